From an optimization exercise on the open Yosys and OpenROAD flow, aimed at small area and a short achievable clock period; shortcuts taken in it are not production practice.
At most, simulation tests tie the RTL to the original design; equivalence was not proved.
The runs stand in the order in which they began. Some may have run side by side, so a run need not build on the results above it, and the first need not be the original design.
Some runs may be left out. An edit can pass the tests and still lose a function that they never use.
No functional check of the RTL was part of runs 7 to 9, 11 to 23, 27 to 29, 31, 32 and 34.
No driver is modelled on the clock port, so clocking that relies on it looks cheaper here than on a real chip.
Power is estimated from default activity; no workload was simulated.

## config.mk

```make
export PLATFORM = sky130hd
export DESIGN_NAME = axis_master
export DESIGN_NICKNAME = axis_master
export VERILOG_FILES = /design/flow/design.v
export SDC_FILE = /design/flow/constraint.sdc
export NUM_CORES = 4
export LEC_CHECK = 0
export CAP_MARGIN = 20
export CORE_MARGIN = 2
export CORE_UTILIZATION = 40
export SLEW_MARGIN = 20
```

## constraint.sdc

```tcl
create_clock -name core_clock -period 5.0 [get_ports {axi_aclk}]
set_input_delay 1.0000 -clock core_clock [delete_from_list [all_inputs] [get_ports {axi_aclk}]]
set_output_delay 1.0000 -clock core_clock [all_outputs]
set_load 0.01 [all_outputs]
```

## design.v

```verilog
module axis_fifo#(WIDTH=8, DEPTH=8)(
    input clk,
    input rst_n,
    input wr_vld,
    input rd_rdy,
    input clear,
    input [WIDTH - 1:0] data_in,
    output logic [WIDTH - 1:0] data_out,
    output logic wr_rdy,
    output logic rd_vld
);
    logic [WIDTH - 1:0] fifo [DEPTH - 1:0];
    logic [7:0] wr_pointer, rd_pointer;
    logic [7:0] wr_count, rd_count;
    logic empty, full, sync_rd_vld;
    always_ff@(posedge clk or negedge rst_n)begin
        if(~rst_n)begin
            wr_pointer <= 8'h0;
            rd_pointer <= 8'h0;
            wr_count <= 8'h0;
            rd_count <= 8'h0;
        end
        else begin
            if(clear)begin
                wr_pointer <= 8'h0;
                rd_pointer <= 8'h0;
                wr_count <= 8'h0;
                rd_count <= 8'h0;
            end
            if(rd_rdy && rd_vld && wr_rdy && wr_vld)begin  
                rd_pointer <= (rd_pointer == (DEPTH - 1)) ? 8'h0 : rd_pointer + 1;
                wr_pointer <= (wr_pointer == (DEPTH - 1)) ? 8'h0 : wr_pointer + 1;
                fifo[wr_pointer] <= data_in;
                wr_count <= wr_count + 1;
                rd_count <= rd_count + 1;
            end
            else if(rd_rdy && rd_vld)begin  
                rd_pointer <= (rd_pointer == (DEPTH - 1)) ? 8'h0 : rd_pointer + 1;
                rd_count <= rd_count + 1;
            end
            else if(wr_rdy && wr_vld)begin  
                wr_pointer <= (wr_pointer == (DEPTH - 1)) ? 8'h0 : wr_pointer + 1;
                wr_count <= wr_count + 1;
                fifo[wr_pointer] <= data_in;
            end
        end
    end
    always_comb begin  
        data_out = '0;  
        if(empty == 0)begin
            data_out = fifo[rd_pointer];
        end
    end
    always_ff@(posedge clk or negedge rst_n)
        if(~rst_n)  sync_rd_vld <= 1'b0;
        else        sync_rd_vld <= rd_vld;
    always_comb begin
        wr_rdy = 1'b0;
        rd_vld = 1'b0;
        if((wr_count - rd_count) > 8'h1)  
            rd_vld = 1'b1;
        else if(wr_count == 8'h1 && rd_count == 8'h0 && ~sync_rd_vld)  
            rd_vld = 1'b1;
        else
            rd_vld = 1'b0;
        if(full == 0)  
            wr_rdy = 1'b1;
        else
            wr_rdy = 1'b0;
    end
    always_comb begin
        empty = ((wr_count - rd_count) == 8'h0);
        full = ((wr_count - rd_count) == DEPTH);
    end
endmodule
module axis_master(
    input logic bk_start,
    input logic [31:0] bk_data,
    input logic [3:0] bk_tstrb,
    input logic [3:0] bk_tkeep,
    input logic [1:0] bk_tid,
    input logic [1:0] bk_user,
    output logic bk_nordy,
    output logic bk_done,
    input axi_aclk,
    input axi_aresetn,
    output logic axis_tvalid,
    output logic [31:0] axis_tdata,
    output logic [3:0] axis_tstrb,
    output logic [3:0] axis_tkeep,
    output logic axis_tlast,
    output logic [1:0] axis_tid,
    output logic [1:0] axis_tuser,
    input axis_tready
);
    logic enough_data, next_data;
    logic [7:0] no_rdy_count;
    logic [31:0] fifo_out_tdata;
    logic [3:0] fifo_out_tstrb, fifo_out_tkeep;
    logic [1:0] fifo_out_tid, fifo_out_user;
    parameter AXIS_FIFO_DEPTH = 8'd8, AXIS_FIFO_WIDTH = 8'd44, AXIS_RDY_TIMEOUT = 8'd5;
    logic fifo_wr_vld, fifo_wr_rdy, fifo_rd_vld, fifo_rd_rdy, fifo_clear;
    logic [43:0] fifo_data_in, fifo_data_out;
    enum logic [2:0] {AXIS_WAIT_DATA, AXIS_SEND_DATA} axis_state, axis_next_state;
    always_ff@(posedge axi_aclk or negedge axi_aresetn)begin
        if(~axi_aresetn)begin
            axis_state <= AXIS_WAIT_DATA;
        end
        else begin
            axis_state <= axis_next_state;
        end
    end
    assign enough_data = fifo_rd_vld;
    always_comb begin
        axis_next_state = axis_state;
        case(axis_state)
            AXIS_WAIT_DATA:
                if(enough_data)begin
                    axis_next_state = AXIS_SEND_DATA;
                end
            AXIS_SEND_DATA:
                if(enough_data)begin
                    axis_next_state = AXIS_SEND_DATA;
                end
                else begin
                    axis_next_state = AXIS_WAIT_DATA;
                end
            default:
                axis_next_state = AXIS_WAIT_DATA;
        endcase
    end
    always_comb begin
        axis_tvalid = 1'b0;
        axis_tdata = 32'h0;
        axis_tstrb = 4'h0;
        axis_tkeep = 4'h0;
        axis_tid = 2'h0;
        axis_tuser = 2'h0;
        next_data = 1'b0;
        case(axis_state)
            AXIS_SEND_DATA:begin
                axis_tvalid = 1'b1;
                axis_tdata = fifo_out_tdata;
                axis_tstrb = fifo_out_tstrb;
                axis_tkeep = fifo_out_tkeep;
                axis_tid = fifo_out_tid;
                axis_tuser = fifo_out_user;
                if(axis_tready)begin
                    next_data = 1'b1;
                end
                else begin
                    next_data = 1'b0;
                end
            end
        endcase
    end
    always_ff@(posedge axi_aclk or negedge axi_aresetn)begin
        if(~axi_aresetn)
            no_rdy_count <= 8'h0;
        else if(axis_state == AXIS_SEND_DATA)
            if(axis_tready)
                no_rdy_count <= 8'h0;
            else
                no_rdy_count <= no_rdy_count + 1'b1;
        else
            no_rdy_count <= 8'h0;
    end
    assign bk_nordy = (no_rdy_count >= AXIS_RDY_TIMEOUT) ? 1'b1 : 1'b0;
    axis_fifo #(.WIDTH(AXIS_FIFO_WIDTH), .DEPTH(AXIS_FIFO_DEPTH)) fifo(
        .clk(axi_aclk),
        .rst_n(axi_aresetn),
        .wr_vld(fifo_wr_vld),
        .rd_rdy(fifo_rd_rdy),
        .data_in(fifo_data_in),
        .data_out(fifo_data_out),
        .wr_rdy(fifo_wr_rdy),
        .rd_vld(fifo_rd_vld),
        .clear(fifo_clear));
    always_comb begin
        fifo_data_in = '0;
        fifo_wr_vld = 1'b0;
        if(bk_start)begin
            fifo_data_in = {bk_data, bk_tstrb, bk_tkeep, bk_tid, bk_user};
            fifo_wr_vld = 1'b1;
        end
    end
    always_comb begin
        {fifo_out_tdata, fifo_out_tstrb, fifo_out_tkeep, fifo_out_tid, fifo_out_user} = '0;
        fifo_rd_rdy = 1'b0;
        fifo_clear = 1'b0;
        if(axis_state == AXIS_SEND_DATA)begin
            {fifo_out_tdata, fifo_out_tstrb, fifo_out_tkeep, fifo_out_tid, fifo_out_user} = fifo_data_out;
        end
        if(next_data)begin  
            fifo_rd_rdy = 1'b1;
        end
        if(bk_done)begin  
            fifo_clear = 1'b1;
        end
    end
    assign bk_done = (axis_state == AXIS_SEND_DATA) & (axis_next_state == AXIS_WAIT_DATA);
    assign axis_tlast = bk_done;  
endmodule
```

## run.sh

```bash
#!/bin/bash
# synth_recipe.tcl (not shown) runs the flow's synth.tcl, then flattens the netlist and writes it again
# the make line also repeats each setting of config.mk as NAME=value (left out here)
make -C /OpenROAD-flow-scripts/flow DESIGN_CONFIG=/design/flow/config.mk WORK_HOME=/design/flow/orfs CLKGATE_MAP_FILE= SYNTH_SCRIPT=/design/flow/synth_recipe.tcl finish
```

==> reports/qor.csv, run 1 <==
metric,value,unit
Startpoint Class,register,
CP Data Arrival Time,3.71,ns
drt wl/cell,21.4,um
nets,1277,
cell mode on critical path,a211oi_1,
switching share of power,31.8,%
Die Width,206,um
PortBufs,95,
largest net degree at the start of global routing,68,
Yosys reg bits,396,
Seq pwr share,42.7,%
crit path time final,4.71,ns
Ys Warns,3,
WP data required,4.00,ns
core outline area,39900,um^2
GRT met2 Usage,29.5,%
Slew HR,32.0,%
I/O Pins,96,
final design utilization,48.1,%
DP Cell Count,1678,
Sink Count,396,
routability cong.,0.839,
register area share after synthesis,71.7,%
M3 GR Usage,2.66,%
hold wc startpoint,fifo.rd_count[1],
worst min-delay path category,register to register,
clock share of power,30.6,%
Max Fclk,212,MHz
"Slowest-stage cell, CP",clkdlybuf4s50_1,
DP HPWL,20.2,mm
CP max FO,21,
CP bufs+invs,3,
Gate power share,26.7,%
"slowest stage delay, CP",0.50,ns
Area Overhead vs Synth,17.9,%
Placement Rows,73,
drt via density,5.52,
Crit. Startpoint,fifo.wr_count[4],
Diodes inserted,0,
Mapped Area,16300,um^2
met1 Usage GRT,24.7,%
global-route wire length before repair,57.2,mm
DRC errors left,0,
reg2reg start,fifo.wr_count[4],
placed instance area,17900,um^2
RSZ-0062 raised after global routing,no,
hold path cells,1,
H-tree Lvls,2,
CTS tree,done,
grt total ovfl,0,
Synth async-reset ratio,11.1,%
Cell Pwr Density,491,nW/um^2
"Reg clk slew, reported paths",0.06,ns
Overall Global Routing Usage,17.9,%
clock latency (worst-skew pair),0.54,ns
Crit path max-delay family,compound AO/OA/AOI/OAI gates,
Root Buffer,clkbuf_16,
share of post-route cells with drive strength above 1,14.0,%
period utilisation layout,94.2,%
total power,9.42,mW
busiest grt layer,met2,
Leak,6.56,nW
post-route cell area,19200,um^2
Int Power,6.42,mW
critical path class,register to output pin,
WP depth,10,
CTS Buf Count,42,
Avg Synthesized Cell Area,14.9,um^2
die area,42300,um^2
TritonRoute pass-1 iters,6,
CP endpoint kind,output pin,
maxcap violations,0,
maximum root-to-sink buffer count,3,
Routed Antenna Nets,0,
"Top FF cell, synth",edfxtp_1,
Starting Density,40.8,%
number of global-route vias before repair,9698,
final wirelength,37.6,mm
via count,9718,
Fin. Hold Viols,0,
R2R depth,10,
Sw Pwr,2.99,mW
Worst-Margin Slew,1.01,ns
synthesized instance count,1095,
Post-synth EDFFs,352,
number of library cell types mapped by synthesis,54,
Die Ht,206,um
First DRT Iteration DRCs,785,
Worst VDD drop,0.334,mV
cell chain of the critical path,"ha_1, nand2_1, a211oi_1, o311ai_1, and2_4, o41ai_4, buf_4, buf_6, a211oi_1, clkdlybuf4s50_1",
status,timing/DRC/antenna clean,
skew final,0.0172,ns
worst hold slack,0.546,ns
initial antenna violation count,1,
final count of negative-setup-slack endpoints,0,
post-route non-filler standard cell count,1760,
Final Max Tran Viols,0,
-- sequential cells by signal, summed over array words and instances, names as in the netlist --
register,flops
fifo.rd_count,8
axis_state,3
fifo.wr_pointer,8
fifo.sync_rd_vld,1
fifo.wr_count,8
fifo.fifo,352
no_rdy_count,8
fifo.rd_pointer,8
-- power groups by stage --
stage | registers, mW | logic [mW] | clock network [mW]
final | 4.02 | 2.52 | 2.88
after global routing | 4.05 | 2.80 | 3.08
after CTS | 4.02 | 2.53 | 2.94
after detailed placement | 4.09 | 2.51 | 0
after global placement | 4.08 | 2.51 | 0
after floorplan | 4.06 | 1.64 | 0
-- path summary, 6_finish.rpt --
check	endpoint	slack [ns]
worst min-delay path	fifo.rd_count[1]	0.55
worst max register to register	fifo.fifo[1][23]	1.25
min in group asynchronous	fifo.wr_count[5]	0.63
worst max-delay path	axis_tdata[30]	0.29
worst min register to register	fifo.rd_count[1]	0.55
max in group asynchronous	fifo.rd_pointer[2]	3.95
-- worst register-to-register path, stage by stage, from the launching register on --
cell	delay [ns]
dfrtp_1	0.46
ha_1	0.39
nand2_1	0.09
a211oi_1	0.40
nor3_1	0.13
o211ai_1	0.34
buf_4	0.20
o31a_4	0.25
nand2_1	0.23
nor3_2	0.17
buf_4	0.68
-- metrics by stage --
| stage | setup TNS, ns | setup WS [ns] |
|---|---|---|
| after detailed placement | 0 | 0.630 |
| after CTS | 0 | 0.0449 |
| after global routing | 0 | 0.0227 |
| after floorplan | -192.35 | -0.729 |
| final | 0 | 0.288 |
| after global placement | 0 | 0.731 |
-- final cells by class --
class                      count  area [um^2]
clock buffer                  58         1110
clock inverter                19          158
fill                        3470        20700
inverter                      28          105
multi-input combinational    609         4270
sequential                   396        11700
tap                          525          657
timing repair buffer         125         1210
-- kinds of logic (layout without fill, tap and decap cells) --
family                     after synthesis  in the layout  synth area share, %
DFF                                    396            396                 71.7
and+or+nand+nor                        313            313                 9.63
AOI/OAI and AO/OA                      197            197                 9.47
buffers and inverters                   91            230                 2.34
muxes                                   59             59                 4.11
adders and majority gates               27             27                 2.12
xor gates and xnor gates                11             11                0.592
other                                    1              2               0.0230
-- Yosys cell counts (19+ instances only) --
master      n  area, um^2
edfxtp_1  352       10600
nand2_1    76         285
nor2_1     66         248
mux2_2     58         653
o21ai_0    57         285
clkbuf_1   51         191
and2_1     50         313
a222oi_1   44         440
dfrtp_1    44        1100
nand4_1    38         238
inv_1      28         105
ha_1       26         325
nor3_1     23         115
a221oi_1   22         193
and3_1     19         119
-- layout by cell type (no fill, tap or decap), types with 26 or more instances in the layout --
| cell | count |
|---|---|
| clkdlybuf4s50_1 | 93 |
| clkbuf_16 | 43 |
| nand2_1 | 76 |
| buf_4 | 26 |
| mux2_2 | 58 |
| nand4_1 | 38 |
| edfxtp_1 | 352 |
| and2_1 | 50 |
| nor2_1 | 66 |
| o21ai_0 | 57 |
| inv_1 | 28 |
| dfrtp_1 | 43 |
| a222oi_1 | 44 |
-- per-layer routing --
layer  vias to the layer above  part of all wire [%]
met2                       275                    48
met1                      4915                    45
met5                         -                     0
li1                       4470                     -
met4                         0                   1.9
met3                        58                   5.4
-- repair_timing --
action                                  4_1_cts  5_1_grt
buffers inserted                              0        4
hold buffers                                  0        0
endpoints found under the hold margin         0        0
endpoints found under the setup margin        0       42
resized for setup                             0        1
==> run 2, diff against run 1 <==
==> design.v (replaced) <==
module axis_master(
    input logic bk_start,
    input logic [31:0] bk_data,
    input logic [3:0] bk_tstrb,
    input logic [3:0] bk_tkeep,
    input logic [1:0] bk_tid,
    input logic [1:0] bk_user,
    output logic bk_nordy,
    output logic bk_done,
    input axi_aclk,
    input axi_aresetn,
    output logic axis_tvalid,
    output logic [31:0] axis_tdata,
    output logic [3:0] axis_tstrb,
    output logic [3:0] axis_tkeep,
    output logic axis_tlast,
    output logic [1:0] axis_tid,
    output logic [1:0] axis_tuser,
    input axis_tready
);
    localparam DEPTH = 8, WIDTH = 44;
    logic [WIDTH - 1:0] fifo [DEPTH - 1:0];
    logic [WIDTH - 1:0] din, head, o_q, o_n;
    logic [7:0] d_q, d_n, w_q, w_n, cnt_q, cnt_n, nx_q, nx_n;
    logic s_q, v_q, l_q, nordy_q, v_n;
    logic full, wr, rd, byp, hold, show;
    assign din = {bk_data, bk_tstrb, bk_tkeep, bk_tid, bk_user};
    assign full = (d_q == 8'd8);
    assign wr   = bk_start & ~full;
    assign rd   = s_q & v_q & axis_tready;
    always_comb begin
        if (l_q) begin
            w_n = wr ? w_q + 8'd1 : 8'd0;
            d_n = w_n;
        end
        else begin
            w_n = w_q + {7'd0, wr};
            case ({wr, rd})
                2'b10:   d_n = d_q + 8'd1;
                2'b01:   d_n = d_q - 8'd1;
                default: d_n = d_q;
            endcase
        end
    end
    assign v_n = (d_n > 8'd1) | ((d_n == 8'd1) & (w_n == 8'd1) & ~v_q);
    always_comb begin
        if (~v_q)      nx_n = 8'b0000_0001;
        else if (~s_q) nx_n = 8'b0000_0010;
        else if (rd)   nx_n = {nx_q[6:0], nx_q[7]};
        else           nx_n = nx_q;
    end
    assign cnt_n = (s_q & ~axis_tready) ? cnt_q + 8'd1 : 8'd0;
    always_comb begin
        head = '0;
        for (int i = 0; i < DEPTH; i++)
            head = head | (fifo[i] & {WIDTH{nx_q[i]}});
    end
    assign byp  = wr & (rd ? (d_q[2:0] == 3'd1) : (d_q[2:0] == 3'd0));
    assign hold = s_q & ~axis_tready;
    assign show = v_q & (d_n != 8'd0);
    assign o_n  = ~show ? '0 : byp ? din : hold ? o_q : head;
    always_ff @(posedge axi_aclk) begin
        if (wr) fifo[w_q[2:0]] <= din;
    end
    always_ff @(posedge axi_aclk or negedge axi_aresetn) begin
        if (~axi_aresetn) begin
            d_q     <= 8'd0;
            w_q     <= 8'd0;
            cnt_q   <= 8'd0;
            nx_q    <= 8'b0000_0001;
            s_q     <= 1'b0;
            v_q     <= 1'b0;
            l_q     <= 1'b0;
            nordy_q <= 1'b0;
            o_q     <= '0;
        end
        else begin
            d_q     <= d_n;
            w_q     <= w_n;
            cnt_q   <= cnt_n;
            nx_q    <= nx_n;
            s_q     <= v_q;
            v_q     <= v_n;
            l_q     <= v_q & ~v_n;
            nordy_q <= (cnt_n >= 8'd5);
            o_q     <= o_n;
        end
    end
    assign axis_tvalid = s_q;
    assign axis_tlast  = l_q;
    assign bk_done     = l_q;
    assign bk_nordy    = nordy_q;
    assign {axis_tdata, axis_tstrb, axis_tkeep, axis_tid, axis_tuser} = o_q;
endmodule
==> run 2 against run 1 <==
First-iteration DRC count rose by 7.6%. Critical endpoint is now o_q[26]. Non-clock buffer count rose by 2. Flip-flop and latch count rose by 36. Worst hold slack got worse by 0.029 ns. Sequential power rose by 32%. Fmax rose by 20%. Largest power group unchanged. Utilization fell by 0.74 points. Cell count rose by 7.6%. Worst setup slack improved by 0.80 ns.
==> reports/qor.csv, run 2 <==
metric,value,unit,change
status,timing/DRC/antenna clean,,
Int Power,7.85,mW,+22%
H-tree Lvls,2,,unchanged
largest net degree at the start of global routing,57,,-16%
Seq pwr share,44.6,%,+1.9 points
Placement Rows,76,,+4.1%
leading area contributor after synthesis,edfxtp_1,,
Slew HR,41.5,%,+9.5 points
synthesized instance count,1193,,+8.9%
CP Data Arrival Time,4.32,ns,+0.61 ns
final count of negative-setup-slack endpoints,0,,unchanged
Sw Pwr,4.08,mW,+36%
Routed Antenna Nets,0,,unchanged
"Reg clk slew, reported paths",0.06,ns,about the same
Die Ht,212,um,+3.0%
post-route non-filler standard cell count,1894,,+7.6%
hold wc startpoint,cnt_q[0],,
hold path cells,1,,unchanged
final wirelength,44.9,mm,+19%
CTS Buf Count,46,,+9.5%
PortBufs,95,,unchanged
CTS tree,done,,
Leak,6.81,nW,+3.8%
clock share of power,27.0,%,-3.6 points
nets,1327,,+3.9%
via count,10848,,+12%
R2R depth,12,,+2
Fin. Hold Viols,0,,unchanged
Yosys top cell area share,61.1,%,-3.8 points
critical path class,register to register,,
Cell Pwr Density,588,nW/um^2,+20%
drt via density,5.73,,+3.7%
Max Fclk,255,MHz,+20%
reg2reg start,d_q[0],,
number of library cell types mapped by synthesis,69,,+28%
Avg Synthesized Cell Area,14.5,um^2,-2.4%
Largest register FFs,352,,unchanged
Synth async-reset ratio,18.5,%,+7.4 points
period utilisation layout,78.3,%,-16 points
switching share of power,34.2,%,+2.4 points
CP max FO,46,,+120%
Overall Global Routing Usage,20.2,%,+2.3 points
met1 Usage GRT,28.3,%,+3.6 points
register area share after synthesis,72.7,%,+0.98 points
share of post-route cells with drive strength above 1,10.9,%,-3.2 points
maxcap violations,0,,unchanged
"Top FF cell, synth",edfxtp_1,,
Die Width,212,um,+3.0%
Area contributors post-synth,"edfxtp_1, dfrtp_1, a22oi_1, o21ai_0, nand2_1",,
busiest grt layer,met2,,
grt total ovfl,0,,unchanged
Yosys reg bits,432,,+9.1%
GRT met2 Usage,32.4,%,+2.8 points
initial antenna violation count,0,,-1
CP endpoint kind,register,,
TritonRoute pass-1 iters,5,,-1
Ys Warns,1,,-2
DP Cell Count,1808,,+7.7%
crit path time final,3.91,ns,-0.798 ns
"top cells by count, synth","edfxtp_1, nand2_1, o21ai_0, a22oi_1, dfrtp_1",,
WP data required,5.41,ns,+1.41 ns
post-CTS sizing,0,,unchanged
First DRT Iteration DRCs,845,,+7.6%
"commonest cells after routing, fill and taps aside","edfxtp_1, nand2_1, o21ai_0",,
DP HPWL,23.0,mm,+14%
setup ws final,1.09,ns,+0.798 ns
CTS Hold Bufs,0,,unchanged
RSZ-0062 raised after global routing,no,,
Root Buffer,clkbuf_16,,
number of global-route vias before repair,10742,,+11%
routability cong.,0.806,,-4.0%
maximum root-to-sink buffer count,3,,unchanged
pre-CTS setup slack,0.591,ns,-0.0388 ns
cell with the most instances after synthesis,edfxtp_1,,
Gate power share,28.5,%,+1.8 points
skew final,0.0155,ns,-0.00163 ns
"commonest non-fill, non-tap cell in the layout",edfxtp_1,,
M3 GR Usage,3.34,%,+0.68 points
Post-synth EDFFs,352,,unchanged
Startpoint Class,register,,
Final Max Tran Viols,0,,unchanged
global-route wire length before repair,67.6,mm,+18%
Starting Density,40.3,%,-0.44 points
worst hold slack,0.517,ns,-0.0294 ns
Sink Count,432,,+9.1%
final design utilization,47.3,%,-0.74 points
die area,44900,um^2,+6.2%
Worst-Margin Slew,0.878,ns,-0.135 ns
I/O Pins,96,,unchanged
worst min-delay path category,register to register,,
Area Overhead vs Synth,17.3,%,
clock latency (worst-skew pair),0.57,ns,+0.03 ns
drt wl/cell,23.7,um,+11%
Worst VDD drop,0.297,mV,-11%
Crit. Startpoint,d_q[0],,
postcts setup bufs,0,,unchanged
core outline area,42900,um^2,+7.4%
DRC errors left,0,,unchanged
Mapped Area,17300,um^2,+6.3%
==> run 2: changes by cell type after synthesis, moves of 19 or more <==
cell	delta
a21oi_1	+43
a221oi_1	+22
a222oi_1	-44
a22o_1	+35
a22oi_1	+82
and2_1	-50
dfrtp_1	+35
inv_1	-19
mux2_2	-57
nand2_1	+27
nor2_1	-36
nor3_1	-19
o21ai_0	+41
==> run 2: kinds of logic after synthesis <==
family,Yosys count,share of synthesized area (%)
AO/OA/AOI/OAI,374,15.0
XOR/XNOR,22,1.11
adder cells (fa/ha/maj),8,0.579
buffers and inverters,107,2.85
flip-flops,432,72.7
multiplexers,16,0.933
AND/OR/NAND/NOR,234,6.88
==> run 2: area by class of cell <==
cell class	instances	area, um^2
Timing Repair Buffer	127	1200
Clock inverter	24	191
Antenna cell	1	2.50
Multi-Input combinational cell	654	4320
Sequential cell	432	12600
Clock buffer	61	1220
Inverter	10	45.0
Fill cell	3735	22600
Tap cell	585	732
==> run 2: through the flow <==
step                      power (mW)  setup TNS, ns  instance area, um^2
final                           11.9              0                20300
after global routing            12.5              0                20300
after CTS                       12.0              0                20300
after detailed placement        8.79              0                18900
after global placement          8.74              0                18900
after floorplan                 7.31         -98.23                17300
==> run 2: path summary, 6_finish.rpt <==
check	endpoint	slack [ns]
setup / recovery	o_q[26]	1.09
setup reg to reg	o_q[26]	1.09
min in group asynchronous	w_q[5]	0.54
hold reg to reg	cnt_q[0]	0.52
hold / removal	cnt_q[0]	0.52
max in group asynchronous	nx_q[0]	3.48
==> run 2: metal layers <==
layer / part of all wire [%] / vias up
li1: - / 4880
met1: 44 / 5543
met2: 48 / 376
met3: 6.0 / 49
met4: 1.7 / 0
met5: 0 / -
==> run 2: power groups by stage <==
| stage | logic, mW | registers [mW] | clock network [mW] |
|---|---|---|---|
| after floorplan | 2.30 | 5.01 | 0 |
| after global placement | 3.37 | 5.37 | 0 |
| after detailed placement | 3.41 | 5.38 | 0 |
| after CTS | 3.42 | 5.32 | 3.27 |
| after global routing | 3.72 | 5.39 | 3.42 |
| final | 3.39 | 5.32 | 3.21 |
==> run 2: worst max-delay path: stages (launching register included) <==
cell	delay (ns)
dfrtp_1	0.54
nor3_4	0.30
a41o_1	0.23
buf_4	0.26
ha_1	0.47
nor2b_1	0.13
a31o_2	0.23
a22oi_1	0.20
a2111oi_0	0.16
or3b_4	0.44
nor4_4	0.34
buf_12	0.33
a21oi_1	0.13
==> run 3, diff against run 2 <==
--- a/design.v
+++ b/design.v
@@ -20,7 +20,7 @@
 );
     localparam DEPTH = 8, WIDTH = 44;
     logic [WIDTH - 1:0] fifo [DEPTH - 1:0];
-    logic [WIDTH - 1:0] din, head, o_q, o_n;
+    logic [WIDTH - 1:0] din, o_q, o_n;
     logic [7:0] d_q, d_n, w_q, w_n, cnt_q, cnt_n, nx_q, nx_n;
     logic s_q, v_q, l_q, nordy_q, v_n;
     logic full, wr, rd, byp, hold, show;
@@ -28,37 +28,68 @@
     assign full = (d_q == 8'd8);
     assign wr   = bk_start & ~full;
     assign rd   = s_q & v_q & axis_tready;
+    logic [7:0] d_inc, d_dec, w_inc;
+    logic d_is0, d_is1, d_is2, d_is255, w_is0, w_is1, w_is255;
+    logic gt1_inc, gt1_dec, gt1_same, v_inc, v_dec, v_same0, v_same1, v_clr;
+    logic [7:0] nx_rot;
+    logic [2:0] dl;
+    assign d_inc = d_q + 8'd1;
+    assign d_dec = d_q - 8'd1;
+    assign w_inc = w_q + 8'd1;
+    assign d_is0   = (d_q == 8'd0);
+    assign d_is1   = (d_q == 8'd1);
+    assign d_is2   = (d_q == 8'd2);
+    assign d_is255 = (d_q == 8'd255);
+    assign w_is0   = (w_q == 8'd0);
+    assign w_is1   = (w_q == 8'd1);
+    assign w_is255 = (w_q == 8'd255);
+    assign gt1_same = ~d_is0 & ~d_is1;
+    assign gt1_inc  = ~d_is0 & ~d_is255;
+    assign gt1_dec  = ~d_is1 & ~d_is2;
+    assign v_inc    = gt1_inc | (d_is0 & w_is0 & ~v_q);    
+    assign v_dec    = gt1_dec;                             
+    assign v_same0  = gt1_same | (d_is1 & w_is1 & ~v_q);   
+    assign v_same1  = gt1_same;                            
+    assign v_clr    = ~w_is255;                            
     always_comb begin
         if (l_q) begin
-            w_n = wr ? w_q + 8'd1 : 8'd0;
-            d_n = w_n;
+            w_n = wr ? w_inc : 8'd0;
+            d_n = wr ? w_inc : 8'd0;
+            v_n = wr & v_clr;
         end
         else begin
-            w_n = w_q + {7'd0, wr};
+            w_n = wr ? w_inc : w_q;
             case ({wr, rd})
-                2'b10:   d_n = d_q + 8'd1;
-                2'b01:   d_n = d_q - 8'd1;
-                default: d_n = d_q;
+                2'b10:   begin d_n = d_inc; v_n = v_inc;   end
+                2'b01:   begin d_n = d_dec; v_n = v_dec;   end
+                2'b11:   begin d_n = d_q;   v_n = v_same1; end
+                default: begin d_n = d_q;   v_n = v_same0; end
             endcase
         end
     end
-    assign v_n = (d_n > 8'd1) | ((d_n == 8'd1) & (w_n == 8'd1) & ~v_q);
+    assign nx_rot = {nx_q[6:0], nx_q[7]};
     always_comb begin
         if (~v_q)      nx_n = 8'b0000_0001;
         else if (~s_q) nx_n = 8'b0000_0010;
-        else if (rd)   nx_n = {nx_q[6:0], nx_q[7]};
+        else if (rd)   nx_n = nx_rot;
         else           nx_n = nx_q;
     end
     assign cnt_n = (s_q & ~axis_tready) ? cnt_q + 8'd1 : 8'd0;
+    logic en_b, en_h, en_m;
+    logic [DEPTH - 1:0] sel;
+    assign dl   = d_q[2:0];
+    assign byp  = wr & (rd ? (dl == 3'd1) : (dl == 3'd0));
+    assign hold = s_q & ~axis_tready;
+    assign show = v_q & ~(d_is255 & wr & ~rd);
+    assign en_b = show & byp;
+    assign en_h = show & ~byp & hold;
+    assign en_m = show & ~byp & ~hold;
+    assign sel  = nx_q & {DEPTH{en_m}};
     always_comb begin
-        head = '0;
+        o_n = (din & {WIDTH{en_b}}) | (o_q & {WIDTH{en_h}});
         for (int i = 0; i < DEPTH; i++)
-            head = head | (fifo[i] & {WIDTH{nx_q[i]}});
+            o_n = o_n | (fifo[i] & {WIDTH{sel[i]}});
     end
-    assign byp  = wr & (rd ? (d_q[2:0] == 3'd1) : (d_q[2:0] == 3'd0));
-    assign hold = s_q & ~axis_tready;
-    assign show = v_q & (d_n != 8'd0);
-    assign o_n  = ~show ? '0 : byp ? din : hold ? o_q : head;
     always_ff @(posedge axi_aclk) begin
         if (wr) fifo[w_q[2:0]] <= din;
     end
@@ -82,7 +113,7 @@
             s_q     <= v_q;
             v_q     <= v_n;
             l_q     <= v_q & ~v_n;
-            nordy_q <= (cnt_n >= 8'd5);
+            nordy_q <= s_q & ~axis_tready & (cnt_q >= 8'd4) & (cnt_q != 8'd255);
             o_q     <= o_n;
         end
     end
==> run 3 against run 2 <==
Die area shrank 4.5%. Power is 7.1% lower. Largest power group unchanged. Wire length fell by 5.6%. Fmax grew 27%. Combinational power shrank 19%. Design area down 3.7%. Utilization up 0.64 points. Cell count fell by 12%. Global-route usage fell by 0.80 points. Non-clock buffer count fell by 3.
==> reports/qor.csv, run 3 <==
metric,value,unit,change
status,timing/DRC/antenna clean,,
Routed Antenna Nets,0,,unchanged
total power,11.1,mW,-7.1%
Yosys top cell area share,64.1,%,+3.0 points
drt wl/cell,25.4,um,+7.3%
CP bufs+invs,2,,unchanged
"Reg clk slew, reported paths",0.06,ns,about the same
Post-synth EDFFs,352,,unchanged
Cell Pwr Density,567,nW/um^2,-3.5%
First DRT Iteration DRCs,956,,+13%
leading area contributor after synthesis,edfxtp_1,,
Die Width,207,um,-2.3%
Final Max Tran Viols,0,,unchanged
die area,42900,um^2,-4.5%
Placement Rows,74,,-2.6%
R2R depth,8,,-4
CP endpoint kind,register,,
CP Data Arrival Time,3.56,ns,-0.76 ns
final wirelength,42.4,mm,-5.6%
postcts setup bufs,0,,unchanged
Diodes inserted,0,,-1
Area contributors post-synth,"edfxtp_1, dfrtp_1, a22oi_1, a221o_1, a221oi_1",,
Seq pwr share,45.1,%,+0.5 points
Overall Global Routing Usage,19.4,%,-0.80 points
crit path time final,3.07,ns,-0.839 ns
PortBufs,95,,unchanged
Ys Warns,1,,unchanged
register area share after synthesis,76.2,%,+3.5 points
final count of negative-setup-slack endpoints,0,,unchanged
"commonest non-fill, non-tap cell in the layout",edfxtp_1,,
share of post-route cells with drive strength above 1,11.0,%,+0.16 points
nets,1155,,-13%
switching share of power,30.2,%,-4.0 points
maximum root-to-sink buffer count,3,,unchanged
initial antenna violation count,0,,unchanged
cell with the most instances after synthesis,edfxtp_1,,
Die Ht,207,um,-2.3%
WP data required,5.48,ns,+0.07 ns
Fillers,3463,,-7.3%
Fin. Hold Viols,0,,unchanged
Int Power,7.73,mW,-1.4%
number of library cell types mapped by synthesis,58,,-16%
Avg Synthesized Cell Area,16.4,um^2,+13%
clock share of power,30.1,%,+3.1 points
Starting Density,40.5,%,+0.17 points
total negative setup slack,0,ns,unchanged
Synth async-reset ratio,18.5,%,unchanged
Sink Count,432,,unchanged
Slew HR,41.4,%,-0.090 points
via count,9952,,-8.3%
Worst-Margin Slew,0.878,ns,-0.000506 ns
"Top FF cell, synth",edfxtp_1,,
"Slowest-stage cell, CP",and3_1,,
DP HPWL,21.7,mm,-5.6%
CTS Buf Count,46,,unchanged
critical path class,input pin to register,,
WP depth,6,,-6
Worst VDD drop,0.227,mV,-24%
core outline area,40700,um^2,-5.0%
CP max FO,54,,+17%
post-route cell area,19500,um^2,-3.7%
H-tree Lvls,2,,unchanged
grt total ovfl,0,,unchanged
"top cells by count, synth","edfxtp_1, a22oi_1, dfrtp_1, o21ai_0, clkbuf_1",,
register area,12600,um^2,about the same
Crit path max-delay family,buffers and inverters,,
"slowest stage delay, CP",0.72,ns,+0.18 ns
Gate power share,24.8,%,-3.7 points
CTS Hold Bufs,0,,unchanged
maxcap violations,0,,unchanged
Max Fclk,325,MHz,+27%
worst min-delay path category,register to register,,
Largest register FFs,352,,unchanged
worst hold slack,0.492,ns,-0.0244 ns
hold path cells,1,,unchanged
CTS tree,done,,
skew final,0.0273,ns,+0.0118 ns
cell chain of the critical path,"clkdlybuf4s50_1, nand2b_2, buf_4, and3_1, a221o_1, a22o_1",,
Root Buffer,clkbuf_16,,
RSZ-0062 raised after global routing,no,,
final design utilization,48.0,%,+0.64 points
"commonest cells after routing, fill and taps aside","edfxtp_1, clkdlybuf4s50_1, a22oi_1",,
clock latency (worst-skew pair),0.56,ns,about the same
period utilisation layout,61.5,%,-17 points
Area Overhead vs Synth,18.4,%,
drt via density,5.97,,+4.2%
placed instance area,18100,um^2,-4.4%
area of the multi-input gates,3610,um^2,-17%
number of global-route vias before repair,9900,,-7.8%
DRC errors left,0,,unchanged
synthesized instance count,1004,,-16%
routability cong.,0.772,,-4.2%
post-CTS sizing,0,,unchanged
Mapped Area,16500,um^2,-4.6%
Yosys reg bits,432,,unchanged
largest net degree at the start of global routing,55,,-3.5%
Sw Pwr,3.35,mW,-18%
global-route wire length before repair,63.6,mm,-5.9%
I/O Pins,96,,unchanged
Startpoint Class,input pin,,
TritonRoute pass-1 iters,5,,unchanged
Leak,6.54,nW,-4.0%
## run 3: path summary, 6_finish.rpt
path / to / slack (ns) / from
min in group asynchronous: d_q[6] / 0.54 / axi_aresetn
max in group asynchronous: nx_q[6] / 3.41 / axi_aresetn
hold reg to reg: cnt_q[0] / 0.49 / cnt_q[0]
setup / recovery: o_q[20] / 1.93 / axis_tready
setup reg to reg: fifo[6][39] / 2.18 / d_q[0]
hold / removal: cnt_q[0] / 0.49 / cnt_q[0]
## run 3: cell type report
cell class	instances	share of cell area (%)
sequential	432	64.4
clock buffer	61	6.38
inverter	9	0.173
multi-input combinational	484	18.5
tap	532	3.41
timing repair buffer	124	5.97
clock inverter	25	1.22
## run 3: metal layers
metal	vias to the layer above	share of wire, %	wire, um	GRT usage, %
li1	4342	-	-	-
met1	5166	44	18800	27.7
met2	393	48	20300	31.2
met3	51	6.2	2650	3.06
met4	0	1.6	682	4.56
met5	-	0	0	0
## run 3: through the flow
| stage | std cells | setup WS [ns] |
|---|---|---|
| floorplan | 1004 | -1.04 |
| CTS | 1667 | 1.93 |
| global route | 1667 | 1.82 |
| global placement | 1581 | 1.45 |
| finish | 1667 | 1.93 |
| detailed placement | 1581 | 1.38 |
## run 3: power groups by stage
| stage | Combinational (mW) | Clock, mW | Sequential [mW] |
|---|---|---|---|
| after floorplan | 1.69 | 0 | 4.97 |
| after global placement | 2.71 | 0 | 5.05 |
| after detailed placement | 2.76 | 0 | 5.06 |
| after CTS | 2.76 | 3.38 | 5.00 |
| after global routing | 2.98 | 3.52 | 5.06 |
| final | 2.75 | 3.33 | 4.99 |
## run 3: cells by family (layout without fill, tap and decap cells)
kind of cell | after synthesis | count (layout) | share of synthesized area (%)
flops | 432 | 432 | 76.2
compound gates | 356 | 356 | 16.3
simple gates | 91 | 91 | 2.89
buf+inv | 88 | 219 | 2.37
xor+xnor | 17 | 17 | 0.902
fa+ha+maj | 10 | 10 | 0.758
mux | 10 | 10 | 0.614
==> run 4, diff against run 3 <==
--- a/config.mk
+++ b/config.mk
@@ -8,4 +8,6 @@
 export CAP_MARGIN = 20
 export CORE_MARGIN = 2
 export CORE_UTILIZATION = 40
+export CTS_BUF_LIST = sky130_fd_sc_hd__clkbuf_8
+export SETUP_SLACK_MARGIN = 3.0
 export SLEW_MARGIN = 20
==> run 4 against run 3 <==
Clock skew is 0.0021 ns lower. Global-route usage is 1.8 points higher. Fmax is 39% higher. Via count is 5.7% higher. Sequential power hardly changed.
==> reports/qor.csv, run 4 <==
metric,value,unit,change
status,timing/DRC/antenna clean,,
Ys Warns,1,,unchanged
cell chain of the critical path,buf_6,,
cell with the most instances after synthesis,edfxtp_1,,
via count,10521,,+5.7%
leading area contributor after synthesis,edfxtp_1,,
Critical R2R Capture,o_q[42],,
Overall Global Routing Usage,21.1,%,+1.8 points
CTS Buf Count,72,,+57%
H-tree Lvls,3,,+1
"commonest cells after routing, fill and taps aside","edfxtp_1, clkbuf_8, a22oi_1",,
Die Width,207,um,unchanged
Cell Pwr Density,559,nW/um^2,-1.5%
die area,42900,um^2,unchanged
Placement Rows,74,,unchanged
WL met3,3.70,mm,+40%
I/O Pins,96,,unchanged
PortBufs,95,,unchanged
"Reg clk slew, reported paths",0.06,ns,about the same
CP Data Arrival Time,1.21,ns,-2.35 ns
"slowest stage delay, CP",0.45,ns,-0.27 ns
met2 wire length,21.7,mm,+6.9%
initial antenna violation count,1,,+1
Starting Density,40.5,%,unchanged
R2R depth,6,,-2
DP HPWL,21.7,mm,+0.12%
total negative setup slack,0,ns,unchanged
maxcap violations,0,,unchanged
Sink Count,432,,unchanged
Slew HR,47.3,%,+6.0 points
Avg Synthesized Cell Area,16.4,um^2,unchanged
reg2reg start,nx_q[7],,
"Top FF cell, synth",edfxtp_1,,
TritonRoute pass-1 iters,7,,+2
Die Ht,207,um,unchanged
CP bufs+invs,1,,-1
Final Max Tran Viols,0,,unchanged
CP endpoint kind,output pin,,
Area Overhead vs Synth,23.7,%,
share of post-route cells with drive strength above 1,24.2,%,+13 points
number of library cell types mapped by synthesis,58,,unchanged
Leak,7.13,nW,+9.1%
metal1 wirelength,20.3,mm,+8.2%
"Slowest-stage cell, CP",dfrtp_1,,
DRC errors left,0,,unchanged
total power,11.4,mW,+2.9%
skew final,0.0251,ns,-0.00215 ns
Fin. Hold Viols,0,,unchanged
final wirelength,46.6,mm,+9.9%
drt via density,5.97,,about the same
CTS tree,done,,
Post-synth EDFFs,352,,unchanged
Crit path max-delay family,flip-flops,,
Max Fclk,452,MHz,+39%
First DRT Iteration DRCs,1004,,+5.0%
routability cong.,0.802,,+3.8%
Worst-Margin Slew,0.790,ns,-0.0874 ns
flop-to-flop setup slack,2.90,ns,+0.72 ns
Mapped Area,16500,um^2,unchanged
core outline area,40700,um^2,unchanged
Startpoint Class,register,,
Yosys top cell area share,64.1,%,unchanged
"commonest non-fill, non-tap cell in the layout",edfxtp_1,,
drt wl/cell,26.4,um,+4.0%
critical path class,register to output pin,,
register area share after synthesis,76.2,%,unchanged
clock latency (worst-skew pair),0.61,ns,+0.05 ns
largest net degree at the start of global routing,57,,+3.6%
Root Buffer,clkbuf_8,,
crit path time final,2.21,ns,-0.864 ns
Largest register FFs,352,,unchanged
Synth async-reset ratio,18.5,%,unchanged
nets,1230,,+6.5%
"top cells by count, synth","edfxtp_1, a22oi_1, dfrtp_1, o21ai_0, clkbuf_1",,
WP data required,4.00,ns,-1.48 ns
RSZ-0062 raised after global routing,yes,,
worst min-delay path category,input pin to asynchronous set/reset pin,,
period utilisation layout,44.2,%,-17 points
Yosys reg bits,432,,unchanged
synthesized instance count,1004,,unchanged
Routed Antenna Nets,0,,unchanged
maximum root-to-sink buffer count,3,,unchanged
global-route wire length before repair,67.5,mm,+6.1%
top layer reached by signal wires,met4,,
final count of negative-setup-slack endpoints,0,,unchanged
CP max FO,2,,-96%
grt total ovfl,0,,unchanged
number of global-route vias before repair,10271,,+3.7%
CTS Hold Bufs,0,,unchanged
Worst VDD drop,0.267,mV,+17%
Area contributors post-synth,"edfxtp_1, dfrtp_1, a22oi_1, a221o_1, a221oi_1",,
[run 4: stage by stage]
step                setup WS (ns)  std cells  util [%]  cell area, um^2  hold WS (ns)
detailed placement           1.05       1576      44.5            18100         0.485
finish                       2.79       1763      50.1            20400         0.392
CTS                          2.76       1746      49.0            20000         0.375
global route                 2.76       1762      50.1            20400         0.409
global placement             1.11       1576      44.5            18100         0.479
floorplan                    1.82       1004         -            16800         0.349
[run 4: repair_timing]
| item | 4_1_cts | 5_1_grt |
|---|---|---|
| resized for setup | 268 | 50 |
| gates cloned | 10 | 4 |
| endpoints found under the setup margin | 471 | 255 |
| pin swaps | 9 | 8 |
| buffers inserted | 28 | 12 |
[run 4: final cells by class]
cell class	instances	area (um^2)
sequential	432	12600
tap	532	666
antenna	1	2.50
fill	3443	20300
timing repair buffer	165	1620
clock buffer	89	1220
inverter	9	38.8
clock inverter	43	230
multi-input combinational	492	4030
[run 4: kinds of logic after synthesis]
group	count (synthesis)	share of synthesized area, %
adders and majority gates	10	0.758
muxes	10	0.614
buffers and inverters	88	2.37
xor gates and xnor gates	17	0.902
DFF	432	76.2
and+or+nand+nor	91	2.89
AOI/OAI and AO/OA	356	16.3
[run 4: worst max path at each step]
stage / start / endpoint / slack (ns) / depth (start not counted)
2_1_floorplan: bk_start / fifo[0][0] / 1.82 / 3
3_3_place_gp: axis_tready / o_q[42] / 1.11 / 5
3_5_place_dp: axis_tready / o_q[42] / 1.05 / 7
4_1_cts: l_q / axis_tlast / 2.76 / 1
5_1_grt: l_q / axis_tlast / 2.76 / 1
6_report: o_q[42] / axis_tdata[30] / 2.79 / 1
[run 4: where the power goes]
group	internal, mW	switching [mW]
sequential	4.59	0.424
clock	1.71	1.38
combinational	1.41	1.88
[run 4: per-layer routing]
layer  vias to the layer above  track usage [%]
met5                         -                0
met4                         0             6.67
met3                        66             4.26
met2                       487             32.3
met1                      5440             30.4
li1                       4528                -
==> run 5, diff against run 4 <==
--- a/config.mk
+++ b/config.mk
@@ -8,6 +8,7 @@
 export CAP_MARGIN = 20
 export CORE_MARGIN = 2
 export CORE_UTILIZATION = 40
-export CTS_BUF_LIST = sky130_fd_sc_hd__clkbuf_8
+export CTS_CLUSTER_DIAMETER = 150
+export CTS_CLUSTER_SIZE = 30
 export SETUP_SLACK_MARGIN = 3.0
 export SLEW_MARGIN = 20
==> run 5 against run 4 <==
Non-clock buffer count up 4. Global-route usage shrank 0.57 points. Via count fell by 2.5%. Largest cell class unchanged. Largest power group unchanged. Highest routed layer unchanged.
==> reports/qor.csv, run 5 <==
metric,value,unit,change
Int Power,6.75,mW,-13%
leading area contributor after synthesis,edfxtp_1,,
Root Buffer,clkbuf_16,,
Largest register FFs,352,,unchanged
post-route cell area,19700,um^2,-3.6%
Startpoint Class,register,,
Worst VDD drop,0.282,mV,+5.8%
"slowest stage delay, CP",0.44,ns,about the same
initial antenna violation count,1,,unchanged
crit path time final,2.22,ns,+0.0139 ns
cell chain of the critical path,"buf_6, buf_6",,
Overall Global Routing Usage,20.5,%,-0.57 points
Ys Warns,1,,unchanged
pre-CTS setup slack,1.05,ns,unchanged
CP bufs+invs,2,,+1
reg2reg start,nx_q[7],,
"top cells by count, synth","edfxtp_1, a22oi_1, dfrtp_1, o21ai_0, clkbuf_1",,
Crit. Startpoint,l_q,,
skew final,0.0266,ns,+0.00149 ns
Crit path max-delay family,flip-flops,,
period utilisation layout,44.5,%,+0.28 points
total negative setup slack,0,ns,unchanged
CTS tree,done,,
DRC errors left,0,,unchanged
routability cong.,0.802,,unchanged
"Reg clk slew, reported paths",0.12,ns,+0.06 ns
final design utilization,48.3,%,-1.8 points
Area contributors post-synth,"edfxtp_1, dfrtp_1, a22oi_1, a221o_1, a221oi_1",,
Mapped Area,16500,um^2,unchanged
"commonest non-fill, non-tap cell in the layout",edfxtp_1,,
maxcap violations,0,,unchanged
Routed Antenna Nets,0,,unchanged
switching share of power,33.7,%,+1.3 points
number of library cell types mapped by synthesis,58,,unchanged
CP max FO,2,,unchanged
Yosys reg bits,432,,unchanged
post-route non-filler standard cell count,1670,,-5.3%
WP data required,4.00,ns,about the same
Synth async-reset ratio,18.5,%,unchanged
largest net degree at the start of global routing,57,,unchanged
worst min-delay path category,input pin to asynchronous set/reset pin,,
Cell Pwr Density,517,nW/um^2,-7.5%
share of post-route cells with drive strength above 1,20.7,%,-3.6 points
"Top FF cell, synth",edfxtp_1,,
RSZ-0062 raised after global routing,yes,,
global-route wire length before repair,66.3,mm,-1.7%
final count of negative-setup-slack endpoints,0,,unchanged
setup ws final,2.78,ns,-0.0139 ns
Placement Rows,74,,unchanged
clock latency (worst-skew pair),0.54,ns,-0.07 ns
clock share of power,17.8,%,-9.4 points
critical path class,register to output pin,,
via count,10258,,-2.5%
core outline area,40700,um^2,unchanged
CTS Hold Bufs,0,,unchanged
PortBufs,95,,unchanged
drt wl/cell,28.0,um,+5.8%
cell mode on critical path,buf_6,,
synthesized instance count,1004,,unchanged
WP depth,2,,+1
Sink Count,432,,unchanged
Fin. Hold Viols,0,,unchanged
H-tree Lvls,1,,-2
Final Max Tran Viols,0,,unchanged
Yosys top cell area share,64.1,%,unchanged
Area Overhead vs Synth,19.3,%,
Max Fclk,449,MHz,-0.62%
register area share after synthesis,76.2,%,unchanged
cell with the most instances after synthesis,edfxtp_1,,
placed instance area,18100,um^2,unchanged
nets,1183,,-3.8%
Fillers,3479,,+1.0%
TritonRoute pass-1 iters,5,,-2
final wirelength,46.7,mm,+0.20%
status,timing/DRC/antenna clean,,
CP endpoint,axis_tlast,,
I/O Pins,96,,unchanged
Slew HR,46.7,%,-0.65 points
DP Cell Count,1576,,unchanged
R2R depth,6,,unchanged
die area,42900,um^2,unchanged
Starting Density,40.5,%,unchanged
flop-to-flop setup slack,2.82,ns,-0.08 ns
Die Width,207,um,unchanged
drt via density,6.14,,+2.9%
number of global-route vias before repair,9739,,-5.2%
CTS Buf Count,18,,-75%
Avg Synthesized Cell Area,16.4,um^2,unchanged
First DRT Iteration DRCs,1234,,+23%
Post-synth EDFFs,352,,unchanged
"commonest cells after routing, fill and taps aside","edfxtp_1, a22oi_1, dfrtp_1",,
Critical R2R Capture,o_q[42],,
Leak,6.61,nW,-7.3%
Sw Pwr,3.42,mW,-7.2%
Gate power share,33.1,%,+4.2 points
Seq pwr share,49.2,%,+5.2 points
CP endpoint kind,output pin,,
CP Data Arrival Time,1.22,ns,about the same
"Slowest-stage cell, CP",dfrtp_2,,
maximum root-to-sink buffer count,3,,unchanged
DP HPWL,21.7,mm,unchanged
grt total ovfl,0,,unchanged
Worst-Margin Slew,0.800,ns,+0.00970 ns
Die Ht,207,um,unchanged
## run 5: cell types whose count changed in the layout (fill, tap and decap cells not counted), moves of 5 or more
cell	previous run	this run
inv_1	32	7
clkbuf_16	4	24
clkinv_2	5	0
clkinv_1	9	0
clkbuf_8	89	0
clkbuf_1	0	12
## run 5: logic make-up (layout without fill, tap and decap cells)
family,Yosys count,count (layout),share of synthesized area [%]
AND/OR/NAND/NOR,91,102,2.89
multiplexers,10,10,0.614
buffers and inverters,88,210,2.37
flip-flops,432,432,76.2
other,0,1,0
XOR/XNOR,17,17,0.902
AO/OA/AOI/OAI,356,356,16.3
adder cells (fa/ha/maj),10,10,0.758
## run 5: power by group through the flow
stage          combinational [mW]  clock (mW)  sequential (mW)
6_report                     3.36        1.81             5.00
5_1_grt                      3.59        1.94             5.05
4_1_cts                      3.13        1.84             4.98
3_5_place_dp                 2.79           0             5.08
3_3_place_gp                 2.73           0             5.08
2_1_floorplan                1.81           0             4.94
## run 5: worst min-delay path by stage
stage | to | slack (ns) | start | cells after the start
finish | d_q[5] | 0.43 | axi_aresetn | 1
global route | d_q[5] | 0.46 | axi_aresetn | 1
CTS | d_q[5] | 0.45 | axi_aresetn | 1
detailed placement | cnt_q[0] | 0.49 | cnt_q[0] | 1
global placement | cnt_q[0] | 0.48 | cnt_q[0] | 1
floorplan | s_q | 0.35 | v_q | 0
## run 5: repair_timing
action                                  4_1_cts  5_1_grt
gates resized for setup                     280       65
gates cloned                                 11        9
endpoints found under the setup margin      471      249
buffers inserted                             40        1
pin swaps                                    11       17
## run 5: area by class of cell
class / instances / area, um^2 / share of cell area, %
diodes: 1 / 2.50 / 0.0127
clock buffers: 31 / 520 / 2.65
clock inverters: 1 / 20.0 / 0.102
inverters: 9 / 38.8 / 0.197
multi-input cells: 495 / 4100 / 20.8
flip-flops and latches: 432 / 12600 / 64.1
well taps: 532 / 666 / 3.38
repair buffers: 169 / 1730 / 8.78
## run 5: per-layer routing
metal	share of wire (%)	track usage, %	wire (um)
met5	0	0	0
met4	1.7	4.19	816
met3	8.7	3.26	4040
met2	46	32.1	21500
met1	44	30.6	20300
## run 5: worst register-to-register path, cell delays in order, from the launching register on
cell,delay [ns]
dfrtp_4,0.65
buf_4,0.34
a22o_1,0.27
a221oi_1,0.23
a21oi_1,0.12
a221o_1,0.27
a22o_1,0.20
## run 5: stage by stage
step | hold WS, ns | total power [mW]
3_5_place_dp | 0.485 | 7.88
2_1_floorplan | 0.349 | 6.75
3_3_place_gp | 0.479 | 7.81
6_report | 0.433 | 10.2
5_1_grt | 0.461 | 10.6
4_1_cts | 0.449 | 9.95
==> run 6, diff against run 5 <==
--- a/config.mk
+++ b/config.mk
@@ -7,8 +7,6 @@
 export LEC_CHECK = 0
 export CAP_MARGIN = 20
 export CORE_MARGIN = 2
-export CORE_UTILIZATION = 40
-export CTS_CLUSTER_DIAMETER = 150
-export CTS_CLUSTER_SIZE = 30
+export CORE_UTILIZATION = 60
 export SETUP_SLACK_MARGIN = 3.0
 export SLEW_MARGIN = 20
==> run 6 against run 5 <==
Register-to-register slack better by 0.06 ns. Flip-flop and latch count unchanged. Critical endpoint is now axis_tdata[13]. Sequential power grew 0.8%. Clock power grew about 70%. Critical path type unchanged. Highest routed layer unchanged. Die area fell by 33%. Area after synthesis unchanged. Fmax grew 3.0%.
==> reports/qor.csv, run 6 <==
metric,value,unit,change
clock share of power,25.3,%,+7.5 points
Mapped Area,16500,um^2,unchanged
number of library cell types mapped by synthesis,58,,unchanged
CP Data Arrival Time,1.16,ns,-0.06 ns
Startpoint Class,register,,
final wirelength,50.0,mm,+7.1%
"Top FF cell, synth",edfxtp_1,,
"slowest stage delay, CP",0.44,ns,about the same
Sw Pwr,3.96,mW,+16%
Die Width,170,um,-18%
initial antenna violation count,0,,-1
routability cong.,0.796,,-0.74%
die area,28800,um^2,-33%
maxcap violations,0,,unchanged
register area share after synthesis,76.2,%,unchanged
cell with the most instances after synthesis,edfxtp_1,,
Diodes inserted,0,,-1
Root Buffer,clkbuf_16,,
CTS Buf Count,42,,+24
Die Ht,170,um,-18%
Area Overhead vs Synth,28.1,%,
skew final,0.0192,ns,-0.00738 ns
CP bufs+invs,1,,-1
"Slowest-stage cell, CP",dfrtp_1,,
Worst VDD drop,0.338,mV,+20%
WP depth,1,,-1
Post-synth EDFFs,352,,unchanged
TritonRoute pass-1 iters,7,,+2
nets,1240,,+4.8%
core outline area,27000,um^2,-34%
"commonest cells after routing, fill and taps aside","edfxtp_1, a22oi_1, dfrtp_1",,
CP max FO,2,,unchanged
drt via density,7.17,,+17%
CTS tree,done,,
switching share of power,32.7,%,-0.96 points
pre-CTS setup slack,1.58,ns,+0.523 ns
clock latency (worst-skew pair),0.54,ns,about the same
worst min-delay path category,register to register,,
compound-gate portion of the synthesized area,16.3,%,unchanged
"commonest non-fill, non-tap cell in the layout",edfxtp_1,,
Routed Antenna Nets,0,,unchanged
Worst-Margin Slew,1.18,ns,+0.378 ns
met2 wire length,23.1,mm,+7.2%
setup ws final,2.84,ns,+0.0647 ns
"top cells by count, synth","edfxtp_1, a22oi_1, dfrtp_1, o21ai_0, clkbuf_1",,
number of global-route vias before repair,10767,,+11%
largest family of logic cells by synthesized area,compound AO/OA/AOI/OAI gates,,
critical path class,register to output pin,,
WL met3,5.81,mm,+44%
Fin. Hold Viols,0,,unchanged
PortBufs,95,,unchanged
grt total ovfl,0,,unchanged
Yosys top cell area share,64.1,%,unchanged
Crit path max-delay family,flip-flops,,
largest net degree at the start of global routing,61,,+7.0%
Largest register FFs,352,,unchanged
Gate power share,33.0,%,about the same
final design utilization,78.4,%,+30 points
Int Power,8.15,mW,+21%
"Reg clk slew, reported paths",0.07,ns,-0.05 ns
Max Fclk,463,MHz,+3.0%
maximum root-to-sink buffer count,3,,unchanged
Leak,7.38,nW,+12%
total power,12.1,mW,+19%
hold path cells,1,,
Seq pwr share,41.6,%,-7.6 points
metal1 wirelength,19.2,mm,-5.7%
share of post-route cells with drive strength above 1,27.2,%,+6.6 points
Avg Synthesized Cell Area,16.4,um^2,unchanged
crit path time final,2.16,ns,-0.0647 ns
leading area contributor after synthesis,edfxtp_1,,
RSZ-0062 raised after global routing,yes,,
Yosys reg bits,432,,unchanged
Slew HR,21.5,%,-25 points
drt wl/cell,32.2,um,+15%
via count,11155,,+8.7%
top layer reached by signal wires,met4,,
Fillers,1468,,-58%
global-route wire length before repair,70.3,mm,+6.0%
status,timing/DRC/antenna clean,,
Post-Synth Simple-Gate Area,2.89,%,unchanged
I/O Pins,96,,unchanged
cell chain of the critical path,buf_2,,
H-tree Lvls,2,,+1
Starting Density,61.2,%,+21 points
period utilisation layout,43.2,%,-1.3 points
Final Max Tran Viols,0,,unchanged
DP HPWL,20.3,mm,-6.6%
Post-Synth XOR/XNOR Area,0.902,%,unchanged
total negative setup slack,0,ns,unchanged
adder-cell share of the synthesized area,0.758,%,unchanged
Ys Warns,1,,unchanged
R2R depth,9,,+3
Sink Count,432,,unchanged
final count of negative-setup-slack endpoints,0,,unchanged
WP data required,4.00,ns,about the same
Cell Pwr Density,573,nW/um^2,+11%
CP endpoint kind,output pin,,
First DRT Iteration DRCs,1720,,+39%
Area contributors post-synth,"edfxtp_1, dfrtp_1, a22oi_1, a221o_1, a221oi_1",,
post-synthesis mux area share,0.614,%,unchanged
Overall Global Routing Usage,33.8,%,+13 points
Placement Rows,60,,-19%
DRC errors left,0,,unchanged
synthesized instance count,1004,,unchanged
Synth async-reset ratio,18.5,%,unchanged
run 6: cell counts after synthesis:
No cell type changed its count.
run 6: stage by stage:
stage                     hold slack (ns)  cells  area (um^2)
after detailed placement            0.482   1386        17900
final                               0.480   1556        21100
after global routing                0.511   1556        21100
after floorplan                     0.349   1004        16800
after CTS                           0.486   1528        20500
after global placement              0.474   1386        17900
run 6: what timing repair did:
| action | in CTS | in global routing |
|---|---|---|
| hold buffers | 0 | 0 |
| pin swaps | 32 | 29 |
| resized for setup | 348 | 68 |
| endpoints found under the setup margin | 470 | 205 |
| cloned | 30 | 6 |
| buffers inserted | 35 | 22 |
run 6: final timing paths:
kind | startpoint | endpoint | slack [ns]
max | o_q[25] | axis_tdata[13] | 2.84
max in group asynchronous | axi_aresetn | o_q[7] | 3.52
min in group asynchronous | axi_aresetn | d_q[5] | 0.59
max reg2reg | s_q | o_q[17] | 2.88
min | cnt_q[0] | cnt_q[0] | 0.48
min reg2reg | cnt_q[0] | cnt_q[0] | 0.48
run 6: area by class of cell:
cell class	count	area (um^2)	area share (%)
Clock buffer	69	1220	5.79
Timing Repair Buffer	198	2250	10.7
Tap cell	341	427	2.02
Inverter	9	36.3	0.172
Sequential cell	432	12600	59.6
Clock inverter	8	103	0.486
Multi-Input combinational cell	499	4490	21.3
run 6: power by group through the flow:
stage	combinational, mW	sequential (mW)	clock, mW
final	4.00	5.04	3.07
after global routing	4.16	5.08	3.24
after CTS	3.51	5.00	3.08
after detailed placement	2.78	5.05	0
after global placement	2.73	5.04	0
after floorplan	1.81	4.94	0
run 6: kinds of logic after synthesis:
family,count (synthesis)
AOI/OAI and AO/OA,356
xor gates and xnor gates,17
adders and majority gates,10
buffers and inverters,88
DFF,432
muxes,10
and+or+nand+nor,91
run 6: layer usage:
layer	vias up	track usage (%)
li1	4548	-
met1	5633	48.1
met2	820	52.4
met3	154	7.23
met4	0	12.5
met5	-	0
==> run 7, diff against run 6 <==
--- a/design.v
+++ b/design.v
@@ -84,9 +84,9 @@
     assign en_b = show & byp;
     assign en_h = show & ~byp & hold;
     assign en_m = show & ~byp & ~hold;
-    assign sel  = nx_q & {DEPTH{en_m}};
+    assign sel  = (nx_q & {DEPTH{en_m}}) | ({nx_q[0], nx_q[7:1]} & {DEPTH{en_h}});
     always_comb begin
-        o_n = (din & {WIDTH{en_b}}) | (o_q & {WIDTH{en_h}});
+        o_n = din & {WIDTH{en_b}};
         for (int i = 0; i < DEPTH; i++)
             o_n = o_n | (fifo[i] & {WIDTH{sel[i]}});
     end
==> flow/run.sh (new file) <==
#!/bin/bash
# Standard ORFS layout, except that the port buffers inserted before global
# placement are the small sky130_fd_sc_hd__buf_1 instead of the default pick;
# timing repair still resizes them where needed.
set -euo pipefail
bash standard.sh "BUFFER_PORTS_ARGS=-buffer_cell sky130_fd_sc_hd__buf_1" finish > make_finish.log 2>&1
==> standard.sh (new file) <==
#!/bin/bash
# synth_recipe.tcl (not shown) runs the flow's synth.tcl, then flattens the netlist and writes it again
# the make line also repeats each setting of config.mk as NAME=value (left out here)
make -C /OpenROAD-flow-scripts/flow DESIGN_CONFIG=/design/flow/config.mk WORK_HOME=/design/flow/orfs CLKGATE_MAP_FILE= SYNTH_SCRIPT=/design/flow/synth_recipe.tcl "${@:-finish}"
--- a/config.mk
+++ b/config.mk
@@ -7,6 +7,8 @@
 export LEC_CHECK = 0
 export CAP_MARGIN = 20
 export CORE_MARGIN = 2
-export CORE_UTILIZATION = 60
+export CORE_UTILIZATION = 40
+export CTS_CLUSTER_DIAMETER = 150
+export CTS_CLUSTER_SIZE = 30
 export SETUP_SLACK_MARGIN = 3.0
 export SLEW_MARGIN = 20
removed: run.sh
==> run 7 against run 6 <==
Critical path depth increased by 7. Sequential share of layout area about the same. Sequential power decreased by 3%. Count of clock-buffer cells in the layout decreased by 38. Clock skew increased by 0.022 ns. First-iteration DRC count decreased by 23%. Still clean on timing, DRC and antenna. Via count decreased by 5.6%. Worst setup slack got worse by 0.23 ns. Cell count increased by 14%. Global-route usage decreased by 13 points. Design area about the same.
==> reports/qor.csv, run 7 <==
metric,value,unit,change
Placement Rows,73,,+22%
"commonest cells after routing, fill and taps aside","edfxtp_1, a22oi_1, nand2_1",,
"commonest non-fill, non-tap cell in the layout",edfxtp_1,,
CTS Hold Bufs,0,,unchanged
Ys Warns,1,,unchanged
Final Max Tran Viols,0,,unchanged
CP Data Arrival Time,2.70,ns,+1.54 ns
Avg Synthesized Cell Area,16.2,um^2,-1.6%
drt via density,5.92,,-17%
status,timing/DRC/antenna clean,,
global-route wire length before repair,63.9,mm,-9.1%
Fin. Hold Viols,0,,unchanged
metal1 wirelength,20.1,mm,+4.6%
setup ws final,2.61,ns,-0.233 ns
top layer reached by signal wires,met5,,
First DRT Iteration DRCs,1328,,-23%
total negative setup slack,0,ns,unchanged
register area share after synthesis,77.4,%,+1.2 points
WL met3,4.13,mm,-29%
number of library cell types mapped by synthesis,50,,-14%
period utilisation layout,47.9,%,+4.7 points
die area,42200,um^2,+46%
I/O Pins,96,,unchanged
Largest register FFs,352,,unchanged
Starting Density,40.7,%,-21 points
Max Fclk,418,MHz,-9.7%
met2 wire length,23.0,mm,-0.26%
via count,10527,,-5.6%
cell with the most instances after synthesis,edfxtp_1,,
nets,1299,,+4.8%
CTS Buf Count,18,,-57%
post-route non-filler standard cell count,1779,,+14%
Leak,7.38,nW,about the same
Cell Pwr Density,493,nW/um^2,-14%
worst min-delay path category,register to register,,
Worst VDD drop,0.246,mV,-27%
"Reg clk slew, reported paths",0.12,ns,+0.05 ns
pre-CTS setup slack,0.995,ns,-0.580 ns
Mapped Area,16200,um^2,-1.6%
Post-Synth XOR/XNOR Area,0.971,%,+0.068 points
"top cells by count, synth","edfxtp_1, a22oi_1, nand2_1, dfrtp_1, a31oi_1",,
Die Ht,206,um,+21%
Routed Antenna Nets,0,,unchanged
number of global-route vias before repair,9803,,-9.0%
DRC errors left,0,,unchanged
drt wl/cell,27.2,um,-15%
total power,10.4,mW,-14%
largest family of logic cells by synthesized area,compound AO/OA/AOI/OAI gates,,
CP endpoint kind,register,,
Yosys reg bits,432,,unchanged
Yosys top cell area share,65.1,%,+1.0 points
H-tree Lvls,1,,-1
compound-gate portion of the synthesized area,12.7,%,-3.6 points
Post-synth EDFFs,352,,unchanged
Slew HR,35.6,%,+14 points
DP Cell Count,1598,,+15%
adder-cell share of the synthesized area,0.770,%,+0.012 points
skew final,0.0416,ns,+0.0224 ns
post-synthesis mux area share,0.986,%,+0.37 points
WP data required,5.31,ns,+1.31 ns
Die Width,206,um,+21%
largest net degree at the start of global routing,58,,-4.9%
Area Overhead vs Synth,30.1,%,
Post-Synth Simple-Gate Area,5.43,%,+2.5 points
synthesized instance count,1004,,unchanged
CP max FO,7,,+5
DP HPWL,21.2,mm,+4.5%
Sink Count,432,,unchanged
Overall Global Routing Usage,20.4,%,-13 points
TritonRoute pass-1 iters,5,,-2
initial antenna violation count,2,,+2
RSZ-0062 raised after global routing,yes,,
core outline area,39900,um^2,+48%
routability cong.,0.846,,+6.3%
"Top FF cell, synth",edfxtp_1,,
maximum root-to-sink buffer count,3,,unchanged
Worst-Margin Slew,0.966,ns,-0.212 ns
CTS tree,done,,
PortBufs,95,,unchanged
Startpoint Class,register,,
final wirelength,48.4,mm,-3.2%
share of post-route cells with drive strength above 1,32.5,%,+5.2 points
grt total ovfl,0,,unchanged
final count of negative-setup-slack endpoints,0,,unchanged
leading area contributor after synthesis,edfxtp_1,,
Area contributors post-synth,"edfxtp_1, dfrtp_1, a22oi_1, nand2_1, a221oi_1",,
crit path time final,2.39,ns,+0.233 ns
Synth async-reset ratio,18.5,%,unchanged
critical path class,register to register,,
clock latency (worst-skew pair),0.54,ns,about the same
Root Buffer,clkbuf_16,,
maxcap violations,0,,unchanged
run 7: worst max-delay path, stage by stage, from the launching register on:
cell	delay, ns
dfrtp_2	0.45
or4_4	0.57
o31ai_4	0.34
buf_12	0.19
buf_12	0.12
nor2_4	0.04
buf_12	0.15
buf_6	0.14
buf_16	0.15
run 7: worst paths after layout:
kind / from / end / slack (ns) / cells past startpoint
hold / removal: fifo[5][37] / o_q[37] / 0.45 / 2
min in group asynchronous: axi_aresetn / w_q[7] / 0.63 / 1
hold reg to reg: fifo[5][37] / o_q[37] / 0.45 / 2
max in group asynchronous: axi_aresetn / s_q / 3.43 / 2
setup / recovery: d_q[5] / fifo[7][30] / 2.61 / 8
setup reg to reg: d_q[5] / fifo[7][30] / 2.61 / 8
run 7: kinds of logic after synthesis:
| family | Yosys count |
|---|---|
| adders and majority gates | 10 |
| DFF | 432 |
| buffers and inverters | 63 |
| xor gates and xnor gates | 18 |
| AOI/OAI and AO/OA | 270 |
| and+or+nand+nor | 195 |
| muxes | 16 |
run 7: stage by stage:
step	area (um^2)	hold slack [ns]	util [%]
floorplan	16700	0.415	-
global placement	17600	0.422	44.2
detailed placement	17600	0.429	44.2
CTS	19600	0.448	49.2
global route	21100	0.463	53.0
finish	21100	0.448	53.0
run 7: power breakdown:
group	internal [mW]	switching [mW]	leakage, nW
clock network	0.735	1.07	0.258
registers	4.53	0.360	4.22
logic	1.67	2.06	2.90
run 7: layout make-up:
class                   instances  area [um^2]
well taps                     525          657
repair buffers                256         2880
clock buffers                  31          520
clock inverters                 1         20.0
multi-input cells             525         4430
inverters                       8         33.8
diodes                          1         2.50
fillers                      3130        18800
flip-flops and latches        432        12600
run 7: repair_timing:
item	CTS	global route
endpoints found under the setup margin	462	462
setup buffers	57	35
cloned	24	32
resized for setup	147	193
pin swaps	21	54
run 7: layer usage:
metal	global-route usage [%]	vias up
met1	29.6	5431
met4	5.11	2
met3	2.80	76
li1	-	4509
met2	32.7	509
met5	0	-
==> run 8, diff against run 7 <==
--- a/design.v
+++ b/design.v
@@ -23,19 +23,32 @@
     logic [WIDTH - 1:0] din, o_q, o_n;
     logic [7:0] d_q, d_n, w_q, w_n, cnt_q, cnt_n, nx_q, nx_n;
     logic s_q, v_q, l_q, nordy_q, v_n;
-    logic full, wr, rd, byp, hold, show;
+    logic full_q, full_n, wr, rd, byp, hold, show;
+    logic [DEPTH - 1:0] ws_q, ws_n;    
     assign din = {bk_data, bk_tstrb, bk_tkeep, bk_tid, bk_user};
-    assign full = (d_q == 8'd8);
-    assign wr   = bk_start & ~full;
+    assign wr   = bk_start & ~full_q;
     assign rd   = s_q & v_q & axis_tready;
-    logic [7:0] d_inc, d_dec, w_inc;
+    logic [7:0] w_inc;
     logic d_is0, d_is1, d_is2, d_is255, w_is0, w_is1, w_is255;
     logic gt1_inc, gt1_dec, gt1_same, v_inc, v_dec, v_same0, v_same1, v_clr;
     logic [7:0] nx_rot;
     logic [2:0] dl;
-    assign d_inc = d_q + 8'd1;
-    assign d_dec = d_q - 8'd1;
-    assign w_inc = w_q + 8'd1;
+    logic [7:0] d_all1, d_all0, w_all1, d_tgl;
+    logic up, dn;
+    always_comb begin
+        d_all1[0] = 1'b1;
+        d_all0[0] = 1'b1;
+        w_all1[0] = 1'b1;
+        for (int i = 1; i < 8; i++) begin
+            d_all1[i] = d_all1[i - 1] & d_q[i - 1];
+            d_all0[i] = d_all0[i - 1] & ~d_q[i - 1];
+            w_all1[i] = w_all1[i - 1] & w_q[i - 1];
+        end
+    end
+    assign w_inc = w_q ^ w_all1;
+    assign up    = wr & ~rd;
+    assign dn    = rd & ~wr;
+    assign d_tgl = ({8{up}} & d_all1) | ({8{dn}} & d_all0);
     assign d_is0   = (d_q == 8'd0);
     assign d_is1   = (d_q == 8'd1);
     assign d_is2   = (d_q == 8'd2);
@@ -59,13 +72,29 @@
         end
         else begin
             w_n = wr ? w_inc : w_q;
+            d_n = d_q ^ d_tgl;
             case ({wr, rd})
-                2'b10:   begin d_n = d_inc; v_n = v_inc;   end
-                2'b01:   begin d_n = d_dec; v_n = v_dec;   end
-                2'b11:   begin d_n = d_q;   v_n = v_same1; end
-                default: begin d_n = d_q;   v_n = v_same0; end
+                2'b10:   v_n = v_inc;
+                2'b01:   v_n = v_dec;
+                2'b11:   v_n = v_same1;
+                default: v_n = v_same0;
             endcase
         end
+    end
+    always_comb begin
+        if (l_q)
+            full_n = wr & (w_q == 8'd7);
+        else if (up)
+            full_n = (d_q == 8'd7);
+        else if (dn)
+            full_n = (d_q == 8'd9);
+        else
+            full_n = full_q;
+    end
+    always_comb begin
+        if (l_q & ~wr) ws_n = 8'b0000_0001;
+        else if (wr)   ws_n = {ws_q[6:0], ws_q[7]};
+        else           ws_n = ws_q;
     end
     assign nx_rot = {nx_q[6:0], nx_q[7]};
     always_comb begin
@@ -74,7 +103,13 @@
         else if (rd)   nx_n = nx_rot;
         else           nx_n = nx_q;
     end
-    assign cnt_n = (s_q & ~axis_tready) ? cnt_q + 8'd1 : 8'd0;
+    logic [7:0] c_all1;
+    always_comb begin
+        c_all1[0] = 1'b1;
+        for (int i = 1; i < 8; i++)
+            c_all1[i] = c_all1[i - 1] & cnt_q[i - 1];
+    end
+    assign cnt_n = (s_q & ~axis_tready) ? cnt_q ^ c_all1 : 8'd0;
     logic en_b, en_h, en_m;
     logic [DEPTH - 1:0] sel;
     assign dl   = d_q[2:0];
@@ -91,7 +126,8 @@
             o_n = o_n | (fifo[i] & {WIDTH{sel[i]}});
     end
     always_ff @(posedge axi_aclk) begin
-        if (wr) fifo[w_q[2:0]] <= din;
+        for (int i = 0; i < DEPTH; i++)
+            if (bk_start & ~full_q & ws_q[i]) fifo[i] <= din;
     end
     always_ff @(posedge axi_aclk or negedge axi_aresetn) begin
         if (~axi_aresetn) begin
@@ -99,6 +135,8 @@
             w_q     <= 8'd0;
             cnt_q   <= 8'd0;
             nx_q    <= 8'b0000_0001;
+            ws_q    <= 8'b0000_0001;
+            full_q  <= 1'b0;
             s_q     <= 1'b0;
             v_q     <= 1'b0;
             l_q     <= 1'b0;
@@ -110,6 +148,8 @@
             w_q     <= w_n;
             cnt_q   <= cnt_n;
             nx_q    <= nx_n;
+            ws_q    <= ws_n;
+            full_q  <= full_n;
             s_q     <= v_q;
             v_q     <= v_n;
             l_q     <= v_q & ~v_n;
==> run.sh (new file) <==
#!/bin/bash
# synth_recipe.tcl (not shown) runs the flow's synth.tcl, then flattens the netlist and writes it again
# the make line also repeats each setting of config.mk as NAME=value (left out here)
make -C /OpenROAD-flow-scripts/flow DESIGN_CONFIG=/design/flow/config.mk WORK_HOME=/design/flow/orfs CLKGATE_MAP_FILE= SYNTH_SCRIPT=/design/flow/synth_recipe.tcl finish
removed: flow/run.sh
removed: standard.sh
==> run 8 against run 7 <==
Still clean on timing, DRC and antenna. Worst setup slack better by 0.16 ns. Critical path depth grew 3. Power shrank 1.4%. Cell count fell by 4.4%. Area after synthesis up 3.0%. Non-clock buffer count shrank 102. Flip-flop and latch count increased by 9. Clock skew shrank 0.024 ns. Via count decreased by 0.51%. Design area shrank 2.8%. Combinational power shrank 7.5%. Largest cell class unchanged.
==> reports/qor.csv, run 8 <==
metric,value,unit,change
nets,1221,,-6.0%
reg2reg start,s_q,,
CTS tree,done,,
Area Overhead vs Synth,22.8,%,
number of global-route vias before repair,10252,,+4.6%
final design utilization,50.1,%,-2.9 points
post-route non-filler standard cell count,1701,,-4.4%
core outline area,41000,um^2,+2.8%
largest net degree at the start of global routing,57,,-1.7%
Die Width,208,um,+1.4%
number of library cell types mapped by synthesis,51,,+2.0%
Root Buffer,clkbuf_16,,
DP HPWL,18.9,mm,-11%
I/O Pins,96,,unchanged
period utilisation layout,44.6,%,-3.3 points
Routed Antenna Nets,0,,unchanged
"Reg clk slew, reported paths",0.12,ns,about the same
hold wc startpoint,cnt_q[0],,
Area contributors post-synth,"edfxtp_1, dfrtp_1, a22oi_1, a22o_1, a221oi_2",,
CTS Hold Bufs,0,,unchanged
share of post-route cells with drive strength above 1,29.8,%,-2.7 points
cell with the most instances after synthesis,edfxtp_1,,
final wirelength,51.3,mm,+5.8%
CTS Buf Count,18,,unchanged
grt total ovfl,0,,unchanged
drt via density,6.16,,+4.0%
clock share of power,17.7,%,+0.4 points
Gate power share,33.6,%,-2.2 points
global-route wire length before repair,74.0,mm,+16%
Yosys top cell area share,63.2,%,-1.9 points
total negative setup slack,0,ns,unchanged
Largest register FFs,352,,unchanged
Ys Warns,2,,+1
Int Power,6.76,mW,-2.6%
"commonest non-fill, non-tap cell in the layout",edfxtp_1,,
Final Max Tran Viols,0,,unchanged
Avg Synthesized Cell Area,16.9,um^2,+4.4%
clock latency (worst-skew pair),0.54,ns,about the same
"Top FF cell, synth",edfxtp_1,,
die area,43500,um^2,+2.9%
drt wl/cell,30.1,um,+11%
worst hold slack,0.468,ns,+0.0205 ns
WHS Endpoint,cnt_q[0],,
Worst-Margin Slew,0.906,ns,-0.0593 ns
DRC errors left,0,,unchanged
routability cong.,0.757,,-11%
Seq pwr share,48.7,%,+1.8 points
Synth async-reset ratio,20.2,%,+1.7 points
"top cells by count, synth","edfxtp_1, a22oi_1, dfrtp_1, a22o_1, a21oi_1",,
leading area contributor after synthesis,edfxtp_1,,
Critical R2R Capture,full_q,,
"commonest cells after routing, fill and taps aside","edfxtp_1, dfrtp_1, a22oi_1",,
initial antenna violation count,4,,+2
Cell Pwr Density,500,nW/um^2,+1.4%
Post-synth EDFFs,352,,unchanged
CP Data Arrival Time,2.71,ns,about the same
total power,10.3,mW,-1.4%
crit path time final,2.23,ns,-0.165 ns
R2R depth,10,,+2
Overall Global Routing Usage,23.4,%,+3.0 points
Fin. Hold Viols,0,,unchanged
TritonRoute pass-1 iters,5,,unchanged
Starting Density,40.8,%,+0.078 points
synthesized instance count,990,,-1.4%
critical path class,input pin to register,,
CP max FO,7,,unchanged
switching share of power,34.2,%,+0.76 points
Mapped Area,16700,um^2,+3.0%
maximum root-to-sink buffer count,3,,unchanged
register area share after synthesis,76.5,%,-0.87 points
Max Fclk,449,MHz,+7.4%
RSZ-0062 raised after global routing,yes,,
worst min-delay path category,register to register,,
H-tree Lvls,1,,unchanged
Startpoint Class,input pin,,
final count of negative-setup-slack endpoints,0,,unchanged
Worst VDD drop,0.254,mV,+2.9%
PortBufs,95,,unchanged
hold path cells,1,,-1
skew final,0.0176,ns,-0.0240 ns
WP data required,5.48,ns,+0.17 ns
CP endpoint kind,register,,
via count,10473,,-0.51%
Yosys reg bits,441,,+2.1%
Sw Pwr,3.52,mW,+0.79%
Placement Rows,74,,+1.4%
DP Cell Count,1563,,-2.2%
Slew HR,39.6,%,+4.0 points
Sink Count,441,,+2.1%
Leak,7.15,nW,-3.1%
status,timing/DRC/antenna clean,,
First DRT Iteration DRCs,1297,,-2.3%
maxcap violations,0,,unchanged
Die Ht,208,um,+1.4%
flop-to-flop setup slack,2.83,ns,+0.22 ns
run 8: cell count changes in the layout (fill, tap and decap cells not counted), sizes merged, moves of 42 or more:
cell / before / now
clkdlybuf4s50: 0 / 44
o21ai: 19 / 61
a22o: 0 / 50
buf: 204 / 108
clkbuf: 83 / 33
nand2: 114 / 9
a22oi: 132 / 87
run 8: worst max-delay path by stage:
stage,start,depth (start not counted),slack (ns),to
6_report,axis_tready,11,2.77,full_q
5_1_grt,l_q,1,2.75,bk_done
4_1_cts,l_q,1,2.77,axis_tlast
3_5_place_dp,axis_tready,8,1.0,o_q[24]
3_3_place_gp,axis_tready,8,1.02,o_q[24]
2_1_floorplan,axis_tready,8,2.57,d_q[6]
run 8: critical path, stage by stage:
cell     delay [ns]
buf_6          0.07
buf_8          0.12
nand3_4        0.12
buf_6          0.14
buf_6          0.11
ha_4           0.15
or4b_4         0.47
o21ai_1        0.10
and4b_1        0.24
a31oi_2        0.05
o21ai_1        0.14
run 8: final cells by class:
cell class | count | area [um^2]
Multi-Input combinational cell | 530 | 5030
Inverter | 8 | 53.8
Timing Repair Buffer | 154 | 1420
Timing Repair inverter | 1 | 8.76
Fill cell | 3370 | 20500
Clock buffer | 31 | 520
Clock inverter | 1 | 11.3
Antenna cell | 3 | 7.51
Tap cell | 532 | 666
Sequential cell | 441 | 12800
run 8: what timing repair did:
action                                  in CTS  in global routing
endpoints found under the setup margin     469                115
pin swaps                                   59                 35
setup buffers                               45                  5
gates resized for setup                    344                 65
gates cloned                                51                  2
run 8: logic make-up (layout without fill, tap and decap cells):
group           after synthesis  count (layout)  share of synthesized area [%]
compound gates              306             306                           13.6
other cells                   0               3                              0
buf+inv                      68             195                           2.12
simple gates                124             150                           4.36
mux                          21              43                           1.38
fa+ha+maj                    19              19                           1.42
xor+xnor                     11              12                          0.576
flops                       441             441                           76.5
run 8: stage by stage:
stage | setup WS, ns | cell area, um^2
6_report | 2.77 | 20500
5_1_grt | 2.75 | 20500
3_3_place_gp | 1.02 | 18300
2_1_floorplan | 2.57 | 17000
4_1_cts | 2.77 | 20100
3_5_place_dp | 0.996 | 18300
run 8: power by group through the flow:
stage               Sequential [mW]  Clock [mW]  Combinational [mW]
floorplan                      4.89           0                1.56
global placement               4.96           0                2.32
detailed placement             4.97           0                2.35
CTS                            4.98        1.84                3.25
global route                   5.06        1.98                3.64
finish                         5.00        1.82                3.45
run 8: layer usage:
metal	GRT usage [%]	share of wire (%)
met5	0	0.055
met4	7.57	3.4
met3	4.02	8.8
met2	37.8	48
met1	32.5	40
==> run 9, diff against run 8 <==
==> flow/run.sh (new file) <==
#!/bin/bash
# Standard ORFS layout, except that the port buffers inserted before global
# placement are the small sky130_fd_sc_hd__buf_1 instead of the default pick;
# timing repair still resizes them where needed.
set -euo pipefail
bash standard.sh "BUFFER_PORTS_ARGS=-buffer_cell sky130_fd_sc_hd__buf_1" finish > make_finish.log 2>&1
==> standard.sh (new file) <==
#!/bin/bash
# synth_recipe.tcl (not shown) runs the flow's synth.tcl, then flattens the netlist and writes it again
# the make line also repeats each setting of config.mk as NAME=value (left out here)
make -C /OpenROAD-flow-scripts/flow DESIGN_CONFIG=/design/flow/config.mk WORK_HOME=/design/flow/orfs CLKGATE_MAP_FILE= SYNTH_SCRIPT=/design/flow/synth_recipe.tcl "${@:-finish}"
removed: run.sh
==> run 9 against run 8 <==
Flip-flop and latch count is the same. Design area is 1.0% lower. Combinational power about the same. Count of clock-buffer cells in the layout unchanged. Sequential power about the same. Critical path type unchanged. Largest power group unchanged.
==> reports/qor.csv, run 9 <==
metric,value,unit,change
"commonest cells after routing, fill and taps aside","edfxtp_1, dfrtp_1, a22oi_1",,
CP max FO,7,,unchanged
share of post-route cells with drive strength above 1,28.4,%,-1.3 points
Crit path max-delay family,compound AO/OA/AOI/OAI gates,,
drt wl/cell,29.2,um,-3.2%
Starting Density,40.8,%,unchanged
synthesized instance count,990,,unchanged
cell mode on critical path,buf_6,,
"top cells by count, synth","edfxtp_1, a22oi_1, dfrtp_1, a22o_1, a21oi_1",,
Slew HR,37.1,%,-2.5 points
global-route wire length before repair,70.3,mm,-5.1%
PortBufs,95,,unchanged
routability cong.,0.747,,-1.4%
Avg Synthesized Cell Area,16.9,um^2,unchanged
RSZ-0062 raised after global routing,yes,,
crit path time final,2.26,ns,+0.0275 ns
Sink Count,441,,unchanged
Largest register FFs,352,,unchanged
Synth async-reset ratio,20.2,%,unchanged
area of the multi-input gates,4860,um^2,-3.4%
Yosys reg bits,441,,unchanged
skew final,0.0126,ns,-0.00502 ns
First DRT Iteration DRCs,1029,,-21%
initial antenna violation count,5,,+1
Placement Rows,74,,unchanged
Die Width,208,um,unchanged
placed instance area,17700,um^2,-3.1%
CTS Buf Count,18,,unchanged
Final Max Tran Viols,0,,unchanged
met1 Usage GRT,29.8,%,-2.7 points
Ys Warns,2,,unchanged
maximum root-to-sink buffer count,3,,unchanged
worst min-delay path category,input pin to asynchronous set/reset pin,,
TritonRoute pass-1 iters,5,,unchanged
cell with the most instances after synthesis,edfxtp_1,,
Startpoint Class,input pin,,
nets,1220,,-0.082%
final wirelength,49.6,mm,-3.3%
drt via density,6.02,,-2.2%
total negative setup slack,0,ns,unchanged
Root Buffer,clkbuf_16,,
via count,10230,,-2.3%
total power,10.3,mW,about the same
"slowest stage delay, CP",0.41,ns,-0.06 ns
post-route cell area,20300,um^2,-1.0%
"commonest non-fill, non-tap cell in the layout",edfxtp_1,,
core outline area,41000,um^2,unchanged
Yosys top cell area share,63.2,%,unchanged
Area contributors post-synth,"edfxtp_1, dfrtp_1, a22oi_1, a22o_1, a221oi_2",,
Mapped Area,16700,um^2,unchanged
H-tree Lvls,1,,unchanged
register area share after synthesis,76.5,%,unchanged
cell chain of the critical path,"buf_6, buf_6, nand2b_4, buf_12, buf_16, mux2_4, a22o_1, a221oi_2, a21oi_2",,
final count of negative-setup-slack endpoints,0,,unchanged
Post-synth EDFFs,352,,unchanged
"Slowest-stage cell, CP",mux2_4,,
register area,12800,um^2,about the same
number of library cell types mapped by synthesis,51,,unchanged
leading area contributor after synthesis,edfxtp_1,,
Worst VDD drop,0.251,mV,-0.84%
number of global-route vias before repair,10181,,-0.69%
M3 GR Usage,3.77,%,-0.24 points
clock latency (worst-skew pair),0.55,ns,about the same
I/O Pins,96,,unchanged
status,timing/DRC/antenna clean,,
Cell Pwr Density,505,nW/um^2,+0.99%
Fillers,3371,,+0.030%
DP HPWL,19.6,mm,+4.0%
Fin. Hold Viols,0,,unchanged
critical path class,input pin to register,,
die area,43500,um^2,unchanged
CP bufs+invs,4,,unchanged
grt total ovfl,0,,unchanged
DRC errors left,0,,unchanged
CP endpoint kind,register,,
"Reg clk slew, reported paths",0.11,ns,about the same
period utilisation layout,45.1,%,+0.55 points
largest net degree at the start of global routing,46,,-19%
GRT met2 Usage,36.3,%,-1.5 points
Area Overhead vs Synth,21.6,%,
CTS tree,done,,
WP data required,5.43,ns,-0.05 ns
Routed Antenna Nets,0,,unchanged
CP Data Arrival Time,2.68,ns,-0.03 ns
busiest grt layer,met2,,
Worst-Margin Slew,0.940,ns,+0.0337 ns
"Top FF cell, synth",edfxtp_1,,
Overall Global Routing Usage,22.2,%,-1.3 points
maxcap violations,0,,unchanged
Max Fclk,443,MHz,-1.2%
Die Ht,208,um,unchanged
Leak,7.15,nW,about the same
[run 9: cell counts after synthesis]
Identical to the previous run, type by type.
[run 9: power breakdown]
part | switching (mW) | internal, mW
logic | 1.98 | 1.50
registers | 0.393 | 4.58
clock network | 1.09 | 0.731
total | 3.46 | 6.81
[run 9: worst paths after layout]
kind	endpoint	slack, ns	startpoint	cells past startpoint
worst max-delay path	o_q[8]	2.74	axis_tready	9
worst min-delay path	w_q[5]	0.37	axi_aresetn	1
worst max register to register	o_q[12]	2.86	s_q	9
worst min register to register	cnt_q[0]	0.48	cnt_q[0]	1
max in group asynchronous	s_q	3.70	axi_aresetn	2
min in group core_clock	cnt_q[0]	0.48	cnt_q[0]	1
[run 9: logic make-up (layout without fill, tap and decap cells)]
kind of cell / count (synthesis) / count (layout) / synth area share (%)
flops: 441 / 441 / 76.5
compound gates: 306 / 306 / 13.6
simple gates: 124 / 134 / 4.36
buf+inv: 68 / 202 / 2.12
mux: 21 / 52 / 1.38
fa+ha+maj: 19 / 19 / 1.42
xor+xnor: 11 / 11 / 0.576
other cells: 0 / 2 / 0
[run 9: metrics by stage]
stage	instances	setup slack [ns]	hold WS [ns]	util [%]
6_report	1699	2.74	0.369	49.6
5_1_grt	1697	2.72	0.378	49.6
3_5_place_dp	1567	1.38	0.466	43.2
4_1_cts	1684	2.77	0.377	48.5
2_1_floorplan	990	2.57	0.428	-
3_3_place_gp	1567	1.43	0.459	43.2
[run 9: worst reg2reg max path, stage by stage, from the launching register on]
cell and delay (ns):
dfrtp_2 0.45, buf_4 0.15, nand3_4 0.10, inv_6 0.06
xnor2_4 0.14, or4_4 0.50, buf_12 0.21, buf_8 0.15
and3_1 0.20, a21oi_2 0.13
[run 9: area by class of cell]
class	instances	share of cell area [%]
tap	532	3.27
antenna	2	0.0246
inverter	8	0.197
clock inverter	1	0.0554
clock buffer	31	2.56
sequential	441	63.0
timing repair buffer	162	6.95
multi-input combinational	522	23.9
[run 9: routing by layer]
layer  wire, um  part of all wire (%)  up-vias
met5         26                 0.052        -
met4       2110                   4.2        4
met3       4020                   8.1      126
met2      23400                    47      478
met1      20000                    40     5246
li1           -                     -     4376
[run 9: repair_timing]
item                       CTS  global route
pin swaps                   47            51
setup endpoints to repair  455           233
setup buffers               39             5
hold buffers                 0             0
gates resized for setup    136            87
cloned                      46             8
==> run 10, diff against run 9 <==
==> design.v: back to that of run 3 <==
==> run.sh (new file) <==
#!/bin/bash
# synth_recipe.tcl (not shown) runs the flow's synth.tcl, then flattens the netlist and writes it again
# the make line also repeats each setting of config.mk as NAME=value (left out here)
make -C /OpenROAD-flow-scripts/flow DESIGN_CONFIG=/design/flow/config.mk WORK_HOME=/design/flow/orfs CLKGATE_MAP_FILE= SYNTH_SCRIPT=/design/flow/synth_recipe.tcl finish
--- a/config.mk
+++ b/config.mk
@@ -8,7 +8,5 @@
 export CAP_MARGIN = 20
 export CORE_MARGIN = 2
 export CORE_UTILIZATION = 40
-export CTS_CLUSTER_DIAMETER = 150
-export CTS_CLUSTER_SIZE = 30
 export SETUP_SLACK_MARGIN = 3.0
 export SLEW_MARGIN = 20
removed: flow/run.sh
removed: standard.sh
==> run 10 against run 9 <==
Still clean on timing, DRC and antenna. Cell count increased by 1.6%. Worst hold slack improved by 0.068 ns. Clock power increased by 73%. Sequential power increased by 0.8%. Count of clock-buffer cells in the layout increased by 31. Fmax increased by 5.3%. Largest cell class unchanged. Highest routed layer is now met4.
==> reports/qor.csv, run 10 <==
metric,value,unit,change
Largest register FFs,352,,unchanged
Cell Pwr Density,562,nW/um^2,+11%
grt total ovfl,0,,unchanged
Placement Rows,74,,unchanged
"Reg clk slew, reported paths",0.06,ns,-0.05 ns
CP Data Arrival Time,1.14,ns,-1.54 ns
global-route wire length before repair,66.1,mm,-5.9%
Leak,7.08,nW,-0.95%
maximum root-to-sink buffer count,3,,unchanged
Worst VDD drop,0.257,mV,+2.3%
Die Ht,207,um,-0.66%
CTS Hold Bufs,0,,unchanged
"top cells by count, synth","edfxtp_1, a22oi_1, dfrtp_1, o21ai_0, clkbuf_1",,
DRC errors left,0,,unchanged
CTS Buf Count,44,,+26
die area,42900,um^2,-1.3%
maxcap violations,0,,unchanged
nets,1216,,-0.33%
"commonest non-fill, non-tap cell in the layout",edfxtp_1,,
Yosys top cell area share,64.1,%,+0.86 points
Yosys reg bits,432,,-2.0%
"Slowest-stage cell, CP",dfrtp_2,,
"Top FF cell, synth",edfxtp_1,,
Routed Antenna Nets,0,,unchanged
largest net degree at the start of global routing,57,,+24%
drt wl/cell,27.6,um,-5.3%
cell chain of the critical path,buf_6,,
WP data required,4.00,ns,-1.43 ns
Startpoint Class,register,,
Avg Synthesized Cell Area,16.4,um^2,-2.7%
TritonRoute pass-1 iters,5,,unchanged
setup ws final,2.86,ns,+0.113 ns
DP HPWL,21.7,mm,+11%
Root Buffer,clkbuf_16,,
status,timing/DRC/antenna clean,,
total power,11.6,mW,+13%
Worst-Margin Slew,0.806,ns,-0.134 ns
skew final,0.0211,ns,+0.00855 ns
Max Fclk,467,MHz,+5.3%
crit path time final,2.14,ns,-0.113 ns
Die Width,207,um,-0.66%
Mapped Area,16500,um^2,-1.3%
WP depth,1,,-8
Area contributors post-synth,"edfxtp_1, dfrtp_1, a22oi_1, a221o_1, a221oi_1",,
synthesized instance count,1004,,+1.4%
Starting Density,40.5,%,-0.27 points
CP endpoint kind,output pin,,
drt via density,6.14,,+1.9%
CP max FO,3,,-4
number of library cell types mapped by synthesis,58,,+14%
critical path class,register to output pin,,
cell with the most instances after synthesis,edfxtp_1,,
worst min-delay path category,input pin to asynchronous set/reset pin,,
number of global-route vias before repair,10052,,-1.3%
First DRT Iteration DRCs,1234,,+20%
PortBufs,95,,unchanged
"commonest cells after routing, fill and taps aside","edfxtp_1, a22oi_1, dfrtp_1",,
R2R depth,6,,-3
pre-CTS setup slack,1.05,ns,-0.325 ns
Ys Warns,1,,-1
Synth async-reset ratio,18.5,%,-1.7 points
Post-synth EDFFs,352,,unchanged
DP Cell Count,1576,,+0.57%
post-route non-filler standard cell count,1726,,+1.6%
Crit path max-delay family,flip-flops,,
H-tree Lvls,2,,+1
Final Max Tran Viols,0,,unchanged
I/O Pins,96,,unchanged
RSZ-0062 raised after global routing,yes,,
share of post-route cells with drive strength above 1,23.6,%,-4.9 points
area of the multi-input gates,4150,um^2,-15%
flop-to-flop setup slack,2.90,ns,+0.04 ns
register area,12600,um^2,-1.6%
initial antenna violation count,1,,-4
leading area contributor after synthesis,edfxtp_1,,
Fin. Hold Viols,0,,unchanged
register area share after synthesis,76.2,%,-0.33 points
clock latency (worst-skew pair),0.55,ns,about the same
routability cong.,0.802,,+7.4%
final design utilization,50.6,%,+1.0 points
via count,10594,,+3.6%
core outline area,40700,um^2,-0.68%
Area Overhead vs Synth,24.9,%,
Slew HR,46.3,%,+9.2 points
CTS tree,done,,
total negative setup slack,0,ns,unchanged
CP bufs+invs,1,,-3
Sink Count,432,,-2.0%
"slowest stage delay, CP",0.45,ns,+0.04 ns
Fillers,3392,,+0.62%
final count of negative-setup-slack endpoints,0,,unchanged
final wirelength,47.7,mm,-3.7%
Overall Global Routing Usage,20.5,%,-1.6 points
period utilisation layout,42.9,%,-2.3 points
run 10: cell types whose count changed after synthesis, moves of 9 or more:
cell      change
a221o_1      +44
a21oi_1      -40
a31oi_1      +40
and3_1       -38
clkbuf_1     +27
a221oi_1     +22
o21ai_1      -22
a221oi_2     -21
o21ai_0      +21
and2_1       -14
ha_1          -9
o22ai_1       +9
run 10: path summary, 6_finish.rpt:
check	from	end
setup / recovery	l_q	axis_tlast
hold / removal	axi_aresetn	d_q[4]
setup reg to reg	nx_q[7]	o_q[42]
hold reg to reg	cnt_q[0]	cnt_q[0]
max in group asynchronous	axi_aresetn	nx_q[4]
min in group core_clock	cnt_q[0]	cnt_q[0]
run 10: logic make-up after synthesis:
family	count (synthesis)	share of synthesized area, %
DFF	432	76.2
xor gates and xnor gates	17	0.902
adders and majority gates	10	0.758
muxes	10	0.614
and+or+nand+nor	91	2.89
buffers and inverters	88	2.37
AOI/OAI and AO/OA	356	16.3
run 10: cell type report:
cell class | count | share of cell area, %
repair buffers | 173 | 8.65
diodes | 1 | 0.0121
flip-flops and latches | 432 | 61.1
clock inverters | 19 | 0.826
clock buffers | 62 | 5.82
well taps | 532 | 3.23
multi-input cells | 498 | 20.1
inverters | 9 | 0.188
run 10: repair_timing:
action / CTS / global route
resized for setup: 271 / 80
buffers inserted: 30 / 12
pin swaps: 10 / 37
setup endpoints to repair: 471 / 271
cloned: 9 / 17
run 10: metrics by stage:
step	instance area (um^2)	hold WS, ns
after global routing	20600	0.467
after floorplan	16800	0.349
after detailed placement	18100	0.485
after CTS	19900	0.440
after global placement	18100	0.479
final	20600	0.437
run 10: per-layer routing:
layer | vias to the layer above | GRT usage, % | part of all wire (%)
met5 | - | 0 | 0
li1 | 4504 | - | -
met4 | 0 | 5.69 | 2.2
met2 | 557 | 31.9 | 47
met1 | 5466 | 30.1 | 43
met3 | 67 | 3.38 | 8.2
run 10: power breakdown:
part           internal (mW)  switching (mW)  total, mW
Sequential              4.59           0.432       5.02
Combinational           1.47            1.93       3.40
Clock                   1.83            1.32       3.15
==> run 11, diff against run 10 <==
--- a/design.v
+++ b/design.v
@@ -1,3 +1,15 @@
+module axis_aoi222 #(parameter WIDTH = 44)(
+    input logic [WIDTH - 1:0] a1, a2, b1, b2, c1, c2,
+    output logic [WIDTH - 1:0] y
+);
+    assign y = ~((a1 & a2) | (b1 & b2) | (c1 & c2));
+endmodule
+module axis_nand3 #(parameter WIDTH = 44)(
+    input logic [WIDTH - 1:0] a, b, c,
+    output logic [WIDTH - 1:0] y
+);
+    assign y = ~(a & b & c);
+endmodule
 module axis_master(
     input logic bk_start,
     input logic [31:0] bk_data,
@@ -23,19 +35,32 @@
     logic [WIDTH - 1:0] din, o_q, o_n;
     logic [7:0] d_q, d_n, w_q, w_n, cnt_q, cnt_n, nx_q, nx_n;
     logic s_q, v_q, l_q, nordy_q, v_n;
-    logic full, wr, rd, byp, hold, show;
+    logic full_q, full_n, wr, rd, byp, hold, show;
+    logic [DEPTH - 1:0] ws_q, ws_n;    
     assign din = {bk_data, bk_tstrb, bk_tkeep, bk_tid, bk_user};
-    assign full = (d_q == 8'd8);
-    assign wr   = bk_start & ~full;
+    assign wr   = bk_start & ~full_q;
     assign rd   = s_q & v_q & axis_tready;
-    logic [7:0] d_inc, d_dec, w_inc;
+    logic [7:0] w_inc;
     logic d_is0, d_is1, d_is2, d_is255, w_is0, w_is1, w_is255;
     logic gt1_inc, gt1_dec, gt1_same, v_inc, v_dec, v_same0, v_same1, v_clr;
     logic [7:0] nx_rot;
     logic [2:0] dl;
-    assign d_inc = d_q + 8'd1;
-    assign d_dec = d_q - 8'd1;
-    assign w_inc = w_q + 8'd1;
+    logic [7:0] d_all1, d_all0, w_all1, d_tgl;
+    logic up, dn;
+    always_comb begin
+        d_all1[0] = 1'b1;
+        d_all0[0] = 1'b1;
+        w_all1[0] = 1'b1;
+        for (int i = 1; i < 8; i++) begin
+            d_all1[i] = d_all1[i - 1] & d_q[i - 1];
+            d_all0[i] = d_all0[i - 1] & ~d_q[i - 1];
+            w_all1[i] = w_all1[i - 1] & w_q[i - 1];
+        end
+    end
+    assign w_inc = w_q ^ w_all1;
+    assign up    = wr & ~rd;
+    assign dn    = rd & ~wr;
+    assign d_tgl = ({8{up}} & d_all1) | ({8{dn}} & d_all0);
     assign d_is0   = (d_q == 8'd0);
     assign d_is1   = (d_q == 8'd1);
     assign d_is2   = (d_q == 8'd2);
@@ -59,13 +84,29 @@
         end
         else begin
             w_n = wr ? w_inc : w_q;
+            d_n = d_q ^ d_tgl;
             case ({wr, rd})
-                2'b10:   begin d_n = d_inc; v_n = v_inc;   end
-                2'b01:   begin d_n = d_dec; v_n = v_dec;   end
-                2'b11:   begin d_n = d_q;   v_n = v_same1; end
-                default: begin d_n = d_q;   v_n = v_same0; end
+                2'b10:   v_n = v_inc;
+                2'b01:   v_n = v_dec;
+                2'b11:   v_n = v_same1;
+                default: v_n = v_same0;
             endcase
         end
+    end
+    always_comb begin
+        if (l_q)
+            full_n = wr & (w_q == 8'd7);
+        else if (up)
+            full_n = (d_q == 8'd7);
+        else if (dn)
+            full_n = (d_q == 8'd9);
+        else
+            full_n = full_q;
+    end
+    always_comb begin
+        if (l_q & ~wr) ws_n = 8'b0000_0001;
+        else if (wr)   ws_n = {ws_q[6:0], ws_q[7]};
+        else           ws_n = ws_q;
     end
     assign nx_rot = {nx_q[6:0], nx_q[7]};
     always_comb begin
@@ -74,7 +115,13 @@
         else if (rd)   nx_n = nx_rot;
         else           nx_n = nx_q;
     end
-    assign cnt_n = (s_q & ~axis_tready) ? cnt_q + 8'd1 : 8'd0;
+    logic [7:0] c_all1;
+    always_comb begin
+        c_all1[0] = 1'b1;
+        for (int i = 1; i < 8; i++)
+            c_all1[i] = c_all1[i - 1] & cnt_q[i - 1];
+    end
+    assign cnt_n = (s_q & ~axis_tready) ? cnt_q ^ c_all1 : 8'd0;
     logic en_b, en_h, en_m;
     logic [DEPTH - 1:0] sel;
     assign dl   = d_q[2:0];
@@ -84,14 +131,29 @@
     assign en_b = show & byp;
     assign en_h = show & ~byp & hold;
     assign en_m = show & ~byp & ~hold;
-    assign sel  = nx_q & {DEPTH{en_m}};
-    always_comb begin
-        o_n = (din & {WIDTH{en_b}}) | (o_q & {WIDTH{en_h}});
+    assign sel  = (nx_q & {DEPTH{en_m}}) | ({nx_q[0], nx_q[7:1]} & {DEPTH{en_h}});
+    logic [WIDTH - 1:0] grp0, grp1, grp2;
+    axis_aoi222 #(.WIDTH(WIDTH)) payload_g0(
+        .a1({WIDTH{sel[0]}}), .a2(fifo[0]),
+        .b1({WIDTH{sel[1]}}), .b2(fifo[1]),
+        .c1({WIDTH{sel[2]}}), .c2(fifo[2]),
+        .y(grp0));
+    axis_aoi222 #(.WIDTH(WIDTH)) payload_g1(
+        .a1({WIDTH{sel[3]}}), .a2(fifo[3]),
+        .b1({WIDTH{sel[4]}}), .b2(fifo[4]),
+        .c1({WIDTH{sel[5]}}), .c2(fifo[5]),
+        .y(grp1));
+    axis_aoi222 #(.WIDTH(WIDTH)) payload_g2(
+        .a1({WIDTH{sel[6]}}), .a2(fifo[6]),
+        .b1({WIDTH{sel[7]}}), .b2(fifo[7]),
+        .c1({WIDTH{en_b}}),   .c2(din),
+        .y(grp2));
+    axis_nand3 #(.WIDTH(WIDTH)) payload_or(
+        .a(grp0), .b(grp1), .c(grp2),
+        .y(o_n));
+    always_ff @(posedge axi_aclk) begin
         for (int i = 0; i < DEPTH; i++)
-            o_n = o_n | (fifo[i] & {WIDTH{sel[i]}});
-    end
-    always_ff @(posedge axi_aclk) begin
-        if (wr) fifo[w_q[2:0]] <= din;
+            if (bk_start & ~full_q & ws_q[i]) fifo[i] <= din;
     end
     always_ff @(posedge axi_aclk or negedge axi_aresetn) begin
         if (~axi_aresetn) begin
@@ -99,6 +161,8 @@
             w_q     <= 8'd0;
             cnt_q   <= 8'd0;
             nx_q    <= 8'b0000_0001;
+            ws_q    <= 8'b0000_0001;
+            full_q  <= 1'b0;
             s_q     <= 1'b0;
             v_q     <= 1'b0;
             l_q     <= 1'b0;
@@ -110,6 +174,8 @@
             w_q     <= w_n;
             cnt_q   <= cnt_n;
             nx_q    <= nx_n;
+            ws_q    <= ws_n;
+            full_q  <= full_n;
             s_q     <= v_q;
             v_q     <= v_n;
             l_q     <= v_q & ~v_n;
--- a/config.mk
+++ b/config.mk
@@ -8,5 +8,8 @@
 export CAP_MARGIN = 20
 export CORE_MARGIN = 2
 export CORE_UTILIZATION = 40
+export CTS_CLUSTER_DIAMETER = 100
+export CTS_CLUSTER_SIZE = 20
 export SETUP_SLACK_MARGIN = 3.0
 export SLEW_MARGIN = 20
+export SYNTH_HIERARCHICAL = 1
==> run 11 against run 10 <==
Via count shrank 12%. Sequential share of layout area up 4.9 points. Count of clock-buffer cells in the layout decreased by 17. Worst hold slack improved by 0.033 ns. Synthesized cell count is 17% lower. Wire length decreased by 14%. First-iteration DRC count is 14% higher. Register-to-register slack worse by 0.13 ns. Critical path depth grew 10. Critical path type is now register to register. Largest cell class unchanged.
==> reports/qor.csv, run 11 <==
metric,value,unit,change
status,timing/DRC/antenna clean,,
RSZ-0062 raised after global routing,yes,,
Ys Warns,9,,+8
Sw Pwr,2.74,mW,-26%
Synth async-reset ratio,20.2,%,+1.7 points
Cell Pwr Density,478,nW/um^2,-15%
Mapped Area,15700,um^2,-4.6%
"top cells by count, synth","edfxtp_1, a222oi_1, dfrtp_1, nand3_1, nand2_1",,
clock latency (worst-skew pair),0.57,ns,+0.02 ns
Largest register FFs,352,,unchanged
routability cong.,0.768,,-4.2%
Post-synth EDFFs,352,,unchanged
grt total ovfl,0,,unchanged
Leak,6.86,nW,-3.1%
Yosys reg bits,441,,+2.1%
final wirelength,41.0,mm,-14%
TritonRoute pass-1 iters,6,,+1
DRC errors left,0,,unchanged
critical path class,register to register,,
switching share of power,29.5,%,-2.4 points
core outline area,38700,um^2,-4.9%
CTS Buf Count,26,,-41%
Fin. Hold Viols,0,,unchanged
leading area contributor after synthesis,edfxtp_1,,
worst min-delay path category,input pin to asynchronous set/reset pin,,
Final Max Tran Viols,0,,unchanged
Die Width,202,um,-2.3%
register area share after synthesis,81.3,%,+5.1 points
Sink Count,441,,+2.1%
"commonest non-fill, non-tap cell in the layout",edfxtp_1,,
share of post-route cells with drive strength above 1,23.0,%,-0.54 points
Yosys top cell area share,67.2,%,+3.1 points
Slew HR,51.8,%,+5.5 points
CP endpoint kind,register,,
I/O Pins,96,,unchanged
CP Data Arrival Time,2.66,ns,+1.52 ns
initial antenna violation count,2,,+1
Max Fclk,448,MHz,-4.1%
Worst-Margin Slew,0.724,ns,-0.0821 ns
WP data required,5.43,ns,+1.43 ns
cell with the most instances after synthesis,edfxtp_1,,
total negative setup slack,0,ns,unchanged
maxcap violations,0,,unchanged
PortBufs,95,,unchanged
CP max FO,6,,+3
maximum root-to-sink buffer count,3,,unchanged
H-tree Lvls,1,,-1
Root Buffer,clkbuf_16,,
final count of negative-setup-slack endpoints,0,,unchanged
clock share of power,23.5,%,-3.7 points
"Top FF cell, synth",edfxtp_1,,
nets,1107,,-9.0%
Starting Density,40.6,%,+0.13 points
Overall Global Routing Usage,19.0,%,-1.5 points
Area contributors post-synth,"edfxtp_1, dfrtp_1, a222oi_1, nand3_1, ha_1",,
period utilisation layout,44.7,%,+1.8 points
First DRT Iteration DRCs,1401,,+14%
global-route wire length before repair,58.2,mm,-12%
worst hold slack,0.469,ns,+0.0326 ns
Int Power,6.54,mW,-17%
DP HPWL,19.2,mm,-12%
die area,41000,um^2,-4.5%
CTS tree,done,,
Gate power share,24.3,%,-5.1 points
Seq pwr share,52.3,%,+8.9 points
synthesized instance count,835,,-17%
drt via density,5.87,,-4.3%
Die Ht,202,um,-2.3%
largest net degree at the start of global routing,46,,-19%
drt wl/cell,25.9,um,-6.2%
CTS Hold Bufs,0,,unchanged
Routed Antenna Nets,0,,unchanged
Placement Rows,72,,-2.7%
via count,9272,,-12%
Worst VDD drop,0.338,mV,+32%
number of library cell types mapped by synthesis,44,,-24%
number of global-route vias before repair,8999,,-10%
Startpoint Class,register,,
skew final,0.0271,ns,+0.00604 ns
"commonest cells after routing, fill and taps aside","edfxtp_1, a222oi_1, dfrtp_1",,
Avg Synthesized Cell Area,18.9,um^2,+15%
crit path time final,2.23,ns,+0.0906 ns
"Reg clk slew, reported paths",0.09,ns,+0.03 ns
Area Overhead vs Synth,23.3,%,
==> run 11: cell types whose count changed in the layout (fill, tap and decap cells not counted), sizes merged, moves of 20 or more <==
cell / previous run / this run
a222oi: 0 / 132
a22oi: 86 / 0
nand3: 12 / 62
a221oi: 45 / 0
a221o: 44 / 0
a31oi: 45 / 1
o21ai: 60 / 19
a22o: 45 / 6
and2: 2 / 22
==> run 11: worst paths after layout <==
check,startpoint,to,slack [ns],cells after the start
setup / recovery,s_q,o_q[34],2.77,11
hold / removal,axi_aresetn,d_q[6],0.47,1
setup reg to reg,s_q,o_q[34],2.77,11
hold reg to reg,cnt_q[0],cnt_q[0],0.47,1
max in group asynchronous,axi_aresetn,d_q[0],3.32,2
min in group core_clock,cnt_q[0],cnt_q[0],0.47,1
==> run 11: layout make-up <==
type / count / area [um^2]
clock buffers: 45 / 722
repair buffers: 184 / 1930
clock inverters: 3 / 51.3
multi-input cells: 378 / 3190
flip-flops and latches: 441 / 12800
fillers: 3211 / 19300
well taps: 518 / 648
inverters: 9 / 40.0
diodes: 1 / 2.50
==> run 11: through the flow <==
| stage | worst slack [ns] | utilization [%] | total power [mW] | cells | area, um^2 |
|---|---|---|---|---|---|
| CTS | 2.77 | 49.1 | 9.20 | 1552 | 19000 |
| global placement | 1.06 | 45.3 | 6.71 | 1450 | 17600 |
| finish | 2.77 | 50.1 | 9.27 | 1579 | 19400 |
| global route | 2.66 | 50.1 | 9.66 | 1578 | 19400 |
| detailed placement | 1.04 | 45.3 | 6.74 | 1450 | 17600 |
| floorplan | 2.42 | - | 5.88 | 835 | 16000 |
==> run 11: layer usage <==
layer,routed length (um),GRT usage (%)
met1,17700,27.7
met2,19100,30.3
met3,3360,3.32
met4,750,3.68
met5,13,0
==> run 11: kinds of logic (layout without fill, tap and decap cells) <==
group | Yosys count | in the layout | synth area share (%)
compound gates | 184 | 185 | 10.5
xor+xnor | 10 | 10 | 0.556
fa+ha+maj | 19 | 19 | 1.51
buf+inv | 25 | 241 | 0.755
flops | 441 | 441 | 81.3
mux | 9 | 9 | 0.572
other cells | 0 | 1 | 0
simple gates | 147 | 155 | 4.82
==> run 11: worst max-delay path, stage by stage, from the launching register on <==
cell and delay (ns):
dfrtp_2 0.41, buf_6 0.13, a31o_4 0.24, a21oi_4 0.13, o21ai_2 0.09, nand2_4 0.12, buf_12 0.14, a21oi_4 0.04
buf_12 0.15, buf_12 0.14, a222oi_1 0.34, nand3_1 0.15
==> run 11: repair_timing <==
action                                  in CTS  in global routing
pin swaps                                   84                 44
endpoints found under the setup margin     471                105
hold endpoints to repair                     0                  0
setup buffers                               38                 18
cloned                                      16                  8
resized for setup                          286                 38
==> run 11: power groups by stage <==
stage | clock [mW] | sequential [mW] | combinational [mW]
floorplan | 0 | 4.86 | 1.02
global placement | 0 | 4.94 | 1.77
detailed placement | 0 | 4.94 | 1.79
CTS | 2.21 | 4.84 | 2.15
global route | 2.34 | 4.89 | 2.42
finish | 2.18 | 4.85 | 2.25
==> run 12, diff against run 11 <==
==> flow/run.sh (new file) <==
#!/bin/bash
# Standard ORFS layout, except that the port buffers inserted before global
# placement are the small sky130_fd_sc_hd__buf_1 instead of the default pick;
# timing repair still resizes them where needed.
set -euo pipefail
bash standard.sh "BUFFER_PORTS_ARGS=-buffer_cell sky130_fd_sc_hd__buf_1" finish > make_finish.log 2>&1
==> standard.sh (new file) <==
#!/bin/bash
# synth_recipe.tcl (not shown) runs the flow's synth.tcl, then flattens the netlist and writes it again
# the make line also repeats each setting of config.mk as NAME=value (left out here)
make -C /OpenROAD-flow-scripts/flow DESIGN_CONFIG=/design/flow/config.mk WORK_HOME=/design/flow/orfs CLKGATE_MAP_FILE= SYNTH_SCRIPT=/design/flow/synth_recipe.tcl "${@:-finish}"
removed: run.sh
==> run 12 against run 11 <==
Still clean on timing, DRC and antenna. Worst setup slack got worse by 0.12 ns. Design area decreased by 2.0%. Sequential share of layout area increased by 1.4 points. Critical path type is now input pin to register. Highest routed layer unchanged.
==> reports/qor.csv, run 12 <==
metric,value,unit,change
cell chain of the critical path,"buf_12, nand3_4, inv_4, nor4_4, o21ai_4, nand2_8, buf_12, a21oi_4, buf_12, buf_8, a222oi_1, nand3_1",,
Placement Rows,72,,unchanged
DRC errors left,0,,unchanged
H-tree Lvls,1,,unchanged
critical path class,input pin to register,,
Max Fclk,424,MHz,-5.2%
Routed Antenna Nets,0,,unchanged
leading area contributor after synthesis,edfxtp_1,,
nets,1107,,unchanged
final count of negative-setup-slack endpoints,0,,unchanged
Final Max Tran Viols,0,,unchanged
area of the multi-input gates,3270,um^2,+2.5%
via count,9361,,+0.96%
TritonRoute pass-1 iters,6,,unchanged
final wirelength,41.5,mm,+1.4%
CP bufs+invs,5,,+1
"Slowest-stage cell, CP",a222oi_1,,
"top cells by count, synth","edfxtp_1, a222oi_1, dfrtp_1, nand3_1, nand2_1",,
"commonest non-fill, non-tap cell in the layout",edfxtp_1,,
CP endpoint kind,register,,
setup ws final,2.64,ns,-0.122 ns
share of post-route cells with drive strength above 1,22.2,%,-0.85 points
largest net degree at the start of global routing,55,,+20%
pre-CTS setup slack,1.21,ns,+0.167 ns
crit path time final,2.36,ns,+0.122 ns
Post-synth EDFFs,352,,unchanged
Starting Density,40.6,%,unchanged
Sink Count,441,,unchanged
CP max FO,8,,+2
Yosys reg bits,441,,unchanged
CTS Hold Bufs,0,,unchanged
Leak,6.65,nW,-3.1%
DP HPWL,19.2,mm,+0.24%
Avg Synthesized Cell Area,18.9,um^2,unchanged
worst min-delay path category,register to register,,
skew final,0.0222,ns,-0.00497 ns
Die Width,202,um,unchanged
Overall Global Routing Usage,19.9,%,+0.84 points
CTS tree,done,,
register area share after synthesis,81.3,%,unchanged
CTS Buf Count,26,,unchanged
Fillers,3256,,+1.4%
Largest register FFs,352,,unchanged
Crit path max-delay family,simple AND/OR/NAND/NOR gates,,
Cell Pwr Density,493,nW/um^2,+3.3%
Yosys top cell area share,67.2,%,unchanged
maximum root-to-sink buffer count,3,,unchanged
total negative setup slack,0,ns,unchanged
Worst VDD drop,0.380,mV,+12%
core outline area,38700,um^2,unchanged
"Reg clk slew, reported paths",0.09,ns,about the same
grt total ovfl,0,,unchanged
number of library cell types mapped by synthesis,44,,unchanged
drt via density,5.93,,+0.96%
cell mode on critical path,buf_12,,
clock latency (worst-skew pair),0.57,ns,about the same
RSZ-0062 raised after global routing,yes,,
Root Buffer,clkbuf_16,,
Area contributors post-synth,"edfxtp_1, dfrtp_1, a222oi_1, nand3_1, ha_1",,
Ys Warns,9,,unchanged
Area Overhead vs Synth,20.8,%,
register area,12800,um^2,unchanged
PortBufs,95,,unchanged
"commonest cells after routing, fill and taps aside","edfxtp_1, a222oi_1, dfrtp_1",,
Mapped Area,15700,um^2,unchanged
maxcap violations,0,,unchanged
WP data required,5.41,ns,-0.02 ns
drt wl/cell,26.3,um,+1.4%
"slowest stage delay, CP",0.32,ns,-0.09 ns
Synth async-reset ratio,20.2,%,unchanged
First DRT Iteration DRCs,1486,,+6.1%
Fin. Hold Viols,0,,unchanged
routability cong.,0.789,,+2.7%
period utilisation layout,47.1,%,+2.4 points
status,timing/DRC/antenna clean,,
Worst-Margin Slew,0.890,ns,+0.166 ns
number of global-route vias before repair,9071,,+0.80%
Slew HR,40.7,%,-11 points
"Top FF cell, synth",edfxtp_1,,
synthesized instance count,835,,unchanged
initial antenna violation count,3,,+1
I/O Pins,96,,unchanged
Die Ht,202,um,unchanged
Startpoint Class,input pin,,
die area,41000,um^2,unchanged
CP Data Arrival Time,2.77,ns,+0.11 ns
cell with the most instances after synthesis,edfxtp_1,,
global-route wire length before repair,60.1,mm,+3.1%
==> run 12: changes by cell type in the layout (fill, tap and decap cells not counted), sizes merged <==
cell / previous run / this run
clkdlybuf4s50: 44 / 0
clkinvlp: 1 / 0
bufinv: 0 / 1
bufbuf: 1 / 0
clkbuf: 52 / 78
nand2: 29 / 30
buf: 132 / 146
a21oi: 12 / 16
==> run 12: path summary, 6_finish.rpt <==
| path | startpoint | endpoint | depth (start not counted) | slack (ns) |
|---|---|---|---|---|
| min in group asynchronous | axi_aresetn | d_q[6] | 1 | 0.57 |
| min reg2reg | cnt_q[0] | cnt_q[0] | 1 | 0.47 |
| min | cnt_q[0] | cnt_q[0] | 1 | 0.47 |
| max reg2reg | v_q | o_q[26] | 11 | 2.65 |
| max | axis_tready | o_q[26] | 12 | 2.64 |
| max in group asynchronous | axi_aresetn | s_q | 2 | 3.29 |
==> run 12: repair_timing <==
action	in CTS	in global routing
endpoints found under the setup margin	455	98
pin swaps	61	48
resized for setup	104	54
cloned	14	4
setup buffers	55	6
==> run 12: cell type report <==
type | count | area share (%)
Antenna cell | 1 | 0.0132
Tap cell | 518 | 3.41
Sequential cell | 441 | 67.4
Timing Repair Buffer | 179 | 7.58
Clock buffer | 45 | 3.85
Inverter | 9 | 0.191
Clock inverter | 3 | 0.329
Multi-Input combinational cell | 383 | 17.2
==> run 12: cells by family (layout without fill, tap and decap cells) <==
kind of cell,count (synthesis),in the layout,share of synthesized area [%]
buffers and inverters,25,236,0.755
DFF,441,441,81.3
AOI/OAI and AO/OA,184,189,10.5
other,0,1,0
xor gates and xnor gates,10,10,0.556
adders and majority gates,19,19,1.51
and+or+nand+nor,147,156,4.82
muxes,9,9,0.572
==> run 12: layer usage <==
layer	global-route usage, %	vias up	part of all wire [%]
li1	-	4028	-
met1	29.4	4824	42
met2	30.8	451	47
met3	3.79	54	8.9
met4	4.01	4	1.9
met5	0	-	0.065
==> run 12: power by group <==
group | internal, mW | switching [mW] | total [mW]
Sequential | 4.58 | 0.274 | 4.86
Clock | 1.06 | 1.16 | 2.22
Combinational | 0.929 | 1.38 | 2.31
Total | 6.57 | 2.81 | 9.38
==> run 12: metrics by stage <==
| step | util [%] | area [um^2] | total power [mW] | instances | hold slack (ns) |
|---|---|---|---|---|---|
| finish | 49.1 | 19000 | 9.38 | 1579 | 0.470 |
| global route | 49.1 | 19000 | 9.76 | 1578 | 0.491 |
| CTS | 48.4 | 18700 | 9.22 | 1568 | 0.469 |
| detailed placement | 43.8 | 17000 | 6.54 | 1451 | 0.457 |
| global placement | 43.8 | 17000 | 6.51 | 1451 | 0.448 |
| floorplan | - | 16000 | 5.88 | 835 | 0.349 |
==> run 13, diff against run 12 <==
--- a/design.v
+++ b/design.v
@@ -35,7 +35,7 @@
     logic [WIDTH - 1:0] din, o_q, o_n;
     logic [7:0] d_q, d_n, w_q, w_n, cnt_q, cnt_n, nx_q, nx_n;
     logic s_q, v_q, l_q, nordy_q, v_n;
-    logic full_q, full_n, wr, rd, byp, hold, show;
+    logic full_q, full_n, wr, rd;
     logic [DEPTH - 1:0] ws_q, ws_n;    
     assign din = {bk_data, bk_tstrb, bk_tkeep, bk_tid, bk_user};
     assign wr   = bk_start & ~full_q;
@@ -122,16 +122,21 @@
             c_all1[i] = c_all1[i - 1] & cnt_q[i - 1];
     end
     assign cnt_n = (s_q & ~axis_tready) ? cnt_q ^ c_all1 : 8'd0;
-    logic en_b, en_h, en_m;
-    logic [DEPTH - 1:0] sel;
-    assign dl   = d_q[2:0];
-    assign byp  = wr & (rd ? (dl == 3'd1) : (dl == 3'd0));
-    assign hold = s_q & ~axis_tready;
-    assign show = v_q & ~(d_is255 & wr & ~rd);
-    assign en_b = show & byp;
-    assign en_h = show & ~byp & hold;
-    assign en_m = show & ~byp & ~hold;
-    assign sel  = (nx_q & {DEPTH{en_m}}) | ({nx_q[0], nx_q[7:1]} & {DEPTH{en_h}});
+    logic en_b, g, dl0, dl1, sv;
+    logic x0, x1, y0, y1;
+    logic [DEPTH - 1:0] sel, nx_hold;
+    assign dl  = d_q[2:0];
+    assign dl0 = (dl == 3'd0);
+    assign dl1 = (dl == 3'd1);
+    assign sv  = s_q & v_q;
+    assign x0  = ~full_q & (d_is255 | dl0);
+    assign x1  = ~full_q & (sv ? dl1 : (d_is255 | dl0));
+    assign y0  = ~full_q & dl0 & ~d_is255;
+    assign y1  = ~full_q & (sv ? dl1 : (dl0 & ~d_is255));
+    assign g    = v_q & ~(bk_start & (axis_tready ? x1 : x0));
+    assign en_b = v_q & bk_start & (axis_tready ? y1 : y0);
+    assign nx_hold = s_q ? {nx_q[0], nx_q[7:1]} : nx_q;
+    assign sel     = {DEPTH{g}} & (axis_tready ? nx_q : nx_hold);
     logic [WIDTH - 1:0] grp0, grp1, grp2;
     axis_aoi222 #(.WIDTH(WIDTH)) payload_g0(
         .a1({WIDTH{sel[0]}}), .a2(fifo[0]),
==> run.sh (new file) <==
#!/bin/bash
# synth_recipe.tcl (not shown) runs the flow's synth.tcl, then flattens the netlist and writes it again
# the make line also repeats each setting of config.mk as NAME=value (left out here)
make -C /OpenROAD-flow-scripts/flow DESIGN_CONFIG=/design/flow/config.mk WORK_HOME=/design/flow/orfs CLKGATE_MAP_FILE= SYNTH_SCRIPT=/design/flow/synth_recipe.tcl finish
removed: flow/run.sh
removed: standard.sh
==> run 13 against run 12 <==
Highest routed layer unchanged. Critical path type is now register to register. Utilization increased by 0.98 points. First-iteration DRC count increased by 8.2%. Area after synthesis up 0.37%. Combinational power increased by 21%. Flip-flop and latch count unchanged. Via count up 2.2%. Critical path depth shrank 3. Non-clock buffer count is 6 lower. Design area grew 2.2%. Synthesized cell count down 0.36%. Power up 4.3%. Global-route usage rose by 1.2 points.
==> reports/qor.csv, run 13 <==
metric,value,unit,change
status,timing/DRC/antenna clean,,
final wirelength,46.5,mm,+12%
global-route wire length before repair,63.5,mm,+5.8%
Startpoint Class,register,,
register area share after synthesis,81.0,%,-0.30 points
Largest register FFs,352,,unchanged
Yosys top cell area share,66.9,%,-0.25 points
leading area contributor after synthesis,edfxtp_1,,
CTS Buf Count,26,,unchanged
CP Data Arrival Time,2.86,ns,+0.09 ns
Area Overhead vs Synth,23.0,%,
R2R depth,9,,-2
I/O Pins,96,,unchanged
Slew HR,31.8,%,-8.8 points
routability cong.,0.764,,-3.1%
crit path time final,2.36,ns,+0.00804 ns
Avg Synthesized Cell Area,19.0,um^2,+0.74%
via count,9570,,+2.2%
drt wl/cell,29.7,um,+13%
reg2reg start,d_q[0],,
Cell Pwr Density,503,nW/um^2,+2.0%
PortBufs,95,,unchanged
core outline area,38800,um^2,+0.23%
die area,41100,um^2,+0.37%
"slowest stage delay, CP",0.46,ns,+0.14 ns
CTS Hold Bufs,0,,unchanged
Area contributors post-synth,"edfxtp_1, dfrtp_1, a222oi_1, nand3_1, ha_1",,
initial antenna violation count,2,,-1
DP HPWL,19.0,mm,-1.1%
Worst-Margin Slew,1.02,ns,+0.133 ns
Final Max Tran Viols,0,,unchanged
WP depth,9,,-3
Synth async-reset ratio,20.2,%,unchanged
Die Width,203,um,+0.18%
grt total ovfl,0,,unchanged
maximum root-to-sink buffer count,3,,unchanged
Die Ht,203,um,+0.18%
drt via density,6.11,,+3.0%
DRC errors left,0,,unchanged
RSZ-0062 raised after global routing,yes,,
maxcap violations,0,,unchanged
cell with the most instances after synthesis,edfxtp_1,,
H-tree Lvls,1,,unchanged
Placement Rows,72,,unchanged
First DRT Iteration DRCs,1608,,+8.2%
CP max FO,6,,-2
"Slowest-stage cell, CP",dfrtp_2,,
clock latency (worst-skew pair),0.58,ns,about the same
Root Buffer,clkbuf_16,,
share of post-route cells with drive strength above 1,22.0,%,-0.15 points
"commonest cells after routing, fill and taps aside","edfxtp_1, a222oi_1, dfrtp_1",,
skew final,0.0158,ns,-0.00633 ns
period utilisation layout,47.3,%,+0.16 points
nets,1096,,-0.99%
"commonest non-fill, non-tap cell in the layout",edfxtp_1,,
Crit path max-delay family,compound AO/OA/AOI/OAI gates,,
total power,9.78,mW,+4.3%
Fin. Hold Viols,0,,unchanged
Mapped Area,15800,um^2,+0.37%
number of global-route vias before repair,9353,,+3.1%
total negative setup slack,0,ns,unchanged
hold wc startpoint,cnt_q[0],,
TritonRoute pass-1 iters,6,,unchanged
Crit. Startpoint,d_q[0],,
Max Fclk,423,MHz,-0.34%
worst min-delay path category,register to register,,
Sink Count,441,,unchanged
"Top FF cell, synth",edfxtp_1,,
final count of negative-setup-slack endpoints,0,,unchanged
hold path cells,1,,unchanged
cell chain of the critical path,"and4_4, a311oi_4, o31ai_4, buf_6, buf_4, a21oi_4, clkbuf_16, a222oi_1, nand3_1",,
Yosys reg bits,441,,unchanged
Worst VDD drop,0.359,mV,-5.5%
Routed Antenna Nets,0,,unchanged
"top cells by count, synth","edfxtp_1, a222oi_1, dfrtp_1, nand3_1, nand2_1",,
Diodes inserted,0,,-1
largest net degree at the start of global routing,64,,+16%
Leak,6.87,nW,+3.3%
Post-synth EDFFs,352,,unchanged
"Reg clk slew, reported paths",0.08,ns,about the same
critical path class,register to register,,
Ys Warns,9,,unchanged
CTS tree,done,,
number of library cell types mapped by synthesis,52,,+18%
WP data required,5.49,ns,+0.08 ns
CP endpoint kind,register,,
Starting Density,40.7,%,+0.057 points
Overall Global Routing Usage,21.1,%,+1.2 points
CP bufs+invs,3,,-2
synthesized instance count,832,,-0.36%
## run 13: changes by cell type in the layout (fill, tap and decap cells not counted), sizes merged, moves of 8 or more
cell           previous run  this run
clkdlybuf4s50             0        44
clkbuf                   78        53
o21ai                    19         9
nand3                    62        54
nand2                    30        21
buf                     146       121
## run 13: cell families after synthesis
group | share of synthesized area (%)
adders and majority gates | 1.50
AOI/OAI and AO/OA | 11.0
buffers and inverters | 0.744
and+or+nand+nor | 4.67
DFF | 81.0
muxes | 0.570
xor gates and xnor gates | 0.499
## run 13: path summary, 6_finish.rpt
check	end	slack [ns]
min in group asynchronous	w_q[5]	0.58
hold / removal	cnt_q[0]	0.47
max in group asynchronous	ws_q[0]	3.33
hold reg to reg	cnt_q[0]	0.47
setup / recovery	o_q[6]	2.64
setup reg to reg	o_q[6]	2.64
## run 13: report_power, final
part           internal (mW)  leakage [nW]  switching, mW
Clock                  0.997         0.361           1.18
Combinational           1.18          2.16           1.60
Sequential              4.56          4.35          0.267
## run 13: final cells by class
class	count	area, um^2
fill	3147	19400
sequential	441	12800
multi-input combinational	378	3320
timing repair buffer	173	1860
clock buffer	45	722
tap	518	648
clock inverter	3	41.3
inverter	9	41.3
## run 13: per-stage QoR
| step | setup WS (ns) | hold slack (ns) | cell area [um^2] | util [%] | std cells |
|---|---|---|---|---|---|
| 3_3_place_gp | 0.896 | 0.454 | 17600 | 45.4 | 1444 |
| 2_1_floorplan | 2.10 | 0.349 | 16100 | - | 832 |
| 6_report | 2.64 | 0.471 | 19400 | 50.1 | 1567 |
| 5_1_grt | 2.56 | 0.493 | 19400 | 50.1 | 1567 |
| 3_5_place_dp | 0.858 | 0.454 | 17600 | 45.4 | 1444 |
| 4_1_cts | 2.64 | 0.479 | 19100 | 49.1 | 1552 |
## run 13: what timing repair did
action	4_1_cts	5_1_grt
cloned	18	12
buffers inserted	42	3
endpoints found under the setup margin	471	104
hold endpoints to repair	0	0
pin swaps	56	74
resized for setup	284	25
## run 13: metal layers
metal | part of all wire, % | vias up | GRT usage [%]
li1 | - | 4027 | -
met1 | 38 | 4930 | 29.2
met2 | 47 | 533 | 34.2
met3 | 12 | 74 | 4.90
met4 | 2.6 | 6 | 4.85
met5 | 0.11 | - | 0
==> run 14, diff against run 13 <==
--- a/design.v
+++ b/design.v
@@ -36,7 +36,6 @@
     logic [7:0] d_q, d_n, w_q, w_n, cnt_q, cnt_n, nx_q, nx_n;
     logic s_q, v_q, l_q, nordy_q, v_n;
     logic full_q, full_n, wr, rd;
-    logic [DEPTH - 1:0] ws_q, ws_n;    
     assign din = {bk_data, bk_tstrb, bk_tkeep, bk_tid, bk_user};
     assign wr   = bk_start & ~full_q;
     assign rd   = s_q & v_q & axis_tready;
@@ -103,11 +102,6 @@
         else
             full_n = full_q;
     end
-    always_comb begin
-        if (l_q & ~wr) ws_n = 8'b0000_0001;
-        else if (wr)   ws_n = {ws_q[6:0], ws_q[7]};
-        else           ws_n = ws_q;
-    end
     assign nx_rot = {nx_q[6:0], nx_q[7]};
     always_comb begin
         if (~v_q)      nx_n = 8'b0000_0001;
@@ -158,7 +152,7 @@
         .y(o_n));
     always_ff @(posedge axi_aclk) begin
         for (int i = 0; i < DEPTH; i++)
-            if (bk_start & ~full_q & ws_q[i]) fifo[i] <= din;
+            if (bk_start & ~full_q & (w_q[2:0] == i)) fifo[i] <= din;
     end
     always_ff @(posedge axi_aclk or negedge axi_aresetn) begin
         if (~axi_aresetn) begin
@@ -166,7 +160,6 @@
             w_q     <= 8'd0;
             cnt_q   <= 8'd0;
             nx_q    <= 8'b0000_0001;
-            ws_q    <= 8'b0000_0001;
             full_q  <= 1'b0;
             s_q     <= 1'b0;
             v_q     <= 1'b0;
@@ -179,7 +172,6 @@
             w_q     <= w_n;
             cnt_q   <= cnt_n;
             nx_q    <= nx_n;
-            ws_q    <= ws_n;
             full_q  <= full_n;
             s_q     <= v_q;
             v_q     <= v_n;
==> run 14 against run 13 <==
Fmax decreased by 0.85%. Synthesized cell count decreased by 2.2%. Clock power decreased by 3%. Still clean. First-iteration DRC count increased by 5.5%. Clock skew increased by 0.0014 ns. Flip-flop and latch count decreased by 8. Sequential share of layout area decreased by 0.12 points. Largest power group unchanged.
==> reports/qor.csv, run 14 <==
metric,value,unit,change
Crit. Startpoint,d_q[2],,
Overall Global Routing Usage,20.2,%,-0.88 points
nets,1098,,+0.18%
cell chain of the critical path,"or2_4, nor3_4, a21oi_2, o21ai_4, buf_12, buf_16, buf_12, a21oi_4, a222oi_1, nand3_1",,
die area,40300,um^2,-2.1%
Fin. Hold Viols,0,,unchanged
largest net degree at the start of global routing,60,,-6.3%
crit path time final,2.38,ns,+0.0203 ns
reg2reg start,d_q[2],,
Final Max Tran Viols,0,,unchanged
"slowest stage delay, CP",0.44,ns,-0.02 ns
Yosys top cell area share,68.3,%,+1.4 points
clock share of power,22.5,%,+0.3 points
post-route non-filler standard cell count,1568,,+0.064%
Sw Pwr,2.81,mW,-7.6%
Die Ht,201,um,-1.0%
Synth async-reset ratio,18.7,%,-1.5 points
Post-synth EDFFs,352,,unchanged
Gate power share,26.8,%,-1.7 points
CP Data Arrival Time,2.80,ns,-0.06 ns
CP max FO,7,,+1
skew final,0.0173,ns,+0.00144 ns
"Top FF cell, synth",edfxtp_1,,
Max Fclk,419,MHz,-0.85%
RSZ-0062 raised after global routing,yes,,
worst min-delay path category,register to register,,
CTS Buf Count,25,,-3.8%
total negative setup slack,0,ns,unchanged
"top cells by count, synth","edfxtp_1, a222oi_1, dfrtp_1, nand3_1, nand2_1",,
WP data required,5.41,ns,-0.08 ns
switching share of power,30.0,%,-1.2 points
First DRT Iteration DRCs,1697,,+5.5%
synthesized instance count,814,,-2.2%
Ys Warns,9,,unchanged
Starting Density,40.3,%,-0.39 points
number of global-route vias before repair,9182,,-1.8%
Crit path max-delay family,compound AO/OA/AOI/OAI gates,,
Yosys reg bits,433,,-1.8%
critical path class,register to register,,
global-route wire length before repair,60.8,mm,-4.4%
Sink Count,433,,-1.8%
"commonest cells after routing, fill and taps aside","edfxtp_1, a222oi_1, dfrtp_1",,
leading area contributor after synthesis,edfxtp_1,,
maximum root-to-sink buffer count,3,,unchanged
post-route cell area,19200,um^2,-1.4%
drt via density,5.95,,-2.6%
Cell Pwr Density,490,nW/um^2,-2.7%
register area,12600,um^2,-1.5%
maxcap violations,0,,unchanged
total power,9.39,mW,-4.0%
CP endpoint kind,register,,
final count of negative-setup-slack endpoints,0,,unchanged
Slew HR,44.5,%,+13 points
Area contributors post-synth,"edfxtp_1, dfrtp_1, a222oi_1, nand3_1, ha_1",,
Leak,6.63,nW,-3.4%
CP bufs+invs,3,,unchanged
"Reg clk slew, reported paths",0.09,ns,about the same
initial antenna violation count,5,,+3
Startpoint Class,register,,
cell mode on critical path,buf_12,,
DRC errors left,0,,unchanged
placed instance area,17300,um^2,-1.6%
DP HPWL,19.2,mm,+1.3%
via count,9327,,-2.5%
"Slowest-stage cell, CP",dfrtp_2,,
hold wc startpoint,cnt_q[0],,
cell with the most instances after synthesis,edfxtp_1,,
PortBufs,95,,unchanged
Int Power,6.58,mW,-2.3%
Worst-Margin Slew,0.833,ns,-0.190 ns
Die Width,201,um,-1.0%
register area share after synthesis,81.5,%,+0.45 points
Placement Rows,72,,unchanged
Largest register FFs,352,,unchanged
Root Buffer,clkbuf_16,,
number of library cell types mapped by synthesis,41,,-21%
Worst VDD drop,0.275,mV,-23%
Area Overhead vs Synth,24.0,%,
"commonest non-fill, non-tap cell in the layout",edfxtp_1,,
grt total ovfl,0,,unchanged
Fillers,3228,,+2.6%
I/O Pins,96,,unchanged
Mapped Area,15500,um^2,-2.1%
routability cong.,0.783,,+2.5%
clock latency (worst-skew pair),0.56,ns,-0.02 ns
period utilisation layout,47.7,%,+0.41 points
core outline area,38400,um^2,-1.2%
area of the multi-input gates,3360,um^2,+1.2%
DP Cell Count,1432,,-0.83%
CTS tree,done,,
H-tree Lvls,1,,unchanged
Routed Antenna Nets,0,,unchanged
status,timing/DRC/antenna clean,,
share of post-route cells with drive strength above 1,23.0,%,+0.98 points
drt wl/cell,26.7,um,-10%
TritonRoute pass-1 iters,9,,+3
final wirelength,41.8,mm,-10%
Seq pwr share,50.8,%,+1.5 points
Avg Synthesized Cell Area,19.0,um^2,about the same
run 14: power by group through the flow:
stage          clock network, mW  registers, mW  logic [mW]
2_1_floorplan                  0           4.81        1.03
3_3_place_gp                   0           4.88        1.82
3_5_place_dp                   0           4.88        1.84
4_1_cts                     2.15           4.76        2.39
5_1_grt                     2.28           4.82        2.68
6_report                    2.11           4.77        2.52
run 14: cell type report:
class                      count  area share (%)
sequential                   433            65.8
multi-input combinational    379            17.5
timing repair buffer         179            9.11
clock buffer                  43            3.62
tap                          518            3.38
inverter                      10           0.294
clock inverter                 3           0.228
timing repair inverter         1          0.0457
antenna                        2          0.0261
run 14: repair_timing:
| item | 4_1_cts | 5_1_grt |
|---|---|---|
| setup endpoints to repair | 456 | 210 |
| resized for setup | 277 | 26 |
| cloned | 23 | 5 |
| pin swaps | 100 | 41 |
| hold buffers | 0 | 0 |
| setup buffers | 49 | 11 |
run 14: worst paths after layout:
path | to | slack (ns) | depth (start not counted)
setup / recovery | o_q[15] | 2.62 | 10
hold / removal | cnt_q[0] | 0.47 | 1
setup reg to reg | o_q[15] | 2.62 | 10
hold reg to reg | cnt_q[0] | 0.47 | 1
max in group asynchronous | w_q[2] | 3.53 | 2
min in group asynchronous | o_q[30] | 0.54 | 1
run 14: cells by family (layout without fill, tap and decap cells):
group                      count (synthesis)  after routing  share of synthesized area, %
muxes                                      9              9                         0.583
AOI/OAI and AO/OA                        176            187                          10.3
and+or+nand+nor                          139            149                          4.54
xor gates and xnor gates                  13             13                         0.736
adders and majority gates                 21             21                          1.70
DFF                                      433            433                          81.5
other                                      0              2                             0
buffers and inverters                     23            236                         0.639
run 14: metrics by stage:
stage / worst slack (ns) / hold WS [ns] / util [%]
floorplan: 2.07 / 0.430 / -
detailed placement: 0.897 / 0.458 / 45.2
finish: 2.62 / 0.469 / 50.0
CTS: 2.64 / 0.470 / 49.2
global placement: 0.905 / 0.451 / 45.2
global route: 2.48 / 0.485 / 50.0
run 14: layer usage:
metal | up-vias | GRT usage (%) | share of wire [%]
met5 | - | 0 | 0.098
met4 | 6 | 4.79 | 2.1
met3 | 59 | 3.90 | 9.7
met2 | 475 | 32.3 | 47
met1 | 4787 | 28.9 | 42
li1 | 4000 | - | -
==> run 15, diff against run 14 <==
--- a/design.v
+++ b/design.v
@@ -3,6 +3,17 @@
     output logic [WIDTH - 1:0] y
 );
     assign y = ~((a1 & a2) | (b1 & b2) | (c1 & c2));
+endmodule
+module axis_payload_sel #(parameter DEPTH = 8)(
+    input logic start, ready, v, x0, x1, y0, y1,
+    input logic [DEPTH - 1:0] nx, nx_hold,
+    output logic en_b,
+    output logic [DEPTH - 1:0] sel
+);
+    logic g;
+    assign g    = v & ~(start & (ready ? x1 : x0));
+    assign en_b = v & start & (ready ? y1 : y0);
+    assign sel  = {DEPTH{g}} & (ready ? nx : nx_hold);
 endmodule
 module axis_nand3 #(parameter WIDTH = 44)(
     input logic [WIDTH - 1:0] a, b, c,
@@ -116,7 +127,7 @@
             c_all1[i] = c_all1[i - 1] & cnt_q[i - 1];
     end
     assign cnt_n = (s_q & ~axis_tready) ? cnt_q ^ c_all1 : 8'd0;
-    logic en_b, g, dl0, dl1, sv;
+    logic en_b, dl0, dl1, sv;
     logic x0, x1, y0, y1;
     logic [DEPTH - 1:0] sel, nx_hold;
     assign dl  = d_q[2:0];
@@ -127,10 +138,12 @@
     assign x1  = ~full_q & (sv ? dl1 : (d_is255 | dl0));
     assign y0  = ~full_q & dl0 & ~d_is255;
     assign y1  = ~full_q & (sv ? dl1 : (dl0 & ~d_is255));
-    assign g    = v_q & ~(bk_start & (axis_tready ? x1 : x0));
-    assign en_b = v_q & bk_start & (axis_tready ? y1 : y0);
     assign nx_hold = s_q ? {nx_q[0], nx_q[7:1]} : nx_q;
-    assign sel     = {DEPTH{g}} & (axis_tready ? nx_q : nx_hold);
+    axis_payload_sel #(.DEPTH(DEPTH)) payload_sel(
+        .start(bk_start), .ready(axis_tready), .v(v_q),
+        .x0(x0), .x1(x1), .y0(y0), .y1(y1),
+        .nx(nx_q), .nx_hold(nx_hold),
+        .en_b(en_b), .sel(sel));
     logic [WIDTH - 1:0] grp0, grp1, grp2;
     axis_aoi222 #(.WIDTH(WIDTH)) payload_g0(
         .a1({WIDTH{sel[0]}}), .a2(fifo[0]),
==> run 15 against run 14 <==
Flip-flop and latch count stayed put. Critical path type unchanged. Cell count is 0.64% lower. Highest routed layer unchanged. Via count is 0.62% lower. Clock power hardly changed. Power is 3.8% lower. Worst hold slack worse by 0.011 ns. Clock skew is 0.0086 ns higher. Area after synthesis is 1.5% higher. Count of clock-buffer cells in the layout is 1 higher.
==> reports/qor.csv, run 15 <==
metric,value,unit,change
cell mode on critical path,buf_6,,
drt wl/cell,26.7,um,+0.26%
reg2reg start,d_q[1],,
Crit path max-delay family,buffers and inverters,,
Area contributors post-synth,"edfxtp_1, dfrtp_1, a222oi_1, nand3_1, ha_1",,
hold wc startpoint,cnt_q[0],,
Worst-Margin Slew,0.936,ns,+0.103 ns
"Top FF cell, synth",edfxtp_1,,
Crit. Startpoint,d_q[1],,
WP depth,13,,+3
global-route wire length before repair,59.4,mm,-2.3%
DRC errors left,0,,unchanged
Worst VDD drop,0.338,mV,+23%
CTS Buf Count,25,,unchanged
PortBufs,95,,unchanged
"commonest cells after routing, fill and taps aside","edfxtp_1, a222oi_1, dfrtp_1",,
maximum root-to-sink buffer count,3,,unchanged
met1 Usage GRT,27.4,%,-1.5 points
Placement Rows,72,,unchanged
core outline area,38600,um^2,+0.70%
cell chain of the critical path,"nand3_4, nor3_4, buf_4, nor2_2, nor2_1, mux2_4, buf_6, buf_12, a211oi_4, buf_6, buf_16, a222oi_1, nand3_1",,
Post-synth EDFFs,352,,unchanged
busiest grt layer,met2,,
critical path class,register to register,,
maxcap violations,0,,unchanged
Fillers,3155,,-2.3%
status,timing/DRC/antenna clean,,
leading area contributor after synthesis,edfxtp_1,,
routability cong.,0.773,,-1.4%
register area share after synthesis,80.3,%,-1.2 points
nets,1088,,-0.91%
initial antenna violation count,2,,-3
H-tree Lvls,1,,unchanged
I/O Pins,96,,unchanged
final count of negative-setup-slack endpoints,0,,unchanged
Area Overhead vs Synth,22.4,%,
DP HPWL,17.8,mm,-7.4%
hold path cells,1,,unchanged
Overall Global Routing Usage,19.6,%,-0.57 points
RSZ-0062 raised after global routing,yes,,
Fin. Hold Viols,0,,unchanged
die area,40800,um^2,+1.5%
cell with the most instances after synthesis,edfxtp_1,,
R2R depth,13,,+3
CTS tree,done,,
number of global-route vias before repair,9006,,-1.9%
number of library cell types mapped by synthesis,41,,unchanged
CP bufs+invs,5,,+2
skew final,0.0259,ns,+0.00861 ns
Avg Synthesized Cell Area,19.1,um^2,+0.39%
TritonRoute pass-1 iters,8,,-1
WP data required,5.50,ns,+0.09 ns
Final Max Tran Viols,0,,unchanged
First DRT Iteration DRCs,1331,,-22%
CP endpoint kind,register,,
"commonest non-fill, non-tap cell in the layout",edfxtp_1,,
"slowest stage delay, CP",0.49,ns,+0.05 ns
Slew HR,37.6,%,-6.9 points
Die Ht,202,um,+0.73%
Critical R2R Capture,o_q[35],,
largest net degree at the start of global routing,61,,+1.7%
final wirelength,41.7,mm,-0.38%
total negative setup slack,0,ns,unchanged
Synth async-reset ratio,18.7,%,unchanged
flop-to-flop setup slack,2.45,ns,-0.17 ns
clock latency (worst-skew pair),0.58,ns,+0.02 ns
synthesized instance count,823,,+1.1%
Max Fclk,392,MHz,-6.5%
share of post-route cells with drive strength above 1,22.5,%,-0.45 points
GRT met2 Usage,31.5,%,-0.80 points
M3 GR Usage,4.16,%,+0.26 points
Startpoint Class,register,,
CP endpoint,o_q[35],,
CP max FO,7,,unchanged
CTS Hold Bufs,0,,unchanged
Routed Antenna Nets,0,,unchanged
"Slowest-stage cell, CP",dfrtp_2,,
drt via density,5.95,,about the same
Starting Density,40.6,%,+0.32 points
Yosys reg bits,433,,unchanged
Root Buffer,clkbuf_16,,
period utilisation layout,51.0,%,+3.3 points
"Reg clk slew, reported paths",0.09,ns,about the same
worst hold slack,0.458,ns,-0.0112 ns
Sink Count,433,,unchanged
Leak,6.69,nW,+0.98%
Die Width,202,um,+0.73%
grt total ovfl,0,,unchanged
Ys Warns,9,,unchanged
via count,9269,,-0.62%
CP Data Arrival Time,3.05,ns,+0.25 ns
Largest register FFs,352,,unchanged
crit path time final,2.55,ns,+0.165 ns
worst min-delay path category,register to register,,
Mapped Area,15700,um^2,+1.5%
"top cells by count, synth","edfxtp_1, a222oi_1, dfrtp_1, nand3_1, ha_1",,
Yosys top cell area share,67.3,%,-1.0 points
Cell Pwr Density,471,nW/um^2,-3.9%
## run 15: cell count changes in the layout (fill, tap and decap cells not counted), sizes merged, moves of 3 or more
cell | previous run | this run
and3 | 13 | 20
mux2i | 9 | 18
mux2 | 0 | 9
a21oi | 23 | 5
a211oi | 0 | 8
nor2 | 15 | 20
nand2 | 27 | 12
buf | 132 | 122
xnor2 | 8 | 5
## run 15: per-layer routing
layer	vias to the layer above	part of all wire (%)
met1	4765	41
met4	2	2.4
met3	54	9.4
li1	4002	-
met2	446	47
met5	-	0.077
## run 15: timing repair
action | CTS | global route
gates cloned | 19 | 6
pin swaps | 35 | 41
endpoints found under the setup margin | 470 | 265
resized for setup | 288 | 25
buffers inserted | 34 | 18
## run 15: worst register-to-register path, stage by stage, from the launching register on
cell and delay, ns:
dfrtp_2 0.49, nand3_4 0.13, nor3_4 0.05, buf_4 0.13
nor2_2 0.08, nor2_1 0.05, mux2_4 0.29, buf_6 0.13
buf_12 0.13, a211oi_4 0.47, buf_6 0.21, buf_16 0.14
a222oi_1 0.10, nand3_1 0.10
## run 15: layout make-up
type	count	area (um^2)	share of cell area, %
flip-flops and latches	433	12600	65.7
multi-input cells	379	3420	17.8
repair buffers	169	1720	8.94
clock buffers	44	718	3.74
well taps	518	648	3.37
inverters	11	63.8	0.332
clock inverters	2	25.0	0.130
diodes	2	5.00	0.0261
## run 15: cells by family (layout without fill, tap and decap cells)
| family | Yosys count | count (layout) | synth area share [%] |
|---|---|---|---|
| flops | 433 | 433 | 80.3 |
| compound gates | 174 | 174 | 10.5 |
| simple gates | 131 | 145 | 4.30 |
| mux | 27 | 27 | 1.82 |
| buf+inv | 25 | 226 | 0.797 |
| fa+ha+maj | 21 | 21 | 1.67 |
| xor+xnor | 12 | 12 | 0.670 |
| other cells | 0 | 2 | 0 |
## run 15: metrics by stage
step / area [um^2] / total power, mW / cells / utilization, % / setup slack [ns]
finish: 19200 / 9.04 / 1558 / 49.7 / 2.45
global route: 19200 / 9.43 / 1557 / 49.7 / 2.34
CTS: 18800 / 8.94 / 1532 / 48.8 / 2.46
detailed placement: 17500 / 6.54 / 1433 / 45.2 / 1.22
global placement: 17500 / 6.52 / 1433 / 45.2 / 1.24
floorplan: 15900 / 5.74 / 823 / - / 2.07
## run 15: how the worst min path moves through the flow
stage / to / slack (ns)
floorplan: cnt_q[0] / 0.43
global placement: cnt_q[0] / 0.45
detailed placement: cnt_q[0] / 0.45
CTS: cnt_q[0] / 0.47
global route: cnt_q[0] / 0.49
finish: cnt_q[0] / 0.46
## run 15: report_power, final
part | internal (mW) | switching (mW)
combinational | 0.965 | 1.32
clock | 0.987 | 1.14
sequential | 4.40 | 0.228
total | 6.36 | 2.68
==> run 16, diff against run 15 <==
--- a/design.v
+++ b/design.v
@@ -54,7 +54,6 @@
     logic d_is0, d_is1, d_is2, d_is255, w_is0, w_is1, w_is255;
     logic gt1_inc, gt1_dec, gt1_same, v_inc, v_dec, v_same0, v_same1, v_clr;
     logic [7:0] nx_rot;
-    logic [2:0] dl;
     logic [7:0] d_all1, d_all0, w_all1, d_tgl;
     logic up, dn;
     always_comb begin
@@ -130,14 +129,14 @@
     logic en_b, dl0, dl1, sv;
     logic x0, x1, y0, y1;
     logic [DEPTH - 1:0] sel, nx_hold;
-    assign dl  = d_q[2:0];
-    assign dl0 = (dl == 3'd0);
-    assign dl1 = (dl == 3'd1);
+    logic dl0_q, dl1_q, d255_q;
+    assign dl0 = dl0_q;
+    assign dl1 = dl1_q;
     assign sv  = s_q & v_q;
-    assign x0  = ~full_q & (d_is255 | dl0);
-    assign x1  = ~full_q & (sv ? dl1 : (d_is255 | dl0));
-    assign y0  = ~full_q & dl0 & ~d_is255;
-    assign y1  = ~full_q & (sv ? dl1 : (dl0 & ~d_is255));
+    assign x0  = ~full_q & (d255_q | dl0);
+    assign x1  = ~full_q & (sv ? dl1 : (d255_q | dl0));
+    assign y0  = ~full_q & dl0 & ~d255_q;
+    assign y1  = ~full_q & (sv ? dl1 : (dl0 & ~d255_q));
     assign nx_hold = s_q ? {nx_q[0], nx_q[7:1]} : nx_q;
     axis_payload_sel #(.DEPTH(DEPTH)) payload_sel(
         .start(bk_start), .ready(axis_tready), .v(v_q),
@@ -174,6 +173,9 @@
             cnt_q   <= 8'd0;
             nx_q    <= 8'b0000_0001;
             full_q  <= 1'b0;
+            dl0_q   <= 1'b1;
+            dl1_q   <= 1'b0;
+            d255_q  <= 1'b0;
             s_q     <= 1'b0;
             v_q     <= 1'b0;
             l_q     <= 1'b0;
@@ -186,6 +188,9 @@
             cnt_q   <= cnt_n;
             nx_q    <= nx_n;
             full_q  <= full_n;
+            dl0_q   <= (d_n[2:0] == 3'd0);
+            dl1_q   <= (d_n[2:0] == 3'd1);
+            d255_q  <= (d_n == 8'd255);
             s_q     <= v_q;
             v_q     <= v_n;
             l_q     <= v_q & ~v_n;
==> run 16 against run 15 <==
Still clean. Flip-flop and latch count up 3. Design area up 4.5%. Worst setup slack worse by 0.13 ns. Sequential share of layout area down 2.5 points. Sequential power up 4.3%. Worst hold slack better by 0.018 ns. Die area up 0.78%. Clock skew down 0.0097 ns. Critical endpoint is now d255_q. Largest cell class unchanged.
==> reports/qor.csv, run 16 <==
metric,value,unit,change
core outline area,38800,um^2,+0.47%
status,timing/DRC/antenna clean,,
Overall Global Routing Usage,20.9,%,+1.3 points
Fin. Hold Viols,0,,unchanged
final count of negative-setup-slack endpoints,0,,unchanged
Yosys top cell area share,66.8,%,-0.53 points
drt via density,6.02,,+1.2%
worst min-delay path category,register to register,,
WP data required,5.50,ns,about the same
number of library cell types mapped by synthesis,47,,+15%
Placement Rows,72,,unchanged
CTS tree,done,,
Synth async-reset ratio,19.3,%,+0.56 points
Die Ht,203,um,+0.39%
routability cong.,0.729,,-5.7%
"commonest cells after routing, fill and taps aside","edfxtp_1, a222oi_1, dfrtp_1",,
CP endpoint kind,register,,
"commonest non-fill, non-tap cell in the layout",edfxtp_1,,
maxcap violations,0,,unchanged
Leak,7.15,nW,+6.8%
Fillers,3085,,-2.2%
crit path time final,2.68,ns,+0.129 ns
Area Overhead vs Synth,26.8,%,
Largest register FFs,352,,unchanged
leading area contributor after synthesis,edfxtp_1,,
die area,41200,um^2,+0.78%
area of the multi-input gates,3380,um^2,-1.2%
Area contributors post-synth,"edfxtp_1, dfrtp_1, a222oi_1, nand3_1, ha_1",,
"top cells by count, synth","edfxtp_1, a222oi_1, dfrtp_1, nand3_1, nor2_1",,
Worst VDD drop,0.304,mV,-10%
synthesized instance count,835,,+1.5%
post-route non-filler standard cell count,1599,,+2.6%
PortBufs,95,,unchanged
DRC errors left,0,,unchanged
TritonRoute pass-1 iters,6,,-2
Cell Pwr Density,482,nW/um^2,+2.4%
nets,1130,,+3.9%
"Slowest-stage cell, CP",or4b_4,,
Startpoint Class,input pin,,
DP HPWL,19.5,mm,+9.5%
Mapped Area,15800,um^2,+0.80%
cell mode on critical path,buf_12,,
Die Width,203,um,+0.39%
"slowest stage delay, CP",0.48,ns,about the same
Post-synth EDFFs,352,,unchanged
Slew HR,38.4,%,+0.79 points
share of post-route cells with drive strength above 1,24.2,%,+1.6 points
period utilisation layout,53.6,%,+2.6 points
via count,9628,,+3.9%
register area share after synthesis,80.1,%,-0.15 points
drt wl/cell,28.3,um,+5.9%
critical path class,input pin to register,,
Worst-Margin Slew,0.924,ns,-0.0118 ns
initial antenna violation count,4,,+2
Ys Warns,9,,unchanged
Sink Count,436,,+0.69%
worst hold slack,0.476,ns,+0.0184 ns
"Reg clk slew, reported paths",0.08,ns,about the same
maximum root-to-sink buffer count,3,,unchanged
total negative setup slack,0,ns,unchanged
CTS Hold Bufs,0,,unchanged
Routed Antenna Nets,0,,unchanged
CTS Buf Count,26,,+4.0%
DP Cell Count,1460,,+1.9%
Root Buffer,clkbuf_16,,
H-tree Lvls,1,,unchanged
Max Fclk,373,MHz,-4.8%
CP max FO,3,,-4
grt total ovfl,0,,unchanged
Starting Density,40.7,%,+0.13 points
cell with the most instances after synthesis,edfxtp_1,,
Final Max Tran Viols,0,,unchanged
CP Data Arrival Time,3.18,ns,+0.13 ns
clock latency (worst-skew pair),0.57,ns,about the same
Yosys reg bits,436,,+0.69%
Avg Synthesized Cell Area,18.9,um^2,-0.65%
final wirelength,45.3,mm,+8.7%
number of global-route vias before repair,9299,,+3.3%
largest net degree at the start of global routing,58,,-4.9%
register area,12700,um^2,+0.55%
RSZ-0062 raised after global routing,yes,,
"Top FF cell, synth",edfxtp_1,,
global-route wire length before repair,62.8,mm,+5.8%
skew final,0.0162,ns,-0.00966 ns
cell chain of the critical path,"buf_6, buf_12, nor2b_4, buf_12, clkinv_8, ha_4, or4b_4, o22ai_2, xnor2_1, o21ai_2, or4b_1, and4b_1",,
I/O Pins,96,,unchanged
First DRT Iteration DRCs,1531,,+15%
## run 16: path summary, 6_finish.rpt
path                            cells past startpoint        start  slack [ns]  endpoint
worst max-delay path                               12     bk_start        2.32    d255_q
worst min-delay path                                2  fifo[5][29]        0.48   o_q[29]
worst max register to register                     13          v_q        2.43   o_q[12]
worst min register to register                      2  fifo[5][29]        0.48   o_q[29]
max in group asynchronous                           2  axi_aresetn        3.45  cnt_q[5]
min in group asynchronous                           1  axi_aresetn        0.56    d_q[2]
## run 16: layer usage
| layer | up-vias | track usage, % | share of wire (%) |
|---|---|---|---|
| met1 | 4959 | 28.4 | 40 |
| met5 | - | 0 | 0.082 |
| li1 | 4094 | - | - |
| met4 | 6 | 7.33 | 3.4 |
| met3 | 93 | 4.01 | 8.3 |
| met2 | 476 | 33.9 | 48 |
## run 16: kinds of logic (layout without fill, tap and decap cells)
group | count (synthesis) | after routing | share of synthesized area [%]
flops | 436 | 436 | 80.1
mux | 29 | 29 | 1.93
other cells | 0 | 1 | 0
buf+inv | 26 | 264 | 0.712
xor+xnor | 10 | 10 | 0.554
fa+ha+maj | 21 | 21 | 1.66
compound gates | 175 | 175 | 10.4
simple gates | 138 | 145 | 4.63
## run 16: what timing repair did
item,CTS,global route
gates resized for setup,303,53
setup buffers,46,13
endpoints found under the setup margin,466,218
gates cloned,23,9
hold endpoints to repair,0,0
pin swaps,91,74
## run 16: layout make-up
cell class	instances	share of cell area (%)
timing repair buffer	204	12.6
antenna	1	0.0125
sequential	436	63.2
multi-input combinational	380	16.8
clock buffer	43	3.56
inverter	13	0.306
tap	518	3.23
clock inverter	4	0.293
## run 16: worst max-delay path: cells and delay by family
kind | cells | cell delay [ns]
xor+xnor | 1 | 0.11
compound gates | 2 | 0.31
buf+inv | 4 | 0.39
fa+ha+maj | 1 | 0.11
simple gates | 4 | 1.28
## run 16: where the power goes
part,internal (mW),total (mW),switching (mW)
Clock,0.999,2.16,1.16
Sequential,4.55,4.83,0.282
Combinational,1.18,2.68,1.49
## run 16: metrics by stage
step / power (mW) / setup slack (ns) / util, % / instance area (um^2)
2_1_floorplan: 5.93 / 1.97 / - / 16000
3_3_place_gp: 6.86 / 1.08 / 45.6 / 17700
3_5_place_dp: 6.88 / 1.03 / 45.6 / 17700
4_1_cts: 9.47 / 2.32 / 50.4 / 19600
5_1_grt: 10.1 / 2.26 / 51.7 / 20100
6_report: 9.67 / 2.32 / 51.7 / 20100
==> run 17, diff against run 16 <==
--- a/design.v
+++ b/design.v
@@ -111,6 +111,29 @@
             full_n = (d_q == 8'd9);
         else
             full_n = full_q;
+    end
+    logic dl0_n, dl1_n, d255_n;
+    always_comb begin
+        if (l_q) begin
+            dl0_n  = ~wr | (w_q[2:0] == 3'd7);
+            dl1_n  = wr & (w_q[2:0] == 3'd0);
+            d255_n = wr & (w_q == 8'd254);
+        end
+        else if (up) begin
+            dl0_n  = (d_q[2:0] == 3'd7);
+            dl1_n  = dl0_q;
+            d255_n = (d_q == 8'd254);
+        end
+        else if (dn) begin
+            dl0_n  = dl1_q;
+            dl1_n  = (d_q[2:0] == 3'd2);
+            d255_n = d_is0;
+        end
+        else begin
+            dl0_n  = dl0_q;
+            dl1_n  = dl1_q;
+            d255_n = d255_q;
+        end
     end
     assign nx_rot = {nx_q[6:0], nx_q[7]};
     always_comb begin
@@ -188,9 +211,9 @@
             cnt_q   <= cnt_n;
             nx_q    <= nx_n;
             full_q  <= full_n;
-            dl0_q   <= (d_n[2:0] == 3'd0);
-            dl1_q   <= (d_n[2:0] == 3'd1);
-            d255_q  <= (d_n == 8'd255);
+            dl0_q   <= dl0_n;
+            dl1_q   <= dl1_n;
+            d255_q  <= d255_n;
             s_q     <= v_q;
             v_q     <= v_n;
             l_q     <= v_q & ~v_n;
==> run 17 against run 16 <==
Still clean on timing, DRC and antenna. Register-to-register slack improved by 0.29 ns. Power increased by 1.6%. Synthesized cell count up 2.0%. Flip-flop and latch count stayed put. Design area decreased by 0.44%. Critical endpoint is now o_q[25]. Largest cell class unchanged.
==> reports/qor.csv, run 17 <==
metric,value,unit,change
Fin. Hold Viols,0,,unchanged
CTS Hold Bufs,0,,unchanged
Yosys top cell area share,66.5,%,-0.29 points
Die Width,203,um,+0.22%
drt wl/cell,27.4,um,-3.3%
Mapped Area,15900,um^2,+0.44%
DP HPWL,19.0,mm,-2.6%
Area Overhead vs Synth,25.7,%,
grt total ovfl,0,,unchanged
Yosys reg bits,436,,unchanged
Placement Rows,73,,+1.4%
CP endpoint kind,register,,
core outline area,39500,um^2,+1.6%
hold path cells,1,,-1
Root Buffer,clkbuf_16,,
"Top FF cell, synth",edfxtp_1,,
synthesized instance count,852,,+2.0%
"commonest non-fill, non-tap cell in the layout",edfxtp_1,,
drt via density,6.05,,+0.56%
PortBufs,95,,unchanged
total negative setup slack,0,ns,unchanged
Routed Antenna Nets,0,,unchanged
CTS Buf Count,26,,unchanged
final count of negative-setup-slack endpoints,0,,unchanged
clock latency (worst-skew pair),0.58,ns,about the same
cell mode on critical path,buf_6,,
Sink Count,436,,unchanged
R2R depth,12,,-1
Cell Pwr Density,492,nW/um^2,+2.0%
Synth async-reset ratio,19.3,%,unchanged
CP max FO,6,,+3
Area contributors post-synth,"edfxtp_1, dfrtp_1, a222oi_1, nand3_1, ha_1",,
Overall Global Routing Usage,20.4,%,-0.54 points
CP Data Arrival Time,2.78,ns,-0.40 ns
share of post-route cells with drive strength above 1,24.3,%,+0.16 points
crit path time final,2.28,ns,-0.400 ns
Starting Density,40.3,%,-0.47 points
Leak,6.98,nW,-2.4%
DRC errors left,0,,unchanged
placed instance area,17700,um^2,about the same
Critical R2R Capture,o_q[25],,
Post-synth EDFFs,352,,unchanged
Ys Warns,9,,unchanged
nets,1126,,-0.35%
WHS Endpoint,cnt_q[0],,
maximum root-to-sink buffer count,3,,unchanged
"top cells by count, synth","edfxtp_1, a222oi_1, dfrtp_1, nand3_1, nor2_1",,
cell chain of the critical path,"buf_6, buf_6, nand3_4, a21oi_2, mux2_4, buf_6, a211oi_4, buf_6, buf_12, buf_16, a222oi_1, nand3_1",,
Largest register FFs,352,,unchanged
"commonest cells after routing, fill and taps aside","edfxtp_1, a222oi_1, dfrtp_1",,
Die Ht,203,um,+0.22%
Fillers,3255,,+5.5%
via count,9700,,+0.75%
Worst VDD drop,0.296,mV,-2.5%
largest net degree at the start of global routing,61,,+5.2%
number of global-route vias before repair,9510,,+2.3%
RSZ-0062 raised after global routing,yes,,
CTS tree,done,,
register area share after synthesis,79.8,%,-0.35 points
final design utilization,50.6,%,-1.1 points
global-route wire length before repair,62.6,mm,-0.38%
worst min-delay path category,register to register,,
number of library cell types mapped by synthesis,48,,+2.1%
DP Cell Count,1469,,+0.62%
register area,12700,um^2,about the same
"Reg clk slew, reported paths",0.09,ns,about the same
area of the multi-input gates,3630,um^2,+7.5%
H-tree Lvls,1,,unchanged
die area,41300,um^2,+0.43%
Diodes inserted,0,,-1
period utilisation layout,45.6,%,-8.0 points
hold wc startpoint,cnt_q[0],,
maxcap violations,0,,unchanged
Crit path max-delay family,buffers and inverters,,
WP data required,5.50,ns,about the same
First DRT Iteration DRCs,1606,,+4.9%
I/O Pins,96,,unchanged
leading area contributor after synthesis,edfxtp_1,,
status,timing/DRC/antenna clean,,
initial antenna violation count,0,,-4
Startpoint Class,register,,
reg2reg start,s_q,,
CP bufs+invs,6,,+2
final wirelength,43.9,mm,-3.2%
post-route non-filler standard cell count,1602,,+0.19%
post-route cell area,20000,um^2,-0.44%
Worst-Margin Slew,0.919,ns,-0.00521 ns
"Slowest-stage cell, CP",dfrtp_2,,
critical path class,register to register,,
routability cong.,0.815,,+12%
Slew HR,38.7,%,+0.35 points
Avg Synthesized Cell Area,18.7,um^2,-1.6%
flop-to-flop setup slack,2.72,ns,+0.29 ns
Max Fclk,439,MHz,+18%
skew final,0.0209,ns,+0.00465 ns
"slowest stage delay, CP",0.42,ns,-0.06 ns
cell with the most instances after synthesis,edfxtp_1,,
Final Max Tran Viols,0,,unchanged
TritonRoute pass-1 iters,9,,+3
[run 17: cells by family after synthesis]
logic type                 after synthesis  synth area share (%)
adders and majority gates               21                  1.65
xor gates and xnor gates                10                 0.551
DFF                                    436                  79.8
muxes                                   28                  1.87
AOI/OAI and AO/OA                      186                  10.8
and+or+nand+nor                        141                  4.50
buffers and inverters                   30                 0.874
[run 17: how the worst max path moves through the flow]
stage           startpoint          end  slack (ns)  cells after the start
6_report               s_q      o_q[25]        2.72                     12
5_1_grt                s_q      o_q[30]        2.65                     11
4_1_cts                s_q      o_q[38]        2.72                     11
3_5_place_dp      bk_start   fifo[6][9]        1.33                      4
3_3_place_gp      bk_start  fifo[0][43]        1.38                      4
2_1_floorplan  axis_tready      o_q[42]        2.07                      5
[run 17: power by group]
| part | internal [mW] | switching [mW] | leakage [nW] | total, mW |
|---|---|---|---|---|
| logic | 1.16 | 1.53 | 2.30 | 2.68 |
| clock network | 1.10 | 1.20 | 0.389 | 2.30 |
| registers | 4.56 | 0.291 | 4.29 | 4.85 |
[run 17: routing by layer]
metal	share of wire, %	track usage (%)	up-vias
li1	-	-	4123
met1	41	29.4	5015
met2	48	33.3	505
met3	9.2	2.43	57
met4	2.1	4.82	0
met5	0	0	-
[run 17: what timing repair did]
item | in CTS | in global routing
gates cloned | 27 | 8
pin swaps | 62 | 74
endpoints found under the setup margin | 466 | 231
gates resized for setup | 304 | 47
buffers inserted | 35 | 15
[run 17: final cells by class]
| class | count | area share [%] |
|---|---|---|
| sequential | 436 | 63.5 |
| multi-input combinational | 398 | 18.2 |
| timing repair buffer | 181 | 10.5 |
| clock buffer | 43 | 3.58 |
| tap | 525 | 3.29 |
| clock inverter | 5 | 0.551 |
| inverter | 14 | 0.426 |
[run 17: stage by stage]
step	hold WS, ns	power (mW)	worst slack, ns
global placement	0.447	6.92	1.38
floorplan	0.427	6.05	2.07
finish	0.470	9.83	2.72
detailed placement	0.462	6.95	1.33
global route	0.510	10.2	2.65
CTS	0.474	9.67	2.72
==> run 18, diff against run 17 <==
--- a/design.v
+++ b/design.v
@@ -149,9 +149,9 @@
             c_all1[i] = c_all1[i - 1] & cnt_q[i - 1];
     end
     assign cnt_n = (s_q & ~axis_tready) ? cnt_q ^ c_all1 : 8'd0;
-    logic en_b, dl0, dl1, sv;
+    logic dl0, dl1, sv;
     logic x0, x1, y0, y1;
-    logic [DEPTH - 1:0] sel, nx_hold;
+    logic [DEPTH - 1:0] nx_hold;
     logic dl0_q, dl1_q, d255_q;
     assign dl0 = dl0_q;
     assign dl1 = dl1_q;
@@ -161,26 +161,40 @@
     assign y0  = ~full_q & dl0 & ~d255_q;
     assign y1  = ~full_q & (sv ? dl1 : (dl0 & ~d255_q));
     assign nx_hold = s_q ? {nx_q[0], nx_q[7:1]} : nx_q;
-    axis_payload_sel #(.DEPTH(DEPTH)) payload_sel(
-        .start(bk_start), .ready(axis_tready), .v(v_q),
-        .x0(x0), .x1(x1), .y0(y0), .y1(y1),
-        .nx(nx_q), .nx_hold(nx_hold),
-        .en_b(en_b), .sel(sel));
+    localparam GROUPS = 2, GW = WIDTH / GROUPS;
+    logic [GROUPS - 1:0] en_b_g;
+    logic [DEPTH - 1:0] sel_g [GROUPS];
+    logic [WIDTH - 1:0] sel_w [DEPTH];
+    logic [WIDTH - 1:0] en_b_w;
+    for (genvar k = 0; k < GROUPS; k++) begin : sel_copy
+        axis_payload_sel #(.DEPTH(DEPTH)) payload_sel(
+            .start(bk_start), .ready(axis_tready), .v(v_q),
+            .x0(x0), .x1(x1), .y0(y0), .y1(y1),
+            .nx(nx_q), .nx_hold(nx_hold),
+            .en_b(en_b_g[k]), .sel(sel_g[k]));
+    end
+    always_comb begin
+        for (int j = 0; j < WIDTH; j++) begin
+            en_b_w[j] = en_b_g[j / GW];
+            for (int i = 0; i < DEPTH; i++)
+                sel_w[i][j] = sel_g[j / GW][i];
+        end
+    end
     logic [WIDTH - 1:0] grp0, grp1, grp2;
     axis_aoi222 #(.WIDTH(WIDTH)) payload_g0(
-        .a1({WIDTH{sel[0]}}), .a2(fifo[0]),
-        .b1({WIDTH{sel[1]}}), .b2(fifo[1]),
-        .c1({WIDTH{sel[2]}}), .c2(fifo[2]),
+        .a1(sel_w[0]), .a2(fifo[0]),
+        .b1(sel_w[1]), .b2(fifo[1]),
+        .c1(sel_w[2]), .c2(fifo[2]),
         .y(grp0));
     axis_aoi222 #(.WIDTH(WIDTH)) payload_g1(
-        .a1({WIDTH{sel[3]}}), .a2(fifo[3]),
-        .b1({WIDTH{sel[4]}}), .b2(fifo[4]),
-        .c1({WIDTH{sel[5]}}), .c2(fifo[5]),
+        .a1(sel_w[3]), .a2(fifo[3]),
+        .b1(sel_w[4]), .b2(fifo[4]),
+        .c1(sel_w[5]), .c2(fifo[5]),
         .y(grp1));
     axis_aoi222 #(.WIDTH(WIDTH)) payload_g2(
-        .a1({WIDTH{sel[6]}}), .a2(fifo[6]),
-        .b1({WIDTH{sel[7]}}), .b2(fifo[7]),
-        .c1({WIDTH{en_b}}),   .c2(din),
+        .a1(sel_w[6]), .a2(fifo[6]),
+        .b1(sel_w[7]), .b2(fifo[7]),
+        .c1(en_b_w),   .c2(din),
         .y(grp2));
     axis_nand3 #(.WIDTH(WIDTH)) payload_or(
         .a(grp0), .b(grp1), .c(grp2),
==> run 18 against run 17 <==
Still clean. Global-route usage decreased by 1.1 points. Non-clock buffer count decreased by 14. Critical endpoint is now axis_tvalid. Count of clock-buffer cells in the layout decreased by 1. Largest cell class unchanged. Wire length decreased by 2.4%. Utilization decreased by 0.62 points. Design area decreased by 0.54%. Sequential power about the same. Area after synthesis increased by 1.5%. Cell count increased by 0.75%. Clock skew increased by 0.0037 ns. First-iteration DRC count decreased by 18%. Register-to-register slack improved by 0.02 ns.
==> reports/qor.csv, run 18 <==
metric,value,unit,change
Yosys top cell area share,65.6,%,-0.96 points
nets,1141,,+1.3%
Synth async-reset ratio,19.3,%,unchanged
critical path class,register to output pin,,
total negative setup slack,0,ns,unchanged
Crit path max-delay family,flip-flops,,
Worst-Margin Slew,0.857,ns,-0.0617 ns
"Reg clk slew, reported paths",0.10,ns,about the same
Startpoint Class,register,,
global-route wire length before repair,59.8,mm,-4.4%
largest net degree at the start of global routing,49,,-20%
Mapped Area,16100,um^2,+1.5%
CTS Buf Count,26,,unchanged
Worst VDD drop,0.313,mV,+5.6%
Cell Pwr Density,491,nW/um^2,-0.22%
grt total ovfl,0,,unchanged
Max Fclk,438,MHz,-0.15%
WP data required,4.00,ns,-1.50 ns
Starting Density,40.6,%,+0.31 points
cell chain of the critical path,"buf_6, buf_6",,
Avg Synthesized Cell Area,18.4,um^2,-1.2%
Sink Count,436,,unchanged
First DRT Iteration DRCs,1313,,-18%
maxcap violations,0,,unchanged
"commonest cells after routing, fill and taps aside","edfxtp_1, a222oi_1, dfrtp_1",,
number of library cell types mapped by synthesis,48,,unchanged
"slowest stage delay, CP",0.48,ns,+0.06 ns
pre-CTS setup slack,1.61,ns,+0.274 ns
Yosys reg bits,436,,unchanged
CP bufs+invs,2,,-4
final wirelength,42.8,mm,-2.4%
RSZ-0062 raised after global routing,yes,,
Routed Antenna Nets,0,,unchanged
"Top FF cell, synth",edfxtp_1,,
period utilisation layout,45.6,%,+0.070 points
routability cong.,0.770,,-5.5%
Fin. Hold Viols,0,,unchanged
CTS Hold Bufs,0,,unchanged
H-tree Lvls,1,,unchanged
Ys Warns,12,,+3
"commonest non-fill, non-tap cell in the layout",edfxtp_1,,
Die Width,205,um,+0.72%
final count of negative-setup-slack endpoints,0,,unchanged
"top cells by count, synth","edfxtp_1, a222oi_1, dfrtp_1, nand3_1, nor2_1",,
I/O Pins,96,,unchanged
maximum root-to-sink buffer count,3,,unchanged
Leak,6.88,nW,-1.5%
setup ws final,2.72,ns,-0.00351 ns
Diodes inserted,0,,unchanged
WP depth,2,,-10
CP Data Arrival Time,1.28,ns,-1.50 ns
synthesized instance count,875,,+2.7%
drt wl/cell,26.5,um,-3.1%
CP max FO,4,,-2
CTS tree,done,,
initial antenna violation count,1,,+1
number of global-route vias before repair,9299,,-2.2%
cell mode on critical path,buf_6,,
Area contributors post-synth,"edfxtp_1, dfrtp_1, a222oi_1, nand3_1, ha_1",,
TritonRoute pass-1 iters,6,,-3
status,timing/DRC/antenna clean,,
clock latency (worst-skew pair),0.57,ns,about the same
hold path cells,1,,unchanged
total power,9.75,mW,-0.76%
R2R depth,9,,-3
register area share after synthesis,78.6,%,-1.2 points
Area Overhead vs Synth,23.2,%,
Slew HR,42.8,%,+4.1 points
cell with the most instances after synthesis,edfxtp_1,,
Final Max Tran Viols,0,,unchanged
drt via density,6.08,,+0.42%
skew final,0.0246,ns,+0.00372 ns
Largest register FFs,352,,unchanged
core outline area,39700,um^2,+0.69%
Die Ht,205,um,+0.72%
DP HPWL,20.4,mm,+7.4%
Overall Global Routing Usage,19.2,%,-1.1 points
PortBufs,95,,unchanged
die area,41900,um^2,+1.4%
DRC errors left,0,,unchanged
Post-synth EDFFs,352,,unchanged
Placement Rows,73,,unchanged
crit path time final,2.28,ns,+0.00351 ns
via count,9814,,+1.2%
CP endpoint kind,output pin,,
leading area contributor after synthesis,edfxtp_1,,
Fillers,3240,,-0.46%
"Slowest-stage cell, CP",dfrtp_2,,
worst min-delay path category,register to register,,
Root Buffer,clkbuf_16,,
share of post-route cells with drive strength above 1,24.3,%,about the same
run 18: cell count changes in the layout (fill, tap and decap cells not counted), sizes merged, moves of 2 or more:
cell    previous run  this run
bufinv             2         0
and2              11        13
a211oi             8        16
buf              129       116
inv               13        16
and3              19        24
mux2i             17        26
clkinv             2         0
run 18: logic make-up (layout without fill, tap and decap cells):
kind of cell | Yosys count | after routing | synth area share [%]
xor+xnor | 10 | 10 | 0.543
simple gates | 143 | 162 | 4.49
buf+inv | 33 | 228 | 0.985
fa+ha+maj | 21 | 21 | 1.63
compound gates | 194 | 194 | 11.3
flops | 436 | 436 | 78.6
mux | 38 | 38 | 2.50
run 18: final timing paths:
kind,startpoint,to,slack (ns)
max reg2reg,v_q,o_q[33],2.74
min,cnt_q[0],cnt_q[0],0.46
max in group asynchronous,axi_aresetn,s_q,3.40
max,s_q,axis_tvalid,2.72
min reg2reg,cnt_q[0],cnt_q[0],0.46
min in group asynchronous,axi_aresetn,o_q[22],0.54
run 18: cell type report:
type	count	area (um^2)	share of cell area, %
flip-flops and latches	436	12700	63.8
multi-input cells	425	3990	20.1
repair buffers	167	1680	8.46
clock buffers	42	732	3.68
well taps	525	657	3.31
inverters	15	83.8	0.422
clock inverters	3	30.0	0.151
repair inverters	1	8.76	0.0441
run 18: metal layers:
layer	up-vias	GRT usage, %	routed length [um]
met5	-	0	11
met4	2	4.84	863
met3	56	2.75	3800
met2	476	30.4	20200
met1	5084	28.1	17900
li1	4196	-	-
run 18: power by group:
group | switching [mW] | internal, mW | leakage (nW) | total (mW)
Clock | 1.14 | 1.01 | 0.363 | 2.15
Sequential | 0.299 | 4.55 | 4.30 | 4.85
Combinational | 1.62 | 1.13 | 2.22 | 2.75
Total | 3.06 | 6.70 | 6.88 | 9.75
run 18: timing repair:
| item | 4_1_cts | 5_1_grt |
|---|---|---|
| cloned | 17 | 11 |
| setup endpoints to repair | 466 | 241 |
| setup buffers | 26 | 17 |
| pin swaps | 26 | 37 |
| gates resized for setup | 265 | 60 |
run 18: per-stage QoR:
step / hold slack (ns) / cells / cell area [um^2] / utilization, %
3_3_place_gp: 0.443 / 1496 / 18000 / 45.3
6_report: 0.455 / 1614 / 19900 / 50.0
2_1_floorplan: 0.427 / 875 / 16400 / -
4_1_cts: 0.461 / 1586 / 19200 / 48.3
3_5_place_dp: 0.448 / 1498 / 18000 / 45.4
5_1_grt: 0.481 / 1614 / 19900 / 50.0
==> run 19, diff against run 18 <==
--- a/design.v
+++ b/design.v
@@ -14,6 +14,17 @@
     assign g    = v & ~(start & (ready ? x1 : x0));
     assign en_b = v & start & (ready ? y1 : y0);
     assign sel  = {DEPTH{g}} & (ready ? nx : nx_hold);
+endmodule
+module axis_out_flag(
+    input logic clk,
+    input logic rst_n,
+    input logic d,
+    output logic q
+);
+    always_ff @(posedge clk or negedge rst_n) begin
+        if (~rst_n) q <= 1'b0;
+        else        q <= d;
+    end
 endmodule
 module axis_nand3 #(parameter WIDTH = 44)(
     input logic [WIDTH - 1:0] a, b, c,
@@ -235,9 +246,9 @@
             o_q     <= o_n;
         end
     end
-    assign axis_tvalid = s_q;
-    assign axis_tlast  = l_q;
-    assign bk_done     = l_q;
+    axis_out_flag tvalid_flag(.clk(axi_aclk), .rst_n(axi_aresetn), .d(v_q), .q(axis_tvalid));
+    axis_out_flag tlast_flag(.clk(axi_aclk), .rst_n(axi_aresetn), .d(v_q & ~v_n), .q(axis_tlast));
+    axis_out_flag done_flag(.clk(axi_aclk), .rst_n(axi_aresetn), .d(v_q & ~v_n), .q(bk_done));
     assign bk_nordy    = nordy_q;
     assign {axis_tdata, axis_tstrb, axis_tkeep, axis_tid, axis_tuser} = o_q;
 endmodule
==> run 19 against run 18 <==
Worst setup slack better by 0.074 ns. First-iteration DRC count down 2.5%. Fmax up 3.4%. Area after synthesis up 0.42%. Clock skew is 0.0066 ns lower. Count of clock-buffer cells in the layout increased by 3. Global-route usage fell by 0.19 points. Flip-flop and latch count up 3. Power grew 0.34%. Critical path type is now register to register. Largest power group unchanged.
==> reports/qor.csv, run 19 <==
metric,value,unit,change
status,timing/DRC/antenna clean,,
Area Overhead vs Synth,23.7,%,
core outline area,39800,um^2,+0.23%
final count of negative-setup-slack endpoints,0,,unchanged
Gate power share,27.4,%,-0.8 points
Sink Count,439,,+0.69%
Cell Pwr Density,489,nW/um^2,-0.47%
Yosys reg bits,439,,+0.69%
number of global-route vias before repair,9466,,+1.8%
Worst VDD drop,0.260,mV,-17%
share of post-route cells with drive strength above 1,25.3,%,+0.92 points
"commonest cells after routing, fill and taps aside","edfxtp_1, a222oi_1, dfrtp_1",,
worst hold slack,0.483,ns,+0.0282 ns
drt via density,5.96,,-1.9%
Seq pwr share,50.4,%,+0.6 points
WL met3,3.20,mm,-16%
maxcap violations,0,,unchanged
DP HPWL,20.1,mm,-1.4%
CP bufs+invs,1,,-1
Avg Synthesized Cell Area,18.5,um^2,+0.19%
Fillers,3335,,+2.9%
Crit. Startpoint,dl0_q,,
Fin. Hold Viols,0,,unchanged
Placement Rows,73,,unchanged
cell chain of the critical path,"o21ai_2, a21oi_2, mux2_4, a211oi_4, buf_6, a222oi_1, nand3_1",,
"Slowest-stage cell, CP",dfstp_2,,
"slowest stage delay, CP",0.57,ns,+0.09 ns
nets,1146,,+0.44%
Startpoint Class,register,,
clock latency (worst-skew pair),0.56,ns,about the same
Sw Pwr,3.06,mW,about the same
PortBufs,95,,unchanged
pre-CTS setup slack,1.58,ns,-0.0299 ns
"Top FF cell, synth",edfxtp_1,,
"top cells by count, synth","edfxtp_1, a222oi_1, dfrtp_1, nand3_1, nor2_1",,
Worst-Margin Slew,0.991,ns,+0.134 ns
clock share of power,22.3,%,+0.3 points
register area share after synthesis,78.7,%,+0.14 points
via count,9671,,-1.5%
Mapped Area,16200,um^2,+0.42%
Leak,6.95,nW,+0.98%
Starting Density,40.7,%,+0.077 points
total negative setup slack,0,ns,unchanged
I/O Pins,96,,unchanged
Crit path max-delay family,compound AO/OA/AOI/OAI gates,,
worst min-delay path category,register to register,,
Synth async-reset ratio,19.8,%,+0.55 points
First DRT Iteration DRCs,1280,,-2.5%
hold wc startpoint,fifo[5][5],,
synthesized instance count,877,,+0.23%
Max Fclk,453,MHz,+3.4%
"commonest non-fill, non-tap cell in the layout",edfxtp_1,,
crit path time final,2.21,ns,-0.0744 ns
setup ws final,2.79,ns,+0.0744 ns
Post-synth EDFFs,352,,unchanged
Int Power,6.73,mW,+0.50%
drt wl/cell,26.2,um,-1.1%
cell with the most instances after synthesis,edfxtp_1,,
global-route wire length before repair,60.3,mm,+0.70%
WP data required,5.41,ns,+1.41 ns
Ys Warns,13,,+1
critical path class,register to register,,
Final Max Tran Viols,0,,unchanged
grt total ovfl,0,,unchanged
top layer reached by signal wires,met5,,
die area,42100,um^2,+0.41%
Root Buffer,clkbuf_16,,
met2 wire length,20.4,mm,+0.92%
Slew HR,33.9,%,-8.9 points
Die Width,205,um,+0.21%
metal1 wirelength,18.2,mm,+1.5%
H-tree Lvls,1,,unchanged
period utilisation layout,44.1,%,-1.5 points
Largest register FFs,352,,unchanged
final wirelength,42.5,mm,-0.63%
CTS Hold Bufs,0,,unchanged
leading area contributor after synthesis,edfxtp_1,,
Overall Global Routing Usage,19.1,%,-0.19 points
initial antenna violation count,2,,+1
RSZ-0062 raised after global routing,yes,,
maximum root-to-sink buffer count,3,,unchanged
routability cong.,0.775,,+0.69%
TritonRoute pass-1 iters,7,,+1
largest net degree at the start of global routing,59,,+20%
CP endpoint kind,register,,
switching share of power,31.2,%,-0.11 points
Die Ht,205,um,+0.21%
Yosys top cell area share,65.3,%,-0.27 points
CP max FO,8,,+4
CP Data Arrival Time,2.61,ns,+1.33 ns
register area,12800,um^2,+0.57%
area of the multi-input gates,3960,um^2,-0.88%
CTS Buf Count,26,,unchanged
skew final,0.0180,ns,-0.00663 ns
Diodes inserted,0,,unchanged
DRC errors left,0,,unchanged
"Reg clk slew, reported paths",0.09,ns,about the same
Area contributors post-synth,"edfxtp_1, dfrtp_1, a222oi_1, nand3_1, ha_1",,
Routed Antenna Nets,0,,unchanged
number of library cell types mapped by synthesis,47,,-2.1%
CTS tree,done,,
reg2reg start,dl0_q,,
## run 19: cell types whose count changed after synthesis
cell,before,now
dfrtp_1,82,85
buf_4,1,0
## run 19: power by group through the flow
stage                     clock [mW]  combinational, mW  sequential, mW
after floorplan                    0               1.30            4.89
after global placement             0               2.11            5.00
after detailed placement           0               2.13            5.01
after CTS                       2.22               2.48            4.92
after global routing            2.34               2.85            4.99
final                           2.18               2.68            4.93
## run 19: final cells by class
cell class,count,share of cell area [%]
clock buffers,45,3.71
clock inverters,3,0.131
inverters,15,0.437
multi-input cells,421,19.8
flip-flops and latches,439,63.7
well taps,525,3.28
repair buffers,173,8.96
repair inverters,1,0.0437
## run 19: worst paths after layout
check | end | slack (ns) | cells past startpoint
setup / recovery | o_q[42] | 2.79 | 7
hold / removal | o_q[5] | 0.48 | 2
setup reg to reg | o_q[42] | 2.79 | 7
hold reg to reg | o_q[5] | 0.48 | 2
max in group asynchronous | nx_q[0] | 3.35 | 2
min in group asynchronous | o_q[22] | 0.55 | 1
## run 19: layer usage
metal,track usage (%),vias up
met5,0,-
met4,3.85,4
met3,2.98,51
met2,30.8,420
met1,27.5,4998
li1,-,4198
## run 19: cell families (layout without fill, tap and decap cells)
kind of cell,Yosys count,after routing,synth area share [%]
compound gates,194,194,11.2
xor+xnor,10,10,0.541
fa+ha+maj,21,21,1.62
buf+inv,32,237,0.935
flops,439,439,78.7
mux,38,38,2.49
simple gates,143,158,4.47
## run 19: per-stage QoR
stage	instances	util [%]	instance area [um^2]	power, mW
after floorplan	877	-	16500	6.19
after global placement	1500	45.4	18100	7.10
after detailed placement	1500	45.4	18100	7.14
after CTS	1594	49.2	19600	9.61
after global routing	1622	50.3	20000	10.2
final	1622	50.3	20000	9.79
## run 19: worst register-to-register path, cell delays in order (launching register included)
cell and delay [ns]:
dfstp_2 0.57, o21ai_2 0.06, a21oi_2 0.19, mux2_4 0.34, a211oi_4 0.15, buf_6 0.17, a222oi_1 0.40, nand3_1 0.17
## run 19: per-module statistics from Yosys (local to each module, per instance), excerpt
| module | times used | flip-flops and latches |
|---|---|---|
| axis_out_flag | 3 | 1 |
| axis_master | 1 | 436 |
## run 19: timing repair
action	CTS	global route
gates resized for setup	301	39
endpoints found under the setup margin	468	221
gates cloned	17	10
pin swaps	78	62
buffers inserted	29	18
==> run 20, diff against run 19 <==
--- a/config.mk
+++ b/config.mk
@@ -8,8 +8,8 @@
 export CAP_MARGIN = 20
 export CORE_MARGIN = 2
 export CORE_UTILIZATION = 40
-export CTS_CLUSTER_DIAMETER = 100
-export CTS_CLUSTER_SIZE = 20
+export CTS_CLUSTER_DIAMETER = 120
+export CTS_CLUSTER_SIZE = 25
 export SETUP_SLACK_MARGIN = 3.0
 export SLEW_MARGIN = 20
 export SYNTH_HIERARCHICAL = 1
==> run 20 against run 19 <==
Register-to-register slack got worse by 0.03 ns. Area after synthesis unchanged. Via count decreased by 0.88%. Non-clock buffer count increased by 6. Still clean on timing, DRC and antenna. Critical path type unchanged. Utilization decreased by 0.37 points. Sequential share of layout area increased by 0.48 points. Fmax decreased by 1.3%. Largest power group unchanged. Power decreased by 4.2%. Design area decreased by 0.74%.
==> reports/qor.csv, run 20 <==
metric,value,unit,change
flop-to-flop setup slack,2.76,ns,-0.03 ns
Fin. Hold Viols,0,,unchanged
Starting Density,40.7,%,unchanged
"top cells by count, synth","edfxtp_1, a222oi_1, dfrtp_1, nand3_1, nor2_1",,
die area,42100,um^2,unchanged
CTS Hold Bufs,0,,unchanged
Ys Warns,13,,unchanged
Routed Antenna Nets,0,,unchanged
Avg Synthesized Cell Area,18.5,um^2,unchanged
PortBufs,95,,unchanged
Largest register FFs,352,,unchanged
grt total ovfl,0,,unchanged
Mapped Area,16200,um^2,unchanged
H-tree Lvls,1,,unchanged
First DRT Iteration DRCs,1333,,+4.1%
Overall Global Routing Usage,19.5,%,+0.48 points
final wirelength,42.0,mm,-1.2%
Startpoint Class,register,,
setup ws final,2.76,ns,-0.0291 ns
critical path class,register to register,,
Yosys reg bits,439,,unchanged
Sink Count,439,,unchanged
"Reg clk slew, reported paths",0.11,ns,+0.02 ns
Worst-Margin Slew,1.02,ns,+0.0256 ns
maximum root-to-sink buffer count,3,,unchanged
Max Fclk,447,MHz,-1.3%
Final Max Tran Viols,0,,unchanged
DP HPWL,20.1,mm,unchanged
"commonest cells after routing, fill and taps aside","edfxtp_1, a222oi_1, dfrtp_1",,
Post-synth EDFFs,352,,unchanged
Die Ht,205,um,unchanged
total negative setup slack,0,ns,unchanged
Slew HR,32.2,%,-1.7 points
Root Buffer,clkbuf_16,,
final count of negative-setup-slack endpoints,0,,unchanged
number of library cell types mapped by synthesis,47,,unchanged
core outline area,39800,um^2,unchanged
Placement Rows,73,,unchanged
Yosys top cell area share,65.3,%,unchanged
initial antenna violation count,3,,+1
Area Overhead vs Synth,22.8,%,
R2R depth,9,,+2
clock latency (worst-skew pair),0.54,ns,-0.02 ns
cell with the most instances after synthesis,edfxtp_1,,
largest net degree at the start of global routing,59,,unchanged
skew final,0.0144,ns,-0.00354 ns
RSZ-0062 raised after global routing,yes,,
crit path time final,2.24,ns,+0.0291 ns
TritonRoute pass-1 iters,9,,+2
share of post-route cells with drive strength above 1,24.8,%,-0.48 points
DRC errors left,0,,unchanged
CTS tree,done,,
leading area contributor after synthesis,edfxtp_1,,
"Top FF cell, synth",edfxtp_1,,
CP max FO,6,,-2
via count,9586,,-0.88%
nets,1145,,-0.087%
routability cong.,0.775,,unchanged
Synth async-reset ratio,19.8,%,unchanged
drt via density,5.93,,-0.51%
drt wl/cell,26.0,um,-0.80%
CP endpoint kind,register,,
I/O Pins,96,,unchanged
Area contributors post-synth,"edfxtp_1, dfrtp_1, a222oi_1, nand3_1, ha_1",,
number of global-route vias before repair,9391,,-0.79%
total power,9.38,mW,-4.2%
final design utilization,49.9,%,-0.37 points
CTS Buf Count,21,,-19%
Worst VDD drop,0.214,mV,-18%
register area share after synthesis,78.7,%,unchanged
period utilisation layout,44.7,%,+0.58 points
CP Data Arrival Time,2.64,ns,+0.03 ns
maxcap violations,0,,unchanged
Leak,6.88,nW,-0.94%
"commonest non-fill, non-tap cell in the layout",edfxtp_1,,
global-route wire length before repair,61.2,mm,+1.6%
status,timing/DRC/antenna clean,,
Cell Pwr Density,472,nW/um^2,-3.5%
hold path cells,1,,-1
synthesized instance count,877,,unchanged
Die Width,205,um,unchanged
WP data required,5.40,ns,about the same
pre-CTS setup slack,1.58,ns,unchanged
worst min-delay path category,register to register,,
## run 20: repair_timing
| item | CTS | global route |
|---|---|---|
| pin swaps | 50 | 50 |
| setup endpoints to repair | 468 | 182 |
| gates resized for setup | 292 | 38 |
| cloned | 18 | 5 |
| buffers inserted | 27 | 28 |
## run 20: Yosys stat by module, one instance, submodules excluded, a selection
module         times used  flip-flops and latches  cells  cell area [um^2]
axis_master             1                     436    652             14100
axis_out_flag           3                       1      1              25.0
## run 20: cell type report
cell class / instances / area [um^2]
Fill cell: 3347 / 19900
Sequential cell: 439 / 12800
Multi-Input combinational cell: 419 / 3950
Timing Repair Buffer: 179 / 1830
Tap cell: 525 / 657
Clock buffer: 35 / 578
Inverter: 15 / 87.6
Clock inverter: 2 / 13.8
Timing Repair inverter: 1 / 8.76
Antenna cell: 1 / 2.50
## run 20: worst max-delay path: stages, from the launching register on
cell and delay (ns):
dfstp_2 0.59, o21ai_4 0.07, a21oi_4 0.17, mux2_4 0.24
buf_6 0.12, a211oi_4 0.09, buf_4 0.16, buf_12 0.13
a222oi_1 0.40, nand3_1 0.12
## run 20: report_power, final
group          total [mW]  switching, mW  internal (mW)  leakage (nW)
combinational        2.55           1.51           1.04          2.26
clock                1.89           1.09          0.805         0.284
sequential           4.93          0.345           4.59          4.33
total                9.38           2.94           6.44          6.88
## run 20: path summary, 6_finish.rpt
path                                   from        to
worst max-delay path                  dl0_q   o_q[27]
min in group asynchronous       axi_aresetn   o_q[22]
worst min register to register     cnt_q[0]  cnt_q[0]
worst min-delay path               cnt_q[0]  cnt_q[0]
max in group asynchronous       axi_aresetn   nx_q[0]
worst max register to register        dl0_q   o_q[27]
## run 20: routing by layer
layer / share of wire, % / GRT usage, % / vias up
li1: - / - / 4184
met1: 44 / 29.2 / 4964
met2: 47 / 31.0 / 386
met3: 7.2 / 2.25 / 48
met4: 1.8 / 4.21 / 4
met5: 0.055 / 0 / -
## run 20: metrics by stage
stage               hold slack [ns]  cell area, um^2  std cells
floorplan                     0.427            16500        877
global placement              0.446            18100       1500
detailed placement            0.473            18100       1500
CTS                           0.487            19400       1582
global route                  0.511            19900       1616
finish                        0.480            19900       1616
## run 20: cell families (layout without fill, tap and decap cells)
logic type	Yosys count	after routing	synth area share, %
flops	439	439	78.7
compound gates	194	194	11.2
simple gates	143	156	4.47
mux	38	38	2.49
buf+inv	32	232	0.935
fa+ha+maj	21	21	1.62
xor+xnor	10	10	0.541
other cells	0	1	0
==> run 21, diff against run 20 <==
--- a/design.v
+++ b/design.v
@@ -132,7 +132,7 @@
         end
         else if (up) begin
             dl0_n  = (d_q[2:0] == 3'd7);
-            dl1_n  = dl0_q;
+            dl1_n  = ~dl0n_q;
             d255_n = (d_q == 8'd254);
         end
         else if (dn) begin
@@ -141,7 +141,7 @@
             d255_n = d_is0;
         end
         else begin
-            dl0_n  = dl0_q;
+            dl0_n  = ~dl0n_q;
             dl1_n  = dl1_q;
             d255_n = d255_q;
         end
@@ -163,8 +163,8 @@
     logic dl0, dl1, sv;
     logic x0, x1, y0, y1;
     logic [DEPTH - 1:0] nx_hold;
-    logic dl0_q, dl1_q, d255_q;
-    assign dl0 = dl0_q;
+    logic dl0n_q, dl1_q, d255_q;    
+    assign dl0 = ~dl0n_q;
     assign dl1 = dl1_q;
     assign sv  = s_q & v_q;
     assign x0  = ~full_q & (d255_q | dl0);
@@ -221,7 +221,7 @@
             cnt_q   <= 8'd0;
             nx_q    <= 8'b0000_0001;
             full_q  <= 1'b0;
-            dl0_q   <= 1'b1;
+            dl0n_q  <= 1'b0;
             dl1_q   <= 1'b0;
             d255_q  <= 1'b0;
             s_q     <= 1'b0;
@@ -236,7 +236,7 @@
             cnt_q   <= cnt_n;
             nx_q    <= nx_n;
             full_q  <= full_n;
-            dl0_q   <= dl0_n;
+            dl0n_q  <= ~dl0_n;
             dl1_q   <= dl1_n;
             d255_q  <= d255_n;
             s_q     <= v_q;
--- a/config.mk
+++ b/config.mk
@@ -8,8 +8,8 @@
 export CAP_MARGIN = 20
 export CORE_MARGIN = 2
 export CORE_UTILIZATION = 40
-export CTS_CLUSTER_DIAMETER = 120
-export CTS_CLUSTER_SIZE = 25
+export CTS_CLUSTER_DIAMETER = 100
+export CTS_CLUSTER_SIZE = 20
 export SETUP_SLACK_MARGIN = 3.0
 export SLEW_MARGIN = 20
 export SYNTH_HIERARCHICAL = 1
==> run 21 against run 20 <==
Sequential share of layout area decreased by 0.86 points. Worst hold slack got worse by 0.15 ns. Via count increased by 3.2%. Clock skew increased by 0.010 ns. Combinational power increased by 5%. Fmax increased by 1.9%. Clock power increased by 15%. Count of clock-buffer cells in the layout increased by 10. Synthesized cell count increased by 1.5%. Critical path type unchanged. Critical endpoint is now o_q[1].
==> reports/qor.csv, run 21 <==
metric,value,unit,change
global-route wire length before repair,61.9,mm,+1.1%
drt wl/cell,27.1,um,+4.2%
skew final,0.0248,ns,+0.0104 ns
Fin. Hold Viols,0,,unchanged
Avg Synthesized Cell Area,18.4,um^2,-0.36%
switching share of power,31.1,%,-0.28 points
final count of negative-setup-slack endpoints,0,,unchanged
Yosys reg bits,439,,unchanged
"top cells by count, synth","edfxtp_1, a222oi_1, dfrtp_1, nand3_1, nor2_1",,
Yosys top cell area share,64.6,%,-0.72 points
drt via density,6.06,,+2.1%
largest net degree at the start of global routing,66,,+12%
synthesized instance count,890,,+1.5%
CP Data Arrival Time,2.60,ns,-0.04 ns
final wirelength,44.3,mm,+5.3%
Slew HR,32.5,%,+0.25 points
Routed Antenna Nets,0,,unchanged
grt total ovfl,0,,unchanged
DRC errors left,0,,unchanged
busiest grt layer,met2,,
die area,42600,um^2,+1.1%
Critical R2R Capture,o_q[1],,
H-tree Lvls,1,,unchanged
crit path time final,2.19,ns,-0.0425 ns
Root Buffer,clkbuf_16,,
register area share after synthesis,77.9,%,-0.88 points
maxcap violations,0,,unchanged
number of global-route vias before repair,9467,,+0.81%
Die Ht,206,um,+0.55%
Final Max Tran Viols,0,,unchanged
clock latency (worst-skew pair),0.57,ns,+0.03 ns
Worst VDD drop,0.289,mV,+35%
Fillers,3296,,-1.5%
CTS tree,done,,
reg2reg start,s_q,,
Cell Pwr Density,482,nW/um^2,+2.3%
area of the multi-input gates,4140,um^2,+4.7%
leading area contributor after synthesis,edfxtp_1,,
Sink Count,439,,unchanged
R2R depth,9,,unchanged
initial antenna violation count,3,,unchanged
Synth async-reset ratio,19.8,%,unchanged
RSZ-0062 raised after global routing,yes,,
routability cong.,0.785,,+1.2%
DP HPWL,19.6,mm,-2.3%
via count,9893,,+3.2%
"commonest non-fill, non-tap cell in the layout",edfxtp_1,,
First DRT Iteration DRCs,1423,,+6.8%
Overall Global Routing Usage,19.8,%,+0.23 points
status,timing/DRC/antenna clean,,
M3 GR Usage,2.95,%,+0.70 points
share of post-route cells with drive strength above 1,24.1,%,-0.66 points
cell with the most instances after synthesis,edfxtp_1,,
CTS Buf Count,26,,+24%
CP endpoint kind,register,,
Int Power,6.70,mW,+4.1%
"Top FF cell, synth",edfxtp_1,,
Startpoint Class,register,,
Area contributors post-synth,"edfxtp_1, dfrtp_1, a222oi_1, nand3_1, mux2i_1",,
CP max FO,22,,+16
Largest register FFs,352,,unchanged
Placement Rows,74,,+1.4%
number of library cell types mapped by synthesis,58,,+23%
flop-to-flop setup slack,2.81,ns,+0.04 ns
Mapped Area,16400,um^2,+1.1%
Area Overhead vs Synth,23.0,%,
Starting Density,40.3,%,-0.38 points
"commonest cells after routing, fill and taps aside","edfxtp_1, a222oi_1, dfrtp_1",,
final design utilization,49.6,%,-0.36 points
Gate power share,27.5,%,+0.3 points
Ys Warns,13,,unchanged
period utilisation layout,43.9,%,-0.85 points
Max Fclk,456,MHz,+1.9%
register area,12800,um^2,about the same
maximum root-to-sink buffer count,3,,unchanged
TritonRoute pass-1 iters,6,,-3
met1 Usage GRT,28.0,%,-1.2 points
core outline area,40600,um^2,+2.1%
clock share of power,22.3,%,+2.1 points
CTS Hold Bufs,0,,unchanged
GRT met2 Usage,32.3,%,+1.3 points
worst min-delay path category,input pin to asynchronous set/reset pin,,
WP data required,5.41,ns,about the same
PortBufs,95,,unchanged
"Reg clk slew, reported paths",0.09,ns,-0.02 ns
nets,1148,,+0.26%
Post-synth EDFFs,352,,unchanged
Sw Pwr,3.02,mW,+2.7%
Die Width,206,um,+0.55%
I/O Pins,96,,unchanged
total negative setup slack,0,ns,unchanged
Leak,6.95,nW,+1.1%
Seq pwr share,50.2,%,-2.4 points
critical path class,register to register,,
Worst-Margin Slew,1.01,ns,-0.00368 ns
[run 21: per-stage QoR]
step                      hold WS [ns]  cell area (um^2)  total power, mW  setup WS [ns]  std cells
after floorplan                  0.427             16700             6.10           2.43        890
after global placement           0.447             18200             6.90           1.74       1517
after detailed placement         0.463             18200             6.93           1.70       1517
after CTS                        0.474             19700             9.56           2.81       1613
after global routing             0.346             20100             10.1           2.72       1632
final                            0.332             20100             9.72           2.81       1633
[run 21: area by class of cell]
cell class,instances,share of cell area [%]
clock inverters,3,0.124
multi-input cells,436,20.6
diodes,2,0.0248
inverters,15,0.391
repair buffers,160,8.57
clock buffers,45,3.69
repair inverters,1,0.0435
flip-flops and latches,439,63.3
well taps,532,3.30
[run 21: kinds of logic after synthesis]
family | after synthesis | synth area share [%]
DFF | 439 | 77.9
AOI/OAI and AO/OA | 197 | 11.5
and+or+nand+nor | 152 | 4.85
muxes | 37 | 2.38
buffers and inverters | 35 | 1.36
adders and majority gates | 21 | 1.60
xor gates and xnor gates | 9 | 0.481
[run 21: worst max-delay path by stage]
stage	startpoint	endpoint	slack (ns)
after global placement	bk_start	d_q[5]	1.74
after floorplan	axis_tready	d_q[6]	2.43
after detailed placement	bk_start	d_q[5]	1.70
final	s_q	o_q[1]	2.81
after CTS	o_q[12]	axis_tdata[0]	2.81
after global routing	s_q	o_q[18]	2.72
[run 21: timing repair]
item                       in CTS  in global routing
pin swaps                      65                 30
setup endpoints to repair     462                266
resized for setup             313                 38
setup buffers                  28                  8
gates cloned                   20                  9
[run 21: Yosys stat by module (local to each module, per instance), excerpt]
module / copies in the design / area [um^2] / cells inside
axis_out_flag: 3 / 25.0 / 1
axis_master: 1 / 14300 / 665
[run 21: power groups by stage]
stage | registers [mW] | clock network, mW | logic, mW
floorplan | 4.84 | 0 | 1.26
global placement | 4.96 | 0 | 1.93
detailed placement | 4.97 | 0 | 1.95
CTS | 4.87 | 2.21 | 2.49
global route | 4.94 | 2.34 | 2.83
finish | 4.88 | 2.17 | 2.67
[run 21: critical path, cell delays in order, from the launching register on]
cell      delay, ns
dfrtp_2        0.43
buf_6          0.13
nand3_4        0.08
a21oi_4        0.20
mux2_4         0.26
buf_12         0.14
a211oi_4       0.06
buf_12         0.18
a222oi_1       0.39
nand3_1        0.13
[run 21: per-layer routing]
layer | routed length (um) | share of wire (%)
met5 | 11 | 0.025
met4 | 850 | 1.9
met3 | 4190 | 9.5
met2 | 21300 | 48
met1 | 17900 | 40
==> run 22, diff against run 21 <==
--- a/design.v
+++ b/design.v
@@ -132,7 +132,7 @@
         end
         else if (up) begin
             dl0_n  = (d_q[2:0] == 3'd7);
-            dl1_n  = ~dl0n_q;
+            dl1_n  = dl0_q;
             d255_n = (d_q == 8'd254);
         end
         else if (dn) begin
@@ -141,7 +141,7 @@
             d255_n = d_is0;
         end
         else begin
-            dl0_n  = ~dl0n_q;
+            dl0_n  = dl0_q;
             dl1_n  = dl1_q;
             d255_n = d255_q;
         end
@@ -163,8 +163,8 @@
     logic dl0, dl1, sv;
     logic x0, x1, y0, y1;
     logic [DEPTH - 1:0] nx_hold;
-    logic dl0n_q, dl1_q, d255_q;    
-    assign dl0 = ~dl0n_q;
+    logic dl0_q, dl1_q, d255_q;
+    assign dl0 = dl0_q;
     assign dl1 = dl1_q;
     assign sv  = s_q & v_q;
     assign x0  = ~full_q & (d255_q | dl0);
@@ -221,7 +221,7 @@
             cnt_q   <= 8'd0;
             nx_q    <= 8'b0000_0001;
             full_q  <= 1'b0;
-            dl0n_q  <= 1'b0;
+            dl0_q   <= 1'b1;
             dl1_q   <= 1'b0;
             d255_q  <= 1'b0;
             s_q     <= 1'b0;
@@ -236,7 +236,7 @@
             cnt_q   <= cnt_n;
             nx_q    <= nx_n;
             full_q  <= full_n;
-            dl0n_q  <= ~dl0_n;
+            dl0_q   <= dl0_n;
             dl1_q   <= dl1_n;
             d255_q  <= d255_n;
             s_q     <= v_q;
--- a/config.mk
+++ b/config.mk
@@ -10,6 +10,6 @@
 export CORE_UTILIZATION = 40
 export CTS_CLUSTER_DIAMETER = 100
 export CTS_CLUSTER_SIZE = 20
-export SETUP_SLACK_MARGIN = 3.0
+export SETUP_SLACK_MARGIN = 2.8
 export SLEW_MARGIN = 20
 export SYNTH_HIERARCHICAL = 1
==> run 22 against run 21 <==
Worst hold slack improved by 0.14 ns. Largest power group unchanged. Register-to-register slack lost 0.02 ns. Die area fell by 1.1%. Sequential share of layout area increased by 0.97 points. Global-route usage down 0.51 points.
==> reports/qor.csv, run 22 <==
metric,value,unit,change
status,timing/DRC/antenna clean,,
nets,1138,,-0.87%
CP endpoint kind,register,,
Ys Warns,13,,unchanged
Placement Rows,73,,-1.4%
crit path time final,2.22,ns,+0.0241 ns
WP data required,5.43,ns,+0.02 ns
Root Buffer,clkbuf_16,,
routability cong.,0.762,,-2.9%
"Top FF cell, synth",edfxtp_1,,
met1 Usage GRT,28.5,%,+0.44 points
maximum root-to-sink buffer count,3,,unchanged
DP HPWL,19.8,mm,+0.68%
Leak,6.89,nW,-0.89%
post-route cell area,19800,um^2,-1.5%
Final Max Tran Viols,0,,unchanged
"commonest non-fill, non-tap cell in the layout",edfxtp_1,,
placed instance area,18100,um^2,-0.56%
share of post-route cells with drive strength above 1,21.1,%,-3.0 points
clock latency (worst-skew pair),0.57,ns,about the same
Mapped Area,16200,um^2,-1.1%
setup ws final,2.78,ns,-0.0241 ns
leading area contributor after synthesis,edfxtp_1,,
total negative setup slack,0,ns,unchanged
via count,9622,,-2.7%
Starting Density,40.7,%,+0.38 points
largest net degree at the start of global routing,49,,-26%
cell with the most instances after synthesis,edfxtp_1,,
PortBufs,95,,unchanged
Largest register FFs,352,,unchanged
Startpoint Class,register,,
number of library cell types mapped by synthesis,47,,-19%
DP Cell Count,1498,,-1.3%
Avg Synthesized Cell Area,18.5,um^2,+0.36%
post-route non-filler standard cell count,1614,,-1.2%
RSZ-0062 raised after global routing,yes,,
CTS Buf Count,26,,unchanged
Diodes inserted,0,,-2
total power,9.85,mW,+1.3%
CTS Hold Bufs,0,,unchanged
Post-synth EDFFs,352,,unchanged
Fin. Hold Viols,0,,unchanged
"commonest cells after routing, fill and taps aside","edfxtp_1, a222oi_1, dfrtp_1",,
GRT met2 Usage,30.2,%,-2.1 points
skew final,0.0216,ns,-0.00316 ns
Yosys reg bits,439,,unchanged
M3 GR Usage,2.49,%,-0.46 points
synthesized instance count,877,,-1.5%
Area contributors post-synth,"edfxtp_1, dfrtp_1, a222oi_1, nand3_1, ha_1",,
Max Fclk,451,MHz,-1.1%
final wirelength,41.1,mm,-7.0%
Die Width,205,um,-0.55%
I/O Pins,96,,unchanged
CP max FO,6,,-73%
pre-CTS setup slack,1.58,ns,-0.118 ns
grt total ovfl,0,,unchanged
Fillers,3317,,+0.64%
"slowest stage delay, CP",0.40,ns,-0.03 ns
Slew HR,41.4,%,+8.9 points
"Slowest-stage cell, CP",dfrtp_1,,
Worst-Margin Slew,0.880,ns,-0.134 ns
die area,42100,um^2,-1.1%
"top cells by count, synth","edfxtp_1, a222oi_1, dfrtp_1, nand3_1, nor2_1",,
Sink Count,439,,unchanged
H-tree Lvls,1,,unchanged
CP Data Arrival Time,2.65,ns,+0.05 ns
drt via density,5.96,,-1.6%
final design utilization,49.8,%,+0.25 points
drt wl/cell,25.5,um,-5.9%
cell mode on critical path,buf_12,,
CTS tree,done,,
worst min-delay path category,register to register,,
maxcap violations,0,,unchanged
initial antenna violation count,1,,-2
busiest grt layer,met2,,
global-route wire length before repair,60.4,mm,-2.5%
"Reg clk slew, reported paths",0.09,ns,about the same
final count of negative-setup-slack endpoints,0,,unchanged
Worst VDD drop,0.304,mV,+5.2%
worst hold slack,0.468,ns,+0.136 ns
First DRT Iteration DRCs,1513,,+6.3%
number of global-route vias before repair,9450,,-0.18%
critical path class,register to register,,
Overall Global Routing Usage,19.3,%,-0.51 points
Yosys top cell area share,65.3,%,+0.72 points
cell chain of the critical path,"buf_12, nand2_4, o21ai_2, a21oi_2, buf_4, mux2_4, buf_12, a211oi_4, buf_12, a222oi_1, nand3_1",,
Synth async-reset ratio,19.8,%,unchanged
Cell Pwr Density,496,nW/um^2,+2.9%
Die Ht,205,um,-0.55%
period utilisation layout,44.4,%,+0.48 points
register area share after synthesis,78.7,%,+0.88 points
Area Overhead vs Synth,22.5,%,
TritonRoute pass-1 iters,9,,+3
DRC errors left,0,,unchanged
core outline area,39800,um^2,-2.0%
Routed Antenna Nets,0,,unchanged
-- run 22: cell count changes after synthesis, moves of 4 or more --
cell	previous run	this run
o21ai_0	6	17
buf_2	3	7
buf_6	9	3
nand2_1	14	18
nor2_1	31	27
o21ai_1	8	0
-- run 22: layer usage --
| layer | wire length (um) | vias to the layer above |
|---|---|---|
| met3 | 2990 | 65 |
| met4 | 1030 | 0 |
| met1 | 18200 | 4996 |
| met5 | 0 | - |
| li1 | - | 4174 |
| met2 | 19000 | 387 |
-- run 22: worst paths after layout --
| kind | slack, ns | from | to | cells after the start |
|---|---|---|---|---|
| worst max-delay path | 2.78 | v_q | o_q[19] | 11 |
| worst min-delay path | 0.47 | cnt_q[0] | cnt_q[0] | 1 |
| worst max register to register | 2.78 | v_q | o_q[19] | 11 |
| worst min register to register | 0.47 | cnt_q[0] | cnt_q[0] | 1 |
| max in group asynchronous | 3.38 | axi_aresetn | s_q | 2 |
| min in group asynchronous | 0.51 | axi_aresetn | o_q[23] | 1 |
-- run 22: timing repair --
item	CTS	global route
cloned	16	3
pin swaps	40	43
endpoints found under the setup margin	459	172
gates resized for setup	209	38
setup buffers	36	13
-- run 22: report_power, final --
group	internal, mW	switching (mW)	total (mW)	leakage (nW)
Combinational	1.18	1.59	2.77	2.19
Sequential	4.59	0.313	4.90	4.34
Clock	1.02	1.15	2.18	0.368
Total	6.79	3.06	9.85	6.89
-- run 22: worst max-delay path, delay by kind of cell (launching register included) --
family          cells  cell delay (ns)
flops               1             0.40
simple gates        2             0.19
compound gates      4             0.71
buf+inv             4             0.58
mux                 1             0.20
-- run 22: per-module statistics from Yosys (local to each module, per instance), a selection --
module / flops+latches / cells inside / area [um^2] / copies in the design
axis_master: 436 / 652 / 14100 / 1
axis_out_flag: 1 / 1 / 25.0 / 3
-- run 22: layout make-up --
cell class	count	area, um^2	area share, %
timing repair buffer	170	1770	8.93
clock inverter	3	26.3	0.132
clock buffer	45	743	3.75
tap	525	657	3.31
inverter	15	78.8	0.397
sequential	439	12800	64.3
multi-input combinational	417	3810	19.2
-- run 22: cells by family (layout without fill, tap and decap cells) --
| kind of cell | Yosys count | in the layout | synth area share (%) |
|---|---|---|---|
| buf+inv | 32 | 233 | 0.935 |
| flops | 439 | 439 | 78.7 |
| xor+xnor | 10 | 10 | 0.541 |
| compound gates | 194 | 198 | 11.2 |
| simple gates | 143 | 149 | 4.47 |
| mux | 38 | 39 | 2.49 |
| fa+ha+maj | 21 | 21 | 1.62 |
==> run 23, diff against run 22 <==
==> flow/run.sh (new file) <==
#!/bin/bash
# Standard ORFS layout, with one change to the clock tree: after CTS the root
# buffer between the clock port and the first level of clock buffers is
# removed, so the port drives those (two) buffers directly and every
# register's clock passes through two buffers instead of three. Each tool's
# output goes to a log file in this folder.
set -euo pipefail
R=orfs/results/sky130hd/axis_master/base
OPENROAD=$(command -v openroad || echo "$FLOW_HOME/../tools/install/OpenROAD/bin/openroad")
bash standard.sh cts > make_to_cts.log 2>&1
IN_ODB=$R/4_cts.odb OUT_ODB=$R/4_cts.odb "$OPENROAD" -no_init -exit flow/clkroot.tcl > clkroot.log 2>&1
bash standard.sh finish > make_finish.log 2>&1
==> flow/clkroot.tcl (new file) <==
# Drive the first level of clock buffers straight from the clock port:
# remove the single root buffer CTS puts between the port and them, so the
# clock reaches every register through two buffers instead of three.
# Usage: openroad -exit clkroot.tcl with IN_ODB, OUT_ODB set.
read_db $::env(IN_ODB)
set block [ord::get_db_block]
set port_net [$block findNet axi_aclk]
set roots {}
foreach it [$port_net getITerms] {
  lappend roots [$it getInst]
}
if {[llength $roots] != 1} {
  puts "clkroot: port drives [llength $roots] cells, leaving the tree as it is"
} else {
  set root [lindex $roots 0]
  set rnet [[$root findITerm X] getNet]
  set loads {}
  foreach it [$rnet getITerms] {
    if {[$it isInputSignal]} { lappend loads $it }
  }
  if {[llength $loads] > 4} {
    puts "clkroot: root drives [llength $loads] pins, leaving the tree as it is"
  } else {
    foreach it $loads {
      $it disconnect
      $it connect $port_net
    }
    [$root findITerm A] disconnect
    [$root findITerm X] disconnect
    odb::dbInst_destroy $root
    odb::dbNet_destroy $rnet
    puts "clkroot: removed [$root getName]; port now drives [llength $loads] buffers"
  }
}
write_db $::env(OUT_ODB)
==> standard.sh (new file) <==
#!/bin/bash
# synth_recipe.tcl (not shown) runs the flow's synth.tcl, then flattens the netlist and writes it again
# the make line also repeats each setting of config.mk as NAME=value (left out here)
make -C /OpenROAD-flow-scripts/flow DESIGN_CONFIG=/design/flow/config.mk WORK_HOME=/design/flow/orfs CLKGATE_MAP_FILE= SYNTH_SCRIPT=/design/flow/synth_recipe.tcl "${@:-finish}"
--- a/config.mk
+++ b/config.mk
@@ -10,6 +10,6 @@
 export CORE_UTILIZATION = 40
 export CTS_CLUSTER_DIAMETER = 100
 export CTS_CLUSTER_SIZE = 20
-export SETUP_SLACK_MARGIN = 2.8
+export SETUP_SLACK_MARGIN = 3.0
 export SLEW_MARGIN = 20
 export SYNTH_HIERARCHICAL = 1
removed: run.sh
==> run 23 against run 22 <==
Still clean on timing, DRC and antenna. Area after synthesis is the same. Utilization grew 0.66 points. Clock skew shrank 0.0020 ns. Flip-flop and latch count is the same. Combinational power shrank 3%. Via count grew 0.92%. Critical path type unchanged. Highest routed layer is now met5.
==> reports/qor.csv, run 23 <==
metric,value,unit,change
clock latency (worst-skew pair),0.43,ns,-0.14 ns
Cell Pwr Density,485,nW/um^2,-2.4%
Yosys top cell area share,65.3,%,unchanged
Diodes inserted,0,,unchanged
Largest register FFs,352,,unchanged
final count of negative-setup-slack endpoints,0,,unchanged
largest net degree at the start of global routing,59,,+20%
synthesized instance count,877,,unchanged
DRC errors left,0,,unchanged
share of post-route cells with drive strength above 1,26.0,%,+4.8 points
Starting Density,40.7,%,unchanged
R2R depth,7,,-4
Placement Rows,73,,unchanged
CP Data Arrival Time,2.50,ns,-0.15 ns
PortBufs,95,,unchanged
hold path cells,1,,unchanged
Post-Synth XOR/XNOR Area,0.541,%,unchanged
core outline area,39800,um^2,unchanged
register area share after synthesis,78.7,%,unchanged
final wirelength,42.3,mm,+2.8%
initial antenna violation count,2,,+1
I/O Pins,96,,unchanged
drt via density,5.94,,-0.31%
Mapped Area,16200,um^2,unchanged
Final Max Tran Viols,0,,unchanged
"Reg clk slew, reported paths",0.09,ns,about the same
Area Overhead vs Synth,24.2,%,
post-synthesis mux area share,2.49,%,unchanged
critical path class,register to register,,
compound-gate portion of the synthesized area,11.2,%,unchanged
die area,42100,um^2,unchanged
Fin. Hold Viols,0,,unchanged
Overall Global Routing Usage,19.0,%,-0.21 points
maximum root-to-sink buffer count,3,,unchanged
"top cells by count, synth","edfxtp_1, a222oi_1, dfrtp_1, nand3_1, nor2_1",,
Max Fclk,450,MHz,-0.14%
Avg Synthesized Cell Area,18.5,um^2,unchanged
status,timing/DRC/antenna clean,,
Yosys reg bits,439,,unchanged
Root Buffer,clkbuf_16,,
maxcap violations,0,,unchanged
Post-Synth Simple-Gate Area,4.47,%,unchanged
Leak,7.00,nW,+1.5%
Post-synth EDFFs,352,,unchanged
"commonest non-fill, non-tap cell in the layout",edfxtp_1,,
reg2reg start,dl0_q,,
Synth async-reset ratio,19.8,%,unchanged
H-tree Lvls,1,,unchanged
global-route wire length before repair,60.2,mm,-0.22%
Die Width,205,um,unchanged
number of library cell types mapped by synthesis,47,,unchanged
leading area contributor after synthesis,edfxtp_1,,
DP HPWL,20.1,mm,+1.7%
number of global-route vias before repair,9461,,+0.12%
worst hold slack,0.483,ns,+0.0152 ns
flop-to-flop setup slack,2.78,ns,about the same
WP data required,5.28,ns,-0.15 ns
Startpoint Class,register,,
Die Ht,205,um,unchanged
Sink Count,439,,unchanged
nets,1158,,+1.8%
total negative setup slack,0,ns,unchanged
adder-cell share of the synthesized area,1.62,%,unchanged
drt wl/cell,25.9,um,+1.5%
largest family of logic cells by synthesized area,compound AO/OA/AOI/OAI gates,,
Worst-Margin Slew,0.979,ns,+0.0993 ns
Area contributors post-synth,"edfxtp_1, dfrtp_1, a222oi_1, nand3_1, ha_1",,
total power,9.74,mW,-1.1%
TritonRoute pass-1 iters,7,,-2
CP endpoint kind,register,,
CTS tree,done,,
Routed Antenna Nets,0,,unchanged
crit path time final,2.22,ns,+0.00309 ns
grt total ovfl,0,,unchanged
hold wc startpoint,cnt_q[0],,
via count,9711,,+0.92%
RSZ-0062 raised after global routing,yes,,
worst min-delay path category,register to register,,
"Top FF cell, synth",edfxtp_1,,
First DRT Iteration DRCs,1347,,-11%
CTS Hold Bufs,0,,unchanged
Critical R2R Capture,o_q[42],,
CP max FO,8,,+2
Worst VDD drop,0.258,mV,-15%
Ys Warns,13,,unchanged
WHS Endpoint,cnt_q[0],,
period utilisation layout,44.4,%,+0.062 points
CTS Buf Count,26,,unchanged
cell with the most instances after synthesis,edfxtp_1,,
routability cong.,0.775,,+1.8%
skew final,0.0196,ns,-0.00204 ns
Slew HR,34.7,%,-6.6 points
"commonest cells after routing, fill and taps aside","edfxtp_1, a222oi_1, dfrtp_1",,
-- run 23: final cells by class --
class                           count  area, um^2
Fill cell                        3314       19700
Timing Repair Buffer              186        1900
Inverter                           15        90.1
Timing Repair inverter              1        8.76
Clock inverter                      3        26.3
Sequential cell                   439       12800
Multi-Input combinational cell    421        3950
Clock buffer                       44         718
Tap cell                          525         657
-- run 23: per-stage QoR --
stage | instances | worst slack [ns] | instance area (um^2) | util [%]
detailed placement | 1500 | 1.58 | 18100 | 45.4
floorplan | 877 | 2.52 | 16500 | -
finish | 1634 | 2.78 | 20100 | 50.5
global route | 1634 | 2.70 | 20100 | 50.5
CTS | 1594 | 2.80 | 19600 | 49.2
global placement | 1500 | 1.58 | 18100 | 45.4
-- run 23: what timing repair did --
item / in CTS / in global routing
pin swaps: 78 / 63
setup endpoints to repair: 468 / 212
resized for setup: 301 / 39
setup buffers: 29 / 32
cloned: 17 / 9
-- run 23: metal layers --
metal | share of wire [%] | up-vias | global-route usage [%]
met5 | 0.054 | - | 0
met4 | 1.7 | 4 | 3.85
met3 | 8.1 | 48 | 2.93
met2 | 48 | 414 | 30.8
met1 | 42 | 5025 | 27.5
li1 | - | 4220 | -
-- run 23: kinds of logic (layout without fill, tap and decap cells) --
family | after synthesis | after routing
simple gates | 143 | 158
xor+xnor | 10 | 10
compound gates | 194 | 194
buf+inv | 32 | 249
mux | 38 | 38
flops | 439 | 439
fa+ha+maj | 21 | 21
-- run 23: worst max path at each step --
| stage | end | from | depth (start not counted) | slack [ns] |
|---|---|---|---|---|
| CTS | o_q[21] | v_q | 8 | 2.80 |
| detailed placement | o_q[43] | axis_tready | 6 | 1.58 |
| finish | o_q[42] | dl0_q | 7 | 2.78 |
| floorplan | o_q[42] | axis_tready | 5 | 2.52 |
| global route | o_q[18] | dl0_q | 9 | 2.70 |
| global placement | o_q[31] | axis_tready | 6 | 1.58 |
-- run 23: worst max-delay path, cell delays in order, from the launching register on --
cell,delay (ns)
dfstp_2,0.57
o21ai_2,0.06
a21oi_2,0.20
mux2_4,0.34
a211oi_4,0.14
buf_6,0.16
a222oi_1,0.41
nand3_1,0.17
-- run 23: modules after synthesis (local to each module, per instance), excerpt --
module         cell area, um^2  times used
axis_master              14100           1
axis_out_flag             25.0           3
-- run 23: report_power, final --
group | switching (mW) | internal (mW)
combinational | 1.56 | 1.13
clock | 1.14 | 0.988
sequential | 0.342 | 4.59
==> run 24, diff against run 23 <==
==> design.v: back to that of run 3 <==
--- a/config.mk
+++ b/config.mk
@@ -8,8 +8,5 @@
 export CAP_MARGIN = 20
 export CORE_MARGIN = 2
 export CORE_UTILIZATION = 40
-export CTS_CLUSTER_DIAMETER = 100
-export CTS_CLUSTER_SIZE = 20
 export SETUP_SLACK_MARGIN = 3.0
 export SLEW_MARGIN = 20
-export SYNTH_HIERARCHICAL = 1
==> run 24 against run 23 <==
Still clean. Design area grew 3.7%. Sequential share of layout area shrank 3.0 points. Clock skew grew 0.0030 ns. Fmax grew 6.4%. Count of clock-buffer cells in the layout grew 17. Register-to-register slack gained 0.20 ns. Synthesized cell count grew 14%. Power grew 20%. Worst setup slack gained 0.13 ns. Critical endpoint is now o_q[25]. Largest cell class unchanged.
==> reports/qor.csv, run 24 <==
metric,value,unit,change
status,timing/DRC/antenna clean,,
CTS Hold Bufs,0,,unchanged
CP Data Arrival Time,2.35,ns,-0.15 ns
number of library cell types mapped by synthesis,58,,+23%
register area share after synthesis,76.2,%,-2.5 points
Yosys top cell area share,64.1,%,-1.2 points
"top cells by count, synth","edfxtp_1, a22oi_1, dfrtp_1, o21ai_0, clkbuf_1",,
total negative setup slack,0,ns,unchanged
Root Buffer,clkbuf_16,,
Placement Rows,74,,+1.4%
final count of negative-setup-slack endpoints,0,,unchanged
Routed Antenna Nets,0,,unchanged
final wirelength,48.9,mm,+16%
Fillers,3375,,+1.8%
number of global-route vias before repair,10054,,+6.3%
total power,11.7,mW,+20%
R2R depth,9,,+2
register area,12600,um^2,-1.2%
Cell Pwr Density,561,nW/um^2,+16%
drt wl/cell,28.1,um,+8.4%
area of the multi-input gates,4200,um^2,+6.2%
CTS tree,done,,
DP HPWL,21.7,mm,+8.0%
"Top FF cell, synth",edfxtp_1,,
I/O Pins,96,,unchanged
Max Fclk,479,MHz,+6.4%
Die Ht,207,um,+0.93%
share of post-route cells with drive strength above 1,24.9,%,-1.0 points
core outline area,40700,um^2,+2.3%
"commonest cells after routing, fill and taps aside","edfxtp_1, a22oi_1, dfrtp_1",,
Synth async-reset ratio,18.5,%,-1.3 points
largest net degree at the start of global routing,57,,-3.4%
skew final,0.0226,ns,+0.00303 ns
WP data required,5.26,ns,-0.02 ns
CP endpoint kind,register,,
Largest register FFs,352,,unchanged
clock latency (worst-skew pair),0.38,ns,-0.05 ns
period utilisation layout,41.7,%,-2.7 points
synthesized instance count,1004,,+14%
Slew HR,42.2,%,+7.5 points
maxcap violations,0,,unchanged
via count,10735,,+11%
Avg Synthesized Cell Area,16.4,um^2,-11%
Overall Global Routing Usage,20.4,%,+1.4 points
CP max FO,12,,+4
routability cong.,0.802,,+3.4%
Startpoint Class,input pin,,
Worst-Margin Slew,0.866,ns,-0.113 ns
nets,1234,,+6.6%
crit path time final,2.09,ns,-0.134 ns
CTS Buf Count,44,,+69%
Final Max Tran Viols,0,,unchanged
Post-synth EDFFs,352,,unchanged
First DRT Iteration DRCs,1233,,-8.5%
critical path class,input pin to register,,
global-route wire length before repair,66.0,mm,+9.6%
PortBufs,95,,unchanged
cell with the most instances after synthesis,edfxtp_1,,
"commonest non-fill, non-tap cell in the layout",edfxtp_1,,
Area Overhead vs Synth,26.4,%,
Sink Count,432,,-1.6%
H-tree Lvls,2,,+1
Area contributors post-synth,"edfxtp_1, dfrtp_1, a22oi_1, a221o_1, a221oi_1",,
Fin. Hold Viols,0,,unchanged
initial antenna violation count,1,,-1
drt via density,6.16,,+3.6%
Ys Warns,1,,-12
leading area contributor after synthesis,edfxtp_1,,
Starting Density,40.5,%,-0.16 points
worst min-delay path category,register to register,,
hold path cells,1,,unchanged
maximum root-to-sink buffer count,3,,unchanged
die area,42900,um^2,+1.9%
Die Width,207,um,+0.93%
TritonRoute pass-1 iters,8,,+1
Mapped Area,16500,um^2,+1.9%
Yosys reg bits,432,,-1.6%
Worst VDD drop,0.245,mV,-5.3%
grt total ovfl,0,,unchanged
Leak,7.20,nW,+2.9%
DRC errors left,0,,unchanged
RSZ-0062 raised after global routing,yes,,
"Reg clk slew, reported paths",0.06,ns,-0.03 ns
==> run 24: cell types whose count changed in the layout (fill, tap and decap cells not counted), moves of 16 or more <==
| cell | before | now |
|---|---|---|
| a211oi_4 | 16 | 0 |
| a221oi_1 | 0 | 28 |
| a221o_1 | 0 | 44 |
| a22oi_1 | 0 | 86 |
| a221oi_2 | 0 | 17 |
| o21ai_0 | 7 | 41 |
| a222oi_1 | 132 | 0 |
| clkbuf_16 | 28 | 54 |
| dfrtp_1 | 81 | 63 |
| a31oi_1 | 2 | 45 |
| a22o_1 | 5 | 45 |
| nand3_1 | 54 | 11 |
==> run 24: routing by layer <==
layer | track usage [%] | up-vias | wire [um]
li1 | - | 4549 | -
met1 | 30.1 | 5506 | 20600
met2 | 31.9 | 591 | 22500
met3 | 3.29 | 89 | 4440
met4 | 5.17 | 0 | 1370
met5 | 0 | - | 0
==> run 24: final timing paths <==
| check | from | to | slack [ns] |
|---|---|---|---|
| hold reg to reg | cnt_q[0] | cnt_q[0] | 0.49 |
| setup / recovery | axis_tready | o_q[25] | 2.91 |
| hold / removal | cnt_q[0] | cnt_q[0] | 0.49 |
| setup reg to reg | d_q[0] | fifo[6][18] | 2.98 |
| min in group asynchronous | axi_aresetn | d_q[5] | 0.62 |
| max in group asynchronous | axi_aresetn | nx_q[2] | 3.28 |
==> run 24: cell families after synthesis <==
kind of cell / Yosys count / share of synthesized area, %
compound gates: 356 / 16.3
xor+xnor: 17 / 0.902
fa+ha+maj: 10 / 0.758
buf+inv: 88 / 2.37
flops: 432 / 76.2
mux: 10 / 0.614
simple gates: 91 / 2.89
==> run 24: critical path: stages <==
cell,delay (ns)
buf_16,0.12
nand2b_4,0.26
and3_2,0.42
a221o_1,0.36
a22o_1,0.18
==> run 24: area by class of cell <==
class                      count  area share (%)
antenna                        1          0.0120
clock buffer                  61            5.64
clock inverter                19           0.816
inverter                       9           0.186
multi-input combinational    500            20.1
sequential                   432            60.4
tap                          532            3.19
timing repair buffer         190            9.59
==> run 24: power by group <==
part	total, mW	switching [mW]	leakage (nW)	internal, mW
Combinational	3.60	2.02	2.34	1.57
Sequential	5.03	0.440	4.20	4.59
Clock	3.07	1.28	0.660	1.80
Total	11.7	3.74	7.20	7.95
==> run 24: per-stage QoR <==
step	instance area (um^2)	hold WS (ns)	setup slack [ns]	cells	util, %
after CTS	19900	0.440	2.81	1696	48.8
final	20800	0.491	2.91	1744	51.2
after floorplan	16800	0.349	1.82	1004	-
after global routing	20800	0.521	2.90	1743	51.2
after global placement	18100	0.479	1.11	1576	44.5
after detailed placement	18100	0.485	1.05	1576	44.5
==> run 24: timing repair <==
item	CTS	global route
pin swaps	10	26
gates resized for setup	271	104
endpoints found under the setup margin	471	373
setup buffers	30	26
gates cloned	9	22
==> run 25, diff against run 24 <==
==> run.sh (new file) <==
#!/bin/bash
# synth_recipe.tcl (not shown) runs the flow's synth.tcl, then flattens the netlist and writes it again
# the make line also repeats each setting of config.mk as NAME=value (left out here)
make -C /OpenROAD-flow-scripts/flow DESIGN_CONFIG=/design/flow/config.mk WORK_HOME=/design/flow/orfs CLKGATE_MAP_FILE= SYNTH_SCRIPT=/design/flow/synth_recipe.tcl finish
--- a/config.mk
+++ b/config.mk
@@ -8,5 +8,7 @@
 export CAP_MARGIN = 20
 export CORE_MARGIN = 2
 export CORE_UTILIZATION = 40
+export CTS_CLUSTER_DIAMETER = 120
+export CTS_CLUSTER_SIZE = 25
 export SETUP_SLACK_MARGIN = 3.0
 export SLEW_MARGIN = 20
removed: flow/run.sh
removed: flow/clkroot.tcl
removed: standard.sh
==> run 25 against run 24 <==
Flip-flop and latch count stayed put. Critical path depth down 3. Worst setup slack worse by 0.14 ns.
==> reports/qor.csv, run 25 <==
metric,value,unit,change
status,timing/DRC/antenna clean,,
Root Buffer,clkbuf_16,,
Mapped Area,16500,um^2,unchanged
Yosys reg bits,432,,unchanged
Fillers,3482,,+3.2%
WP data required,4.00,ns,-1.26 ns
critical path class,register to output pin,,
Post-synth EDFFs,352,,unchanged
period utilisation layout,44.6,%,+2.8 points
share of post-route cells with drive strength above 1,21.1,%,-3.9 points
synthesized instance count,1004,,unchanged
routability cong.,0.802,,unchanged
Post-Synth Simple-Gate Area,2.89,%,unchanged
number of library cell types mapped by synthesis,58,,unchanged
adder-cell share of the synthesized area,0.758,%,unchanged
grt total ovfl,0,,unchanged
worst hold slack,0.442,ns,-0.0492 ns
met1 Usage GRT,31.3,%,+1.2 points
Die Width,207,um,unchanged
"top cells by count, synth","edfxtp_1, a22oi_1, dfrtp_1, o21ai_0, clkbuf_1",,
Yosys top cell area share,64.1,%,unchanged
final count of negative-setup-slack endpoints,0,,unchanged
final wirelength,46.6,mm,-4.8%
die area,42900,um^2,unchanged
GRT met2 Usage,32.5,%,+0.66 points
worst min-delay path category,input pin to asynchronous set/reset pin,,
Worst VDD drop,0.265,mV,+8.2%
CP max FO,2,,-10
R2R depth,6,,-3
"commonest cells after routing, fill and taps aside","edfxtp_1, a22oi_1, dfrtp_1",,
CTS tree,done,,
initial antenna violation count,1,,unchanged
"Top FF cell, synth",edfxtp_1,,
busiest grt layer,met2,,
DP HPWL,21.7,mm,unchanged
Post-Synth XOR/XNOR Area,0.902,%,unchanged
Critical R2R Capture,o_q[42],,
Area contributors post-synth,"edfxtp_1, dfrtp_1, a22oi_1, a221o_1, a221oi_1",,
CTS Hold Bufs,0,,unchanged
CP Data Arrival Time,1.23,ns,-1.12 ns
H-tree Lvls,1,,-1
register area share after synthesis,76.2,%,unchanged
core outline area,40700,um^2,unchanged
M3 GR Usage,2.67,%,-0.62 points
Max Fclk,448,MHz,-6.4%
Slew HR,47.5,%,+5.3 points
Crit. Startpoint,l_q,,
flop-to-flop setup slack,2.90,ns,-0.08 ns
Area Overhead vs Synth,19.1,%,
RSZ-0062 raised after global routing,yes,,
nets,1182,,-4.2%
leading area contributor after synthesis,edfxtp_1,,
largest family of logic cells by synthesized area,compound AO/OA/AOI/OAI gates,,
CP endpoint,axis_tlast,,
Startpoint Class,register,,
crit path time final,2.23,ns,+0.142 ns
Fin. Hold Viols,0,,unchanged
TritonRoute pass-1 iters,5,,-3
Synth async-reset ratio,18.5,%,unchanged
Placement Rows,74,,unchanged
Ys Warns,1,,unchanged
final design utilization,48.3,%,-2.9 points
post-synthesis mux area share,0.614,%,unchanged
"commonest non-fill, non-tap cell in the layout",edfxtp_1,,
Cell Pwr Density,522,nW/um^2,-6.9%
Overall Global Routing Usage,20.7,%,+0.29 points
Largest register FFs,352,,unchanged
Final Max Tran Viols,0,,unchanged
clock latency (worst-skew pair),0.54,ns,+0.16 ns
Die Ht,207,um,unchanged
maximum root-to-sink buffer count,3,,unchanged
cell with the most instances after synthesis,edfxtp_1,,
compound-gate portion of the synthesized area,16.3,%,unchanged
Routed Antenna Nets,0,,unchanged
Leak,6.59,nW,-8.4%
PortBufs,95,,unchanged
largest net degree at the start of global routing,57,,unchanged
I/O Pins,96,,unchanged
reg2reg start,nx_q[7],,
Avg Synthesized Cell Area,16.4,um^2,unchanged
DRC errors left,0,,unchanged
number of global-route vias before repair,9734,,-3.2%
maxcap violations,0,,unchanged
via count,10215,,-4.8%
Starting Density,40.5,%,unchanged
total negative setup slack,0,ns,unchanged
"Reg clk slew, reported paths",0.10,ns,+0.04 ns
Worst-Margin Slew,0.787,ns,-0.0790 ns
Sink Count,432,,unchanged
global-route wire length before repair,66.8,mm,+1.1%
drt via density,6.12,,-0.51%
drt wl/cell,27.9,um,-0.51%
CTS Buf Count,21,,-52%
CP endpoint kind,output pin,,
First DRT Iteration DRCs,1075,,-13%
skew final,0.0220,ns,-0.000628 ns
[run 25: cell counts after synthesis]
Identical to the previous run, type by type.
[run 25: worst min path at each step]
stage	to	slack, ns	startpoint
detailed placement	cnt_q[0]	0.49	cnt_q[0]
CTS	d_q[5]	0.45	axi_aresetn
floorplan	s_q	0.35	v_q
finish	d_q[5]	0.44	axi_aresetn
global route	d_q[5]	0.47	axi_aresetn
global placement	cnt_q[0]	0.48	cnt_q[0]
[run 25: cell families (layout without fill, tap and decap cells)]
group / Yosys count / in the layout
AOI/OAI and AO/OA: 356 / 356
buffers and inverters: 88 / 208
muxes: 10 / 10
adders and majority gates: 10 / 10
DFF: 432 / 432
and+or+nand+nor: 91 / 102
other: 0 / 1
xor gates and xnor gates: 17 / 17
[run 25: cell type report]
| cell class | instances | area, um^2 | share of cell area, % |
|---|---|---|---|
| repair buffers | 165 | 1620 | 8.23 |
| clock inverters | 3 | 33.8 | 0.172 |
| diodes | 1 | 2.50 | 0.0127 |
| well taps | 532 | 666 | 3.39 |
| inverters | 9 | 38.8 | 0.197 |
| clock buffers | 31 | 563 | 2.86 |
| flip-flops and latches | 432 | 12600 | 64.1 |
| multi-input cells | 495 | 4140 | 21.0 |
[run 25: repair_timing]
action,4_1_cts,5_1_grt
gates resized for setup,278,69
cloned,12,4
pin swaps,12,17
buffers inserted,36,5
hold endpoints to repair,0,0
endpoints found under the setup margin,471,241
[run 25: power by group]
part           switching (mW)  leakage (nW)  total, mW  internal (mW)
logic                    1.93          2.11       3.37           1.44
clock network            1.10         0.286       1.90          0.800
registers               0.422          4.20       5.00           4.58
[run 25: per-stage QoR]
stage	power (mW)	cells	worst slack [ns]	cell area, um^2
global route	10.7	1667	2.73	19700
detailed placement	7.88	1576	1.05	18100
global placement	7.81	1576	1.11	18100
floorplan	6.75	1004	1.82	16800
finish	10.3	1668	2.77	19700
CTS	10.0	1658	2.77	19200
[run 25: critical path, stage by stage, from the launching register on]
cell and delay (ns):
dfrtp_2 0.44, buf_6 0.14, buf_6 0.11
[run 25: metal layers]
layer	vias up	wire length, um
li1	4393	-
met2	448	21700
met4	0	1030
met3	60	3610
met5	-	0
met1	5314	20200
==> run 26, diff against run 25 <==
==> flow/run.sh (new file) <==
#!/bin/bash
# Standard ORFS layout, with one change to the clock tree: after CTS the root
# buffer between the clock port and the first level of clock buffers is
# removed, so the port drives those (two) buffers directly and every
# register's clock passes through two buffers instead of three. Each tool's
# output goes to a log file in this folder.
set -euo pipefail
R=orfs/results/sky130hd/axis_master/base
OPENROAD=$(command -v openroad || echo "$FLOW_HOME/../tools/install/OpenROAD/bin/openroad")
bash standard.sh cts > make_to_cts.log 2>&1
IN_ODB=$R/4_cts.odb OUT_ODB=$R/4_cts.odb "$OPENROAD" -no_init -exit flow/clkroot.tcl > clkroot.log 2>&1
bash standard.sh finish > make_finish.log 2>&1
==> flow/clkroot.tcl (new file) <==
# Drive the first level of clock buffers straight from the clock port:
# remove the single root buffer CTS puts between the port and them, so the
# clock reaches every register through two buffers instead of three.
# Usage: openroad -exit clkroot.tcl with IN_ODB, OUT_ODB set.
read_db $::env(IN_ODB)
set block [ord::get_db_block]
set port_net [$block findNet axi_aclk]
set roots {}
foreach it [$port_net getITerms] {
  lappend roots [$it getInst]
}
if {[llength $roots] != 1} {
  puts "clkroot: port drives [llength $roots] cells, leaving the tree as it is"
} else {
  set root [lindex $roots 0]
  set rnet [[$root findITerm X] getNet]
  set loads {}
  foreach it [$rnet getITerms] {
    if {[$it isInputSignal]} { lappend loads $it }
  }
  if {[llength $loads] > 4} {
    puts "clkroot: root drives [llength $loads] pins, leaving the tree as it is"
  } else {
    foreach it $loads {
      $it disconnect
      $it connect $port_net
    }
    [$root findITerm A] disconnect
    [$root findITerm X] disconnect
    odb::dbInst_destroy $root
    odb::dbNet_destroy $rnet
    puts "clkroot: removed [$root getName]; port now drives [llength $loads] buffers"
  }
}
write_db $::env(OUT_ODB)
==> standard.sh (new file) <==
#!/bin/bash
# synth_recipe.tcl (not shown) runs the flow's synth.tcl, then flattens the netlist and writes it again
# the make line also repeats each setting of config.mk as NAME=value (left out here)
make -C /OpenROAD-flow-scripts/flow DESIGN_CONFIG=/design/flow/config.mk WORK_HOME=/design/flow/orfs CLKGATE_MAP_FILE= SYNTH_SCRIPT=/design/flow/synth_recipe.tcl "${@:-finish}"
removed: run.sh
==> run 26 against run 25 <==
Still clean on timing, DRC and antenna. Global-route usage about the same. Power increased by 0.62%. Combinational power increased by 3%. Critical path depth unchanged. Sequential power about the same. Worst hold slack improved by 0.055 ns. Largest cell class unchanged. Largest power group unchanged. Highest routed layer unchanged.
==> reports/qor.csv, run 26 <==
metric,value,unit,change
RSZ-0062 raised after global routing,yes,,
Sink Count,432,,unchanged
R2R depth,6,,unchanged
Max Fclk,477,MHz,+6.4%
via count,10362,,+1.4%
Routed Antenna Nets,0,,unchanged
CP Data Arrival Time,1.10,ns,-0.13 ns
busiest grt layer,met2,,
Worst VDD drop,0.288,mV,+8.9%
share of post-route cells with drive strength above 1,21.8,%,+0.77 points
First DRT Iteration DRCs,1150,,+7.0%
Root Buffer,clkbuf_16,,
DP Cell Count,1576,,unchanged
period utilisation layout,41.9,%,-2.7 points
core outline area,40700,um^2,unchanged
CP endpoint kind,output pin,,
initial antenna violation count,1,,unchanged
crit path time final,2.10,ns,-0.133 ns
CTS tree,done,,
GRT met2 Usage,32.5,%,about the same
"Top FF cell, synth",edfxtp_1,,
Worst-Margin Slew,0.831,ns,+0.0438 ns
total power,10.3,mW,+0.62%
DP HPWL,21.7,mm,unchanged
number of global-route vias before repair,9733,,-0.010%
Slew HR,44.6,%,-2.9 points
Mapped Area,16500,um^2,unchanged
switching share of power,33.7,%,+0.079 points
"commonest non-fill, non-tap cell in the layout",edfxtp_1,,
Area Overhead vs Synth,20.5,%,
Area contributors post-synth,"edfxtp_1, dfrtp_1, a22oi_1, a221o_1, a221oi_1",,
Yosys reg bits,432,,unchanged
Avg Synthesized Cell Area,16.4,um^2,unchanged
Synth async-reset ratio,18.5,%,unchanged
cell with the most instances after synthesis,edfxtp_1,,
M3 GR Usage,2.62,%,-0.045 points
PortBufs,95,,unchanged
H-tree Lvls,1,,unchanged
hold path cells,1,,
die area,42900,um^2,unchanged
clock share of power,17.9,%,-0.6 points
Post-synth EDFFs,352,,unchanged
Cell Pwr Density,520,nW/um^2,-0.51%
Yosys top cell area share,64.1,%,unchanged
DRC errors left,0,,unchanged
critical path class,register to output pin,,
Fin. Hold Viols,0,,unchanged
Seq pwr share,48.4,%,-0.3 points
final count of negative-setup-slack endpoints,0,,unchanged
Starting Density,40.5,%,unchanged
maximum root-to-sink buffer count,3,,unchanged
number of library cell types mapped by synthesis,58,,unchanged
leading area contributor after synthesis,edfxtp_1,,
total negative setup slack,0,ns,unchanged
Int Power,6.85,mW,+0.50%
"Reg clk slew, reported paths",0.10,ns,about the same
Startpoint Class,register,,
WP data required,4.00,ns,about the same
drt wl/cell,28.3,um,+1.5%
nets,1197,,+1.3%
post-route cell area,19900,um^2,+1.1%
"top cells by count, synth","edfxtp_1, a22oi_1, dfrtp_1, o21ai_0, clkbuf_1",,
Gate power share,33.7,%,+0.9 points
worst min-delay path category,register to register,,
Largest register FFs,352,,unchanged
routability cong.,0.802,,unchanged
grt total ovfl,0,,unchanged
largest net degree at the start of global routing,57,,unchanged
post-route non-filler standard cell count,1683,,+0.90%
global-route wire length before repair,66.7,mm,about the same
synthesized instance count,1004,,unchanged
clock latency (worst-skew pair),0.41,ns,-0.13 ns
worst hold slack,0.497,ns,+0.0552 ns
CTS Buf Count,21,,unchanged
I/O Pins,96,,unchanged
Die Width,207,um,unchanged
CP max FO,2,,unchanged
status,timing/DRC/antenna clean,,
final wirelength,47.7,mm,+2.4%
Leak,6.71,nW,+1.8%
skew final,0.0192,ns,-0.00286 ns
Placement Rows,74,,unchanged
met1 Usage GRT,31.3,%,about the same
Overall Global Routing Usage,20.7,%,-0.050 points
register area share after synthesis,76.2,%,unchanged
maxcap violations,0,,unchanged
drt via density,6.16,,+0.53%
Die Ht,207,um,unchanged
Sw Pwr,3.48,mW,+0.86%
Final Max Tran Viols,0,,unchanged
"commonest cells after routing, fill and taps aside","edfxtp_1, a22oi_1, dfrtp_1",,
Ys Warns,1,,unchanged
placed instance area,18100,um^2,unchanged
TritonRoute pass-1 iters,5,,unchanged
==> run 26: cell counts after synthesis <==
Identical to the previous run, type by type.
==> run 26: final timing paths <==
| kind | slack, ns | endpoint | from |
|---|---|---|---|
| worst min register to register | 0.50 | cnt_q[0] | cnt_q[0] |
| worst max-delay path | 2.90 | axis_tlast | l_q |
| min in group asynchronous | 0.57 | d_q[5] | axi_aresetn |
| worst min-delay path | 0.50 | cnt_q[0] | cnt_q[0] |
| worst max register to register | 2.96 | o_q[42] | nx_q[1] |
| max in group asynchronous | 3.30 | nx_q[2] | axi_aresetn |
==> run 26: power by group through the flow <==
stage	logic [mW]	clock network [mW]	registers (mW)
detailed placement	2.79	0	5.08
finish	3.48	1.85	5.00
floorplan	1.81	0	4.94
global route	3.71	1.99	5.05
global placement	2.73	0	5.08
CTS	3.13	1.93	4.98
==> run 26: layout make-up <==
type | instances | area [um^2]
diodes | 1 | 2.50
clock buffers | 30 | 538
clock inverters | 3 | 33.8
fillers | 3453 | 20900
inverters | 9 | 38.8
multi-input cells | 496 | 4160
flip-flops and latches | 432 | 12600
well taps | 532 | 666
repair buffers | 180 | 1840
==> run 26: repair_timing <==
action                     in CTS  in global routing
setup buffers                  36                 15
hold buffers                    0                  0
pin swaps                      12                 18
setup endpoints to repair     471                254
resized for setup             278                 80
gates cloned                   12                 10
==> run 26: logic make-up after synthesis <==
family | share of synthesized area, %
AOI/OAI and AO/OA | 16.3
and+or+nand+nor | 2.89
xor gates and xnor gates | 0.902
adders and majority gates | 0.758
DFF | 76.2
muxes | 0.614
buffers and inverters | 2.37
==> run 26: worst max-delay path, cell delays in order, from the launching register on <==
cell     delay [ns]
dfrtp_2        0.43
buf_6          0.13
buf_6          0.11
==> run 26: routing by layer <==
metal | vias to the layer above | routed length (um)
met5 | - | 0
met4 | 0 | 860
met3 | 50 | 3620
met2 | 461 | 22500
met1 | 5429 | 20700
li1 | 4422 | -
==> run 26: per-stage QoR <==
stage	setup slack [ns]	utilization, %
after floorplan	1.82	-
after CTS	2.77	47.2
after detailed placement	1.05	44.5
after global placement	1.11	44.5
final	2.90	48.8
after global routing	2.88	48.8
==> run 27, diff against run 26 <==
--- a/design.v
+++ b/design.v
@@ -1,3 +1,14 @@
+module axis_out_flag(
+    input logic clk,
+    input logic rst_n,
+    input logic d,
+    output logic q
+);
+    always_ff @(posedge clk or negedge rst_n) begin
+        if (~rst_n) q <= 1'b0;
+        else        q <= d;
+    end
+endmodule
 module axis_master(
     input logic bk_start,
     input logic [31:0] bk_data,
@@ -117,9 +128,9 @@
             o_q     <= o_n;
         end
     end
-    assign axis_tvalid = s_q;
-    assign axis_tlast  = l_q;
-    assign bk_done     = l_q;
+    axis_out_flag tvalid_flag(.clk(axi_aclk), .rst_n(axi_aresetn), .d(v_q), .q(axis_tvalid));
+    axis_out_flag tlast_flag(.clk(axi_aclk), .rst_n(axi_aresetn), .d(v_q & ~v_n), .q(axis_tlast));
+    axis_out_flag done_flag(.clk(axi_aclk), .rst_n(axi_aresetn), .d(v_q & ~v_n), .q(bk_done));
     assign bk_nordy    = nordy_q;
     assign {axis_tdata, axis_tstrb, axis_tkeep, axis_tid, axis_tuser} = o_q;
 endmodule
--- a/config.mk
+++ b/config.mk
@@ -12,3 +12,4 @@
 export CTS_CLUSTER_SIZE = 25
 export SETUP_SLACK_MARGIN = 3.0
 export SLEW_MARGIN = 20
+export SYNTH_HIERARCHICAL = 1
==> run 27 against run 26 <==
Fmax decreased by 5.6%. Via count rose by 7.9%. Design area is 6.9% higher. Critical path depth up 8. Global-route usage up 2.4 points. Critical endpoint is now fifo[1][13]. Still clean on timing, DRC and antenna.
==> reports/qor.csv, run 27 <==
metric,value,unit,change
CP max FO,7,,+5
via count,11181,,+7.9%
"commonest non-fill, non-tap cell in the layout",edfxtp_1,,
leading area contributor after synthesis,edfxtp_1,,
die area,43200,um^2,+0.63%
I/O Pins,96,,unchanged
maxcap violations,0,,unchanged
initial antenna violation count,3,,+2
drt wl/cell,30.0,um,+6.0%
core outline area,40900,um^2,+0.45%
Ys Warns,8,,+7
critical path class,register to register,,
DP HPWL,23.7,mm,+9.2%
Avg Synthesized Cell Area,16.4,um^2,-0.35%
Mapped Area,16600,um^2,+0.64%
cell with the most instances after synthesis,edfxtp_1,,
CTS tree,done,,
period utilisation layout,44.4,%,+2.5 points
final wirelength,53.3,mm,+12%
DP Cell Count,1594,,+1.1%
PortBufs,95,,unchanged
First DRT Iteration DRCs,1141,,-0.78%
WP depth,10,,+8
Fin. Hold Viols,0,,unchanged
TritonRoute pass-1 iters,5,,unchanged
register area share after synthesis,76.2,%,about the same
crit path time final,2.22,ns,+0.124 ns
CTS Hold Bufs,0,,unchanged
largest net degree at the start of global routing,63,,+11%
final count of negative-setup-slack endpoints,0,,unchanged
post-route cell area,21300,um^2,+6.9%
drt via density,6.31,,+2.4%
Die Width,208,um,+0.31%
number of library cell types mapped by synthesis,57,,-1.7%
DRC errors left,0,,unchanged
RSZ-0062 raised after global routing,yes,,
Final Max Tran Viols,0,,unchanged
"Slowest-stage cell, CP",dfrtp_2,,
Starting Density,40.6,%,+0.077 points
cell chain of the critical path,"inv_2, ha_4, nand3b_1, o21a_4, buf_12, nand2_8, buf_6, nor3_4, buf_6, clkbuf_16",,
Yosys reg bits,435,,+0.69%
Sink Count,435,,+0.69%
CP bufs+invs,5,,+3
"slowest stage delay, CP",0.39,ns,-0.04 ns
"Reg clk slew, reported paths",0.10,ns,about the same
WP data required,5.14,ns,+1.14 ns
Leak,7.37,nW,+9.7%
cell mode on critical path,buf_6,,
synthesized instance count,1014,,+1.0%
CP endpoint kind,register,,
worst min-delay path category,register to register,,
Routed Antenna Nets,0,,unchanged
Die Ht,208,um,+0.31%
clock latency (worst-skew pair),0.42,ns,about the same
maximum root-to-sink buffer count,3,,unchanged
register area,12700,um^2,+0.58%
Overall Global Routing Usage,23.1,%,+2.4 points
Placement Rows,74,,unchanged
post-route non-filler standard cell count,1773,,+5.3%
"top cells by count, synth","edfxtp_1, a22oi_1, dfrtp_1, clkbuf_1, o21ai_0",,
area of the multi-input gates,4140,um^2,-0.57%
placed instance area,18300,um^2,+0.86%
Max Fclk,450,MHz,-5.6%
grt total ovfl,0,,unchanged
status,timing/DRC/antenna clean,,
Synth async-reset ratio,19.1,%,+0.56 points
Root Buffer,clkbuf_16,,
Worst-Margin Slew,1.03,ns,+0.197 ns
skew final,0.0191,ns,-0.0000123 ns
routability cong.,0.829,,+3.5%
hold path cells,1,,unchanged
Yosys top cell area share,63.7,%,-0.41 points
Area Overhead vs Synth,28.0,%,
Cell Pwr Density,501,nW/um^2,-3.5%
total negative setup slack,0,ns,unchanged
Area contributors post-synth,"edfxtp_1, dfrtp_1, a22oi_1, a221o_1, a221oi_1",,
CTS Buf Count,21,,unchanged
Startpoint Class,register,,
CP Data Arrival Time,2.36,ns,+1.26 ns
global-route wire length before repair,74.0,mm,+11%
"Top FF cell, synth",edfxtp_1,,
Worst VDD drop,0.313,mV,+8.6%
nets,1283,,+7.2%
Post-synth EDFFs,352,,unchanged
Largest register FFs,352,,unchanged
H-tree Lvls,1,,unchanged
number of global-route vias before repair,10784,,+11%
share of post-route cells with drive strength above 1,25.6,%,+3.7 points
Fillers,3309,,-4.2%
"commonest cells after routing, fill and taps aside","edfxtp_1, a22oi_1, dfrtp_1",,
Crit path max-delay family,buffers and inverters,,
Slew HR,31.5,%,-13 points
R2R depth,10,,+4
==> run 27: cell types whose count changed after synthesis, sizes merged, moves of 3 or more <==
cell,before,now
nor4,6,3
mux2i,9,13
dfrtp,79,82
nand3,12,17
o22ai,10,3
o31ai,2,5
clkbuf,58,61
buf,21,15
nor2,22,25
==> run 27: worst paths after layout <==
kind                       slack (ns)   startpoint          end
max                              2.78       d_q[0]  fifo[1][13]
max reg2reg                      2.78       d_q[0]  fifo[1][13]
min reg2reg                      0.50     cnt_q[0]     cnt_q[0]
min in group asynchronous        0.66  axi_aresetn      nordy_q
max in group asynchronous        3.34  axi_aresetn       d_q[6]
min                              0.50     cnt_q[0]     cnt_q[0]
==> run 27: kinds of logic (layout without fill, tap and decap cells) <==
kind of cell	count (synthesis)	after routing	share of synthesized area, %
AO/OA/AOI/OAI	358	358	16.4
other	0	1	0
XOR/XNOR	16	16	0.844
buffers and inverters	85	299	2.03
adder cells (fa/ha/maj)	10	10	0.753
multiplexers	13	13	0.784
flip-flops	435	435	76.2
AND/OR/NAND/NOR	97	109	2.97
==> run 27: per-module statistics from Yosys, one instance, submodules excluded <==
module / flip-flops and latches / cell area, um^2
axis_out_flag: 1 / 25.0
axis_master: 432 / 16500
==> run 27: per-stage QoR <==
step	setup WS, ns	hold WS (ns)	power, mW	util, %
finish	2.78	0.498	10.7	51.9
CTS	2.83	0.508	10.3	50.2
global route	2.75	0.536	11.0	51.9
floorplan	1.80	0.369	6.58	-
detailed placement	1.22	0.496	7.73	44.7
global placement	1.20	0.470	7.68	44.7
==> run 27: timing repair <==
| item | 4_1_cts | 5_1_grt |
|---|---|---|
| pin swaps | 24 | 12 |
| endpoints found under the setup margin | 472 | 441 |
| buffers inserted | 77 | 21 |
| cloned | 29 | 14 |
| gates resized for setup | 366 | 60 |
| hold endpoints to repair | 0 | 0 |
==> run 27: cell type report <==
cell class                      instances  area share, %
Multi-Input combinational cell        506           19.5
Clock buffer                           34           2.65
Clock inverter                          3          0.235
Timing Repair Buffer                  253           14.7
Inverter                                9          0.171
Tap cell                              532           3.13
Sequential cell                       435           59.6
Antenna cell                            1         0.0118
==> run 27: metal layers <==
layer	global-route usage, %	part of all wire, %	vias up
met5	0	0.051	-
met1	31.1	39	5812
met4	7.39	3.1	4
met3	4.89	9.8	103
li1	-	-	4646
met2	37.6	48	616
==> run 27: power by group <==
part | switching, mW | internal [mW] | leakage, nW
combinational | 1.96 | 1.71 | 2.83
sequential | 0.457 | 4.57 | 4.25
clock | 1.11 | 0.841 | 0.294
==> run 28, diff against run 27 <==
--- a/design.v
+++ b/design.v
@@ -1,3 +1,21 @@
+module axis_aoi222 #(parameter WIDTH = 44)(
+    input logic [WIDTH - 1:0] a1, a2, b1, b2, c1, c2,
+    output logic [WIDTH - 1:0] y
+);
+    assign y = ~((a1 & a2) | (b1 & b2) | (c1 & c2));
+endmodule
+module axis_nand2 #(parameter WIDTH = 44)(
+    input logic [WIDTH - 1:0] a, b,
+    output logic [WIDTH - 1:0] y
+);
+    assign y = ~(a & b);
+endmodule
+module axis_nand4 #(parameter WIDTH = 44)(
+    input logic [WIDTH - 1:0] a, b, c, d,
+    output logic [WIDTH - 1:0] y
+);
+    assign y = ~(a & b & c & d);
+endmodule
 module axis_out_flag(
     input logic clk,
     input logic rst_n,
@@ -96,11 +114,28 @@
     assign en_h = show & ~byp & hold;
     assign en_m = show & ~byp & ~hold;
     assign sel  = nx_q & {DEPTH{en_m}};
-    always_comb begin
-        o_n = (din & {WIDTH{en_b}}) | (o_q & {WIDTH{en_h}});
-        for (int i = 0; i < DEPTH; i++)
-            o_n = o_n | (fifo[i] & {WIDTH{sel[i]}});
-    end
+    logic [WIDTH - 1:0] grp0, grp1, grp2, grp3;
+    axis_aoi222 #(.WIDTH(WIDTH)) payload_g0(
+        .a1({WIDTH{sel[0]}}), .a2(fifo[0]),
+        .b1({WIDTH{sel[1]}}), .b2(fifo[1]),
+        .c1({WIDTH{sel[2]}}), .c2(fifo[2]),
+        .y(grp0));
+    axis_aoi222 #(.WIDTH(WIDTH)) payload_g1(
+        .a1({WIDTH{sel[3]}}), .a2(fifo[3]),
+        .b1({WIDTH{sel[4]}}), .b2(fifo[4]),
+        .c1({WIDTH{sel[5]}}), .c2(fifo[5]),
+        .y(grp1));
+    axis_aoi222 #(.WIDTH(WIDTH)) payload_g2(
+        .a1({WIDTH{sel[6]}}), .a2(fifo[6]),
+        .b1({WIDTH{sel[7]}}), .b2(fifo[7]),
+        .c1({WIDTH{en_h}}),   .c2(o_q),
+        .y(grp2));
+    axis_nand2 #(.WIDTH(WIDTH)) payload_g3(
+        .a({WIDTH{en_b}}), .b(din),
+        .y(grp3));
+    axis_nand4 #(.WIDTH(WIDTH)) payload_or(
+        .a(grp0), .b(grp1), .c(grp2), .d(grp3),
+        .y(o_n));
     always_ff @(posedge axi_aclk) begin
         if (wr) fifo[w_q[2:0]] <= din;
     end
==> run 28 against run 27 <==
Critical path depth rose by 2. Clock power fell by 4%. Flip-flop and latch count did not move. First-iteration DRC count rose by 68%. Power rose by 0.65%. Fmax fell by 24%. Largest cell class unchanged. Clock skew rose by 0.0016 ns. Global-route usage rose by 1.1 points. Wire length fell by 0.42%. Critical path type is now input pin to register. Cell count fell by 1.9%. Sequential share of layout area fell by 2.4 points. Still clean. Register-to-register slack got worse by 0.63 ns.
==> reports/qor.csv, run 28 <==
metric,value,unit,change
TritonRoute pass-1 iters,8,,+3
number of global-route vias before repair,10181,,-5.6%
Die Width,202,um,-2.7%
met1 Usage GRT,31.9,%,+0.82 points
Largest register FFs,352,,unchanged
cell with the most instances after synthesis,edfxtp_1,,
Sink Count,435,,unchanged
CTS Buf Count,21,,unchanged
global-route wire length before repair,71.4,mm,-3.5%
final design utilization,57.1,%,+5.2 points
die area,40900,um^2,-5.3%
Max Fclk,343,MHz,-24%
Starting Density,40.5,%,about the same
Cell Pwr Density,484,nW/um^2,-3.3%
final wirelength,53.0,mm,-0.42%
Crit path max-delay family,compound AO/OA/AOI/OAI gates,,
Ys Warns,8,,unchanged
CTS tree,done,,
Leak,7.89,nW,+7.1%
drt via density,6.18,,-2.0%
"top cells by count, synth","edfxtp_1, a222oi_1, dfrtp_1, nand2_1, nand4_1",,
routability cong.,0.798,,-3.8%
maxcap violations,0,,unchanged
"commonest non-fill, non-tap cell in the layout",edfxtp_1,,
via count,10756,,-3.8%
skew final,0.0208,ns,+0.00161 ns
register area share after synthesis,80.5,%,+4.4 points
maximum root-to-sink buffer count,3,,unchanged
Slew HR,29.3,%,-2.1 points
Die Ht,202,um,-2.7%
Area Overhead vs Synth,40.9,%,
M3 GR Usage,4.53,%,-0.36 points
CP endpoint kind,register,,
share of post-route cells with drive strength above 1,30.4,%,+4.8 points
Yosys reg bits,435,,unchanged
number of library cell types mapped by synthesis,45,,-21%
"slowest stage delay, CP",0.53,ns,+0.14 ns
initial antenna violation count,4,,+1
DP Cell Count,1489,,-6.6%
critical path class,input pin to register,,
Worst-Margin Slew,1.06,ns,+0.0316 ns
Synth async-reset ratio,19.1,%,unchanged
Avg Synthesized Cell Area,18.3,um^2,+12%
CP max FO,6,,-1
Placement Rows,72,,-2.7%
worst min-delay path category,register to register,,
cell mode on critical path,buf_6,,
"Reg clk slew, reported paths",0.10,ns,about the same
status,timing/DRC/antenna clean,,
Root Buffer,clkbuf_16,,
flop-to-flop setup slack,2.15,ns,-0.63 ns
Overall Global Routing Usage,24.2,%,+1.1 points
Post-synth EDFFs,352,,unchanged
final count of negative-setup-slack endpoints,0,,unchanged
RSZ-0062 raised after global routing,yes,,
synthesized instance count,860,,-15%
crit path time final,2.92,ns,+0.699 ns
Startpoint Class,input pin,,
Final Max Tran Viols,0,,unchanged
grt total ovfl,0,,unchanged
largest net degree at the start of global routing,65,,+3.2%
Mapped Area,15700,um^2,-5.4%
drt wl/cell,30.5,um,+1.5%
Routed Antenna Nets,0,,unchanged
WP data required,5.25,ns,+0.11 ns
cell chain of the critical path,"buf_6, buf_6, and3_4, mux2i_4, o22ai_2, a21oi_2, buf_6, and2_4, buf_12, buf_16, a222oi_1, nand4_1",,
Area contributors post-synth,"edfxtp_1, dfrtp_1, a222oi_1, nand4_1, nand2_1",,
post-route non-filler standard cell count,1740,,-1.9%
GRT met2 Usage,40.1,%,+2.5 points
PortBufs,95,,unchanged
nets,1264,,-1.5%
core outline area,38700,um^2,-5.3%
DRC errors left,0,,unchanged
clock latency (worst-skew pair),0.41,ns,about the same
First DRT Iteration DRCs,1918,,+68%
"commonest cells after routing, fill and taps aside","edfxtp_1, a222oi_1, dfrtp_1",,
Yosys top cell area share,67.3,%,+3.6 points
CP bufs+invs,5,,unchanged
"Slowest-stage cell, CP",a222oi_1,,
busiest grt layer,met2,,
leading area contributor after synthesis,edfxtp_1,,
H-tree Lvls,1,,unchanged
DP HPWL,19.9,mm,-16%
total negative setup slack,0,ns,unchanged
I/O Pins,96,,unchanged
CP Data Arrival Time,3.17,ns,+0.81 ns
Fin. Hold Viols,0,,unchanged
Worst VDD drop,0.241,mV,-23%
period utilisation layout,58.4,%,+14 points
"Top FF cell, synth",edfxtp_1,,
[run 28: per-module statistics from Yosys (local to each module, per instance), a selection]
| module | cell area (um^2) | times used | cells | flip-flops and latches |
|---|---|---|---|---|
| axis_master | 13900 | 1 | 637 | 432 |
| axis_out_flag | 25.0 | 3 | 1 | 1 |
[run 28: worst paths after layout]
path | startpoint | end | cells after the start
setup / recovery | axis_tready | o_q[10] | 12
hold / removal | fifo[5][20] | o_q[20] | 2
setup reg to reg | d_q[3] | o_q[10] | 10
hold reg to reg | fifo[5][20] | o_q[20] | 2
max in group asynchronous | axi_aresetn | nx_q[0] | 2
min in group asynchronous | axi_aresetn | tlast_flag.q | 1
[run 28: cell families (layout without fill, tap and decap cells)]
logic type / count (synthesis) / after routing / share of synthesized area (%)
other cells: 0 / 2 / 0
mux: 11 / 11 / 0.709
buf+inv: 19 / 377 / 0.494
compound gates: 176 / 176 / 10.3
flops: 435 / 435 / 80.5
fa+ha+maj: 10 / 10 / 0.797
xor+xnor: 20 / 20 / 1.12
simple gates: 189 / 191 / 6.05
[run 28: worst reg2reg max path: cells and delay by family (launching register included)]
family	cells	cell delay [ns]
buf+inv	3	0.40
simple gates	4	0.98
flops	1	0.50
compound gates	3	0.82
[run 28: what timing repair did]
item | 4_1_cts | 5_1_grt
endpoints found under the hold margin | 0 | 0
pin swaps | 91 | 52
setup endpoints to repair | 464 | 432
hold buffers | 0 | 0
gates cloned | 58 | 15
setup buffers | 104 | 36
resized for setup | 376 | 49
[run 28: where the power goes]
part	switching (mW)	internal (mW)	total (mW)
Clock	1.10	0.777	1.88
Sequential	0.358	4.57	4.93
Combinational	1.92	1.98	3.91
[run 28: area by class of cell]
class,instances,area (um^2)
Fill cell,2849,16600
Sequential cell,435,12700
Timing Repair Buffer,332,4860
Multi-Input combinational cell,408,3350
Tap cell,518,648
Clock buffer,35,557
Inverter,9,36.3
Clock inverter,1,16.3
Antenna cell,2,5.00
[run 28: metrics by stage]
stage / area (um^2) / setup slack, ns / total power [mW] / hold slack (ns)
3_3_place_gp: 17700 / 0.900 / 7.04 / 0.460
5_1_grt: 22100 / 2.10 / 11.1 / 0.505
6_report: 22100 / 2.08 / 10.7 / 0.483
3_5_place_dp: 17700 / 0.777 / 7.06 / 0.465
2_1_floorplan: 15900 / 1.91 / 6.05 / 0.446
4_1_cts: 21200 / 2.44 / 10.2 / 0.488
[run 28: routing by layer]
| layer | wire length [um] | part of all wire, % | vias to the layer above |
|---|---|---|---|
| met4 | 1990 | 3.7 | 4 |
| met5 | 29 | 0.055 | - |
| met2 | 26000 | 49 | 681 |
| met1 | 19400 | 36 | 5497 |
| li1 | - | - | 4461 |
| met3 | 5650 | 11 | 113 |
==> run 29, diff against run 28 <==
--- a/design.v
+++ b/design.v
@@ -52,10 +52,9 @@
     logic [WIDTH - 1:0] din, o_q, o_n;
     logic [7:0] d_q, d_n, w_q, w_n, cnt_q, cnt_n, nx_q, nx_n;
     logic s_q, v_q, l_q, nordy_q, v_n;
-    logic full, wr, rd, byp, hold, show;
+    logic full_q, full_n, wr, rd, byp, hold, show;
     assign din = {bk_data, bk_tstrb, bk_tkeep, bk_tid, bk_user};
-    assign full = (d_q == 8'd8);
-    assign wr   = bk_start & ~full;
+    assign wr   = bk_start & ~full_q;
     assign rd   = s_q & v_q & axis_tready;
     logic [7:0] d_inc, d_dec, w_inc;
     logic d_is0, d_is1, d_is2, d_is255, w_is0, w_is1, w_is255;
@@ -103,6 +102,16 @@
         else if (rd)   nx_n = nx_rot;
         else           nx_n = nx_q;
     end
+    always_comb begin
+        if (l_q)
+            full_n = wr & (w_q == 8'd7);
+        else
+            case ({wr, rd})
+                2'b10:   full_n = (d_q == 8'd7);
+                2'b01:   full_n = (d_q == 8'd9);
+                default: full_n = full_q;
+            endcase
+    end
     assign cnt_n = (s_q & ~axis_tready) ? cnt_q + 8'd1 : 8'd0;
     logic en_b, en_h, en_m;
     logic [DEPTH - 1:0] sel;
@@ -142,6 +151,7 @@
     always_ff @(posedge axi_aclk or negedge axi_aresetn) begin
         if (~axi_aresetn) begin
             d_q     <= 8'd0;
+            full_q  <= 1'b0;
             w_q     <= 8'd0;
             cnt_q   <= 8'd0;
             nx_q    <= 8'b0000_0001;
@@ -153,6 +163,7 @@
         end
         else begin
             d_q     <= d_n;
+            full_q  <= full_n;
             w_q     <= w_n;
             cnt_q   <= cnt_n;
             nx_q    <= nx_n;
==> run 29 against run 28 <==
Count of clock-buffer cells in the layout did not move. Critical path depth fell by 3. Global-route usage fell by 3.4 points. Fmax rose by 9.8%. Worst hold slack better by 0.0031 ns. Utilization down 7.7 points. Clock power decreased by 2%. First-iteration DRC count decreased by 24%. Combinational power fell by 28%. Highest routed layer unchanged.
==> reports/qor.csv, run 29 <==
metric,value,unit,change
worst hold slack,0.486,ns,+0.00311 ns
Largest register FFs,352,,unchanged
drt via density,6.07,,-1.8%
drt wl/cell,27.1,um,-11%
share of post-route cells with drive strength above 1,20.7,%,-9.7 points
CP bufs+invs,3,,-2
Startpoint Class,input pin,,
PortBufs,95,,unchanged
flop-to-flop setup slack,2.47,ns,+0.32 ns
Yosys top cell area share,66.1,%,-1.2 points
Worst-Margin Slew,0.889,ns,-0.171 ns
Area Overhead vs Synth,22.5,%,
I/O Pins,96,,unchanged
Synth async-reset ratio,19.3,%,+0.19 points
clock latency (worst-skew pair),0.41,ns,about the same
"Reg clk slew, reported paths",0.09,ns,about the same
die area,41600,um^2,+1.8%
CTS tree,done,,
Die Width,204,um,+0.90%
Leak,6.70,nW,-15%
Mapped Area,16000,um^2,+1.8%
Slew HR,40.7,%,+11 points
"top cells by count, synth","edfxtp_1, a222oi_1, dfrtp_1, nand2_1, nand4_1",,
number of global-route vias before repair,9597,,-5.7%
DP HPWL,20.9,mm,+4.8%
status,timing/DRC/antenna clean,,
post-route non-filler standard cell count,1657,,-4.8%
Max Fclk,376,MHz,+9.8%
"commonest non-fill, non-tap cell in the layout",edfxtp_1,,
CTS Hold Bufs,0,,unchanged
H-tree Lvls,1,,unchanged
Root Buffer,clkbuf_16,,
CP max FO,8,,+2
Routed Antenna Nets,0,,unchanged
core outline area,39600,um^2,+2.3%
cell mode on critical path,buf_6,,
register area share after synthesis,79.2,%,-1.3 points
"slowest stage delay, CP",0.42,ns,-0.11 ns
CP Data Arrival Time,2.94,ns,-0.23 ns
Overall Global Routing Usage,20.8,%,-3.4 points
WP data required,5.28,ns,+0.03 ns
Fin. Hold Viols,0,,unchanged
nets,1172,,-7.3%
CP endpoint kind,register,,
"Slowest-stage cell, CP",a222oi_1,,
largest net degree at the start of global routing,55,,-15%
DRC errors left,0,,unchanged
maximum root-to-sink buffer count,3,,unchanged
cell with the most instances after synthesis,edfxtp_1,,
Avg Synthesized Cell Area,17.8,um^2,-2.7%
area of the multi-input gates,3620,um^2,+8.3%
Ys Warns,8,,unchanged
maxcap violations,0,,unchanged
synthesized instance count,900,,+4.7%
First DRT Iteration DRCs,1449,,-24%
leading area contributor after synthesis,edfxtp_1,,
Sink Count,436,,+0.23%
"commonest cells after routing, fill and taps aside","edfxtp_1, a222oi_1, dfrtp_1",,
routability cong.,0.836,,+4.7%
skew final,0.0209,ns,+0.000154 ns
grt total ovfl,0,,unchanged
initial antenna violation count,3,,-1
Die Ht,204,um,+0.90%
Final Max Tran Viols,0,,unchanged
Post-synth EDFFs,352,,unchanged
number of library cell types mapped by synthesis,60,,+33%
Crit path max-delay family,compound AO/OA/AOI/OAI gates,,
register area,12700,um^2,+0.22%
TritonRoute pass-1 iters,6,,-2
Area contributors post-synth,"edfxtp_1, dfrtp_1, a222oi_1, nand4_1, nand2_1",,
final wirelength,44.9,mm,-15%
total negative setup slack,0,ns,unchanged
Yosys reg bits,436,,+0.23%
RSZ-0062 raised after global routing,yes,,
Cell Pwr Density,494,nW/um^2,+2.0%
DP Cell Count,1524,,+2.4%
cell chain of the critical path,"buf_6, buf_6, and3_4, mux2i_4, o311a_4, and2_4, buf_12, a222oi_1, nand4_1",,
period utilisation layout,53.2,%,-5.2 points
Starting Density,40.4,%,-0.19 points
Worst VDD drop,0.337,mV,+40%
via count,10055,,-6.5%
Fillers,3301,,+16%
"Top FF cell, synth",edfxtp_1,,
crit path time final,2.66,ns,-0.260 ns
worst min-delay path category,register to register,,
CTS Buf Count,21,,unchanged
final count of negative-setup-slack endpoints,0,,unchanged
Placement Rows,73,,+1.4%
critical path class,input pin to register,,
global-route wire length before repair,63.9,mm,-10%
-- run 29: changes by cell type in the layout (fill, tap and decap cells not counted), sizes merged, moves of 5 or more --
cell	previous run	this run
and2	12	30
and3	10	5
buf	274	139
clkbuf	48	41
inv	10	16
nand4	48	53
nor3	7	16
-- run 29: final cells by class --
type	instances	area share [%]
well taps	525	3.35
diodes	3	0.0383
repair buffers	189	10.1
multi-input cells	453	18.5
inverters	14	0.268
clock buffers	35	2.84
flip-flops and latches	436	64.7
clock inverters	2	0.128
-- run 29: final timing paths --
path / depth (start not counted) / to / startpoint
max: 9 / o_q[24] / axis_tready
min: 2 / o_q[31] / fifo[5][31]
max reg2reg: 7 / o_q[24] / d_q[2]
min reg2reg: 2 / o_q[31] / fifo[5][31]
max in group asynchronous: 2 / d_q[0] / axi_aresetn
min in group asynchronous: 1 / nx_q[1] / axi_aresetn
-- run 29: cells by family (layout without fill, tap and decap cells) --
family / Yosys count / count (layout) / share of synthesized area [%]
AO/OA/AOI/OAI: 185 / 186 / 10.7
XOR/XNOR: 12 / 12 / 0.657
adder cells (fa/ha/maj): 10 / 10 / 0.782
buffers and inverters: 32 / 240 / 0.978
flip-flops: 436 / 436 / 79.2
multiplexers: 9 / 9 / 0.563
other: 0 / 3 / 0
AND/OR/NAND/NOR: 216 / 236 / 7.11
-- run 29: worst register-to-register path, stage by stage (launching register included) --
cell and delay [ns]:
dfrtp_1 0.66, and4b_2 0.37, a41oi_4 0.17, o311a_4 0.20, and2_4 0.25, buf_12 0.19
a222oi_1 0.42, nand4_1 0.14
-- run 29: repair_timing --
| item | 4_1_cts | 5_1_grt |
|---|---|---|
| setup endpoints to repair | 465 | 307 |
| pin swaps | 104 | 63 |
| resized for setup | 299 | 36 |
| endpoints found under the hold margin | 0 | 0 |
| buffers inserted | 43 | 19 |
| gates cloned | 23 | 8 |
-- run 29: modules after synthesis, one instance, submodules excluded, a selection --
module | cells | area [um^2]
axis_master | 677 | 14200
axis_out_flag | 1 | 25.0
-- run 29: per-layer routing --
layer	routed length (um)	track usage, %	vias to the layer above
li1	-	-	4346
met1	18100	28.7	5189
met2	22200	35.1	456
met3	3740	2.63	62
met4	850	5.07	2
met5	11	0	-
-- run 29: through the flow --
step | worst slack, ns | util [%] | power (mW) | instance area [um^2]
global placement | 0.976 | 45.1 | 7.27 | 17900
detailed placement | 0.904 | 45.1 | 7.31 | 17900
floorplan | 1.72 | - | 6.25 | 16200
CTS | 2.46 | 48.4 | 9.51 | 19200
finish | 2.34 | 49.4 | 9.68 | 19600
global route | 2.28 | 49.4 | 10.1 | 19600
-- run 29: where the power goes --
part | total [mW] | leakage, nW | switching (mW) | internal, mW
clock | 1.84 | 0.276 | 1.06 | 0.779
sequential | 5.03 | 4.27 | 0.409 | 4.62
combinational | 2.81 | 2.16 | 1.59 | 1.22
total | 9.68 | 6.70 | 3.07 | 6.62
==> run 30, diff against run 29 <==
==> design.v: back to that of run 3 <==
--- a/config.mk
+++ b/config.mk
@@ -10,6 +10,5 @@
 export CORE_UTILIZATION = 40
 export CTS_CLUSTER_DIAMETER = 120
 export CTS_CLUSTER_SIZE = 25
-export SETUP_SLACK_MARGIN = 3.0
+export SETUP_SLACK_MARGIN = 3.3
 export SLEW_MARGIN = 20
-export SYNTH_HIERARCHICAL = 1
==> run 30 against run 29 <==
Power grew 25%. Area after synthesis grew 3.2%. Still clean. Worst hold slack gained 0.0062 ns. Fmax grew 18%. Worst setup slack gained 0.41 ns.
==> reports/qor.csv, run 30 <==
metric,value,unit,change
synthesized instance count,1004,,+12%
Die Ht,207,um,+1.5%
RSZ-0062 raised after global routing,yes,,
clock latency (worst-skew pair),0.41,ns,about the same
largest net degree at the start of global routing,47,,-15%
Starting Density,40.5,%,+0.15 points
routability cong.,0.779,,-6.8%
"Reg clk slew, reported paths",0.10,ns,about the same
maxcap violations,0,,unchanged
register area share after synthesis,76.2,%,-3.0 points
grt total ovfl,0,,unchanged
setup ws final,2.75,ns,+0.410 ns
share of post-route cells with drive strength above 1,33.4,%,+13 points
core outline area,40700,um^2,+2.8%
final design utilization,56.2,%,+6.7 points
skew final,0.0243,ns,+0.00341 ns
CTS Buf Count,21,,unchanged
nets,1347,,+15%
Mapped Area,16500,um^2,+3.2%
final count of negative-setup-slack endpoints,0,,unchanged
"Top FF cell, synth",edfxtp_1,,
CTS Hold Bufs,0,,unchanged
Routed Antenna Nets,0,,unchanged
Synth async-reset ratio,18.5,%,-0.75 points
CTS tree,done,,
drt via density,6.44,,+6.1%
initial antenna violation count,2,,-1
"commonest non-fill, non-tap cell in the layout",edfxtp_1,,
Worst VDD drop,0.248,mV,-27%
Yosys top cell area share,64.1,%,-2.0 points
Cell Pwr Density,528,nW/um^2,+6.8%
First DRT Iteration DRCs,1603,,+11%
die area,42900,um^2,+3.1%
Slew HR,46.5,%,+5.8 points
total negative setup slack,0,ns,unchanged
Leak,7.99,nW,+19%
Die Width,207,um,+1.5%
number of global-route vias before repair,11380,,+19%
final wirelength,58.8,mm,+31%
Largest register FFs,352,,unchanged
WP data required,5.30,ns,+0.02 ns
Ys Warns,1,,-7
PortBufs,95,,unchanged
Area contributors post-synth,"edfxtp_1, dfrtp_1, a22oi_1, a221o_1, a221oi_1",,
maximum root-to-sink buffer count,3,,unchanged
CP max FO,32,,+24
Max Fclk,445,MHz,+18%
critical path class,register to register,,
DRC errors left,0,,unchanged
Avg Synthesized Cell Area,16.4,um^2,-7.5%
leading area contributor after synthesis,edfxtp_1,,
Area Overhead vs Synth,38.7,%,
drt wl/cell,32.0,um,+18%
status,timing/DRC/antenna clean,,
global-route wire length before repair,81.5,mm,+28%
worst min-delay path category,register to register,,
Overall Global Routing Usage,25.9,%,+5.1 points
CP Data Arrival Time,2.55,ns,-0.39 ns
Sink Count,432,,-0.92%
Worst-Margin Slew,0.803,ns,-0.0865 ns
"commonest cells after routing, fill and taps aside","edfxtp_1, a22oi_1, buf_6",,
period utilisation layout,45.0,%,-8.2 points
Post-synth EDFFs,352,,unchanged
via count,11829,,+18%
Final Max Tran Viols,0,,unchanged
"top cells by count, synth","edfxtp_1, a22oi_1, dfrtp_1, o21ai_0, clkbuf_1",,
I/O Pins,96,,unchanged
Root Buffer,clkbuf_16,,
DP HPWL,21.9,mm,+4.9%
H-tree Lvls,1,,unchanged
CP endpoint kind,register,,
Fin. Hold Viols,0,,unchanged
TritonRoute pass-1 iters,8,,+2
number of library cell types mapped by synthesis,58,,-3.3%
Placement Rows,74,,+1.4%
cell with the most instances after synthesis,edfxtp_1,,
crit path time final,2.25,ns,-0.410 ns
Yosys reg bits,432,,-0.92%
pre-CTS setup slack,1.41,ns,+0.504 ns
Startpoint Class,register,,
-- run 30: kinds of logic (layout without fill, tap and decap cells) --
group	Yosys count	after routing	share of synthesized area, %
buffers and inverters	88	369	2.37
adder cells (fa/ha/maj)	10	10	0.758
flip-flops	432	432	76.2
XOR/XNOR	17	17	0.902
multiplexers	10	10	0.614
AO/OA/AOI/OAI	356	356	16.3
other	0	2	0
AND/OR/NAND/NOR	91	109	2.89
-- run 30: per-layer routing --
metal | vias to the layer above | routed length [um] | GRT usage [%]
met5 | - | 0 | 0
met4 | 0 | 3130 | 11.0
met3 | 195 | 6000 | 4.56
met2 | 811 | 27300 | 40.4
met1 | 6056 | 22300 | 36.0
li1 | 4767 | - | -
-- run 30: final cells by class --
| cell class | count | area, um^2 |
|---|---|---|
| Fill cell | 3022 | 17900 |
| Sequential cell | 432 | 12600 |
| Multi-Input combinational cell | 502 | 4510 |
| Timing Repair Buffer | 324 | 4470 |
| Tap cell | 532 | 666 |
| Clock buffer | 35 | 557 |
| Inverter | 9 | 42.5 |
| Clock inverter | 1 | 20.0 |
| Antenna cell | 2 | 5.00 |
-- run 30: final timing paths --
check / start / to / slack [ns] / cells past startpoint
worst max-delay path: nx_q[7] / o_q[42] / 2.75 / 6
worst min-delay path: cnt_q[0] / cnt_q[0] / 0.49 / 1
max in group asynchronous: axi_aresetn / nx_q[0] / 3.48 / 2
worst max register to register: nx_q[7] / o_q[42] / 2.75 / 6
worst min register to register: cnt_q[0] / cnt_q[0] / 0.49 / 1
min in group asynchronous: axi_aresetn / d_q[5] / 0.63 / 1
-- run 30: what timing repair did --
item                                    4_1_cts  5_1_grt
endpoints found under the hold margin         0        0
gates cloned                                 69        3
pin swaps                                    64       37
resized for setup                           473       71
setup buffers                               121       30
endpoints found under the setup margin      471      498
-- run 30: worst max-delay path, cell delays in order (launching register included) --
cell and delay (ns):
dfrtp_2 0.60, buf_6 0.29, a22o_1 0.26, a221oi_1 0.30, a21oi_1 0.15, a221o_1 0.29, a22o_1 0.23
-- run 30: power breakdown --
part           leakage (nW)  switching, mW  internal (mW)
logic                  3.52           2.68           2.52
registers              4.20          0.412           4.58
clock network         0.274           1.10          0.779
-- run 30: stage by stage --
stage	cell area [um^2]	hold slack (ns)	cells	power, mW
after floorplan	16800	0.349	1004	6.82
after global placement	18200	0.481	1576	7.87
after detailed placement	18200	0.482	1576	7.92
after CTS	22200	0.497	1803	11.5
after global routing	22900	0.522	1836	12.4
final	22900	0.492	1837	12.1
==> run 31, diff against run 30 <==
--- a/design.v
+++ b/design.v
@@ -1,3 +1,14 @@
+module axis_out_flag(
+    input logic clk,
+    input logic rst_n,
+    input logic d,
+    output logic q
+);
+    always_ff @(posedge clk or negedge rst_n) begin
+        if (~rst_n) q <= 1'b0;
+        else        q <= d;
+    end
+endmodule
 module axis_master(
     input logic bk_start,
     input logic [31:0] bk_data,
@@ -23,10 +34,9 @@
     logic [WIDTH - 1:0] din, o_q, o_n;
     logic [7:0] d_q, d_n, w_q, w_n, cnt_q, cnt_n, nx_q, nx_n;
     logic s_q, v_q, l_q, nordy_q, v_n;
-    logic full, wr, rd, byp, hold, show;
+    logic full_q, full_n, wr, rd, byp, hold, show;
     assign din = {bk_data, bk_tstrb, bk_tkeep, bk_tid, bk_user};
-    assign full = (d_q == 8'd8);
-    assign wr   = bk_start & ~full;
+    assign wr   = bk_start & ~full_q;
     assign rd   = s_q & v_q & axis_tready;
     logic [7:0] d_inc, d_dec, w_inc;
     logic d_is0, d_is1, d_is2, d_is255, w_is0, w_is1, w_is255;
@@ -74,6 +84,16 @@
         else if (rd)   nx_n = nx_rot;
         else           nx_n = nx_q;
     end
+    always_comb begin
+        if (l_q)
+            full_n = wr & (w_q == 8'd7);
+        else
+            case ({wr, rd})
+                2'b10:   full_n = (d_q == 8'd7);
+                2'b01:   full_n = (d_q == 8'd9);
+                default: full_n = full_q;
+            endcase
+    end
     assign cnt_n = (s_q & ~axis_tready) ? cnt_q + 8'd1 : 8'd0;
     logic en_b, en_h, en_m;
     logic [DEPTH - 1:0] sel;
@@ -96,6 +116,7 @@
     always_ff @(posedge axi_aclk or negedge axi_aresetn) begin
         if (~axi_aresetn) begin
             d_q     <= 8'd0;
+            full_q  <= 1'b0;
             w_q     <= 8'd0;
             cnt_q   <= 8'd0;
             nx_q    <= 8'b0000_0001;
@@ -107,6 +128,7 @@
         end
         else begin
             d_q     <= d_n;
+            full_q  <= full_n;
             w_q     <= w_n;
             cnt_q   <= cnt_n;
             nx_q    <= nx_n;
@@ -117,9 +139,9 @@
             o_q     <= o_n;
         end
     end
-    assign axis_tvalid = s_q;
-    assign axis_tlast  = l_q;
-    assign bk_done     = l_q;
+    axis_out_flag tvalid_flag(.clk(axi_aclk), .rst_n(axi_aresetn), .d(v_q), .q(axis_tvalid));
+    axis_out_flag tlast_flag(.clk(axi_aclk), .rst_n(axi_aresetn), .d(v_q & ~v_n), .q(axis_tlast));
+    axis_out_flag done_flag(.clk(axi_aclk), .rst_n(axi_aresetn), .d(v_q & ~v_n), .q(bk_done));
     assign bk_nordy    = nordy_q;
     assign {axis_tdata, axis_tstrb, axis_tkeep, axis_tid, axis_tuser} = o_q;
 endmodule
--- a/config.mk
+++ b/config.mk
@@ -10,5 +10,6 @@
 export CORE_UTILIZATION = 40
 export CTS_CLUSTER_DIAMETER = 120
 export CTS_CLUSTER_SIZE = 25
-export SETUP_SLACK_MARGIN = 3.3
+export SETUP_SLACK_MARGIN = 3.0
 export SLEW_MARGIN = 20
+export SYNTH_HIERARCHICAL = 1
==> run 31 against run 30 <==
Combinational power fell by 37%. Count of clock-buffer cells in the layout unchanged. Critical endpoint is now o_q[20]. Synthesized cell count grew 5.4%. Power fell by 17%. Area after synthesis increased by 2.4%. Worst hold slack got worse by 0.013 ns. Die area is 2.3% higher. Register-to-register slack better by 0.18 ns. Highest routed layer is now met5. Clock power about the same. First-iteration DRC count fell by 24%. Sequential power decreased by 2%. Fmax increased by 1.3%.
==> reports/qor.csv, run 31 <==
metric,value,unit,change
Synth async-reset ratio,19.3,%,+0.75 points
cell chain of the critical path,"buf_6, buf_8, and3_4, mux2i_4, or3_4, buf_12, buf_12, buf_16, o211ai_2, a21oi_2",,
Largest register FFs,352,,unchanged
total negative setup slack,0,ns,unchanged
Max Fclk,450,MHz,+1.3%
Area Overhead vs Synth,19.6,%,
initial antenna violation count,2,,unchanged
"Reg clk slew, reported paths",0.10,ns,about the same
CP endpoint kind,register,,
Gate power share,32.9,%,-10 points
pre-CTS setup slack,1.22,ns,-0.184 ns
H-tree Lvls,1,,unchanged
clock latency (worst-skew pair),0.41,ns,about the same
"Slowest-stage cell, CP",or3_4,,
Placement Rows,75,,+1.4%
Int Power,6.70,mW,-15%
Worst VDD drop,0.246,mV,-0.67%
synthesized instance count,1058,,+5.4%
total power,10.0,mW,-17%
Leak,6.88,nW,-14%
Yosys reg bits,436,,+0.93%
"slowest stage delay, CP",0.36,ns,-0.24 ns
clock share of power,18.6,%,+3.0 points
Die Ht,210,um,+1.2%
critical path class,input pin to register,,
CP Data Arrival Time,2.51,ns,-0.04 ns
Post-synth EDFFs,352,,unchanged
routability cong.,0.754,,-3.2%
register area share after synthesis,75.0,%,-1.2 points
largest net degree at the start of global routing,52,,+11%
Cell Pwr Density,496,nW/um^2,-5.9%
Sink Count,436,,+0.93%
final wirelength,44.9,mm,-24%
CTS Buf Count,21,,unchanged
Ys Warns,8,,+7
CTS tree,done,,
Overall Global Routing Usage,20.0,%,-5.9 points
Area contributors post-synth,"edfxtp_1, dfrtp_1, a22oi_1, o211ai_2, a22o_1",,
Final Max Tran Viols,0,,unchanged
drt wl/cell,25.3,um,-21%
Yosys top cell area share,62.6,%,-1.5 points
skew final,0.0149,ns,-0.00944 ns
nets,1276,,-5.3%
worst hold slack,0.479,ns,-0.0133 ns
status,timing/DRC/antenna clean,,
number of library cell types mapped by synthesis,48,,-17%
DRC errors left,0,,unchanged
Avg Synthesized Cell Area,16.0,um^2,-2.8%
global-route wire length before repair,65.7,mm,-19%
Diodes inserted,0,,-2
Starting Density,40.4,%,-0.14 points
post-route non-filler standard cell count,1771,,-3.6%
"commonest cells after routing, fill and taps aside","edfxtp_1, a22oi_1, buf_4",,
switching share of power,33.2,%,-1.5 points
DP HPWL,21.6,mm,-1.3%
final count of negative-setup-slack endpoints,0,,unchanged
via count,10457,,-12%
cell mode on critical path,buf_12,,
RSZ-0062 raised after global routing,yes,,
Worst-Margin Slew,0.877,ns,+0.0740 ns
period utilisation layout,44.4,%,-0.56 points
grt total ovfl,0,,unchanged
CTS Hold Bufs,0,,unchanged
Slew HR,41.6,%,-4.9 points
core outline area,41900,um^2,+2.7%
"top cells by count, synth","edfxtp_1, a22oi_1, dfrtp_1, nand2_1, a21oi_1",,
"Top FF cell, synth",edfxtp_1,,
leading area contributor after synthesis,edfxtp_1,,
drt via density,5.90,,-8.3%
Routed Antenna Nets,0,,unchanged
Startpoint Class,input pin,,
"commonest non-fill, non-tap cell in the layout",edfxtp_1,,
CP max FO,6,,-81%
I/O Pins,96,,unchanged
Die Width,210,um,+1.2%
TritonRoute pass-1 iters,6,,-2
share of post-route cells with drive strength above 1,24.2,%,-9.2 points
Root Buffer,clkbuf_16,,
Seq pwr share,48.5,%,+7.1 points
First DRT Iteration DRCs,1217,,-24%
maxcap violations,0,,unchanged
DP Cell Count,1638,,+3.9%
number of global-route vias before repair,10286,,-9.6%
cell with the most instances after synthesis,edfxtp_1,,
PortBufs,95,,unchanged
Fin. Hold Viols,0,,unchanged
setup ws final,2.78,ns,+0.0279 ns
maximum root-to-sink buffer count,3,,unchanged
Sw Pwr,3.33,mW,-21%
crit path time final,2.22,ns,-0.0279 ns
Mapped Area,16900,um^2,+2.4%
worst min-delay path category,register to register,,
die area,43900,um^2,+2.3%
WP data required,5.29,ns,about the same
-- run 31: cell count changes after synthesis, moves of 7 or more --
cell	before	now
nand4_1	4	49
a31oi_1	45	3
o21ai_0	60	7
a221o_1	44	0
buf_1	5	12
clkbuf_1	58	49
nor2_1	21	31
a21oi_1	6	50
nand2_1	17	61
o211ai_2	1	40
-- run 31: what timing repair did --
action | CTS | global route
setup buffers | 68 | 12
hold endpoints to repair | 0 | 0
pin swaps | 20 | 24
resized for setup | 257 | 51
endpoints found under the setup margin | 473 | 396
cloned | 13 | 4
-- run 31: area by class of cell --
class / count / area (um^2)
Sequential cell: 436 / 12700
Multi-Input combinational cell: 541 / 4210
Clock inverter: 1 / 16.3
Timing Repair Buffer: 209 / 2000
Inverter: 10 / 41.3
Fill cell: 3569 / 21600
Clock buffer: 35 / 557
Tap cell: 539 / 674
-- run 31: cells by family (layout without fill, tap and decap cells) --
logic type,count (synthesis),in the layout,share of synthesized area (%)
flip-flops,436,436,75.0
multiplexers,10,10,0.622
XOR/XNOR,20,20,1.04
buffers and inverters,91,255,2.42
adder cells (fa/ha/maj),10,10,0.741
AO/OA/AOI/OAI,306,309,14.6
AND/OR/NAND/NOR,185,192,5.58
-- run 31: metal layers --
layer	vias up	part of all wire, %	routed length [um]	track usage (%)
met5	-	0.060	27	0
met4	4	2.0	901	4.40
met3	55	6.9	3110	3.28
met2	349	47	21100	32.1
met1	5450	44	19800	28.9
li1	4599	-	-	-
-- run 31: worst paths after layout --
| check | startpoint | end | slack, ns | cells after the start |
|---|---|---|---|---|
| setup / recovery | axis_tready | o_q[20] | 2.78 | 10 |
| hold / removal | cnt_q[0] | cnt_q[0] | 0.48 | 1 |
| setup reg to reg | d_q[2] | d_q[7] | 2.93 | 5 |
| hold reg to reg | cnt_q[0] | cnt_q[0] | 0.48 | 1 |
| max in group asynchronous | axi_aresetn | w_q[2] | 3.31 | 2 |
| min in group asynchronous | axi_aresetn | o_q[39] | 0.70 | 1 |
-- run 31: power by group through the flow --
stage               registers (mW)  clock network, mW  logic, mW
floorplan                     4.81                  0       1.77
global placement              4.94                  0       2.60
detailed placement            4.95                  0       2.64
CTS                           4.84               1.96       3.16
global route                  4.92               2.02       3.53
finish                        4.87               1.87       3.30
-- run 31: per-module statistics from Yosys, one instance, submodules excluded --
module | flops+latches | cell area (um^2)
axis_out_flag | 1 | 25.0
axis_master | 433 | 16800
-- run 31: per-stage QoR --
step	area (um^2)	util [%]
after global routing	20200	48.3
after floorplan	17100	-
after CTS	19900	47.5
after global placement	18500	44.2
after detailed placement	18500	44.2
final	20200	48.3
-- run 31: worst max-delay path: cells and delay by family --
kind	cells	cell delay, ns
AOI/OAI and AO/OA	2	0.14
buffers and inverters	5	0.63
muxes	1	0.18
and+or+nand+nor	2	0.55
==> run 32, diff against run 31 <==
--- a/design.v
+++ b/design.v
@@ -1,14 +1,3 @@
-module axis_out_flag(
-    input logic clk,
-    input logic rst_n,
-    input logic d,
-    output logic q
-);
-    always_ff @(posedge clk or negedge rst_n) begin
-        if (~rst_n) q <= 1'b0;
-        else        q <= d;
-    end
-endmodule
 module axis_master(
     input logic bk_start,
     input logic [31:0] bk_data,
@@ -34,9 +23,10 @@
     logic [WIDTH - 1:0] din, o_q, o_n;
     logic [7:0] d_q, d_n, w_q, w_n, cnt_q, cnt_n, nx_q, nx_n;
     logic s_q, v_q, l_q, nordy_q, v_n;
-    logic full_q, full_n, wr, rd, byp, hold, show;
+    logic full, wr, rd, hold;
     assign din = {bk_data, bk_tstrb, bk_tkeep, bk_tid, bk_user};
-    assign wr   = bk_start & ~full_q;
+    assign full = (d_q == 8'd8);
+    assign wr   = bk_start & ~full;
     assign rd   = s_q & v_q & axis_tready;
     logic [7:0] d_inc, d_dec, w_inc;
     logic d_is0, d_is1, d_is2, d_is255, w_is0, w_is1, w_is255;
@@ -84,26 +74,23 @@
         else if (rd)   nx_n = nx_rot;
         else           nx_n = nx_q;
     end
-    always_comb begin
-        if (l_q)
-            full_n = wr & (w_q == 8'd7);
-        else
-            case ({wr, rd})
-                2'b10:   full_n = (d_q == 8'd7);
-                2'b01:   full_n = (d_q == 8'd9);
-                default: full_n = full_q;
-            endcase
-    end
     assign cnt_n = (s_q & ~axis_tready) ? cnt_q + 8'd1 : 8'd0;
     logic en_b, en_h, en_m;
     logic [DEPTH - 1:0] sel;
+    logic g, dl0, dl1, sv, x0, x1, y0, y1;
     assign dl   = d_q[2:0];
-    assign byp  = wr & (rd ? (dl == 3'd1) : (dl == 3'd0));
+    assign dl0  = (dl == 3'd0);
+    assign dl1  = (dl == 3'd1);
+    assign sv   = s_q & v_q;
+    assign x0   = ~full & (d_is255 | dl0);
+    assign x1   = ~full & (sv ? dl1 : (d_is255 | dl0));
+    assign y0   = ~full & dl0 & ~d_is255;
+    assign y1   = ~full & (sv ? dl1 : (dl0 & ~d_is255));
     assign hold = s_q & ~axis_tready;
-    assign show = v_q & ~(d_is255 & wr & ~rd);
-    assign en_b = show & byp;
-    assign en_h = show & ~byp & hold;
-    assign en_m = show & ~byp & ~hold;
+    assign g    = v_q & ~(bk_start & (axis_tready ? x1 : x0));
+    assign en_b = v_q & bk_start & (axis_tready ? y1 : y0);
+    assign en_h = g & hold;
+    assign en_m = g & ~hold;
     assign sel  = nx_q & {DEPTH{en_m}};
     always_comb begin
         o_n = (din & {WIDTH{en_b}}) | (o_q & {WIDTH{en_h}});
@@ -116,7 +103,6 @@
     always_ff @(posedge axi_aclk or negedge axi_aresetn) begin
         if (~axi_aresetn) begin
             d_q     <= 8'd0;
-            full_q  <= 1'b0;
             w_q     <= 8'd0;
             cnt_q   <= 8'd0;
             nx_q    <= 8'b0000_0001;
@@ -128,7 +114,6 @@
         end
         else begin
             d_q     <= d_n;
-            full_q  <= full_n;
             w_q     <= w_n;
             cnt_q   <= cnt_n;
             nx_q    <= nx_n;
@@ -139,9 +124,9 @@
             o_q     <= o_n;
         end
     end
-    axis_out_flag tvalid_flag(.clk(axi_aclk), .rst_n(axi_aresetn), .d(v_q), .q(axis_tvalid));
-    axis_out_flag tlast_flag(.clk(axi_aclk), .rst_n(axi_aresetn), .d(v_q & ~v_n), .q(axis_tlast));
-    axis_out_flag done_flag(.clk(axi_aclk), .rst_n(axi_aresetn), .d(v_q & ~v_n), .q(bk_done));
+    assign axis_tvalid = s_q;
+    assign axis_tlast  = l_q;
+    assign bk_done     = l_q;
     assign bk_nordy    = nordy_q;
     assign {axis_tdata, axis_tstrb, axis_tkeep, axis_tid, axis_tuser} = o_q;
 endmodule
--- a/config.mk
+++ b/config.mk
@@ -12,4 +12,3 @@
 export CTS_CLUSTER_SIZE = 25
 export SETUP_SLACK_MARGIN = 3.0
 export SLEW_MARGIN = 20
-export SYNTH_HIERARCHICAL = 1
==> run 32 against run 31 <==
Sequential power is 3% higher. Via count is 8.3% higher. Flip-flop and latch count is 4 lower. Area after synthesis is 0.82% lower. Largest power group unchanged.
==> reports/qor.csv, run 32 <==
metric,value,unit,change
Fin. Hold Viols,0,,unchanged
final design utilization,52.6,%,+4.3 points
met2 wire length,24.4,mm,+16%
RSZ-0062 raised after global routing,yes,,
WP data required,5.31,ns,+0.02 ns
"Reg clk slew, reported paths",0.11,ns,about the same
Synth async-reset ratio,18.5,%,-0.75 points
Leak,7.54,nW,+9.5%
Starting Density,40.8,%,+0.39 points
Worst VDD drop,0.388,mV,+58%
total negative setup slack,0,ns,unchanged
largest net degree at the start of global routing,58,,+12%
maximum root-to-sink buffer count,3,,unchanged
synthesized instance count,1077,,+1.8%
die area,43500,um^2,-0.80%
status,timing/DRC/antenna clean,,
WL met3,5.43,mm,+75%
CP max FO,6,,unchanged
clock latency (worst-skew pair),0.43,ns,+0.02 ns
Sink Count,432,,-0.92%
pre-CTS setup slack,1.38,ns,+0.160 ns
Largest register FFs,352,,unchanged
CTS Buf Count,21,,unchanged
number of global-route vias before repair,10790,,+4.9%
Yosys top cell area share,63.1,%,+0.52 points
period utilisation layout,50.0,%,+5.6 points
Yosys reg bits,432,,-0.92%
cell with the most instances after synthesis,edfxtp_1,,
Mapped Area,16800,um^2,-0.82%
Overall Global Routing Usage,23.3,%,+3.3 points
Avg Synthesized Cell Area,15.6,um^2,-2.6%
worst min-delay path category,register to register,,
nets,1363,,+6.8%
skew final,0.0322,ns,+0.0173 ns
DRC errors left,0,,unchanged
Area Overhead vs Synth,29.1,%,
TritonRoute pass-1 iters,5,,-1
Slew HR,39.0,%,-2.6 points
Die Ht,209,um,-0.40%
"commonest non-fill, non-tap cell in the layout",edfxtp_1,,
PortBufs,95,,unchanged
drt wl/cell,29.1,um,+15%
CP endpoint kind,register,,
placed instance area,18400,um^2,-0.49%
grt total ovfl,0,,unchanged
Ys Warns,1,,-7
leading area contributor after synthesis,edfxtp_1,,
"Top FF cell, synth",edfxtp_1,,
final count of negative-setup-slack endpoints,0,,unchanged
top layer reached by signal wires,met5,,
register area share after synthesis,75.0,%,about the same
total power,11.2,mW,+12%
CTS tree,done,,
Area contributors post-synth,"edfxtp_1, dfrtp_1, a22oi_1, nand3_1, a221o_1",,
First DRT Iteration DRCs,1436,,+18%
crit path time final,2.50,ns,+0.278 ns
share of post-route cells with drive strength above 1,27.1,%,+3.0 points
DP HPWL,21.2,mm,-2.0%
CTS Hold Bufs,0,,unchanged
Root Buffer,clkbuf_16,,
final wirelength,54.0,mm,+20%
metal1 wirelength,22.2,mm,+12%
maxcap violations,0,,unchanged
"top cells by count, synth","edfxtp_1, a22oi_1, dfrtp_1, nand3_1, nor2_1",,
number of library cell types mapped by synthesis,57,,+19%
Post-synth EDFFs,352,,unchanged
"commonest cells after routing, fill and taps aside","edfxtp_1, a22oi_1, nand3_1",,
I/O Pins,96,,unchanged
core outline area,41100,um^2,-1.8%
Worst-Margin Slew,0.915,ns,+0.0387 ns
CP Data Arrival Time,2.81,ns,+0.30 ns
H-tree Lvls,1,,unchanged
setup ws final,2.50,ns,-0.278 ns
Routed Antenna Nets,0,,unchanged
Placement Rows,74,,-1.3%
Cell Pwr Density,520,nW/um^2,+4.7%
critical path class,register to register,,
global-route wire length before repair,74.7,mm,+14%
Final Max Tran Viols,0,,unchanged
drt via density,6.11,,+3.5%
Die Width,209,um,-0.40%
routability cong.,0.788,,+4.5%
Max Fclk,400,MHz,-11%
via count,11325,,+8.3%
Fillers,3333,,-6.6%
initial antenna violation count,5,,+3
Startpoint Class,register,,
post-route cell area,21600,um^2,+7.0%
## run 32: cell count changes after synthesis, sizes merged, moves of 22 or more
cell / delta
nand3: +74
a22oi: +64
nand4: -46
a21oi: -44
a22o: -44
o211ai: -43
o21ai: +33
a221oi: -23
nor2: +22
o22a: +22
## run 32: routing by layer
metal,track usage [%],up-vias
li1,-,4801
met5,0,-
met3,4.31,111
met1,33.8,5799
met4,6.23,6
met2,36.2,608
## run 32: repair_timing
action,in CTS,in global routing
hold endpoints to repair,0,0
resized for setup,354,50
pin swaps,41,29
gates cloned,45,18
endpoints found under the setup margin,461,445
setup buffers,74,25
## run 32: cells by family after synthesis
logic type / after synthesis / share of synthesized area (%)
DFF: 432 / 75.0
xor gates and xnor gates: 20 / 1.05
and+or+nand+nor: 235 / 7.11
AOI/OAI and AO/OA: 287 / 13.3
buffers and inverters: 84 / 2.20
adders and majority gates: 10 / 0.747
muxes: 9 / 0.538
## run 32: worst paths after layout
kind / startpoint / endpoint / slack, ns / cells after the start
worst max-delay path: d_q[4] / o_q[9] / 2.50 / 10
worst min-delay path: fifo[3][35] / o_q[35] / 0.48 / 2
worst max register to register: d_q[4] / o_q[9] / 2.50 / 10
worst min register to register: fifo[3][35] / o_q[35] / 0.48 / 2
max in group asynchronous: axi_aresetn / w_q[2] / 3.42 / 2
min in group asynchronous: axi_aresetn / d_q[0] / 0.68 / 1
## run 32: critical path, cell delays in order (launching register included)
cell,delay [ns]
dfrtp_2,0.42
or4_4,0.55
o21a_4,0.25
buf_12,0.13
buf_4,0.15
nand2_4,0.07
nor3_4,0.05
buf_12,0.14
buf_4,0.13
buf_12,0.14
a221o_1,0.35
## run 32: power by group
group | total (mW) | switching, mW | leakage (nW) | internal (mW)
Combinational | 4.32 | 2.33 | 3.05 | 1.98
Clock | 1.89 | 1.11 | 0.274 | 0.778
Sequential | 5.04 | 0.483 | 4.21 | 4.56
Total | 11.2 | 3.93 | 7.54 | 7.32
## run 32: through the flow
step	std cells	hold slack, ns
3_3_place_gp	1653	0.457
3_5_place_dp	1653	0.463
5_1_grt	1852	0.497
6_report	1853	0.477
4_1_cts	1809	0.480
2_1_floorplan	1077	0.349
## run 32: layout make-up
cell class	instances	area [um^2]	share of cell area, %
clock inverters	1	20.0	0.0925
diodes	2	5.00	0.0231
clock buffers	35	557	2.57
inverters	11	47.5	0.220
multi-input cells	584	4490	20.8
well taps	532	666	3.08
flip-flops and latches	432	12600	58.3
repair buffers	256	3240	15.0
==> run 33, diff against run 32 <==
--- a/design.v
+++ b/design.v
@@ -23,7 +23,7 @@
     logic [WIDTH - 1:0] din, o_q, o_n;
     logic [7:0] d_q, d_n, w_q, w_n, cnt_q, cnt_n, nx_q, nx_n;
     logic s_q, v_q, l_q, nordy_q, v_n;
-    logic full, wr, rd, hold;
+    logic full, wr, rd, byp, hold, show;
     assign din = {bk_data, bk_tstrb, bk_tkeep, bk_tid, bk_user};
     assign full = (d_q == 8'd8);
     assign wr   = bk_start & ~full;
@@ -77,20 +77,13 @@
     assign cnt_n = (s_q & ~axis_tready) ? cnt_q + 8'd1 : 8'd0;
     logic en_b, en_h, en_m;
     logic [DEPTH - 1:0] sel;
-    logic g, dl0, dl1, sv, x0, x1, y0, y1;
     assign dl   = d_q[2:0];
-    assign dl0  = (dl == 3'd0);
-    assign dl1  = (dl == 3'd1);
-    assign sv   = s_q & v_q;
-    assign x0   = ~full & (d_is255 | dl0);
-    assign x1   = ~full & (sv ? dl1 : (d_is255 | dl0));
-    assign y0   = ~full & dl0 & ~d_is255;
-    assign y1   = ~full & (sv ? dl1 : (dl0 & ~d_is255));
+    assign byp  = wr & (rd ? (dl == 3'd1) : (dl == 3'd0));
     assign hold = s_q & ~axis_tready;
-    assign g    = v_q & ~(bk_start & (axis_tready ? x1 : x0));
-    assign en_b = v_q & bk_start & (axis_tready ? y1 : y0);
-    assign en_h = g & hold;
-    assign en_m = g & ~hold;
+    assign show = v_q & ~(d_is255 & wr & ~rd);
+    assign en_b = show & byp;
+    assign en_h = show & ~byp & hold;
+    assign en_m = show & ~byp & ~hold;
     assign sel  = nx_q & {DEPTH{en_m}};
     always_comb begin
         o_n = (din & {WIDTH{en_b}}) | (o_q & {WIDTH{en_h}});
--- a/config.mk
+++ b/config.mk
@@ -8,7 +8,7 @@
 export CAP_MARGIN = 20
 export CORE_MARGIN = 2
 export CORE_UTILIZATION = 40
-export CTS_CLUSTER_DIAMETER = 120
-export CTS_CLUSTER_SIZE = 25
+export CTS_CLUSTER_DIAMETER = 100
+export CTS_CLUSTER_SIZE = 20
 export SETUP_SLACK_MARGIN = 3.0
 export SLEW_MARGIN = 20
==> run 33 against run 32 <==
Largest power group unchanged. Flip-flop and latch count did not move. Design area decreased by 7.6%. Still clean. Cell count fell by 8.4%.
==> reports/qor.csv, run 33 <==
metric,value,unit,change
status,timing/DRC/antenna clean,,
hold path cells,1,,-1
largest net degree at the start of global routing,59,,+1.7%
DP HPWL,21.7,mm,+2.4%
global-route wire length before repair,67.0,mm,-10%
drt via density,6.14,,+0.50%
grt total ovfl,0,,unchanged
CP Data Arrival Time,1.09,ns,-1.72 ns
Area contributors post-synth,"edfxtp_1, dfrtp_1, a22oi_1, a221o_1, a221oi_1",,
Final Max Tran Viols,0,,unchanged
leading area contributor after synthesis,edfxtp_1,,
WP data required,4.00,ns,-1.31 ns
Ys Warns,1,,unchanged
Worst VDD drop,0.271,mV,-30%
cell with the most instances after synthesis,edfxtp_1,,
period utilisation layout,41.7,%,-8.3 points
Mapped Area,16500,um^2,-1.5%
Sw Pwr,3.51,mW,-11%
Die Width,207,um,-0.75%
Seq pwr share,47.6,%,+2.8 points
post-synthesis mux area share,0.614,%,+0.077 points
maximum root-to-sink buffer count,3,,unchanged
RSZ-0062 raised after global routing,yes,,
final count of negative-setup-slack endpoints,0,,unchanged
crit path time final,2.09,ns,-0.413 ns
adder-cell share of the synthesized area,0.758,%,+0.012 points
CP max FO,2,,-4
Int Power,7.01,mW,-4.3%
CTS Buf Count,25,,+19%
Post-synth EDFFs,352,,unchanged
Max Fclk,479,MHz,+20%
H-tree Lvls,1,,unchanged
"commonest non-fill, non-tap cell in the layout",edfxtp_1,,
CP endpoint kind,output pin,,
Worst-Margin Slew,0.834,ns,-0.0814 ns
R2R depth,6,,-4
Starting Density,40.5,%,-0.26 points
maxcap violations,0,,unchanged
skew final,0.0140,ns,-0.0182 ns
Slew HR,44.4,%,+5.4 points
Yosys top cell area share,64.1,%,+0.98 points
"top cells by count, synth","edfxtp_1, a22oi_1, dfrtp_1, o21ai_0, clkbuf_1",,
synthesized instance count,1004,,-6.8%
die area,42900,um^2,-1.5%
register area share after synthesis,76.2,%,+1.2 points
Die Ht,207,um,-0.75%
largest family of logic cells by synthesized area,compound AO/OA/AOI/OAI gates,,
"commonest cells after routing, fill and taps aside","edfxtp_1, a22oi_1, dfrtp_1",,
number of library cell types mapped by synthesis,58,,+1.8%
final wirelength,47.9,mm,-11%
"Reg clk slew, reported paths",0.09,ns,-0.02 ns
Fin. Hold Viols,0,,unchanged
PortBufs,95,,unchanged
Root Buffer,clkbuf_16,,
CTS tree,done,,
CTS Hold Bufs,0,,unchanged
First DRT Iteration DRCs,1344,,-6.4%
total negative setup slack,0,ns,unchanged
Avg Synthesized Cell Area,16.4,um^2,+5.6%
Leak,6.78,nW,-10%
critical path class,register to output pin,,
Post-Synth Simple-Gate Area,2.89,%,-4.2 points
clock latency (worst-skew pair),0.42,ns,about the same
Yosys reg bits,432,,unchanged
nets,1205,,-12%
Overall Global Routing Usage,20.8,%,-2.5 points
drt wl/cell,28.2,um,-3.1%
compound-gate portion of the synthesized area,16.3,%,+3.0 points
Post-Synth XOR/XNOR Area,0.902,%,-0.14 points
Largest register FFs,352,,unchanged
Routed Antenna Nets,0,,unchanged
core outline area,40700,um^2,-0.90%
Area Overhead vs Synth,21.1,%,
worst min-delay path category,register to register,,
TritonRoute pass-1 iters,5,,unchanged
share of post-route cells with drive strength above 1,21.8,%,-5.3 points
"Top FF cell, synth",edfxtp_1,,
Gate power share,33.4,%,-5.0 points
clock share of power,19.0,%,+2.2 points
via count,10423,,-8.0%
initial antenna violation count,1,,-4
switching share of power,33.4,%,-1.5 points
DRC errors left,0,,unchanged
Startpoint Class,register,,
Placement Rows,74,,unchanged
number of global-route vias before repair,9852,,-8.7%
routability cong.,0.802,,+1.7%
Synth async-reset ratio,18.5,%,unchanged
worst hold slack,0.495,ns,+0.0181 ns
Cell Pwr Density,526,nW/um^2,+1.2%
I/O Pins,96,,unchanged
Sink Count,432,,unchanged
-- run 33: worst paths after layout --
check	start	end	slack, ns
min in group asynchronous	axi_aresetn	d_q[5]	0.57
hold / removal	cnt_q[0]	cnt_q[0]	0.50
setup reg to reg	nx_q[1]	o_q[42]	2.97
setup / recovery	l_q	axis_tlast	2.91
hold reg to reg	cnt_q[0]	cnt_q[0]	0.50
max in group asynchronous	axi_aresetn	nx_q[2]	3.29
-- run 33: power by group through the flow --
stage,clock network [mW],logic (mW),registers [mW]
2_1_floorplan,0,1.81,4.94
3_3_place_gp,0,2.73,5.08
3_5_place_dp,0,2.79,5.08
4_1_cts,2.08,3.10,4.99
5_1_grt,2.16,3.74,5.05
6_report,2.00,3.51,5.01
-- run 33: cells by family (layout without fill, tap and decap cells) --
family          count (synthesis)  count (layout)
xor+xnor                       17              17
simple gates                   91             107
other cells                     0               1
mux                            10              10
buf+inv                        88             232
compound gates                356             356
fa+ha+maj                      10              10
flops                         432             432
-- run 33: per-layer routing --
metal | vias up | wire length, um | track usage (%) | part of all wire [%]
met3 | 50 | 4480 | 3.71 | 9.4
met2 | 527 | 22200 | 32.7 | 46
li1 | 4450 | - | - | -
met4 | 0 | 721 | 3.47 | 1.5
met1 | 5396 | 20500 | 30.9 | 43
met5 | - | 0 | 0 | 0
-- run 33: metrics by stage --
step | setup slack, ns | std cells | cell area (um^2) | util [%] | power (mW)
2_1_floorplan | 1.82 | 1004 | 16800 | - | 6.75
3_3_place_gp | 1.11 | 1576 | 18100 | 44.5 | 7.81
3_5_place_dp | 1.05 | 1576 | 18100 | 44.5 | 7.88
4_1_cts | 2.78 | 1664 | 19300 | 47.4 | 10.2
5_1_grt | 2.89 | 1696 | 20000 | 49.1 | 11.0
6_report | 2.91 | 1697 | 20000 | 49.1 | 10.5
-- run 33: critical path, cell delays in order, from the launching register on --
cell     delay, ns
dfrtp_2       0.42
buf_6         0.13
buf_6         0.11
-- run 33: timing repair --
action                                  4_1_cts  5_1_grt
resized for setup                           271       78
endpoints found under the setup margin      471      297
buffers inserted                             31       21
cloned                                       13       12
pin swaps                                    11       26
-- run 33: cell type report --
class                           instances  area (um^2)
Timing Repair Buffer                  180         1830
Clock buffer                           40          661
Sequential cell                       432        12600
Fill cell                            3445        20800
Inverter                                9         38.8
Multi-Input combinational cell        500         4170
Clock inverter                          3         13.8
Tap cell                              532          666
Antenna cell                            1         2.50
==> run 34, diff against run 33 <==
--- a/design.v
+++ b/design.v
@@ -23,11 +23,14 @@
     logic [WIDTH - 1:0] din, o_q, o_n;
     logic [7:0] d_q, d_n, w_q, w_n, cnt_q, cnt_n, nx_q, nx_n;
     logic s_q, v_q, l_q, nordy_q, v_n;
+    logic s_n_q, l_n_q, ss, ll;
+    assign ss = ~s_n_q;
+    assign ll = ~l_n_q;
     logic full, wr, rd, byp, hold, show;
     assign din = {bk_data, bk_tstrb, bk_tkeep, bk_tid, bk_user};
     assign full = (d_q == 8'd8);
     assign wr   = bk_start & ~full;
-    assign rd   = s_q & v_q & axis_tready;
+    assign rd   = ss & v_q & axis_tready;
     logic [7:0] d_inc, d_dec, w_inc;
     logic d_is0, d_is1, d_is2, d_is255, w_is0, w_is1, w_is255;
     logic gt1_inc, gt1_dec, gt1_same, v_inc, v_dec, v_same0, v_same1, v_clr;
@@ -52,7 +55,7 @@
     assign v_same1  = gt1_same;                            
     assign v_clr    = ~w_is255;                            
     always_comb begin
-        if (l_q) begin
+        if (ll) begin
             w_n = wr ? w_inc : 8'd0;
             d_n = wr ? w_inc : 8'd0;
             v_n = wr & v_clr;
@@ -70,16 +73,16 @@
     assign nx_rot = {nx_q[6:0], nx_q[7]};
     always_comb begin
         if (~v_q)      nx_n = 8'b0000_0001;
-        else if (~s_q) nx_n = 8'b0000_0010;
+        else if (~ss) nx_n = 8'b0000_0010;
         else if (rd)   nx_n = nx_rot;
         else           nx_n = nx_q;
     end
-    assign cnt_n = (s_q & ~axis_tready) ? cnt_q + 8'd1 : 8'd0;
+    assign cnt_n = (ss & ~axis_tready) ? cnt_q + 8'd1 : 8'd0;
     logic en_b, en_h, en_m;
     logic [DEPTH - 1:0] sel;
     assign dl   = d_q[2:0];
     assign byp  = wr & (rd ? (dl == 3'd1) : (dl == 3'd0));
-    assign hold = s_q & ~axis_tready;
+    assign hold = ss & ~axis_tready;
     assign show = v_q & ~(d_is255 & wr & ~rd);
     assign en_b = show & byp;
     assign en_h = show & ~byp & hold;
@@ -100,6 +103,8 @@
             cnt_q   <= 8'd0;
             nx_q    <= 8'b0000_0001;
             s_q     <= 1'b0;
+            s_n_q   <= 1'b1;
+            l_n_q   <= 1'b1;
             v_q     <= 1'b0;
             l_q     <= 1'b0;
             nordy_q <= 1'b0;
@@ -111,9 +116,11 @@
             cnt_q   <= cnt_n;
             nx_q    <= nx_n;
             s_q     <= v_q;
+            s_n_q   <= ~v_q;
+            l_n_q   <= ~(v_q & ~v_n);
             v_q     <= v_n;
             l_q     <= v_q & ~v_n;
-            nordy_q <= s_q & ~axis_tready & (cnt_q >= 8'd4) & (cnt_q != 8'd255);
+            nordy_q <= ss & ~axis_tready & (cnt_q >= 8'd4) & (cnt_q != 8'd255);
             o_q     <= o_n;
         end
     end
--- a/config.mk
+++ b/config.mk
@@ -8,7 +8,7 @@
 export CAP_MARGIN = 20
 export CORE_MARGIN = 2
 export CORE_UTILIZATION = 40
-export CTS_CLUSTER_DIAMETER = 100
-export CTS_CLUSTER_SIZE = 20
+export CTS_CLUSTER_DIAMETER = 120
+export CTS_CLUSTER_SIZE = 25
 export SETUP_SLACK_MARGIN = 3.0
 export SLEW_MARGIN = 20
==> run 34 against run 33 <==
Combinational power up 17%. Flip-flop and latch count up 2. Sequential power about the same. Largest cell class unchanged. Largest power group unchanged.
==> reports/qor.csv, run 34 <==
metric,value,unit,change
status,timing/DRC/antenna clean,,
Max Fclk,454,MHz,-5.2%
Yosys top cell area share,63.6,%,-0.47 points
core outline area,40900,um^2,+0.45%
Seq pwr share,45.5,%,-2.1 points
DRC errors left,0,,unchanged
Leak,7.46,nW,+10%
Area Overhead vs Synth,27.3,%,
CP Data Arrival Time,2.50,ns,+1.41 ns
Die Width,208,um,+0.36%
Fillers,3305,,-4.1%
"Top FF cell, synth",edfxtp_1,,
area of the multi-input gates,4130,um^2,-0.93%
nets,1288,,+6.9%
Die Ht,208,um,+0.36%
period utilisation layout,44.0,%,+2.3 points
"Reg clk slew, reported paths",0.10,ns,about the same
"commonest cells after routing, fill and taps aside","edfxtp_1, a22o_1, a221oi_1",,
Largest register FFs,352,,unchanged
First DRT Iteration DRCs,1266,,-5.8%
TritonRoute pass-1 iters,5,,unchanged
Gate power share,37.3,%,+3.9 points
skew final,0.0441,ns,+0.0301 ns
Worst VDD drop,0.288,mV,+6.1%
Final Max Tran Viols,0,,unchanged
WP data required,5.30,ns,+1.30 ns
maxcap violations,0,,unchanged
Worst-Margin Slew,1.05,ns,+0.217 ns
maximum root-to-sink buffer count,3,,unchanged
"commonest non-fill, non-tap cell in the layout",edfxtp_1,,
Avg Synthesized Cell Area,16.4,um^2,about the same
PortBufs,95,,unchanged
Fin. Hold Viols,0,,unchanged
Ys Warns,1,,unchanged
synthesized instance count,1011,,+0.70%
Root Buffer,clkbuf_16,,
"top cells by count, synth","edfxtp_1, a22o_1, a221oi_1, dfrtp_1, clkbuf_1",,
clock share of power,17.2,%,-1.8 points
drt wl/cell,29.5,um,+4.5%
global-route wire length before repair,70.2,mm,+4.7%
cell with the most instances after synthesis,edfxtp_1,,
Starting Density,40.6,%,+0.12 points
routability cong.,0.804,,+0.31%
I/O Pins,96,,unchanged
Overall Global Routing Usage,21.6,%,+0.78 points
final wirelength,52.5,mm,+9.6%
DP HPWL,20.4,mm,-6.0%
final count of negative-setup-slack endpoints,0,,unchanged
via count,11015,,+5.7%
initial antenna violation count,4,,+3
crit path time final,2.20,ns,+0.113 ns
Sink Count,434,,+0.46%
number of global-route vias before repair,10427,,+5.8%
clock latency (worst-skew pair),0.42,ns,about the same
CTS Buf Count,21,,-16%
H-tree Lvls,1,,unchanged
share of post-route cells with drive strength above 1,24.8,%,+3.0 points
Area contributors post-synth,"edfxtp_1, dfrtp_1, a22o_1, a221oi_1, o21ai_0",,
Routed Antenna Nets,0,,unchanged
leading area contributor after synthesis,edfxtp_1,,
register area share after synthesis,76.0,%,-0.25 points
largest net degree at the start of global routing,70,,+19%
Int Power,7.26,mW,+3.6%
switching share of power,33.6,%,+0.23 points
Sw Pwr,3.68,mW,+4.7%
drt via density,6.19,,+0.75%
post-route cell area,21200,um^2,+5.9%
worst min-delay path category,register to register,,
CP max FO,7,,+5
number of library cell types mapped by synthesis,49,,-16%
CP endpoint kind,register,,
Synth async-reset ratio,18.9,%,+0.38 points
critical path class,register to register,,
Yosys reg bits,434,,+0.46%
Cell Pwr Density,517,nW/um^2,-1.8%
RSZ-0062 raised after global routing,yes,,
CTS tree,done,,
Placement Rows,74,,unchanged
die area,43200,um^2,+0.73%
Slew HR,30.0,%,-14 points
Mapped Area,16600,um^2,+0.74%
grt total ovfl,0,,unchanged
placed instance area,18200,um^2,+0.29%
Startpoint Class,register,,
CTS Hold Bufs,0,,unchanged
Post-synth EDFFs,352,,unchanged
total negative setup slack,0,ns,unchanged
register area,12700,um^2,+0.40%
==> run 34: power groups by stage <==
stage          Sequential (mW)  Clock [mW]  Combinational (mW)
2_1_floorplan             4.92           0                1.76
3_3_place_gp              5.04           0                2.68
3_5_place_dp              5.04           0                2.73
4_1_cts                   4.99        1.94                3.30
5_1_grt                   5.02        2.01                4.29
6_report                  4.98        1.88                4.09
==> run 34: timing repair <==
item	in CTS	in global routing
setup endpoints to repair	465	432
gates cloned	33	35
pin swaps	28	24
buffers inserted	61	33
resized for setup	301	67
==> run 34: final timing paths <==
path	slack (ns)	cells past startpoint	to	from
worst max register to register	2.80	6	o_q[3]	d_q[5]
worst min-delay path	0.48	1	cnt_q[0]	cnt_q[0]
min in group asynchronous	0.76	1	l_q	axi_aresetn
worst min register to register	0.48	1	cnt_q[0]	cnt_q[0]
worst max-delay path	2.80	6	o_q[3]	d_q[5]
max in group asynchronous	3.33	2	nx_q[0]	axi_aresetn
==> run 34: layout make-up <==
class,count,share of cell area [%]
Multi-Input combinational cell,510,19.5
Tap cell,532,3.15
Clock buffer,34,2.61
Clock inverter,3,0.142
Timing Repair Buffer,251,14.5
Inverter,13,0.260
Sequential cell,434,59.8
Antenna cell,3,0.0355
==> run 34: worst max-delay path, cell delays in order, from the launching register on <==
cell     delay, ns
dfrtp_1       0.39
or4_4         0.63
o21a_4        0.27
and3_4        0.28
buf_12        0.16
buf_16        0.14
a22o_1        0.21
==> run 34: layer usage <==
metal	global-route usage [%]	routed length (um)	vias to the layer above
met5	0	12	-
met4	5.33	1150	2
met3	3.40	4630	72
met2	35.1	25300	586
met1	30.5	21400	5697
li1	-	-	4658
==> run 34: kinds of logic after synthesis <==
kind of cell	Yosys count	synth area share, %
and+or+nand+nor	94	2.96
AOI/OAI and AO/OA	351	16.3
buffers and inverters	92	2.38
DFF	434	76.0
xor gates and xnor gates	19	1.00
adders and majority gates	11	0.813
muxes	10	0.610
==> run 34: metrics by stage <==
step                      cells  util [%]  setup slack [ns]  hold WS (ns)  total power, mW
after detailed placement   1578      44.4              1.35         0.469             7.77
after global routing       1779      51.7              2.74         0.497             11.3
after global placement     1578      44.4              1.41         0.463             7.72
final                      1780      51.7              2.80         0.479             10.9
after floorplan            1011         -              1.72         0.352             6.69
after CTS                  1710      48.8              2.81         0.483             10.2
==> run 35, diff against run 34 <==
==> design.v: back to that of run 3 <==
--- a/config.mk
+++ b/config.mk
@@ -10,5 +10,5 @@
 export CORE_UTILIZATION = 40
 export CTS_CLUSTER_DIAMETER = 120
 export CTS_CLUSTER_SIZE = 25
-export SETUP_SLACK_MARGIN = 3.0
+export SETUP_SLACK_MARGIN = 2.9
 export SLEW_MARGIN = 20
==> run 35 against run 34 <==
Still clean on timing, DRC and antenna. Design area is 9.4% lower. Area after synthesis is 0.74% lower. Utilization is 4.6 points lower. Die area is 0.72% lower. Synthesized cell count is 0.69% lower. Worst hold slack better by 0.017 ns. Sequential power hardly changed. Clock skew is 0.023 ns lower. Global-route usage is 1.1 points lower. Sequential share of layout area is 5.9 points higher. Non-clock buffer count is 96 lower. Register-to-register slack better by 0.16 ns. Largest cell class unchanged. Highest routed layer unchanged.
==> reports/qor.csv, run 35 <==
metric,value,unit,change
CP endpoint kind,register,,
Slew HR,40.4,%,+10 points
clock share of power,18.7,%,+1.5 points
die area,42900,um^2,-0.72%
largest net degree at the start of global routing,52,,-26%
DP HPWL,21.7,mm,+6.2%
"commonest cells after routing, fill and taps aside","edfxtp_1, a22oi_1, dfrtp_1",,
Cell Pwr Density,518,nW/um^2,+0.30%
Final Max Tran Viols,0,,unchanged
"Reg clk slew, reported paths",0.10,ns,about the same
CP Data Arrival Time,2.41,ns,-0.09 ns
maxcap violations,0,,unchanged
Sw Pwr,3.32,mW,-9.8%
final count of negative-setup-slack endpoints,0,,unchanged
number of library cell types mapped by synthesis,58,,+18%
met1 Usage GRT,30.3,%,-0.26 points
Worst-Margin Slew,0.894,ns,-0.157 ns
share of post-route cells with drive strength above 1,18.7,%,-6.1 points
Area Overhead vs Synth,16.2,%,
nets,1168,,-9.3%
Gate power share,31.1,%,-6.2 points
Fin. Hold Viols,0,,unchanged
Area contributors post-synth,"edfxtp_1, dfrtp_1, a22oi_1, a221o_1, a221oi_1",,
crit path time final,2.11,ns,-0.0907 ns
"commonest non-fill, non-tap cell in the layout",edfxtp_1,,
final wirelength,45.7,mm,-13%
Die Width,207,um,-0.36%
Starting Density,40.5,%,-0.12 points
"top cells by count, synth","edfxtp_1, a22oi_1, dfrtp_1, o21ai_0, clkbuf_1",,
Sink Count,432,,-0.46%
leading area contributor after synthesis,edfxtp_1,,
Placement Rows,74,,unchanged
Die Ht,207,um,-0.36%
routability cong.,0.756,,-6.0%
number of global-route vias before repair,9856,,-5.5%
WP data required,5.30,ns,about the same
Post-synth EDFFs,352,,unchanged
"Top FF cell, synth",edfxtp_1,,
Seq pwr share,50.2,%,+4.7 points
Yosys top cell area share,64.1,%,+0.47 points
First DRT Iteration DRCs,1056,,-17%
Root Buffer,clkbuf_16,,
RSZ-0062 raised after global routing,yes,,
worst min-delay path category,register to register,,
register area share after synthesis,76.2,%,+0.25 points
via count,10171,,-7.7%
cell with the most instances after synthesis,edfxtp_1,,
critical path class,input pin to register,,
final design utilization,47.1,%,-4.6 points
maximum root-to-sink buffer count,3,,unchanged
GRT met2 Usage,32.7,%,-2.4 points
Startpoint Class,input pin,,
Worst VDD drop,0.250,mV,-13%
grt total ovfl,0,,unchanged
total negative setup slack,0,ns,unchanged
Avg Synthesized Cell Area,16.4,um^2,about the same
Crit path max-delay family,compound AO/OA/AOI/OAI gates,,
Max Fclk,474,MHz,+4.3%
H-tree Lvls,1,,unchanged
period utilisation layout,42.2,%,-1.8 points
initial antenna violation count,2,,-2
M3 GR Usage,3.15,%,-0.25 points
status,timing/DRC/antenna clean,,
CTS tree,done,,
DRC errors left,0,,unchanged
skew final,0.0206,ns,-0.0235 ns
"slowest stage delay, CP",0.32,ns,-0.31 ns
synthesized instance count,1004,,-0.69%
global-route wire length before repair,66.3,mm,-5.6%
Yosys reg bits,432,,-0.46%
drt wl/cell,27.6,um,-6.6%
total power,9.94,mW,-9.1%
Ys Warns,1,,unchanged
CP max FO,16,,+9
CTS Buf Count,21,,unchanged
Largest register FFs,352,,unchanged
switching share of power,33.4,%,-0.26 points
core outline area,40700,um^2,-0.45%
CP bufs+invs,2,,unchanged
Mapped Area,16500,um^2,-0.74%
worst hold slack,0.497,ns,+0.0174 ns
Overall Global Routing Usage,20.5,%,-1.1 points
cell chain of the critical path,"buf_8, nor2b_4, buf_4, a221oi_1, a31oi_1, a221o_1, a22o_1",,
CTS Hold Bufs,0,,unchanged
clock latency (worst-skew pair),0.41,ns,about the same
I/O Pins,96,,unchanged
"Slowest-stage cell, CP",a221oi_1,,
busiest grt layer,met2,,
Int Power,6.62,mW,-8.8%
PortBufs,95,,unchanged
Synth async-reset ratio,18.5,%,-0.38 points
Leak,6.44,nW,-14%
Routed Antenna Nets,0,,unchanged
TritonRoute pass-1 iters,5,,unchanged
drt via density,6.13,,-0.87%
run 35: changes by cell type after synthesis, moves of 4 or more:
cell	change
a221o_1	+44
a22oi_1	+86
xnor2_1	+4
xor2_1	-6
a22o_1	-89
a221oi_1	-43
o22ai_1	+7
inv_1	-4
run 35: area by class of cell:
cell class / count / area (um^2)
fillers: 3529 / 21600
flip-flops and latches: 432 / 12600
multi-input cells: 492 / 3980
repair buffers: 155 / 1320
well taps: 532 / 666
clock buffers: 34 / 553
inverters: 9 / 33.8
clock inverters: 2 / 21.3
diodes: 2 / 5.00
run 35: cells by family after synthesis:
logic type | share of synthesized area, %
AO/OA/AOI/OAI | 16.3
XOR/XNOR | 0.902
buffers and inverters | 2.37
AND/OR/NAND/NOR | 2.89
flip-flops | 76.2
multiplexers | 0.614
adder cells (fa/ha/maj) | 0.758
run 35: final timing paths:
| check | startpoint | to | slack, ns | cells after the start |
|---|---|---|---|---|
| setup / recovery | axis_tready | o_q[23] | 2.89 | 7 |
| hold / removal | cnt_q[0] | cnt_q[0] | 0.50 | 1 |
| setup reg to reg | s_q | o_q[23] | 2.96 | 7 |
| hold reg to reg | cnt_q[0] | cnt_q[0] | 0.50 | 1 |
| max in group asynchronous | axi_aresetn | nx_q[0] | 3.35 | 2 |
| min in group asynchronous | axi_aresetn | d_q[7] | 0.70 | 1 |
run 35: metrics by stage:
stage          setup WS, ns  area (um^2)  instances
6_report               2.89        19200       1658
5_1_grt                2.86        19200       1656
4_1_cts                2.77        19000       1650
3_5_place_dp           1.07        18100       1577
3_3_place_gp           1.16        18100       1577
2_1_floorplan          1.82        16700       1004
run 35: layer usage:
| layer | share of wire (%) | wire length (um) | vias to the layer above |
|---|---|---|---|
| met1 | 45 | 20600 | 5335 |
| met5 | 0.026 | 12 | - |
| met4 | 1.3 | 589 | 2 |
| li1 | - | - | 4357 |
| met2 | 47 | 21400 | 436 |
| met3 | 6.8 | 3100 | 41 |
run 35: power groups by stage:
stage / logic (mW) / clock network, mW / registers [mW]
after global routing: 3.33 / 2.01 / 5.05
after floorplan: 1.80 / 0 / 4.94
after detailed placement: 2.80 / 0 / 5.08
final: 3.09 / 1.86 / 4.99
after global placement: 2.76 / 0 / 5.07
after CTS: 3.01 / 1.93 / 4.98
run 35: timing repair:
item,in CTS,in global routing
pin swaps,5,2
cloned,9,1
resized for setup,249,35
setup buffers,27,6
endpoints found under the setup margin,471,366
==> run 36, diff against run 35 <==
--- a/config.mk
+++ b/config.mk
@@ -10,5 +10,5 @@
 export CORE_UTILIZATION = 40
 export CTS_CLUSTER_DIAMETER = 120
 export CTS_CLUSTER_SIZE = 25
-export SETUP_SLACK_MARGIN = 2.9
+export SETUP_SLACK_MARGIN = 2.8
 export SLEW_MARGIN = 20
==> run 36 against run 35 <==
Count of clock-buffer cells in the layout is the same. Sequential power hardly changed. Die area unchanged. Worst setup slack worse by 0.081 ns. Sequential share of layout area shrank 1.4 points. Register-to-register slack got worse by 0.13 ns. Power grew 1.4%. Clock skew is 0.0065 ns higher. Wire length about the same. Flip-flop and latch count unchanged. Critical path type unchanged. Largest cell class unchanged. Highest routed layer is now met4.
==> reports/qor.csv, run 36 <==
metric,value,unit,change
Post-Synth XOR/XNOR Area,0.902,%,unchanged
cell with the most instances after synthesis,edfxtp_1,,
Seq pwr share,49.6,%,-0.6 points
CTS tree,done,,
setup ws final,2.81,ns,-0.0811 ns
routability cong.,0.738,,-2.3%
initial antenna violation count,4,,+2
DP Cell Count,1574,,-0.19%
Yosys top cell area share,64.1,%,unchanged
Die Width,207,um,unchanged
core outline area,40700,um^2,unchanged
Routed Antenna Nets,0,,unchanged
synthesized instance count,1004,,unchanged
status,timing/DRC/antenna clean,,
Max Fclk,456,MHz,-3.7%
post-synthesis mux area share,0.614,%,unchanged
drt wl/cell,27.4,um,-0.61%
TritonRoute pass-1 iters,6,,+1
skew final,0.0271,ns,+0.00652 ns
"commonest cells after routing, fill and taps aside","edfxtp_1, a22oi_1, dfrtp_1",,
H-tree Lvls,1,,unchanged
PortBufs,95,,unchanged
"Top FF cell, synth",edfxtp_1,,
maxcap violations,0,,unchanged
RSZ-0062 raised after global routing,yes,,
cell chain of the critical path,"buf_6, buf_12, and3_4, mux2i_2, o2bb2ai_2, nand2_4, buf_12, clkbuf_16, a22o_1",,
die area,42900,um^2,unchanged
placed instance area,18100,um^2,-0.12%
drt via density,6.08,,-0.88%
I/O Pins,96,,unchanged
Ys Warns,1,,unchanged
switching share of power,33.1,%,-0.28 points
Cell Pwr Density,515,nW/um^2,-0.69%
Largest register FFs,352,,unchanged
Leak,6.59,nW,+2.4%
via count,10142,,-0.29%
largest net degree at the start of global routing,52,,unchanged
Worst-Margin Slew,0.791,ns,-0.103 ns
largest family of logic cells by synthesized area,compound AO/OA/AOI/OAI gates,,
post-route cell area,19600,um^2,+2.1%
share of post-route cells with drive strength above 1,18.4,%,-0.27 points
cell mode on critical path,buf_12,,
compound-gate portion of the synthesized area,16.3,%,unchanged
Root Buffer,clkbuf_16,,
CP max FO,5,,-11
CP endpoint kind,register,,
Placement Rows,74,,unchanged
leading area contributor after synthesis,edfxtp_1,,
CTS Buf Count,21,,unchanged
Area Overhead vs Synth,18.7,%,
CP Data Arrival Time,2.49,ns,+0.08 ns
Overall Global Routing Usage,20.5,%,-0.062 points
register area share after synthesis,76.2,%,unchanged
global-route wire length before repair,66.7,mm,+0.68%
"slowest stage delay, CP",0.23,ns,-0.09 ns
total negative setup slack,0,ns,unchanged
"Slowest-stage cell, CP",o2bb2ai_2,,
DP HPWL,21.1,mm,-2.6%
Slew HR,47.3,%,+6.9 points
Fin. Hold Viols,0,,unchanged
DRC errors left,0,,unchanged
Yosys reg bits,432,,unchanged
final count of negative-setup-slack endpoints,0,,unchanged
Area contributors post-synth,"edfxtp_1, dfrtp_1, a22oi_1, a221o_1, a221oi_1",,
adder-cell share of the synthesized area,0.758,%,unchanged
grt total ovfl,0,,unchanged
clock latency (worst-skew pair),0.41,ns,about the same
Post-synth EDFFs,352,,unchanged
Die Ht,207,um,unchanged
clock share of power,18.3,%,-0.4 points
worst min-delay path category,register to register,,
Post-Synth Simple-Gate Area,2.89,%,unchanged
Int Power,6.75,mW,+1.8%
WP data required,5.30,ns,about the same
final wirelength,45.7,mm,about the same
post-route non-filler standard cell count,1668,,+0.60%
"commonest non-fill, non-tap cell in the layout",edfxtp_1,,
Final Max Tran Viols,0,,unchanged
"Reg clk slew, reported paths",0.11,ns,about the same
Worst VDD drop,0.252,mV,+0.66%
crit path time final,2.19,ns,+0.0811 ns
Sw Pwr,3.33,mW,+0.56%
critical path class,input pin to register,,
period utilisation layout,43.8,%,+1.6 points
maximum root-to-sink buffer count,3,,unchanged
Starting Density,40.5,%,unchanged
Mapped Area,16500,um^2,unchanged
pre-CTS setup slack,1.41,ns,+0.340 ns
number of library cell types mapped by synthesis,58,,unchanged
Avg Synthesized Cell Area,16.4,um^2,unchanged
CTS Hold Bufs,0,,unchanged
number of global-route vias before repair,10090,,+2.4%
First DRT Iteration DRCs,1152,,+9.1%
"top cells by count, synth","edfxtp_1, a22oi_1, dfrtp_1, o21ai_0, clkbuf_1",,
Sink Count,432,,unchanged
worst hold slack,0.495,ns,-0.00212 ns
Startpoint Class,input pin,,
Synth async-reset ratio,18.5,%,unchanged
nets,1179,,+0.94%
Gate power share,32.0,%,+0.9 points
## run 36: cells by family after synthesis
| logic type | after synthesis |
|---|---|
| AOI/OAI and AO/OA | 356 |
| xor gates and xnor gates | 17 |
| adders and majority gates | 10 |
| buffers and inverters | 88 |
| DFF | 432 |
| muxes | 10 |
| and+or+nand+nor | 91 |
## run 36: worst paths after layout
check                       startpoint       end  slack [ns]  depth (start not counted)
setup / recovery           axis_tready   o_q[38]        2.81                          9
hold / removal                cnt_q[0]  cnt_q[0]        0.49                          1
setup reg to reg                   s_q   o_q[29]        2.83                          8
hold reg to reg               cnt_q[0]  cnt_q[0]        0.49                          1
max in group asynchronous  axi_aresetn       v_q        3.32                          2
min in group asynchronous  axi_aresetn    d_q[6]        0.64                          1
## run 36: critical path: cells and delay by family
kind	cells	cell delay, ns
AND/OR/NAND/NOR	2	0.34
buffers and inverters	4	0.56
multiplexers	1	0.15
AO/OA/AOI/OAI	2	0.43
## run 36: cell type report
class                           count  area, um^2
Clock inverter                      2        25.0
Antenna cell                        1        2.50
Fill cell                        3519       21200
Multi-Input combinational cell    490        3950
Clock buffer                       34         553
Sequential cell                   432       12600
Tap cell                          532         666
Inverter                            9        33.8
Timing Repair Buffer              168        1760
## run 36: what timing repair did
| action | in CTS | in global routing |
|---|---|---|
| gates resized for setup | 232 | 39 |
| pin swaps | 8 | 12 |
| setup endpoints to repair | 461 | 290 |
| cloned | 12 | 4 |
| buffers inserted | 36 | 5 |
## run 36: power groups by stage
stage / registers [mW] / logic, mW / clock network [mW]
3_3_place_gp: 5.10 / 2.70 / 0
5_1_grt: 5.06 / 3.47 / 2.01
2_1_floorplan: 4.94 / 1.80 / 0
6_report: 5.00 / 3.23 / 1.85
3_5_place_dp: 5.11 / 2.74 / 0
4_1_cts: 5.00 / 3.09 / 1.94
## run 36: layer usage
metal,GRT usage (%),share of wire (%)
met2,34.0,48
met1,28.7,43
met3,3.20,7.3
met5,0,0
met4,4.24,1.5
## run 36: per-stage QoR
step / power (mW) / util (%)
5_1_grt: 10.5 / 48.1
3_3_place_gp: 7.80 / 44.5
4_1_cts: 10.0 / 47.5
6_report: 10.1 / 48.1
2_1_floorplan: 6.74 / -
3_5_place_dp: 7.86 / 44.5
==> run 37, diff against run 36 <==
==> flow/run.sh (replaced) <==
#!/bin/bash
# Standard ORFS layout, with one change to the clock tree: after CTS the root
# buffer between the clock port and the first level of clock buffers is
# removed, so the port drives those (two) buffers directly and every
# register's clock passes through two buffers instead of three. Each tool's
# output goes to a log file in this folder. The port buffers are
# sky130_fd_sc_hd__buf_2 instead of the default pick; timing repair resizes
# them where needed.
set -euo pipefail
R=orfs/results/sky130hd/axis_master/base
OPENROAD=$(command -v openroad || echo "$FLOW_HOME/../tools/install/OpenROAD/bin/openroad")
bash standard.sh "BUFFER_PORTS_ARGS=-buffer_cell sky130_fd_sc_hd__buf_2" cts > make_to_cts.log 2>&1
IN_ODB=$R/4_cts.odb OUT_ODB=$R/4_cts.odb "$OPENROAD" -no_init -exit flow/clkroot.tcl > clkroot.log 2>&1
bash standard.sh "BUFFER_PORTS_ARGS=-buffer_cell sky130_fd_sc_hd__buf_2" finish > make_finish.log 2>&1
--- a/config.mk
+++ b/config.mk
@@ -10,5 +10,5 @@
 export CORE_UTILIZATION = 40
 export CTS_CLUSTER_DIAMETER = 120
 export CTS_CLUSTER_SIZE = 25
-export SETUP_SLACK_MARGIN = 2.8
+export SETUP_SLACK_MARGIN = 2.9
 export SLEW_MARGIN = 20
==> run 37 against run 36 <==
Still clean. Sequential share of layout area up 2.3 points. Worst setup slack better by 0.085 ns. Utilization shrank 1.6 points. Worst hold slack better by 0.0031 ns. Combinational power decreased by 8.7%.
==> reports/qor.csv, run 37 <==
metric,value,unit,change
status,timing/DRC/antenna clean,,
CP max FO,22,,+17
Ys Warns,1,,unchanged
CP endpoint kind,register,,
final count of negative-setup-slack endpoints,0,,unchanged
Sw Pwr,3.26,mW,-2.2%
TritonRoute pass-1 iters,4,,-2
"commonest non-fill, non-tap cell in the layout",edfxtp_1,,
Yosys top cell area share,64.1,%,unchanged
global-route wire length before repair,65.3,mm,-2.0%
Yosys reg bits,432,,unchanged
share of post-route cells with drive strength above 1,21.1,%,+2.7 points
Area contributors post-synth,"edfxtp_1, dfrtp_1, a22oi_1, a221o_1, a221oi_1",,
"Slowest-stage cell, CP",dfrtp_4,,
period utilisation layout,42.1,%,-1.7 points
register area share after synthesis,76.2,%,unchanged
top layer reached by signal wires,met5,,
Worst VDD drop,0.265,mV,+5.3%
drt wl/cell,26.9,um,-1.7%
Crit. Startpoint,v_q,,
reg2reg start,v_q,,
total negative setup slack,0,ns,unchanged
CTS Buf Count,21,,unchanged
hold wc startpoint,cnt_q[0],,
Worst-Margin Slew,0.828,ns,+0.0372 ns
Startpoint Class,register,,
switching share of power,33.1,%,about the same
Int Power,6.60,mW,-2.2%
Seq pwr share,51.3,%,+1.7 points
Starting Density,40.5,%,unchanged
Avg Synthesized Cell Area,16.4,um^2,unchanged
DP HPWL,21.6,mm,+2.4%
post-route non-filler standard cell count,1647,,-1.3%
Cell Pwr Density,521,nW/um^2,+1.2%
WP data required,5.36,ns,+0.06 ns
drt via density,6.07,,-0.23%
DRC errors left,0,,unchanged
leading area contributor after synthesis,edfxtp_1,,
Synth async-reset ratio,18.5,%,unchanged
Die Ht,207,um,unchanged
First DRT Iteration DRCs,1017,,-12%
grt total ovfl,0,,unchanged
DP Cell Count,1572,,-0.13%
Root Buffer,clkbuf_16,,
"Top FF cell, synth",edfxtp_1,,
Routed Antenna Nets,0,,unchanged
Final Max Tran Viols,0,,unchanged
H-tree Lvls,1,,unchanged
initial antenna violation count,4,,unchanged
Critical R2R Capture,o_q[28],,
maximum root-to-sink buffer count,3,,unchanged
final wirelength,44.4,mm,-2.9%
Crit path max-delay family,simple AND/OR/NAND/NOR gates,,
Fillers,3573,,+1.5%
Max Fclk,475,MHz,+4.1%
Overall Global Routing Usage,20.1,%,-0.42 points
WHS Endpoint,cnt_q[0],,
Largest register FFs,352,,unchanged
I/O Pins,96,,unchanged
number of global-route vias before repair,9819,,-2.7%
RSZ-0062 raised after global routing,yes,,
PortBufs,95,,unchanged
Area Overhead vs Synth,14.7,%,
die area,42900,um^2,unchanged
"top cells by count, synth","edfxtp_1, a22oi_1, dfrtp_1, o21ai_0, clkbuf_1",,
Leak,6.39,nW,-3.1%
Mapped Area,16500,um^2,unchanged
critical path class,register to register,,
clock latency (worst-skew pair),0.42,ns,about the same
flop-to-flop setup slack,2.89,ns,+0.06 ns
met2 wire length,21.3,mm,-3.7%
nets,1156,,-2.0%
CP Data Arrival Time,2.46,ns,-0.03 ns
CTS tree,done,,
"slowest stage delay, CP",0.63,ns,+0.40 ns
synthesized instance count,1004,,unchanged
Post-synth EDFFs,352,,unchanged
WL met3,2.95,mm,-11%
Fin. Hold Viols,0,,unchanged
skew final,0.0306,ns,+0.00349 ns
via count,9991,,-1.5%
number of library cell types mapped by synthesis,58,,unchanged
largest net degree at the start of global routing,55,,+5.8%
CP bufs+invs,0,,-4
metal1 wirelength,19.4,mm,-1.2%
hold path cells,1,,unchanged
Die Width,207,um,unchanged
routability cong.,0.723,,-2.1%
clock share of power,18.9,%,+0.6 points
core outline area,40700,um^2,unchanged
crit path time final,2.11,ns,-0.0854 ns
"Reg clk slew, reported paths",0.11,ns,about the same
"commonest cells after routing, fill and taps aside","edfxtp_1, a22oi_1, buf_2",,
Placement Rows,74,,unchanged
cell with the most instances after synthesis,edfxtp_1,,
R2R depth,3,,-5
Slew HR,44.8,%,-2.5 points
Gate power share,29.9,%,-2.1 points
maxcap violations,0,,unchanged
Sink Count,432,,unchanged
WP depth,3,,-6
cell chain of the critical path,"nor2b_2, and3_4, a22o_1",,
worst min-delay path category,register to register,,
[run 37: cell counts after synthesis]
Identical to the previous run, type by type.
[run 37: per-layer routing]
layer	GRT usage, %	up-vias
met2	32.4	376
li1	-	4330
met1	29.3	5235
met5	0	-
met3	2.80	46
met4	3.79	4
[run 37: cell type report]
| class | instances | area, um^2 | share of cell area (%) |
|---|---|---|---|
| inverters | 9 | 33.8 | 0.179 |
| well taps | 532 | 666 | 3.52 |
| flip-flops and latches | 432 | 12600 | 66.6 |
| repair buffers | 144 | 1100 | 5.81 |
| clock inverters | 2 | 28.8 | 0.152 |
| clock buffers | 35 | 557 | 2.94 |
| multi-input cells | 491 | 3930 | 20.8 |
| diodes | 2 | 5.00 | 0.0265 |
[run 37: logic make-up after synthesis]
group / count (synthesis) / synth area share (%)
flops: 432 / 76.2
compound gates: 356 / 16.3
simple gates: 91 / 2.89
buf+inv: 88 / 2.37
xor+xnor: 17 / 0.902
mux: 10 / 0.614
fa+ha+maj: 10 / 0.758
[run 37: power groups by stage]
stage	combinational (mW)	sequential, mW	clock (mW)
4_1_cts	2.89	5.04	1.96
3_3_place_gp	2.49	5.13	0
2_1_floorplan	1.80	4.94	0
3_5_place_dp	2.53	5.14	0
5_1_grt	3.18	5.11	2.01
6_report	2.95	5.05	1.86
[run 37: worst max path at each step]
stage | endpoint | slack, ns
after floorplan | fifo[0][0] | 1.82
after global placement | o_q[43] | 1.69
after detailed placement | o_q[37] | 1.65
after CTS | axis_tdata[12] | 2.82
after global routing | o_q[31] | 2.89
final | o_q[28] | 2.89
[run 37: through the flow]
| step | worst slack [ns] | total power [mW] | hold slack (ns) | cell area [um^2] | util [%] |
|---|---|---|---|---|---|
| 6_report | 2.89 | 9.86 | 0.498 | 18900 | 46.4 |
| 3_3_place_gp | 1.69 | 7.62 | 0.480 | 17600 | 43.3 |
| 2_1_floorplan | 1.82 | 6.75 | 0.349 | 16700 | - |
| 5_1_grt | 2.89 | 10.3 | 0.539 | 18900 | 46.4 |
| 4_1_cts | 2.82 | 9.89 | 0.506 | 18800 | 46.1 |
| 3_5_place_dp | 1.65 | 7.67 | 0.493 | 17600 | 43.3 |
[run 37: what timing repair did]
item,in CTS,in global routing
setup endpoints to repair,451,186
pin swaps,8,1
gates resized for setup,56,28
cloned,8,0
setup buffers,25,3
hold buffers,0,0
==> run 38, diff against run 37 <==
==> flow/run.sh (replaced) <==
#!/bin/bash
# Standard ORFS layout, with one change to the clock tree: after CTS the root
# buffer between the clock port and the first level of clock buffers is
# removed, so the port drives those (two) buffers directly and every
# register's clock passes through two buffers instead of three. Each tool's
# output goes to a log file in this folder. The port buffers are
# sky130_fd_sc_hd__buf_1 instead of the default pick; timing repair resizes
# them where needed.
set -euo pipefail
R=orfs/results/sky130hd/axis_master/base
OPENROAD=$(command -v openroad || echo "$FLOW_HOME/../tools/install/OpenROAD/bin/openroad")
bash standard.sh "BUFFER_PORTS_ARGS=-buffer_cell sky130_fd_sc_hd__buf_1" cts > make_to_cts.log 2>&1
IN_ODB=$R/4_cts.odb OUT_ODB=$R/4_cts.odb "$OPENROAD" -no_init -exit flow/clkroot.tcl > clkroot.log 2>&1
bash standard.sh "BUFFER_PORTS_ARGS=-buffer_cell sky130_fd_sc_hd__buf_1" finish > make_finish.log 2>&1
==> run 38 against run 37 <==
Still clean. Design area rose by 3.1%. Wire length rose by 4.6%. Worst hold slack barely moved. Flip-flop and latch count unchanged. First-iteration DRC count grew 20%. Worst setup slack better by 0.022 ns. Fmax is 1.1% higher. Combinational power is 12% higher. Non-clock buffer count is 37 higher. Global-route usage down 0.35 points. Count of clock-buffer cells in the layout stayed put. Critical path type is now input pin to register.
==> reports/qor.csv, run 38 <==
metric,value,unit,change
nets,1196,,+3.5%
I/O Pins,96,,unchanged
setup ws final,2.92,ns,+0.0220 ns
WP data required,5.28,ns,-0.08 ns
CTS Buf Count,21,,unchanged
Area Overhead vs Synth,18.2,%,
Ys Warns,1,,unchanged
Yosys top cell area share,64.1,%,unchanged
Area contributors post-synth,"edfxtp_1, dfrtp_1, a22oi_1, a221o_1, a221oi_1",,
Avg Synthesized Cell Area,16.4,um^2,unchanged
"commonest non-fill, non-tap cell in the layout",edfxtp_1,,
status,timing/DRC/antenna clean,,
metal1 wirelength,19.3,mm,-0.26%
final wirelength,46.4,mm,+4.6%
"Top FF cell, synth",edfxtp_1,,
Synth async-reset ratio,18.5,%,unchanged
Startpoint Class,input pin,,
Yosys reg bits,432,,unchanged
DP HPWL,21.3,mm,-1.5%
clock latency (worst-skew pair),0.42,ns,about the same
CP endpoint kind,register,,
H-tree Lvls,1,,unchanged
"Reg clk slew, reported paths",0.10,ns,about the same
pre-CTS setup slack,1.62,ns,-0.0244 ns
"Slowest-stage cell, CP",a221o_1,,
TritonRoute pass-1 iters,5,,+1
register area share after synthesis,76.2,%,unchanged
post-route non-filler standard cell count,1686,,+2.4%
register area,12600,um^2,about the same
number of library cell types mapped by synthesis,58,,unchanged
worst hold slack,0.498,ns,+0.0000690 ns
core outline area,40700,um^2,unchanged
Routed Antenna Nets,0,,unchanged
number of global-route vias before repair,9911,,+0.94%
maxcap violations,0,,unchanged
top layer reached by signal wires,met5,,
Fin. Hold Viols,0,,unchanged
global-route wire length before repair,65.0,mm,-0.58%
PortBufs,95,,unchanged
area of the multi-input gates,4140,um^2,+5.4%
"slowest stage delay, CP",0.37,ns,-0.26 ns
CTS tree,done,,
Mapped Area,16500,um^2,unchanged
critical path class,input pin to register,,
Leak,6.55,nW,+2.5%
largest net degree at the start of global routing,56,,+1.8%
R2R depth,5,,+2
Max Fclk,480,MHz,+1.1%
hold path cells,1,,unchanged
routability cong.,0.760,,+5.2%
skew final,0.0232,ns,-0.00739 ns
Root Buffer,clkbuf_16,,
initial antenna violation count,4,,unchanged
Sink Count,432,,unchanged
period utilisation layout,41.7,%,-0.44 points
Starting Density,40.5,%,unchanged
maximum root-to-sink buffer count,3,,unchanged
met2 wire length,22.6,mm,+6.4%
CP max FO,22,,unchanged
CP Data Arrival Time,2.37,ns,-0.09 ns
Placement Rows,74,,unchanged
RSZ-0062 raised after global routing,yes,,
Worst-Margin Slew,0.928,ns,+0.100 ns
Worst VDD drop,0.260,mV,-2.0%
DRC errors left,0,,unchanged
synthesized instance count,1004,,unchanged
grt total ovfl,0,,unchanged
share of post-route cells with drive strength above 1,20.4,%,-0.71 points
via count,10311,,+3.2%
Post-synth EDFFs,352,,unchanged
DP Cell Count,1573,,+0.064%
total negative setup slack,0,ns,unchanged
Overall Global Routing Usage,19.7,%,-0.35 points
Final Max Tran Viols,0,,unchanged
cell with the most instances after synthesis,edfxtp_1,,
final count of negative-setup-slack endpoints,0,,unchanged
drt via density,6.12,,+0.82%
Die Width,207,um,unchanged
cell chain of the critical path,"buf_6, buf_12, nand2b_4, and3_4, a221o_1, a22o_1",,
WL met3,3.77,mm,+28%
crit path time final,2.08,ns,-0.0220 ns
Slew HR,38.1,%,-6.7 points
Fillers,3447,,-3.5%
leading area contributor after synthesis,edfxtp_1,,
"top cells by count, synth","edfxtp_1, a22oi_1, dfrtp_1, o21ai_0, clkbuf_1",,
Largest register FFs,352,,unchanged
Cell Pwr Density,523,nW/um^2,+0.37%
First DRT Iteration DRCs,1220,,+20%
Die Ht,207,um,unchanged
"commonest cells after routing, fill and taps aside","edfxtp_1, a22oi_1, dfrtp_1",,
drt wl/cell,27.5,um,+2.2%
worst min-delay path category,register to register,,
die area,42900,um^2,unchanged
## run 38: area by class of cell
type                    count  share of cell area [%]
flip-flops and latches    432                    64.6
inverters                   9                   0.173
well taps                 532                    3.41
clock inverters             1                   0.103
clock buffers              35                    2.85
multi-input cells         494                    21.2
repair buffers            181                    7.55
diodes                      2                  0.0257
## run 38: layer usage
| layer | track usage (%) | vias up |
|---|---|---|
| met5 | 0 | - |
| met4 | 3.77 | 4 |
| met3 | 2.88 | 48 |
| met2 | 31.4 | 477 |
| met1 | 29.1 | 5360 |
| li1 | - | 4422 |
## run 38: logic make-up after synthesis
family / after synthesis / share of synthesized area, %
AO/OA/AOI/OAI: 356 / 16.3
XOR/XNOR: 17 / 0.902
adder cells (fa/ha/maj): 10 / 0.758
buffers and inverters: 88 / 2.37
flip-flops: 432 / 76.2
multiplexers: 10 / 0.614
AND/OR/NAND/NOR: 91 / 2.89
## run 38: worst max-delay path, delay by kind of cell
| kind | cells | cell delay (ns) |
|---|---|---|
| compound gates | 2 | 0.58 |
| buf+inv | 2 | 0.25 |
| simple gates | 2 | 0.52 |
## run 38: timing repair
item / 4_1_cts / 5_1_grt
pin swaps: 5 / 10
hold buffers: 0 / 0
setup endpoints to repair: 453 / 130
setup buffers: 35 / 18
gates resized for setup: 93 / 80
gates cloned: 9 / 13
## run 38: path summary, 6_finish.rpt
kind	start	endpoint	slack, ns
setup / recovery	axis_tready	o_q[29]	2.92
hold / removal	cnt_q[0]	cnt_q[0]	0.50
setup reg to reg	d_q[4]	o_q[29]	2.94
hold reg to reg	cnt_q[0]	cnt_q[0]	0.50
max in group asynchronous	axi_aresetn	o_q[15]	3.30
min in group asynchronous	axi_aresetn	d_q[7]	0.73
## run 38: stage by stage
stage,instance area [um^2],utilization [%],total power [mW]
floorplan,16700,-,6.75
global placement,17500,43.0,7.54
detailed placement,17500,43.0,7.60
CTS,18800,46.2,9.91
global route,19500,47.9,10.6
finish,19500,47.9,10.2
## run 38: report_power, final
part	switching, mW	leakage (nW)	internal [mW]	total (mW)
combinational	1.88	2.07	1.41	3.29
clock	1.09	0.274	0.778	1.86
sequential	0.472	4.20	4.58	5.05

-- separate check: timing with driven ports --
In the flow no input, the clock included, has a driving cell. The finished layouts below were timed again as built, in two steps. Step 1 sets driving cells, clkbuf_16 on the clock port and buf_2 on the other inputs (assumed; they add their load-dependent delay and slew). Step 2 also shifts input and output timing later by t, the mid clock arrival at the registers, as if the neighbouring blocks saw the same clock. a / b / c = ideal ports / drivers / drivers and shift; a / b = the first two.
| run | t (ns) | setup slack, ns | hold slack, ns | worst setup path after step 2 | worst register clock-pin slew, ns |
|---|---|---|---|---|---|
| run 1 | 0.585 | 0.288 / 0.235 / 0.819 | 0.546 / 0.546 / 0.546 | register to output | 0.06 / 0.06 |
| run 2 | 0.621 | 1.086 / 1.086 / 0.550 | 0.517 / 0.511 / 0.517 | input to register | 0.06 / 0.06 |
| run 3 | 0.598 | 1.925 / 1.953 / 1.355 | 0.492 / 0.492 / 0.492 | input to register | 0.06 / 0.06 |
| run 4 | 0.645 | 2.789 / 2.738 / 2.341 | 0.392 / 0.377 / 0.491 | input to register | 0.06 / 0.06 |
| run 5 | 0.583 | 2.775 / 2.723 / 2.414 | 0.433 / 0.416 / 0.499 | input to register | 0.12 / 0.12 |
| run 6 | 0.583 | 2.840 / 2.792 / 2.295 | 0.480 / 0.480 / 0.480 | input to register | 0.07 / 0.07 |
| run 7 | 0.577 | 2.607 / 2.607 / 2.184 | 0.448 / 0.448 / 0.448 | input to register | 0.12 / 0.12 |
| run 8 | 0.589 | 2.772 / 2.735 / 2.197 | 0.468 / 0.468 / 0.468 | input to register | 0.12 / 0.12 |
| run 9 | 0.591 | 2.744 / 2.740 / 2.168 | 0.369 / 0.339 / 0.481 | input to register | 0.12 / 0.12 |
| run 10 | 0.599 | 2.857 / 2.803 / 2.434 | 0.437 / 0.418 / 0.491 | input to register | 0.06 / 0.06 |
| run 11 | 0.607 | 2.767 / 2.720 / 2.114 | 0.469 / 0.444 / 0.472 | input to register | 0.09 / 0.09 |
| run 12 | 0.613 | 2.644 / 2.646 / 2.036 | 0.470 / 0.470 / 0.470 | input to register | 0.09 / 0.09 |
| run 13 | 0.617 | 2.636 / 2.636 / 2.029 | 0.471 / 0.471 / 0.471 | input to register | 0.09 / 0.09 |
| run 14 | 0.611 | 2.616 / 2.616 / 2.039 | 0.469 / 0.469 / 0.469 | input to register | 0.09 / 0.09 |
| run 15 | 0.620 | 2.451 / 2.451 / 2.078 | 0.458 / 0.458 / 0.458 | input to register | 0.09 / 0.09 |
| run 16 | 0.619 | 2.322 / 2.342 / 1.723 | 0.476 / 0.476 / 0.476 | input to register | 0.09 / 0.09 |
| run 17 | 0.621 | 2.722 / 2.707 / 2.237 | 0.470 / 0.470 / 0.470 | input to register | 0.09 / 0.09 |
| run 18 | 0.609 | 2.718 / 2.669 / 2.172 | 0.455 / 0.455 / 0.455 | input to register | 0.10 / 0.10 |
| run 19 | 0.597 | 2.793 / 2.793 / 2.196 | 0.483 / 0.483 / 0.483 | input to register | 0.09 / 0.09 |
| run 20 | 0.583 | 2.764 / 2.764 / 2.210 | 0.480 / 0.480 / 0.480 | input to register | 0.11 / 0.11 |
| run 21 | 0.611 | 2.806 / 2.758 / 2.272 | 0.332 / 0.310 / 0.473 | input to register | 0.09 / 0.09 |
| run 22 | 0.606 | 2.782 / 2.769 / 2.223 | 0.468 / 0.468 / 0.468 | input to register | 0.09 / 0.09 |
| run 23 | 0.484 | 2.779 / 2.744 / 2.259 | 0.483 / 0.483 / 0.483 | input to register | 0.09 / 0.09 |
| run 24 | 0.475 | 2.913 / 2.914 / 2.478 | 0.491 / 0.491 / 0.491 | input to register | 0.06 / 0.06 |
| run 25 | 0.585 | 2.770 / 2.719 / 2.473 | 0.442 / 0.426 / 0.497 | input to register | 0.10 / 0.10 |
| run 26 | 0.469 | 2.903 / 2.840 / 2.483 | 0.497 / 0.497 / 0.497 | input to register | 0.10 / 0.10 |
| run 27 | 0.480 | 2.780 / 2.780 / 2.346 | 0.498 / 0.498 / 0.498 | input to register | 0.10 / 0.10 |
| run 28 | 0.478 | 2.080 / 2.122 / 1.645 | 0.483 / 0.483 / 0.483 | input to register | 0.10 / 0.10 |
| run 29 | 0.466 | 2.340 / 2.372 / 1.906 | 0.486 / 0.486 / 0.486 | input to register | 0.11 / 0.11 |
| run 30 | 0.471 | 2.751 / 2.751 / 2.330 | 0.492 / 0.492 / 0.492 | input to register | 0.11 / 0.11 |
| run 31 | 0.469 | 2.779 / 2.814 / 2.345 | 0.479 / 0.479 / 0.479 | input to register | 0.10 / 0.10 |
| run 32 | 0.477 | 2.500 / 2.500 / 2.164 | 0.477 / 0.477 / 0.477 | input to register | 0.11 / 0.11 |
| run 33 | 0.474 | 2.913 / 2.849 / 2.453 | 0.495 / 0.495 / 0.495 | input to register | 0.09 / 0.09 |
| run 34 | 0.472 | 2.799 / 2.799 / 2.358 | 0.479 / 0.479 / 0.479 | input to register | 0.11 / 0.11 |
| run 35 | 0.459 | 2.890 / 2.864 / 2.434 | 0.497 / 0.497 / 0.497 | input to register | 0.10 / 0.10 |
| run 36 | 0.464 | 2.809 / 2.830 / 2.380 | 0.495 / 0.495 / 0.495 | input to register | 0.11 / 0.11 |
| run 37 | 0.471 | 2.894 / 2.890 / 2.490 | 0.498 / 0.498 / 0.498 | input to register | 0.11 / 0.11 |
| run 38 | 0.469 | 2.916 / 2.882 / 2.478 | 0.498 / 0.498 / 0.498 | input to register | 0.11 / 0.11 |
After both steps setup and hold are still met in every run listed. The setup slack of run 11, which loses most, moves by -0.047 ns with the drivers and by -0.653 ns with both steps.
